This design comes from an exercise in tuning for small area, a short achievable clock period and few clock cycles on the open sky130 flow, not from production work. Where RTL was checked, it was by simulation tests only, not by an equivalence proof against the original. Order is by start time. A run may have started before the one above it ended, and the first run may already hold edits. Not every run is shown, and edits may drop behaviour that the tests do not exercise. Only the layout flow was run in runs 1, 2, 5 to 8, 11 to 16, 23 to 28 and 37; the RTL was not checked for function there. No activity file was given, so power comes from the tool's default toggle rates.

## design/flow/design.v

```verilog
`timescale 1ns/100ps
`default_nettype none
module M1 (
   input  logic		Clock,
   input  logic		Resetn, 
   input  logic		start,
   output logic		done,
   input  logic   [15:0]   SRAM_read_data,
   output logic [17:0]	SRAM_address,
   output logic [15:0]	SRAM_write_data,
   output logic		SRAM_we_n
);
typedef enum logic [4:0] {
	S_IDLE,
	S_LEAD_IN0,
	S_LEAD_IN1,
	S_LEAD_IN2,
	S_LEAD_IN3,
	S_LEAD_IN4,
	S_LEAD_IN5,
	S_LEAD_IN6,
	S_LEAD_IN7,
	S_LEAD_IN8,
	S_COMMON_0,
	S_COMMON_1,
	S_COMMON_2,
	S_COMMON_3,
	S_COMMON_4,
	S_COMMON_5,
	S_COMMON_6,
	S_COMMON_7,
	S_LEAD_OUT0,
	S_LEAD_OUT1,
	S_LEAD_OUT2,
	S_LEAD_OUT3,
	S_LEAD_OUT4
} M1_state;
M1_state M1_S_state;
localparam [13:0] base_memory_Y = 14'd0;
localparam [15:0]base_memory_U = 16'd13824;
localparam [15:0]base_memory_V = 16'd20736;
localparam [17:0]base_memory_RGB = 18'd220672;
logic [13:0] memory_Y;
logic [15:0] memory_U;
logic [15:0] memory_V;
logic [17:0] memory_RGB;
logic [13:0] memory_offset_Y;
logic [15:0] memory_offset_UV;
logic [17:0] memory_offset_RGB;
logic [7:0] U9_m, U7_m, U5_m, U3_m, U1_m;
logic [7:0] U9_p, U7_p, U5_p, U3_p, U1_p;
logic [7:0] V9_m, V7_m, V5_m, V3_m, V1_m;
logic [7:0] V9_p, V7_p, V5_p, V3_p, V1_p;
logic [7:0] Uodd;
logic [7:0] Vodd;
logic [7:0] U_prime_even, V_prime_even;
logic [7:0] Ye, Yo;
logic [31:0] M0, M1, M2, M3;
logic [31:0] M0_buff, M1_buff, M2_buff, M3_buff;
logic [31:0] M0_op_1, M0_op_2, M1_op_1, M1_op_2, M2_op_1, M2_op_2, M3_op_1, M3_op_2;
logic [31:0] accU_prime, accV_prime;  
logic [7:0] U_prime_odd, V_prime_odd;
logic [31:0] Re, Ro;
logic [31:0] Ge, Go;
logic [31:0] Be, Bo;
logic [7:0] Re_write, Ro_write;
logic [7:0] Ge_write, Go_write;
logic [7:0] Be_write, Bo_write;
logic even_cycle, new_row;
logic [7:0] pixel_compute_counter;
logic [7:0] pixel_column_counter;
always_ff @ (posedge Clock or negedge Resetn) begin
	if (~Resetn) begin
		SRAM_we_n <= 1'b1;			
		done <= 1'd0;
		SRAM_write_data <= 16'd0;
		SRAM_address <= 18'd0;
		M1_S_state <= S_IDLE;
		U9_m <= 8'h0; U7_m <= 8'h0; U5_m <= 8'h0; U3_m <= 8'h0; U1_m <= 8'h0;
		U1_p <= 8'h0; U3_p <= 8'h0; U5_p <= 8'h0; U7_p <= 8'h0; U9_p <= 8'h0;
		V9_m <= 8'h0; V7_m <= 8'h0; V5_m <= 8'h0; V3_m <= 8'h0; V1_m <= 8'h0; 
		V1_p <= 8'h0; V3_p <= 8'h0; V5_p <= 8'h0; V7_p <= 8'h0; V9_p <= 8'h0;
		Ye <= 8'h0;
		Yo <= 8'h0;
		Uodd <= 8'h0;
		Vodd <= 8'h0;
		U_prime_even <= 8'h0;
		V_prime_even <= 8'h0;
		accU_prime <= 32'h0; 
		accV_prime <= 32'h0;
		new_row <= 1'b1;
		M0_op_1 <= 32'h0; M0_op_2 <= 32'h0; M1_op_1 <= 32'h0; M1_op_2 <= 32'h0; M2_op_1 <= 32'h0;
		M2_op_2 <= 32'h0; M3_op_1 <= 32'h0; M3_op_2<= 32'h0;
		Re <= 8'h0;
		Ro <= 8'h0;
		Ge <= 8'h0;
		Go <= 8'h0;
		Be <= 8'h0;	
		Bo <= 8'h0;
		M0_buff <= 32'h0;
		M1_buff <= 32'h0;
		M2_buff <= 32'h0;
		M3_buff <= 32'h0;
		memory_Y <= base_memory_Y;
		memory_U <= base_memory_U;
		memory_V <= base_memory_V;
		memory_RGB <= base_memory_RGB;
		memory_offset_Y <= 14'd0;
		memory_offset_UV <= 15'd0;
		memory_offset_RGB <= 17'd0;
		even_cycle <= 1'b1;
		pixel_compute_counter <= 8'h0;
		pixel_column_counter <= 8'h0;
	end else begin
			case (M1_S_state)
			S_IDLE: begin
					memory_Y <= base_memory_Y;
					memory_U <= base_memory_U;
					memory_V <= base_memory_V;
					memory_RGB <= base_memory_RGB;
					if (start == 1'b1) begin
						done <= 1'd0;
						memory_offset_Y <= 14'd0;
						memory_offset_RGB <= 18'd0;
						pixel_column_counter <= 8'h0;
						even_cycle <= 1'b1;
						memory_offset_UV <= 16'd0;
						M1_S_state <= S_LEAD_IN0;
						SRAM_address <= memory_U;  
					end 
			end
			S_LEAD_IN0: begin
					SRAM_address <= memory_V + memory_offset_UV;  
					memory_offset_UV <= memory_offset_UV + 1'b1;   
					SRAM_we_n <= 1'b1;
					M1_S_state <= S_LEAD_IN1;
					new_row <= 1'b1;
					pixel_compute_counter <= 7'b0;
			end
			S_LEAD_IN1: begin
					SRAM_address <= memory_U + memory_offset_UV;   
					M1_S_state <= S_LEAD_IN2;          					
			end
			S_LEAD_IN2: begin
					SRAM_address <= memory_V + memory_offset_UV;   
					U9_m <= SRAM_read_data[15:8]; 	
					U7_m <= SRAM_read_data[15:8]; 
					U5_m <= SRAM_read_data[15:8];  
					U3_m <= SRAM_read_data[15:8]; 
					U1_m <= SRAM_read_data[15:8];
					U1_p <= SRAM_read_data[7:0];
					memory_offset_UV <= memory_offset_UV + 1'b1;
					M1_S_state <= S_LEAD_IN3;			
			end
			S_LEAD_IN3: begin
					SRAM_address <= memory_U + memory_offset_UV;   
					V9_m <= SRAM_read_data[15:8]; 
					V7_m <= SRAM_read_data[15:8]; 
					V5_m <= SRAM_read_data[15:8];  
					V3_m <= SRAM_read_data[15:8]; 
					V1_m <= SRAM_read_data[15:8];
					V1_p <= SRAM_read_data[7:0];
					M1_S_state <= S_LEAD_IN4;				
			end
			S_LEAD_IN4: begin
					SRAM_address <= memory_V + memory_offset_UV;  
					memory_offset_UV <= memory_offset_UV + 1'b1;
					U3_p <= SRAM_read_data[15:8];
					U5_p <= SRAM_read_data[7:0];  
					M1_S_state <= S_LEAD_IN5;				
			end
			S_LEAD_IN5: begin
					SRAM_address <= memory_Y + memory_offset_Y;  
					V3_p <= SRAM_read_data[15:8];
					V5_p <= SRAM_read_data[7:0];  
					memory_offset_Y <= memory_offset_Y + 1'b1;
					M1_S_state <= S_LEAD_IN6;				
			end
			S_LEAD_IN6: begin 
					U7_p <= SRAM_read_data[15:8];
					U9_p <= SRAM_read_data[7:0];  
					M1_S_state <= S_LEAD_IN7;				
			end
			S_LEAD_IN7: begin
					V7_p <= SRAM_read_data[15:8];
					V9_p <= SRAM_read_data[7:0];  
					M1_S_state <= S_LEAD_IN8;				
			end
			S_LEAD_IN8: begin
					Ye <= SRAM_read_data[15:8];
					Yo <= SRAM_read_data[7:0];
					SRAM_address <= memory_RGB + memory_offset_RGB;
					U_prime_even <= U1_m;	
					V_prime_even <= V1_m;
					M0_op_1 <= 32'd36;   M0_op_2 <= {24'd0, U9_m};
					M1_op_1 <= 32'd98;   M1_op_2 <= {24'd0, U7_m};
					M2_op_1 <= 32'd233;  M2_op_2 <= {24'd0, U5_m};
					M3_op_1 <= 32'd528;  M3_op_2 <= {24'd0, U3_m};
					M1_S_state <= S_COMMON_0;				
			end
			S_COMMON_7: begin
					SRAM_address <= memory_RGB + memory_offset_RGB;
					Ye <= SRAM_read_data[15:8];
					Yo <= SRAM_read_data[7:0];
					Go <= (M1_buff - M3_buff - M0 + 32'd16384);
					Bo <= (M1_buff + M1 + 32'd16384);
					U_prime_even <= U1_m;	
					SRAM_write_data <= {Re_write, Ge_write};  
					V_prime_even <= V1_m;
					if(!new_row) begin 
					SRAM_we_n <= 1'b0;
					memory_offset_RGB <= memory_offset_RGB + 1'b1;
					end
					M0_op_1 <= 32'd36;   M0_op_2 <= {24'd0, U9_m};
					M1_op_1 <= 32'd98;   M1_op_2 <= {24'd0, U7_m};
					M2_op_1 <= 32'd233;  M2_op_2 <= {24'd0, U5_m};
					M3_op_1 <= 32'd528;  M3_op_2 <= {24'd0, U3_m};
					even_cycle <= !even_cycle;
					if(pixel_compute_counter < 190)
					M1_S_state <= S_COMMON_0;		
					else 
					M1_S_state <= S_LEAD_OUT0;
			end
			S_COMMON_0: begin
					SRAM_address <= memory_RGB + memory_offset_RGB;
					if(!new_row) begin 
					SRAM_we_n <= 1'b0;
					memory_offset_RGB <= memory_offset_RGB + 1'b1;
					end
					M0_op_1 <= 32'd1815; M0_op_2 <= {24'd0, U1_m};
					M1_op_1 <= 32'd1815; M1_op_2 <= {24'd0, U1_p};
					M2_op_1 <= 32'd528;  M2_op_2 <= {24'd0, U3_p};
					M3_op_1 <= 32'd233;  M3_op_2 <= {24'd0, U5_p};
					accU_prime <= M0 - M1 - M2 + M3;
					SRAM_write_data <= {Be_write, Ro_write};  
					M1_S_state <= S_COMMON_1; 
			end
			S_COMMON_1: begin
					SRAM_address <= memory_RGB + memory_offset_RGB;
					SRAM_write_data <= {Go_write, Bo_write};  
					if(!new_row) begin 
					SRAM_we_n <= 1'b0;
					memory_offset_RGB <= memory_offset_RGB + 1'b1;
					pixel_compute_counter <= pixel_compute_counter + 2'd2;
					end
					M0_op_1 <= 32'd98;   M0_op_2 <= {24'd0, U7_p};
					M1_op_1 <= 32'd36;   M1_op_2 <= {24'd0, U9_p};
					M2_op_1 <= 32'd36;   M2_op_2 <= {24'd0, V9_m};
					M3_op_1 <= 32'd98;   M3_op_2 <= {24'd0, V7_m};
				    accU_prime <= M0 + M1 + M2 - M3 + accU_prime;
					new_row <= 1'b0;
					M1_S_state <= S_COMMON_2;			
			end
			S_COMMON_2: begin
					if(even_cycle && pixel_compute_counter < 180) begin
						SRAM_address <= memory_U + memory_offset_UV;   
					end 
					M0_op_1 <= 32'd233;  M0_op_2 <= {24'd0, V5_m};
					M1_op_1 <= 32'd528;  M1_op_2 <= {24'd0, V3_m};
					M2_op_1 <= 32'd1815; M2_op_2 <= {24'd0, V1_m};
					M3_op_1 <= 32'd1815; M3_op_2 <= {24'd0, V1_p};
					SRAM_we_n <= 1'b1;
					accU_prime <= accU_prime - M0 + M1 + 32'd2048;  
					accV_prime <= M2 - M3;
					M1_S_state <= S_COMMON_3;				
			end
			S_COMMON_3: begin
					if(even_cycle && pixel_compute_counter < 180) begin  
					SRAM_address <= memory_V + memory_offset_UV;   
					memory_offset_UV <= memory_offset_UV + 1'b1;
					end 
					M0_op_1 <= 32'd528;  M0_op_2 <= {24'd0, V3_p};
					M1_op_1 <= 32'd233;  M1_op_2 <= {24'd0, V5_p};
					M2_op_1 <= 32'd98;   M2_op_2 <= {24'd0, V7_p};
					M3_op_1 <= 32'd36;   M3_op_2 <= {24'd0, V9_p};
					accV_prime <= -M0 + M1 + M2 + M3 + accV_prime;
					M1_S_state <= S_COMMON_4;				
			end
			S_COMMON_4: begin
				if(pixel_compute_counter < 190) begin  
					SRAM_address <= memory_Y + memory_offset_Y;   
					memory_offset_Y <= memory_offset_Y + 1'b1;	
				end 
					M0_op_1 <= 32'sd38142; M0_op_2 <= ({24'd0, Ye} - 32'sd16);             
					M1_op_1 <= 32'sd38142; M1_op_2 <= ({24'd0, Yo} - 32'sd16);             
					M2_op_1 <= 32'sd12845; M2_op_2 <= ({24'd0, U_prime_even} - 32'sd128); 
					M3_op_1 <= 32'sd12845; M3_op_2 <= ({24'd0, U_prime_odd}  - 32'sd128);
					accV_prime <= M0 - M1 - M2 + M3 + accV_prime + 32'd2048;   
					M1_S_state <= S_COMMON_5;				
			end
			S_COMMON_5: begin 
					U9_m <= U7_m;	
					U7_m <= U5_m;
					U5_m <= U3_m; 
					U3_m <= U1_m;
					U1_m <= U1_p;
					U1_p <= U3_p;
					U3_p <= U5_p;
					U5_p <= U7_p;  
					U7_p <= U9_p;  
					if(even_cycle && pixel_compute_counter < 180) begin
						U9_p <= SRAM_read_data[15:8];
						Uodd <= SRAM_read_data[7:0]; 
					end else if(!even_cycle && pixel_compute_counter < 180) begin
						U9_p <= Uodd;
					end
					M0_op_1 <= 32'sd66093; M0_op_2 <= ({24'd0, U_prime_even} - 32'sd128);
					M1_op_1 <= 32'sd52298; M1_op_2 <= ({24'd0, V_prime_even} - 32'sd128);  
					M2_op_1 <= 32'sd52298; M2_op_2 <= ({24'd0, V_prime_odd} - 32'sd128);  
					M3_op_1 <= 32'sd26640; M3_op_2 <= ({24'd0, V_prime_even} - 32'sd128);
					M0_buff <= M0;
					M1_buff <= M1;
					M2_buff <= M2;
					M3_buff <= M3;
					M1_S_state <= S_COMMON_6;				
			end   
			S_COMMON_6: begin
					V9_m <= V7_m;	
					V7_m <= V5_m;
					V5_m <= V3_m; 
					V3_m <= V1_m;
					V1_m <= V1_p;
					V1_p <= V3_p;
					V3_p <= V5_p;
					V5_p <= V7_p;  
					V7_p <= V9_p;  
					Re <= (M0_buff + M1 + 32'd16384);
					Ro <= (M1_buff + M2 + 32'd16384);
					Ge <= (M0_buff - M2_buff - M3 + 32'd16384);
					Be <= (M0_buff + M0 + 32'd16384);
					M0_op_1 <= 32'sd26640; M0_op_2 <= ({24'd0, V_prime_odd} - 32'sd128);
					M1_op_1 <= 32'sd66093; M1_op_2 <= ({24'd0, U_prime_odd} - 32'sd128);
					if(even_cycle && pixel_compute_counter < 180) begin
						V9_p <= SRAM_read_data[15:8];
						Vodd <= SRAM_read_data[7:0]; 
					end else if(!even_cycle && pixel_compute_counter < 180) begin
						V9_p <= Vodd;					
					end
					M1_S_state <= S_COMMON_7;
			end
			S_LEAD_OUT0: begin
					SRAM_address <= memory_RGB + memory_offset_RGB;
					SRAM_write_data <= {Be_write, Ro_write}; 
					memory_offset_RGB <= memory_offset_RGB + 1'b1;
					M1_S_state <= S_LEAD_OUT1;				
			end
			S_LEAD_OUT1: begin
				    SRAM_address <= memory_RGB + memory_offset_RGB;
					SRAM_write_data <= {Go_write, Bo_write}; 
					memory_offset_RGB <= memory_offset_RGB + 1'b1;
					M1_S_state <= S_LEAD_OUT2;
			end
			S_LEAD_OUT2: begin
			if(pixel_column_counter < 8'd143) begin
					M1_S_state <= S_LEAD_IN0;		
					new_row <= 1'b1;
					SRAM_address <= memory_U + memory_offset_UV;
					pixel_column_counter <= pixel_column_counter + 8'h1;	
					SRAM_we_n <= 1'b1;
			end else begin
					SRAM_we_n <= 1'b1;
					M1_S_state <= S_IDLE;
					done <= 1'b1;
					end
			end 
			default: M1_S_state <= S_IDLE;
			endcase
	end
	end
assign Re_write = Re[31] ? 8'h00 : |Re[30:23] ? 8'hFF : Re[22:15];  
assign Ro_write = Ro[31] ? 8'h00 : |Ro[30:23] ? 8'hFF : Ro[22:15];
assign Ge_write = Ge[31] ? 8'h00 : |Ge[30:23] ? 8'hFF : Ge[22:15];
assign Go_write = Go[31] ? 8'h00 : |Go[30:23] ? 8'hFF : Go[22:15];
assign Be_write = Be[31] ? 8'h00 : |Be[30:23] ? 8'hFF : Be[22:15];
assign Bo_write = Bo[31] ? 8'h00 : |Bo[30:23] ? 8'hFF : Bo[22:15];
assign U_prime_odd = accU_prime[31] ? 8'h00 : |accU_prime[30:20] ? 8'hFF : accU_prime[19:12];
assign V_prime_odd = accV_prime[31] ? 8'h00 : |accV_prime[30:20] ? 8'hFF : accV_prime[19:12];
logic [63:0] M0_result, M1_result, M2_result, M3_result;
assign M0 = M0_result[31:0];
assign M1 = M1_result[31:0];
assign M2 = M2_result[31:0];
assign M3 = M3_result[31:0];
assign M0_result = M0_op_1 * M0_op_2;
assign M1_result = M1_op_1 * M1_op_2;
assign M2_result = M2_op_1 * M2_op_2;
assign M3_result = M3_op_1 * M3_op_2;
endmodule
```

## design/flow/run.sh

```bash
#!/bin/bash
# synth_recipe.tcl (not shown) runs the flow's synth.tcl, then flattens the netlist and writes it again
# the make line also repeats each setting of config.mk as NAME=value (left out here)
make -C /OpenROAD-flow-scripts/flow DESIGN_CONFIG=/design/flow/config.mk WORK_HOME=/design/flow/orfs CLKGATE_MAP_FILE= SYNTH_SCRIPT=/design/flow/synth_recipe.tcl finish
```

## design/flow/config.mk

```make
export PLATFORM = sky130hd
export DESIGN_NAME = M1
export DESIGN_NICKNAME = M1
export VERILOG_FILES = /design/flow/design.v
export SDC_FILE = /design/flow/constraint.sdc
export NUM_CORES = 4
export LEC_CHECK = 0
export CAP_MARGIN = 20
export CORE_MARGIN = 2
export CORE_UTILIZATION = 40
export SLEW_MARGIN = 20
```

## design/flow/constraint.sdc

```tcl
create_clock -name core_clock -period 14.0 [get_ports {Clock}]
set_input_delay 2.8000 -clock core_clock [delete_from_list [all_inputs] [get_ports {Clock}]]
set_output_delay 2.8000 -clock core_clock [all_outputs]
set_load 0.01 [all_outputs]
```

==> impl_results.md, run 1 <==
* Status: complete, no violations
* DR iter-0 viols at 5,645
* Distinct cell type count after synthesis at 96
* Arrival @ worst endpoint at 13.50 ns
* Crit. End Element: register
* Setup TNS at 0 ns
* Worst Hold Class: reg2reg
* Worst slack at placement at 1.161 ns
* Critical Path Max Stage Delay at 0.83 ns
* CP most frequent cell: inv_1
* Final hold vios at 0
* Largest net degree at the start of global routing at around 190
* Final worst slack at approximately 1.1 ns
* Register-to-register setup slack at between 1 and 1.5 ns
* FP Rows at 176
* CP max-delay cell: dfrtp_1
* CTS Hold Buffers Added at 0
* CTS buffer count at 89
* Post-DR vias/cell at 5.454
* Top_reg_cell synth: dfrtp_1
* Ys Warns at 1
* CTS root buf: clkbuf_16
* #FFs+latches synth at 689
* Post-Syn Area per Cell at 9.289 sq um
* Die width at about 500 um
* Placed Area at 97,290 sq um
* Fillers at about 22,000
* Worst slew pin tran at 1.161 ns
* Post-synth top area cell: fa_1
* Reg-to-reg endpoint: accV_prime[31]
* RSZ-0062 raised after global routing: false
* WHS Endpoint: Ge[22]
* Multi-input gate area at 67,690 sq um
* Syn Inst Count at 9,992
* Sequential share of the synthesized area at 18.58%
* Final wirelength at about 300,000 um
* Slew headroom at 22.31%
* Worst r2r src: M1_op_2[30]
* Io pins at 55
* Initial antenna violation count at 12
* DIE AREA at roughly 240,000 sq um
* CTS tree: built
* Clock buffer depth at 3
* Post-synth EDFFs at 0
* Required time of the worst setup path at 14.58 ns
* DR pass1 iterations at 7
* R2R cell count at between 40 and 50
* HP Start: Ge[22]
* Register Area at roughly 17,000 sq um
* Port buffer count at 54
* Hold Path Depth at 2
* Number of clock sinks at 689
* Total number of vias at 71,240
* Postcts setup bufs at 0
* Vias in the first global route at 73,880
* Max-capacitance violation count at 0
* Netlist Area Pre-Place at 92,820 sq um
* DR WL/cell at 22.98 um
* Core area at 230,300 sq um
* First-pass GRT wire length at 459,300 um
* Residual DRC at 0
* Worst setup SP type: register
* Slew Viols, Final at 0
* Design area at around 100,000 sq um
* Skew-Pair Late Insertion Delay at between 0.7 and 0.8 ns
* Top cell type's share of synthesized area at 25.75%
* GRT overflow at 0
* Die height at 485.7 um
* Area grow syn2layout at 8.137%
* Post-synth top cells: inv_1, ha_1, fa_1, nand2_1, dfrtp_1
* Post-layout min period at 12.92 ns
* H-Tree Depth at 3
* HPWL after DPL at 248,600 um
* Post-CTS sizing at 0
* Fmax at slightly below 80 MHz
* Fraction of layout cells with a size suffix above 1 at 4.148%
* Nets@finish at 12,400
* Period utilization at 92.32%
* Synth async-reset ratio at 100.0%
* Count leader, synth: inv_1
* Routability congestion estimate at a little under 1
* Clock Skew at between 0.09 and 0.1 ns
* GRT Overall Usage at between 20% and 30%
* Worst-path clk slew at 0.06 ns
* Crit Path Max Fanout at 26
* Initial Util at 40.30%
* CP Class: reg2reg
* Top cells by area, synth: fa_1, dfrtp_1, ha_1
* Final setup vio count at 0
* Routed Antenna Nets at 0
==> logic make-up (layout without fill, tap and decap cells) <==
family	count (synthesis)	count (layout)	share of synthesized area (%)
adders and majority gates	2427	2427	42.36
buffers and inverters	2156	2193	8.746
and+or+nand+nor	2110	2110	10.53
AOI/OAI and AO/OA	1957	1957	13.41
DFF	689	689	18.58
xor gates and xnor gates	542	542	5.162
muxes	110	110	1.217
other	1	8	0.004040
==> flip-flops by register name, indices dropped and copies added, names as in the netlist, 11 cells and up <==
name               cells
Bo                    17
M3_op_1               13
M1_buff               32
Go                    17
accV_prime            32
memory_offset_RGB     18
M1_op_1               11
M0_buff               32
accU_prime            32
Ge                    17
Re                    17
M2_buff               32
SRAM_address          18
M0_op_1               13
M3_buff               32
Be                    17
memory_offset_Y       14
Ro                    17
SRAM_write_data       16
memory_offset_UV      16
==> metal layers <==
metal  routed length, um  GRT usage, %  vias to the layer above
met1              126300         33.94                    35790
met2              139100         41.29                     2323
met4               14500         11.03                        6
li1                    -             -                    32600
met5                  41             0                        -
met3               20210         4.192                      526
==> metrics by stage <==
stage | util [%] | hold WS (ns) | std cells
finish | 43.57 | 0.4649 | 13060
CTS | 43.54 | 0.4711 | 13050
detailed placement | 42.24 | 0.4591 | 12890
floorplan | - | 0.4334 | 9992
global route | 43.57 | 0.4998 | 13060
global placement | 42.22 | 0.4536 | 12890
==> worst max-delay path by stage <==
stage,from,endpoint,slack (ns),cells past startpoint
final,M1_op_2[30],accV_prime[31],1.08,48
after global routing,M1_op_2[30],accV_prime[31],0.32,44
after CTS,M1_op_2[30],accV_prime[31],1.12,47
after detailed placement,M1_op_2[30],accV_prime[31],1.16,47
after global placement,M1_op_2[30],accV_prime[31],1.16,47
after floorplan,M1_op_2[30],accV_prime[31],2.74,47
==> worst max-delay path: cells and delay by family (launching register included) <==
kind / cells / cell delay, ns
AO/OA/AOI/OAI: 13 / 3.23
XOR/XNOR: 4 / 0.62
adder cells (fa/ha/maj): 14 / 6.07
buffers and inverters: 12 / 1.05
flip-flops: 1 / 0.83
AND/OR/NAND/NOR: 5 / 0.93
==> cell usage in the layout, fill, tap and decap left out, types with 328 or more instances in the layout <==
cell / Yosys / layout
ha_1: 1226 / 1226
nor2_1: 352 / 335
o21ai_0: 651 / 651
fa_1: 1194 / 1194
and2_1: 340 / 340
a21oi_1: 440 / 439
nand2_1: 946 / 943
dfrtp_1: 686 / 684
inv_1: 1823 / 1823
xnor2_1: 333 / 328
==> final cells by class <==
cell class,count,share of cell area [%]
inverters,1827,6.833
multi-input cells,7147,67.44
clock buffers,129,2.568
clock inverters,32,0.4189
repair buffers,205,1.763
diodes,7,0.01745
well taps,3026,3.772
flip-flops and latches,689,17.18
Power of run 1 is left out: the tool's default activity adds up to more than one toggle a clock period on the data nets, which glitch-free logic cannot reach.
==> inputs of run 2 (changes only) <==
==> design/flow/design.v (replaced) <==
`timescale 1ns/100ps
`default_nettype none
module M1 (
   input  logic         Clock,
   input  logic         Resetn,
   input  logic         start,
   output logic         done,
   input  logic  [15:0] SRAM_read_data,
   output logic  [17:0] SRAM_address,
   output logic  [15:0] SRAM_write_data,
   output logic         SRAM_we_n
);
localparam [17:0] BASE_U   = 18'd13824;
localparam [17:0] BASE_V   = 18'd20736;
localparam [17:0] BASE_RGB = 18'd220672;
localparam [1:0] S_IDLE = 2'd0, S_FILL = 2'd1, S_RUN = 2'd2;
logic [1:0]  state;
logic [2:0]  ph;         
logic [6:0]  mc;         
logic [4:0]  fo;         
logic [13:0] YP;         
logic [12:0] CP;         
logic [17:0] WP;         
logic [7:0]  win [0:19];
logic [15:0] UB;
logic [7:0]  VB;
logic [15:0] Yr;
logic [7:0]  Up, Vp, B0h;
logic [8:0]  s0, s1, s2, s3, s4;
logic signed [22:0] F;
logic [7:0]  Fc;
assign s0 = {1'b0, win[0]} + {1'b0, win[18]};
assign s1 = {1'b0, win[2]} + {1'b0, win[16]};
assign s2 = {1'b0, win[4]} + {1'b0, win[14]};
assign s3 = {1'b0, win[6]} + {1'b0, win[12]};
assign s4 = {1'b0, win[8]} + {1'b0, win[10]};
assign F = 23'sd36 * $signed({14'd0, s0}) - 23'sd98 * $signed({14'd0, s1})
         - 23'sd233 * $signed({14'd0, s2}) + 23'sd528 * $signed({14'd0, s3})
         + 23'sd1815 * $signed({14'd0, s4}) + 23'sd2048;
assign Fc = F[22] ? 8'h00 : (|F[21:20]) ? 8'hFF : F[19:12];
logic        odd_sel;
logic [7:0]  Yi, Ui, Vi;
logic signed [26:0] R, G, B;
logic [7:0]  Rc, Gc, Bc;
assign Yi = odd_sel ? Yr[7:0] : Yr[15:8];
assign Ui = odd_sel ? Up : win[7];
assign Vi = odd_sel ? Vp : win[8];
assign R = 27'sd38142 * $signed({19'd0, Yi}) + 27'sd52298 * $signed({19'd0, Vi})
         + (27'sd16384 - 27'sd610272 - 27'sd6694144);
assign G = 27'sd38142 * $signed({19'd0, Yi}) - 27'sd12845 * $signed({19'd0, Ui})
         - 27'sd26640 * $signed({19'd0, Vi})
         + (27'sd16384 - 27'sd610272 + 27'sd1644160 + 27'sd3409920);
assign B = 27'sd38142 * $signed({19'd0, Yi}) + 27'sd66093 * $signed({19'd0, Ui})
         + (27'sd16384 - 27'sd610272 - 27'sd8459904);
assign Rc = R[26] ? 8'h00 : (|R[25:23]) ? 8'hFF : R[22:15];
assign Gc = G[26] ? 8'h00 : (|G[25:23]) ? 8'hFF : G[22:15];
assign Bc = B[26] ? 8'h00 : (|B[25:23]) ? 8'hFF : B[22:15];
logic run, fill;
logic m_neg;           
logic m_odd;           
logic [6:0] m;         
logic last_row;
assign run   = (state == S_RUN);
assign fill  = (state == S_FILL);
assign m_neg = (mc == 7'd0);
assign m     = mc - 7'd1;
assign m_odd = ~mc[0];
assign last_row = CP[12] & CP[11] & CP[9] & CP[8];    
localparam [2:0] SH_NONE = 3'd0, SH_BUS = 3'd1, SH_UBH = 3'd2, SH_UBL = 3'd3,
                 SH_VB = 3'd4, SH_CLAMP = 3'd5;
logic [2:0] sh;
logic ub_ld, vb_ld, y_ld, up_ld, vp_ld;
always_comb begin
   sh = SH_NONE;
   ub_ld = 1'b0; vb_ld = 1'b0; y_ld = 1'b0; up_ld = 1'b0; vp_ld = 1'b0;
   odd_sel = 1'b1;
   if (run) begin
      case (ph)
         3'd1: odd_sel = 1'b0;
         3'd2: begin
            if (mc == 7'd96) begin               
               sh = SH_BUS; ub_ld = 1'b1;
            end else if (!m_odd && m <= 7'd88 && !m_neg) begin
               sh = SH_BUS; vb_ld = 1'b1;
            end else if (m_odd && (m_neg || m <= 7'd89)) begin
               sh = SH_VB;
            end else
               sh = SH_CLAMP;
            if (m_odd && (m_neg || m <= 7'd87)) ub_ld = 1'b1;
         end
         3'd3: begin
            y_ld = 1'b1; up_ld = 1'b1;
            if (mc == 7'd96) begin               
               sh = SH_BUS; vb_ld = 1'b1;
            end else if (m_odd && (m_neg || m <= 7'd87))
               sh = SH_UBH;
            else if (!m_odd && m <= 7'd88)
               sh = SH_UBL;
            else
               sh = SH_CLAMP;
         end
         3'd4: begin
            vp_ld = 1'b1;
            if (mc == 7'd96) sh = SH_CLAMP;      
         end
         default: ;
      endcase
   end else if (fill) begin
      case (fo)
         5'd2:  begin sh = SH_BUS; ub_ld = 1'b1; end    
         5'd3:  begin sh = SH_BUS; vb_ld = 1'b1; end    
         5'd12: sh = SH_UBL;                            
         5'd13: sh = SH_VB;                             
         5'd14: begin sh = SH_BUS; ub_ld = 1'b1; end    
         5'd15: begin sh = SH_BUS; vb_ld = 1'b1; end    
         5'd16: sh = SH_UBL;                            
         5'd17: sh = SH_VB;                             
         5'd18: begin sh = SH_BUS; ub_ld = 1'b1; end    
         5'd19: begin sh = SH_BUS; vb_ld = 1'b1; end    
         5'd20: sh = SH_UBL;                            
         default: if (fo >= 5'd4) sh = SH_CLAMP;
      endcase
   end
end
logic [7:0] sh_in;
always_comb begin
   case (sh)
      SH_BUS:  sh_in = SRAM_read_data[15:8];
      SH_UBH:  sh_in = UB[15:8];
      SH_UBL:  sh_in = UB[7:0];
      SH_VB:   sh_in = VB;
      default: sh_in = win[18];
   endcase
end
always_ff @(posedge Clock) begin
   if (sh != SH_NONE) begin
      for (int i = 0; i < 19; i++) win[i] <= win[i+1];
      win[19] <= sh_in;
   end
   if (ub_ld) UB <= SRAM_read_data;
   if (vb_ld) VB <= SRAM_read_data[7:0];
   if (y_ld)  Yr <= SRAM_read_data;
   if (up_ld) Up <= Fc;
   if (vp_ld) Vp <= Fc;
   if (run && ph == 3'd1) B0h <= Bc;
   if (run) begin
      case (ph)
         3'd1: SRAM_write_data <= {Rc, Gc};
         3'd2: SRAM_write_data <= {B0h, Rc};
         3'd3: SRAM_write_data <= {Gc, Bc};
         default: ;
      endcase
   end
end
always_ff @(posedge Clock or negedge Resetn) begin
   if (~Resetn) begin
      state <= S_IDLE;
      done <= 1'b0;
      SRAM_we_n <= 1'b1;
      SRAM_address <= 18'd0;
      ph <= 3'd0;
      mc <= 7'd0;
      fo <= 5'd0;
      YP <= 14'd0;
      CP <= 13'd0;
      WP <= BASE_RGB;
   end else begin
      SRAM_we_n <= 1'b1;
      case (state)
         S_IDLE: begin
            if (start) begin
               done <= 1'b0;
               state <= S_FILL;
               fo <= 5'd0;
               YP <= 14'd0;
               CP <= 13'd0;
               WP <= BASE_RGB;
               SRAM_address <= BASE_U;               
            end
         end
         S_FILL: begin
            fo <= fo + 5'd1;
            case (fo)
               5'd0:  begin SRAM_address <= BASE_V + CP; CP <= CP + 13'd1; end
               5'd11: SRAM_address <= BASE_U + CP;
               5'd12: begin SRAM_address <= BASE_V + CP; CP <= CP + 13'd1; end
               5'd15: SRAM_address <= BASE_U + CP;
               5'd16: begin SRAM_address <= BASE_V + CP; CP <= CP + 13'd1; end
               5'd20: SRAM_address <= BASE_U + CP;   
               default: ;
            endcase
            if (fo == 5'd20) begin
               state <= S_RUN;
               ph <= 3'd0;
               mc <= 7'd0;
            end
         end
         default: begin  
            ph <= (ph == 3'd4) ? 3'd0 : ph + 3'd1;
            case (ph)
               3'd0: begin
                  if (mc != 7'd96) begin
                     SRAM_address <= {4'd0, YP};
                     YP <= YP + 14'd1;
                  end else if (!last_row) begin
                     SRAM_address <= BASE_V + CP;
                     CP <= CP + 13'd1;
                  end
               end
               3'd1, 3'd2, 3'd3: begin
                  if (!m_neg) begin
                     SRAM_address <= WP;
                     SRAM_we_n <= 1'b0;
                     WP <= WP + 18'd1;
                  end
               end
               default: begin  
                  if (mc == 7'd96) begin
                     if (last_row) begin
                        state <= S_IDLE;
                        done <= 1'b1;
                     end else begin
                        state <= S_FILL;
                        fo <= 5'd5;
                     end
                  end else begin
                     mc <= mc + 7'd1;
                     if (mc == 7'd95) begin
                        if (!last_row) SRAM_address <= BASE_U + CP;    
                     end else if (mc[0] && mc <= 7'd87) begin
                        SRAM_address <= BASE_U + CP;                   
                     end else if (!mc[0] && mc <= 7'd88) begin
                        SRAM_address <= BASE_V + CP;                   
                        CP <= CP + 13'd1;
                     end
                  end
               end
            endcase
         end
      endcase
   end
end
endmodule
==> impl_results.md, run 2 <==
* Status: complete, no violations (unchanged)
* Final hold vios at 0 (unchanged)
* Placed insts at 4,212 (was 12,890)
* Number of clock sinks at 322 (was 689)
* CTS Hold Buffers Added at 0 (unchanged)
* Die width at 288.4 um (was 485.7 um)
* Post-layout min period at 10.60 ns (was 12.92 ns)
* Critical Path Max Stage Delay at 0.63 ns (was 0.83 ns)
* Routed Antenna Nets at 0 (unchanged)
* Global route hottest layer: met2 (unchanged)
* Initial Util at 40.29% (was 40.30%)
* CTS tree: built (unchanged)
* Crit Path Max Fanout at 29 (was 26)
* Synth async-reset ratio at 25.47% (was 100.0%)
* Sequential share of the synthesized area at 28.65% (was 18.58%)
* Slew Viols, Final at 0 (unchanged)
* Arrival @ worst endpoint at 10.90 ns (was 13.50 ns)
* Worst r2r src: state[0] (was M1_op_2[30])
* Top_reg_cell synth: edfxtp_1 (was dfrtp_1)
* Io pins at 55 (unchanged)
* CP Class: reg2reg (unchanged)
* Register-to-register setup slack at 3.40 ns (was 1.08 ns)
* Top cell type's share of synthesized area at 24.06% (was 25.75%)
* Met2 Use GR at 29.27% (was 41.29%)
* RSZ-0062 raised after global routing: false (unchanged)
* Nets@finish at 4,019 (was 12,400)
* Post-synth EDFFs at 240 (was 0)
* Delay-heaviest family, CP: adder cells (unchanged)
* DIE AREA at 83,170 sq um (was 235,900 sq um)
* Clock buffer depth at 3 (unchanged)
* Syn Inst Count at 3,137 (was 9,992)
* Required time of the worst setup path at 14.30 ns (was 14.58 ns)
* Most flops, register: win
* Post-synth top area cell: ha_1 (was fa_1)
* Netlist Area Pre-Place at 32,350 sq um (was 92,820 sq um)
* Worst Hold Class: reg2reg (unchanged)
* Skew-Pair Late Insertion Delay at 0.55 ns (was 0.78 ns)
* Area grow syn2layout at 9.298% (was 8.137%)
* Reg-to-reg endpoint: SRAM_write_data[4] (was accV_prime[31])
* DR iter-0 viols at 1,356 (was 5,645)
* WHS Endpoint: win[2][0] (was Ge[22])
* Distinct cell type count after synthesis at 98 (was 96)
* Met3 usage at 1.438% (was 4.192%)
* CP max-delay cell: dfrtp_1 (unchanged)
* DR WL/cell at 16.82 um (was 22.98 um)
* Final setup vio count at 0 (unchanged)
* Count leader, synth: ha_1 (was inv_1)
* Worst setup SP type: register (unchanged)
* Worst slew pin tran at 1.001 ns (was 1.161 ns)
* Initial antenna violation count at 0 (was 12)
* Ant. Diodes at 0 (was 7)
* Top cells by area, synth: ha_1, edfxtp_1, fa_1 (was fa_1, dfrtp_1, ha_1)
* Final Non-Filler Cells at 4,277 (was 13,060)
* Slew headroom at 33.02% (was 22.31%)
* Post-synth top cells: ha_1, inv_1, edfxtp_1, fa_1, nor2_1 (was inv_1, ha_1, fa_1, nand2_1, dfrtp_1)
* CP most frequent cell: ha_1 (was inv_1)
* Postcts setup bufs at 0 (unchanged)
* GRT met1 Usage at 24.72% (was 33.94%)
* Worst path bufs/invs at 5 (was 12)
* Fillers at 7,568 (was 22,320)
* Max-capacitance violation count at 0 (unchanged)
* Worst-path clk slew at 0.06 ns (about the same)
* Top Registers: win: 160 flops, SRAM_address: 18 flops, WP: 18 flops
* Vias in the first global route at 21,730 (was 73,880)
* Most frequent cells in the layout: ha_1, inv_1, edfxtp_1, fa_1, nor2_1 (was inv_1, ha_1, fa_1, nand2_1, dfrtp_1)
* Die height at 288.4 um (was 485.7 um)
* GRT Overall Usage at 17.52% (was 25.59%)
* Final wirelength at 71,920 um (was 300,200 um)
* Fmax at 94.32 MHz (was 77.37 MHz)
* Routability congestion estimate at 0.9020 (was 0.9705)
* Post-Syn Area per Cell at 10.31 sq um (was 9.289 sq um)
* Core area at 80,290 sq um (was 230,300 sq um)
* Largest net degree at the start of global routing at 95 (was 188)
* #FFs+latches synth at 322 (was 689)
* CTS root buf: clkbuf_16 (unchanged)
* Port buffer count at 54 (unchanged)
* Total number of vias at 22,140 (was 71,240)
* Residual DRC at 0 (unchanged)
* First-pass GRT wire length at 116,500 um (was 459,300 um)
* Period utilization at 75.73% (was 92.32%)
* R2R cell count at 34 (was 48)
* Crit. End Element: register (unchanged)
* CTS buffer count at 35 (was 89)
* Post-CTS sizing at 0 (unchanged)
* Largest register FFs at 160
* Fraction of layout cells with a size suffix above 1 at 4.507% (was 4.148%)
* Ys Warns at 2 (was 1)
* GRT overflow at 0 (unchanged)
* Commonest non-fill, non-tap cell in the layout: ha_1 (was inv_1)
* Clock Skew at 0.02056 ns (was 0.09078 ns)
* FP Rows at 104 (was 176)
* DR pass1 iterations at 5 (was 7)
* H-Tree Depth at 2 (was 3)
* Hold Path Depth at 0 (was 2)
* Post-DR vias/cell at 5.177 (was 5.454)
* HPWL after DPL at 59,160 um (was 248,600 um)
* Setup TNS at 0 ns (unchanged)
* HP Start: win[3][0] (was Ge[22])
run 2: layer usage:
metal / wire length [um] / share of wire, % / up-vias
met4: 1477 / 2.1 / 0
met3: 2255 / 3.1 / 62
met2: 33800 / 47 / 341
met5: 0 / 0 / -
met1: 34390 / 48 / 10610
li1: - / - / 11130
run 2: worst max-delay path by stage:
| stage | startpoint | to | cells after the start |
|---|---|---|---|
| after floorplan | ph[1] | SRAM_write_data[4] | 38 |
| after global placement | state[0] | SRAM_write_data[7] | 34 |
| after detailed placement | state[0] | SRAM_write_data[4] | 34 |
| after CTS | state[0] | SRAM_write_data[4] | 34 |
| after global routing | state[0] | SRAM_write_data[4] | 37 |
| final | state[0] | SRAM_write_data[4] | 34 |
run 2: final cells by class:
| class | instances | area [sq um] | area share [%] |
|---|---|---|---|
| clock buffer | 39 | 890.9 | 2.519 |
| multi-input combinational | 2319 | 21200 | 59.95 |
| tap | 1060 | 1326 | 3.751 |
| sequential | 322 | 9269 | 26.21 |
| inverter | 443 | 1663 | 4.703 |
| clock inverter | 25 | 360.3 | 1.019 |
| timing repair buffer | 69 | 653.1 | 1.847 |
run 2: worst reg2reg max path, delay by kind of cell, from the launching register on:
kind | cells | cell delay, ns
AND/OR/NAND/NOR | 6 | 1.84
adder cells (fa/ha/maj) | 9 | 3.23
AO/OA/AOI/OAI | 9 | 1.96
XOR/XNOR | 3 | 1.08
flip-flops | 1 | 0.63
buffers and inverters | 5 | 0.70
multiplexers | 2 | 0.90
run 2: stage by stage:
stage	area, sq um	hold slack (ns)	utilization, %	worst slack [ns]
floorplan	32350	0.4003	-	4.429
global placement	34090	0.4007	42.46	3.641
detailed placement	34100	0.4045	42.47	3.402
CTS	35350	0.4140	44.03	3.350
global route	35360	0.4192	44.04	2.663
finish	35360	0.4144	44.04	3.398
run 2: cells by family (layout without fill, tap and decap cells):
kind of cell,after synthesis,count (layout),share of synthesized area (%)
flops,322,322,28.65
buf+inv,496,576,5.875
compound gates,635,635,13.19
xor+xnor,228,228,6.173
simple gates,603,603,9.035
fa+ha+maj,810,810,35.69
mux,43,43,1.388
Power of run 2 is not shown: the default activity estimate is doubtful for this run.
==> inputs of run 3 (changes only) <==
==> design/flow/design.v (replaced) <==
`timescale 1ns/100ps
`default_nettype none
module M1 (
   input  logic         Clock,
   input  logic         Resetn,
   input  logic         start,
   output logic         done,
   input  logic  [15:0] SRAM_read_data,
   output logic  [17:0] SRAM_address,
   output logic  [15:0] SRAM_write_data,
   output logic         SRAM_we_n
);
localparam [17:0] BASE_U   = 18'd13824;
localparam [17:0] BASE_V   = 18'd20736;
localparam [17:0] BASE_RGB = 18'd220672;
localparam [1:0] S_IDLE = 2'd0, S_FILL = 2'd1, S_RUN = 2'd2;
logic [1:0]  state;
logic [2:0]  ph;         
logic [6:0]  mc;         
logic [4:0]  fo;         
logic [13:0] YP;         
logic [12:0] CP;         
logic [17:0] WP;         
logic [7:0]  win [0:19];
logic [15:0] UB;
logic [7:0]  VB;
logic [15:0] Yr;
logic [7:0]  Up, Vp, B0h;
logic [8:0]  fs0, fs1, fs2, fs3, fs4;
logic [9:0]  fs24;
logic [21:0] Fs;
logic [7:0]  Fc;
assign fs0 = {1'b0, win[0]} + {1'b0, win[18]};
assign fs1 = {1'b0, win[2]} + {1'b0, win[16]};
assign fs2 = {1'b0, win[4]} + {1'b0, win[14]};
assign fs3 = {1'b0, win[6]} + {1'b0, win[12]};
assign fs4 = {1'b0, win[8]} + {1'b0, win[10]};
assign fs24 = {1'b0, fs2} + {1'b0, fs4};
logic [8:0]  nfs0, nfs1, nfs3, nfs4;
logic [9:0]  nfs24;
assign nfs0 = ~fs0;
assign nfs1 = ~fs1;
assign nfs3 = ~fs3;
assign nfs4 = ~fs4;
assign nfs24 = ~fs24;
logic fl1, fl2, fl3, fl4, fl5, fl6, fl7, fl8, fl9, fl10, fl11, fl12, fl13, fl14, fl15, fl16;
logic fl17, fl18, fl19, fl20, fl21, fl22, fl23, fl24, fl25, fl26, fl27, fl28, fl29, fl30, fl31, fl32;
logic fl33, fl34, fl35, fl36, fl37, fl38, fl39, fl40, fl41, fl42, fl43, fl44, fl45, fl46, fl47, fl48;
logic fl49, fl50, fl51, fl52, fl53, fl54, fl55, fl56, fl57, fl58, fl59, fl60, fl61, fl62, fl63, fl64;
logic fl65, fl66, fl67, fl68, fl69, fl70, fl71, fl72, fl73, fl74, fl75, fl76, fl77, fl78, fl79, fl80;
logic fl81, fl82, fl83, fl84, fl85, fl86, fl87, fl88, fl89, fl90, fl91, fl92, fl93, fl94, fl95, fl96;
logic fl97, fl98, fl99, fl100, fl101, fl102, fl103, fl104, fl105, fl106, fl107, fl108, fl109, fl110, fl111, fl112;
logic fl113, fl114, fl115, fl116, fl117, fl118, fl119, fl120, fl121, fl122, fl123, fl124, fl125, fl126, fl127, fl128;
logic fl129, fl130, fl131, fl132, fl133, fl134, fl135, fl136, fl137, fl138, fl139, fl140, fl141, fl142, fl143, fl144;
logic fl145, fl146, fl147, fl148, fl149, fl150, fl151, fl152, fl153, fl154, fl155, fl156, fl157, fl158, fl159, fl160;
logic fl161, fl162, fl163, fl164, fl165, fl166, fl167, fl168, fl169, fl170, fl171, fl172, fl173, fl174, fl175, fl176;
logic fl177, fl178, fl179, fl180, fl181, fl182, fl183, fl184, fl185, fl186, fl187, fl188, fl189, fl190;
assign fl1 = fs0[4] ^ fs0[1];
assign fl2 = fs0[4] & fs0[1];
assign fl3 = fs0[5] ^ fs0[2];
assign fl4 = fs0[5] & fs0[2];
assign fl5 = fs0[6] ^ fs0[3] ^ nfs1[7];
assign fl6 = (fs0[6] & fs0[3]) | (nfs1[7] & (fs0[6] ^ fs0[3]));
assign fl7 = nfs1[3] ^ nfs1[2];
assign fl8 = nfs1[3] & nfs1[2];
assign fl9 = fs0[7] ^ fs0[4] ^ nfs1[8];
assign fl10 = (fs0[7] & fs0[4]) | (nfs1[8] & (fs0[7] ^ fs0[4]));
assign fl11 = nfs1[4] ^ nfs1[3] ^ nfs24[9];
assign fl12 = (nfs1[4] & nfs1[3]) | (nfs24[9] & (nfs1[4] ^ nfs1[3]));
assign fl13 = fs0[8] ^ fs0[5] ^ nfs1[5];
assign fl14 = (fs0[8] & fs0[5]) | (nfs1[5] & (fs0[8] ^ fs0[5]));
assign fl15 = fs0[6] ^ nfs1[6];
assign fl16 = fs0[6] & nfs1[6];
assign fl17 = fs0[7] ^ nfs1[7];
assign fl18 = fs0[7] & nfs1[7];
assign fl19 = fs0[3] ^ fs0[0] ^ nfs1[4];
assign fl20 = (fs0[3] & fs0[0]) | (nfs1[4] & (fs0[3] ^ fs0[0]));
assign fl21 = nfs1[0] ^ nfs24[5];
assign fl22 = nfs1[0] & nfs24[5];
assign fl23 = fl1 ^ nfs1[5] ^ nfs1[1];
assign fl24 = (fl1 & nfs1[5]) | (nfs1[1] & (fl1 ^ nfs1[5]));
assign fl25 = nfs1[0] ^ nfs24[6] ^ nfs24[3];
assign fl26 = (nfs1[0] & nfs24[6]) | (nfs24[3] & (nfs1[0] ^ nfs24[6]));
assign fl27 = fs24[1] ^ fs3[2];
assign fl28 = fs24[1] & fs3[2];
assign fl29 = fl3 ^ nfs1[6] ^ nfs1[2];
assign fl30 = (fl3 & nfs1[6]) | (nfs1[2] & (fl3 ^ nfs1[6]));
assign fl31 = nfs1[1] ^ nfs24[7] ^ nfs24[4];
assign fl32 = (nfs1[1] & nfs24[7]) | (nfs24[4] & (nfs1[1] ^ nfs24[7]));
assign fl33 = fs24[2] ^ fs3[3] ^ fl2;
assign fl34 = (fs24[2] & fs3[3]) | (fl2 & (fs24[2] ^ fs3[3]));
assign fl35 = fl5 ^ fl7 ^ nfs24[8];
assign fl36 = (fl5 & fl7) | (nfs24[8] & (fl5 ^ fl7));
assign fl37 = nfs24[5] ^ fs24[3] ^ nfs24[0];
assign fl38 = (nfs24[5] & fs24[3]) | (nfs24[0] & (nfs24[5] ^ fs24[3]));
assign fl39 = fs3[4] ^ fl4 ^ fl30;
assign fl40 = (fs3[4] & fl4) | (fl30 & (fs3[4] ^ fl4));
assign fl41 = fl9 ^ fl11 ^ nfs24[6];
assign fl42 = (fl9 & fl11) | (nfs24[6] & (fl9 ^ fl11));
assign fl43 = fs24[4] ^ nfs24[1] ^ fs3[5];
assign fl44 = (fs24[4] & nfs24[1]) | (fs3[5] & (fs24[4] ^ nfs24[1]));
assign fl45 = fs3[0] ^ fl6 ^ fl8;
assign fl46 = (fs3[0] & fl6) | (fl8 & (fs3[0] ^ fl6));
assign fl47 = fl13 ^ nfs1[4] ^ nfs24[7];
assign fl48 = (fl13 & nfs1[4]) | (nfs24[7] & (fl13 ^ nfs1[4]));
assign fl49 = fs24[5] ^ nfs24[2] ^ fs3[6];
assign fl50 = (fs24[5] & nfs24[2]) | (fs3[6] & (fs24[5] ^ nfs24[2]));
assign fl51 = fs3[1] ^ fl10 ^ fl12;
assign fl52 = (fs3[1] & fl10) | (fl12 & (fs3[1] ^ fl10));
assign fl53 = fl15 ^ nfs1[5] ^ nfs24[8];
assign fl54 = (fl15 & nfs1[5]) | (nfs24[8] & (fl15 ^ nfs1[5]));
assign fl55 = fs24[6] ^ nfs24[3] ^ fs3[7];
assign fl56 = (fs24[6] & nfs24[3]) | (fs3[7] & (fs24[6] ^ nfs24[3]));
assign fl57 = fs3[2] ^ fs4[0] ^ fl14;
assign fl58 = (fs3[2] & fs4[0]) | (fl14 & (fs3[2] ^ fs4[0]));
assign fl59 = fl17 ^ nfs1[6] ^ nfs24[9];
assign fl60 = (fl17 & nfs1[6]) | (nfs24[9] & (fl17 ^ nfs1[6]));
assign fl61 = fs24[7] ^ nfs24[4] ^ fs3[8];
assign fl62 = (fs24[7] & nfs24[4]) | (fs3[8] & (fs24[7] ^ nfs24[4]));
assign fl63 = fs3[3] ^ fs4[1] ^ fl16;
assign fl64 = (fs3[3] & fs4[1]) | (fl16 & (fs3[3] ^ fs4[1]));
assign fl65 = fs0[8] ^ nfs1[8] ^ nfs1[7];
assign fl66 = (fs0[8] & nfs1[8]) | (nfs1[7] & (fs0[8] ^ nfs1[8]));
assign fl67 = fs24[8] ^ nfs24[5] ^ fs3[4];
assign fl68 = (fs24[8] & nfs24[5]) | (fs3[4] & (fs24[8] ^ nfs24[5]));
assign fl69 = fs4[2] ^ fl18 ^ fl60;
assign fl70 = (fs4[2] & fl18) | (fl60 & (fs4[2] ^ fl18));
assign fl71 = nfs1[8] ^ fs24[9] ^ nfs24[6];
assign fl72 = (nfs1[8] & fs24[9]) | (nfs24[6] & (nfs1[8] ^ fs24[9]));
assign fl73 = fs0[1] ^ nfs1[2];
assign fl74 = fs0[1] & nfs1[2];
assign fl75 = fs0[2] ^ nfs1[3] ^ nfs24[4];
assign fl76 = (fs0[2] & nfs1[3]) | (nfs24[4] & (fs0[2] ^ nfs1[3]));
assign fl77 = fl19 ^ fl21 ^ nfs24[2];
assign fl78 = (fl19 & fl21) | (nfs24[2] & (fl19 ^ fl21));
assign fl79 = fs24[0] ^ fs3[1];
assign fl80 = fs24[0] & fs3[1];
assign fl81 = fl23 ^ fl25 ^ fl27;
assign fl82 = (fl23 & fl25) | (fl27 & (fl23 ^ fl25));
assign fl83 = fl20 ^ fl22 ^ fl78;
assign fl84 = (fl20 & fl22) | (fl78 & (fl20 ^ fl22));
assign fl85 = fl29 ^ fl31 ^ fl33;
assign fl86 = (fl29 & fl31) | (fl33 & (fl29 ^ fl31));
assign fl87 = fl24 ^ fl26 ^ fl28;
assign fl88 = (fl24 & fl26) | (fl28 & (fl24 ^ fl26));
assign fl89 = fl35 ^ fl37 ^ fl39;
assign fl90 = (fl35 & fl37) | (fl39 & (fl35 ^ fl37));
assign fl91 = fl32 ^ fl34 ^ fl86;
assign fl92 = (fl32 & fl34) | (fl86 & (fl32 ^ fl34));
assign fl93 = fl41 ^ fl43 ^ fl45;
assign fl94 = (fl41 & fl43) | (fl45 & (fl41 ^ fl43));
assign fl95 = fl36 ^ fl38 ^ fl40;
assign fl96 = (fl36 & fl38) | (fl40 & (fl36 ^ fl38));
assign fl97 = fl47 ^ fl49 ^ fl51;
assign fl98 = (fl47 & fl49) | (fl51 & (fl47 ^ fl49));
assign fl99 = fl42 ^ fl44 ^ fl46;
assign fl100 = (fl42 & fl44) | (fl46 & (fl42 ^ fl44));
assign fl101 = fl53 ^ fl55 ^ fl57;
assign fl102 = (fl53 & fl55) | (fl57 & (fl53 ^ fl55));
assign fl103 = fl48 ^ fl50 ^ fl52;
assign fl104 = (fl48 & fl50) | (fl52 & (fl48 ^ fl50));
assign fl105 = fl59 ^ fl61 ^ fl63;
assign fl106 = (fl59 & fl61) | (fl63 & (fl59 ^ fl61));
assign fl107 = fl54 ^ fl56 ^ fl58;
assign fl108 = (fl54 & fl56) | (fl58 & (fl54 ^ fl56));
assign fl109 = fl65 ^ fl67 ^ fl69;
assign fl110 = (fl65 & fl67) | (fl69 & (fl65 ^ fl67));
assign fl111 = fl62 ^ fl64 ^ fl106;
assign fl112 = (fl62 & fl64) | (fl106 & (fl62 ^ fl64));
assign fl113 = fl71 ^ fs3[5] ^ fs4[3];
assign fl114 = (fl71 & fs3[5]) | (fs4[3] & (fl71 ^ fs3[5]));
assign fl115 = fl66 ^ fl68 ^ fl70;
assign fl116 = (fl66 & fl68) | (fl70 & (fl66 ^ fl68));
assign fl117 = nfs24[7] ^ fs3[6] ^ fs4[4];
assign fl118 = (nfs24[7] & fs3[6]) | (fs4[4] & (nfs24[7] ^ fs3[6]));
assign fl119 = nfs24[8] ^ fs3[7];
assign fl120 = nfs24[8] & fs3[7];
assign fl121 = nfs24[9] ^ fs3[8];
assign fl122 = nfs24[9] & fs3[8];
assign fl123 = fl73 ^ nfs24[3];
assign fl124 = fl73 & nfs24[3];
assign fl125 = fl75 ^ nfs24[1] ^ fs3[0];
assign fl126 = (fl75 & nfs24[1]) | (fs3[0] & (fl75 ^ nfs24[1]));
assign fl127 = fl77 ^ fl79 ^ fl76;
assign fl128 = (fl77 & fl79) | (fl76 & (fl77 ^ fl79));
assign fl129 = fl81 ^ fl83 ^ fl80;
assign fl130 = (fl81 & fl83) | (fl80 & (fl81 ^ fl83));
assign fl131 = fl85 ^ fl87 ^ fl82;
assign fl132 = (fl85 & fl87) | (fl82 & (fl85 ^ fl87));
assign fl133 = fl89 ^ fl91 ^ fl88;
assign fl134 = (fl89 & fl91) | (fl88 & (fl89 ^ fl91));
assign fl135 = fl93 ^ fl95 ^ fl90;
assign fl136 = (fl93 & fl95) | (fl90 & (fl93 ^ fl95));
assign fl137 = fl97 ^ fl99 ^ fl94;
assign fl138 = (fl97 & fl99) | (fl94 & (fl97 ^ fl99));
assign fl139 = fl101 ^ fl103 ^ fl98;
assign fl140 = (fl101 & fl103) | (fl98 & (fl101 ^ fl103));
assign fl141 = fl105 ^ fl107 ^ fl102;
assign fl142 = (fl105 & fl107) | (fl102 & (fl105 ^ fl107));
assign fl143 = fl109 ^ fl111 ^ fl108;
assign fl144 = (fl109 & fl111) | (fl108 & (fl109 ^ fl111));
assign fl145 = fl113 ^ fl115 ^ fl110;
assign fl146 = (fl113 & fl115) | (fl110 & (fl113 ^ fl115));
assign fl147 = fl117 ^ fl72 ^ fl114;
assign fl148 = (fl117 & fl72) | (fl114 & (fl117 ^ fl72));
assign fl149 = fl119 ^ fs4[5] ^ fl118;
assign fl150 = (fl119 & fs4[5]) | (fl118 & (fl119 ^ fs4[5]));
assign fl151 = fl121 ^ fs4[6] ^ fl120;
assign fl152 = (fl121 & fs4[6]) | (fl120 & (fl121 ^ fs4[6]));
assign fl153 = nfs1[0] ^ nfs24[1];
assign fl154 = nfs1[0] & nfs24[1];
assign fl155 = fs0[0] ^ nfs1[1] ^ nfs24[2];
assign fl156 = (fs0[0] & nfs1[1]) | (nfs24[2] & (fs0[0] ^ nfs1[1]));
assign fl157 = fl123 ^ nfs24[0] ^ fl156;
assign fl158 = (fl123 & nfs24[0]) | (fl156 & (fl123 ^ nfs24[0]));
assign fl159 = fl125 ^ fl74 ^ fl124;
assign fl160 = (fl125 & fl74) | (fl124 & (fl125 ^ fl74));
assign fl161 = fl127 ^ fl126 ^ fl160;
assign fl162 = (fl127 & fl126) | (fl160 & (fl127 ^ fl126));
assign fl163 = fl129 ^ fl128 ^ fl162;
assign fl164 = (fl129 & fl128) | (fl162 & (fl129 ^ fl128));
assign fl165 = fl131 ^ fl84 ^ fl130;
assign fl166 = (fl131 & fl84) | (fl130 & (fl131 ^ fl84));
assign fl167 = fl133 ^ fl132 ^ fl166;
assign fl168 = (fl133 & fl132) | (fl166 & (fl133 ^ fl132));
assign fl169 = fl135 ^ fl92 ^ fl134;
assign fl170 = (fl135 & fl92) | (fl134 & (fl135 ^ fl92));
assign fl171 = fl137 ^ fl96 ^ fl136;
assign fl172 = (fl137 & fl96) | (fl136 & (fl137 ^ fl96));
assign fl173 = fl139 ^ fl100 ^ fl138;
assign fl174 = (fl139 & fl100) | (fl138 & (fl139 ^ fl100));
assign fl175 = fl141 ^ fl104 ^ fl140;
assign fl176 = (fl141 & fl104) | (fl140 & (fl141 ^ fl104));
assign fl177 = fl143 ^ fl142 ^ fl176;
assign fl178 = (fl143 & fl142) | (fl176 & (fl143 ^ fl142));
assign fl179 = fl145 ^ fl112 ^ fl144;
assign fl180 = (fl145 & fl112) | (fl144 & (fl145 ^ fl112));
assign fl181 = fl147 ^ fl116 ^ fl146;
assign fl182 = (fl147 & fl116) | (fl146 & (fl147 ^ fl116));
assign fl183 = fl149 ^ fl148 ^ fl182;
assign fl184 = (fl149 & fl148) | (fl182 & (fl149 ^ fl148));
assign fl185 = fl151 ^ fl150 ^ fl184;
assign fl186 = (fl151 & fl150) | (fl184 & (fl151 ^ fl150));
assign fl187 = fs4[7] ^ fl122 ^ fl152;
assign fl188 = (fs4[7] & fl122) | (fl152 & (fs4[7] ^ fl122));
assign fl189 = fs4[8] ^ fl188;
assign fl190 = fs4[8] & fl188;
assign Fs = {1'b1, fl190, fl189, fl187, fl185, fl183, fl181, fl179, fl177, fl175, fl173, fl171, fl169, fl167, fl165, fl163, fl161, fl159, fl157, fl155, fl153, nfs24[0]} + {1'b0, 1'b1, 1'b1, fl186, 1'b1, 1'b1, fl180, fl178, 1'b1, fl174, fl172, fl170, fl168, 1'b1, fl164, 1'b1, 1'b1, fl158, 1'b1, fl154, 1'b1, 1'b1};
assign Fc = Fs[21] ? 8'h00 : Fs[20] ? 8'hFF : Fs[19:12];
logic        odd_sel;
logic [7:0]  Yi, Ui, Vi;
logic [24:0] Rs, Gs;
logic [25:0] Bs;
logic [7:0]  Rc, Gc, Bc;
assign Yi = odd_sel ? Yr[7:0] : Yr[15:8];
assign Ui = odd_sel ? Up : win[7];
assign Vi = odd_sel ? Vp : win[8];
logic [7:0]  nYi, nUi, nVi;
assign nYi = ~Yi;
assign nUi = ~Ui;
assign nVi = ~Vi;
logic px1, px2, px3, px4, px5, px6, px7, px8, px9, px10, px11, px12, px13, px14, px15, px16;
logic px17, px18, px19, px20, px21, px22, px23, px24, px25, px26, px27, px28, px29, px30, px31, px32;
logic px33, px34, px35, px36, px37, px38, px39, px40, px41, px42, px43, px44, px45, px46, px47, px48;
logic px49, px50, px51, px52, px53, px54, px55, px56, px57, px58, px59, px60, px61, px62, px63, px64;
logic px65, px66, px67, px68, px69, px70, px71, px72, px73, px74, px75, px76, px77, px78, px79, px80;
logic px81, px82, px83, px84, px85, px86, px87, px88, px89, px90, px91, px92, px93, px94, px95, px96;
logic px97, px98, px99, px100, px101, px102, px103, px104, px105, px106, px107, px108, px109, px110, px111, px112;
logic px113, px114, px115, px116, px117, px118, px119, px120, px121, px122, px123, px124, px125, px126, px127, px128;
logic px129, px130, px131, px132, px133, px134, px135, px136, px137, px138, px139, px140, px141, px142, px143, px144;
logic px145, px146, px147, px148, px149, px150, px151, px152, px153, px154, px155, px156, px157, px158, px159, px160;
logic px161, px162, px163, px164, px165, px166, px167, px168, px169, px170, px171, px172, px173, px174, px175, px176;
logic px177, px178, px179, px180, px181, px182, px183, px184, px185, px186, px187, px188, px189, px190, px191, px192;
logic px193, px194, px195, px196, px197, px198, px199, px200, px201, px202, px203, px204, px205, px206, px207, px208;
logic px209, px210, px211, px212, px213, px214, px215, px216, px217, px218, px219, px220, px221, px222, px223, px224;
logic px225, px226, px227, px228, px229, px230, px231, px232, px233, px234, px235, px236, px237, px238, px239, px240;
logic px241, px242, px243, px244, px245, px246, px247, px248, px249, px250, px251, px252, px253, px254, px255, px256;
logic px257, px258, px259, px260, px261, px262, px263, px264, px265, px266, px267, px268, px269, px270, px271, px272;
logic px273, px274, px275, px276, px277, px278, px279, px280, px281, px282, px283, px284, px285, px286, px287, px288;
logic px289, px290, px291, px292, px293, px294, px295, px296, px297, px298, px299, px300, px301, px302, px303, px304;
logic px305, px306, px307, px308, px309, px310, px311, px312, px313, px314, px315, px316, px317, px318, px319, px320;
logic px321, px322, px323, px324, px325, px326, px327, px328, px329, px330, px331, px332, px333, px334, px335, px336;
logic px337, px338, px339, px340, px341, px342, px343, px344, px345, px346, px347, px348, px349, px350, px351, px352;
logic px353, px354, px355, px356, px357, px358, px359, px360, px361, px362, px363, px364, px365, px366, px367, px368;
logic px369, px370, px371, px372, px373, px374, px375, px376, px377, px378, px379, px380, px381, px382, px383, px384;
logic px385, px386, px387, px388, px389, px390, px391, px392, px393, px394, px395, px396, px397, px398, px399, px400;
logic px401, px402, px403, px404, px405, px406, px407, px408, px409, px410, px411, px412, px413, px414, px415, px416;
logic px417, px418, px419, px420, px421, px422, px423, px424, px425, px426, px427, px428, px429, px430, px431, px432;
logic px433, px434, px435, px436, px437, px438;
assign px1 = Yi[7] ^ Yi[5];
assign px2 = Yi[7] & Yi[5];
assign px3 = Yi[6] ^ Yi[4];
assign px4 = Yi[6] & Yi[4];
assign px5 = Yi[7] ^ Yi[5];
assign px6 = Yi[7] & Yi[5];
assign px7 = Yi[4] ^ Yi[2];
assign px8 = Yi[4] & Yi[2];
assign px9 = Yi[5] ^ Yi[3] ^ Yi[1];
assign px10 = (Yi[5] & Yi[3]) | (Yi[1] & (Yi[5] ^ Yi[3]));
assign px11 = Yi[6] ^ Yi[4] ^ Yi[2];
assign px12 = (Yi[6] & Yi[4]) | (Yi[2] & (Yi[6] ^ Yi[4]));
assign px13 = px1 ^ Yi[3] ^ Yi[0];
assign px14 = (px1 & Yi[3]) | (Yi[0] & (px1 ^ Yi[3]));
assign px15 = px3 ^ Yi[1] ^ px2;
assign px16 = (px3 & Yi[1]) | (px2 & (px3 ^ Yi[1]));
assign px17 = px5 ^ Yi[2] ^ px4;
assign px18 = (px5 & Yi[2]) | (px4 & (px5 ^ Yi[2]));
assign px19 = Yi[6] ^ Yi[3] ^ px6;
assign px20 = (Yi[6] & Yi[3]) | (px6 & (Yi[6] ^ Yi[3]));
assign px21 = Yi[7] ^ Yi[4];
assign px22 = Yi[7] & Yi[4];
assign px23 = Yi[2] ^ Yi[0];
assign px24 = Yi[2] & Yi[0];
assign px25 = Yi[3] ^ Yi[1] ^ px24;
assign px26 = (Yi[3] & Yi[1]) | (px24 & (Yi[3] ^ Yi[1]));
assign px27 = px7 ^ Yi[0] ^ px26;
assign px28 = (px7 & Yi[0]) | (px26 & (px7 ^ Yi[0]));
assign px29 = px9 ^ px8 ^ px28;
assign px30 = (px9 & px8) | (px28 & (px9 ^ px8));
assign px31 = px11 ^ px10 ^ px30;
assign px32 = (px11 & px10) | (px30 & (px11 ^ px10));
assign px33 = px13 ^ px12 ^ px32;
assign px34 = (px13 & px12) | (px32 & (px13 ^ px12));
assign px35 = px15 ^ px14 ^ px34;
assign px36 = (px15 & px14) | (px34 & (px15 ^ px14));
assign px37 = px17 ^ px16 ^ px36;
assign px38 = (px17 & px16) | (px36 & (px17 ^ px16));
assign px39 = px19 ^ px18 ^ px38;
assign px40 = (px19 & px18) | (px38 & (px19 ^ px18));
assign px41 = px21 ^ px20 ^ px40;
assign px42 = (px21 & px20) | (px40 & (px21 ^ px20));
assign px43 = Yi[5] ^ px22 ^ px42;
assign px44 = (Yi[5] & px22) | (px42 & (Yi[5] ^ px22));
assign px45 = Yi[6] ^ px44;
assign px46 = Yi[6] & px44;
assign px47 = Yi[7] ^ px46;
assign px48 = Yi[7] & px46;
assign px49 = nYi[7] ^ Yi[0] ^ Vi[7];
assign px50 = (nYi[7] & Yi[0]) | (Vi[7] & (nYi[7] ^ Yi[0]));
assign px51 = px25 ^ Vi[5];
assign px52 = px25 & Vi[5];
assign px53 = px27 ^ Vi[6];
assign px54 = px27 & Vi[6];
assign px55 = px29 ^ Vi[7];
assign px56 = px29 & Vi[7];
assign px57 = px31 ^ Vi[4] ^ Vi[3];
assign px58 = (px31 & Vi[4]) | (Vi[3] & (px31 ^ Vi[4]));
assign px59 = px33 ^ Vi[5] ^ Vi[4];
assign px60 = (px33 & Vi[5]) | (Vi[4] & (px33 ^ Vi[5]));
assign px61 = Vi[1] ^ Vi[0];
assign px62 = Vi[1] & Vi[0];
assign px63 = px35 ^ Vi[6] ^ Vi[5];
assign px64 = (px35 & Vi[6]) | (Vi[5] & (px35 ^ Vi[6]));
assign px65 = Vi[2] ^ Vi[1];
assign px66 = Vi[2] & Vi[1];
assign px67 = px37 ^ Vi[7] ^ Vi[6];
assign px68 = (px37 & Vi[7]) | (Vi[6] & (px37 ^ Vi[7]));
assign px69 = Vi[3] ^ Vi[2];
assign px70 = Vi[3] & Vi[2];
assign px71 = px39 ^ Vi[7] ^ Vi[4];
assign px72 = (px39 & Vi[7]) | (Vi[4] & (px39 ^ Vi[7]));
assign px73 = nYi[4] ^ Vi[4];
assign px74 = nYi[4] & Vi[4];
assign px75 = nYi[5] ^ Vi[5] ^ Vi[3];
assign px76 = (nYi[5] & Vi[5]) | (Vi[3] & (nYi[5] ^ Vi[5]));
assign px77 = nYi[6] ^ Vi[6] ^ Vi[4];
assign px78 = (nYi[6] & Vi[6]) | (Vi[4] & (nYi[6] ^ Vi[6]));
assign px79 = px49 ^ Vi[5] ^ Vi[2];
assign px80 = (px49 & Vi[5]) | (Vi[2] & (px49 ^ Vi[5]));
assign px81 = Yi[1] ^ Vi[6] ^ Vi[3];
assign px82 = (Yi[1] & Vi[6]) | (Vi[3] & (Yi[1] ^ Vi[6]));
assign px83 = px23 ^ Vi[7] ^ Vi[4];
assign px84 = (px23 & Vi[7]) | (Vi[4] & (px23 ^ Vi[7]));
assign px85 = px51 ^ Vi[1] ^ Vi[0];
assign px86 = (px51 & Vi[1]) | (Vi[0] & (px51 ^ Vi[1]));
assign px87 = px53 ^ Vi[2] ^ Vi[1];
assign px88 = (px53 & Vi[2]) | (Vi[1] & (px53 ^ Vi[2]));
assign px89 = px55 ^ Vi[3] ^ Vi[2];
assign px90 = (px55 & Vi[3]) | (Vi[2] & (px55 ^ Vi[3]));
assign px91 = px57 ^ Vi[0] ^ px56;
assign px92 = (px57 & Vi[0]) | (px56 & (px57 ^ Vi[0]));
assign px93 = px59 ^ px61 ^ px58;
assign px94 = (px59 & px61) | (px58 & (px59 ^ px61));
assign px95 = px63 ^ px65 ^ px60;
assign px96 = (px63 & px65) | (px60 & (px63 ^ px65));
assign px97 = px67 ^ px69 ^ px64;
assign px98 = (px67 & px69) | (px64 & (px67 ^ px69));
assign px99 = px71 ^ Vi[3] ^ px68;
assign px100 = (px71 & Vi[3]) | (px68 & (px71 ^ Vi[3]));
assign px101 = px41 ^ Vi[5] ^ Vi[4];
assign px102 = (px41 & Vi[5]) | (Vi[4] & (px41 ^ Vi[5]));
assign px103 = px43 ^ Vi[6] ^ Vi[5];
assign px104 = (px43 & Vi[6]) | (Vi[5] & (px43 ^ Vi[6]));
assign px105 = px45 ^ Vi[7];
assign px106 = px45 & Vi[7];
assign px107 = nYi[0] ^ Vi[0];
assign px108 = nYi[0] & Vi[0];
assign px109 = nYi[1] ^ Vi[1];
assign px110 = nYi[1] & Vi[1];
assign px111 = nYi[2] ^ Vi[2] ^ Vi[0];
assign px112 = (nYi[2] & Vi[2]) | (Vi[0] & (nYi[2] ^ Vi[2]));
assign px113 = nYi[3] ^ Vi[3] ^ Vi[1];
assign px114 = (nYi[3] & Vi[3]) | (Vi[1] & (nYi[3] ^ Vi[3]));
assign px115 = px73 ^ Vi[2] ^ px114;
assign px116 = (px73 & Vi[2]) | (px114 & (px73 ^ Vi[2]));
assign px117 = px75 ^ Vi[0] ^ px74;
assign px118 = (px75 & Vi[0]) | (px74 & (px75 ^ Vi[0]));
assign px119 = px77 ^ Vi[1] ^ px76;
assign px120 = (px77 & Vi[1]) | (px76 & (px77 ^ Vi[1]));
assign px121 = px79 ^ px78 ^ px120;
assign px122 = (px79 & px78) | (px120 & (px79 ^ px78));
assign px123 = px81 ^ px50 ^ px80;
assign px124 = (px81 & px50) | (px80 & (px81 ^ px50));
assign px125 = px83 ^ Vi[0] ^ px82;
assign px126 = (px83 & Vi[0]) | (px82 & (px83 ^ Vi[0]));
assign px127 = px85 ^ px84 ^ px126;
assign px128 = (px85 & px84) | (px126 & (px85 ^ px84));
assign px129 = px87 ^ px52 ^ px86;
assign px130 = (px87 & px52) | (px86 & (px87 ^ px52));
assign px131 = px89 ^ px54 ^ px88;
assign px132 = (px89 & px54) | (px88 & (px89 ^ px54));
assign px133 = px91 ^ px90 ^ px132;
assign px134 = (px91 & px90) | (px132 & (px91 ^ px90));
assign px135 = px93 ^ px92 ^ px134;
assign px136 = (px93 & px92) | (px134 & (px93 ^ px92));
assign px137 = px95 ^ px62 ^ px94;
assign px138 = (px95 & px62) | (px94 & (px95 ^ px62));
assign px139 = px97 ^ px66 ^ px96;
assign px140 = (px97 & px66) | (px96 & (px97 ^ px66));
assign px141 = px99 ^ px70 ^ px98;
assign px142 = (px99 & px70) | (px98 & (px99 ^ px70));
assign px143 = px101 ^ px72 ^ px100;
assign px144 = (px101 & px72) | (px100 & (px101 ^ px72));
assign px145 = px103 ^ px102 ^ px144;
assign px146 = (px103 & px102) | (px144 & (px103 ^ px102));
assign px147 = px105 ^ Vi[6] ^ px104;
assign px148 = (px105 & Vi[6]) | (px104 & (px105 ^ Vi[6]));
assign px149 = px47 ^ Vi[7] ^ px106;
assign px150 = (px47 & Vi[7]) | (px106 & (px47 ^ Vi[7]));
assign px151 = px48 ^ px150;
assign px152 = px48 & px150;
assign px153 = nYi[5] ^ nUi[6];
assign px154 = nYi[5] & nUi[6];
assign px155 = nYi[6] ^ nUi[7] ^ nUi[5];
assign px156 = (nYi[6] & nUi[7]) | (nUi[5] & (nYi[6] ^ nUi[7]));
assign px157 = nYi[7] ^ Yi[0] ^ nUi[6];
assign px158 = (nYi[7] & Yi[0]) | (nUi[6] & (nYi[7] ^ Yi[0]));
assign px159 = Yi[1] ^ nUi[7];
assign px160 = Yi[1] & nUi[7];
assign px161 = px29 ^ nUi[4];
assign px162 = px29 & nUi[4];
assign px163 = px31 ^ nUi[5] ^ nUi[2];
assign px164 = (px31 & nUi[5]) | (nUi[2] & (px31 ^ nUi[5]));
assign px165 = nUi[1] ^ nVi[3];
assign px166 = nUi[1] & nVi[3];
assign px167 = px33 ^ nUi[6] ^ nUi[3];
assign px168 = (px33 & nUi[6]) | (nUi[3] & (px33 ^ nUi[6]));
assign px169 = nUi[2] ^ nVi[4];
assign px170 = nUi[2] & nVi[4];
assign px171 = px35 ^ nUi[7] ^ nUi[4];
assign px172 = (px35 & nUi[7]) | (nUi[4] & (px35 ^ nUi[7]));
assign px173 = nUi[3] ^ nVi[5];
assign px174 = nUi[3] & nVi[5];
assign px175 = px37 ^ nUi[5] ^ nUi[4];
assign px176 = (px37 & nUi[5]) | (nUi[4] & (px37 ^ nUi[5]));
assign px177 = nVi[6] ^ nVi[4];
assign px178 = nVi[6] & nVi[4];
assign px179 = px39 ^ nUi[6] ^ nUi[5];
assign px180 = (px39 & nUi[6]) | (nUi[5] & (px39 ^ nUi[6]));
assign px181 = px41 ^ nUi[7];
assign px182 = px41 & nUi[7];
assign px183 = nYi[2] ^ nUi[3];
assign px184 = nYi[2] & nUi[3];
assign px185 = nYi[3] ^ nUi[4] ^ nUi[2];
assign px186 = (nYi[3] & nUi[4]) | (nUi[2] & (nYi[3] ^ nUi[4]));
assign px187 = nUi[1] ^ nVi[0];
assign px188 = nUi[1] & nVi[0];
assign px189 = nYi[4] ^ nUi[5] ^ nUi[3];
assign px190 = (nYi[4] & nUi[5]) | (nUi[3] & (nYi[4] ^ nUi[5]));
assign px191 = nUi[2] ^ nUi[0] ^ nVi[1];
assign px192 = (nUi[2] & nUi[0]) | (nVi[1] & (nUi[2] ^ nUi[0]));
assign px193 = px153 ^ nUi[4] ^ nUi[3];
assign px194 = (px153 & nUi[4]) | (nUi[3] & (px153 ^ nUi[4]));
assign px195 = nUi[1] ^ nVi[2] ^ px190;
assign px196 = (nUi[1] & nVi[2]) | (px190 & (nUi[1] ^ nVi[2]));
assign px197 = px155 ^ nUi[4] ^ nUi[2];
assign px198 = (px155 & nUi[4]) | (nUi[2] & (px155 ^ nUi[4]));
assign px199 = nVi[3] ^ px154 ^ px194;
assign px200 = (nVi[3] & px154) | (px194 & (nVi[3] ^ px154));
assign px201 = px157 ^ nUi[5] ^ nUi[3];
assign px202 = (px157 & nUi[5]) | (nUi[3] & (px157 ^ nUi[5]));
assign px203 = nVi[4] ^ px156 ^ px198;
assign px204 = (nVi[4] & px156) | (px198 & (nVi[4] ^ px156));
assign px205 = px159 ^ nUi[6] ^ nUi[4];
assign px206 = (px159 & nUi[6]) | (nUi[4] & (px159 ^ nUi[6]));
assign px207 = nUi[0] ^ nVi[5] ^ px158;
assign px208 = (nUi[0] & nVi[5]) | (px158 & (nUi[0] ^ nVi[5]));
assign px209 = px23 ^ nUi[7] ^ nUi[5];
assign px210 = (px23 & nUi[7]) | (nUi[5] & (px23 ^ nUi[7]));
assign px211 = nUi[1] ^ nVi[6] ^ px160;
assign px212 = (nUi[1] & nVi[6]) | (px160 & (nUi[1] ^ nVi[6]));
assign px213 = px25 ^ nUi[6] ^ nUi[2];
assign px214 = (px25 & nUi[6]) | (nUi[2] & (px25 ^ nUi[6]));
assign px215 = nVi[7] ^ nVi[0] ^ px210;
assign px216 = (nVi[7] & nVi[0]) | (px210 & (nVi[7] ^ nVi[0]));
assign px217 = px27 ^ nUi[7] ^ nUi[3];
assign px218 = (px27 & nUi[7]) | (nUi[3] & (px27 ^ nUi[7]));
assign px219 = nUi[0] ^ nVi[1];
assign px220 = nUi[0] & nVi[1];
assign px221 = px161 ^ nUi[1] ^ nUi[0];
assign px222 = (px161 & nUi[1]) | (nUi[0] & (px161 ^ nUi[1]));
assign px223 = nVi[2] ^ nVi[0] ^ px218;
assign px224 = (nVi[2] & nVi[0]) | (px218 & (nVi[2] ^ nVi[0]));
assign px225 = px163 ^ px165 ^ nVi[1];
assign px226 = (px163 & px165) | (nVi[1] & (px163 ^ px165));
assign px227 = nVi[0] ^ px162 ^ px222;
assign px228 = (nVi[0] & px162) | (px222 & (nVi[0] ^ px162));
assign px229 = px167 ^ px169 ^ nVi[2];
assign px230 = (px167 & px169) | (nVi[2] & (px167 ^ px169));
assign px231 = nVi[1] ^ px164 ^ px166;
assign px232 = (nVi[1] & px164) | (px166 & (nVi[1] ^ px164));
assign px233 = px171 ^ px173 ^ nVi[3];
assign px234 = (px171 & px173) | (nVi[3] & (px171 ^ px173));
assign px235 = nVi[2] ^ px168 ^ px170;
assign px236 = (nVi[2] & px168) | (px170 & (nVi[2] ^ px168));
assign px237 = px175 ^ px177 ^ nVi[3];
assign px238 = (px175 & px177) | (nVi[3] & (px175 ^ px177));
assign px239 = px172 ^ px174 ^ px234;
assign px240 = (px172 & px174) | (px234 & (px172 ^ px174));
assign px241 = px179 ^ nVi[7] ^ nVi[5];
assign px242 = (px179 & nVi[7]) | (nVi[5] & (px179 ^ nVi[7]));
assign px243 = nVi[4] ^ px176 ^ px178;
assign px244 = (nVi[4] & px176) | (px178 & (nVi[4] ^ px176));
assign px245 = px181 ^ nUi[6] ^ nVi[6];
assign px246 = (px181 & nUi[6]) | (nVi[6] & (px181 ^ nUi[6]));
assign px247 = nVi[5] ^ px180 ^ px242;
assign px248 = (nVi[5] & px180) | (px242 & (nVi[5] ^ px180));
assign px249 = px43 ^ nUi[7] ^ nVi[7];
assign px250 = (px43 & nUi[7]) | (nVi[7] & (px43 ^ nUi[7]));
assign px251 = nVi[6] ^ px182;
assign px252 = nVi[6] & px182;
assign px253 = px45 ^ nVi[7];
assign px254 = px45 & nVi[7];
assign px255 = nYi[1] ^ nUi[2];
assign px256 = nYi[1] & nUi[2];
assign px257 = px183 ^ nUi[1] ^ nUi[0];
assign px258 = (px183 & nUi[1]) | (nUi[0] & (px183 ^ nUi[1]));
assign px259 = px185 ^ px187 ^ px184;
assign px260 = (px185 & px187) | (px184 & (px185 ^ px187));
assign px261 = px189 ^ px191 ^ px186;
assign px262 = (px189 & px191) | (px186 & (px189 ^ px191));
assign px263 = px193 ^ px195 ^ px192;
assign px264 = (px193 & px195) | (px192 & (px193 ^ px195));
assign px265 = px197 ^ px199 ^ px196;
assign px266 = (px197 & px199) | (px196 & (px197 ^ px199));
assign px267 = px201 ^ px203 ^ px200;
assign px268 = (px201 & px203) | (px200 & (px201 ^ px203));
assign px269 = px205 ^ px207 ^ px202;
assign px270 = (px205 & px207) | (px202 & (px205 ^ px207));
assign px271 = px209 ^ px211 ^ px206;
assign px272 = (px209 & px211) | (px206 & (px209 ^ px211));
assign px273 = px213 ^ px215 ^ px212;
assign px274 = (px213 & px215) | (px212 & (px213 ^ px215));
assign px275 = px217 ^ px219 ^ px214;
assign px276 = (px217 & px219) | (px214 & (px217 ^ px219));
assign px277 = px221 ^ px223 ^ px220;
assign px278 = (px221 & px223) | (px220 & (px221 ^ px223));
assign px279 = px225 ^ px227 ^ px224;
assign px280 = (px225 & px227) | (px224 & (px225 ^ px227));
assign px281 = px229 ^ px231 ^ px226;
assign px282 = (px229 & px231) | (px226 & (px229 ^ px231));
assign px283 = px233 ^ px235 ^ px230;
assign px284 = (px233 & px235) | (px230 & (px233 ^ px235));
assign px285 = px237 ^ px239 ^ px236;
assign px286 = (px237 & px239) | (px236 & (px237 ^ px239));
assign px287 = px241 ^ px243 ^ px238;
assign px288 = (px241 & px243) | (px238 & (px241 ^ px243));
assign px289 = px245 ^ px247 ^ px244;
assign px290 = (px245 & px247) | (px244 & (px245 ^ px247));
assign px291 = px249 ^ px251 ^ px246;
assign px292 = (px249 & px251) | (px246 & (px249 ^ px251));
assign px293 = px253 ^ px250 ^ px252;
assign px294 = (px253 & px250) | (px252 & (px253 ^ px250));
assign px295 = nYi[0] ^ nUi[1];
assign px296 = nYi[0] & nUi[1];
assign px297 = px255 ^ nUi[0] ^ px296;
assign px298 = (px255 & nUi[0]) | (px296 & (px255 ^ nUi[0]));
assign px299 = px257 ^ px256 ^ px298;
assign px300 = (px257 & px256) | (px298 & (px257 ^ px256));
assign px301 = px259 ^ px258 ^ px300;
assign px302 = (px259 & px258) | (px300 & (px259 ^ px258));
assign px303 = px261 ^ px188 ^ px260;
assign px304 = (px261 & px188) | (px260 & (px261 ^ px188));
assign px305 = px263 ^ px262 ^ px304;
assign px306 = (px263 & px262) | (px304 & (px263 ^ px262));
assign px307 = px265 ^ px264 ^ px306;
assign px308 = (px265 & px264) | (px306 & (px265 ^ px264));
assign px309 = px267 ^ px266 ^ px308;
assign px310 = (px267 & px266) | (px308 & (px267 ^ px266));
assign px311 = px269 ^ px204 ^ px268;
assign px312 = (px269 & px204) | (px268 & (px269 ^ px204));
assign px313 = px271 ^ px208 ^ px270;
assign px314 = (px271 & px208) | (px270 & (px271 ^ px208));
assign px315 = px273 ^ px272 ^ px314;
assign px316 = (px273 & px272) | (px314 & (px273 ^ px272));
assign px317 = px275 ^ px216 ^ px274;
assign px318 = (px275 & px216) | (px274 & (px275 ^ px216));
assign px319 = px277 ^ px276 ^ px318;
assign px320 = (px277 & px276) | (px318 & (px277 ^ px276));
assign px321 = px279 ^ px278 ^ px320;
assign px322 = (px279 & px278) | (px320 & (px279 ^ px278));
assign px323 = px281 ^ px228 ^ px280;
assign px324 = (px281 & px228) | (px280 & (px281 ^ px228));
assign px325 = px283 ^ px232 ^ px282;
assign px326 = (px283 & px232) | (px282 & (px283 ^ px232));
assign px327 = px285 ^ px284 ^ px326;
assign px328 = (px285 & px284) | (px326 & (px285 ^ px284));
assign px329 = px287 ^ px240 ^ px286;
assign px330 = (px287 & px240) | (px286 & (px287 ^ px240));
assign px331 = px289 ^ px288 ^ px330;
assign px332 = (px289 & px288) | (px330 & (px289 ^ px288));
assign px333 = px291 ^ px248 ^ px290;
assign px334 = (px291 & px248) | (px290 & (px291 ^ px248));
assign px335 = px293 ^ px292 ^ px334;
assign px336 = (px293 & px292) | (px334 & (px293 ^ px292));
assign px337 = px47 ^ px254 ^ px294;
assign px338 = (px47 & px254) | (px294 & (px47 ^ px254));
assign px339 = px48 ^ px338;
assign px340 = px48 & px338;
assign px341 = nYi[4] ^ Ui[5] ^ Ui[3];
assign px342 = (nYi[4] & Ui[5]) | (Ui[3] & (nYi[4] ^ Ui[5]));
assign px343 = nYi[5] ^ Ui[6] ^ Ui[4];
assign px344 = (nYi[5] & Ui[6]) | (Ui[4] & (nYi[5] ^ Ui[6]));
assign px345 = nYi[6] ^ Ui[7] ^ Ui[5];
assign px346 = (nYi[6] & Ui[7]) | (Ui[5] & (nYi[6] ^ Ui[7]));
assign px347 = Ui[4] ^ Ui[2];
assign px348 = Ui[4] & Ui[2];
assign px349 = nYi[7] ^ Yi[0] ^ Ui[6];
assign px350 = (nYi[7] & Yi[0]) | (Ui[6] & (nYi[7] ^ Yi[0]));
assign px351 = Ui[5] ^ Ui[3] ^ px346;
assign px352 = (Ui[5] & Ui[3]) | (px346 & (Ui[5] ^ Ui[3]));
assign px353 = Yi[1] ^ Ui[7] ^ Ui[6];
assign px354 = (Yi[1] & Ui[7]) | (Ui[6] & (Yi[1] ^ Ui[7]));
assign px355 = Ui[4] ^ Ui[0] ^ px350;
assign px356 = (Ui[4] & Ui[0]) | (px350 & (Ui[4] ^ Ui[0]));
assign px357 = px23 ^ Ui[7] ^ Ui[5];
assign px358 = (px23 & Ui[7]) | (Ui[5] & (px23 ^ Ui[7]));
assign px359 = Ui[1] ^ px354;
assign px360 = Ui[1] & px354;
assign px361 = px25 ^ Ui[6];
assign px362 = px25 & Ui[6];
assign px363 = px27 ^ Ui[7];
assign px364 = px27 & Ui[7];
assign px365 = nYi[2] ^ Ui[3];
assign px366 = nYi[2] & Ui[3];
assign px367 = nYi[3] ^ Ui[4] ^ Ui[2];
assign px368 = (nYi[3] & Ui[4]) | (Ui[2] & (nYi[3] ^ Ui[4]));
assign px369 = px341 ^ Ui[2] ^ Ui[0];
assign px370 = (px341 & Ui[2]) | (Ui[0] & (px341 ^ Ui[2]));
assign px371 = px343 ^ Ui[3] ^ Ui[1];
assign px372 = (px343 & Ui[3]) | (Ui[1] & (px343 ^ Ui[3]));
assign px373 = px345 ^ px347 ^ px344;
assign px374 = (px345 & px347) | (px344 & (px345 ^ px347));
assign px375 = px349 ^ px351 ^ px348;
assign px376 = (px349 & px351) | (px348 & (px349 ^ px351));
assign px377 = px353 ^ px355 ^ px352;
assign px378 = (px353 & px355) | (px352 & (px353 ^ px355));
assign px379 = px357 ^ px359 ^ px356;
assign px380 = (px357 & px359) | (px356 & (px357 ^ px359));
assign px381 = px361 ^ Ui[2] ^ px358;
assign px382 = (px361 & Ui[2]) | (px358 & (px361 ^ Ui[2]));
assign px383 = px363 ^ Ui[3] ^ px362;
assign px384 = (px363 & Ui[3]) | (px362 & (px363 ^ Ui[3]));
assign px385 = px29 ^ Ui[4];
assign px386 = px29 & Ui[4];
assign px387 = px31 ^ Ui[5];
assign px388 = px31 & Ui[5];
assign px389 = px33 ^ Ui[6];
assign px390 = px33 & Ui[6];
assign px391 = px35 ^ Ui[7] ^ Ui[0];
assign px392 = (px35 & Ui[7]) | (Ui[0] & (px35 ^ Ui[7]));
assign px393 = nYi[0] ^ Ui[1];
assign px394 = nYi[0] & Ui[1];
assign px395 = nYi[1] ^ Ui[2] ^ Ui[0];
assign px396 = (nYi[1] & Ui[2]) | (Ui[0] & (nYi[1] ^ Ui[2]));
assign px397 = px365 ^ Ui[1] ^ Ui[0];
assign px398 = (px365 & Ui[1]) | (Ui[0] & (px365 ^ Ui[1]));
assign px399 = px367 ^ Ui[1] ^ px366;
assign px400 = (px367 & Ui[1]) | (px366 & (px367 ^ Ui[1]));
assign px401 = px369 ^ px368 ^ px400;
assign px402 = (px369 & px368) | (px400 & (px369 ^ px368));
assign px403 = px371 ^ px342 ^ px370;
assign px404 = (px371 & px342) | (px370 & (px371 ^ px342));
assign px405 = px373 ^ px372 ^ px404;
assign px406 = (px373 & px372) | (px404 & (px373 ^ px372));
assign px407 = px375 ^ px374 ^ px406;
assign px408 = (px375 & px374) | (px406 & (px375 ^ px374));
assign px409 = px377 ^ px376 ^ px408;
assign px410 = (px377 & px376) | (px408 & (px377 ^ px376));
assign px411 = px379 ^ px378 ^ px410;
assign px412 = (px379 & px378) | (px410 & (px379 ^ px378));
assign px413 = px381 ^ px360 ^ px380;
assign px414 = (px381 & px360) | (px380 & (px381 ^ px360));
assign px415 = px383 ^ px382 ^ px414;
assign px416 = (px383 & px382) | (px414 & (px383 ^ px382));
assign px417 = px385 ^ px364 ^ px384;
assign px418 = (px385 & px364) | (px384 & (px385 ^ px364));
assign px419 = px387 ^ px386 ^ px418;
assign px420 = (px387 & px386) | (px418 & (px387 ^ px386));
assign px421 = px389 ^ px388 ^ px420;
assign px422 = (px389 & px388) | (px420 & (px389 ^ px388));
assign px423 = px391 ^ px390 ^ px422;
assign px424 = (px391 & px390) | (px422 & (px391 ^ px390));
assign px425 = px37 ^ Ui[1] ^ px392;
assign px426 = (px37 & Ui[1]) | (px392 & (px37 ^ Ui[1]));
assign px427 = px39 ^ Ui[2] ^ px426;
assign px428 = (px39 & Ui[2]) | (px426 & (px39 ^ Ui[2]));
assign px429 = px41 ^ Ui[3];
assign px430 = px41 & Ui[3];
assign px431 = px43 ^ Ui[4] ^ px430;
assign px432 = (px43 & Ui[4]) | (px430 & (px43 ^ Ui[4]));
assign px433 = px45 ^ Ui[5] ^ px432;
assign px434 = (px45 & Ui[5]) | (px432 & (px45 ^ Ui[5]));
assign px435 = px47 ^ Ui[6] ^ px434;
assign px436 = (px47 & Ui[6]) | (px434 & (px47 ^ Ui[6]));
assign px437 = px48 ^ Ui[7];
assign px438 = px48 & Ui[7];
assign Rs = {px152, px151, px149, px147, px145, px143, px141, px139, px137, px135, px133, px131, px129, px127, px125, px123, px121, px119, px117, px115, px113, px111, px109, px107, 1'b0} + {1'b1, 1'b1, px148, px146, 1'b1, px142, px140, px138, px136, 1'b1, 1'b1, px130, px128, 1'b1, px124, px122, 1'b1, px118, px116, 1'b1, px112, px110, px108, 1'b1, 1'b0};
assign Gs = {px340, px339, px337, px335, px333, px331, px329, px327, px325, px323, px321, px319, px317, px315, px313, px311, px309, px307, px305, px303, px301, px299, px297, px295, nUi[0]} + {1'b1, 1'b1, px336, 1'b1, px332, 1'b1, px328, 1'b1, px324, px322, 1'b1, 1'b1, px316, 1'b1, px312, px310, 1'b1, 1'b1, 1'b1, px302, 1'b1, 1'b1, 1'b1, 1'b1, 1'b1};
assign Bs = {1'b1, px438, px437, px435, px433, px431, px429, px427, px425, px423, px421, px419, px417, px415, px413, px411, px409, px407, px405, px403, px401, px399, px397, px395, px393, Ui[0]} + {1'b0, 1'b1, px436, 1'b1, 1'b1, 1'b1, px428, 1'b1, px424, 1'b1, 1'b1, 1'b1, px416, 1'b1, px412, 1'b1, 1'b1, 1'b1, 1'b1, px402, 1'b1, px398, px396, px394, 1'b1, 1'b0};
assign Rc = Rs[24] ? 8'h00 : Rs[23] ? 8'hFF : Rs[22:15];
assign Gc = Gs[24] ? 8'h00 : Gs[23] ? 8'hFF : Gs[22:15];
assign Bc = Bs[25] ? 8'h00 : (Bs[24] | Bs[23]) ? 8'hFF : Bs[22:15];
logic run, fill;
logic m_neg;           
logic m_odd;           
logic [6:0] m;         
logic last_row;
assign run   = (state == S_RUN);
assign fill  = (state == S_FILL);
assign m_neg = (mc == 7'd0);
assign m     = mc - 7'd1;
assign m_odd = ~mc[0];
assign last_row = CP[12] & CP[11] & CP[9] & CP[8];    
localparam [2:0] SH_NONE = 3'd0, SH_BUS = 3'd1, SH_UBH = 3'd2, SH_UBL = 3'd3,
                 SH_VB = 3'd4, SH_CLAMP = 3'd5;
logic [2:0] sh;
logic ub_ld, vb_ld, y_ld, up_ld, vp_ld;
always_comb begin
   sh = SH_NONE;
   ub_ld = 1'b0; vb_ld = 1'b0; y_ld = 1'b0; up_ld = 1'b0; vp_ld = 1'b0;
   odd_sel = 1'b1;
   if (run) begin
      case (ph)
         3'd1: odd_sel = 1'b0;
         3'd2: begin
            if (mc == 7'd96) begin               
               sh = SH_BUS; ub_ld = 1'b1;
            end else if (!m_odd && m <= 7'd88 && !m_neg) begin
               sh = SH_BUS; vb_ld = 1'b1;
            end else if (m_odd && (m_neg || m <= 7'd89)) begin
               sh = SH_VB;
            end else
               sh = SH_CLAMP;
            if (m_odd && (m_neg || m <= 7'd87)) ub_ld = 1'b1;
         end
         3'd3: begin
            y_ld = 1'b1; up_ld = 1'b1;
            if (mc == 7'd96) begin               
               sh = SH_BUS; vb_ld = 1'b1;
            end else if (m_odd && (m_neg || m <= 7'd87))
               sh = SH_UBH;
            else if (!m_odd && m <= 7'd88)
               sh = SH_UBL;
            else
               sh = SH_CLAMP;
         end
         3'd4: begin
            vp_ld = 1'b1;
            if (mc == 7'd96) sh = SH_CLAMP;      
         end
         default: ;
      endcase
   end else if (fill) begin
      case (fo)
         5'd2:  begin sh = SH_BUS; ub_ld = 1'b1; end    
         5'd3:  begin sh = SH_BUS; vb_ld = 1'b1; end    
         5'd12: sh = SH_UBL;                            
         5'd13: sh = SH_VB;                             
         5'd14: begin sh = SH_BUS; ub_ld = 1'b1; end    
         5'd15: begin sh = SH_BUS; vb_ld = 1'b1; end    
         5'd16: sh = SH_UBL;                            
         5'd17: sh = SH_VB;                             
         5'd18: begin sh = SH_BUS; ub_ld = 1'b1; end    
         5'd19: begin sh = SH_BUS; vb_ld = 1'b1; end    
         5'd20: sh = SH_UBL;                            
         default: if (fo >= 5'd4) sh = SH_CLAMP;
      endcase
   end
end
logic [7:0] sh_in;
always_comb begin
   case (sh)
      SH_BUS:  sh_in = SRAM_read_data[15:8];
      SH_UBH:  sh_in = UB[15:8];
      SH_UBL:  sh_in = UB[7:0];
      SH_VB:   sh_in = VB;
      default: sh_in = win[18];
   endcase
end
always_ff @(posedge Clock) begin
   if (sh != SH_NONE) begin
      for (int i = 0; i < 19; i++) win[i] <= win[i+1];
      win[19] <= sh_in;
   end
   if (ub_ld) UB <= SRAM_read_data;
   if (vb_ld) VB <= SRAM_read_data[7:0];
   if (y_ld)  Yr <= SRAM_read_data;
   if (up_ld) Up <= Fc;
   if (vp_ld) Vp <= Fc;
   B0h <= Bc;
   case (ph)
      3'd1:    SRAM_write_data <= {Rc, Gc};
      3'd2:    SRAM_write_data <= {B0h, Rc};
      default: SRAM_write_data <= {Gc, Bc};
   endcase
end
always_ff @(posedge Clock or negedge Resetn) begin
   if (~Resetn) begin
      state <= S_IDLE;
      done <= 1'b0;
      SRAM_we_n <= 1'b1;
   end else begin
      SRAM_we_n <= 1'b1;
      case (state)
         S_IDLE: if (start) begin
            done <= 1'b0;
            state <= S_FILL;
         end
         S_FILL: if (fo == 5'd20) state <= S_RUN;
         default: begin  
            if ((ph == 3'd1 || ph == 3'd2 || ph == 3'd3) && !m_neg) SRAM_we_n <= 1'b0;
            if (ph == 3'd4 && mc == 7'd96) begin
               if (last_row) begin
                  state <= S_IDLE;
                  done <= 1'b1;
               end else
                  state <= S_FILL;
            end
         end
      endcase
   end
end
always_ff @(posedge Clock) begin
   case (state)
      S_IDLE: begin
         if (start) begin
            fo <= 5'd0;
            YP <= 14'd0;
            CP <= 13'd0;
            WP <= BASE_RGB;
            SRAM_address <= BASE_U;               
         end
      end
      S_FILL: begin
         fo <= fo + 5'd1;
         case (fo)
            5'd0:  begin SRAM_address <= BASE_V + CP; CP <= CP + 13'd1; end
            5'd11: SRAM_address <= BASE_U + CP;
            5'd12: begin SRAM_address <= BASE_V + CP; CP <= CP + 13'd1; end
            5'd15: SRAM_address <= BASE_U + CP;
            5'd16: begin SRAM_address <= BASE_V + CP; CP <= CP + 13'd1; end
            5'd20: SRAM_address <= BASE_U + CP;   
            default: ;
         endcase
         ph <= 3'd0;
         mc <= 7'd0;
      end
      default: begin  
         ph <= (ph == 3'd4) ? 3'd0 : ph + 3'd1;
         case (ph)
            3'd0: begin
               if (mc != 7'd96) begin
                  SRAM_address <= {4'd0, YP};
                  YP <= YP + 14'd1;
               end else if (!last_row) begin
                  SRAM_address <= BASE_V + CP;
                  CP <= CP + 13'd1;
               end
            end
            3'd1, 3'd2, 3'd3: begin
               if (!m_neg) begin
                  SRAM_address <= WP;
                  WP <= WP + 18'd1;
               end
            end
            default: begin  
               if (mc == 7'd96) begin
                  fo <= 5'd5;
               end else begin
                  mc <= mc + 7'd1;
                  if (mc == 7'd95) begin
                     if (!last_row) SRAM_address <= BASE_U + CP;    
                  end else if (mc[0] && mc <= 7'd87) begin
                     SRAM_address <= BASE_U + CP;                   
                  end else if (!mc[0] && mc <= 7'd88) begin
                     SRAM_address <= BASE_V + CP;                   
                     CP <= CP + 13'd1;
                  end
               end
            end
         endcase
      end
   endcase
end
endmodule
==> impl_results.md, run 3 <==
* Most flops, register: win (unchanged)
* Post-synth top cells: inv_1, edfxtp_1, fa_1, ha_1, nor2_1 (was ha_1, inv_1, edfxtp_1, fa_1, nor2_1)
* Number of clock sinks at 322 (unchanged)
* Top_reg_cell synth: edfxtp_1 (unchanged)
* Post-synth top area cell: edfxtp_1 (was ha_1)
* Worst Hold Class: reg2reg (unchanged)
* Top cells by area, synth: edfxtp_1, fa_1, ha_1 (was ha_1, edfxtp_1, fa_1)
* Most frequent cells in the layout: inv_1, edfxtp_1, fa_1, ha_1, nor2_1 (was ha_1, inv_1, edfxtp_1, fa_1, nor2_1)
* Largest register FFs at 160 (unchanged)
* Critical Path Max Stage Delay at 0.82 ns (was 0.63 ns)
* Post-layout min period at 10.52 ns (was 10.60 ns)
* Commonest non-fill, non-tap cell in the layout: inv_1 (was ha_1)
* Setup TNS at 0 ns (unchanged)
* DIE AREA at 62,620 sq um (was 83,170 sq um)
* Crit path capture: SRAM_write_data[13] (was SRAM_write_data[4])
* Netlist Area Pre-Place at 24,250 sq um (was 32,350 sq um)
* Die width at 250.2 um (was 288.4 um)
* Fmax at 95.09 MHz (was 94.32 MHz)
* Worst r2r src: state[1] (was state[0])
* Arrival @ worst endpoint at 10.97 ns (was 10.90 ns)
* Initial antenna violation count at 0 (unchanged)
* Post-synth EDFFs at 294 (was 240)
* Core area at 60,130 sq um (was 80,290 sq um)
* Ys Warns at 2 (unchanged)
* Count leader, synth: inv_1 (was ha_1)
* Ant. Diodes at 0 (unchanged)
* DR iter-0 viols at 942 (was 1,356)
* Io pins at 55 (unchanged)
* Post-Syn Area per Cell at 11.60 sq um (was 10.31 sq um)
* Synth async-reset ratio at 1.242% (was 25.47%)
* CTS buffer count at 36 (was 35)
* Worst hold margin at 0.4164 ns (was 0.4144 ns)
* Slew Viols, Final at 0 (unchanged)
* CTS root buf: clkbuf_16 (unchanged)
* Port buffer count at 54 (unchanged)
* Delay-heaviest family, CP: adder cells (unchanged)
* Clock buffer depth at 3 (unchanged)
* RSZ-0062 raised after global routing: false (unchanged)
* Sequential share of the synthesized area at 38.80% (was 28.65%)
* Slew headroom at 27.08% (was 33.02%)
* Distinct cell type count after synthesis at 83 (was 98)
* Crit. End Element: register (unchanged)
* GRT overflow at 0 (unchanged)
* Period utilization at 75.12% (was 75.73%)
* First-pass GRT wire length at 92,850 um (was 116,500 um)
* Reg-to-reg endpoint: SRAM_write_data[13] (was SRAM_write_data[4])
* Vias in the first global route at 16,660 (was 21,730)
* Worst Setup SP: state[1] (was state[0])
* Top cell type's share of synthesized area at 36.40% (was 24.06%)
* #FFs+latches synth at 322 (unchanged)
* Crit Path Max Fanout at 25 (was 29)
* CP Class: reg2reg (unchanged)
* Total number of vias at 15,590 (was 22,140)
* DR pass1 iterations at 6 (was 5)
* Worst path bufs/invs at 6 (was 5)
* Final hold vios at 0 (unchanged)
* Post-CTS sizing at 0 (unchanged)
* H-Tree Depth at 2 (unchanged)
* CTS tree: built (unchanged)
* Nets@finish at 2,617 (was 4,019)
* HPWL after DPL at 45,340 um (was 59,160 um)
* Area grow syn2layout at 11.18% (was 9.298%)
* DR WL/cell at 19.48 um (was 16.82 um)
* Die height at 250.2 um (was 288.4 um)
* Register-to-register setup slack at 3.48 ns (was 3.40 ns)
* Fraction of layout cells with a size suffix above 1 at 5.032% (was 4.507%)
* Residual DRC at 0 (unchanged)
* Syn Inst Count at 2,091 (was 3,137)
* Largest net degree at the start of global routing at 84 (was 95)
* R2R cell count at 29 (was 34)
* Final wirelength at 57,830 um (was 71,920 um)
* Initial Util at 40.33% (was 40.29%)
* CTS Hold Buffers Added at 0 (unchanged)
* CP max-delay cell: dfrtp_1 (unchanged)
* Final setup vio count at 0 (unchanged)
* Top Registers: win: 160 flops, SRAM_address: 18 flops, WP: 18 flops (unchanged)
* Required time of the worst setup path at 14.46 ns (was 14.30 ns)
* Routability congestion estimate at 0.8844 (was 0.9020)
* GRT Overall Usage at 18.93% (was 17.52%)
* CP most frequent cell: fa_1 (was ha_1)
* FP Rows at 90 (was 104)
* Postcts setup bufs at 0 (unchanged)
* Worst slew pin tran at 1.090 ns (was 1.001 ns)
* Post-DR vias/cell at 5.253 (was 5.177)
* Skew-Pair Late Insertion Delay at 0.55 ns (about the same)
* Max-capacitance violation count at 0 (unchanged)
* Status: complete, no violations (unchanged)
* Clock Skew at 0.01842 ns (was 0.02056 ns)
* Worst-path clk slew at 0.06 ns (about the same)
* Routed Antenna Nets at 0 (unchanged)
* Worst setup SP type: register (unchanged)
* WP depth at 29 (was 34)
## run 3: cell count changes in the layout (fill, tap and decap cells not counted), moves of 54 or more
cell / delta
ha_1: -452
xnor2_1: -78
fa_1: +80
dfrtp_1: -71
nand2_1: -67
a21oi_1: -80
edfxtp_1: +54
o21ai_0: -64
## run 3: worst min path at each step
stage / cells past startpoint / from / slack (ns) / to
final: 0 / win[3][4] / 0.42 / win[2][4]
after global routing: 0 / win[17][4] / 0.42 / win[16][4]
after CTS: 0 / win[3][4] / 0.42 / win[2][4]
after detailed placement: 0 / win[3][7] / 0.40 / win[2][7]
after global placement: 0 / win[15][2] / 0.40 / win[14][2]
after floorplan: 0 / win[1][0] / 0.40 / win[0][0]
## run 3: area by class of cell
| type | instances | area [sq um] |
|---|---|---|
| Clock buffer | 52 | 1012 |
| Inverter | 395 | 1483 |
| Tap cell | 782 | 978.4 |
| Clock inverter | 12 | 145.1 |
| Fill cell | 5600 | 33170 |
| Multi-Input combinational cell | 1325 | 13200 |
| Timing Repair Buffer | 80 | 735.7 |
| Sequential cell | 322 | 9410 |
## run 3: cell families after synthesis
group | after synthesis | synth area share (%)
flops | 322 | 38.80
fa+ha+maj | 438 | 30.89
buf+inv | 444 | 7.073
mux | 40 | 1.775
simple gates | 395 | 8.027
compound gates | 353 | 9.859
xor+xnor | 99 | 3.575
## run 3: routing by layer
metal	global-route usage [%]	vias to the layer above	wire length, um
met5	0	-	0
met4	5.680	0	1543
met3	2.432	82	2171
met2	32.27	353	28500
met1	25.26	7887	25610
li1	-	7268	-
## run 3: worst register-to-register path: cells and delay by family (launching register included)
family / cells / cell delay, ns
AOI/OAI and AO/OA: 3 / 0.96
xor gates and xnor gates: 1 / 0.57
adders and majority gates: 14 / 5.83
buffers and inverters: 6 / 0.98
DFF: 1 / 0.82
muxes: 1 / 0.49
and+or+nand+nor: 4 / 0.81
## run 3: through the flow
| step | util (%) | instance area (sq um) | setup WS, ns | std cells |
|---|---|---|---|---|
| final | 44.84 | 26960 | 3.484 | 2968 |
| after global routing | 44.84 | 26960 | 2.864 | 2968 |
| after CTS | 44.80 | 26940 | 3.600 | 2968 |
| after detailed placement | 42.88 | 25780 | 3.566 | 2904 |
| after global placement | 42.88 | 25780 | 3.915 | 2904 |
| after floorplan | - | 24250 | 4.292 | 2091 |
Testbench counts for the RTL of run 3, summed over its fixed seeds: cycles 432,900.
Power of run 3 is not shown: the default activity estimate is doubtful for this run.
==> inputs of run 4 (changes only) <==
--- a/design/flow/config.mk
+++ b/design/flow/config.mk
@@ -6,6 +6,8 @@
 export NUM_CORES = 4
 export LEC_CHECK = 0
+export ABC_CLOCK_PERIOD_IN_PS = 4000
 export CAP_MARGIN = 20
 export CORE_MARGIN = 2
-export CORE_UTILIZATION = 40
+export CORE_UTILIZATION = 55
+export SETUP_SLACK_MARGIN = 5
 export SLEW_MARGIN = 20
==> impl_results.md, run 4 <==
* Clock Skew at 0.01482 ns (was 0.01842 ns)
* Largest net degree at the start of global routing at 88 (was 84)
* CP max-delay cell: fa_2 (was dfrtp_1)
* HP Start: win[19][7] (was win[3][4])
* Number of clock sinks at 322 (unchanged)
* Top cell type's share of synthesized area at 36.40% (unchanged)
* Commonest non-fill, non-tap cell in the layout: inv_1 (unchanged)
* CTS root buf: clkbuf_16 (unchanged)
* Reg-to-reg endpoint: SRAM_write_data[6] (was SRAM_write_data[13])
* Setup TNS at 0 ns (unchanged)
* Fraction of layout cells with a size suffix above 1 at 9.222% (was 5.032%)
* Most frequent cells in the layout: inv_1, edfxtp_1, fa_1, ha_1, nor2_1 (unchanged)
* Post-Syn Area per Cell at 11.60 sq um (unchanged)
* CP Class: reg2reg (unchanged)
* Distinct cell type count after synthesis at 83 (unchanged)
* Area grow syn2layout at 12.98% (was 11.18%)
* #FFs+latches synth at 322 (unchanged)
* R2R cell count at 30 (was 29)
* Initial antenna violation count at 0 (unchanged)
* Vias in the first global route at 16,510 (was 16,660)
* Worst-path clk slew at 0.06 ns (about the same)
* GRT Overall Usage at 26.80% (was 18.93%)
* Multi-input gate area at 13,480 sq um (was 13,200 sq um)
* DR iter-0 viols at 1,206 (was 942)
* Most flops, register: win (unchanged)
* Die height at 214.0 um (was 250.2 um)
* CP most frequent cell: fa_2 (was fa_1)
* Port buffer count at 54 (unchanged)
* Top_reg_cell synth: edfxtp_1 (unchanged)
* Final wirelength at 59,980 um (was 57,830 um)
* H-Tree Depth at 2 (unchanged)
* FP Rows at 76 (was 90)
* Clock buffer depth at 3 (unchanged)
* Count leader, synth: inv_1 (unchanged)
* Largest register FFs at 160 (unchanged)
* Post-DR vias/cell at 5.642 (was 5.253)
* Post-synth top area cell: edfxtp_1 (unchanged)
* Post-synth top cells: inv_1, edfxtp_1, fa_1, ha_1, nor2_1 (unchanged)
* Worst r2r src: ph[0] (was state[1])
* Initial Util at 56.06% (was 40.33%)
* Worst hold margin at 0.4135 ns (was 0.4164 ns)
* Routability congestion estimate at 0.9422 (was 0.8844)
* DR pass1 iterations at 5 (was 6)
* GRT overflow at 0 (unchanged)
* Final worst slack at 5.255 ns (was 3.484 ns)
* Residual DRC at 0 (unchanged)
* DR WL/cell at 21.36 um (was 19.48 um)
* Required time of the worst setup path at 14.42 ns (was 14.46 ns)
* Register Area at 9415 sq um (was 9410 sq um)
* Slew headroom at 28.97% (was 27.08%)
* Final hold vios at 0 (unchanged)
* Crit Path Max Fanout at 8 (was 25)
* Core area at 43,270 sq um (was 60,130 sq um)
* Worst setup SP type: register (unchanged)
* Top cells by area, synth: edfxtp_1, fa_1, ha_1 (unchanged)
* Max-capacitance violation count at 0 (unchanged)
* Hold Path Depth at 0 (unchanged)
* Sequential share of the synthesized area at 38.80% (unchanged)
* Syn Inst Count at 2,091 (unchanged)
* WHS Endpoint: win[18][7] (was win[2][4])
* First-pass GRT wire length at 94,250 um (was 92,850 um)
* Worst slew pin tran at 1.061 ns (was 1.090 ns)
* Ys Warns at 2 (unchanged)
* Total number of vias at 15,840 (was 15,590)
* CTS buffer count at 38 (was 36)
* Io pins at 55 (unchanged)
* Arrival @ worst endpoint at 9.17 ns (was 10.97 ns)
* CTS tree: built (unchanged)
* Fillers at 3,460 (was 5,600)
* Critical Path Max Stage Delay at 0.57 ns (was 0.82 ns)
* Status: complete, no violations (unchanged)
* Worst Setup SP: ph[0] (was state[1])
* RSZ-0062 raised after global routing: false (unchanged)
* Synth async-reset ratio at 1.242% (unchanged)
* Skew-Pair Late Insertion Delay at 0.54 ns (was 0.55 ns)
* Fmax at 114.4 MHz (was 95.09 MHz)
* Die width at 214.0 um (was 250.2 um)
* Routed Antenna Nets at 0 (unchanged)
* Worst slack at placement at 3.906 ns (was 3.566 ns)
* Top Registers: win: 160 flops, SRAM_address: 18 flops, WP: 18 flops (unchanged)
* Nets@finish at 2,654 (was 2,617)
* Crit. End Element: register (unchanged)
* Slew Viols, Final at 0 (unchanged)
* Ant. Diodes at 0 (unchanged)
* Post-layout min period at 8.745 ns (was 10.52 ns)
* Post-synth EDFFs at 294 (unchanged)
* Worst Hold Class: reg2reg (unchanged)
* HPWL after DPL at 46,180 um (was 45,340 um)
* Final setup vio count at 0 (unchanged)
* Period utilization at 62.46% (was 75.12%)
* Register-to-register setup slack at 5.25 ns (was 3.48 ns)
* Netlist Area Pre-Place at 24,250 sq um (unchanged)
* DIE AREA at 45,790 sq um (was 62,620 sq um)
[run 4: cell counts after synthesis]
Identical to the previous run, type by type.
[run 4: worst max-delay path: cells and delay by family (launching register included)]
| kind | cells | cell delay (ns) |
|---|---|---|
| multiplexers | 1 | 0.34 |
| buffers and inverters | 5 | 0.43 |
| AO/OA/AOI/OAI | 6 | 1.32 |
| adder cells (fa/ha/maj) | 16 | 5.63 |
| flip-flops | 1 | 0.46 |
| AND/OR/NAND/NOR | 2 | 0.45 |
[run 4: logic make-up after synthesis]
| kind of cell | synth area share, % |
|---|---|
| adder cells (fa/ha/maj) | 30.89 |
| buffers and inverters | 7.073 |
| multiplexers | 1.775 |
| AND/OR/NAND/NOR | 8.027 |
| XOR/XNOR | 3.575 |
| flip-flops | 38.80 |
| AO/OA/AOI/OAI | 9.859 |
[run 4: layout make-up]
class / count / area share [%]
timing repair buffer: 114 / 3.781
tap: 585 / 2.671
clock buffer: 52 / 3.927
inverter: 395 / 5.420
multi-input combinational: 1326 / 49.20
sequential: 322 / 34.36
clock inverter: 14 / 0.6393
[run 4: worst max-delay path by stage]
stage	slack, ns	to
2_1_floorplan	5.02	SRAM_write_data[13]
3_3_place_gp	4.07	SRAM_write_data[13]
3_5_place_dp	3.91	SRAM_write_data[13]
4_1_cts	5.03	Up[1]
5_1_grt	4.95	SRAM_write_data[5]
6_report	5.25	SRAM_write_data[6]
[run 4: routing by layer]
layer  track usage (%)  wire [um]  up-vias
met5                 0          0        -
met4             8.415       1851        0
met3             4.360       2837       92
met2             45.12      29430      376
met1             35.80      25860     8032
li1                  -          -     7342
[run 4: metrics by stage]
stage	instances	area (sq um)	util, %
after floorplan	2091	24310	-
after global placement	2707	25580	59.13
after detailed placement	2708	25590	59.14
after CTS	2788	27080	62.59
after global routing	2808	27400	63.33
final	2808	27400	63.33
[run 4: timing repair]
item	4_1_cts	5_1_grt
gates resized for setup	28	35
pin swaps	3	17
setup buffers	12	20
hold buffers	0	0
cloned	2	0
endpoints found under the setup margin	32	32
Power of run 4 is not shown: the default activity estimate is doubtful for this run.
## Run 5: large edit since run 4, in outline
design/flow/design.v: 916 -> 992 lines; modules unchanged: 0
  M1: edited, 914 -> 990 lines, shown in part
==> module M1, changes in run 5, first 40 of 1063 lines <==
@@ -92,6 +92,6 @@
 assign fl37 = nfs24[5] ^ fs24[3] ^ nfs24[0];
 assign fl38 = (nfs24[5] & fs24[3]) | (nfs24[0] & (nfs24[5] ^ fs24[3]));
-assign fl39 = fs3[4] ^ fl4 ^ fl30;
-assign fl40 = (fs3[4] & fl4) | (fl30 & (fs3[4] ^ fl4));
+assign fl39 = fs3[4] ^ fl4 ^ 1'b1;
+assign fl40 = (fs3[4] & fl4) | (1'b1 & (fs3[4] ^ fl4));
 assign fl41 = fl9 ^ fl11 ^ nfs24[6];
 assign fl42 = (fl9 & fl11) | (nfs24[6] & (fl9 ^ fl11));
@@ -122,6 +122,6 @@
 assign fl67 = fs24[8] ^ nfs24[5] ^ fs3[4];
 assign fl68 = (fs24[8] & nfs24[5]) | (fs3[4] & (fs24[8] ^ nfs24[5]));
-assign fl69 = fs4[2] ^ fl18 ^ fl60;
-assign fl70 = (fs4[2] & fl18) | (fl60 & (fs4[2] ^ fl18));
+assign fl69 = fs4[2] ^ fl18 ^ 1'b1;
+assign fl70 = (fs4[2] & fl18) | (1'b1 & (fs4[2] ^ fl18));
 assign fl71 = nfs1[8] ^ fs24[9] ^ nfs24[6];
 assign fl72 = (nfs1[8] & fs24[9]) | (nfs24[6] & (nfs1[8] ^ fs24[9]));
@@ -136,6 +136,6 @@
 assign fl81 = fl23 ^ fl25 ^ fl27;
 assign fl82 = (fl23 & fl25) | (fl27 & (fl23 ^ fl25));
-assign fl83 = fl20 ^ fl22 ^ fl78;
-assign fl84 = (fl20 & fl22) | (fl78 & (fl20 ^ fl22));
+assign fl83 = fl20 ^ fl22 ^ 1'b1;
+assign fl84 = (fl20 & fl22) | (1'b1 & (fl20 ^ fl22));
 assign fl85 = fl29 ^ fl31 ^ fl33;
 assign fl86 = (fl29 & fl31) | (fl33 & (fl29 ^ fl31));
@@ -144,6 +144,6 @@
 assign fl89 = fl35 ^ fl37 ^ fl39;
 assign fl90 = (fl35 & fl37) | (fl39 & (fl35 ^ fl37));
-assign fl91 = fl32 ^ fl34 ^ fl86;
-assign fl92 = (fl32 & fl34) | (fl86 & (fl32 ^ fl34));
+assign fl91 = fl30 ^ fl32 ^ fl34;
+assign fl92 = (fl30 & fl32) | (fl34 & (fl30 ^ fl32));
 assign fl93 = fl41 ^ fl43 ^ fl45;
 assign fl94 = (fl41 & fl43) | (fl45 & (fl41 ^ fl43));
@@ -164,6 +164,6 @@
 assign fl109 = fl65 ^ fl67 ^ fl69;
 assign fl110 = (fl65 & fl67) | (fl69 & (fl65 ^ fl67));
-assign fl111 = fl62 ^ fl64 ^ fl106;
==> impl_results.md, run 5 <==
* Critical Path Max Stage Delay at 0.55 ns (was 0.57 ns)
* Worst Hold Class: reg2reg (unchanged)
* Synth async-reset ratio at 1.156% (was 1.242%)
* Top cells by area, synth: edfxtp_1, fa_1, ha_1 (unchanged)
* Die width at 221.1 um (was 214.0 um)
* DR iter-0 viols at 1,090 (was 1,206)
* Area grow syn2layout at 9.670% (was 12.98%)
* Io pins at 55 (unchanged)
* Ys Warns at 2 (unchanged)
* CTS Hold Buffers Added at 0 (unchanged)
* Slew Viols, Final at 0 (unchanged)
* Period utilization at 60.56% (was 62.46%)
* First-pass GRT wire length at 96,010 um (was 94,250 um)
* Most frequent cells in the layout: inv_1, edfxtp_1, fa_1, ha_1, nor2_1 (unchanged)
* GRT overflow at 0 (unchanged)
* Crit Path Max Fanout at 7 (was 8)
* Post-Synth XOR/XNOR Area at 3.378% (was 3.575%)
* DIE AREA at 48,900 sq um (was 45,790 sq um)
* Number of clock sinks at 346 (was 322)
* Largest register FFs at 160 (unchanged)
* Worst slew pin tran at 1.037 ns (was 1.061 ns)
* Most flops, register: win (unchanged)
* Syn Inst Count at 2,304 (was 2,091)
* H-Tree Depth at 2 (unchanged)
* #FFs+latches synth at 346 (was 322)
* Largest family of logic cells by synthesized area: adder cells (unchanged)
* Post-synth top area cell: edfxtp_1 (unchanged)
* CTS root buf: clkbuf_16 (unchanged)
* Status: complete, no violations (unchanged)
* Post-DR vias/cell at 5.535 (was 5.642)
* Port buffer count at 54 (unchanged)
* Post-Syn Area per Cell at 11.25 sq um (was 11.60 sq um)
* Skew-Pair Late Insertion Delay at 0.56 ns (was 0.54 ns)
* Top Registers: win: 160 flops, SRAM_address: 18 flops, WP: 18 flops (unchanged)
* Top cell type's share of synthesized area at 34.05% (was 36.40%)
* DR pass1 iterations at 7 (was 5)
* Residual DRC at 0 (unchanged)
* Post-Synth Adder-Cell Area at 31.47% (was 30.89%)
* Compound-cell area share of the yosys netlist at 9.391% (was 9.859%)
* Max-capacitance violation count at 0 (unchanged)
* Count leader, synth: inv_1 (unchanged)
* DR WL/cell at 20.07 um (was 21.36 um)
* RSZ-0062 raised after global routing: false (unchanged)
* CTS tree: built (unchanged)
* Slew headroom at 30.90% (was 28.97%)
* CP max-delay cell: fa_1 (was fa_2)
* Required time of the worst setup path at 14.30 ns (was 14.42 ns)
* Final core utilization at 61.08% (was 63.33%)
* Post-layout min period at 8.479 ns (was 8.745 ns)
* Netlist Area Pre-Place at 25,930 sq um (was 24,250 sq um)
* Ant. Diodes at 0 (unchanged)
* Post-synth top cells: inv_1, edfxtp_1, fa_1, ha_1, nor2_1 (unchanged)
* HPWL after DPL at 47,380 um (was 46,180 um)
* CP most frequent cell: fa_1 (was fa_2)
* Commonest non-fill, non-tap cell in the layout: inv_1 (unchanged)
* Largest net degree at the start of global routing at 85 (was 88)
* Total number of vias at 16,630 (was 15,840)
* Die height at 221.1 um (was 214.0 um)
* Final setup vio count at 0 (unchanged)
* Initial antenna violation count at 0 (unchanged)
* Sequential share of the synthesized area at 38.15% (was 38.80%)
* Delay-heaviest family, CP: adder cells (unchanged)
* Post-synth EDFFs at 294 (unchanged)
* Setup TNS at 0 ns (unchanged)
* Final wirelength at 60,290 um (was 59,980 um)
* Distinct cell type count after synthesis at 87 (was 83)
* Routability congestion estimate at 0.9091 (was 0.9422)
* Arrival @ worst endpoint at 8.78 ns (was 9.17 ns)
* Worst path bufs/invs at 5 (unchanged)
* Routed Antenna Nets at 0 (unchanged)
* Final Non-Filler Cells at 3,004 (was 2,808)
* Core area at 46,560 sq um (was 43,270 sq um)
* Placed insts at 2,934 (was 2,708)
* GRT Overall Usage at 25.38% (was 26.80%)
* Fmax at 117.9 MHz (was 114.4 MHz)
* CP Class: reg2reg (unchanged)
* Top_reg_cell synth: edfxtp_1 (unchanged)
* Crit. End Element: register (unchanged)
* Fraction of layout cells with a size suffix above 1 at 5.590% (was 9.222%)
* Clock Skew at 0.01158 ns (was 0.01482 ns)
* Vias in the first global route at 17,360 (was 16,510)
* Post-synthesis mux area share at 2.061% (was 1.775%)
* Worst-path clk slew at 0.07 ns (was 0.06 ns)
* Simple-gate share of the synthesized area at 7.407% (was 8.027%)
* Clock buffer depth at 3 (unchanged)
* CTS buffer count at 39 (was 38)
* Final hold vios at 0 (unchanged)
* Worst setup SP type: register (unchanged)
* FP Rows at 79 (was 76)
* Nets@finish at 2,885 (was 2,654)
* Initial Util at 55.69% (was 56.06%)
-- run 5: cell types whose count changed after synthesis, sizes merged, moves of 12 or more --
| cell | delta |
|---|---|
| nand3 | +13 |
| a2111oi | -16 |
| mux2 | +19 |
| ha | +71 |
| a21oi | +16 |
| nor4 | -12 |
| dfxtp | +24 |
| nor2 | +18 |
| inv | +113 |
-- run 5: per-layer routing --
| layer | wire (um) | GRT usage, % | part of all wire [%] | vias to the layer above |
|---|---|---|---|---|
| met5 | 0 | 0 | 0 | - |
| met4 | 1481 | 7.318 | 2.5 | 0 |
| met3 | 2600 | 3.227 | 4.3 | 79 |
| met2 | 28710 | 41.62 | 48 | 374 |
| met1 | 27510 | 35.73 | 46 | 8354 |
| li1 | - | - | - | 7821 |
-- run 5: stage by stage --
| step | hold slack (ns) | worst slack, ns | cell area, sq um |
|---|---|---|---|
| after floorplan | 0.4003 | 6.009 | 25930 |
| after global placement | 0.4006 | 5.341 | 27130 |
| after detailed placement | 0.4045 | 5.149 | 27130 |
| after CTS | 0.4143 | 5.151 | 28390 |
| after global routing | 0.4184 | 4.978 | 28440 |
| final | 0.4124 | 5.521 | 28440 |
-- run 5: timing repair --
item                                    4_1_cts  5_1_grt
endpoints found under the hold margin         0        0
endpoints found under the setup margin        0       16
setup buffers                                 0        0
resized for setup                             0        8
-- run 5: final cells by class --
cell class | count | area [sq um]
Sequential cell | 346 | 9891
Clock inverter | 23 | 196.4
Fill cell | 3842 | 18120
Multi-Input combinational cell | 1407 | 13990
Inverter | 507 | 1903
Clock buffer | 47 | 1059
Timing Repair Buffer | 67 | 635.6
Tap cell | 607 | 759.5
-- run 5: worst paths after layout --
check                      startpoint   endpoint  slack [ns]  depth (start not counted)
max                         win[8][0]      Vp[6]        5.52                         32
min                         win[9][1]  win[8][1]        0.41                          0
max reg2reg                 win[8][0]      Vp[6]        5.52                         32
min reg2reg                 win[9][1]  win[8][1]        0.41                          0
max in group asynchronous      Resetn  SRAM_we_n       11.28                          1
min in group asynchronous      Resetn       done        2.46                          1
-- run 5: kinds of logic after synthesis --
kind of cell    count (synthesis)
simple gates                  402
compound gates                357
xor+xnor                      100
fa+ha+maj                     498
buf+inv                       551
flops                         346
mux                            50
Power of run 5 is not shown: the default activity estimate is doubtful for this run.
==> inputs of run 6 (changes only) <==
--- a/design/flow/design.v
+++ b/design/flow/design.v
@@ -29,5 +29,5 @@
 logic [8:0]  fs0, fs1, fs2, fs3, fs4;
 logic [9:0]  fs24;
-logic [21:0] Fs;
+logic [21:0] Fs, FrowA, FrowB, FrA, FrB;
 logic [7:0]  Fc;
 assign fs0 = {1'b0, win[0]} + {1'b0, win[18]};
@@ -246,5 +246,11 @@
 assign fl189 = fs4[8] ^ 1'b1;
 assign fl190 = fs4[8] & 1'b1;
-assign Fs = {1'b1, 1'b1, fl189, fl187, fl185, fl183, fl181, fl179, fl177, fl175, fl173, fl171, fl169, fl167, fl165, fl163, fl161, fl159, fl157, fl155, fl153, nfs24[0]} + {1'b0, fl190, fl188, fl186, fl184, fl182, fl180, fl178, fl176, fl174, fl172, fl170, fl168, fl166, fl164, fl162, fl160, fl158, fl156, fl154, 1'b1, 1'b1};
+assign FrowA = {1'b1, 1'b1, fl189, fl187, fl185, fl183, fl181, fl179, fl177, fl175, fl173, fl171, fl169, fl167, fl165, fl163, fl161, fl159, fl157, fl155, fl153, nfs24[0]};
+assign FrowB = {1'b0, fl190, fl188, fl186, fl184, fl182, fl180, fl178, fl176, fl174, fl172, fl170, fl168, fl166, fl164, fl162, fl160, fl158, fl156, fl154, 1'b1, 1'b1};
+always_ff @(posedge Clock) begin
+   FrA <= FrowA;
+   FrB <= FrowB;
+end
+assign Fs = FrA + FrB;
 assign Fc = Fs[21] ? 8'h00 : Fs[20] ? 8'hFF : Fs[19:12];
 logic        odd_sel;
@@ -829,5 +835,5 @@
    if (run) begin
       case (ph)
-         3'd0: odd_sel = 1'b0;
+         3'd0: begin odd_sel = 1'b0; vp_ld = 1'b1; end
          3'd2: begin
             if (mc == 7'd96) begin               
@@ -842,5 +848,5 @@
          end
          3'd3: begin
-            y_ld = 1'b1; up_ld = 1'b1;
+            y_ld = 1'b1;
             if (mc == 7'd96) begin               
                sh = SH_BUS; vb_ld = 1'b1;
@@ -853,5 +859,5 @@
          end
          3'd4: begin
-            vp_ld = 1'b1;
+            up_ld = 1'b1;
             if (mc == 7'd96) sh = SH_CLAMP;      
          end
==> impl_results.md, run 6 <==
* Fraction of layout cells with a size suffix above 1 at 5.403% (was 5.590%)
* DR WL/cell at 19.62 um (was 20.07 um)
* Placed insts at 3,016 (was 2,934)
* Final Non-Filler Cells at 3,096 (was 3,004)
* First-pass GRT wire length at 97,390 um (was 96,010 um)
* CP max-delay cell: a2111oi_0 (was fa_1)
* Fmax at 145.7 MHz (was 117.9 MHz)
* Worst path bufs/invs at 4 (was 5)
* Top Registers: win: 160 flops, FrA: 20 flops, FrB: 19 flops (was win: 160 flops, SRAM_address: 18 flops, WP: 18 flops)
* Top_reg_cell synth: edfxtp_1 (unchanged)
* Status: complete, no violations (unchanged)
* RSZ-0062 raised after global routing: false (unchanged)
* DR iter-0 viols at 1,172 (was 1,090)
* Residual DRC at 0 (unchanged)
* Final worst slack at 7.136 ns (was 5.521 ns)
* Count leader, synth: inv_1 (unchanged)
* CTS Hold Buffers Added at 0 (unchanged)
* GRT Overall Usage at 25.16% (was 25.38%)
* Post-CTS sizing at 0 (unchanged)
* Total number of vias at 16,990 (was 16,630)
* Commonest non-fill, non-tap cell in the layout: inv_1 (unchanged)
* Critical Path Max Stage Delay at 0.82 ns (was 0.55 ns)
* H-Tree Depth at 2 (unchanged)
* Worst slew pin tran at 1.107 ns (was 1.037 ns)
* Routability congestion estimate at 0.9206 (was 0.9091)
* Crit. End Element: register (unchanged)
* Reg-to-reg endpoint: SRAM_write_data[13] (was Vp[6])
* Routed Antenna Nets at 0 (unchanged)
* Largest net degree at the start of global routing at 58 (was 85)
* Worst slack at placement at 7.195 ns (was 5.149 ns)
* DR pass1 iterations at 8 (was 7)
* HP Start: win[9][3] (was win[9][1])
* Die height at 224.4 um (was 221.1 um)
* Post-synth top area cell: edfxtp_1 (unchanged)
* Nets@finish at 2,961 (was 2,885)
* Area grow syn2layout at 10.08% (was 9.670%)
* Initial Util at 55.86% (was 55.69%)
* Sequential share of the synthesized area at 39.93% (was 38.15%)
* CTS buffer count at 43 (was 39)
* Distinct cell type count after synthesis at 83 (was 87)
* Synth async-reset ratio at 1.039% (was 1.156%)
* Ys Warns at 2 (unchanged)
* Worst r2r src: Yi[1] (was win[8][0])
* CP Class: reg2reg (unchanged)
* Io pins at 55 (unchanged)
* Required time of the worst setup path at 14.50 ns (was 14.30 ns)
* R2R cell count at 19 (was 32)
* CTS root buf: clkbuf_16 (unchanged)
* WHS Endpoint: win[8][3] (was win[8][1])
* Crit Path Max Fanout at 6 (was 7)
* Top cells by area, synth: edfxtp_1, fa_1, ha_1 (unchanged)
* Most frequent cells in the layout: inv_1, edfxtp_1, fa_1, ha_1, nand2_1 (was inv_1, edfxtp_1, fa_1, ha_1, nor2_1)
* Post-synth top cells: inv_1, edfxtp_1, fa_1, ha_1, nor2_1 (unchanged)
* CTS tree: built (unchanged)
* Final hold vios at 0 (unchanged)
* Top cell type's share of synthesized area at 33.03% (was 34.05%)
* Core area at 47,850 sq um (was 46,560 sq um)
* Initial antenna violation count at 2 (was 0)
* Postcts setup bufs at 0 (unchanged)
* Clock buffer depth at 3 (unchanged)
* Delay-heaviest family, CP: adder cells (unchanged)
* Fillers at 3,940 (was 3,842)
* Arrival @ worst endpoint at 7.36 ns (was 8.78 ns)
* CP cell instances: inv_1, fa_1, ha_1, fa_1, inv_1, fa_1, inv_1, fa_1, fa_1, inv_1, ha_1, o21ai_0, a21oi_1, a2111oi_0, a21oi_1, o41ai_1, xnor2_1, nand2_1, o211ai_1
* Number of clock sinks at 385 (was 346)
* Post-layout min period at 6.864 ns (was 8.479 ns)
* Worst Hold Class: reg2reg (unchanged)
* Final wirelength at 60,750 um (was 60,290 um)
* Port buffer count at 54 (unchanged)
* Post-synth EDFFs at 294 (unchanged)
* Post-DR vias/cell at 5.487 (was 5.535)
* Netlist Area Pre-Place at 26,730 sq um (was 25,930 sq um)
* HPWL after DPL at 47,870 um (was 47,380 um)
* GRT overflow at 0 (unchanged)
* Hold Path Depth at 0 (unchanged)
* Largest register FFs at 160 (unchanged)
* Worst-path clk slew at 0.06 ns (was 0.07 ns)
* CP most frequent cell: fa_1 (unchanged)
* DIE AREA at 50,370 sq um (was 48,900 sq um)
* Period utilization at 49.03% (was 60.56%)
* Register-to-register setup slack at 7.14 ns (was 5.52 ns)
* Skew-Pair Late Insertion Delay at 0.58 ns (was 0.56 ns)
* Slew headroom at 25.91% (was 30.90%)
* Setup TNS at 0 ns (unchanged)
* Most flops, register: win (unchanged)
* Worst setup SP type: register (unchanged)
* Post-Syn Area per Cell at 11.26 sq um (was 11.25 sq um)
* Final setup vio count at 0 (unchanged)
* Vias in the first global route at 17,510 (was 17,360)
* Syn Inst Count at 2,373 (was 2,304)
* Max-capacitance violation count at 0 (unchanged)
* Slew Viols, Final at 0 (unchanged)
* Die width at 224.4 um (was 221.1 um)
* Clock Skew at 0.03462 ns (was 0.01158 ns)
* FP Rows at 80 (was 79)
* #FFs+latches synth at 385 (was 346)
## run 6: stage by stage
stage               hold slack [ns]  utilization, %  instance area (sq um)
finish                       0.4059           61.49                  29420
detailed placement           0.4045           58.53                  28000
global placement             0.4009           58.53                  28000
CTS                          0.4058           61.45                  29400
floorplan                    0.4003               -                  26730
global route                 0.4220           61.49                  29420
## run 6: area by class of cell
| class | count | area, sq um | area share (%) |
|---|---|---|---|
| Sequential cell | 385 | 10670 | 36.27 |
| Multi-Input combinational cell | 1413 | 13930 | 47.34 |
| Antenna cell | 1 | 2.502 | 0.008505 |
| Clock buffer | 55 | 1182 | 4.019 |
| Inverter | 536 | 2012 | 6.838 |
| Clock inverter | 24 | 219.0 | 0.7442 |
| Timing Repair Buffer | 67 | 638.1 | 2.169 |
| Tap cell | 615 | 769.5 | 2.615 |
## run 6: cells by family (layout without fill, tap and decap cells)
family	Yosys count	in the layout	share of synthesized area [%]
adder cells (fa/ha/maj)	502	502	30.66
buffers and inverters	575	682	8.127
other	0	1	0
AND/OR/NAND/NOR	404	404	7.064
XOR/XNOR	98	98	3.240
AO/OA/AOI/OAI	371	371	9.428
multiplexers	38	38	1.550
flip-flops	385	385	39.93
## run 6: worst register-to-register path, delay by kind of cell, from the launching register on
family,cells,cell delay (ns)
XOR/XNOR,1,0.32
buffers and inverters,4,0.40
flip-flops,1,0.64
adder cells (fa/ha/maj),7,3.25
AND/OR/NAND/NOR,1,0.29
AO/OA/AOI/OAI,6,1.88
## run 6: metal layers
layer	up-vias	wire, um	part of all wire, %	GRT usage (%)
li1	8078	-	-	-
met1	8492	28760	47	37.22
met2	342	28000	46	39.70
met3	73	2832	4.7	3.658
met4	2	1139	1.9	5.576
met5	-	13	0.021	0
## run 6: worst max path at each step
stage	depth (start not counted)	startpoint	slack (ns)	endpoint
6_report	19	Yi[1]	7.14	SRAM_write_data[13]
5_1_grt	19	Yi[1]	6.65	SRAM_write_data[3]
4_1_cts	19	Yi[1]	7.17	SRAM_write_data[12]
3_5_place_dp	19	Yi[1]	7.19	SRAM_write_data[13]
3_3_place_gp	19	Yi[1]	7.38	SRAM_write_data[4]
2_1_floorplan	11	mc[0]	6.00	win[0][0]
Power of run 6 is not shown: the default activity estimate is doubtful for this run.
==> inputs of run 7 (changes only) <==
==> design/flow/flow/run.sh (new file) <==
#!/bin/bash
set -euo pipefail
bash standard.sh SETUP_SLACK_MARGIN=9 finish > standard_make.log 2>&1
==> design/flow/standard.sh (new file) <==
#!/bin/bash
# synth_recipe.tcl (not shown) runs the flow's synth.tcl, then flattens the netlist and writes it again
# the make line also repeats each setting of config.mk as NAME=value (left out here)
make -C /OpenROAD-flow-scripts/flow DESIGN_CONFIG=/design/flow/config.mk WORK_HOME=/design/flow/orfs CLKGATE_MAP_FILE= SYNTH_SCRIPT=/design/flow/synth_recipe.tcl "${@:-finish}"
removed: design/flow/run.sh
==> impl_results.md, run 7 <==
* Worst-path clk slew at 0.06 ns (about the same)
* Die width at 224.4 um (unchanged)
* Final worst slack at 8.075 ns (was 7.136 ns)
* Met2 Use GR at 42.36% (was 39.70%)
* Nets@finish at 3,052 (was 2,961)
* Slew headroom at 16.47% (was 25.91%)
* FP Rows at 80 (unchanged)
* Post-DR vias/cell at 5.541 (was 5.487)
* Crit Path Max Fanout at 3 (was 6)
* Delay-heaviest family, CP: adder cells (unchanged)
* Max-capacitance violation count at 0 (unchanged)
* Largest register FFs at 160 (unchanged)
* Skew-Pair Late Insertion Delay at 0.58 ns (about the same)
* Slew Viols, Final at 0 (unchanged)
* Top cell type's share of synthesized area at 33.03% (unchanged)
* HPWL after DPL at 48,550 um (was 47,870 um)
* Die height at 224.4 um (unchanged)
* Required time of the worst setup path at 14.44 ns (was 14.50 ns)
* Worst Hold Class: reg2reg (unchanged)
* Clock buffer depth at 3 (unchanged)
* Distinct cell type count after synthesis at 83 (unchanged)
* Post-Syn Area per Cell at 11.26 sq um (unchanged)
* Global route hottest layer: met2 (unchanged)
* Post-synth top cells: inv_1, edfxtp_1, fa_1, ha_1, nor2_1 (unchanged)
* Top cells by area, synth: edfxtp_1, fa_1, ha_1 (unchanged)
* Core area at 47,850 sq um (unchanged)
* Commonest non-fill, non-tap cell in the layout: inv_1 (unchanged)
* Worst setup SP type: register (unchanged)
* Io pins at 55 (unchanged)
* Synth async-reset ratio at 1.039% (unchanged)
* Post-layout min period at 5.925 ns (was 6.864 ns)
* H-Tree Depth at 2 (unchanged)
* Top Registers: win: 160 flops, FrA: 20 flops, FrB: 19 flops (unchanged)
* Total number of vias at 17,640 (was 16,990)
* Worst hold margin at 0.4131 ns (was 0.4059 ns)
* Routability congestion estimate at 0.9111 (was 0.9206)
* Fraction of layout cells with a size suffix above 1 at 17.17% (was 5.403%)
* GRT Overall Usage at 25.99% (was 25.16%)
* CTS buffer count at 42 (was 43)
* Status: complete, no violations (unchanged)
* Initial Util at 55.86% (unchanged)
* Ys Warns at 2 (unchanged)
* Top_reg_cell synth: edfxtp_1 (unchanged)
* GRT overflow at 0 (unchanged)
* Worst slew pin tran at 1.250 ns (was 1.107 ns)
* Area grow syn2layout at 18.02% (was 10.08%)
* CP cell instances: buf_4, fa_2, inv_2, fa_1, inv_1, ha_2, fa_2, a21oi_2, nor2_2, nor2_1, o21bai_1, a21oi_2, o21bai_1, a21o_1, inv_2, fa_1, fa_1, inv_2, fa_1, inv_2, fa_2, fa_2 (was inv_1, fa_1, ha_1, fa_1, inv_1, fa_1, inv_1, fa_1, fa_1, inv_1, ha_1, o21ai_0, a21oi_1, a2111oi_0, a21oi_1, o41ai_1, xnor2_1, nand2_1, o211ai_1)
* RSZ-0062 raised after global routing: true (was false)
* CTS root buf: clkbuf_16 (unchanged)
* Final wirelength at 64,120 um (was 60,750 um)
* Setup TNS at 0 ns (unchanged)
* Netlist Area Pre-Place at 26,730 sq um (unchanged)
* #FFs+latches synth at 385 (unchanged)
* Worst path bufs/invs at 6 (was 4)
* Clock Skew at 0.02892 ns (was 0.03462 ns)
* Met3 usage at 3.475% (was 3.658%)
* Crit. End Element: register (unchanged)
* First-pass GRT wire length at 100,400 um (was 97,390 um)
* Post-synth top area cell: edfxtp_1 (unchanged)
* Count leader, synth: inv_1 (unchanged)
* CTS Hold Buffers Added at 0 (unchanged)
* Critical Path Max Stage Delay at 0.58 ns (was 0.82 ns)
* DIE AREA at 50,370 sq um (unchanged)
* Most frequent cells in the layout: inv_1, edfxtp_1, fa_1, ha_1, nand2_1 (unchanged)
* CP Class: reg2reg (unchanged)
* Final setup vio count at 0 (unchanged)
* DR iter-0 viols at 1,226 (was 1,172)
* Arrival @ worst endpoint at 6.36 ns (was 7.36 ns)
* Routed Antenna Nets at 0 (unchanged)
* Period utilization at 42.32% (was 49.03%)
* Fillers at 3,677 (was 3,940)
* DR pass1 iterations at 5 (was 8)
* Vias in the first global route at 18,350 (was 17,510)
* Most flops, register: win (unchanged)
* Initial antenna violation count at 1 (was 2)
* DR WL/cell at 20.14 um (was 19.62 um)
* Worst slack at placement at 7.955 ns (was 7.195 ns)
* CP max-delay cell: fa_2 (was a2111oi_0)
* Sequential share of the synthesized area at 39.93% (unchanged)
* Number of clock sinks at 385 (unchanged)
* Largest net degree at the start of global routing at 82 (was 58)
* Residual DRC at 0 (unchanged)
* Fmax at 168.8 MHz (was 145.7 MHz)
* GRT met1 Usage at 36.74% (was 37.22%)
* Syn Inst Count at 2,373 (unchanged)
* Port buffer count at 54 (unchanged)
* CTS tree: built (unchanged)
* Final hold vios at 0 (unchanged)
* Post-synth EDFFs at 294 (unchanged)
## run 7: cell counts after synthesis
No cell type changed its count.
## run 7: repair_timing
| item | 4_1_cts | 5_1_grt |
|---|---|---|
| pin swaps | 75 | 93 |
| resized for setup | 127 | 113 |
| setup buffers | 52 | 40 |
| setup endpoints to repair | 183 | 103 |
| endpoints found under the hold margin | 0 | 0 |
## run 7: path summary, 6_finish.rpt
check	to	from	cells after the start	slack [ns]
worst max-delay path	FrA[9]	win[8][1]	22	8.07
worst min-delay path	win[8][7]	win[9][7]	0	0.41
worst max register to register	FrA[9]	win[8][1]	22	8.07
worst min register to register	win[8][7]	win[9][7]	0	0.41
max in group asynchronous	SRAM_we_n	Resetn	1	11.33
min in group asynchronous	state[1]	Resetn	1	2.43
## run 7: area by class of cell
| type | instances | area (sq um) | area share (%) |
|---|---|---|---|
| multi-input combinational | 1413 | 15170 | 48.09 |
| sequential | 385 | 10700 | 33.93 |
| inverter | 536 | 2046 | 6.485 |
| timing repair buffer | 159 | 1441 | 4.569 |
| clock buffer | 58 | 1172 | 3.717 |
| tap | 615 | 769.5 | 2.439 |
| clock inverter | 17 | 240.2 | 0.7616 |
| antenna | 1 | 2.502 | 0.007933 |
## run 7: logic make-up after synthesis
group                      count (synthesis)  synth area share (%)
xor gates and xnor gates                  98                 3.240
AOI/OAI and AO/OA                        371                 9.428
buffers and inverters                    575                 8.127
muxes                                     38                 1.550
and+or+nand+nor                          404                 7.064
adders and majority gates                502                 30.66
DFF                                      385                 39.93
## run 7: worst reg2reg max path: cells and delay by family, from the launching register on
kind,cells,cell delay (ns)
flip-flops,1,0.44
adder cells (fa/ha/maj),9,4.01
AO/OA/AOI/OAI,5,0.74
buffers and inverters,6,0.42
AND/OR/NAND/NOR,2,0.20
## run 7: per-stage QoR
step / std cells / instance area, sq um / utilization (%)
global route: 3183 / 31540 / 65.92
finish: 3184 / 31540 / 65.93
global placement: 3015 / 28370 / 59.29
detailed placement: 3015 / 28370 / 59.30
floorplan: 2373 / 27110 / -
CTS: 3142 / 30720 / 64.21
## run 7: per-layer routing
metal,wire (um),part of all wire (%),vias to the layer above
li1,-,-,8282
met2,30270,47,418
met4,1770,2.8,0
met5,0,0,-
met1,29150,45,8836
met3,2932,4.6,105
Power of run 7 is not shown: the default activity estimate is doubtful for this run.
==> inputs of run 8 (changes only) <==
==> design/flow/flow/run.sh (replaced) <==
#!/bin/bash
set -euo pipefail
bash standard.sh SETUP_SLACK_MARGIN=7 finish > standard_make.log 2>&1
==> impl_results.md, run 8 <==
* Clock buffer depth at 3 (unchanged)
* Top cells by area, synth: edfxtp_1, fa_1, ha_1 (unchanged)
* Fillers at 3,942 (was 3,677)
* Clock Skew at 0.02519 ns (was 0.02892 ns)
* Initial Util at 55.86% (unchanged)
* Initial antenna violation count at 2 (was 1)
* Nets@finish at 2,962 (was 3,052)
* Routability congestion estimate at 0.9088 (was 0.9111)
* Fraction of layout cells with a size suffix above 1 at 5.482% (was 17.17%)
* CTS root buf: clkbuf_16 (unchanged)
* Top_reg_cell synth: edfxtp_1 (unchanged)
* Vias in the first global route at 17,610 (was 18,350)
* Max-capacitance violation count at 0 (unchanged)
* Final setup vio count at 0 (unchanged)
* #FFs+latches synth at 385 (unchanged)
* H-Tree Depth at 2 (unchanged)
* Final hold vios at 0 (unchanged)
* Most frequent cells in the layout: inv_1, edfxtp_1, fa_1, ha_1, nand2_1 (unchanged)
* Crit. End Element: register (unchanged)
* Most flops, register: win (unchanged)
* Routed Antenna Nets at 0 (unchanged)
* First-pass GRT wire length at 97,370 um (was 100,400 um)
* GRT overflow at 0 (unchanged)
* Setup TNS at 0 ns (unchanged)
* Slew headroom at 23.13% (was 16.47%)
* Worst setup SP type: register (unchanged)
* DR iter-0 viols at 1,291 (was 1,226)
* Die height at 224.4 um (unchanged)
* Status: complete, no violations (unchanged)
* HPWL after DPL at 47,880 um (was 48,550 um)
* CTS tree: built (unchanged)
* CTS buffer count at 43 (was 42)
* Top Registers: win: 160 flops, FrA: 20 flops, FrB: 19 flops (unchanged)
* Residual DRC at 0 (unchanged)
* Fmax at 152.7 MHz (was 168.8 MHz)
* Count leader, synth: inv_1 (unchanged)
* Multi-input gate area at 13,930 sq um (was 15,170 sq um)
* Synth async-reset ratio at 1.039% (unchanged)
* Worst Hold Class: reg2reg (unchanged)
* Number of clock sinks at 385 (unchanged)
* Post-DR vias/cell at 5.513 (was 5.541)
* Syn Inst Count at 2,373 (unchanged)
* DR pass1 iterations at 7 (was 5)
* Post-synth top cells: inv_1, edfxtp_1, fa_1, ha_1, nor2_1 (unchanged)
* Arrival @ worst endpoint at 7.03 ns (was 6.36 ns)
* Core area at 47,850 sq um (unchanged)
* Required time of the worst setup path at 14.48 ns (was 14.44 ns)
* Skew-Pair Late Insertion Delay at 0.57 ns (was 0.58 ns)
* Area grow syn2layout at 10.25% (was 18.02%)
* Period utilization at 46.77% (was 42.32%)
* Distinct cell type count after synthesis at 83 (unchanged)
* Slew Viols, Final at 0 (unchanged)
* Ys Warns at 2 (unchanged)
* Netlist Area Pre-Place at 26,730 sq um (unchanged)
* Worst slew pin tran at 1.149 ns (was 1.250 ns)
* Port buffer count at 54 (unchanged)
* Post-Syn Area per Cell at 11.26 sq um (unchanged)
* Final wirelength at 61,050 um (was 64,120 um)
* FP Rows at 80 (unchanged)
* Hold Path Depth at 0 (unchanged)
* Worst-path clk slew at 0.06 ns (about the same)
* Worst Setup SP: Yi[7] (was win[8][1])
* Die width at 224.4 um (unchanged)
* Crit Path Max Fanout at 10 (was 3)
* CP Class: reg2reg (unchanged)
* Commonest non-fill, non-tap cell in the layout: inv_1 (unchanged)
* Post-layout min period at 6.548 ns (was 5.925 ns)
* HP Start: win[11][4] (was win[9][7])
* CTS Hold Buffers Added at 0 (unchanged)
* Postcts setup bufs at 0 (was 52)
* DR WL/cell at 19.71 um (was 20.14 um)
* Worst r2r src: Yi[7] (was win[8][1])
* Largest register FFs at 160 (unchanged)
* Io pins at 55 (unchanged)
* Post-synth top area cell: edfxtp_1 (unchanged)
* Total number of vias at 17,080 (was 17,640)
* DIE AREA at 50,370 sq um (unchanged)
* R2R cell count at 20 (was 22)
* Post-synth EDFFs at 294 (unchanged)
* Sequential share of the synthesized area at 39.93% (unchanged)
* Top cell type's share of synthesized area at 33.03% (unchanged)
* RSZ-0062 raised after global routing: false (was true)
* Register Area at 10,670 sq um (was 10,700 sq um)
* Largest net degree at the start of global routing at 93 (was 82)
* Post-CTS sizing at 0 (was 127)
* GRT Overall Usage at 25.32% (was 25.99%)
==> run 8: cell counts after synthesis <==
Identical to the previous run, type by type.
==> run 8: through the flow <==
stage                     util (%)  hold WS (ns)  std cells  instance area (sq um)  worst slack [ns]
after CTS                    61.53        0.4034       3096                  29440             7.228
after detailed placement     58.55        0.4045       3017                  28010             7.252
after global placement       58.54        0.4005       3017                  28010             7.361
final                        61.58        0.4090       3098                  29470             7.452
after global routing         61.57        0.4223       3096                  29460             7.119
after floorplan                  -        0.4003       2373                  26730             8.054
==> run 8: area by class of cell <==
class | instances | area share (%)
antenna | 2 | 0.01699
clock buffer | 52 | 3.919
clock inverter | 27 | 0.9172
inverter | 536 | 6.828
multi-input combinational | 1413 | 47.29
sequential | 385 | 36.22
tap | 615 | 2.611
timing repair buffer | 68 | 2.204
==> run 8: routing by layer <==
| metal | track usage (%) | up-vias | wire [um] |
|---|---|---|---|
| li1 | - | 8072 | - |
| met1 | 36.23 | 8462 | 28040 |
| met2 | 39.51 | 450 | 27480 |
| met3 | 4.768 | 96 | 3823 |
| met4 | 7.691 | 0 | 1707 |
| met5 | 0 | - | 0 |
==> run 8: path summary, 6_finish.rpt <==
check	end	slack [ns]
worst min-delay path	win[10][4]	0.41
worst max register to register	SRAM_write_data[4]	7.45
min in group asynchronous	done	2.45
worst min register to register	win[10][4]	0.41
worst max-delay path	SRAM_write_data[4]	7.45
max in group asynchronous	SRAM_we_n	11.31
==> run 8: kinds of logic after synthesis <==
| family | synth area share, % |
|---|---|
| AND/OR/NAND/NOR | 7.064 |
| multiplexers | 1.550 |
| XOR/XNOR | 3.240 |
| adder cells (fa/ha/maj) | 30.66 |
| flip-flops | 39.93 |
| AO/OA/AOI/OAI | 9.428 |
| buffers and inverters | 8.127 |
==> run 8: critical path: stages (launching register included) <==
cell and delay (ns):
dfxtp_1 0.64, ha_1 0.38, fa_1 0.53, inv_1 0.05
ha_1 0.32, inv_1 0.11, fa_1 0.47, fa_1 0.52
inv_1 0.06, fa_1 0.52, inv_1 0.05, fa_1 0.47
ha_1 0.37, a21oi_1 0.25, nor2b_1 0.07, o21ai_0 0.18
a21oi_1 0.13, a221oi_1 0.39, xnor2_1 0.41, o21ai_0 0.30
o221ai_1 0.24
Power of run 8 is not shown: the default activity estimate is doubtful for this run.
==> inputs of run 9 (changes only) <==
--- a/design/flow/design.v
+++ b/design/flow/design.v
@@ -23,18 +23,27 @@
 logic [17:0] WP;         
 logic [7:0]  win [0:19];
-logic [15:0] UB;
-logic [7:0]  VB;
+logic [7:0]  UB;
+logic [15:0] VB;
 logic [15:0] Yr;
 logic [7:0]  Up, Vp, B0h;
-logic [8:0]  fs0, fs1, fs2, fs3, fs4;
+logic [8:0]  ps0, ps1, ps2, ps3, ps4;
+logic [9:0]  ps24;
+logic [8:0]  fs0, fs1, fs3, fs4;
 logic [9:0]  fs24;
 logic [21:0] Fs, FrowA, FrowB, FrA, FrB;
 logic [7:0]  Fc;
-assign fs0 = {1'b0, win[0]} + {1'b0, win[18]};
-assign fs1 = {1'b0, win[2]} + {1'b0, win[16]};
-assign fs2 = {1'b0, win[4]} + {1'b0, win[14]};
-assign fs3 = {1'b0, win[6]} + {1'b0, win[12]};
-assign fs4 = {1'b0, win[8]} + {1'b0, win[10]};
-assign fs24 = {1'b0, fs2} + {1'b0, fs4};
+assign ps0 = {1'b0, win[1]} + {1'b0, win[19]};
+assign ps1 = {1'b0, win[3]} + {1'b0, win[17]};
+assign ps2 = {1'b0, win[5]} + {1'b0, win[15]};
+assign ps3 = {1'b0, win[7]} + {1'b0, win[13]};
+assign ps4 = {1'b0, win[9]} + {1'b0, win[11]};
+assign ps24 = {1'b0, ps2} + {1'b0, ps4};
+always_ff @(posedge Clock) begin
+   fs0 <= ps0;
+   fs1 <= ps1;
+   fs3 <= ps3;
+   fs4 <= ps4;
+   fs24 <= ps24;
+end
 logic [8:0]  nfs0, nfs1, nfs3, nfs4;
 logic [9:0]  nfs24;
@@ -258,9 +267,11 @@
 logic [24:0] Rs, Gs;
 logic [25:0] Bs;
+logic [9:0]  Rr, Gr;
+logic [10:0] Br;
 logic [7:0]  Rc, Gc, Bc;
 always_ff @(posedge Clock) begin
    Yi <= odd_sel ? Yr[7:0] : Yr[15:8];
-   Ui <= odd_sel ? Up : win[7];
-   Vi <= odd_sel ? Vp : win[8];
+   Ui <= odd_sel ? Up : win[8];
+   Vi <= odd_sel ? Vp : win[7];
 end
 logic [7:0]  nYi, nUi, nVi;
@@ -811,7 +822,12 @@
 assign Gs = {1'b1, px383, px381, px379, px377, px375, px373, px371, px369, px367, px365, px363, px361, px359, px357, px355, px353, px351, px349, px347, px345, px343, px341, px339, nUi[0]} + {px384, px382, px380, px378, px376, px374, px372, px370, px368, px366, px364, px362, px360, px358, px356, px354, px352, px350, px348, px346, px344, px342, px340, 1'b1, 1'b1};
 assign Bs = {1'b1, px462, px507, px505, px503, px501, px499, px497, px495, px493, px491, px489, px487, px485, px483, px481, px479, px477, px475, px473, px471, px469, px467, px465, px463, Ui[0]} + {1'b0, px508, px506, px504, px502, px500, px498, px496, px494, px492, px490, px488, px486, px484, px482, px480, px478, px476, px474, px472, px470, px468, px466, px464, 1'b1, 1'b0};
-assign Rc = Rs[24] ? 8'h00 : Rs[23] ? 8'hFF : Rs[22:15];
-assign Gc = Gs[24] ? 8'h00 : Gs[23] ? 8'hFF : Gs[22:15];
-assign Bc = Bs[25] ? 8'h00 : (Bs[24] | Bs[23]) ? 8'hFF : Bs[22:15];
+always_ff @(posedge Clock) begin
+   Rr <= Rs[24:15];
+   Gr <= Gs[24:15];
+   Br <= Bs[25:15];
+end
+assign Rc = Rr[9] ? 8'h00 : Rr[8] ? 8'hFF : Rr[7:0];
+assign Gc = Gr[9] ? 8'h00 : Gr[8] ? 8'hFF : Gr[7:0];
+assign Bc = Br[10] ? 8'h00 : (Br[9] | Br[8]) ? 8'hFF : Br[7:0];
 logic run, fill;
 logic m_neg;           
@@ -825,6 +841,6 @@
 assign m_odd = ~mc[0];
 assign last_row = CP[12] & CP[11] & CP[9] & CP[8];    
-localparam [2:0] SH_NONE = 3'd0, SH_BUS = 3'd1, SH_UBH = 3'd2, SH_UBL = 3'd3,
-                 SH_VB = 3'd4, SH_CLAMP = 3'd5;
+localparam [2:0] SH_NONE = 3'd0, SH_BUS = 3'd1, SH_VBH = 3'd2, SH_VBL = 3'd3,
+                 SH_UB = 3'd4, SH_CLAMP = 3'd5;
 logic [2:0] sh;
 logic ub_ld, vb_ld, y_ld, up_ld, vp_ld;
@@ -835,46 +851,47 @@
    if (run) begin
       case (ph)
-         3'd0: begin odd_sel = 1'b0; vp_ld = 1'b1; end
+         3'd0: up_ld = 1'b1;
+         3'd1: ;
          3'd2: begin
             if (mc == 7'd96) begin               
-               sh = SH_BUS; ub_ld = 1'b1;
-            end else if (!m_odd && m <= 7'd88 && !m_neg) begin
                sh = SH_BUS; vb_ld = 1'b1;
+            end else if (!m_odd && m <= 7'd88 && !m_neg) begin
+               sh = SH_BUS; ub_ld = 1'b1;
             end else if (m_odd && (m_neg || m <= 7'd89)) begin
-               sh = SH_VB;
+               sh = SH_UB;
             end else
                sh = SH_CLAMP;
-            if (m_odd && (m_neg || m <= 7'd87)) ub_ld = 1'b1;
+            if (m_odd && (m_neg || m <= 7'd87)) vb_ld = 1'b1;
          end
          3'd3: begin
             y_ld = 1'b1;
             if (mc == 7'd96) begin               
-               sh = SH_BUS; vb_ld = 1'b1;
+               sh = SH_BUS; ub_ld = 1'b1;
             end else if (m_odd && (m_neg || m <= 7'd87))
-               sh = SH_UBH;
+               sh = SH_VBH;
             else if (!m_odd && m <= 7'd88)
-               sh = SH_UBL;
+               sh = SH_VBL;
             else
                sh = SH_CLAMP;
          end
-         3'd4: begin
-            up_ld = 1'b1;
+         default: begin  
+            vp_ld = 1'b1;
+            odd_sel = 1'b0;
             if (mc == 7'd96) sh = SH_CLAMP;      
          end
-         default: ;
       endcase
    end else if (fill) begin
       case (fo)
-         5'd2:  begin sh = SH_BUS; ub_ld = 1'b1; end    
-         5'd3:  begin sh = SH_BUS; vb_ld = 1'b1; end    
-         5'd12: sh = SH_UBL;                            
-         5'd13: sh = SH_VB;                             
-         5'd14: begin sh = SH_BUS; ub_ld = 1'b1; end    
-         5'd15: begin sh = SH_BUS; vb_ld = 1'b1; end    
-         5'd16: sh = SH_UBL;                            
-         5'd17: sh = SH_VB;                             
-         5'd18: begin sh = SH_BUS; ub_ld = 1'b1; end    
-         5'd19: begin sh = SH_BUS; vb_ld = 1'b1; end    
-         5'd20: sh = SH_UBL;                            
+         5'd2:  begin sh = SH_BUS; vb_ld = 1'b1; end    
+         5'd3:  begin sh = SH_BUS; ub_ld = 1'b1; end    
+         5'd12: sh = SH_VBL;                            
+         5'd13: sh = SH_UB;                             
+         5'd14: begin sh = SH_BUS; vb_ld = 1'b1; end    
+         5'd15: begin sh = SH_BUS; ub_ld = 1'b1; end    
+         5'd16: sh = SH_VBL;                            
+         5'd17: sh = SH_UB;                             
+         5'd18: begin sh = SH_BUS; vb_ld = 1'b1; end    
+         5'd19: begin sh = SH_BUS; ub_ld = 1'b1; end    
+         5'd20: sh = SH_VBL;                            
          default: if (fo >= 5'd4) sh = SH_CLAMP;
       endcase
@@ -885,7 +902,7 @@
    case (sh)
       SH_BUS:  sh_in = SRAM_read_data[15:8];
-      SH_UBH:  sh_in = UB[15:8];
-      SH_UBL:  sh_in = UB[7:0];
-      SH_VB:   sh_in = VB;
+      SH_VBH:  sh_in = VB[15:8];
+      SH_VBL:  sh_in = VB[7:0];
+      SH_UB:   sh_in = UB;
       default: sh_in = win[18];
    endcase
@@ -896,6 +913,6 @@
       win[19] <= sh_in;
    end
-   if (ub_ld) UB <= SRAM_read_data;
-   if (vb_ld) VB <= SRAM_read_data[7:0];
+   if (ub_ld) UB <= SRAM_read_data[7:0];
+   if (vb_ld) VB <= SRAM_read_data;
    if (y_ld)  Yr <= SRAM_read_data;
    if (up_ld) Up <= Fc;
@@ -942,5 +959,5 @@
             CP <= 13'd0;
             WP <= BASE_RGB;
-            SRAM_address <= BASE_U;               
+            SRAM_address <= BASE_V;               
          end
       end
@@ -948,10 +965,10 @@
          fo <= fo + 5'd1;
          case (fo)
-            5'd0:  begin SRAM_address <= BASE_V + CP; CP <= CP + 13'd1; end
-            5'd11: SRAM_address <= BASE_U + CP;
-            5'd12: begin SRAM_address <= BASE_V + CP; CP <= CP + 13'd1; end
-            5'd15: SRAM_address <= BASE_U + CP;
-            5'd16: begin SRAM_address <= BASE_V + CP; CP <= CP + 13'd1; end
-            5'd20: SRAM_address <= BASE_U + CP;   
+            5'd0:  begin SRAM_address <= BASE_U + CP; CP <= CP + 13'd1; end
+            5'd11: SRAM_address <= BASE_V + CP;
+            5'd12: begin SRAM_address <= BASE_U + CP; CP <= CP + 13'd1; end
+            5'd15: SRAM_address <= BASE_V + CP;
+            5'd16: begin SRAM_address <= BASE_U + CP; CP <= CP + 13'd1; end
+            5'd20: SRAM_address <= BASE_V + CP;   
             default: ;
          endcase
@@ -967,5 +984,5 @@
                   YP <= YP + 14'd1;
                end else if (!last_row) begin
-                  SRAM_address <= BASE_V + CP;
+                  SRAM_address <= BASE_U + CP;
                   CP <= CP + 13'd1;
                end
@@ -983,9 +1000,9 @@
                   mc <= mc + 7'd1;
                   if (mc == 7'd95) begin
-                     if (!last_row) SRAM_address <= BASE_U + CP;    
+                     if (!last_row) SRAM_address <= BASE_V + CP;    
                   end else if (mc[0] && mc <= 7'd87) begin
-                     SRAM_address <= BASE_U + CP;                   
-                  end else if (!mc[0] && mc <= 7'd88) begin
                      SRAM_address <= BASE_V + CP;                   
+                  end else if (!mc[0] && mc <= 7'd88) begin
+                     SRAM_address <= BASE_U + CP;                   
                      CP <= CP + 13'd1;
                   end
==> design/flow/run.sh (new file) <==
#!/bin/bash
# synth_recipe.tcl (not shown) runs the flow's synth.tcl, then flattens the netlist and writes it again
# the make line also repeats each setting of config.mk as NAME=value (left out here)
make -C /OpenROAD-flow-scripts/flow DESIGN_CONFIG=/design/flow/config.mk WORK_HOME=/design/flow/orfs CLKGATE_MAP_FILE= SYNTH_SCRIPT=/design/flow/synth_recipe.tcl finish
removed: design/flow/flow/run.sh
removed: design/flow/standard.sh
==> impl_results.md, run 9 <==
* Period utilization at 44.81% (was 46.77%)
* Delay-heaviest family, CP: adder cells (unchanged)
* RSZ-0062 raised after global routing: false (unchanged)
* Postcts setup bufs at 0 (unchanged)
* Top cells by area, synth: edfxtp_1, fa_1, dfxtp_1 (was edfxtp_1, fa_1, ha_1)
* CTS root buf: clkbuf_16 (unchanged)
* Critical Path Max Stage Delay at 0.55 ns (was 0.64 ns)
* Vias in the first global route at 17,740 (was 17,610)
* Fillers at 4,107 (was 3,942)
* HPWL after DPL at 47,630 um (was 47,880 um)
* CTS tree: built (unchanged)
* Max-capacitance violation count at 0 (unchanged)
* Fmax at 159.4 MHz (was 152.7 MHz)
* Design area at 30,550 sq um (was 29,470 sq um)
* Worst Hold Class: reg2reg (unchanged)
* Post-layout min period at 6.273 ns (was 6.548 ns)
* Fraction of layout cells with a size suffix above 1 at 4.224% (was 5.482%)
* DR pass1 iterations at 5 (was 7)
* Post-synth top cells: inv_1, edfxtp_1, fa_1, ha_1, dfxtp_1 (was inv_1, edfxtp_1, fa_1, ha_1, nor2_1)
* Most flops, register: win (unchanged)
* Final wirelength at 61,140 um (was 61,050 um)
* Final hold vios at 0 (unchanged)
* CP cell instances: inv_1, fa_1, ha_1, inv_1, fa_1, fa_1, inv_1, fa_1, fa_1, inv_1, ha_1, o211ai_1, nor2_1, o211ai_1, o31ai_1, a221o_1, a41oi_1, a21oi_1, a21oi_1, xor2_1 (was ha_1, fa_1, inv_1, ha_1, inv_1, fa_1, fa_1, inv_1, fa_1, inv_1, fa_1, ha_1, a21oi_1, nor2b_1, o21ai_0, a21oi_1, a221oi_1, xnor2_1, o21ai_0, o221ai_1)
* Ant. Diodes at 0 (was 2)
* CP max-delay cell: fa_1 (was dfxtp_1)
* Setup TNS at 0 ns (unchanged)
* Final core utilization at 61.26% (was 61.58%)
* Clock Skew at 0.02334 ns (was 0.02519 ns)
* Status: complete, no violations (unchanged)
* Post-DR vias/cell at 5.264 (was 5.513)
* Worst path bufs/invs at 4 (unchanged)
* Ys Warns at 2 (unchanged)
* Worst-path clk slew at 0.06 ns (about the same)
* Nets@finish at 3,006 (was 2,962)
* Top_reg_cell synth: edfxtp_1 (unchanged)
* Multi-input gate area at 13,480 sq um (was 13,930 sq um)
* Post-CTS sizing at 0 (unchanged)
* Placed Area at 28,940 sq um (was 28,010 sq um)
* Post-synth top area cell: edfxtp_1 (unchanged)
* Register Area at 11,970 sq um (was 10,670 sq um)
* Routability congestion estimate at 0.9480 (was 0.9088)
* CTS Hold Buffers Added at 0 (unchanged)
* Clock buffer depth at 3 (unchanged)
* Worst setup SP type: register (unchanged)
* CP Class: reg2reg (unchanged)
* Io pins at 55 (unchanged)
* DR iter-0 viols at 1,224 (was 1,291)
* Post-synth EDFFs at 286 (was 294)
* Residual DRC at 0 (unchanged)
* Syn Inst Count at 2,426 (was 2,373)
* GRT Overall Usage at 24.50% (was 25.32%)
* Slew headroom at 32.90% (was 23.13%)
* Required time of the worst setup path at 14.47 ns (was 14.48 ns)
* Area grow syn2layout at 10.46% (was 10.25%)
* GRT overflow at 0 (unchanged)
* Commonest non-fill, non-tap cell in the layout: inv_1 (unchanged)
* Distinct cell type count after synthesis at 73 (was 83)
* First-pass GRT wire length at 98,340 um (was 97,370 um)
* Top Registers: win: 152 flops, FrA: 20 flops, FrB: 19 flops (was win: 160 flops, FrA: 20 flops, FrB: 19 flops)
* Port buffer count at 54 (unchanged)
* Slew Viols, Final at 0 (unchanged)
* Die height at 228.2 um (was 224.4 um)
* DR WL/cell at 19.08 um (was 19.71 um)
* Largest net degree at the start of global routing at 55 (was 93)
* Crit. End Element: register (unchanged)
* Total number of vias at 16,870 (was 17,080)
* Post-Syn Area per Cell at 11.40 sq um (was 11.26 sq um)
* Initial antenna violation count at 1 (was 2)
* Netlist Area Pre-Place at 27,650 sq um (was 26,730 sq um)
* Sequential share of the synthesized area at 43.29% (was 39.93%)
* CP most frequent cell: fa_1 (unchanged)
* Crit Path Max Fanout at 8 (was 10)
* Synth async-reset ratio at 0.8811% (was 1.039%)
* Arrival @ worst endpoint at 6.74 ns (was 7.03 ns)
* Most frequent cells in the layout: inv_1, edfxtp_1, fa_1, ha_1, dfxtp_1 (was inv_1, edfxtp_1, fa_1, ha_1, nand2_1)
* H-Tree Depth at 2 (unchanged)
* Die width at 228.2 um (was 224.4 um)
* Number of clock sinks at 454 (was 385)
* Initial Util at 55.46% (was 55.86%)
* Routed Antenna Nets at 0 (unchanged)
* CTS buffer count at 50 (was 43)
* Final setup vio count at 0 (unchanged)
* Largest register FFs at 152 (was 160)
* DIE AREA at 52,090 sq um (was 50,370 sq um)
* FP Rows at 82 (was 80)
* Top cell type's share of synthesized area at 31.06% (was 33.03%)
* Count leader, synth: inv_1 (unchanged)
* #FFs+latches synth at 454 (was 385)
* Skew-Pair Late Insertion Delay at 0.60 ns (was 0.57 ns)
* Core area at 49,860 sq um (was 47,850 sq um)
* Worst slew pin tran at 1.003 ns (was 1.149 ns)
[run 9: cell types whose count changed in the layout (fill, tap and decap cells not counted), moves of 11 or more]
cell	change
a211oi_1	-11
a22oi_1	+14
dfxtp_1	+77
mux2_2	-25
nand2_1	+17
nor2_1	+30
o21bai_1	-13
o32ai_1	+14
xor2_1	+16
[run 9: layout make-up]
class | instances | area share [%]
multi-input combinational | 1380 | 44.12
sequential | 454 | 39.20
clock buffer | 70 | 4.678
clock inverter | 24 | 0.5776
inverter | 542 | 6.660
tap | 672 | 2.753
timing repair buffer | 63 | 2.015
[run 9: worst paths after layout]
check | cells after the start | start | to | slack [ns]
setup / recovery | 20 | Yi[6] | Gr[9] | 7.73
hold / removal | 0 | fs4[8] | FrB[20] | 0.36
setup reg to reg | 20 | Yi[6] | Gr[9] | 7.73
hold reg to reg | 0 | fs4[8] | FrB[20] | 0.36
max in group asynchronous | 1 | Resetn | SRAM_we_n | 11.30
min in group asynchronous | 1 | Resetn | done | 2.44
[run 9: logic make-up (layout without fill, tap and decap cells)]
kind of cell               after synthesis  in the layout  synth area share (%)
DFF                                    454            454                 43.29
buffers and inverters                  592            699                 8.094
AOI/OAI and AO/OA                      326            326                 7.954
and+or+nand+nor                        426            426                 6.932
adders and majority gates              502            502                 29.64
xor gates and xnor gates               112            112                 3.574
muxes                                   14             14                0.5158
[run 9: through the flow]
step	setup slack, ns	hold slack (ns)	std cells
floorplan	7.615	0.3308	2426
global placement	7.915	0.3369	3110
detailed placement	7.777	0.3510	3111
CTS	7.755	0.3529	3205
global route	7.332	0.3644	3205
finish	7.727	0.3569	3205
[run 9: per-layer routing]
layer,GRT usage (%),wire length [um]
met1,35.22,28900
met2,38.58,27670
met3,4.275,2946
met4,6.883,1615
met5,0,7
Testbench counts for the RTL of run 9, summed over its fixed seeds: cycles 432,900.
Power of run 9 is left out: the tool's default activity adds up to more than one toggle a clock period on the data nets, which glitch-free logic cannot reach.
==> inputs of run 10 (changes only) <==
==> design/flow/flow/run.sh (new file) <==
#!/bin/bash
set -euo pipefail
bash standard.sh SETUP_SLACK_MARGIN=9 finish > standard_make.log 2>&1
==> design/flow/standard.sh (new file) <==
#!/bin/bash
# synth_recipe.tcl (not shown) runs the flow's synth.tcl, then flattens the netlist and writes it again
# the make line also repeats each setting of config.mk as NAME=value (left out here)
make -C /OpenROAD-flow-scripts/flow DESIGN_CONFIG=/design/flow/config.mk WORK_HOME=/design/flow/orfs CLKGATE_MAP_FILE= SYNTH_SCRIPT=/design/flow/synth_recipe.tcl "${@:-finish}"
removed: design/flow/run.sh
==> impl_results.md, run 10 <==
* Worst slew pin tran at 0.9856 ns (was 1.003 ns)
* Worst-path clk slew at 0.06 ns (about the same)
* Register-to-register setup slack at 8.50 ns (was 7.73 ns)
* Final wirelength at 62,700 um (was 61,140 um)
* Number of clock sinks at 454 (unchanged)
* Crit path capture: Gr[9] (unchanged)
* Sequential share of the synthesized area at 43.29% (unchanged)
* Distinct cell type count after synthesis at 73 (unchanged)
* Initial Util at 55.46% (unchanged)
* Worst slack at placement at 8.336 ns (was 7.777 ns)
* FP Rows at 82 (unchanged)
* Final setup vio count at 0 (unchanged)
* Post-DR vias/cell at 5.295 (was 5.264)
* Clock buffer depth at 3 (unchanged)
* Fillers at 4,049 (was 4,107)
* Top cell type's share of synthesized area at 31.06% (unchanged)
* Fraction of layout cells with a size suffix above 1 at 8.932% (was 4.224%)
* Worst r2r src: Yi[6] (unchanged)
* Worst hold margin at 0.3578 ns (was 0.3569 ns)
* Final worst slack at 8.503 ns (was 7.727 ns)
* Top Registers: win: 152 flops, FrA: 20 flops, FrB: 19 flops (unchanged)
* Max-capacitance violation count at 0 (unchanged)
* Initial antenna violation count at 2 (was 1)
* Skew-Pair Late Insertion Delay at 0.62 ns (was 0.60 ns)
* Worst setup SP type: register (unchanged)
* Post-synth top cells: inv_1, edfxtp_1, fa_1, ha_1, dfxtp_1 (unchanged)
* HPWL after DPL at 48,050 um (was 47,630 um)
* Ys Warns at 2 (unchanged)
* DR iter-0 viols at 1,188 (was 1,224)
* DR pass1 iterations at 5 (unchanged)
* CTS buffer count at 49 (was 50)
* Residual DRC at 0 (unchanged)
* DIE AREA at 52,090 sq um (unchanged)
* Routed Antenna Nets at 0 (unchanged)
* #FFs+latches synth at 454 (unchanged)
* Top_reg_cell synth: edfxtp_1 (unchanged)
* Routability congestion estimate at 0.9064 (was 0.9480)
* Status: complete, no violations (unchanged)
* Netlist Area Pre-Place at 27,650 sq um (unchanged)
* Die width at 228.2 um (unchanged)
* Reg-to-reg endpoint: Gr[9] (unchanged)
* Count leader, synth: inv_1 (unchanged)
* Post-Syn Area per Cell at 11.40 sq um (unchanged)
* Largest register FFs at 152 (unchanged)
* Port buffer count at 54 (unchanged)
* CTS Hold Buffers Added at 0 (unchanged)
* Syn Inst Count at 2,426 (unchanged)
* Slew headroom at 34.29% (was 32.90%)
* CP Class: reg2reg (unchanged)
* Io pins at 55 (unchanged)
* DR WL/cell at 19.31 um (was 19.08 um)
* Area grow syn2layout at 13.54% (was 10.46%)
* Nets@finish at 3,049 (was 3,006)
* Final core utilization at 62.97% (was 61.26%)
* Multi-input gate area at 13,800 sq um (was 13,480 sq um)
* CTS root buf: clkbuf_16 (unchanged)
* Required time of the worst setup path at 14.48 ns (was 14.47 ns)
* Die height at 228.2 um (unchanged)
* Setup TNS at 0 ns (unchanged)
* Arrival @ worst endpoint at 5.97 ns (was 6.74 ns)
* Period utilization at 39.26% (was 44.81%)
* Clock Skew at 0.03409 ns (was 0.02334 ns)
* Final hold vios at 0 (unchanged)
* Synth async-reset ratio at 0.8811% (unchanged)
* Register Area at 12,000 sq um (was 11,970 sq um)
* Hold Path Depth at 0 (unchanged)
* Worst Hold Class: reg2reg (unchanged)
* Worst Setup SP: Yi[6] (unchanged)
* Post-synth EDFFs at 286 (unchanged)
* Top cells by area, synth: edfxtp_1, fa_1, dfxtp_1 (unchanged)
* Post-synth top area cell: edfxtp_1 (unchanged)
* GRT Overall Usage at 24.72% (was 24.50%)
* CTS tree: built (unchanged)
* First-pass GRT wire length at 99,100 um (was 98,340 um)
* RSZ-0062 raised after global routing: true (was false)
* R2R cell count at 20 (unchanged)
* Crit Path Max Fanout at 8 (unchanged)
* Most flops, register: win (unchanged)
* Core area at 49,860 sq um (unchanged)
* Largest net degree at the start of global routing at 95 (was 55)
* Ant. Diodes at 0 (unchanged)
* Fmax at 181.9 MHz (was 159.4 MHz)
* GRT overflow at 0 (unchanged)
* Vias in the first global route at 17,810 (was 17,740)
* Crit. End Element: register (unchanged)
* Most frequent cells in the layout: inv_1, edfxtp_1, fa_1, ha_1, dfxtp_1 (unchanged)
* Commonest non-fill, non-tap cell in the layout: inv_1 (unchanged)
* Slew Viols, Final at 0 (unchanged)
* H-Tree Depth at 2 (unchanged)
* Post-layout min period at 5.497 ns (was 6.273 ns)
* Total number of vias at 17,190 (was 16,870)
[run 10: cell count changes in the layout (fill, tap and decap cells not counted), moves of 7 or more]
cell,change
clkbuf_1,-7
inv_2,+15
a21oi_1,-9
ha_1,-11
ha_4,+11
dfxtp_4,+7
buf_4,+35
inv_1,-23
a21oi_2,+9
buf_6,+7
dfxtp_1,-10
clkinvlp_4,+7
[run 10: cells by family after synthesis]
| logic type | Yosys count | share of synthesized area (%) |
|---|---|---|
| buf+inv | 592 | 8.094 |
| simple gates | 426 | 6.932 |
| flops | 454 | 43.29 |
| mux | 14 | 0.5158 |
| xor+xnor | 112 | 3.574 |
| fa+ha+maj | 502 | 29.64 |
| compound gates | 326 | 7.954 |
[run 10: how the worst min path moves through the flow]
| stage | start | endpoint |
|---|---|---|
| 3_3_place_gp | fs4[8] | FrB[20] |
| 2_1_floorplan | fs4[8] | FrB[20] |
| 5_1_grt | fs4[8] | FrB[20] |
| 6_report | fs4[8] | FrB[20] |
| 4_1_cts | fs4[8] | FrB[20] |
| 3_5_place_dp | fs4[8] | FrB[20] |
[run 10: metrics by stage]
stage	instances	instance area, sq um
2_1_floorplan	2426	27790
3_3_place_gp	3111	29060
3_5_place_dp	3111	29060
4_1_cts	3232	31140
5_1_grt	3247	31400
6_report	3247	31400
[run 10: area by class of cell]
cell class | instances | area share, %
Multi-Input combinational cell | 1381 | 43.96
Sequential cell | 454 | 38.23
Inverter | 542 | 6.575
Clock buffer | 59 | 4.184
Timing Repair Buffer | 106 | 3.112
Tap cell | 672 | 2.678
Clock inverter | 33 | 1.267
[run 10: timing repair]
action	CTS	global route
gates cloned	0	1
setup endpoints to repair	77	82
setup buffers	29	14
pin swaps	26	28
gates resized for setup	29	35
[run 10: worst max-delay path, cell delays in order (launching register included)]
cell,delay [ns]
dfxtp_4,0.37
inv_8,0.10
fa_1,0.41
ha_1,0.29
inv_2,0.09
fa_1,0.44
fa_1,0.54
inv_2,0.04
fa_1,0.46
fa_1,0.52
inv_2,0.05
ha_4,0.26
o211ai_1,0.09
nor2_2,0.18
o211ai_1,0.18
o31ai_4,0.39
a221o_1,0.32
a41oi_2,0.18
a21oi_2,0.23
a21oi_2,0.08
xor2_1,0.16
[run 10: layer usage]
| metal | track usage, % | vias to the layer above | wire length, um |
|---|---|---|---|
| li1 | - | 8166 | - |
| met1 | 36.35 | 8533 | 29720 |
| met2 | 38.28 | 392 | 28010 |
| met3 | 3.900 | 102 | 3262 |
| met4 | 7.087 | 0 | 1714 |
| met5 | 0 | - | 0 |
Power of run 10 is left out for the same reason.
==> run 11: too many edits to list; what changed since run 10 <==
design/flow/design.v: 1015 -> 726 lines; modules unchanged: 0
  M1: edited, 1013 -> 716 lines, shown in part
  m1_fa: new, 4 lines
  m1_ha: new, 4 lines
==> module M1 as of run 11, first 54 of 716 lines <==
module M1 (
   input  logic         Clock,
   input  logic         Resetn,
   input  logic         start,
   output logic         done,
   input  logic  [15:0] SRAM_read_data,
   output logic  [17:0] SRAM_address,
   output logic  [15:0] SRAM_write_data,
   output logic         SRAM_we_n
);
localparam [17:0] BASE_U   = 18'd13824;
localparam [17:0] BASE_V   = 18'd20736;
localparam [17:0] BASE_RGB = 18'd220672;
localparam [1:0] S_IDLE = 2'd0, S_FILL = 2'd1, S_RUN = 2'd2;
logic [1:0]  state;
logic [2:0]  ph;         
logic [6:0]  mc;         
logic [13:0] YP;         
logic [12:0] CP;         
logic [15:0] WP;         
logic [7:0]  win [0:19];
logic [7:0]  UB;
logic [15:0] VB;
logic [15:0] Yr;
logic [7:0]  Up, Vp, B0h;
logic [8:0]  ps0, ps1, ps2, ps3, ps4;
logic [9:0]  ps24;
logic [8:0]  fs0, fs1, fs3, fs4;
logic [9:0]  fs24;
logic [21:0] Fs, FrowA, FrowB, FrA, FrB;
logic [7:0]  Fc;
assign ps0 = {1'b0, win[1]} + {1'b0, win[19]};
assign ps1 = {1'b0, win[3]} + {1'b0, win[17]};
assign ps2 = {1'b0, win[5]} + {1'b0, win[15]};
assign ps3 = {1'b0, win[7]} + {1'b0, win[13]};
assign ps4 = {1'b0, win[9]} + {1'b0, win[11]};
assign ps24 = {1'b0, ps2} + {1'b0, ps4};
always_ff @(posedge Clock) begin
   fs0 <= ps0;
   fs1 <= ps1;
   fs3 <= ps3;
   fs4 <= ps4;
   fs24 <= ps24;
end
logic [8:0]  nfs0, nfs1, nfs3, nfs4;
logic [9:0]  nfs24;
assign nfs0 = ~fs0;
assign nfs1 = ~fs1;
assign nfs3 = ~fs3;
assign nfs4 = ~fs4;
assign nfs24 = ~fs24;
logic fl1, fl2, fl3, fl4, fl5, fl6, fl7, fl8, fl9, fl10, fl11, fl12, fl13, fl14, fl15, fl16;
logic fl17, fl18, fl19, fl20, fl21, fl22, fl23, fl24, fl25, fl26, fl27, fl28, fl29, fl30, fl31, fl32;
logic fl33, fl34, fl35, fl36, fl37, fl38, fl39, fl40, fl41, fl42, fl43, fl44, fl45, fl46, fl47, fl48;
==> module m1_fa as of run 11 <==
module m1_fa (input logic a, input logic b, input logic c, output logic s, output logic co);
assign s = a ^ b ^ c;
assign co = (a & b) | (c & (a ^ b));
endmodule
==> module m1_ha as of run 11 <==
module m1_ha (input logic a, input logic b, output logic s, output logic co);
assign s = a ^ b;
assign co = a & b;
endmodule
--- a/design/flow/config.mk
+++ b/design/flow/config.mk
@@ -12,2 +12,3 @@
 export SETUP_SLACK_MARGIN = 5
 export SLEW_MARGIN = 20
+export SYNTH_HIERARCHICAL = 1
==> impl_results.md, run 11 <==
* First-pass GRT wire length at 100,200 um (was 99,100 um)
* Initial antenna violation count at 0 (was 2)
* CTS buffer count at 48 (was 49)
* Residual DRC at 0 (unchanged)
* Worst Hold Class: reg2reg (unchanged)
* Skew-Pair Late Insertion Delay at 0.59 ns (was 0.62 ns)
* Worst slew pin tran at 1.056 ns (was 0.9856 ns)
* Routed Antenna Nets at 0 (unchanged)
* Top cells by area, synth: edfxtp_1, fa_1, dfxtp_1 (unchanged)
* Syn Inst Count at 2,310 (was 2,426)
* Crit. End Element: register (unchanged)
* Most frequent cells in the layout: inv_1, edfxtp_1, fa_1, ha_1, dfxtp_1 (unchanged)
* Worst-path clk slew at 0.06 ns (about the same)
* CTS tree: built (unchanged)
* Max-capacitance violation count at 0 (unchanged)
* #FFs+latches synth at 446 (was 454)
* Slew Viols, Final at 0 (unchanged)
* CP cell instances: ha_4, fa_1, inv_1, ha_1, inv_2, fa_1, fa_1, fa_1, fa_1, ha_4, and4_1, and4_1, a32o_2, a211oi_4, buf_6, o31ai_4, o41ai_2, o21ai_0, xor2_1 (was inv_8, fa_1, ha_1, inv_2, fa_1, fa_1, inv_2, fa_1, fa_1, inv_2, ha_4, o211ai_1, nor2_2, o211ai_1, o31ai_4, a221o_1, a41oi_2, a21oi_2, a21oi_2, xor2_1)
* H-Tree Depth at 2 (unchanged)
* DIE AREA at 51,470 sq um (was 52,090 sq um)
* Post-DR vias/cell at 5.611 (was 5.295)
* CTS root buf: clkbuf_16 (unchanged)
* DR pass1 iterations at 6 (was 5)
* Count leader, synth: inv_1 (unchanged)
* Setup TNS at 0 ns (unchanged)
* Core area at 48,950 sq um (was 49,860 sq um)
* Netlist Area Pre-Place at 27,320 sq um (was 27,650 sq um)
* CP Class: reg2reg (unchanged)
* RSZ-0062 raised after global routing: true (unchanged)
* Slew headroom at 29.37% (was 34.29%)
* GRT Overall Usage at 25.45% (was 24.72%)
* Total number of vias at 17,360 (was 17,190)
* Post-synth EDFFs at 261 (was 286)
* GRT overflow at 0 (unchanged)
* Top cell type's share of synthesized area at 28.69% (was 31.06%)
* Final hold vios at 0 (unchanged)
* Initial Util at 55.81% (was 55.46%)
* Arrival @ worst endpoint at 5.95 ns (was 5.97 ns)
* Multi-input gate area at 14,610 sq um (was 13,800 sq um)
* DR WL/cell at 20.42 um (was 19.31 um)
* Status: complete, no violations (unchanged)
* Top_reg_cell synth: edfxtp_1 (unchanged)
* Die width at 226.9 um (was 228.2 um)
* Largest net degree at the start of global routing at 59 (was 95)
* CP most frequent cell: fa_1 (unchanged)
* Period utilization at 39.21% (was 39.26%)
* FP Rows at 81 (was 82)
* Critical Path Max Stage Delay at 0.52 ns (was 0.54 ns)
* Clock buffer depth at 3 (unchanged)
* Vias in the first global route at 18,110 (was 17,810)
* Fmax at 182.2 MHz (was 181.9 MHz)
* Routability congestion estimate at 0.8896 (was 0.9064)
* Crit Path Max Fanout at 4 (was 8)
* Final setup vio count at 0 (unchanged)
* Final wirelength at 63,170 um (was 62,700 um)
* Final core utilization at 62.64% (was 62.97%)
* CP max-delay cell: fa_1 (unchanged)
* Synth async-reset ratio at 0.8969% (was 0.8811%)
* Post-synth top cells: inv_1, edfxtp_1, fa_1, ha_1, dfxtp_1 (unchanged)
* Commonest non-fill, non-tap cell in the layout: inv_1 (unchanged)
* Post-Syn Area per Cell at 11.83 sq um (was 11.40 sq um)
* Largest register FFs at 152 (unchanged)
* HPWL after DPL at 47,480 um (was 48,050 um)
* Top Registers: win: 152 flops, FrA: 20 flops, FrB: 19 flops (unchanged)
* Post-layout min period at 5.489 ns (was 5.497 ns)
* Fraction of layout cells with a size suffix above 1 at 9.259% (was 8.932%)
* DR iter-0 viols at 1,194 (was 1,188)
* Io pins at 55 (unchanged)
* Number of clock sinks at 446 (was 454)
* Die height at 226.9 um (was 228.2 um)
* Nets@finish at 2,907 (was 3,049)
* Clock Skew at 0.03341 ns (was 0.03409 ns)
* Worst setup SP type: register (unchanged)
* Required time of the worst setup path at 14.46 ns (was 14.48 ns)
* Sequential share of the synthesized area at 42.32% (was 43.29%)
* Register Area at 11,580 sq um (was 12,000 sq um)
* Ant. Diodes at 0 (unchanged)
* Port buffer count at 54 (unchanged)
* Post-synth top area cell: edfxtp_1 (unchanged)
* Area grow syn2layout at 12.23% (was 13.54%)
* Distinct cell type count after synthesis at 78 (was 73)
* Most flops, register: win (unchanged)
* Fillers at 3,872 (was 4,049)
* Ys Warns at 8 (was 2)
-- run 11: changes by cell type in the layout (fill, tap and decap cells not counted), sizes merged, moves of 21 or more --
cell / before / now
a21oi: 84 / 105
edfxtp: 286 / 261
inv: 541 / 313
mux2: 2 / 23
nand2: 136 / 98
nor2: 148 / 118
o21ai: 61 / 90
o21bai: 14 / 39
-- run 11: cells by family after synthesis --
logic type | count (synthesis) | synth area share [%]
AOI/OAI and AO/OA | 447 | 10.90
xor gates and xnor gates | 100 | 3.206
adders and majority gates | 495 | 29.73
buffers and inverters | 380 | 5.280
DFF | 446 | 42.32
muxes | 26 | 1.058
and+or+nand+nor | 416 | 7.506
-- run 11: layout make-up --
type	count	share of cell area (%)
Clock buffer	57	4.195
Clock inverter	30	0.8733
Inverter	313	3.844
Multi-Input combinational cell	1484	47.66
Sequential cell	446	37.77
Tap cell	664	2.710
Timing Repair Buffer	98	2.914
Timing Repair inverter	2	0.04081
-- run 11: modules after synthesis (local to each module, per instance) --
module | cell area (sq um) | flip-flops and latches | copies in the design | cells
M1 | 21780 | 446 | 1 | 2014
m1_ha | 12.51 | 0 | 52 | 1
m1_fa | 20.02 | 0 | 244 | 1
-- run 11: path summary, 6_finish.rpt --
path	depth (start not counted)	from	end	slack (ns)
worst max-delay path	19	Yi[5]	Gr[8]	8.51
worst min-delay path	0	fs4[8]	FrB[20]	0.37
worst max register to register	19	Yi[5]	Gr[8]	8.51
worst min register to register	0	fs4[8]	FrB[20]	0.37
max in group asynchronous	1	Resetn	SRAM_we_n	11.29
min in group asynchronous	1	Resetn	done	2.45
-- run 11: per-stage QoR --
step / std cells / area (sq um) / setup WS, ns / hold WS, ns
global route: 3094 / 30660 / 8.337 / 0.3913
global placement: 2979 / 28660 / 8.400 / 0.3562
finish: 3094 / 30660 / 8.511 / 0.3749
CTS: 3084 / 30490 / 8.542 / 0.3740
floorplan: 2310 / 27440 / 8.607 / 0.3308
detailed placement: 2979 / 28660 / 8.298 / 0.3604
-- run 11: timing repair --
action / 4_1_cts / 5_1_grt
cloned: 1 / 1
pin swaps: 31 / 18
gates resized for setup: 33 / 24
buffers inserted: 17 / 9
hold buffers: 0 / 0
endpoints found under the setup margin: 131 / 156
-- run 11: critical path: cells and delay by family, from the launching register on --
family / cells / cell delay [ns]
DFF: 1 / 0.37
adders and majority gates: 8 / 3.21
xor gates and xnor gates: 1 / 0.17
buffers and inverters: 3 / 0.25
and+or+nand+nor: 2 / 0.32
AOI/OAI and AO/OA: 5 / 1.07
-- run 11: per-layer routing --
layer / share of wire [%] / global-route usage (%) / vias to the layer above
li1: - / - / 8197
met3: 4.5 / 3.797 / 108
met1: 47 / 36.59 / 8620
met5: 0 / 0 / -
met2: 47 / 40.44 / 434
met4: 2.3 / 6.982 / 0
Power of run 11 is not shown: the default activity estimate is doubtful for this run.
--- run 12: outline of the changes from run 11 ---
design/flow/design.v: 726 -> 735 lines; modules unchanged: 2
  M1: edited, 716 -> 725 lines, shown in part
==> module M1 as of run 12, first 54 of 725 lines <==
module M1 (
   input  logic         Clock,
   input  logic         Resetn,
   input  logic         start,
   output logic         done,
   input  logic  [15:0] SRAM_read_data,
   output logic  [17:0] SRAM_address,
   output logic  [15:0] SRAM_write_data,
   output logic         SRAM_we_n
);
localparam [17:0] BASE_U   = 18'd13824;
localparam [17:0] BASE_V   = 18'd20736;
localparam [17:0] BASE_RGB = 18'd220672;
localparam [1:0] S_IDLE = 2'd0, S_FILL = 2'd1, S_RUN = 2'd2;
logic [1:0]  state;
logic [2:0]  ph;         
logic [6:0]  mc;         
logic [13:0] YP;         
logic [12:0] CP;         
logic [15:0] WP;         
logic [7:0]  win [0:19];
logic [7:0]  UB;
logic [15:0] VB;
logic [15:0] Yr;
logic [7:0]  Up, Vp, B0h;
logic [8:0]  ps0, ps1, ps2, ps3, ps4;
logic [9:0]  ps24;
logic [8:0]  fs0, fs1, fs3, fs4;
logic [9:0]  fs24;
logic [21:0] Fs, FrowA, FrowB, FrA, FrB;
logic [7:0]  Fc;
assign ps0 = {1'b0, win[1]} + {1'b0, win[19]};
assign ps1 = {1'b0, win[3]} + {1'b0, win[17]};
assign ps2 = {1'b0, win[5]} + {1'b0, win[15]};
assign ps3 = {1'b0, win[7]} + {1'b0, win[13]};
assign ps4 = {1'b0, win[9]} + {1'b0, win[11]};
assign ps24 = {1'b0, ps2} + {1'b0, ps4};
always_ff @(posedge Clock) begin
   fs0 <= ps0;
   fs1 <= ps1;
   fs3 <= ps3;
   fs4 <= ps4;
   fs24 <= ps24;
end
logic [8:0]  nfs0, nfs1, nfs3, nfs4;
logic [9:0]  nfs24;
assign nfs0 = ~fs0;
assign nfs1 = ~fs1;
assign nfs3 = ~fs3;
assign nfs4 = ~fs4;
assign nfs24 = ~fs24;
logic fl1, fl2, fl3, fl4, fl5, fl6, fl7, fl8, fl9, fl10, fl11, fl12, fl13, fl14, fl15, fl16;
logic fl17, fl18, fl19, fl20, fl21, fl22, fl23, fl24, fl25, fl26, fl27, fl28, fl29, fl30, fl31, fl32;
logic fl33, fl34, fl35, fl36, fl37, fl38, fl39, fl40, fl41, fl42, fl43, fl44, fl45, fl46, fl47, fl48;
==> impl_results.md, run 12 <==
* First-pass GRT wire length at 95,960 um (was 100,200 um)
* Slew Viols, Final at 0 (unchanged)
* Core area at 48,750 sq um (was 48,950 sq um)
* Largest register FFs at 152 (unchanged)
* Worst Setup SP: Yi[2] (was Yi[5])
* Fraction of layout cells with a size suffix above 1 at 7.644% (was 9.259%)
* Initial antenna violation count at 1 (was 0)
* Total number of vias at 17,230 (was 17,360)
* Area grow syn2layout at 11.78% (was 12.23%)
* Post-DR vias/cell at 5.656 (was 5.611)
* CP Class: reg2reg (unchanged)
* CTS tree: built (unchanged)
* Most flops, register: win (unchanged)
* Largest family of logic cells by synthesized area: adder cells (unchanged)
* CTS buffer count at 48 (unchanged)
* Vias in the first global route at 17,310 (was 18,110)
* Final core utilization at 62.05% (was 62.64%)
* Compound-cell area share of the yosys netlist at 11.11% (was 10.90%)
* Initial Util at 55.51% (was 55.81%)
* Required time of the worst setup path at 14.48 ns (was 14.46 ns)
* Post-synthesis mux area share at 1.077% (was 1.058%)
* RSZ-0062 raised after global routing: true (unchanged)
* WP depth at 11 (was 19)
* Period utilization at 34.23% (was 39.21%)
* Syn Inst Count at 2,262 (was 2,310)
* Post-layout min period at 4.792 ns (was 5.489 ns)
* Fmax at 208.7 MHz (was 182.2 MHz)
* Final wirelength at 61,070 um (was 63,170 um)
* GRT overflow at 0 (unchanged)
* HPWL after DPL at 46,010 um (was 47,480 um)
* Clock Skew at 0.01885 ns (was 0.03341 ns)
* Largest net degree at the start of global routing at 77 (was 59)
* Final setup vio count at 0 (unchanged)
* Status: complete, no violations (unchanged)
* Post-Syn Area per Cell at 11.96 sq um (was 11.83 sq um)
* Post-synth EDFFs at 261 (unchanged)
* Netlist Area Pre-Place at 27,060 sq um (was 27,320 sq um)
* DR pass1 iterations at 5 (was 6)
* Sequential share of the synthesized area at 42.73% (was 42.32%)
* Distinct cell type count after synthesis at 80 (was 78)
* DR WL/cell at 20.05 um (was 20.42 um)
* Routed Antenna Nets at 0 (unchanged)
* Commonest non-fill, non-tap cell in the layout: inv_1 (unchanged)
* Arrival @ worst endpoint at 5.27 ns (was 5.95 ns)
* Worst r2r src: Yi[2] (was Yi[5])
* Worst setup SP type: register (unchanged)
* #FFs+latches synth at 446 (unchanged)
* Crit Path Max Fanout at 13 (was 4)
* Worst path bufs/invs at 1 (was 3)
* Most frequent cells in the layout: inv_1, fa_1, edfxtp_1, ha_1, dfxtp_1 (was inv_1, edfxtp_1, fa_1, ha_1, dfxtp_1)
* Final hold vios at 0 (unchanged)
* Top cell type's share of synthesized area at 28.96% (was 28.69%)
* Post-Synth XOR/XNOR Area at 3.070% (was 3.206%)
* Ys Warns at 8 (unchanged)
* Worst slew pin tran at 1.030 ns (was 1.056 ns)
* Top Registers: win: 152 flops, FrA: 20 flops, FrB: 19 flops (unchanged)
* R2R cell count at 11 (was 19)
* GRT Overall Usage at 24.53% (was 25.45%)
* Fillers at 3,909 (was 3,872)
* Delay-heaviest family, CP: adder cells (unchanged)
* Clock buffer depth at 3 (unchanged)
* Worst-path clk slew at 0.06 ns (about the same)
* Worst hold margin at 0.3636 ns (was 0.3749 ns)
* Die width at 225.8 um (was 226.9 um)
* Post-Synth Adder-Cell Area at 29.72% (was 29.73%)
* DIE AREA at 50,990 sq um (was 51,470 sq um)
* Nets@finish at 2,845 (was 2,907)
* Synth async-reset ratio at 0.8969% (unchanged)
* CTS root buf: clkbuf_16 (unchanged)
* Port buffer count at 54 (unchanged)
* Design area at 30,250 sq um (was 30,660 sq um)
* Die height at 225.8 um (was 226.9 um)
* Reg-to-reg endpoint: Rr[8] (was Gr[8])
* Routability congestion estimate at 0.8998 (was 0.8896)
* Setup TNS at 0 ns (unchanged)
* Crit. End Element: register (unchanged)
* Residual DRC at 0 (unchanged)
* Skew-Pair Late Insertion Delay at 0.59 ns (about the same)
* CP cell instances: buf_4, fa_1, fa_1, fa_1, fa_1, ha_1, and4_1, a31oi_2, a311oi_1, or4b_2, and3_1 (was ha_4, fa_1, inv_1, ha_1, inv_2, fa_1, fa_1, fa_1, fa_1, ha_4, and4_1, and4_1, a32o_2, a211oi_4, buf_6, o31ai_4, o41ai_2, o21ai_0, xor2_1)
* Crit path capture: Rr[8] (was Gr[8])
* Register-to-register setup slack at 9.21 ns (was 8.51 ns)
* Count leader, synth: inv_1 (unchanged)
* Top cells by area, synth: edfxtp_1, fa_1, dfxtp_1 (unchanged)
* CP most frequent cell: fa_1 (unchanged)
* FP Rows at 81 (unchanged)
* Number of clock sinks at 446 (unchanged)
* Placed Area at 28,360 sq um (was 28,660 sq um)
* Slew headroom at 30.69% (was 29.37%)
* Post-synth top area cell: edfxtp_1 (unchanged)
* Max-capacitance violation count at 0 (unchanged)
* Post-synth top cells: inv_1, fa_1, edfxtp_1, ha_1, dfxtp_1 (was inv_1, edfxtp_1, fa_1, ha_1, dfxtp_1)
* CTS Hold Buffers Added at 0 (unchanged)
* DR iter-0 viols at 1,167 (was 1,194)
* CP max-delay cell: or4b_2 (was fa_1)
* Top_reg_cell synth: edfxtp_1 (unchanged)
* Io pins at 55 (unchanged)
* Critical Path Max Stage Delay at 0.65 ns (was 0.52 ns)
* H-Tree Depth at 2 (unchanged)
* Simple-gate share of the synthesized area at 7.342% (was 7.506%)
* Worst Hold Class: reg2reg (unchanged)
-- run 12: changes by cell type after synthesis, sizes merged, moves of 8 or more --
cell / delta
a2111oi: +11
a211oi: +16
a21boi: +10
and2: +8
ha: -16
inv: -27
nand2b: -13
nor2: +11
nor3: -12
o211ai: -8
o21bai: -9
o221a: -9
o22ai: -13
-- run 12: routing by layer --
layer	vias up	share of wire, %	GRT usage, %
li1	8052	-	-
met4	0	1.7	5.618
met3	83	4.6	3.123
met1	8645	48	36.08
met5	-	0	0
met2	448	46	39.07
-- run 12: final cells by class --
type | count | area (sq um) | area share (%)
inverters | 286 | 1092 | 3.611
well taps | 664 | 830.8 | 2.746
diodes | 1 | 2.502 | 0.008272
clock inverters | 28 | 332.8 | 1.100
flip-flops and latches | 446 | 11580 | 38.28
clock buffers | 62 | 1324 | 4.376
multi-input cells | 1465 | 14240 | 47.08
repair buffers | 94 | 848.3 | 2.804
-- run 12: Yosys stat by module (local to each module, per instance) --
module	copies in the design	area (sq um)	flip-flops and latches
M1	1	21480	446
m1_ha	46	12.51	0
m1_fa	250	20.02	0
-- run 12: stage by stage --
stage	std cells	setup slack, ns
2_1_floorplan	2262	9.231
3_3_place_gp	2935	8.898
3_5_place_dp	2935	8.755
4_1_cts	3027	9.030
5_1_grt	3045	8.943
6_report	3046	9.208
-- run 12: kinds of logic (layout without fill, tap and decap cells) --
kind of cell               after synthesis  in the layout
adders and majority gates              485            485
AOI/OAI and AO/OA                      449            449
DFF                                    446            446
and+or+nand+nor                        410            411
buffers and inverters                  352            470
xor gates and xnor gates                94             94
muxes                                   26             26
other                                    0              1
-- run 12: worst reg2reg max path: cells and delay by family, from the launching register on --
| family | cells | cell delay, ns |
|---|---|---|
| adder cells (fa/ha/maj) | 5 | 2.39 |
| flip-flops | 1 | 0.38 |
| AO/OA/AOI/OAI | 2 | 0.50 |
| AND/OR/NAND/NOR | 3 | 1.08 |
| buffers and inverters | 1 | 0.35 |
-- run 12: worst min path at each step --
stage | to | slack [ns] | depth (start not counted) | start
4_1_cts | FrB[20] | 0.36 | 0 | fs4[8]
6_report | FrB[20] | 0.36 | 0 | fs4[8]
3_5_place_dp | FrB[20] | 0.35 | 0 | fs4[8]
5_1_grt | FrB[20] | 0.38 | 0 | fs4[8]
3_3_place_gp | FrB[20] | 0.35 | 0 | fs4[8]
2_1_floorplan | FrB[20] | 0.33 | 0 | fs4[8]
-- run 12: what timing repair did --
action / CTS / global route
buffers inserted: 1 / 18
endpoints found under the setup margin: 156 / 159
gates resized for setup: 6 / 21
cloned: 1 / 0
pin swaps: 1 / 4
Power of run 12 is not shown: the default activity estimate is doubtful for this run.
==> inputs of run 13 (changes only) <==
--- a/design/flow/design.v
+++ b/design/flow/design.v
@@ -175,5 +175,4 @@
 assign Fs = FrA + FrB;
 assign Fc = Fs[21] ? 8'h00 : Fs[20] ? 8'hFF : Fs[19:12];
-logic        odd_sel;
 logic [7:0]  Yi, Ui, Vi;
 logic [24:0] Rs, Gs;
@@ -183,7 +182,7 @@
 logic [7:0]  Rc, Gc, Bc;
 always_ff @(posedge Clock) begin
-   Yi <= odd_sel ? Yr[7:0] : Yr[15:8];
-   Ui <= odd_sel ? Up : win[8];
-   Vi <= odd_sel ? Vp : win[7];
+   Yi <= odd_sel_q ? Yr[7:0] : Yr[15:8];
+   Ui <= odd_sel_q ? Up : win[8];
+   Vi <= odd_sel_q ? Vp : win[7];
 end
 logic [7:0]  nYi, nUi, nVi;
@@ -553,34 +552,70 @@
 assign m_odd = ~mc[0];
 assign last_row = CP[12] & CP[11] & CP[9] & CP[8];    
+logic [1:0] state_n;
+logic [2:0] ph_n;
+logic [6:0] mc_n;
+always_comb begin
+   state_n = state; ph_n = ph; mc_n = mc;
+   case (state)
+      S_IDLE: if (start) begin
+         state_n = S_FILL; mc_n = 7'd0;
+      end
+      S_FILL: begin
+         ph_n = 3'd0;
+         if (mc == 7'd20) begin
+            state_n = S_RUN; mc_n = 7'd0;
+         end else
+            mc_n = mc + 7'd1;
+      end
+      default: begin  
+         ph_n = (ph == 3'd4) ? 3'd0 : ph + 3'd1;
+         if (ph == 3'd4) begin
+            if (mc == 7'd96) begin
+               state_n = last_row ? S_IDLE : S_FILL;
+               mc_n = 7'd5;
+            end else
+               mc_n = mc + 7'd1;
+         end
+      end
+   endcase
+end
 localparam [2:0] SH_NONE = 3'd0, SH_BUS = 3'd1, SH_VBH = 3'd2, SH_VBL = 3'd3,
                  SH_UB = 3'd4, SH_CLAMP = 3'd5;
-logic [2:0] sh;
-logic ub_ld, vb_ld, y_ld, up_ld, vp_ld;
+logic [2:0] sh, sh_q;
+logic ub_ld, vb_ld, y_ld, up_ld, vp_ld, odd_sel;
+logic ub_ld_q, vb_ld_q, y_ld_q, up_ld_q, vp_ld_q, odd_sel_q, shift_q;
+logic n_run, n_fill, n_neg, n_odd;
+logic [6:0] n_m;
+assign n_run = (state_n == S_RUN);
+assign n_fill = (state_n == S_FILL);
+assign n_neg = (mc_n == 7'd0);
+assign n_m   = mc_n - 7'd1;
+assign n_odd = ~mc_n[0];
 always_comb begin
    sh = SH_NONE;
    ub_ld = 1'b0; vb_ld = 1'b0; y_ld = 1'b0; up_ld = 1'b0; vp_ld = 1'b0;
    odd_sel = 1'b1;
-   if (run) begin
-      case (ph)
+   if (n_run) begin
+      case (ph_n)
          3'd0: up_ld = 1'b1;
          3'd1: ;
          3'd2: begin
-            if (mc == 7'd96) begin               
+            if (mc_n == 7'd96) begin               
                sh = SH_BUS; vb_ld = 1'b1;
-            end else if (!m_odd && m <= 7'd88 && !m_neg) begin
+            end else if (!n_odd && n_m <= 7'd88 && !n_neg) begin
                sh = SH_BUS; ub_ld = 1'b1;
-            end else if (m_odd && (m_neg || m <= 7'd89)) begin
+            end else if (n_odd && (n_neg || n_m <= 7'd89)) begin
                sh = SH_UB;
             end else
                sh = SH_CLAMP;
-            if (m_odd && (m_neg || m <= 7'd87)) vb_ld = 1'b1;
+            if (n_odd && (n_neg || n_m <= 7'd87)) vb_ld = 1'b1;
          end
          3'd3: begin
             y_ld = 1'b1;
-            if (mc == 7'd96) begin               
+            if (mc_n == 7'd96) begin               
                sh = SH_BUS; ub_ld = 1'b1;
-            end else if (m_odd && (m_neg || m <= 7'd87))
+            end else if (n_odd && (n_neg || n_m <= 7'd87))
                sh = SH_VBH;
-            else if (!m_odd && m <= 7'd88)
+            else if (!n_odd && n_m <= 7'd88)
                sh = SH_VBL;
             else
@@ -590,9 +625,9 @@
             vp_ld = 1'b1;
             odd_sel = 1'b0;
-            if (mc == 7'd96) sh = SH_CLAMP;      
+            if (mc_n == 7'd96) sh = SH_CLAMP;      
          end
       endcase
-   end else if (fill) begin
-      case (mc[4:0])
+   end else if (n_fill) begin
+      case (mc_n[4:0])
          5'd2:  begin sh = SH_BUS; vb_ld = 1'b1; end    
          5'd3:  begin sh = SH_BUS; ub_ld = 1'b1; end    
@@ -606,11 +641,17 @@
          5'd19: begin sh = SH_BUS; ub_ld = 1'b1; end    
          5'd20: sh = SH_VBL;                            
-         default: if (mc >= 7'd4) sh = SH_CLAMP;
+         default: if (mc_n >= 7'd4) sh = SH_CLAMP;
       endcase
    end
 end
+always_ff @(posedge Clock) begin
+   sh_q <= sh;
+   shift_q <= (sh != SH_NONE);
+   ub_ld_q <= ub_ld; vb_ld_q <= vb_ld; y_ld_q <= y_ld;
+   up_ld_q <= up_ld; vp_ld_q <= vp_ld; odd_sel_q <= odd_sel;
+end
 logic [7:0] sh_in;
 always_comb begin
-   case (sh)
+   case (sh_q)
       SH_BUS:  sh_in = SRAM_read_data[15:8];
       SH_VBH:  sh_in = VB[15:8];
@@ -621,13 +662,13 @@
 end
 always_ff @(posedge Clock) begin
-   if (sh != SH_NONE) begin
+   if (shift_q) begin
       for (int i = 0; i < 19; i++) win[i] <= win[i+1];
       win[19] <= sh_in;
    end
-   if (ub_ld) UB <= SRAM_read_data[7:0];
-   if (vb_ld) VB <= SRAM_read_data;
-   if (y_ld)  Yr <= SRAM_read_data;
-   if (up_ld) Up <= Fc;
-   if (vp_ld) Vp <= Fc;
+   if (ub_ld_q) UB <= SRAM_read_data[7:0];
+   if (vb_ld_q) VB <= SRAM_read_data;
+   if (y_ld_q)  Yr <= SRAM_read_data;
+   if (up_ld_q) Up <= Fc;
+   if (vp_ld_q) Vp <= Fc;
    B0h <= Bc;
    case (ph)
@@ -645,28 +686,21 @@
       SRAM_we_n <= 1'b1;
       case (state)
-         S_IDLE: if (start) begin
-            done <= 1'b0;
-            state <= S_FILL;
-         end
-         S_FILL: if (mc == 7'd20) state <= S_RUN;
+         S_IDLE: if (start) done <= 1'b0;
+         S_FILL: ;
          default: begin  
             if ((ph == 3'd1 || ph == 3'd2 || ph == 3'd3) && !m_neg) SRAM_we_n <= 1'b0;
-            if (ph == 3'd4 && mc == 7'd96) begin
-               if (last_row) begin
-                  state <= S_IDLE;
-                  done <= 1'b1;
-               end else
-                  state <= S_FILL;
-            end
+            if (ph == 3'd4 && mc == 7'd96 && last_row) done <= 1'b1;
          end
       endcase
+      state <= state_n;
    end
 end
 always_ff @(posedge Clock) begin
    SRAM_address <= {2'b11, WP};        
+   ph <= ph_n;
+   mc <= mc_n;
    case (state)
       S_IDLE: begin
          if (start) begin
-            mc <= 7'd0;
             YP <= 14'd0;
             CP <= 13'd0;
@@ -676,5 +710,4 @@
       end
       S_FILL: begin
-         mc <= (mc == 7'd20) ? 7'd0 : mc + 7'd1;
          case (mc[4:0])
             5'd0:  begin SRAM_address <= BASE_U + CP; CP <= CP + 13'd1; end
@@ -686,8 +719,6 @@
             default: ;
          endcase
-         ph <= 3'd0;
       end
       default: begin  
-         ph <= (ph == 3'd4) ? 3'd0 : ph + 3'd1;
          case (ph)
             3'd0: begin
@@ -707,8 +738,5 @@
             end
             default: begin  
-               if (mc == 7'd96) begin
-                  mc <= 7'd5;
-               end else begin
-                  mc <= mc + 7'd1;
+               if (mc != 7'd96) begin
                   if (mc == 7'd95) begin
                      if (!last_row) SRAM_address <= BASE_V + CP;    
==> impl_results.md, run 13 <==
* Status: complete, no violations (unchanged)
* Worst slew pin tran at 1.014 ns (was 1.030 ns)
* Die height at 226.6 um (was 225.8 um)
* Placed Area at 28,520 sq um (was 28,360 sq um)
* GRT overflow at 0 (unchanged)
* Worst setup SP type: input port (was register)
* Skew-Pair Late Insertion Delay at 0.60 ns (was 0.59 ns)
* HPWL after DPL at 45,630 um (was 46,010 um)
* Final setup vio count at 0 (unchanged)
* Post-synth top cells: inv_1, fa_1, edfxtp_1, ha_1, dfxtp_1 (unchanged)
* Fillers at 3,935 (was 3,909)
* Fraction of layout cells with a size suffix above 1 at 9.526% (was 7.644%)
* Final wirelength at 60,570 um (was 61,070 um)
* Top cell type's share of synthesized area at 27.66% (was 28.96%)
* RSZ-0062 raised after global routing: true (unchanged)
* Most frequent cells in the layout: fa_1, inv_1, edfxtp_1, ha_1, dfxtp_1 (was inv_1, fa_1, edfxtp_1, ha_1, dfxtp_1)
* Commonest non-fill, non-tap cell in the layout: fa_1 (was inv_1)
* DR iter-0 viols at 1,107 (was 1,167)
* Crit Path Max Fanout at 4 (was 13)
* Fmax at 195.5 MHz (was 208.7 MHz)
* Io pins at 55 (unchanged)
* Period utilization at 36.54% (was 34.23%)
* Final core utilization at 62.50% (was 62.05%)
* GRT Overall Usage at 24.91% (was 24.53%)
* Post-synth top area cell: edfxtp_1 (unchanged)
* Top_reg_cell synth: edfxtp_1 (unchanged)
* Multi-input gate area at 14,480 sq um (was 14,240 sq um)
* Top Registers: win: 152 flops, FrA: 20 flops, FrB: 19 flops (unchanged)
* Syn Inst Count at 2,277 (was 2,262)
* Area grow syn2layout at 12.28% (was 11.78%)
* Slew headroom at 32.40% (was 30.69%)
* Residual DRC at 0 (unchanged)
* CTS tree: built (unchanged)
* Routability congestion estimate at 0.8901 (was 0.8998)
* Distinct cell type count after synthesis at 86 (was 80)
* Post-Syn Area per Cell at 11.97 sq um (was 11.96 sq um)
* CTS root buf: clkbuf_16 (unchanged)
* Largest net degree at the start of global routing at 83 (was 77)
* Top cells by area, synth: edfxtp_1, fa_1, dfxtp_1 (unchanged)
* Initial antenna violation count at 0 (was 1)
* Arrival @ worst endpoint at 5.58 ns (was 5.27 ns)
* Post-DR vias/cell at 5.528 (was 5.656)
* Crit. End Element: register (unchanged)
* Ys Warns at 8 (unchanged)
* Design area at 30,590 sq um (was 30,250 sq um)
* Nets@finish at 2,869 (was 2,845)
* Total number of vias at 16,960 (was 17,230)
* Worst Hold Class: reg2reg (unchanged)
* Sequential share of the synthesized area at 42.80% (was 42.73%)
* #FFs+latches synth at 456 (was 446)
* Clock buffer depth at 3 (unchanged)
* Routed Antenna Nets at 0 (unchanged)
* Netlist Area Pre-Place at 27,250 sq um (was 27,060 sq um)
* Setup TNS at 0 ns (unchanged)
* Die width at 226.6 um (was 225.8 um)
* H-Tree Depth at 2 (unchanged)
* FP Rows at 81 (unchanged)
* Post-layout min period at 5.115 ns (was 4.792 ns)
* Core area at 48,950 sq um (was 48,750 sq um)
* DR WL/cell at 19.74 um (was 20.05 um)
* Vias in the first global route at 17,970 (was 17,310)
* Required time of the worst setup path at 14.47 ns (was 14.48 ns)
* Clock Skew at 0.02439 ns (was 0.01885 ns)
* First-pass GRT wire length at 97,940 um (was 95,960 um)
* Initial Util at 55.66% (was 55.51%)
* CP Class: in2reg (was reg2reg)
* Register Area at 11,690 sq um (was 11,580 sq um)
* Slew Viols, Final at 0 (unchanged)
* Count leader, synth: inv_1 (unchanged)
* Worst-path clk slew at 0.06 ns (about the same)
* Port buffer count at 54 (unchanged)
* CTS buffer count at 49 (was 48)
* Post-synth EDFFs at 251 (was 261)
* DR pass1 iterations at 5 (unchanged)
* DIE AREA at 51,340 sq um (was 50,990 sq um)
* Most flops, register: win (unchanged)
* Number of clock sinks at 456 (was 446)
* Max-capacitance violation count at 0 (unchanged)
* Final hold vios at 0 (unchanged)
* Largest register FFs at 152 (unchanged)
* Ant. Diodes at 0 (was 1)
* Synth async-reset ratio at 0.8772% (was 0.8969%)
-- run 13: cell type report --
| cell class | count | area share, % |
|---|---|---|
| clock buffers | 73 | 4.601 |
| flip-flops and latches | 456 | 38.20 |
| repair buffers | 101 | 3.124 |
| multi-input cells | 1486 | 47.34 |
| clock inverters | 19 | 0.6175 |
| inverters | 269 | 3.399 |
| well taps | 664 | 2.716 |
-- run 13: critical path: stages --
cell and delay (ns):
buf_8 0.10, or3_4 0.33, and3_4 0.18, a32o_2 0.24
buf_6 0.14, ha_4 0.17, buf_4 0.14, buf_4 0.14
xnor2_4 0.20, and3_1 0.22, nand4_1 0.15, a311oi_2 0.30
o21ai_2 0.10, a2111o_1 0.37
-- run 13: metrics by stage --
stage          cells  setup WS [ns]  hold slack [ns]
6_report        3068          8.885           0.3558
5_1_grt         3068          8.782           0.3679
4_1_cts         3061          8.833           0.3618
3_5_place_dp    2947          7.246           0.3521
3_3_place_gp    2947          7.263           0.3395
2_1_floorplan   2277          8.550           0.3308
-- run 13: final timing paths --
| kind | start | end | slack (ns) | depth (start not counted) |
|---|---|---|---|---|
| hold / removal | fs4[8] | FrB[20] | 0.36 | 0 |
| setup / recovery | start | shift_q | 8.89 | 14 |
| max in group asynchronous | Resetn | SRAM_we_n | 11.36 | 1 |
| setup reg to reg | Yi[5] | Gr[8] | 9.22 | 14 |
| min in group asynchronous | Resetn | state[0] | 2.40 | 1 |
| hold reg to reg | fs4[8] | FrB[20] | 0.36 | 0 |
-- run 13: per-layer routing --
metal | wire, um | track usage, % | vias to the layer above
met2 | 29540 | 42.08 | 351
met4 | 1356 | 6.473 | 0
li1 | - | - | 8082
met3 | 2526 | 3.939 | 93
met1 | 27140 | 33.70 | 8435
met5 | 0 | 0 | -
-- run 13: cells by family after synthesis --
kind of cell    Yosys count  synth area share (%)
fa+ha+maj               487                 29.61
xor+xnor                 91                 2.925
simple gates            446                 7.976
flops                   456                 42.80
mux                      35                 1.442
compound gates          427                 10.52
buf+inv                 335                 4.725
-- run 13: what timing repair did --
item	CTS	global route
setup endpoints to repair	14	14
setup buffers	22	7
hold buffers	0	0
resized for setup	37	34
pin swaps	6	6
gates cloned	0	0
-- run 13: per-module statistics from Yosys, one instance, submodules excluded --
module  cells  flops+latches  times used
m1_fa       1              0         250
M1       1981            456           1
m1_ha       1              0          46
Power of run 13 is not shown: the default activity estimate is doubtful for this run.
==> inputs of run 14 (changes only) <==
==> design/flow/flow/run.sh (replaced) <==
#!/bin/bash
set -euo pipefail
bash standard.sh SETUP_SLACK_MARGIN=10 finish > standard_make.log 2>&1
==> impl_results.md, run 14 <==
* Status: complete, no violations (unchanged)
* GRT Overall Usage at 25.67% (was 24.91%)
* Required time of the worst setup path at 14.48 ns (was 14.47 ns)
* DR pass1 iterations at 5 (unchanged)
* Commonest non-fill, non-tap cell in the layout: fa_1 (unchanged)
* Most frequent cells in the layout: fa_1, edfxtp_1, inv_1, ha_1, dfxtp_1 (was fa_1, inv_1, edfxtp_1, ha_1, dfxtp_1)
* Initial Util at 55.66% (unchanged)
* Top_reg_cell synth: edfxtp_1 (unchanged)
* DIE AREA at 51,340 sq um (unchanged)
* R2R cell count at 15 (was 14)
* Worst-path clk slew at 0.06 ns (about the same)
* Crit Path Max Fanout at 6 (was 4)
* Slew headroom at 29.76% (was 32.40%)
* Worst Setup SP: start (unchanged)
* Final hold vios at 0 (unchanged)
* Io pins at 55 (unchanged)
* Ys Warns at 8 (unchanged)
* Clock Skew at 0.01271 ns (was 0.02439 ns)
* Port buffer count at 54 (unchanged)
* HPWL after DPL at 45,730 um (was 45,630 um)
* Skew-Pair Late Insertion Delay at 0.61 ns (was 0.60 ns)
* Worst Hold Class: reg2reg (unchanged)
* DR iter-0 viols at 1,319 (was 1,107)
* Clock buffer depth at 3 (unchanged)
* Top cells by area, synth: edfxtp_1, fa_1, dfxtp_1 (unchanged)
* Initial antenna violation count at 3 (was 0)
* Fraction of layout cells with a size suffix above 1 at 16.26% (was 9.526%)
* Hold Path Depth at 0 (unchanged)
* RSZ-0062 raised after global routing: true (unchanged)
* Worst setup SP type: input port (unchanged)
* Top Registers: win: 152 flops, FrA: 20 flops, FrB: 19 flops (unchanged)
* Die height at 226.6 um (unchanged)
* Period utilization at 37.10% (was 36.54%)
* Synth async-reset ratio at 0.8772% (unchanged)
* Setup TNS at 0 ns (unchanged)
* DR WL/cell at 20.29 um (was 19.74 um)
* Crit. End Element: register (unchanged)
* Post-layout min period at 5.194 ns (was 5.115 ns)
* CP Class: in2reg (unchanged)
* #FFs+latches synth at 456 (unchanged)
* Most flops, register: win (unchanged)
* Largest register FFs at 152 (unchanged)
* Syn Inst Count at 2,277 (unchanged)
* Post-synth EDFFs at 251 (unchanged)
* Register-to-register setup slack at 9.45 ns (was 9.22 ns)
* Slew Viols, Final at 0 (unchanged)
* GRT overflow at 0 (unchanged)
* Largest net degree at the start of global routing at 78 (was 83)
* First-pass GRT wire length at 100,400 um (was 97,940 um)
* Routability congestion estimate at 0.8780 (was 0.8901)
* Max-capacitance violation count at 0 (unchanged)
* Post-Syn Area per Cell at 11.97 sq um (unchanged)
* Total number of vias at 17,550 (was 16,960)
* Residual DRC at 0 (unchanged)
* Area grow syn2layout at 16.61% (was 12.28%)
* Fillers at 3,734 (was 3,935)
* Post-DR vias/cell at 5.594 (was 5.528)
* Fmax at 192.5 MHz (was 195.5 MHz)
* H-Tree Depth at 2 (unchanged)
* Post-synth top area cell: edfxtp_1 (unchanged)
* CTS buffer count at 50 (was 49)
* Die width at 226.6 um (unchanged)
* Worst slew pin tran at 1.052 ns (was 1.014 ns)
* Routed Antenna Nets at 0 (unchanged)
* Final core utilization at 64.91% (was 62.50%)
* Distinct cell type count after synthesis at 86 (unchanged)
* Top cell type's share of synthesized area at 27.66% (unchanged)
* Core area at 48,950 sq um (unchanged)
* Multi-input gate area at 14,840 sq um (was 14,480 sq um)
* Final wirelength at 63,640 um (was 60,570 um)
* Worst r2r src: Yi[5] (unchanged)
* FP Rows at 81 (unchanged)
* CTS tree: built (unchanged)
* HP Start: fs4[8] (unchanged)
* Number of clock sinks at 456 (unchanged)
* Post-synth top cells: inv_1, fa_1, edfxtp_1, ha_1, dfxtp_1 (unchanged)
* Nets@finish at 2,936 (was 2,869)
* Vias in the first global route at 18,060 (was 17,970)
* Sequential share of the synthesized area at 42.80% (unchanged)
* Arrival @ worst endpoint at 5.68 ns (was 5.58 ns)
* Netlist Area Pre-Place at 27,250 sq um (unchanged)
* Count leader, synth: inv_1 (unchanged)
* Final setup vio count at 0 (unchanged)
* CTS root buf: clkbuf_16 (unchanged)
* Register Area at 11,750 sq um (was 11,690 sq um)
## run 14: per-layer routing
layer  part of all wire, %  vias up  track usage, %
met5                     0        -               0
met4                   3.1        0           8.659
met3                   5.5      134           4.898
met2                    46      458           40.07
met1                    46     8727           36.26
li1                      -     8228               -
## run 14: worst paths after layout
check / to
hold / removal: FrB[20]
setup reg to reg: Gr[7]
setup / recovery: shift_q
hold reg to reg: FrB[20]
min in group asynchronous: done
max in group asynchronous: SRAM_we_n
## run 14: what timing repair did
item	in CTS	in global routing
buffers inserted	77	28
pin swaps	71	60
hold buffers	0	0
endpoints found under the setup margin	121	45
gates resized for setup	188	58
## run 14: cells by family after synthesis
kind of cell    count (synthesis)  synth area share [%]
buf+inv                       335                 4.725
compound gates                427                 10.52
fa+ha+maj                     487                 29.61
xor+xnor                       91                 2.925
simple gates                  446                 7.976
flops                         456                 42.80
mux                            35                 1.442
## run 14: metrics by stage
| step | hold WS, ns | area, sq um | instances | worst slack [ns] |
|---|---|---|---|---|
| after floorplan | 0.3308 | 27400 | 2277 | 8.550 |
| after global routing | 0.3521 | 31770 | 3136 | 8.731 |
| after CTS | 0.3502 | 31360 | 3108 | 8.790 |
| after global placement | 0.3355 | 28560 | 2937 | 7.134 |
| after detailed placement | 0.3364 | 28560 | 2937 | 7.141 |
| final | 0.3494 | 31770 | 3137 | 8.806 |
## run 14: area by class of cell
type	count	share of cell area [%]
Antenna cell	1	0.007876
Tap cell	664	2.615
Sequential cell	456	36.99
Clock buffer	70	4.737
Inverter	269	3.284
Timing Repair Buffer	167	4.556
Multi-Input combinational cell	1486	46.72
Clock inverter	24	1.095
## run 14: Yosys stat by module (local to each module, per instance)
module	cells	area, sq um
M1	1981	21670
m1_ha	1	12.51
m1_fa	1	20.02
## run 14: critical path, stage by stage
cell,delay [ns]
buf_12,0.10
or3_4,0.38
and3_4,0.18
a32o_2,0.23
buf_6,0.13
nand4_4,0.13
nand4_1,0.11
or4_4,0.45
a2111oi_4,0.39
a211oi_2,0.11
a221o_1,0.36
a2111o_1,0.29
Power of run 14 is not shown: the default activity estimate is doubtful for this run.
==> inputs of run 15 (changes only) <==
--- a/design/flow/design.v
+++ b/design/flow/design.v
@@ -175,4 +175,5 @@
 assign Fs = FrA + FrB;
 assign Fc = Fs[21] ? 8'h00 : Fs[20] ? 8'hFF : Fs[19:12];
+logic        odd_sel;
 logic [7:0]  Yi, Ui, Vi;
 logic [24:0] Rs, Gs;
@@ -182,7 +183,7 @@
 logic [7:0]  Rc, Gc, Bc;
 always_ff @(posedge Clock) begin
-   Yi <= odd_sel_q ? Yr[7:0] : Yr[15:8];
-   Ui <= odd_sel_q ? Up : win[8];
-   Vi <= odd_sel_q ? Vp : win[7];
+   Yi <= odd_sel ? Yr[7:0] : Yr[15:8];
+   Ui <= odd_sel ? Up : win[8];
+   Vi <= odd_sel ? Vp : win[7];
 end
 logic [7:0]  nYi, nUi, nVi;
@@ -542,80 +543,55 @@
 assign Bc = Br[10] ? 8'h00 : (Br[9] | Br[8]) ? 8'hFF : Br[7:0];
 logic run, fill;
-logic m_neg;           
-logic m_odd;           
-logic [6:0] m;         
 logic last_row;
 assign run   = (state == S_RUN);
 assign fill  = (state == S_FILL);
-assign m_neg = (mc == 7'd0);
-assign m     = mc - 7'd1;
-assign m_odd = ~mc[0];
 assign last_row = CP[12] & CP[11] & CP[9] & CP[8];    
-logic [1:0] state_n;
-logic [2:0] ph_n;
-logic [6:0] mc_n;
-always_comb begin
-   state_n = state; ph_n = ph; mc_n = mc;
-   case (state)
-      S_IDLE: if (start) begin
-         state_n = S_FILL; mc_n = 7'd0;
-      end
-      S_FILL: begin
-         ph_n = 3'd0;
-         if (mc == 7'd20) begin
-            state_n = S_RUN; mc_n = 7'd0;
-         end else
-            mc_n = mc + 7'd1;
-      end
-      default: begin  
-         ph_n = (ph == 3'd4) ? 3'd0 : ph + 3'd1;
-         if (ph == 3'd4) begin
-            if (mc == 7'd96) begin
-               state_n = last_row ? S_IDLE : S_FILL;
-               mc_n = 7'd5;
-            end else
-               mc_n = mc + 7'd1;
-         end
-      end
-   endcase
+logic f_last, f_neg, f_odd, f_ubus, f_uub, f_vbh, f_vbl;
+logic [6:0] mc_new, m_new;
+logic upd_flags;
+assign mc_new = (state == S_FILL) ? 7'd0 : mc + 7'd1;
+assign m_new  = mc_new - 7'd1;
+assign upd_flags = (state == S_FILL) || (state == S_RUN && ph == 3'd4);
+always_ff @(posedge Clock) begin
+   if (upd_flags) begin
+      f_last <= (mc_new == 7'd96);
+      f_neg  <= (mc_new == 7'd0);
+      f_odd  <= ~mc_new[0];
+      f_ubus <= mc_new[0] && mc_new != 7'd0 && m_new <= 7'd88;
+      f_uub  <= ~mc_new[0] && (mc_new == 7'd0 || m_new <= 7'd89);
+      f_vbh  <= ~mc_new[0] && (mc_new == 7'd0 || m_new <= 7'd87);
+      f_vbl  <= mc_new[0] && mc_new != 7'd0 && m_new <= 7'd88;
+   end
 end
 localparam [2:0] SH_NONE = 3'd0, SH_BUS = 3'd1, SH_VBH = 3'd2, SH_VBL = 3'd3,
                  SH_UB = 3'd4, SH_CLAMP = 3'd5;
-logic [2:0] sh, sh_q;
-logic ub_ld, vb_ld, y_ld, up_ld, vp_ld, odd_sel;
-logic ub_ld_q, vb_ld_q, y_ld_q, up_ld_q, vp_ld_q, odd_sel_q, shift_q;
-logic n_run, n_fill, n_neg, n_odd;
-logic [6:0] n_m;
-assign n_run = (state_n == S_RUN);
-assign n_fill = (state_n == S_FILL);
-assign n_neg = (mc_n == 7'd0);
-assign n_m   = mc_n - 7'd1;
-assign n_odd = ~mc_n[0];
+logic [2:0] sh;
+logic ub_ld, vb_ld, y_ld, up_ld, vp_ld;
 always_comb begin
    sh = SH_NONE;
    ub_ld = 1'b0; vb_ld = 1'b0; y_ld = 1'b0; up_ld = 1'b0; vp_ld = 1'b0;
    odd_sel = 1'b1;
-   if (n_run) begin
-      case (ph_n)
+   if (run) begin
+      case (ph)
          3'd0: up_ld = 1'b1;
          3'd1: ;
          3'd2: begin
-            if (mc_n == 7'd96) begin               
+            if (f_last) begin                    
                sh = SH_BUS; vb_ld = 1'b1;
-            end else if (!n_odd && n_m <= 7'd88 && !n_neg) begin
+            end else if (f_ubus) begin
                sh = SH_BUS; ub_ld = 1'b1;
-            end else if (n_odd && (n_neg || n_m <= 7'd89)) begin
+            end else if (f_uub) begin
                sh = SH_UB;
             end else
                sh = SH_CLAMP;
-            if (n_odd && (n_neg || n_m <= 7'd87)) vb_ld = 1'b1;
+            if (f_vbh) vb_ld = 1'b1;
          end
          3'd3: begin
             y_ld = 1'b1;
-            if (mc_n == 7'd96) begin               
+            if (f_last) begin                    
                sh = SH_BUS; ub_ld = 1'b1;
-            end else if (n_odd && (n_neg || n_m <= 7'd87))
+            end else if (f_vbh)
                sh = SH_VBH;
-            else if (!n_odd && n_m <= 7'd88)
+            else if (f_vbl)
                sh = SH_VBL;
             else
@@ -625,9 +601,9 @@
             vp_ld = 1'b1;
             odd_sel = 1'b0;
-            if (mc_n == 7'd96) sh = SH_CLAMP;      
+            if (f_last) sh = SH_CLAMP;           
          end
       endcase
-   end else if (n_fill) begin
-      case (mc_n[4:0])
+   end else if (fill) begin
+      case (mc[4:0])
          5'd2:  begin sh = SH_BUS; vb_ld = 1'b1; end    
          5'd3:  begin sh = SH_BUS; ub_ld = 1'b1; end    
@@ -641,17 +617,11 @@
          5'd19: begin sh = SH_BUS; ub_ld = 1'b1; end    
          5'd20: sh = SH_VBL;                            
-         default: if (mc_n >= 7'd4) sh = SH_CLAMP;
+         default: if (mc >= 7'd4) sh = SH_CLAMP;
       endcase
    end
 end
-always_ff @(posedge Clock) begin
-   sh_q <= sh;
-   shift_q <= (sh != SH_NONE);
-   ub_ld_q <= ub_ld; vb_ld_q <= vb_ld; y_ld_q <= y_ld;
-   up_ld_q <= up_ld; vp_ld_q <= vp_ld; odd_sel_q <= odd_sel;
-end
 logic [7:0] sh_in;
 always_comb begin
-   case (sh_q)
+   case (sh)
       SH_BUS:  sh_in = SRAM_read_data[15:8];
       SH_VBH:  sh_in = VB[15:8];
@@ -662,13 +632,13 @@
 end
 always_ff @(posedge Clock) begin
-   if (shift_q) begin
+   if (sh != SH_NONE) begin
       for (int i = 0; i < 19; i++) win[i] <= win[i+1];
       win[19] <= sh_in;
    end
-   if (ub_ld_q) UB <= SRAM_read_data[7:0];
-   if (vb_ld_q) VB <= SRAM_read_data;
-   if (y_ld_q)  Yr <= SRAM_read_data;
-   if (up_ld_q) Up <= Fc;
-   if (vp_ld_q) Vp <= Fc;
+   if (ub_ld) UB <= SRAM_read_data[7:0];
+   if (vb_ld) VB <= SRAM_read_data;
+   if (y_ld)  Yr <= SRAM_read_data;
+   if (up_ld) Up <= Fc;
+   if (vp_ld) Vp <= Fc;
    B0h <= Bc;
    case (ph)
@@ -686,21 +656,28 @@
       SRAM_we_n <= 1'b1;
       case (state)
-         S_IDLE: if (start) done <= 1'b0;
-         S_FILL: ;
+         S_IDLE: if (start) begin
+            done <= 1'b0;
+            state <= S_FILL;
+         end
+         S_FILL: if (mc == 7'd20) state <= S_RUN;
          default: begin  
-            if ((ph == 3'd1 || ph == 3'd2 || ph == 3'd3) && !m_neg) SRAM_we_n <= 1'b0;
-            if (ph == 3'd4 && mc == 7'd96 && last_row) done <= 1'b1;
+            if ((ph == 3'd1 || ph == 3'd2 || ph == 3'd3) && !f_neg) SRAM_we_n <= 1'b0;
+            if (ph == 3'd4 && f_last) begin
+               if (last_row) begin
+                  state <= S_IDLE;
+                  done <= 1'b1;
+               end else
+                  state <= S_FILL;
+            end
          end
       endcase
-      state <= state_n;
    end
 end
 always_ff @(posedge Clock) begin
    SRAM_address <= {2'b11, WP};        
-   ph <= ph_n;
-   mc <= mc_n;
    case (state)
       S_IDLE: begin
          if (start) begin
+            mc <= 7'd0;
             YP <= 14'd0;
             CP <= 13'd0;
@@ -710,4 +687,5 @@
       end
       S_FILL: begin
+         mc <= (mc == 7'd20) ? 7'd0 : mc + 7'd1;
          case (mc[4:0])
             5'd0:  begin SRAM_address <= BASE_U + CP; CP <= CP + 13'd1; end
@@ -719,9 +697,11 @@
             default: ;
          endcase
+         ph <= 3'd0;
       end
       default: begin  
+         ph <= (ph == 3'd4) ? 3'd0 : ph + 3'd1;
          case (ph)
             3'd0: begin
-               if (mc != 7'd96) begin
+               if (!f_last) begin
                   SRAM_address <= {4'd0, YP};
                   YP <= YP + 14'd1;
@@ -732,5 +712,5 @@
             end
             3'd1, 3'd2, 3'd3: begin
-               if (!m_neg) begin
+               if (!f_neg) begin
                   SRAM_address <= {2'b11, WP};
                   WP <= WP + 16'd1;
@@ -738,5 +718,8 @@
             end
             default: begin  
-               if (mc != 7'd96) begin
+               if (f_last) begin
+                  mc <= 7'd5;
+               end else begin
+                  mc <= mc + 7'd1;
                   if (mc == 7'd95) begin
                      if (!last_row) SRAM_address <= BASE_V + CP;    
==> design/flow/flow/run.sh (replaced) <==
#!/bin/bash
set -euo pipefail
bash standard.sh SETUP_SLACK_MARGIN=9 finish > standard_make.log 2>&1
==> impl_results.md, run 15 <==
* Largest register FFs at 152 (unchanged)
* Ys Warns at 8 (unchanged)
* Number of clock sinks at 451 (was 456)
* Met3 wire length at 2927 um (was 3509 um)
* #FFs+latches synth at 451 (was 456)
* Vias in the first global route at 18,250 (was 18,060)
* Fmax at 206.9 MHz (was 192.5 MHz)
* Commonest non-fill, non-tap cell in the layout: inv_1 (was fa_1)
* H-Tree Depth at 2 (unchanged)
* Slew Viols, Final at 0 (unchanged)
* Fraction of layout cells with a size suffix above 1 at 6.561% (was 16.26%)
* DR iter-0 viols at 1,461 (was 1,319)
* Clock buffer depth at 3 (unchanged)
* Routed Antenna Nets at 0 (unchanged)
* DR WL/cell at 20.14 um (was 20.29 um)
* Critical Path Max Stage Delay at 0.64 ns (was 0.45 ns)
* GRT Overall Usage at 24.68% (was 25.67%)
* Most frequent cells in the layout: inv_1, edfxtp_1, fa_1, ha_1, nand2_1 (was fa_1, edfxtp_1, inv_1, ha_1, dfxtp_1)
* CTS Hold Buffers Added at 0 (unchanged)
* Max-capacitance violation count at 0 (unchanged)
* Routability congestion estimate at 0.8668 (was 0.8780)
* Worst Hold Class: reg2reg (unchanged)
* Post-DR vias/cell at 5.687 (was 5.594)
* Arrival @ worst endpoint at 5.36 ns (was 5.68 ns)
* DR WL met2 at 28,650 um (was 29,080 um)
* CP cell instances: clkinvlp_4, buf_4, fa_1, fa_1, fa_1, fa_1, ha_1, a21oi_1, o22ai_1, o21a_1, a41oi_1, o211ai_1, a31oi_1, nor2b_1 (was buf_12, or3_4, and3_4, a32o_2, buf_6, nand4_4, nand4_1, or4_4, a2111oi_4, a211oi_2, a221o_1, a2111o_1)
* Worst setup SP type: register (was input port)
* GRT overflow at 0 (unchanged)
* Crit Path Max Fanout at 7 (was 6)
* Worst-path clk slew at 0.06 ns (about the same)
* Residual DRC at 0 (unchanged)
* Total number of vias at 17,860 (was 17,550)
* Skew-Pair Late Insertion Delay at 0.60 ns (was 0.61 ns)
* Setup TNS at 0 ns (unchanged)
* WL met1 at 30,210 um (was 29,080 um)
* Top cells by area, synth: edfxtp_1, fa_1, dfxtp_1 (unchanged)
* DR pass1 iterations at 7 (was 5)
* Distinct cell type count after synthesis at 90 (was 86)
* Fillers at 4,110 (was 3,734)
* Nets@finish at 2,937 (was 2,936)
* CP max-delay cell: dfxtp_1 (was or4_4)
* Final hold vios at 0 (unchanged)
* Post-synth EDFFs at 266 (was 251)
* DIE AREA at 52,080 sq um (was 51,340 sq um)
* HPWL after DPL at 48,030 um (was 45,730 um)
* Synth async-reset ratio at 0.8869% (was 0.8772%)
* Top_reg_cell synth: edfxtp_1 (unchanged)
* Port buffer count at 54 (unchanged)
* Most flops, register: win (unchanged)
* Register Area at 11,740 sq um (was 11,750 sq um)
* Post-layout min period at 4.833 ns (was 5.194 ns)
* Count leader, synth: inv_1 (unchanged)
* Die width at 228.2 um (was 226.6 um)
* CTS tree: built (unchanged)
* Post-Syn Area per Cell at 11.70 sq um (was 11.97 sq um)
* First-pass GRT wire length at 101,000 um (was 100,400 um)
* Netlist Area Pre-Place at 27,650 sq um (was 27,250 sq um)
* FP Rows at 82 (was 81)
* Top Registers: win: 152 flops, FrA: 20 flops, FrB: 19 flops (unchanged)
* Final setup vio count at 0 (unchanged)
* Worst slew pin tran at 1.090 ns (was 1.052 ns)
* Core area at 49,860 sq um (was 48,950 sq um)
* Post-synth top cells: inv_1, edfxtp_1, fa_1, ha_1, dfxtp_1 (was inv_1, fa_1, edfxtp_1, ha_1, dfxtp_1)
* Initial Util at 55.45% (was 55.66%)
* Required time of the worst setup path at 14.53 ns (was 14.48 ns)
* Initial antenna violation count at 1 (was 3)
* RSZ-0062 raised after global routing: true (unchanged)
* Io pins at 55 (unchanged)
* Slew headroom at 27.16% (was 29.76%)
* Syn Inst Count at 2,363 (was 2,277)
* Post-synth top area cell: edfxtp_1 (unchanged)
* Period utilization at 34.52% (was 37.10%)
* Die height at 228.2 um (was 226.6 um)
* Area grow syn2layout at 11.12% (was 16.61%)
* Largest net degree at the start of global routing at 153 (was 78)
* Status: complete, no violations (unchanged)
* CP most frequent cell: fa_1
* CTS root buf: clkbuf_16 (unchanged)
* Top cell type's share of synthesized area at 28.89% (was 27.66%)
* CTS buffer count at 48 (was 50)
* Sequential share of the synthesized area at 42.36% (was 42.80%)
* Clock Skew at 0.01785 ns (was 0.01271 ns)
* Crit. End Element: register (unchanged)
* Ant. Diodes at 0 (was 1)
* Final wirelength at 63,250 um (was 63,640 um)
* CP Class: reg2reg (was in2reg)
* Max Used Layer: met4 (unchanged)
* Multi-input gate area at 14,680 sq um (was 14,840 sq um)
run 15: cell types whose count changed after synthesis, sizes merged, moves of 13 or more:
| cell | before | now |
|---|---|---|
| o21ai | 83 | 114 |
| nand2 | 127 | 179 |
| mux2 | 34 | 1 |
| dfxtp | 201 | 181 |
| edfxtp | 251 | 266 |
| nor2 | 121 | 134 |
run 15: path summary, 6_finish.rpt:
kind                         from         to  slack [ns]  cells past startpoint
hold / removal             fs4[8]    FrB[20]        0.35                      0
hold reg to reg            fs4[8]    FrB[20]        0.35                      0
setup reg to reg            Ui[5]      Gr[9]        9.17                     14
max in group asynchronous  Resetn  SRAM_we_n       11.35                      1
min in group asynchronous  Resetn       done        2.41                      1
setup / recovery            Ui[5]      Gr[9]        9.17                     14
run 15: area by class of cell:
cell class	count	area share, %
Clock buffer	58	4.443
Clock inverter	31	0.8959
Inverter	272	3.360
Multi-Input combinational cell	1573	47.77
Sequential cell	451	38.21
Tap cell	672	2.736
Timing Repair Buffer	84	2.594
run 15: critical path, delay by kind of cell, from the launching register on:
kind / cells / cell delay (ns)
fa+ha+maj: 5 / 2.37
compound gates: 6 / 1.11
flops: 1 / 0.64
buf+inv: 2 / 0.48
simple gates: 1 / 0.16
run 15: layer usage:
metal	vias up	GRT usage, %
met5	-	0
met4	0	6.087
met3	86	3.138
met2	457	38.19
met1	8939	37.21
li1	8381	-
run 15: per-stage QoR:
step	hold WS [ns]	cells	cell area [sq um]	setup slack, ns	utilization, %
detailed placement	0.3376	3037	28870	8.383	57.91
global route	0.3632	3141	30730	8.938	61.62
global placement	0.3365	3037	28870	8.541	57.91
finish	0.3496	3141	30730	9.167	61.62
floorplan	0.3308	2363	27650	9.218	-
CTS	0.3512	3126	30550	9.068	61.26
run 15: cell families after synthesis:
group,share of synthesized area [%]
AO/OA/AOI/OAI,11.27
buffers and inverters,4.738
AND/OR/NAND/NOR,8.819
multiplexers,0.3665
flip-flops,42.36
adder cells (fa/ha/maj),29.44
XOR/XNOR,3.009
run 15: Yosys stat by module, one instance, submodules excluded:
| module | copies in the design | flip-flops and latches |
|---|---|---|
| M1 | 1 | 451 |
| m1_fa | 250 | 0 |
| m1_ha | 46 | 0 |
run 15: repair_timing:
item	4_1_cts	5_1_grt
setup endpoints to repair	19	14
buffers inserted	0	13
pin swaps	0	1
gates resized for setup	11	16
Power of run 15 is not shown: default switching activity piles up to over one toggle a cycle in this logic, so the estimate is an artifact.
==> inputs of run 16 (changes only) <==
==> design/flow/flow/run.sh (replaced) <==
#!/bin/bash
set -euo pipefail
bash standard.sh SETUP_SLACK_MARGIN=10 finish > standard_make.log 2>&1
==> impl_results.md, run 16 <==
* Status: complete, no violations (unchanged)
* Top_reg_cell synth: edfxtp_1 (unchanged)
* Vias in the first global route at 18,380 (was 18,250)
* Post-Syn Area per Cell at 11.70 sq um (unchanged)
* CP most frequent cell: fa_1 (unchanged)
* Final wirelength at 66,340 um (was 63,250 um)
* Distinct cell type count after synthesis at 90 (unchanged)
* Multi-input gate area at 15,120 sq um (was 14,680 sq um)
* GRT overflow at 0 (unchanged)
* Most flops, register: win (unchanged)
* Slew Viols, Final at 0 (unchanged)
* Required time of the worst setup path at 14.54 ns (was 14.53 ns)
* Post-synth top area cell: edfxtp_1 (unchanged)
* Count leader, synth: inv_1 (unchanged)
* Sequential share of the synthesized area at 42.36% (unchanged)
* Top Registers: win: 152 flops, FrA: 20 flops, FrB: 19 flops (unchanged)
* Critical Path Max Stage Delay at 0.56 ns (was 0.64 ns)
* HPWL after DPL at 49,050 um (was 48,030 um)
* DR WL/cell at 20.72 um (was 20.14 um)
* Delay-heaviest family, CP: adder cells (unchanged)
* Worst r2r src: Yi[7] (was Ui[5])
* Io pins at 55 (unchanged)
* Initial antenna violation count at 7 (was 1)
* Synth async-reset ratio at 0.8869% (unchanged)
* Max-capacitance violation count at 0 (unchanged)
* Residual DRC at 0 (unchanged)
* #FFs+latches synth at 451 (unchanged)
* Period utilization at 31.59% (was 34.52%)
* Largest register FFs at 152 (unchanged)
* Clock buffer depth at 3 (unchanged)
* Post-synth top cells: inv_1, edfxtp_1, fa_1, ha_1, dfxtp_1 (unchanged)
* Top cells by area, synth: edfxtp_1, fa_1, dfxtp_1 (unchanged)
* Netlist Area Pre-Place at 27,650 sq um (unchanged)
* Die width at 228.2 um (unchanged)
* Worst Setup SP: Yi[7] (was Ui[5])
* Initial Util at 55.45% (unchanged)
* Top cell type's share of synthesized area at 28.89% (unchanged)
* Worst Hold Class: reg2reg (unchanged)
* Port buffer count at 54 (unchanged)
* Routability congestion estimate at 0.8945 (was 0.8668)
* Crit Path Max Fanout at 7 (unchanged)
* CP max-delay cell: fa_1 (was dfxtp_1)
* Area grow syn2layout at 14.76% (was 11.12%)
* Arrival @ worst endpoint at 4.96 ns (was 5.36 ns)
* CP Class: reg2reg (unchanged)
* HP Start: fs4[8] (unchanged)
* GRT Overall Usage at 25.75% (was 24.68%)
* Worst hold margin at 0.3501 ns (was 0.3496 ns)
* Total number of vias at 18,280 (was 17,860)
* FP Rows at 82 (unchanged)
* DR pass1 iterations at 5 (was 7)
* Final worst slack at 9.577 ns (was 9.167 ns)
* Fmax at 226.1 MHz (was 206.9 MHz)
* Skew-Pair Late Insertion Delay at 0.61 ns (was 0.60 ns)
* Setup TNS at 0 ns (unchanged)
* Final hold vios at 0 (unchanged)
* Most frequent cells in the layout: edfxtp_1, inv_1, fa_1, ha_1, nand2_1 (was inv_1, edfxtp_1, fa_1, ha_1, nand2_1)
* Die height at 228.2 um (unchanged)
* DR iter-0 viols at 1,462 (was 1,461)
* Register Area at 11,790 sq um (was 11,740 sq um)
* Largest net degree at the start of global routing at 153 (unchanged)
* Post-synth EDFFs at 266 (unchanged)
* CTS tree: built (unchanged)
* Post-DR vias/cell at 5.711 (was 5.687)
* RSZ-0062 raised after global routing: true (unchanged)
* Clock Skew at 0.02521 ns (was 0.01785 ns)
* Post-layout min period at 4.423 ns (was 4.833 ns)
* Final setup vio count at 0 (unchanged)
* Routed Antenna Nets at 0 (unchanged)
* Worst-path clk slew at 0.06 ns (about the same)
* DIE AREA at 52,080 sq um (unchanged)
* CTS root buf: clkbuf_16 (unchanged)
* CTS buffer count at 48 (unchanged)
* Worst path bufs/invs at 1 (was 2)
* First-pass GRT wire length at 103,900 um (was 101,000 um)
* Fraction of layout cells with a size suffix above 1 at 12.66% (was 6.561%)
* CP cell instances: buf_4, ha_4, fa_1, fa_1, fa_1, fa_1, ha_2, a21oi_1, o22ai_1, o21a_1, a41oi_2, o211ai_1, a31oi_1, nor2b_2 (was clkinvlp_4, buf_4, fa_1, fa_1, fa_1, fa_1, ha_1, a21oi_1, o22ai_1, o21a_1, a41oi_1, o211ai_1, a31oi_1, nor2b_1)
* Crit. End Element: register (unchanged)
* Slew headroom at 25.56% (was 27.16%)
* CTS Hold Buffers Added at 0 (unchanged)
* Commonest non-fill, non-tap cell in the layout: edfxtp_1 (was inv_1)
* Ys Warns at 8 (unchanged)
* H-Tree Depth at 2 (unchanged)
* Worst slew pin tran at 1.114 ns (was 1.090 ns)
* Core area at 49,860 sq um (unchanged)
* Nets@finish at 2,995 (was 2,937)
* Worst setup SP type: register (unchanged)
* Worst slack at placement at 9.239 ns (was 8.383 ns)
* Syn Inst Count at 2,363 (unchanged)
* Number of clock sinks at 451 (unchanged)
* Fillers at 3,996 (was 4,110)
-- run 16: cell counts after synthesis --
No cell type changed its count.
-- run 16: layer usage --
layer  wire (um)  part of all wire [%]  GRT usage (%)
met1       30860                    47          38.46
met2       29250                    44          38.36
met3        4198                   6.3          4.725
met4        1981                   3.0          8.007
met5          41                 0.062              0
-- run 16: cells by family (layout without fill, tap and decap cells) --
group,after synthesis,count (layout),share of synthesized area (%)
simple gates,510,510,8.819
fa+ha+maj,494,494,29.44
compound gates,464,464,11.27
flops,451,451,42.36
buf+inv,339,504,4.738
xor+xnor,95,95,3.009
mux,10,10,0.3665
other cells,0,1,0
-- run 16: what timing repair did --
item,4_1_cts,5_1_grt
pin swaps,55,44
buffers inserted,65,11
gates resized for setup,145,47
endpoints found under the setup margin,80,118
-- run 16: path summary, 6_finish.rpt --
check                      depth (start not counted)  slack [ns]   endpoint
min in group asynchronous                          1        2.41   state[1]
setup reg to reg                                  14        9.58      Gr[9]
hold reg to reg                                    0        0.35    FrB[20]
setup / recovery                                  14        9.58      Gr[9]
max in group asynchronous                          1       11.36  SRAM_we_n
hold / removal                                     0        0.35    FrB[20]
-- run 16: worst reg2reg max path: stages, from the launching register on --
cell      delay, ns
dfxtp_4        0.38
buf_4          0.15
ha_4           0.23
fa_1           0.56
fa_1           0.44
fa_1           0.47
fa_1           0.55
ha_2           0.32
a21oi_1        0.21
o22ai_1        0.14
o21a_1         0.19
a41oi_2        0.16
o211ai_1       0.15
a31oi_1        0.21
nor2b_2        0.18
-- run 16: metrics by stage --
stage / instances / cell area (sq um) / utilization (%)
final: 3201 / 31730 / 63.64
after global routing: 3200 / 31730 / 63.63
after CTS: 3188 / 31470 / 63.11
after detailed placement: 3033 / 29000 / 58.16
after global placement: 3033 / 29000 / 58.15
after floorplan: 2363 / 27810 / -
-- run 16: layout make-up --
cell class | count | share of cell area (%)
antenna | 1 | 0.007886
clock buffer | 61 | 4.195
clock inverter | 29 | 1.163
inverter | 272 | 3.328
multi-input combinational | 1573 | 47.65
sequential | 451 | 37.15
tap | 672 | 2.650
timing repair buffer | 142 | 3.856
-- run 16: Yosys stat by module (local to each module, per instance) --
module / copies in the design / cells inside
m1_fa: 250 / 1
m1_ha: 46 / 1
M1: 1 / 2067
Power of run 16 is left out for the same reason.
==> inputs of run 17 (changes only) <==
--- a/design/flow/design.v
+++ b/design/flow/design.v
@@ -177,6 +177,8 @@
 logic        odd_sel;
 logic [7:0]  Yi, Ui, Vi;
-logic [24:0] Rs, Gs;
-logic [25:0] Bs;
+logic [15:0] Rlo, Glo, Blo;
+logic [9:0]  RhA, RhB, GhA, GhB, RqA, RqB, GqA, GqB;
+logic [10:0] BhA, BhB, BqA, BqB;
+logic        Rq15, Gq15, Bq15;
 logic [9:0]  Rr, Gr;
 logic [10:0] Br;
@@ -531,12 +533,21 @@
 assign px526 = px481 | px480;
 m1_ha u_px527 (.a(Ui[7]), .b(px482), .s(px527), .co(px528));
-assign Rs = {1'b1, 1'b1, px183, px181, px179, px177, px175, px173, px171, px169, px167, px165, px163, px161, px159, px157, px155, px153, px151, px149, px147, px145, px143, px141, 1'b0} + {1'b0, px184, px182, px180, px178, px176, px174, px172, px170, px168, px166, px164, px162, px160, px158, px156, px154, px152, px150, px148, px146, px144, px142, 1'b1, 1'b0};
-assign Gs = {1'b1, 1'b1, px399, px397, px395, px393, px391, px389, px387, px385, px383, px381, px379, px377, px375, px373, px371, px369, px367, px365, px363, px361, px359, px357, nUi[0]} + {1'b0, px400, px398, px396, px394, px392, px390, px388, px386, px384, px382, px380, px378, px376, px374, px372, px370, px368, px366, px364, px362, px360, px358, 1'b1, 1'b1};
-assign Bs = {1'b1, 1'b1, px527, px525, px523, px521, px519, px517, px515, px513, px511, px509, px507, px505, px503, px501, px499, px497, px495, px493, px491, px489, px487, px485, px483, Ui[0]} + {1'b0, px528, px526, px524, px522, px520, px518, px516, px514, px512, px510, px508, px506, px504, px502, px500, px498, px496, px494, px492, px490, px488, px486, px484, 1'b1, 1'b0};
+assign Rlo = {1'b0, {px167, px165, px163, px161, px159, px157, px155, px153, px151, px149, px147, px145, px143, px141, 1'b0}} + {1'b0, {px166, px164, px162, px160, px158, px156, px154, px152, px150, px148, px146, px144, px142, 1'b1, 1'b0}};
+assign RhA = {1'b1, 1'b1, px183, px181, px179, px177, px175, px173, px171, px169};
+assign RhB = {1'b0, px184, px182, px180, px178, px176, px174, px172, px170, px168};
+assign Glo = {1'b0, {px383, px381, px379, px377, px375, px373, px371, px369, px367, px365, px363, px361, px359, px357, nUi[0]}} + {1'b0, {px382, px380, px378, px376, px374, px372, px370, px368, px366, px364, px362, px360, px358, 1'b1, 1'b1}};
+assign GhA = {1'b1, 1'b1, px399, px397, px395, px393, px391, px389, px387, px385};
+assign GhB = {1'b0, px400, px398, px396, px394, px392, px390, px388, px386, px384};
+assign Blo = {1'b0, {px509, px507, px505, px503, px501, px499, px497, px495, px493, px491, px489, px487, px485, px483, Ui[0]}} + {1'b0, {px508, px506, px504, px502, px500, px498, px496, px494, px492, px490, px488, px486, px484, 1'b1, 1'b0}};
+assign BhA = {1'b1, 1'b1, px527, px525, px523, px521, px519, px517, px515, px513, px511};
+assign BhB = {1'b0, px528, px526, px524, px522, px520, px518, px516, px514, px512, px510};
 always_ff @(posedge Clock) begin
-   Rr <= Rs[24:15];
-   Gr <= Gs[24:15];
-   Br <= Bs[25:15];
+   RqA <= RhA; RqB <= RhB; Rq15 <= Rlo[15];
+   GqA <= GhA; GqB <= GhB; Gq15 <= Glo[15];
+   BqA <= BhA; BqB <= BhB; Bq15 <= Blo[15];
 end
+assign Rr = RqA + RqB + {9'd0, Rq15};
+assign Gr = GqA + GqB + {9'd0, Gq15};
+assign Br = BqA + BqB + {10'd0, Bq15};
 assign Rc = Rr[9] ? 8'h00 : Rr[8] ? 8'hFF : Rr[7:0];
 assign Gc = Gr[9] ? 8'h00 : Gr[8] ? 8'hFF : Gr[7:0];
==> design/flow/flow/run.sh (replaced) <==
#!/bin/bash
set -euo pipefail
bash standard.sh SETUP_SLACK_MARGIN=9 finish > standard_make.log 2>&1
==> impl_results.md, run 17 <==
* Clock buffer depth at 3 (unchanged)
* CP Class: reg2out (was reg2reg)
* Final worst slack at 9.551 ns (was 9.577 ns)
* Final Non-Filler Cells at 3,147 (was 3,201)
* Initial Util at 55.65% (was 55.45%)
* CTS buffer count at 51 (was 48)
* Fillers at 4,108 (was 3,996)
* Core area at 50,070 sq um (was 49,860 sq um)
* Post-synth top cells: inv_1, fa_1, edfxtp_1, ha_1, dfxtp_1 (was inv_1, edfxtp_1, fa_1, ha_1, dfxtp_1)
* Worst Hold Class: reg2reg (unchanged)
* Worst setup SP type: register (unchanged)
* Initial antenna violation count at 0 (was 7)
* Worst-path clk slew at 0.06 ns (about the same)
* Post-synth top area cell: edfxtp_1 (unchanged)
* Critical Path Max Stage Delay at 0.53 ns (was 0.56 ns)
* GRT overflow at 0 (unchanged)
* RSZ-0062 raised after global routing: false (was true)
* Top_reg_cell synth: edfxtp_1 (unchanged)
* CTS Hold Buffers Added at 0 (unchanged)
* Io pins at 55 (unchanged)
* Post-synth EDFFs at 266 (unchanged)
* Delay-heaviest family, CP: flip-flops (was adder cells)
* Most flops, register: win (unchanged)
* Count leader, synth: inv_1 (unchanged)
* Nets@finish at 2,943 (was 2,995)
* Ys Warns at 8 (unchanged)
* Max-capacitance violation count at 0 (unchanged)
* Distinct cell type count after synthesis at 90 (unchanged)
* Worst path bufs/invs at 1 (unchanged)
* Post-DR vias/cell at 5.554 (was 5.711)
* DR iter-0 viols at 1,382 (was 1,462)
* Design area at 30,940 sq um (was 31,730 sq um)
* Fraction of layout cells with a size suffix above 1 at 5.899% (was 12.66%)
* Vias in the first global route at 18,490 (was 18,380)
* Slew Viols, Final at 0 (unchanged)
* #FFs+latches synth at 476 (was 451)
* Worst slew pin tran at 1.059 ns (was 1.114 ns)
* Largest register FFs at 152 (unchanged)
* Crit Path Max Fanout at 1 (was 7)
* Multi-input gate area at 14,360 sq um (was 15,120 sq um)
* Placed insts at 3,050 (was 3,033)
* Fmax at 224.8 MHz (was 226.1 MHz)
* Top cell type's share of synthesized area at 28.67% (was 28.89%)
* Skew-Pair Late Insertion Delay at 0.61 ns (about the same)
* Largest net degree at the start of global routing at 153 (unchanged)
* HPWL after DPL at 47,660 um (was 49,050 um)
* Slew headroom at 29.11% (was 25.56%)
* Arrival @ worst endpoint at 1.65 ns (was 4.96 ns)
* Clock Skew at 0.01879 ns (was 0.02521 ns)
* GRT Overall Usage at 24.74% (was 25.75%)
* Port buffer count at 54 (unchanged)
* DIE AREA at 52,480 sq um (was 52,080 sq um)
* Residual DRC at 0 (unchanged)
* Post-layout min period at 4.449 ns (was 4.423 ns)
* Postcts setup bufs at 0 (was 65)
* Ant. Diodes at 0 (was 1)
* R2R cell count at 9 (was 14)
* Post-Syn Area per Cell at 11.83 sq um (was 11.70 sq um)
* Sequential share of the synthesized area at 43.83% (was 42.36%)
* DR WL/cell at 19.97 um (was 20.72 um)
* Die height at 229.1 um (was 228.2 um)
* H-Tree Depth at 2 (unchanged)
* Area grow syn2layout at 11.02% (was 14.76%)
* CTS tree: built (unchanged)
* First-pass GRT wire length at 101,200 um (was 103,900 um)
* Die width at 229.1 um (was 228.2 um)
* Status: complete, no violations (unchanged)
* Worst slack at placement at 9.047 ns (was 9.239 ns)
* Most frequent cells in the layout: inv_1, fa_1, edfxtp_1, ha_1, dfxtp_1 (was edfxtp_1, inv_1, fa_1, ha_1, nand2_1)
* Hold Path Depth at 0 (unchanged)
* Synth async-reset ratio at 0.8403% (was 0.8869%)
* Top cells by area, synth: edfxtp_1, fa_1, dfxtp_1 (unchanged)
* Top Registers: win: 152 flops, FrA: 20 flops, FrB: 19 flops (unchanged)
* Syn Inst Count at 2,356 (was 2,363)
* Routability congestion estimate at 0.8954 (was 0.8945)
* FP Rows at 82 (unchanged)
* Final setup vio count at 0 (unchanged)
* WP depth at 1 (was 14)
* Number of clock sinks at 476 (was 451)
* CTS root buf: clkbuf_16 (unchanged)
* Placed Area at 29,180 sq um (was 29,000 sq um)
* Post-CTS sizing at 0 (was 145)
* Crit. End Element: primary output (was register)
* Register Area at 12,210 sq um (was 11,790 sq um)
* CP cell instances: clkdlybuf4s50_1 (was buf_4, ha_4, fa_1, fa_1, fa_1, fa_1, ha_2, a21oi_1, o22ai_1, o21a_1, a41oi_2, o211ai_1, a31oi_1, nor2b_2)
* Commonest non-fill, non-tap cell in the layout: inv_1 (was edfxtp_1)
* Total number of vias at 17,480 (was 18,280)
* Period utilization at 31.78% (was 31.59%)
* Required time of the worst setup path at 11.20 ns (was 14.54 ns)
* DR pass1 iterations at 6 (was 5)
* Setup TNS at 0 ns (unchanged)
* Routed Antenna Nets at 0 (unchanged)
* Final hold vios at 0 (unchanged)
* Netlist Area Pre-Place at 27,860 sq um (was 27,650 sq um)
* CP max-delay cell: dfstp_2 (was fa_1)
* Final wirelength at 62,830 um (was 66,340 um)
==> run 17: changes by cell type after synthesis, sizes merged, moves of 10 or more <==
| cell | previous run | this run |
|---|---|---|
| dfxtp | 181 | 206 |
| a21oi | 98 | 122 |
| a211oi | 31 | 15 |
| nand3 | 50 | 34 |
| o21bai | 22 | 6 |
| nor2 | 134 | 146 |
| inv | 270 | 281 |
| nand2 | 179 | 190 |
| a221oi | 22 | 12 |
| clkbuf | 46 | 36 |
==> run 17: kinds of logic (layout without fill, tap and decap cells) <==
kind of cell               after synthesis  after routing  synth area share, %
DFF                                    476            476                43.83
muxes                                   21             21               0.8172
xor gates and xnor gates                96             96                3.044
adders and majority gates              493            493                29.38
and+or+nand+nor                        500            500                8.105
buffers and inverters                  337            456                4.706
AOI/OAI and AO/OA                      433            433                10.12
==> run 17: through the flow <==
stage / util, % / hold WS, ns
after global routing: 61.79 / 0.3733
after detailed placement: 58.29 / 0.3456
final: 61.79 / 0.3650
after global placement: 58.29 / 0.3378
after CTS: 61.73 / 0.3650
after floorplan: - / 0.3308
==> run 17: Yosys stat by module, one instance, submodules excluded <==
module | cells | area (sq um)
M1 | 2060 | 22280
m1_fa | 1 | 20.02
m1_ha | 1 | 12.51
==> run 17: final timing paths <==
check                          start        end  slack (ns)
min reg2reg                   fs4[8]    FrB[20]        0.37
max in group asynchronous     Resetn  SRAM_we_n       11.36
min                           fs4[8]    FrB[20]        0.37
max                        SRAM_we_n  SRAM_we_n        9.55
max reg2reg                    Ui[2]       Gq15        9.80
min in group asynchronous     Resetn       done        2.40
==> run 17: metal layers <==
layer	GRT usage (%)	routed length [um]	up-vias
li1	-	-	8223
met1	35.15	29100	8757
met2	39.51	28980	391
met3	3.698	3072	106
met4	7.752	1683	0
met5	0	0	-
==> run 17: cell type report <==
type,instances,area share (%)
clock inverter,16,0.7240
timing repair buffer,78,2.394
multi-input combinational,1543,46.43
inverter,282,3.422
tap,672,2.718
clock buffer,80,4.837
sequential,476,39.48
Testbench counts for the RTL of run 17, summed over its fixed seeds: cycles 432,900.
Power of run 17 is not shown: the default activity estimate is doubtful for this run.
==> inputs of run 18 (changes only) <==
==> design/flow/flow/run.sh (replaced) <==
#!/bin/bash
set -euo pipefail
bash standard.sh SETUP_SLACK_MARGIN=10 finish > standard_make.log 2>&1
==> impl_results.md, run 18 <==
* Status: complete, no violations (unchanged)
* Synth async-reset ratio at 0.8403% (unchanged)
* WHS Endpoint: FrB[20] (unchanged)
* Skew-Pair Late Insertion Delay at 0.62 ns (was 0.61 ns)
* Initial antenna violation count at 0 (unchanged)
* DIE AREA at 52,480 sq um (unchanged)
* DR iter-0 viols at 1,450 (was 1,382)
* Worst setup SP type: register (unchanged)
* Count leader, synth: inv_1 (unchanged)
* Worst slack at placement at 9.017 ns (was 9.047 ns)
* Distinct cell type count after synthesis at 90 (unchanged)
* CP Class: reg2out (unchanged)
* Vias in the first global route at 18,270 (was 18,490)
* Top cells by area, synth: edfxtp_1, fa_1, dfxtp_1 (unchanged)
* CP cell instances: buf_6 (was clkdlybuf4s50_1)
* Max-capacitance violation count at 0 (unchanged)
* Post-synth EDFFs at 266 (unchanged)
* #FFs+latches synth at 476 (unchanged)
* Setup TNS at 0 ns (unchanged)
* Final hold vios at 0 (unchanged)
* Fraction of layout cells with a size suffix above 1 at 9.193% (was 5.899%)
* Final wirelength at 63,320 um (was 62,830 um)
* H-Tree Depth at 2 (unchanged)
* FP Rows at 82 (unchanged)
* Number of clock sinks at 476 (unchanged)
* Post-layout min period at 4.034 ns (was 4.449 ns)
* Final Non-Filler Cells at 3,174 (was 3,147)
* Core area at 50,070 sq um (unchanged)
* Syn Inst Count at 2,356 (unchanged)
* Clock buffer depth at 3 (unchanged)
* CTS tree: built (unchanged)
* Most flops, register: win (unchanged)
* Largest register FFs at 152 (unchanged)
* Clock Skew at 0.02590 ns (was 0.01879 ns)
* Final core utilization at 62.47% (was 61.79%)
* Hold Path Depth at 0 (unchanged)
* Area grow syn2layout at 12.25% (was 11.02%)
* Die width at 229.1 um (unchanged)
* DR pass1 iterations at 7 (was 6)
* Crit. End Element: primary output (unchanged)
* Commonest non-fill, non-tap cell in the layout: inv_1 (unchanged)
* Register-to-register setup slack at 10.15 ns (was 9.80 ns)
* Final worst slack at 9.966 ns (was 9.551 ns)
* CP max-delay cell: dfstp_2 (unchanged)
* Top_reg_cell synth: edfxtp_1 (unchanged)
* R2R cell count at 9 (unchanged)
* CTS buffer count at 51 (unchanged)
* Top Registers: win: 152 flops, FrA: 20 flops, FrB: 19 flops (unchanged)
* Required time of the worst setup path at 11.20 ns (about the same)
* Netlist Area Pre-Place at 27,860 sq um (unchanged)
* Post-Syn Area per Cell at 11.83 sq um (unchanged)
* Slew headroom at 31.97% (was 29.11%)
* Worst slew pin tran at 1.005 ns (was 1.059 ns)
* Worst r2r src: Ui[6] (was Ui[2])
* Ant. Diodes at 0 (unchanged)
* Post-DR vias/cell at 5.559 (was 5.554)
* Io pins at 55 (unchanged)
* HP Start: fs4[8] (unchanged)
* CTS root buf: clkbuf_16 (unchanged)
* HPWL after DPL at 47,280 um (was 47,660 um)
* Reg-to-reg endpoint: Gq15 (unchanged)
* Delay-heaviest family, CP: flip-flops (unchanged)
* Sequential share of the synthesized area at 43.83% (unchanged)
* Fmax at 247.9 MHz (was 224.8 MHz)
* Port buffer count at 54 (unchanged)
* Arrival @ worst endpoint at 1.23 ns (was 1.65 ns)
* Worst-path clk slew at 0.06 ns (about the same)
* Slew Viols, Final at 0 (unchanged)
* Most frequent cells in the layout: inv_1, fa_1, edfxtp_1, ha_1, dfxtp_1 (unchanged)
* Residual DRC at 0 (unchanged)
* Nets@finish at 2,970 (was 2,943)
* Critical Path Max Stage Delay at 0.53 ns (about the same)
* DR WL/cell at 19.95 um (was 19.97 um)
* Top cell type's share of synthesized area at 28.67% (unchanged)
* Post-synth top cells: inv_1, fa_1, edfxtp_1, ha_1, dfxtp_1 (unchanged)
* Routability congestion estimate at 0.8841 (was 0.8954)
* RSZ-0062 raised after global routing: true (was false)
* Initial Util at 55.65% (unchanged)
* First-pass GRT wire length at 100,100 um (was 101,200 um)
* Post-synth top area cell: edfxtp_1 (unchanged)
* Worst Hold Class: reg2reg (unchanged)
* Period utilization at 28.81% (was 31.78%)
* Largest net degree at the start of global routing at 153 (unchanged)
* Die height at 229.1 um (unchanged)
* GRT Overall Usage at 24.56% (was 24.74%)
* GRT overflow at 0 (unchanged)
* Ys Warns at 8 (unchanged)
* Placed insts at 3,048 (was 3,050)
* Total number of vias at 17,640 (was 17,480)
* Worst path bufs/invs at 1 (unchanged)
* Final setup vio count at 0 (unchanged)
* Routed Antenna Nets at 0 (unchanged)
* Crit Path Max Fanout at 1 (unchanged)
-- run 18: cell counts after synthesis --
No cell type changed its count.
-- run 18: layout make-up --
| cell class | instances | area (sq um) |
|---|---|---|
| clock inverter | 32 | 344.1 |
| timing repair buffer | 105 | 890.9 |
| tap | 672 | 840.8 |
| clock buffer | 64 | 1469 |
| multi-input combinational | 1543 | 14410 |
| fill | 4124 | 18790 |
| inverter | 282 | 1085 |
| sequential | 476 | 12240 |
-- run 18: worst max-delay path by stage --
stage          startpoint         to  slack [ns]  cells after the start
6_report        SRAM_we_n  SRAM_we_n        9.97                      1
5_1_grt         SRAM_we_n  SRAM_we_n        9.92                      1
4_1_cts         SRAM_we_n  SRAM_we_n        9.77                      1
3_5_place_dp        start      CP[4]        9.02                      3
3_3_place_gp        start      CP[0]        9.08                      3
2_1_floorplan       Yi[6]       Gq15       10.04                      9
-- run 18: through the flow --
| stage | cell area [sq um] | hold slack (ns) |
|---|---|---|
| after floorplan | 27880 | 0.3308 |
| after global placement | 29170 | 0.3396 |
| after detailed placement | 29170 | 0.3393 |
| after CTS | 31050 | 0.3689 |
| after global routing | 31280 | 0.3789 |
| final | 31280 | 0.3685 |
-- run 18: per-module statistics from Yosys (local to each module, per instance) --
module / times used / cells inside / flip-flops and latches
M1: 1 / 2060 / 476
m1_ha: 46 / 1 / 0
m1_fa: 250 / 1 / 0
-- run 18: what timing repair did --
item | 4_1_cts | 5_1_grt
pin swaps | 1 | 2
setup endpoints to repair | 91 | 155
hold buffers | 0 | 0
gates resized for setup | 93 | 41
buffers inserted | 7 | 22
-- run 18: routing by layer --
metal	track usage (%)	vias to the layer above	routed length, um	part of all wire (%)
li1	-	8283	-	-
met1	35.13	8813	29540	47
met2	38.92	444	28820	46
met3	4.196	103	3393	5.4
met4	6.920	0	1570	2.5
met5	0	-	0	0
-- run 18: cell families after synthesis --
group           after synthesis  synth area share [%]
buf+inv                     337                 4.706
mux                          21                0.8172
xor+xnor                     96                 3.044
simple gates                500                 8.105
compound gates              433                 10.12
flops                       476                 43.83
fa+ha+maj                   493                 29.38
Power of run 18 is not shown: the default activity estimate is doubtful for this run.
==> inputs of run 19 (changes only) <==
==> design/flow/flow/run.sh (replaced) <==
#!/bin/bash
set -euo pipefail
bash standard.sh SETUP_SLACK_MARGIN=11 finish > standard_make.log 2>&1
==> impl_results.md, run 19 <==
* Delay-heaviest family, CP: flip-flops (unchanged)
* FP Rows at 82 (unchanged)
* Clock Skew at 0.02270 ns (was 0.02590 ns)
* Ant. Diodes at 0 (unchanged)
* Ys Warns at 8 (unchanged)
* Io pins at 55 (unchanged)
* Slew Viols, Final at 0 (unchanged)
* Worst slew pin tran at 1.006 ns (was 1.005 ns)
* Routed Antenna Nets at 0 (unchanged)
* Slew headroom at 32.23% (was 31.97%)
* Required time of the worst setup path at 11.20 ns (about the same)
* Port buffer count at 54 (unchanged)
* Final Non-Filler Cells at 3,250 (was 3,174)
* Post-synth top cells: inv_1, fa_1, edfxtp_1, ha_1, dfxtp_1 (unchanged)
* Residual DRC at 0 (unchanged)
* Clock buffer depth at 3 (unchanged)
* Status: complete, no violations (unchanged)
* Fmax at 248.1 MHz (was 247.9 MHz)
* H-Tree Depth at 2 (unchanged)
* Final wirelength at 67,340 um (was 63,320 um)
* Placed insts at 3,039 (was 3,048)
* Final worst slack at 9.970 ns (was 9.966 ns)
* CTS tree: built (unchanged)
* DR iter-0 viols at 1,495 (was 1,450)
* Worst hold margin at 0.3822 ns (was 0.3685 ns)
* Period utilization at 28.79% (was 28.81%)
* Top cells by area, synth: edfxtp_1, fa_1, dfxtp_1 (unchanged)
* Number of clock sinks at 476 (unchanged)
* Post-synth top area cell: edfxtp_1 (unchanged)
* Synth async-reset ratio at 0.8403% (unchanged)
* CTS root buf: clkbuf_16 (unchanged)
* Sequential share of the synthesized area at 43.83% (unchanged)
* Worst path bufs/invs at 1 (unchanged)
* Critical Path Max Stage Delay at 0.53 ns (about the same)
* Worst Hold Class: reg2reg (unchanged)
* Post-DR vias/cell at 5.596 (was 5.559)
* Skew-Pair Late Insertion Delay at 0.60 ns (was 0.62 ns)
* Distinct cell type count after synthesis at 90 (unchanged)
* Arrival @ worst endpoint at 1.23 ns (about the same)
* Initial antenna violation count at 0 (unchanged)
* GRT overflow at 0 (unchanged)
* Commonest non-fill, non-tap cell in the layout: edfxtp_1 (was inv_1)
* Post-layout min period at 4.030 ns (was 4.034 ns)
* Final setup vio count at 0 (unchanged)
* CP cell instances: buf_6 (unchanged)
* Worst-path clk slew at 0.06 ns (about the same)
* DIE AREA at 52,480 sq um (unchanged)
* Worst slack at placement at 9.080 ns (was 9.017 ns)
* #FFs+latches synth at 476 (unchanged)
* Fraction of layout cells with a size suffix above 1 at 18.93% (was 9.193%)
* CP max-delay cell: dfstp_2 (unchanged)
* Initial Util at 55.65% (unchanged)
* Most frequent cells in the layout: edfxtp_1, inv_1, fa_1, ha_1, nand2_1 (was inv_1, fa_1, edfxtp_1, ha_1, dfxtp_1)
* DR pass1 iterations at 6 (was 7)
* CTS buffer count at 50 (was 51)
* CP Class: reg2out (unchanged)
* Syn Inst Count at 2,356 (unchanged)
* Core area at 50,070 sq um (unchanged)
* Total number of vias at 18,190 (was 17,640)
* DR WL/cell at 20.72 um (was 19.95 um)
* First-pass GRT wire length at 104,800 um (was 100,100 um)
* Nets@finish at 3,047 (was 2,970)
* Final hold vios at 0 (unchanged)
* RSZ-0062 raised after global routing: true (unchanged)
* Max-capacitance violation count at 0 (unchanged)
* Die width at 229.1 um (unchanged)
* Setup TNS at 0 ns (unchanged)
* Netlist Area Pre-Place at 27,860 sq um (unchanged)
* Largest net degree at the start of global routing at 54 (was 153)
* Vias in the first global route at 18,500 (was 18,270)
* Top cell type's share of synthesized area at 28.67% (unchanged)
* Post-Syn Area per Cell at 11.83 sq um (unchanged)
* Area grow syn2layout at 18.27% (was 12.25%)
* GRT Overall Usage at 25.99% (was 24.56%)
* Routability congestion estimate at 0.8817 (was 0.8841)
* Top_reg_cell synth: edfxtp_1 (unchanged)
* Crit Path Max Fanout at 1 (unchanged)
* Top Registers: win: 152 flops, FrA: 20 flops, FrB: 19 flops (unchanged)
* Crit. End Element: primary output (unchanged)
* Count leader, synth: inv_1 (unchanged)
* Post-synth EDFFs at 266 (unchanged)
* Die height at 229.1 um (unchanged)
* Most flops, register: win (unchanged)
* Worst setup SP type: register (unchanged)
* Largest register FFs at 152 (unchanged)
* HPWL after DPL at 47,950 um (was 47,280 um)
-- run 19: worst register-to-register path: stages, from the launching register on --
cell,delay [ns]
dfxtp_4,0.42
ha_4,0.22
fa_1,0.52
fa_1,0.42
fa_1,0.53
fa_1,0.47
ha_4,0.29
and3_4,0.18
nand3_2,0.06
a21oi_2,0.13
nand2_1,0.06
o211ai_1,0.16
-- run 19: final cells by class --
type,count,area (sq um)
well taps,672,840.8
repair buffers,178,1785
fillers,3927,17110
flip-flops and latches,476,12370
inverters,282,1110
clock buffers,76,1463
multi-input cells,1548,15150
clock inverters,18,240.2
-- run 19: path summary, 6_finish.rpt --
check,cells past startpoint,to,slack (ns),start
hold / removal,0,FrB[20],0.38,fs4[8]
setup / recovery,1,SRAM_we_n,9.97,SRAM_we_n
setup reg to reg,11,Gq15,10.45,Yi[6]
hold reg to reg,0,FrB[20],0.38,fs4[8]
min in group asynchronous,1,done,2.40,Resetn
max in group asynchronous,1,SRAM_we_n,11.36,Resetn
-- run 19: per-layer routing --
metal	routed length [um]	share of wire, %	vias to the layer above	GRT usage (%)
li1	-	-	8464	-
met5	0	0	-	0
met1	31330	47	9085	38.46
met4	1382	2.1	0	6.169
met3	3886	5.8	89	3.548
met2	30750	46	549	40.95
-- run 19: per-module statistics from Yosys (local to each module, per instance) --
module	area (sq um)	cells	flip-flops and latches
M1	22280	2060	476
m1_fa	20.02	1	0
m1_ha	12.51	1	0
-- run 19: logic make-up (layout without fill, tap and decap cells) --
group           count (synthesis)  count (layout)  synth area share, %
compound gates                433             433                10.12
buf+inv                       337             554                4.706
mux                            21              21               0.8172
flops                         476             476                43.83
simple gates                  500             505                8.105
fa+ha+maj                     493             493                29.38
xor+xnor                       96              96                3.044
-- run 19: metrics by stage --
step           area [sq um]  utilization, %
2_1_floorplan         28240               -
3_3_place_gp          29450           58.83
3_5_place_dp          29450           58.83
4_1_cts               32420           64.75
5_1_grt               32950           65.82
6_report              32950           65.82
-- run 19: timing repair --
item | 4_1_cts | 5_1_grt
hold buffers | 0 | 0
setup endpoints to repair | 321 | 245
pin swaps | 81 | 47
buffers inserted | 76 | 33
resized for setup | 353 | 66
cloned | 6 | 2
Power of run 19 is not shown: the default activity estimate is doubtful for this run.
==> inputs of run 20 (changes only) <==
--- a/design/flow/design.v
+++ b/design/flow/design.v
@@ -25,10 +25,12 @@
 logic [15:0] VB;
 logic [15:0] Yr;
-logic [7:0]  Up, Vp, B0h;
+logic [7:0]  Vp, B0h;
 logic [8:0]  ps0, ps1, ps2, ps3, ps4;
 logic [9:0]  ps24;
 logic [8:0]  fs0, fs1, fs3, fs4;
 logic [9:0]  fs24;
-logic [21:0] Fs, FrowA, FrowB, FrA, FrB;
+logic [12:0] Flo;
+logic [9:0]  FhA, FhB, FqA, FqB, Fs;
+logic        Fq12;
 logic [7:0]  Fc;
 assign ps0 = {1'b0, win[1]} + {1'b0, win[19]};
@@ -167,12 +169,14 @@
 assign fl189 = ~fs4[8];
 assign fl190 = fs4[8];
-assign FrowA = {1'b1, 1'b1, fl189, fl187, fl185, fl183, fl181, fl179, fl177, fl175, fl173, fl171, fl169, fl167, fl165, fl163, fl161, fl159, fl157, fl155, fl153, nfs24[0]};
-assign FrowB = {1'b0, fl190, fl188, fl186, fl184, fl182, fl180, fl178, fl176, fl174, fl172, fl170, fl168, fl166, fl164, fl162, fl160, fl158, fl156, fl154, 1'b1, 1'b1};
+assign Flo = {1'b0, {fl173, fl171, fl169, fl167, fl165, fl163, fl161, fl159, fl157, fl155, fl153, nfs24[0]}} + {1'b0, {fl172, fl170, fl168, fl166, fl164, fl162, fl160, fl158, fl156, fl154, 1'b1, 1'b1}};
+assign FhA = {1'b1, 1'b1, fl189, fl187, fl185, fl183, fl181, fl179, fl177, fl175};
+assign FhB = {1'b0, fl190, fl188, fl186, fl184, fl182, fl180, fl178, fl176, fl174};
 always_ff @(posedge Clock) begin
-   FrA <= FrowA;
-   FrB <= FrowB;
+   FqA <= FhA;
+   FqB <= FhB;
+   Fq12 <= Flo[12];
 end
-assign Fs = FrA + FrB;
-assign Fc = Fs[21] ? 8'h00 : Fs[20] ? 8'hFF : Fs[19:12];
+assign Fs = FqA + FqB + {9'd0, Fq12};
+assign Fc = Fs[9] ? 8'h00 : Fs[8] ? 8'hFF : Fs[7:0];
 logic        odd_sel;
 logic [7:0]  Yi, Ui, Vi;
@@ -186,5 +190,6 @@
 always_ff @(posedge Clock) begin
    Yi <= odd_sel ? Yr[7:0] : Yr[15:8];
-   Ui <= odd_sel ? Up : win[8];
+   if (!odd_sel) Ui <= win[8];
+   else if (up_ld) Ui <= Fc;        
    Vi <= odd_sel ? Vp : win[7];
 end
@@ -650,5 +655,4 @@
    if (vb_ld) VB <= SRAM_read_data;
    if (y_ld)  Yr <= SRAM_read_data;
-   if (up_ld) Up <= Fc;
    if (vp_ld) Vp <= Fc;
    B0h <= Bc;
==> design/flow/flow/run.sh (replaced) <==
#!/bin/bash
set -euo pipefail
bash standard.sh SETUP_SLACK_MARGIN=10 finish > standard_make.log 2>&1
--- a/design/flow/config.mk
+++ b/design/flow/config.mk
@@ -10,4 +10,6 @@
 export CORE_MARGIN = 2
 export CORE_UTILIZATION = 55
+export CTS_BUF_LIST = sky130_fd_sc_hd__clkbuf_8 sky130_fd_sc_hd__clkbuf_16
+export CTS_CLUSTER_SIZE = 20
 export SETUP_SLACK_MARGIN = 5
 export SLEW_MARGIN = 20
==> impl_results.md, run 20 <==
* Nets@finish at 2,899 (was 3,047)
* Total number of vias at 17,410 (was 18,190)
* Worst path bufs/invs at 1 (unchanged)
* Slew Viols, Final at 0 (unchanged)
* CP Class: reg2out (unchanged)
* Post-synth top area cell: edfxtp_1 (unchanged)
* Routability congestion estimate at 0.9076 (was 0.8817)
* Slew headroom at 35.92% (was 32.23%)
* Number of clock sinks at 447 (was 476)
* Top Registers: win: 152 flops, SRAM_address: 17 flops (was win: 152 flops, FrA: 20 flops, FrB: 19 flops)
* DR iter-0 viols at 1,419 (was 1,495)
* Largest register FFs at 152 (unchanged)
* Most flops, register: win (unchanged)
* CTS root buf: clkbuf_16 (unchanged)
* Delay-heaviest family, CP: flip-flops (unchanged)
* Max-capacitance violation count at 0 (unchanged)
* Required time of the worst setup path at 11.20 ns (about the same)
* Final hold vios at 0 (unchanged)
* #FFs+latches synth at 447 (was 476)
* Setup TNS at 0 ns (unchanged)
* Final wirelength at 62,070 um (was 67,340 um)
* Syn Inst Count at 2,292 (was 2,356)
* Post-DR vias/cell at 5.638 (was 5.596)
* Commonest non-fill, non-tap cell in the layout: inv_1 (was edfxtp_1)
* H-Tree Depth at 2 (unchanged)
* Initial Util at 55.87% (was 55.65%)
* Routed Antenna Nets at 0 (unchanged)
* Post-layout min period at 4.019 ns (was 4.030 ns)
* HPWL after DPL at 46,610 um (was 47,950 um)
* Crit. End Element: primary output (unchanged)
* Critical Path Max Stage Delay at 0.53 ns (about the same)
* Sequential share of the synthesized area at 42.45% (was 43.83%)
* Worst slew pin tran at 0.9612 ns (was 1.006 ns)
* CP max-delay cell: dfstp_2 (unchanged)
* Fraction of layout cells with a size suffix above 1 at 9.657% (was 18.93%)
* Count leader, synth: inv_1 (unchanged)
* CTS tree: built (unchanged)
* Post-synth EDFFs at 266 (unchanged)
* Final core utilization at 62.53% (was 65.82%)
* CP cell instances: buf_6 (unchanged)
* Met3 wire length at 3173 um (was 3886 um)
* Skew-Pair Late Insertion Delay at 0.61 ns (was 0.60 ns)
* Vias in the first global route at 17,730 (was 18,500)
* Status: complete, no violations (unchanged)
* Io pins at 55 (unchanged)
* Die height at 227.2 um (was 229.1 um)
* Max Used Layer: met4 (unchanged)
* Port buffer count at 54 (unchanged)
* Worst setup SP type: register (unchanged)
* Ys Warns at 8 (unchanged)
* FP Rows at 81 (was 82)
* Post-synth top cells: inv_1, fa_1, edfxtp_1, ha_1, dfxtp_1 (unchanged)
* Crit Path Max Fanout at 1 (unchanged)
* Top_reg_cell synth: edfxtp_1 (unchanged)
* DIE AREA at 51,630 sq um (was 52,480 sq um)
* Residual DRC at 0 (unchanged)
* Largest net degree at the start of global routing at 87 (was 54)
* DR WL met2 at 27,980 um (was 30,750 um)
* Clock Skew at 0.03276 ns (was 0.02270 ns)
* Netlist Area Pre-Place at 27,400 sq um (was 27,860 sq um)
* Clock buffer depth at 3 (unchanged)
* Most frequent cells in the layout: inv_1, fa_1, edfxtp_1, ha_1, dfxtp_1 (was edfxtp_1, inv_1, fa_1, ha_1, nand2_1)
* RSZ-0062 raised after global routing: true (unchanged)
* Arrival @ worst endpoint at 1.22 ns (was 1.23 ns)
* GRT overflow at 0 (unchanged)
* Area grow syn2layout at 11.92% (was 18.27%)
* GRT Overall Usage at 24.98% (was 25.99%)
* Initial antenna violation count at 0 (unchanged)
* Period utilization at 28.71% (was 28.79%)
* Top cell type's share of synthesized area at 29.15% (was 28.67%)
* Post-Syn Area per Cell at 11.96 sq um (was 11.83 sq um)
* Worst-path clk slew at 0.06 ns (about the same)
* WL met1 at 29,640 um (was 31,330 um)
* Worst Hold Class: reg2reg (unchanged)
* DR pass1 iterations at 8 (was 6)
* DR WL/cell at 20.10 um (was 20.72 um)
* CTS buffer count at 49 (was 50)
* Fmax at 248.8 MHz (was 248.1 MHz)
* Synth async-reset ratio at 0.8949% (was 0.8403%)
* Distinct cell type count after synthesis at 85 (was 90)
* Final setup vio count at 0 (unchanged)
* CTS Hold Buffers Added at 0 (unchanged)
* Core area at 49,050 sq um (was 50,070 sq um)
* First-pass GRT wire length at 98,210 um (was 104,800 um)
* Die width at 227.2 um (was 229.1 um)
* Top cells by area, synth: edfxtp_1, fa_1, dfxtp_1 (unchanged)
## run 20: area by class of cell
cell class	instances	area (sq um)
antenna	1	2.502
clock buffer	55	1320
clock inverter	32	376.6
fill	3937	18380
inverter	297	1141
multi-input combinational	1490	14480
sequential	447	11650
tap	664	830.8
timing repair buffer	102	874.6
## run 20: path summary, 6_finish.rpt
kind                            from         to  slack [ns]  cells past startpoint
max                        SRAM_we_n  SRAM_we_n        9.98                      1
min                           fs4[8]     FqB[8]        0.37                      0
max reg2reg                   fs1[7]       Fq12       10.02                     10
min reg2reg                   fs4[8]     FqB[8]        0.37                      0
max in group asynchronous     Resetn  SRAM_we_n       11.38                      1
min in group asynchronous     Resetn   state[1]        2.39                      1
## run 20: what timing repair did
| action | CTS | global route |
|---|---|---|
| setup buffers | 12 | 13 |
| pin swaps | 4 | 3 |
| gates resized for setup | 108 | 26 |
| cloned | 1 | 0 |
| endpoints found under the hold margin | 0 | 0 |
| setup endpoints to repair | 154 | 43 |
## run 20: cell families after synthesis
| family | share of synthesized area [%] |
|---|---|
| flops | 42.45 |
| simple gates | 7.397 |
| compound gates | 10.58 |
| xor+xnor | 2.991 |
| fa+ha+maj | 30.04 |
| mux | 1.484 |
| buf+inv | 5.054 |
## run 20: per-module statistics from Yosys (local to each module, per instance)
module	cell area, sq um	times used	flops+latches	cells inside
m1_fa	20.02	250	0	1
M1	21820	1	447	1996
m1_ha	12.51	46	0	1
## run 20: metal layers
layer  vias to the layer above  track usage (%)
met1                      8743            37.50
met2                       456            38.54
met5                         -                0
met4                         0            5.735
met3                        74            3.820
li1                       8136                -
## run 20: per-stage QoR
stage               instances  cell area [sq um]  hold WS, ns  setup slack, ns
finish                   3088              30670       0.3664            9.981
global route             3087              30670       0.3740            9.918
CTS                      3073              30530       0.3694            9.938
detailed placement       2973              28700       0.3608            9.229
global placement         2973              28700       0.3416            9.283
floorplan                2292              27420       0.3308            9.975
Testbench counts for the RTL of run 20, summed over its fixed seeds: cycles 432,900.
Power of run 20 is not shown: default switching activity piles up to over one toggle a cycle in this logic, so the estimate is an artifact.
==> inputs of run 21 (changes only) <==
--- a/design/flow/config.mk
+++ b/design/flow/config.mk
@@ -10,6 +10,5 @@
 export CORE_MARGIN = 2
 export CORE_UTILIZATION = 55
-export CTS_BUF_LIST = sky130_fd_sc_hd__clkbuf_8 sky130_fd_sc_hd__clkbuf_16
-export CTS_CLUSTER_SIZE = 20
+export CTS_BUF_LIST = sky130_fd_sc_hd__clkbuf_4 sky130_fd_sc_hd__clkbuf_8
 export SETUP_SLACK_MARGIN = 5
 export SLEW_MARGIN = 20
==> impl_results.md, run 21 <==
* Worst setup SP type: register (unchanged)
* DIE AREA at 51,630 sq um (unchanged)
* Worst r2r src: Yi[6] (was fs1[7])
* Worst Hold Class: reg2reg (unchanged)
* Distinct cell type count after synthesis at 85 (unchanged)
* Slew Viols, Final at 0 (unchanged)
* Commonest non-fill, non-tap cell in the layout: inv_1 (unchanged)
* Ys Warns at 8 (unchanged)
* CP max-delay cell: dfstp_2 (unchanged)
* DR pass1 iterations at 6 (was 8)
* Sequential share of the synthesized area at 42.45% (unchanged)
* Residual DRC at 0 (unchanged)
* Synth async-reset ratio at 0.8949% (unchanged)
* Clock buffer depth at 3 (unchanged)
* FP Rows at 81 (unchanged)
* HPWL after DPL at 46,610 um (unchanged)
* Register-to-register setup slack at 10.04 ns (was 10.02 ns)
* Fmax at 246.7 MHz (was 248.8 MHz)
* Core area at 49,050 sq um (unchanged)
* Largest register FFs at 152 (unchanged)
* Die height at 227.2 um (unchanged)
* Hold Path Depth at 0 (unchanged)
* Critical Path Max Stage Delay at 0.52 ns (was 0.53 ns)
* Top cell type's share of synthesized area at 29.15% (unchanged)
* Worst-path clk slew at 0.07 ns (was 0.06 ns)
* Nets@finish at 2,916 (was 2,899)
* Post-layout min period at 4.054 ns (was 4.019 ns)
* Post-synth top cells: inv_1, fa_1, edfxtp_1, ha_1, dfxtp_1 (unchanged)
* Slew headroom at 38.56% (was 35.92%)
* Post-synth top area cell: edfxtp_1 (unchanged)
* Reg-to-reg endpoint: Gq15 (was Fq12)
* Final hold vios at 0 (unchanged)
* Initial Util at 55.87% (unchanged)
* Delay-heaviest family, CP: flip-flops (unchanged)
* Crit Path Max Fanout at 1 (unchanged)
* Crit. End Element: primary output (unchanged)
* Global route hottest layer: met2 (unchanged)
* GRT met1 Usage at 37.55% (was 37.50%)
* Required time of the worst setup path at 11.20 ns (about the same)
* Worst path bufs/invs at 1 (unchanged)
* Port buffer count at 54 (unchanged)
* Met3 usage at 4.040% (was 3.820%)
* Vias in the first global route at 18,120 (was 17,730)
* Initial antenna violation count at 1 (was 0)
* Fillers at 4,008 (was 3,937)
* Period utilization at 28.96% (was 28.71%)
* Setup TNS at 0 ns (unchanged)
* Top Registers: win: 152 flops, SRAM_address: 17 flops (unchanged)
* Post-synth EDFFs at 266 (unchanged)
* Max-capacitance violation count at 0 (unchanged)
* RSZ-0062 raised after global routing: true (unchanged)
* Top cells by area, synth: edfxtp_1, fa_1, dfxtp_1 (unchanged)
* Area grow syn2layout at 11.10% (was 11.92%)
* DR iter-0 viols at 1,402 (was 1,419)
* HP Start: fs4[8] (unchanged)
* Count leader, synth: inv_1 (unchanged)
* Die width at 227.2 um (unchanged)
* R2R cell count at 12 (was 10)
* Skew-Pair Late Insertion Delay at 0.65 ns (was 0.61 ns)
* Most flops, register: win (unchanged)
* Post-Syn Area per Cell at 11.96 sq um (unchanged)
* Status: complete, no violations (unchanged)
* Arrival @ worst endpoint at 1.25 ns (was 1.22 ns)
* Io pins at 55 (unchanged)
* CTS tree: built (unchanged)
* Netlist Area Pre-Place at 27,400 sq um (unchanged)
* Final wirelength at 62,780 um (was 62,070 um)
* CTS root buf: clkbuf_8 (was clkbuf_16)
* Met2 Use GR at 39.05% (was 38.54%)
* Final setup vio count at 0 (unchanged)
* #FFs+latches synth at 447 (unchanged)
* Top_reg_cell synth: edfxtp_1 (unchanged)
* Total number of vias at 17,530 (was 17,410)
* Routed Antenna Nets at 0 (unchanged)
* Routability congestion estimate at 0.9076 (unchanged)
* WHS Endpoint: FqB[8] (unchanged)
* GRT Overall Usage at 25.32% (was 24.98%)
* Largest net degree at the start of global routing at 87 (unchanged)
* CP cell instances: buf_6 (unchanged)
* CTS buffer count at 78 (was 49)
* Post-DR vias/cell at 5.593 (was 5.638)
* GRT overflow at 0 (unchanged)
* Clock Skew at 0.02461 ns (was 0.03276 ns)
* Number of clock sinks at 447 (unchanged)
* CP Class: reg2out (unchanged)
* Most frequent cells in the layout: inv_1, fa_1, edfxtp_1, ha_1, dfxtp_1 (unchanged)
* Fraction of layout cells with a size suffix above 1 at 12.20% (was 9.657%)
* First-pass GRT wire length at 99,330 um (was 98,210 um)
* H-Tree Depth at 3 (was 2)
* Syn Inst Count at 2,292 (unchanged)
* Worst slew pin tran at 0.9119 ns (was 0.9612 ns)
* DR WL/cell at 20.03 um (was 20.10 um)
## run 21: modules after synthesis (local to each module, per instance)
module,cell area [sq um],flip-flops and latches,cells inside,copies in the design
M1,21820,447,1996,1
m1_fa,20.02,0,1,250
m1_ha,12.51,0,1,46
## run 21: per-layer routing
metal	vias to the layer above	part of all wire, %
met3	113	5.0
met1	8764	48
met4	2	2.3
met5	-	0.019
li1	8173	-
met2	475	45
## run 21: how the worst max path moves through the flow
stage                          from        end  slack [ns]  cells after the start
after detailed placement      start      CP[7]        9.23                      5
after global routing      SRAM_we_n  SRAM_we_n        9.88                      1
after floorplan               start      WP[0]        9.98                      2
after global placement        start      CP[0]        9.28                      5
after CTS                 SRAM_we_n  SRAM_we_n        9.89                      1
final                     SRAM_we_n  SRAM_we_n        9.95                      1
## run 21: timing repair
action | CTS | global route
pin swaps | 3 | 5
cloned | 1 | 0
endpoints found under the setup margin | 139 | 101
setup buffers | 11 | 2
resized for setup | 169 | 9
hold buffers | 0 | 0
## run 21: logic make-up (layout without fill, tap and decap cells)
logic type	count (synthesis)	count (layout)	synth area share, %
AO/OA/AOI/OAI	441	441	10.58
XOR/XNOR	91	91	2.991
adder cells (fa/ha/maj)	496	496	30.04
buffers and inverters	356	531	5.054
flip-flops	447	447	42.45
multiplexers	37	37	1.484
other	0	2	0
AND/OR/NAND/NOR	424	425	7.397
## run 21: area by class of cell
cell class | count | area (sq um) | share of cell area, %
multi-input cells | 1490 | 14460 | 47.49
flip-flops and latches | 447 | 11640 | 38.25
clock buffers | 119 | 1438 | 4.722
inverters | 297 | 1134 | 3.723
well taps | 664 | 830.8 | 2.729
repair buffers | 90 | 669.4 | 2.199
clock inverters | 25 | 265.3 | 0.8712
diodes | 2 | 5.005 | 0.01644
## run 21: stage by stage
step	instances	area (sq um)	hold slack, ns	util, %	setup WS (ns)
after detailed placement	2973	28700	0.3608	58.50	9.229
after CTS	3129	30380	0.3624	61.94	9.891
final	3134	30450	0.3616	62.07	9.946
after global routing	3132	30440	0.3730	62.06	9.883
after global placement	2973	28700	0.3416	58.50	9.283
after floorplan	2292	27420	0.3308	-	9.975
Power of run 21 is left out for the same reason.
==> inputs of run 22 (changes only) <==
--- a/design/flow/config.mk
+++ b/design/flow/config.mk
@@ -10,5 +10,4 @@
 export CORE_MARGIN = 2
 export CORE_UTILIZATION = 55
-export CTS_BUF_LIST = sky130_fd_sc_hd__clkbuf_4 sky130_fd_sc_hd__clkbuf_8
 export SETUP_SLACK_MARGIN = 5
 export SLEW_MARGIN = 20
==> impl_results.md, run 22 <==
* DR iter-0 viols at 1,419 (was 1,402)
* Final setup vio count at 0 (unchanged)
* Worst Hold Class: reg2reg (unchanged)
* Post-DR vias/cell at 5.620 (was 5.593)
* Total number of vias at 17,350 (was 17,530)
* DIE AREA at 51,630 sq um (unchanged)
* Top cell type's share of synthesized area at 29.15% (unchanged)
* Synth async-reset ratio at 0.8949% (unchanged)
* CTS root buf: clkbuf_16 (was clkbuf_8)
* Arrival @ worst endpoint at 1.22 ns (was 1.25 ns)
* Post-synth EDFFs at 266 (unchanged)
* Commonest non-fill, non-tap cell in the layout: inv_1 (unchanged)
* Final worst slack at 9.981 ns (was 9.946 ns)
* Fraction of layout cells with a size suffix above 1 at 9.657% (was 12.20%)
* Io pins at 55 (unchanged)
* Status: complete, no violations (unchanged)
* Most flops, register: win (unchanged)
* Required time of the worst setup path at 11.20 ns (about the same)
* Largest net degree at the start of global routing at 87 (unchanged)
* Setup TNS at 0 ns (unchanged)
* Core area at 49,050 sq um (unchanged)
* Slew Viols, Final at 0 (unchanged)
* #FFs+latches synth at 447 (unchanged)
* Most frequent cells in the layout: inv_1, fa_1, edfxtp_1, ha_1, dfxtp_1 (unchanged)
* Residual DRC at 0 (unchanged)
* FP Rows at 81 (unchanged)
* Worst slew pin tran at 0.9587 ns (was 0.9119 ns)
* Period utilization at 28.71% (was 28.96%)
* Nets@finish at 2,899 (was 2,916)
* Netlist Area Pre-Place at 27,400 sq um (unchanged)
* CTS tree: built (unchanged)
* Max-capacitance violation count at 0 (unchanged)
* Placed Area at 28,700 sq um (unchanged)
* Post-synth top area cell: edfxtp_1 (unchanged)
* Vias in the first global route at 17,730 (was 18,120)
* First-pass GRT wire length at 98,210 um (was 99,330 um)
* Critical Path Max Stage Delay at 0.53 ns (was 0.52 ns)
* Initial Util at 55.87% (unchanged)
* Distinct cell type count after synthesis at 85 (unchanged)
* Worst slack at placement at 9.229 ns (unchanged)
* Multi-input gate area at 14,480 sq um (was 14,460 sq um)
* Post-layout min period at 4.019 ns (was 4.054 ns)
* Area grow syn2layout at 11.92% (was 11.10%)
* DR WL/cell at 20.11 um (was 20.03 um)
* Post-synth top cells: inv_1, fa_1, edfxtp_1, ha_1, dfxtp_1 (unchanged)
* Worst setup SP type: register (unchanged)
* Post-Syn Area per Cell at 11.96 sq um (unchanged)
* Clock Skew at 0.03126 ns (was 0.02461 ns)
* CP Class: reg2out (unchanged)
* Worst-path clk slew at 0.06 ns (was 0.07 ns)
* Top Registers: win: 152 flops, SRAM_address: 17 flops (unchanged)
* Largest register FFs at 152 (unchanged)
* Slew headroom at 36.08% (was 38.56%)
* Ys Warns at 8 (unchanged)
* Sequential share of the synthesized area at 42.45% (unchanged)
* Number of clock sinks at 447 (unchanged)
* Crit. End Element: primary output (unchanged)
* Port buffer count at 54 (unchanged)
* Final wirelength at 62,110 um (was 62,780 um)
* Top_reg_cell synth: edfxtp_1 (unchanged)
* GRT Overall Usage at 24.98% (was 25.32%)
* Skew-Pair Late Insertion Delay at 0.61 ns (was 0.65 ns)
* GRT overflow at 0 (unchanged)
* Routability congestion estimate at 0.9076 (unchanged)
* Crit Path Max Fanout at 1 (unchanged)
* Initial antenna violation count at 0 (was 1)
* Clock buffer depth at 3 (unchanged)
* H-Tree Depth at 2 (was 3)
* Routed Antenna Nets at 0 (unchanged)
* Fmax at 248.8 MHz (was 246.7 MHz)
* Delay-heaviest family, CP: flip-flops (unchanged)
* Final hold vios at 0 (unchanged)
* CP max-delay cell: dfstp_2 (unchanged)
* Worst path bufs/invs at 1 (unchanged)
* CP cell instances: buf_6 (unchanged)
* Register Area at 11,650 sq um (was 11,640 sq um)
* RSZ-0062 raised after global routing: true (unchanged)
* Top cells by area, synth: edfxtp_1, fa_1, dfxtp_1 (unchanged)
* Design area at 30,670 sq um (was 30,450 sq um)
* DR pass1 iterations at 6 (unchanged)
* HPWL after DPL at 46,610 um (unchanged)
* Count leader, synth: inv_1 (unchanged)
* Fillers at 3,937 (was 4,008)
* CTS buffer count at 49 (was 78)
* Syn Inst Count at 2,292 (unchanged)
* Die width at 227.2 um (unchanged)
* Die height at 227.2 um (unchanged)
## run 22: layer usage
layer	global-route usage (%)	vias up	wire length [um]
li1	-	8131	-
met1	37.50	8676	29600
met2	38.54	465	28000
met3	3.820	82	3238
met4	5.735	0	1265
met5	0	-	0
## run 22: path summary, 6_finish.rpt
| check | startpoint | endpoint | depth (start not counted) | slack (ns) |
|---|---|---|---|---|
| max in group asynchronous | Resetn | SRAM_we_n | 1 | 11.38 |
| min | fs4[8] | FqB[8] | 0 | 0.37 |
| max | SRAM_we_n | SRAM_we_n | 1 | 9.98 |
| max reg2reg | fs1[7] | Fq12 | 10 | 10.02 |
| min in group asynchronous | Resetn | state[1] | 1 | 2.39 |
| min reg2reg | fs4[8] | FqB[8] | 0 | 0.37 |
## run 22: through the flow
step	std cells	hold WS (ns)	utilization, %
6_report	3088	0.3664	62.53
5_1_grt	3087	0.3740	62.52
4_1_cts	3073	0.3694	62.25
2_1_floorplan	2292	0.3308	-
3_5_place_dp	2973	0.3608	58.50
3_3_place_gp	2973	0.3416	58.50
## run 22: cell type report
type	count	share of cell area, %
multi-input cells	1490	47.20
clock inverters	23	1.118
well taps	664	2.709
inverters	297	3.720
clock buffers	64	4.414
flip-flops and latches	447	37.98
repair buffers	102	2.852
diodes	1	0.008159
## run 22: kinds of logic after synthesis
kind of cell	synth area share [%]
AOI/OAI and AO/OA	10.58
xor gates and xnor gates	2.991
adders and majority gates	30.04
buffers and inverters	5.054
DFF	42.45
muxes	1.484
and+or+nand+nor	7.397
## run 22: what timing repair did
item                                   CTS  global route
hold buffers                             0             0
resized for setup                      108            26
setup buffers                           12            13
pin swaps                                4             3
cloned                                   1             0
setup endpoints to repair              154            43
endpoints found under the hold margin    0             0
## run 22: Yosys stat by module, one instance, submodules excluded
module / flip-flops and latches / cells inside / area [sq um]
M1: 447 / 1996 / 21820
m1_fa: 0 / 1 / 20.02
m1_ha: 0 / 1 / 12.51
Power of run 22 is left out for the same reason.
==> inputs of run 23 (changes only) <==
--- a/design/flow/design.v
+++ b/design/flow/design.v
@@ -663,11 +663,13 @@
    endcase
 end
+logic we_q;
+assign SRAM_we_n = ~we_q;
 always_ff @(posedge Clock or negedge Resetn) begin
    if (~Resetn) begin
       state <= S_IDLE;
       done <= 1'b0;
-      SRAM_we_n <= 1'b1;
+      we_q <= 1'b0;
    end else begin
-      SRAM_we_n <= 1'b1;
+      we_q <= 1'b0;
       case (state)
          S_IDLE: if (start) begin
@@ -677,5 +679,5 @@
          S_FILL: if (mc == 7'd20) state <= S_RUN;
          default: begin  
-            if ((ph == 3'd1 || ph == 3'd2 || ph == 3'd3) && !f_neg) SRAM_we_n <= 1'b0;
+            if ((ph == 3'd1 || ph == 3'd2 || ph == 3'd3) && !f_neg) we_q <= 1'b1;
             if (ph == 3'd4 && f_last) begin
                if (last_row) begin
--- a/design/flow/config.mk
+++ b/design/flow/config.mk
@@ -10,4 +10,5 @@
 export CORE_MARGIN = 2
 export CORE_UTILIZATION = 55
+export CTS_BUF_LIST = sky130_fd_sc_hd__clkbuf_4 sky130_fd_sc_hd__clkbuf_8
 export SETUP_SLACK_MARGIN = 5
 export SLEW_MARGIN = 20
==> impl_results.md, run 23 <==
* Design area at 30,460 sq um (was 30,670 sq um)
* Crit Path Max Fanout at 2 (was 1)
* HPWL after DPL at 47,810 um (was 46,610 um)
* Max-capacitance violation count at 0 (unchanged)
* Worst-path clk slew at 0.06 ns (about the same)
* Top cell type's share of synthesized area at 29.10% (was 29.15%)
* HP Start: fs4[8] (unchanged)
* Distinct cell type count after synthesis at 97 (was 85)
* Fmax at 246.1 MHz (was 248.8 MHz)
* Ys Warns at 8 (unchanged)
* Required time of the worst setup path at 11.20 ns (about the same)
* Final Non-Filler Cells at 3,139 (was 3,088)
* Routability congestion estimate at 0.9029 (was 0.9076)
* Post-DR vias/cell at 5.574 (was 5.620)
* Worst path bufs/invs at 1 (unchanged)
* Skew-Pair Late Insertion Delay at 0.68 ns (was 0.61 ns)
* Top Registers: win: 152 flops, SRAM_address: 17 flops (unchanged)
* Area grow syn2layout at 10.97% (was 11.92%)
* DR WL/cell at 20.29 um (was 20.11 um)
* Initial antenna violation count at 2 (was 0)
* First-pass GRT wire length at 100,100 um (was 98,210 um)
* Worst setup SP type: register (unchanged)
* Post-synth top cells: inv_1, fa_1, edfxtp_1, ha_1, dfxtp_1 (unchanged)
* Netlist Area Pre-Place at 27,450 sq um (was 27,400 sq um)
* CTS buffer count at 77 (was 49)
* Arrival @ worst endpoint at 1.26 ns (was 1.22 ns)
* Vias in the first global route at 18,010 (was 17,730)
* Worst slew pin tran at 1.117 ns (was 0.9587 ns)
* Most frequent cells in the layout: inv_1, fa_1, edfxtp_1, ha_1, dfxtp_1 (unchanged)
* Nets@finish at 2,925 (was 2,899)
* CP Class: reg2out (unchanged)
* Post-layout min period at 4.064 ns (was 4.019 ns)
* Setup TNS at 0 ns (unchanged)
* DR iter-0 viols at 1,414 (was 1,419)
* Fillers at 4,010 (was 3,937)
* Post-Syn Area per Cell at 11.95 sq um (was 11.96 sq um)
* Status: complete, no violations (unchanged)
* DR pass1 iterations at 5 (was 6)
* Register-to-register setup slack at 10.13 ns (was 10.02 ns)
* Top cells by area, synth: edfxtp_1, fa_1, dfxtp_1 (unchanged)
* Multi-input gate area at 14,550 sq um (was 14,480 sq um)
* Die height at 227.4 um (was 227.2 um)
* Slew headroom at 25.50% (was 36.08%)
* CTS Hold Buffers Added at 0 (unchanged)
* Worst Setup SP: done (was SRAM_we_n)
* Clock buffer depth at 3 (unchanged)
* Worst r2r src: fs24[9] (was fs1[7])
* Io pins at 55 (unchanged)
* H-Tree Depth at 3 (was 2)
* DIE AREA at 51,700 sq um (was 51,630 sq um)
* Final worst slack at 9.936 ns (was 9.981 ns)
* Placed Area at 28,690 sq um (was 28,700 sq um)
* Slew Viols, Final at 0 (unchanged)
* WHS Endpoint: FqB[8] (unchanged)
* CP cell instances: buf_2 (was buf_6)
* CTS root buf: clkbuf_8 (was clkbuf_16)
* Crit. End Element: primary output (unchanged)
* Period utilization at 29.03% (was 28.71%)
* Largest register FFs at 152 (unchanged)
* Routed Antenna Nets at 0 (unchanged)
* Register Area at 11,650 sq um (about the same)
* Placed insts at 2,969 (was 2,973)
* GRT Overall Usage at 25.68% (was 24.98%)
* Total number of vias at 17,500 (was 17,350)
* RSZ-0062 raised after global routing: true (unchanged)
* Core area at 49,050 sq um (unchanged)
* Fraction of layout cells with a size suffix above 1 at 11.36% (was 9.657%)
* Number of clock sinks at 447 (unchanged)
* Critical Path Max Stage Delay at 0.43 ns (was 0.53 ns)
* Final setup vio count at 0 (unchanged)
* Hold Path Depth at 0 (unchanged)
* Final hold vios at 0 (unchanged)
* Die width at 227.4 um (was 227.2 um)
* Final wirelength at 63,680 um (was 62,110 um)
* Worst slack at placement at 9.289 ns (was 9.229 ns)
* Reg-to-reg endpoint: Fq12 (unchanged)
* Post-synth EDFFs at 266 (unchanged)
* Post-synth top area cell: edfxtp_1 (unchanged)
* CP max-delay cell: dfrtp_1 (was dfstp_2)
* Clock Skew at 0.04954 ns (was 0.03126 ns)
* Worst Hold Class: reg2reg (unchanged)
* Commonest non-fill, non-tap cell in the layout: inv_1 (unchanged)
* GRT overflow at 0 (unchanged)
* Count leader, synth: inv_1 (unchanged)
* Synth async-reset ratio at 0.8949% (unchanged)
* R2R cell count at 10 (unchanged)
* Port buffer count at 54 (unchanged)
* Top_reg_cell synth: edfxtp_1 (unchanged)
* Delay-heaviest family, CP: flip-flops (unchanged)
* Syn Inst Count at 2,296 (was 2,292)
* Most flops, register: win (unchanged)
* Residual DRC at 0 (unchanged)
* Sequential share of the synthesized area at 42.38% (was 42.45%)
* FP Rows at 81 (unchanged)
* #FFs+latches synth at 447 (unchanged)
* CTS tree: built (unchanged)
* Largest net degree at the start of global routing at 85 (was 87)
* Initial Util at 55.95% (was 55.87%)
-- run 23: cell count changes in the layout (fill, tap and decap cells not counted), moves of 10 or more --
cell,before,now
clkbuf_16,50,0
clkdlybuf4s15_1,13,0
nand2_1,110,139
mux2_2,29,10
clkbuf_8,5,88
buf_2,5,33
mux2i_1,8,18
a221oi_1,21,9
clkbuf_4,1,33
-- run 23: final cells by class --
| cell class | instances | share of cell area [%] |
|---|---|---|
| multi-input cells | 1507 | 47.78 |
| flip-flops and latches | 447 | 38.24 |
| clock buffers | 121 | 4.790 |
| inverters | 283 | 3.549 |
| well taps | 664 | 2.728 |
| repair buffers | 97 | 2.383 |
| clock inverters | 19 | 0.5258 |
| diodes | 1 | 0.008216 |
-- run 23: per-layer routing --
| metal | track usage (%) | wire length, um |
|---|---|---|
| met5 | 0 | 0 |
| met4 | 8.033 | 1686 |
| met3 | 5.098 | 3832 |
| met2 | 38.88 | 28200 |
| met1 | 37.46 | 29960 |
-- run 23: what timing repair did --
item / in CTS / in global routing
gates resized for setup: 160 / 15
setup buffers: 6 / 23
endpoints found under the setup margin: 121 / 107
pin swaps: 0 / 2
endpoints found under the hold margin: 0 / 0
-- run 23: cell families after synthesis --
group	share of synthesized area [%]
buffers and inverters	4.837
muxes	1.067
adders and majority gates	29.96
and+or+nand+nor	7.923
DFF	42.38
xor gates and xnor gates	2.900
AOI/OAI and AO/OA	10.93
-- run 23: worst max path at each step --
stage	endpoint	depth (start not counted)
6_report	done	1
5_1_grt	done	1
4_1_cts	done	1
3_5_place_dp	YP[3]	3
3_3_place_gp	YP[0]	3
2_1_floorplan	win[10][0]	10
-- run 23: per-module statistics from Yosys (local to each module, per instance) --
module  flip-flops and latches  times used  cells inside
M1                         447           1          2000
m1_fa                        0         250             1
m1_ha                        0          46             1
-- run 23: stage by stage --
step | hold slack [ns] | util, %
final | 0.3712 | 62.09
after global routing | 0.3803 | 62.09
after CTS | 0.3692 | 61.62
after detailed placement | 0.3546 | 58.49
after global placement | 0.3358 | 58.49
after floorplan | 0.3308 | -
Power of run 23 is left out for the same reason.
==> inputs of run 24 (changes only) <==
--- a/design/flow/config.mk
+++ b/design/flow/config.mk
@@ -9,5 +9,5 @@
 export CAP_MARGIN = 20
 export CORE_MARGIN = 2
-export CORE_UTILIZATION = 55
+export CORE_UTILIZATION = 65
 export CTS_BUF_LIST = sky130_fd_sc_hd__clkbuf_4 sky130_fd_sc_hd__clkbuf_8
 export SETUP_SLACK_MARGIN = 5
==> impl_results.md, run 24 <==
* Status: complete, no violations (unchanged)
* Largest register FFs at 152 (unchanged)
* Register-to-register setup slack at 10.05 ns (was 10.13 ns)
* Area grow syn2layout at 10.08% (was 10.97%)
* Ys Warns at 8 (unchanged)
* Io pins at 55 (unchanged)
* Slew Viols, Final at 0 (unchanged)
* Residual DRC at 0 (unchanged)
* Routed Antenna Nets at 0 (unchanged)
* CTS buffer count at 75 (was 77)
* Fmax at 250.8 MHz (was 246.1 MHz)
* Slew headroom at 36.28% (was 25.50%)
* Port buffer count at 54 (unchanged)
* Post-DR vias/cell at 5.873 (was 5.574)
* Top cell type's share of synthesized area at 29.10% (unchanged)
* Final core utilization at 72.19% (was 62.09%)
* Most frequent cells in the layout: inv_1, fa_1, edfxtp_1, ha_1, dfxtp_1 (unchanged)
* Fraction of layout cells with a size suffix above 1 at 10.50% (was 11.36%)
* Reg-to-reg endpoint: Gq15 (was Fq12)
* Crit Path Max Fanout at 1 (was 2)
* Core area at 41,850 sq um (was 49,050 sq um)
* Die height at 209.5 um (was 227.4 um)
* Post-Syn Area per Cell at 11.95 sq um (unchanged)
* Largest net degree at the start of global routing at 91 (was 85)
* HP Start: fs4[8] (unchanged)
* Most flops, register: win (unchanged)
* DIE AREA at 43,880 sq um (was 51,700 sq um)
* Netlist Area Pre-Place at 27,450 sq um (unchanged)
* Max-capacitance violation count at 0 (unchanged)
* #FFs+latches synth at 447 (unchanged)
* First-pass GRT wire length at 99,190 um (was 100,100 um)
* Worst Hold Class: reg2reg (unchanged)
* Period utilization at 28.48% (was 29.03%)
* Worst slack at placement at 9.350 ns (was 9.289 ns)
* Top_reg_cell synth: edfxtp_1 (unchanged)
* Critical Path Max Stage Delay at 0.37 ns (was 0.43 ns)
* Initial antenna violation count at 1 (was 2)
* Top Registers: win: 152 flops, SRAM_address: 17 flops (unchanged)
* Worst r2r src: Yi[4] (was fs24[9])
* Top cells by area, synth: edfxtp_1, fa_1, dfxtp_1 (unchanged)
* Crit. End Element: primary output (unchanged)
* Number of clock sinks at 447 (unchanged)
* Die width at 209.5 um (was 227.4 um)
* Final setup vio count at 0 (unchanged)
* Worst setup SP type: register (unchanged)
* CP cell instances: inv_1, buf_2 (was buf_2)
* GRT Overall Usage at 29.49% (was 25.68%)
* Count leader, synth: inv_1 (unchanged)
* Synth async-reset ratio at 0.8949% (unchanged)
* Post-synth EDFFs at 266 (unchanged)
* Worst-path clk slew at 0.07 ns (was 0.06 ns)
* Design area at 30,210 sq um (was 30,460 sq um)
* Final worst slack at 10.01 ns (was 9.936 ns)
* Total number of vias at 17,600 (was 17,500)
* Clock buffer depth at 3 (unchanged)
* FP Rows at 75 (was 81)
* CP max-delay cell: dfrtp_1 (unchanged)
* Required time of the worst setup path at 11.20 ns (about the same)
* Syn Inst Count at 2,296 (unchanged)
* Vias in the first global route at 18,400 (was 18,010)
* Hold Path Depth at 0 (unchanged)
* Placed Area at 28,540 sq um (was 28,690 sq um)
* CTS Hold Buffers Added at 0 (unchanged)
* Clock Skew at 0.02925 ns (was 0.04954 ns)
* HPWL after DPL at 45,960 um (was 47,810 um)
* Arrival @ worst endpoint at 1.19 ns (was 1.26 ns)
* CP Class: reg2out (unchanged)
* DR pass1 iterations at 6 (was 5)
* Nets@finish at 2,906 (was 2,925)
* Setup TNS at 0 ns (unchanged)
* H-Tree Depth at 3 (unchanged)
* Routability congestion estimate at 0.9287 (was 0.9029)
* Distinct cell type count after synthesis at 97 (unchanged)
* GRT overflow at 0 (unchanged)
* Final hold vios at 0 (unchanged)
* DR iter-0 viols at 1,446 (was 1,414)
* Skew-Pair Late Insertion Delay at 0.67 ns (was 0.68 ns)
* CTS root buf: clkbuf_8 (unchanged)
* Initial Util at 65.58% (was 55.95%)
* Post-synth top cells: inv_1, fa_1, edfxtp_1, ha_1, dfxtp_1 (unchanged)
* Worst slew pin tran at 0.9538 ns (was 1.117 ns)
* Post-layout min period at 3.988 ns (was 4.064 ns)
* R2R cell count at 9 (was 10)
* RSZ-0062 raised after global routing: true (unchanged)
* Commonest non-fill, non-tap cell in the layout: inv_1 (unchanged)
* DR WL/cell at 20.64 um (was 20.29 um)
* Worst Setup SP: we_q (was done)
* WHS Endpoint: FqB[8] (unchanged)
* Sequential share of the synthesized area at 42.38% (unchanged)
* CTS tree: built (unchanged)
* Final wirelength at 61,840 um (was 63,680 um)
* Post-synth top area cell: edfxtp_1 (unchanged)
[run 24: cell counts after synthesis]
No cell type changed its count.
[run 24: stage by stage]
stage	hold slack, ns	cells
after floorplan	0.3308	2296
after global placement	0.3377	2845
after detailed placement	0.3537	2845
after CTS	0.3576	2989
after global routing	0.3861	2996
final	0.3600	2996
[run 24: area by class of cell]
type	instances	area, sq um
timing repair buffer	80	571.8
fill	2936	11640
inverter	283	1077
multi-input combinational	1507	14550
tap	539	674.4
clock buffer	113	1361
clock inverter	26	329.1
sequential	447	11650
antenna	1	2.502
[run 24: modules after synthesis (local to each module, per instance)]
| module | cells | copies in the design | flops+latches |
|---|---|---|---|
| m1_fa | 1 | 250 | 0 |
| M1 | 2000 | 1 | 447 |
| m1_ha | 1 | 46 | 0 |
[run 24: kinds of logic after synthesis]
group	share of synthesized area [%]
AO/OA/AOI/OAI	10.93
XOR/XNOR	2.900
adder cells (fa/ha/maj)	29.96
buffers and inverters	4.837
flip-flops	42.38
multiplexers	1.067
AND/OR/NAND/NOR	7.923
[run 24: how the worst max path moves through the flow]
| stage | cells after the start | endpoint | slack, ns |
|---|---|---|---|
| after global routing | 11 | Gq15 | 9.88 |
| final | 2 | SRAM_we_n | 10.01 |
| after detailed placement | 3 | YP[0] | 9.35 |
| after CTS | 2 | SRAM_we_n | 9.95 |
| after floorplan | 10 | win[10][0] | 10.03 |
| after global placement | 3 | YP[0] | 9.38 |
[run 24: worst max-delay path, delay by kind of cell (launching register included)]
| kind | cells | cell delay (ns) |
|---|---|---|
| buffers and inverters | 2 | 0.16 |
| DFF | 1 | 0.37 |
[run 24: timing repair]
action	CTS	global route
resized for setup	158	8
setup endpoints to repair	37	102
buffers inserted	5	6
[run 24: metal layers]
| metal | up-vias | part of all wire, % | track usage (%) |
|---|---|---|---|
| met2 | 542 | 45 | 45.70 |
| met1 | 8797 | 46 | 42.82 |
| met5 | - | 0 | 0 |
| met3 | 92 | 6.7 | 5.581 |
| li1 | 8164 | - | - |
| met4 | 0 | 2.1 | 9.122 |
Power of run 24 is left out for the same reason.
==> inputs of run 25 (changes only) <==
--- a/design/flow/config.mk
+++ b/design/flow/config.mk
@@ -6,5 +6,5 @@
 export NUM_CORES = 4
 export LEC_CHECK = 0
-export ABC_CLOCK_PERIOD_IN_PS = 4000
+export ABC_CLOCK_PERIOD_IN_PS = 7000
 export CAP_MARGIN = 20
 export CORE_MARGIN = 2
==> impl_results.md, run 25 <==
* Sequential share of the synthesized area at 42.38% (unchanged)
* HP Start: fs4[8] (unchanged)
* Slew headroom at 36.28% (unchanged)
* Hold Path Depth at 0 (unchanged)
* Most frequent cells in the layout: inv_1, fa_1, edfxtp_1, ha_1, dfxtp_1 (unchanged)
* CP max-delay cell: dfrtp_1 (unchanged)
* Area grow syn2layout at 10.08% (unchanged)
* Die height at 209.5 um (unchanged)
* Fmax at 250.8 MHz (unchanged)
* Number of clock sinks at 447 (unchanged)
* Nets@finish at 2,906 (unchanged)
* Ys Warns at 8 (unchanged)
* Post-synth top cells: inv_1, fa_1, edfxtp_1, ha_1, dfxtp_1 (unchanged)
* Post-synth top area cell: edfxtp_1 (unchanged)
* Largest net degree at the start of global routing at 91 (unchanged)
* Vias in the first global route at 18,400 (unchanged)
* Die width at 209.5 um (unchanged)
* Register-to-register setup slack at 10.05 ns (about the same)
* Initial Util at 65.58% (unchanged)
* Critical Path Max Stage Delay at 0.37 ns (about the same)
* DR WL/cell at 20.64 um (unchanged)
* Required time of the worst setup path at 11.20 ns (about the same)
* Crit Path Max Fanout at 1 (unchanged)
* Setup TNS at 0 ns (unchanged)
* Post-DR vias/cell at 5.873 (unchanged)
* Skew-Pair Late Insertion Delay at 0.67 ns (about the same)
* Core area at 41,850 sq um (unchanged)
* Initial antenna violation count at 1 (unchanged)
* GRT overflow at 0 (unchanged)
* Worst path bufs/invs at 2 (unchanged)
* Status: complete, no violations (unchanged)
* FP Rows at 75 (unchanged)
* DIE AREA at 43,880 sq um (unchanged)
* GRT Overall Usage at 29.49% (unchanged)
* Max-capacitance violation count at 0 (unchanged)
* Io pins at 55 (unchanged)
* Worst slew pin tran at 0.9538 ns (unchanged)
* HPWL after DPL at 45,960 um (unchanged)
* Crit. End Element: primary output (unchanged)
* RSZ-0062 raised after global routing: true (unchanged)
* Arrival @ worst endpoint at 1.19 ns (about the same)
* Worst r2r src: Yi[4] (unchanged)
* Clock buffer depth at 3 (unchanged)
* CTS buffer count at 75 (unchanged)
* Syn Inst Count at 2,296 (unchanged)
* Period utilization at 28.48% (unchanged)
* Total number of vias at 17,600 (unchanged)
* Clock Skew at 0.02925 ns (unchanged)
* DR pass1 iterations at 6 (unchanged)
* Largest register FFs at 152 (unchanged)
* CTS tree: built (unchanged)
* Routed Antenna Nets at 0 (unchanged)
* Top_reg_cell synth: edfxtp_1 (unchanged)
* Commonest non-fill, non-tap cell in the layout: inv_1 (unchanged)
* Routability congestion estimate at 0.9287 (unchanged)
* First-pass GRT wire length at 99,190 um (unchanged)
* Most flops, register: win (unchanged)
* Post-Syn Area per Cell at 11.95 sq um (unchanged)
* #FFs+latches synth at 447 (unchanged)
* CTS root buf: clkbuf_8 (unchanged)
* Final setup vio count at 0 (unchanged)
* Worst setup SP type: register (unchanged)
* Reg-to-reg endpoint: Gq15 (unchanged)
* H-Tree Depth at 3 (unchanged)
* Port buffer count at 54 (unchanged)
* Count leader, synth: inv_1 (unchanged)
* Synth async-reset ratio at 0.8949% (unchanged)
* Distinct cell type count after synthesis at 97 (unchanged)
* Fraction of layout cells with a size suffix above 1 at 10.50% (unchanged)
* DR iter-0 viols at 1,446 (unchanged)
* Slew Viols, Final at 0 (unchanged)
* Worst-path clk slew at 0.07 ns (about the same)
* Post-synth EDFFs at 266 (unchanged)
* Top cells by area, synth: edfxtp_1, fa_1, dfxtp_1 (unchanged)
* Final wirelength at 61,840 um (unchanged)
* WHS Endpoint: FqB[8] (unchanged)
* Residual DRC at 0 (unchanged)
* Netlist Area Pre-Place at 27,450 sq um (unchanged)
* Post-layout min period at 3.988 ns (unchanged)
* Top cell type's share of synthesized area at 29.10% (unchanged)
* Worst Hold Class: reg2reg (unchanged)
* CTS Hold Buffers Added at 0 (unchanged)
* Delay-heaviest family, CP: flip-flops (unchanged)
* Top Registers: win: 152 flops, SRAM_address: 17 flops (unchanged)
* R2R cell count at 9 (unchanged)
* Final hold vios at 0 (unchanged)
* CP cell instances: inv_1, buf_2 (unchanged)
* CP Class: reg2out (unchanged)
## run 25: per-layer routing
layer / vias to the layer above / share of wire (%) / global-route usage [%]
li1: 8164 / - / -
met1: 8797 / 46 / 42.82
met2: 542 / 45 / 45.70
met3: 92 / 6.7 / 5.581
met4: 0 / 2.1 / 9.122
met5: - / 0 / 0
## run 25: how the worst max path moves through the flow
stage | from | end | slack (ns) | cells after the start
final | we_q | SRAM_we_n | 10.01 | 2
after global routing | Vi[0] | Gq15 | 9.88 | 11
after CTS | we_q | SRAM_we_n | 9.95 | 2
after detailed placement | start | YP[0] | 9.35 | 3
after global placement | start | YP[0] | 9.38 | 3
after floorplan | ph[2] | win[10][0] | 10.03 | 10
## run 25: area by class of cell
class,count,area [sq um]
multi-input cells,1507,14550
flip-flops and latches,447,11650
fillers,2936,11640
clock buffers,113,1361
inverters,283,1077
well taps,539,674.4
repair buffers,80,571.8
clock inverters,26,329.1
diodes,1,2.502
## run 25: cell families (layout without fill, tap and decap cells)
family / after synthesis / after routing / synth area share, %
muxes: 28 / 28 / 1.067
xor gates and xnor gates: 90 / 90 / 2.900
buffers and inverters: 342 / 502 / 4.837
and+or+nand+nor: 452 / 452 / 7.923
DFF: 447 / 447 / 42.38
other: 0 / 1 / 0
AOI/OAI and AO/OA: 442 / 442 / 10.93
adders and majority gates: 495 / 495 / 29.96
## run 25: modules after synthesis (local to each module, per instance)
module | copies in the design | flops+latches
m1_ha | 46 | 0
m1_fa | 250 | 0
M1 | 1 | 447
## run 25: stage by stage
| stage | instances | instance area [sq um] | utilization (%) | setup WS [ns] | hold slack (ns) |
|---|---|---|---|---|---|
| 4_1_cts | 2989 | 30120 | 71.96 | 9.949 | 0.3576 |
| 5_1_grt | 2996 | 30210 | 72.19 | 9.878 | 0.3861 |
| 2_1_floorplan | 2296 | 27460 | - | 10.03 | 0.3308 |
| 3_3_place_gp | 2845 | 28540 | 68.19 | 9.378 | 0.3377 |
| 3_5_place_dp | 2845 | 28540 | 68.19 | 9.350 | 0.3537 |
| 6_report | 2996 | 30210 | 72.19 | 10.01 | 0.3600 |
## run 25: repair_timing
item	in CTS	in global routing
setup buffers	5	6
gates resized for setup	158	8
setup endpoints to repair	37	102
Power of run 25 is left out for the same reason.
==> inputs of run 26 (changes only) <==
--- a/design/flow/config.mk
+++ b/design/flow/config.mk
@@ -6,5 +6,6 @@
 export NUM_CORES = 4
 export LEC_CHECK = 0
-export ABC_CLOCK_PERIOD_IN_PS = 7000
+export ABC_AREA = 1
+export ABC_CLOCK_PERIOD_IN_PS = 4000
 export CAP_MARGIN = 20
 export CORE_MARGIN = 2
==> impl_results.md, run 26 <==
* Clock Skew at 0.03304 ns (was 0.02925 ns)
* Register-to-register setup slack at 10.13 ns (was 10.05 ns)
* Post-Synth XOR/XNOR Area at 2.047% (was 2.899%)
* Post-synthesis mux area share at 0% (was 1.067%)
* Crit Path Max Fanout at 11 (was 1)
* Die width at 209.2 um (was 209.5 um)
* Synth async-reset ratio at 0.8949% (unchanged)
* Count leader, synth: inv_1 (unchanged)
* Sequential share of the synthesized area at 42.48% (was 42.38%)
* Io pins at 55 (unchanged)
* Commonest non-fill, non-tap cell in the layout: inv_1 (unchanged)
* Die height at 209.2 um (was 209.5 um)
* DR iter-0 viols at 1,431 (was 1,446)
* Worst Setup SP: start (was we_q)
* Ys Warns at 8 (unchanged)
* Top_reg_cell synth: edfxtp_1 (unchanged)
* Clock buffer depth at 3 (unchanged)
* Distinct cell type count after synthesis at 55 (was 97)
* Required time of the worst setup path at 14.60 ns (was 11.20 ns)
* Hold Path Depth at 0 (unchanged)
* Arrival @ worst endpoint at 4.58 ns (was 1.19 ns)
* Final wirelength at 63,360 um (was 61,840 um)
* Vias in the first global route at 18,700 (was 18,400)
* Final setup vio count at 0 (unchanged)
* Worst-path clk slew at 0.06 ns (was 0.07 ns)
* DR pass1 iterations at 6 (unchanged)
* CTS tree: built (unchanged)
* GRT Overall Usage at 29.71% (was 29.49%)
* FP Rows at 75 (unchanged)
* Status: complete, no violations (unchanged)
* Syn Inst Count at 2,551 (was 2,296)
* Top Registers: win: 152 flops, SRAM_address: 17 flops (unchanged)
* Slew headroom at 29.54% (was 36.28%)
* CTS buffer count at 74 (was 75)
* Crit path capture: SRAM_address[11] (was SRAM_we_n)
* Largest family of logic cells by synthesized area: adder cells (unchanged)
* Top cell type's share of synthesized area at 29.18% (was 29.10%)
* Fmax at 251.4 MHz (was 250.8 MHz)
* Post-synth top area cell: edfxtp_1 (unchanged)
* Reg-to-reg endpoint: Gq15 (unchanged)
* Max-capacitance violation count at 0 (unchanged)
* Fraction of layout cells with a size suffix above 1 at 10.25% (was 10.50%)
* Post-Synth Adder-Cell Area at 29.96% (about the same)
* Simple-gate share of the synthesized area at 11.55% (was 7.923%)
* First-pass GRT wire length at 99,560 um (was 99,190 um)
* Area grow syn2layout at 10.39% (was 10.08%)
* GRT overflow at 0 (unchanged)
* Register Area at 11,640 sq um (was 11,650 sq um)
* Fillers at 3,017 (was 2,936)
* Worst hold margin at 0.3676 ns (was 0.3600 ns)
* CTS Hold Buffers Added at 0 (unchanged)
* #FFs+latches synth at 447 (unchanged)
* Period utilization at 28.41% (was 28.48%)
* Most frequent cells in the layout: inv_1, nand2_1, edfxtp_1, fa_1, ha_1 (was inv_1, fa_1, edfxtp_1, ha_1, dfxtp_1)
* Skew-Pair Late Insertion Delay at 0.68 ns (was 0.67 ns)
* Crit. End Element: register (was primary output)
* CP Class: in2reg (was reg2out)
* R2R cell count at 9 (unchanged)
* Total number of vias at 18,640 (was 17,600)
* Final hold vios at 0 (unchanged)
* Largest net degree at the start of global routing at 77 (was 91)
* DIE AREA at 43,780 sq um (was 43,880 sq um)
* Most flops, register: win (unchanged)
* Initial antenna violation count at 3 (was 1)
* Worst slew pin tran at 1.056 ns (was 0.9538 ns)
* Number of clock sinks at 447 (unchanged)
* Core area at 41,760 sq um (was 41,850 sq um)
* Multi-input gate area at 14,000 sq um (was 14,550 sq um)
* Compound-cell area share of the yosys netlist at 7.235% (was 10.93%)
* Worst r2r src: Ui[1] (was Yi[4])
* Initial Util at 65.56% (was 65.58%)
* CTS root buf: clkbuf_8 (unchanged)
* Post-synth EDFFs at 266 (unchanged)
* Slew Viols, Final at 0 (unchanged)
* Port buffer count at 54 (unchanged)
* Worst Hold Class: reg2reg (unchanged)
* Setup TNS at 0 ns (unchanged)
* Top cells by area, synth: edfxtp_1, fa_1, dfxtp_1 (unchanged)
* Post-Syn Area per Cell at 10.73 sq um (was 11.95 sq um)
* RSZ-0062 raised after global routing: true (unchanged)
* Post-DR vias/cell at 5.679 (was 5.873)
* H-Tree Depth at 3 (unchanged)
* HPWL after DPL at 48,190 um (was 45,960 um)
* Worst setup SP type: input port (was register)
* Routed Antenna Nets at 0 (unchanged)
* Nets@finish at 3,192 (was 2,906)
* Netlist Area Pre-Place at 27,380 sq um (was 27,450 sq um)
* DR WL/cell at 19.31 um (was 20.64 um)
* Routability congestion estimate at 0.9360 (was 0.9287)
* Largest register FFs at 152 (unchanged)
* Residual DRC at 0 (unchanged)
* Post-layout min period at 3.977 ns (was 3.988 ns)
* Post-synth top cells: inv_1, nand2_1, fa_1, edfxtp_1, ha_1 (was inv_1, fa_1, edfxtp_1, ha_1, dfxtp_1)
## run 26: layout make-up
class | count | area share, %
Multi-Input combinational cell | 1628 | 46.31
Sequential cell | 447 | 38.52
Inverter | 435 | 5.453
Clock buffer | 121 | 4.786
Timing Repair Buffer | 94 | 2.252
Tap cell | 539 | 2.232
Clock inverter | 16 | 0.4264
Antenna cell | 2 | 0.01656
## run 26: worst min path at each step
stage | slack, ns | to | startpoint
after floorplan | 0.33 | FqB[8] | fs4[8]
after global placement | 0.36 | FqB[8] | fs4[8]
after detailed placement | 0.37 | FqB[8] | fs4[8]
after CTS | 0.38 | FqB[8] | fs4[8]
after global routing | 0.38 | FqB[8] | fs4[8]
final | 0.37 | FqB[8] | fs4[8]
## run 26: worst max-delay path, stage by stage
cell and delay (ns):
clkdlybuf4s50_1 0.45, nor2_2 0.22, inv_1 0.07, o21ai_1 0.20, o21ai_2 0.28, inv_1 0.21, nand2_1 0.06, and3_1 0.18
a21oi_1 0.11
## run 26: cell families after synthesis
kind of cell,after synthesis
compound gates,348
fa+ha+maj,493
xor+xnor,64
flops,447
buf+inv,477
simple gates,722
## run 26: per-layer routing
layer	up-vias	GRT usage, %	wire length [um]
met4	0	8.892	1370
met1	9114	43.64	28180
li1	8719	-	-
met3	105	5.185	4828
met5	-	0	0
met2	702	45.83	28980
## run 26: Yosys stat by module, one instance, submodules excluded
| module | cell area, sq um | flip-flops and latches | copies in the design |
|---|---|---|---|
| M1 | 21800 | 447 | 1 |
| m1_fa | 20.02 | 0 | 250 |
| m1_ha | 12.51 | 0 | 46 |
## run 26: what timing repair did
item | CTS | global route
gates cloned | 1 | 0
endpoints found under the setup margin | 193 | 189
pin swaps | 1 | 12
setup buffers | 5 | 20
gates resized for setup | 151 | 23
## run 26: metrics by stage
step	utilization (%)	cell area [sq um]	setup slack (ns)	instances
floorplan	-	27400	10.04	2551
global placement	68.33	28530	9.198	3117
detailed placement	68.34	28540	9.146	3117
CTS	71.87	30010	9.856	3260
global route	72.37	30220	9.880	3282
finish	72.37	30220	10.02	3282
Power of run 26 is left out for the same reason.
==> inputs of run 27 (changes only) <==
--- a/design/flow/design.v
+++ b/design/flow/design.v
@@ -34,9 +34,9 @@
 logic        Fq12;
 logic [7:0]  Fc;
-assign ps0 = {1'b0, win[1]} + {1'b0, win[19]};
-assign ps1 = {1'b0, win[3]} + {1'b0, win[17]};
+m1_rca #(8) u_ps0 (.a(win[1]), .b(win[19]), .ci(1'b0), .s(ps0[7:0]), .co(ps0[8]));
+m1_rca #(8) u_ps1 (.a(win[3]), .b(win[17]), .ci(1'b0), .s(ps1[7:0]), .co(ps1[8]));
 assign ps2 = {1'b0, win[5]} + {1'b0, win[15]};
-assign ps3 = {1'b0, win[7]} + {1'b0, win[13]};
-assign ps4 = {1'b0, win[9]} + {1'b0, win[11]};
+m1_rca #(8) u_ps3 (.a(win[7]), .b(win[13]), .ci(1'b0), .s(ps3[7:0]), .co(ps3[8]));
+m1_rca #(8) u_ps4 (.a(win[9]), .b(win[11]), .ci(1'b0), .s(ps4[7:0]), .co(ps4[8]));
 assign ps24 = {1'b0, ps2} + {1'b0, ps4};
 always_ff @(posedge Clock) begin
@@ -177,5 +177,6 @@
    Fq12 <= Flo[12];
 end
-assign Fs = FqA + FqB + {9'd0, Fq12};
+logic Fs_co;
+m1_rca #(10) u_fs (.a(FqA), .b(FqB), .ci(Fq12), .s(Fs), .co(Fs_co));
 assign Fc = Fs[9] ? 8'h00 : Fs[8] ? 8'hFF : Fs[7:0];
 logic        odd_sel;
@@ -552,7 +553,8 @@
    BqA <= BhA; BqB <= BhB; Bq15 <= Blo[15];
 end
-assign Rr = RqA + RqB + {9'd0, Rq15};
-assign Gr = GqA + GqB + {9'd0, Gq15};
-assign Br = BqA + BqB + {10'd0, Bq15};
+logic Rr_co, Gr_co, Br_co;
+m1_rca #(10) u_rr (.a(RqA), .b(RqB), .ci(Rq15), .s(Rr), .co(Rr_co));
+m1_rca #(10) u_gr (.a(GqA), .b(GqB), .ci(Gq15), .s(Gr), .co(Gr_co));
+m1_rca #(11) u_br (.a(BqA), .b(BqB), .ci(Bq15), .s(Br), .co(Br_co));
 assign Rc = Rr[9] ? 8'h00 : Rr[8] ? 8'hFF : Rr[7:0];
 assign Gc = Gr[9] ? 8'h00 : Gr[8] ? 8'hFF : Gr[7:0];
@@ -754,4 +756,18 @@
 end
 endmodule
+module m1_rca #(parameter int N = 8) (
+   input  logic [N-1:0] a,
+   input  logic [N-1:0] b,
+   input  logic         ci,
+   output logic [N-1:0] s,
+   output logic         co
+);
+logic [N:0] c;
+assign c[0] = ci;
+for (genvar i = 0; i < N; i++) begin : g_bit
+   m1_fa u_fa (.a(a[i]), .b(b[i]), .c(c[i]), .s(s[i]), .co(c[i+1]));
+end
+assign co = c[N];
+endmodule
 module m1_fa (input logic a, input logic b, input logic c, output logic s, output logic co);
 assign s = a ^ b ^ c;
--- a/design/flow/config.mk
+++ b/design/flow/config.mk
@@ -6,5 +6,4 @@
 export NUM_CORES = 4
 export LEC_CHECK = 0
-export ABC_AREA = 1
 export ABC_CLOCK_PERIOD_IN_PS = 4000
 export CAP_MARGIN = 20
==> impl_results.md, run 27 <==
* Slew Viols, Final at 0 (unchanged)
* Period utilization at 34.76% (was 28.41%)
* Worst slack at placement at 8.704 ns (was 9.146 ns)
* Top Registers: win: 152 flops, SRAM_address: 17 flops (unchanged)
* Routability congestion estimate at 0.8949 (was 0.9360)
* Io pins at 55 (unchanged)
* Count leader, synth: fa_1 (was inv_1)
* Most frequent cells in the layout: fa_1, edfxtp_1, inv_1, dfxtp_1, ha_1 (was inv_1, nand2_1, edfxtp_1, fa_1, ha_1)
* Top cells by area, synth: edfxtp_1, fa_1, dfxtp_1 (unchanged)
* Area grow syn2layout at 14.31% (was 10.39%)
* Top_reg_cell synth: edfxtp_1 (unchanged)
* CTS tree: built (unchanged)
* Nets@finish at 2,625 (was 3,192)
* Post-Syn Area per Cell at 13.30 sq um (was 10.73 sq um)
* Post-synthesis mux area share at 1.782% (was 0%)
* Ys Warns at 9 (was 8)
* Ant. Diodes at 0 (was 2)
* Worst setup SP type: register (was input port)
* Commonest non-fill, non-tap cell in the layout: fa_1 (was inv_1)
* Post-synth EDFFs at 266 (unchanged)
* CTS root buf: clkbuf_8 (unchanged)
* Crit Path Max Fanout at 8 (was 11)
* CP Class: reg2reg (was in2reg)
* Top cell type's share of synthesized area at 30.75% (was 29.18%)
* Placed Area at 27,300 sq um (was 28,540 sq um)
* Largest family of logic cells by synthesized area: adder cells (unchanged)
* Vias in the first global route at 16,630 (was 18,700)
* CTS Hold Buffers Added at 0 (unchanged)
* Residual DRC at 0 (unchanged)
* Post-synth top cells: fa_1, edfxtp_1, inv_1, dfxtp_1, ha_1 (was inv_1, nand2_1, fa_1, edfxtp_1, ha_1)
* Post-DR vias/cell at 5.848 (was 5.679)
* Multi-input gate area at 13,890 sq um (was 14,000 sq um)
* Total number of vias at 15,770 (was 18,640)
* Syn Inst Count at 1,953 (was 2,551)
* RSZ-0062 raised after global routing: true (unchanged)
* Worst slew pin tran at 1.134 ns (was 1.056 ns)
* Final Non-Filler Cells at 2,697 (was 3,282)
* Register Area at 11,650 sq um (was 11,640 sq um)
* Post-Synth Adder-Cell Area at 33.34% (was 29.96%)
* Clock buffer depth at 3 (unchanged)
* Slew headroom at 24.13% (was 29.54%)
* Placed insts at 2,505 (was 3,117)
* DR pass1 iterations at 6 (unchanged)
* Simple-gate share of the synthesized area at 6.295% (was 11.55%)
* Fillers at 2,560 (was 3,017)
* Post-Synth XOR/XNOR Area at 1.845% (was 2.047%)
* Synth async-reset ratio at 0.8949% (unchanged)
* Design area at 29,700 sq um (was 30,220 sq um)
* Initial Util at 65.69% (was 65.56%)
* Die height at 203.9 um (was 209.2 um)
* Status: complete, no violations (unchanged)
* CTS buffer count at 76 (was 74)
* Fraction of layout cells with a size suffix above 1 at 19.43% (was 10.25%)
* HPWL after DPL at 42,320 um (was 48,190 um)
* Routed Antenna Nets at 0 (unchanged)
* Core area at 39,550 sq um (was 41,760 sq um)
* Required time of the worst setup path at 14.49 ns (was 14.60 ns)
* Clock Skew at 0.04585 ns (was 0.03304 ns)
* Setup TNS at 0 ns (unchanged)
* Most flops, register: win (unchanged)
* Post-synth top area cell: edfxtp_1 (unchanged)
* Number of clock sinks at 447 (unchanged)
* Distinct cell type count after synthesis at 76 (was 55)
* GRT overflow at 0 (unchanged)
* Compound-cell area share of the yosys netlist at 7.956% (was 7.235%)
* Crit. End Element: register (unchanged)
* Final hold vios at 0 (unchanged)
* Worst-path clk slew at 0.06 ns (about the same)
* Sequential share of the synthesized area at 44.77% (was 42.48%)
* Post-layout min period at 4.866 ns (was 3.977 ns)
* #FFs+latches synth at 447 (unchanged)
* Worst Hold Class: reg2reg (unchanged)
* Final worst slack at 9.134 ns (was 10.02 ns)
* DR WL/cell at 21.79 um (was 19.31 um)
* Die width at 203.9 um (was 209.2 um)
* Max-capacitance violation count at 0 (unchanged)
* Skew-Pair Late Insertion Delay at 0.66 ns (was 0.68 ns)
* Largest net degree at the start of global routing at 73 (was 77)
* Final wirelength at 58,780 um (was 63,360 um)
* Arrival @ worst endpoint at 5.36 ns (was 4.58 ns)
* Netlist Area Pre-Place at 25,980 sq um (was 27,380 sq um)
* DR iter-0 viols at 1,119 (was 1,431)
* Port buffer count at 54 (unchanged)
* First-pass GRT wire length at 91,880 um (was 99,560 um)
* GRT Overall Usage at 29.57% (was 29.71%)
* H-Tree Depth at 3 (unchanged)
* Final setup vio count at 0 (unchanged)
* Largest register FFs at 152 (unchanged)
* DIE AREA at 41,580 sq um (was 43,780 sq um)
* Initial antenna violation count at 1 (was 3)
* Fmax at 205.5 MHz (was 251.4 MHz)
* FP Rows at 73 (was 75)
==> run 27: per-module statistics from Yosys, one instance, submodules excluded, excerpt <==
module / times used / cells inside
M1: 1 / 1584
m1_fa: 323 / 1
m1_ha: 46 / 1
==> run 27: cells by family after synthesis <==
group | after synthesis
buf+inv | 268
flops | 447
other cells | 2
simple gates | 343
fa+ha+maj | 493
mux | 42
xor+xnor | 53
compound gates | 305
==> run 27: layer usage <==
metal	global-route usage [%]	wire, um
met1	41.15	24570
met2	47.41	28360
met3	5.756	4221
met4	9.750	1630
met5	0	7
==> run 27: final timing paths <==
path                            startpoint                 end  slack [ns]  cells past startpoint
worst max register to register      BqA[0]  SRAM_write_data[0]        9.13                     15
min in group asynchronous           Resetn                done        2.34                      1
worst max-delay path                BqA[0]  SRAM_write_data[0]        9.13                     15
max in group asynchronous           Resetn            state[1]       11.47                      1
worst min register to register      fs4[8]              FqB[8]        0.36                      0
worst min-delay path                fs4[8]              FqB[8]        0.36                      0
==> run 27: area by class of cell <==
cell class	instances	area share [%]
inverters	208	2.743
clock buffers	115	4.719
clock inverters	22	0.9732
flip-flops and latches	447	39.23
multi-input cells	1253	46.78
repair buffers	127	3.345
well taps	525	2.212
==> run 27: repair_timing <==
action / in CTS / in global routing
pin swaps: 55 / 14
setup endpoints to repair: 223 / 137
gates cloned: 1 / 0
gates resized for setup: 232 / 32
endpoints found under the hold margin: 0 / 0
buffers inserted: 28 / 25
==> run 27: critical path, stage by stage (launching register included) <==
cell      delay (ns)
dfxtp_2         0.32
fa_2            0.38
fa_2            0.34
fa_2            0.35
fa_2            0.35
fa_2            0.34
fa_2            0.34
fa_2            0.35
fa_2            0.34
fa_2            0.35
fa_2            0.35
fa_2            0.55
buf_12          0.13
nor2_2          0.05
nand2_2         0.07
o221ai_2        0.09
==> run 27: stage by stage <==
step	utilization, %	hold WS, ns
after floorplan	-	0.3308
after global placement	69.01	0.3438
after detailed placement	69.02	0.3568
after CTS	74.30	0.3650
after global routing	75.09	0.3688
final	75.09	0.3642
Power of run 27 is left out for the same reason.
==> inputs of run 28 (changes only) <==
--- a/design/flow/design.v
+++ b/design/flow/design.v
@@ -177,6 +177,5 @@
    Fq12 <= Flo[12];
 end
-logic Fs_co;
-m1_rca #(10) u_fs (.a(FqA), .b(FqB), .ci(Fq12), .s(Fs), .co(Fs_co));
+assign Fs = FqA + FqB + {9'd0, Fq12};
 assign Fc = Fs[9] ? 8'h00 : Fs[8] ? 8'hFF : Fs[7:0];
 logic        odd_sel;
@@ -553,8 +552,7 @@
    BqA <= BhA; BqB <= BhB; Bq15 <= Blo[15];
 end
-logic Rr_co, Gr_co, Br_co;
-m1_rca #(10) u_rr (.a(RqA), .b(RqB), .ci(Rq15), .s(Rr), .co(Rr_co));
-m1_rca #(10) u_gr (.a(GqA), .b(GqB), .ci(Gq15), .s(Gr), .co(Gr_co));
-m1_rca #(11) u_br (.a(BqA), .b(BqB), .ci(Bq15), .s(Br), .co(Br_co));
+assign Rr = RqA + RqB + {9'd0, Rq15};
+assign Gr = GqA + GqB + {9'd0, Gq15};
+assign Br = BqA + BqB + {10'd0, Bq15};
 assign Rc = Rr[9] ? 8'h00 : Rr[8] ? 8'hFF : Rr[7:0];
 assign Gc = Gr[9] ? 8'h00 : Gr[8] ? 8'hFF : Gr[7:0];
==> impl_results.md, run 28 <==
* Routability congestion estimate at 0.9412 (was 0.8949)
* Routed Antenna Nets at 0 (unchanged)
* Count leader, synth: fa_1 (unchanged)
* Slew Viols, Final at 0 (unchanged)
* CTS Hold Buffers Added at 0 (unchanged)
* Post-DR vias/cell at 5.956 (was 5.848)
* Total number of vias at 17,010 (was 15,770)
* Max-capacitance violation count at 0 (unchanged)
* Fillers at 2,762 (was 2,560)
* CTS tree: built (unchanged)
* Top_reg_cell synth: edfxtp_1 (unchanged)
* Core area at 40,740 sq um (was 39,550 sq um)
* Setup TNS at 0 ns (unchanged)
* #FFs+latches synth at 447 (unchanged)
* Largest net degree at the start of global routing at 153 (was 73)
* RSZ-0062 raised after global routing: true (unchanged)
* Top cell type's share of synthesized area at 29.85% (was 30.75%)
* DR iter-0 viols at 1,401 (was 1,119)
* Post-synth EDFFs at 266 (unchanged)
* Crit Path Max Fanout at 4 (was 8)
* Final hold vios at 0 (unchanged)
* CP Class: reg2reg (unchanged)
* FP Rows at 74 (was 73)
* Post-Syn Area per Cell at 12.56 sq um (was 13.30 sq um)
* Number of clock sinks at 447 (unchanged)
* Period utilization at 33.50% (was 34.76%)
* Most flops, register: win (unchanged)
* Post-layout min period at 4.690 ns (was 4.866 ns)
* HPWL after DPL at 45,580 um (was 42,320 um)
* Sequential share of the synthesized area at 43.47% (was 44.77%)
* Top Registers: win: 152 flops, SRAM_address: 17 flops (unchanged)
* Synth async-reset ratio at 0.8949% (unchanged)
* Fmax at 213.2 MHz (was 205.5 MHz)
* Nets@finish at 2,773 (was 2,625)
* Worst Hold Class: reg2reg (unchanged)
* DR pass1 iterations at 5 (was 6)
* Status: complete, no violations (unchanged)
* Top cells by area, synth: edfxtp_1, fa_1, dfxtp_1 (unchanged)
* Worst slack at placement at 9.003 ns (was 8.704 ns)
* Largest register FFs at 152 (unchanged)
* Port buffer count at 54 (unchanged)
* Clock Skew at 0.06372 ns (was 0.04585 ns)
* Residual DRC at 0 (unchanged)
* GRT overflow at 0 (unchanged)
* Crit. End Element: register (unchanged)
* Final wirelength at 60,870 um (was 58,780 um)
* Worst slew pin tran at 1.108 ns (was 1.134 ns)
* Placed Area at 27,930 sq um (was 27,300 sq um)
* Netlist Area Pre-Place at 26,760 sq um (was 25,980 sq um)
* First-pass GRT wire length at 95,050 um (was 91,880 um)
* Register Area at 11,650 sq um (about the same)
* Design area at 29,900 sq um (was 29,700 sq um)
* Arrival @ worst endpoint at 5.25 ns (was 5.36 ns)
* Clock buffer depth at 3 (unchanged)
* Die width at 206.9 um (was 203.9 um)
* Required time of the worst setup path at 14.56 ns (was 14.49 ns)
* Final setup vio count at 0 (unchanged)
* Vias in the first global route at 17,400 (was 16,630)
* Final worst slack at 9.310 ns (was 9.134 ns)
* Most frequent cells in the layout: fa_1, edfxtp_1, inv_1, ha_1, dfxtp_1 (was fa_1, edfxtp_1, inv_1, dfxtp_1, ha_1)
* Syn Inst Count at 2,130 (was 1,953)
* Multi-input gate area at 14,140 sq um (was 13,890 sq um)
* Io pins at 55 (unchanged)
* Slew headroom at 26.11% (was 24.13%)
* Ant. Diodes at 0 (unchanged)
* Die height at 206.9 um (was 203.9 um)
* Post-synth top area cell: edfxtp_1 (unchanged)
* Worst hold margin at 0.4045 ns (was 0.3642 ns)
* CTS buffer count at 74 (was 76)
* Ys Warns at 9 (unchanged)
* Worst-path clk slew at 0.06 ns (about the same)
* CTS root buf: clkbuf_8 (unchanged)
* Post-synth top cells: fa_1, edfxtp_1, inv_1, ha_1, dfxtp_1 (was fa_1, edfxtp_1, inv_1, dfxtp_1, ha_1)
* Initial antenna violation count at 0 (was 1)
* Fraction of layout cells with a size suffix above 1 at 13.94% (was 19.43%)
* DR WL/cell at 21.31 um (was 21.79 um)
* Distinct cell type count after synthesis at 83 (was 76)
* Worst setup SP type: register (unchanged)
* Commonest non-fill, non-tap cell in the layout: fa_1 (unchanged)
* H-Tree Depth at 3 (unchanged)
* DIE AREA at 42,810 sq um (was 41,580 sq um)
* Initial Util at 65.68% (was 65.69%)
* GRT Overall Usage at 29.76% (was 29.57%)
* Skew-Pair Late Insertion Delay at 0.69 ns (was 0.66 ns)
* Area grow syn2layout at 11.75% (was 14.31%)
==> run 28: per-module statistics from Yosys (local to each module, per instance), excerpt <==
module	times used	flops+latches	cells
M1	1	447	1802
m1_fa	282	0	1
m1_ha	46	0	1
==> run 28: stage by stage <==
step | cells | utilization, %
global placement | 2680 | 68.53
CTS | 2823 | 72.57
global route | 2856 | 73.41
finish | 2856 | 73.41
detailed placement | 2680 | 68.55
floorplan | 2133 | -
==> run 28: what timing repair did <==
action                                  CTS  global route
buffers inserted                          8            32
endpoints found under the hold margin     0             0
endpoints found under the setup margin   73            89
resized for setup                       170            23
pin swaps                                 3             5
==> run 28: final cells by class <==
class	count	area share, %
well taps	532	2.226
clock inverters	24	0.9916
multi-input cells	1399	47.30
flip-flops and latches	447	38.97
inverters	226	2.899
clock buffers	111	4.648
repair buffers	117	2.966
==> run 28: logic make-up (layout without fill, tap and decap cells) <==
| group | count (synthesis) | after routing | share of synthesized area, % |
|---|---|---|---|
| flops | 447 | 447 | 43.47 |
| compound gates | 395 | 395 | 9.988 |
| simple gates | 399 | 399 | 6.981 |
| xor+xnor | 67 | 67 | 2.244 |
| mux | 45 | 45 | 1.828 |
| buf+inv | 287 | 478 | 4.227 |
| other cells | 1 | 4 | 0.01401 |
| fa+ha+maj | 489 | 489 | 31.25 |
==> run 28: critical path, cell delays in order, from the launching register on <==
cell and delay (ns):
edfxtp_1 0.43, fa_2 0.38, fa_2 0.36, fa_2 0.35
fa_2 0.35, fa_2 0.35, fa_2 0.36, fa_2 0.34
fa_1 0.47, fa_1 0.55, ha_4 0.22, a21oi_1 0.16
o21ai_1 0.10, xor2_1 0.15
==> run 28: path summary, 6_finish.rpt <==
check,endpoint,slack [ns],startpoint,depth (start not counted)
worst max-delay path,fs24[8],9.31,win[11][0],13
worst min-delay path,win[3][1],0.40,win[4][1],0
worst max register to register,fs24[8],9.31,win[11][0],13
worst min register to register,win[3][1],0.40,win[4][1],0
max in group asynchronous,we_q,11.40,Resetn,1
min in group asynchronous,state[1],2.37,Resetn,1
==> run 28: per-layer routing <==
metal | up-vias | wire length (um) | global-route usage, %
met5 | - | 0 | 0
met4 | 0 | 1351 | 8.561
met3 | 94 | 4401 | 7.551
met2 | 564 | 28130 | 45.75
met1 | 8644 | 26990 | 42.49
li1 | 7709 | - | -
Power of run 28 is not shown: the default activity estimate is doubtful for this run.
==> inputs of run 29 (changes only) <==
--- a/design/flow/design.v
+++ b/design/flow/design.v
@@ -23,6 +23,6 @@
 logic [7:0]  win [0:19];
 logic [7:0]  UB;
-logic [15:0] VB;
-logic [15:0] Yr;
+logic [7:0]  VBh, VBl;    
+logic [7:0]  Yrh, Yrl;    
 logic [7:0]  Vp, B0h;
 logic [8:0]  ps0, ps1, ps2, ps3, ps4;
@@ -38,5 +38,5 @@
 assign ps2 = {1'b0, win[5]} + {1'b0, win[15]};
 m1_rca #(8) u_ps3 (.a(win[7]), .b(win[13]), .ci(1'b0), .s(ps3[7:0]), .co(ps3[8]));
-m1_rca #(8) u_ps4 (.a(win[9]), .b(win[11]), .ci(1'b0), .s(ps4[7:0]), .co(ps4[8]));
+assign ps4 = {1'b0, win[9]} + {1'b0, win[11]};
 assign ps24 = {1'b0, ps2} + {1'b0, ps4};
 always_ff @(posedge Clock) begin
@@ -189,5 +189,5 @@
 logic [7:0]  Rc, Gc, Bc;
 always_ff @(posedge Clock) begin
-   Yi <= odd_sel ? Yr[7:0] : Yr[15:8];
+   Yi <= odd_sel ? Yrl : Yrh;
    if (!odd_sel) Ui <= win[8];
    else if (up_ld) Ui <= Fc;        
@@ -641,6 +641,6 @@
    case (sh)
       SH_BUS:  sh_in = SRAM_read_data[15:8];
-      SH_VBH:  sh_in = VB[15:8];
-      SH_VBL:  sh_in = VB[7:0];
+      SH_VBH:  sh_in = VBh;
+      SH_VBL:  sh_in = VBl;
       SH_UB:   sh_in = UB;
       default: sh_in = win[18];
@@ -653,6 +653,8 @@
    end
    if (ub_ld) UB <= SRAM_read_data[7:0];
-   if (vb_ld) VB <= SRAM_read_data;
-   if (y_ld)  Yr <= SRAM_read_data;
+   VBh <= SRAM_read_data[15:8];
+   Yrh <= SRAM_read_data[15:8];
+   if (vb_ld) VBl <= SRAM_read_data[7:0];
+   if (y_ld)  Yrl <= SRAM_read_data[7:0];
    if (vp_ld) Vp <= Fc;
    B0h <= Bc;
--- a/design/flow/config.mk
+++ b/design/flow/config.mk
@@ -9,5 +9,5 @@
 export CAP_MARGIN = 20
 export CORE_MARGIN = 2
-export CORE_UTILIZATION = 65
+export CORE_UTILIZATION = 75
 export CTS_BUF_LIST = sky130_fd_sc_hd__clkbuf_4 sky130_fd_sc_hd__clkbuf_8
 export SETUP_SLACK_MARGIN = 5
==> impl_results.md, run 29 <==
* Post-Syn Area per Cell at 12.28 sq um (was 12.56 sq um)
* Reg-to-reg endpoint: Gq15 (was fs24[8])
* Routed Antenna Nets at 0 (unchanged)
* Most frequent cells in the layout: fa_1, edfxtp_1, inv_1, ha_1, dfxtp_1 (unchanged)
* Io pins at 55 (unchanged)
* Post-synth top cells: fa_1, inv_1, edfxtp_1, ha_1, dfxtp_1 (was fa_1, edfxtp_1, inv_1, ha_1, dfxtp_1)
* HP Start: fs4[8] (was win[4][1])
* WP depth at 9 (was 13)
* Required time of the worst setup path at 14.51 ns (was 14.56 ns)
* Worst Hold Class: reg2reg (unchanged)
* Netlist Area Pre-Place at 26,420 sq um (was 26,760 sq um)
* Slew headroom at 32.62% (was 26.11%)
* Crit. End Element: register (unchanged)
* HPWL after DPL at 47,280 um (was 45,580 um)
* Worst-path clk slew at 0.08 ns (was 0.06 ns)
* CTS Hold Buffers Added at 0 (unchanged)
* Synth async-reset ratio at 0.9112% (was 0.8949%)
* CP Class: reg2reg (unchanged)
* Top Registers: win: 152 flops, SRAM_address: 17 flops (unchanged)
* Clock Skew at 0.03486 ns (was 0.06372 ns)
* GRT Overall Usage at 38.37% (was 29.76%)
* Most flops, register: win (unchanged)
* CP cell instances: clkinvlp_4, fa_1, fa_1, fa_1, fa_1, ha_1, a21o_1, a221oi_1, o211ai_1 (was fa_2, fa_2, fa_2, fa_2, fa_2, fa_2, fa_2, fa_1, fa_1, ha_4, a21oi_1, o21ai_1, xor2_1)
* Crit Path Max Fanout at 7 (was 4)
* Commonest non-fill, non-tap cell in the layout: fa_1 (unchanged)
* Initial Util at 76.29% (was 65.68%)
* DR WL/cell at 24.50 um (was 21.31 um)
* Top cell type's share of synthesized area at 28.42% (was 29.85%)
* Critical Path Max Stage Delay at 0.56 ns (was 0.55 ns)
* Final worst slack at 9.978 ns (was 9.310 ns)
* Status: complete, no violations (unchanged)
* Register-to-register setup slack at 9.98 ns (was 9.31 ns)
* CTS root buf: clkbuf_8 (unchanged)
* Placed Area at 27,440 sq um (was 27,930 sq um)
* Post-synth top area cell: edfxtp_1 (unchanged)
* First-pass GRT wire length at 104,800 um (was 95,050 um)
* Routability congestion estimate at 1.023 (was 0.9412)
* FP Rows at 68 (was 74)
* H-Tree Depth at 3 (unchanged)
* Number of clock sinks at 439 (was 447)
* Ys Warns at 9 (unchanged)
* Core area at 34,630 sq um (was 40,740 sq um)
* Worst setup SP type: register (unchanged)
* Worst slack at placement at 9.001 ns (was 9.003 ns)
* Period utilization at 28.73% (was 33.50%)
* CP most frequent cell: fa_1 (was fa_2)
* Post-layout min period at 4.022 ns (was 4.690 ns)
* Post-DR vias/cell at 6.466 (was 5.956)
* DR iter-0 viols at 1,846 (was 1,401)
* CTS tree: built (unchanged)
* Worst hold margin at 0.3649 ns (was 0.4045 ns)
* Distinct cell type count after synthesis at 85 (was 83)
* Nets@finish at 2,783 (was 2,773)
* #FFs+latches synth at 439 (was 447)
* Post-synth EDFFs at 250 (was 266)
* Top_reg_cell synth: edfxtp_1 (unchanged)
* Total number of vias at 18,040 (was 17,010)
* Max-capacitance violation count at 0 (unchanged)
* WHS Endpoint: FqB[8] (was win[3][1])
* Fillers at 1,699 (was 2,762)
* GRT overflow at 0 (unchanged)
* Arrival @ worst endpoint at 4.53 ns (was 5.25 ns)
* Initial antenna violation count at 2 (was 0)
* Worst path bufs/invs at 1 (was 0)
* Slew Viols, Final at 0 (unchanged)
* Setup TNS at 0 ns (unchanged)
* Largest register FFs at 152 (unchanged)
* WL met1 at 25,130 um (was 26,990 um)
* Clock buffer depth at 3 (unchanged)
* Vias in the first global route at 18,800 (was 17,400)
* Die width at 191.7 um (was 206.9 um)
* Met3 wire length at 6131 um (was 4401 um)
* Final hold vios at 0 (unchanged)
* Count leader, synth: fa_1 (unchanged)
* Max Used Layer: met4 (unchanged)
* Die height at 191.7 um (was 206.9 um)
* Area grow syn2layout at 10.97% (was 11.75%)
* Sequential share of the synthesized area at 42.81% (was 43.47%)
* Port buffer count at 54 (unchanged)
* R2R cell count at 9 (was 13)
* Residual DRC at 0 (unchanged)
* Hold Path Depth at 0 (unchanged)
* DIE AREA at 36,740 sq um (was 42,810 sq um)
* DR WL met2 at 32,620 um (was 28,130 um)
* Final setup vio count at 0 (unchanged)
* DR pass1 iterations at 6 (was 5)
* Syn Inst Count at 2,151 (was 2,130)
* Worst slew pin tran at 1.011 ns (was 1.108 ns)
* CTS buffer count at 71 (was 74)
* Final wirelength at 68,330 um (was 60,870 um)
* Fraction of layout cells with a size suffix above 1 at 12.05% (was 13.94%)
* RSZ-0062 raised after global routing: true (unchanged)
* CP max-delay cell: edfxtp_1 (was fa_1)
* Delay-heaviest family, CP: adder cells (unchanged)
* Design area at 29,320 sq um (was 29,900 sq um)
* Top cells by area, synth: edfxtp_1, fa_1, dfxtp_1 (unchanged)
* Largest net degree at the start of global routing at 64 (was 153)
* Skew-Pair Late Insertion Delay at 0.65 ns (was 0.69 ns)
* Worst r2r src: Ui[6] (was win[11][0])
* Fmax at 248.6 MHz (was 213.2 MHz)
## run 29: changes by cell type after synthesis, sizes merged, moves of 6 or more
| cell | delta |
|---|---|
| nand2 | +35 |
| inv | +30 |
| nor2 | -29 |
| mux2 | -22 |
| edfxtp | -16 |
| a21oi | -9 |
| dfxtp | +8 |
| xnor2 | +8 |
| fa | -7 |
| ha | +7 |
| o21ai | +7 |
| a2bb2oi | +6 |
## run 29: layout make-up
type / count / area [sq um] / share of cell area (%)
Antenna cell: 2 / 5.005 / 0.01707
Clock buffer: 102 / 1272 / 4.340
Clock inverter: 28 / 335.3 / 1.144
Inverter: 259 / 994.7 / 3.393
Multi-Input combinational cell: 1405 / 14030 / 47.84
Sequential cell: 439 / 11340 / 38.68
Tap cell: 455 / 569.3 / 1.942
Timing Repair Buffer: 99 / 774.5 / 2.642
## run 29: logic make-up (layout without fill, tap and decap cells)
group / Yosys count / count (layout) / share of synthesized area (%)
other cells: 1 / 5 / 0.01419
mux: 20 / 20 / 0.8004
buf+inv: 311 / 488 / 4.589
flops: 439 / 439 / 42.81
fa+ha+maj: 490 / 490 / 31.49
xor+xnor: 79 / 79 / 2.647
compound gates: 396 / 396 / 10.11
simple gates: 415 / 417 / 7.535
## run 29: metrics by stage
stage / cells / utilization, %
5_1_grt: 2789 / 84.67
3_5_place_dp: 2627 / 79.24
4_1_cts: 2768 / 84.12
6_report: 2789 / 84.67
3_3_place_gp: 2627 / 79.24
2_1_floorplan: 2153 / -
## run 29: how the worst max path moves through the flow
stage / from / end / slack [ns]
6_report: Ui[6] / Gq15 / 9.98
5_1_grt: Ui[6] / Gq15 / 9.82
4_1_cts: we_q / SRAM_we_n / 9.99
3_5_place_dp: start / SRAM_address[7] / 9.00
3_3_place_gp: start / SRAM_address[1] / 9.05
2_1_floorplan: start / YP[0] / 10.04
## run 29: what timing repair did
| action | CTS | global route |
|---|---|---|
| pin swaps | 5 | 5 |
| gates resized for setup | 149 | 25 |
| endpoints found under the hold margin | 0 | 0 |
| setup endpoints to repair | 224 | 107 |
| setup buffers | 9 | 19 |
| cloned | 2 | 0 |
## run 29: Yosys stat by module (local to each module, per instance), excerpt
module,cells,times used,cell area (sq um)
m1_ha,1,46,12.51
M1,1831,1,20360
m1_fa,1,274,20.02
## run 29: worst register-to-register path: stages (launching register included)
cell,delay (ns)
edfxtp_1,0.56
clkinvlp_4,0.35
fa_1,0.55
fa_1,0.54
fa_1,0.52
fa_1,0.49
ha_1,0.30
a21o_1,0.18
a221oi_1,0.30
o211ai_1,0.12
## run 29: layer usage
| metal | GRT usage [%] | vias up |
|---|---|---|
| li1 | - | 7703 |
| met3 | 9.191 | 306 |
| met1 | 48.14 | 8996 |
| met5 | 0 | - |
| met4 | 21.54 | 0 |
| met2 | 61.82 | 1030 |
Testbench counts for the RTL of run 29, summed over its fixed seeds: cycles 432,900.
Power of run 29 is not shown: default switching activity piles up to over one toggle a cycle in this logic, so the estimate is an artifact.
==> inputs of run 30 (changes only) <==
--- a/design/flow/config.mk
+++ b/design/flow/config.mk
@@ -9,5 +9,5 @@
 export CAP_MARGIN = 20
 export CORE_MARGIN = 2
-export CORE_UTILIZATION = 75
+export CORE_UTILIZATION = 65
 export CTS_BUF_LIST = sky130_fd_sc_hd__clkbuf_4 sky130_fd_sc_hd__clkbuf_8
 export SETUP_SLACK_MARGIN = 5
==> impl_results.md, run 30 <==
* Global route hottest layer: met2 (unchanged)
* Largest register FFs at 152 (unchanged)
* DR WL/cell at 21.81 um (was 24.50 um)
* DIE AREA at 42,270 sq um (was 36,740 sq um)
* Most frequent cells in the layout: fa_1, edfxtp_1, inv_1, ha_1, dfxtp_1 (unchanged)
* Worst Hold Class: reg2reg (unchanged)
* First-pass GRT wire length at 97,650 um (was 104,800 um)
* Die width at 205.6 um (was 191.7 um)
* Worst-path clk slew at 0.06 ns (was 0.08 ns)
* CP Class: reg2out (was reg2reg)
* Sequential share of the synthesized area at 42.81% (unchanged)
* Skew-Pair Late Insertion Delay at 0.65 ns (about the same)
* Final wirelength at 62,340 um (was 68,330 um)
* Post-synth top cells: fa_1, inv_1, edfxtp_1, ha_1, dfxtp_1 (unchanged)
* Core area at 39,910 sq um (was 34,630 sq um)
* Total number of vias at 17,000 (was 18,040)
* DR pass1 iterations at 6 (unchanged)
* Setup TNS at 0 ns (unchanged)
* Final setup vio count at 0 (unchanged)
* Port buffer count at 54 (unchanged)
* Ys Warns at 9 (unchanged)
* DR iter-0 viols at 1,311 (was 1,846)
* Distinct cell type count after synthesis at 85 (unchanged)
* Initial Util at 66.19% (was 76.29%)
* Period utilization at 28.27% (was 28.73%)
* Slew Viols, Final at 0 (unchanged)
* Post-synth top area cell: edfxtp_1 (unchanged)
* RSZ-0062 raised after global routing: true (unchanged)
* Most flops, register: win (unchanged)
* Count leader, synth: fa_1 (unchanged)
* Worst path bufs/invs at 2 (was 1)
* Met3 usage at 6.272% (was 9.191%)
* CTS buffer count at 73 (was 71)
* Largest net degree at the start of global routing at 83 (was 64)
* Clock buffer depth at 3 (unchanged)
* Vias in the first global route at 17,560 (was 18,800)
* Required time of the worst setup path at 11.20 ns (was 14.51 ns)
* Delay-heaviest family, CP: flip-flops (was adder cells)
* HPWL after DPL at 46,720 um (was 47,280 um)
* Netlist Area Pre-Place at 26,420 sq um (unchanged)
* CP cell instances: inv_1, buf_2 (was clkinvlp_4, fa_1, fa_1, fa_1, fa_1, ha_1, a21o_1, a221oi_1, o211ai_1)
* Ant. Diodes at 0 (was 2)
* Critical Path Max Stage Delay at 0.37 ns (was 0.56 ns)
* Final hold vios at 0 (unchanged)
* Fillers at 2,682 (was 1,699)
* Area grow syn2layout at 11.04% (was 10.97%)
* Crit Path Max Fanout at 1 (was 7)
* Top Registers: win: 152 flops, SRAM_address: 17 flops (unchanged)
* CTS root buf: clkbuf_8 (unchanged)
* Status: complete, no violations (unchanged)
* Post-DR vias/cell at 5.946 (was 6.466)
* Synth async-reset ratio at 0.9112% (unchanged)
* GRT overflow at 0 (unchanged)
* Max-capacitance violation count at 0 (unchanged)
* Slew headroom at 28.34% (was 32.62%)
* Post-Syn Area per Cell at 12.28 sq um (unchanged)
* H-Tree Depth at 3 (unchanged)
* Arrival @ worst endpoint at 1.16 ns (was 4.53 ns)
* FP Rows at 73 (was 68)
* Top cell type's share of synthesized area at 28.42% (unchanged)
* Routability congestion estimate at 0.9070 (was 1.023)
* Post-layout min period at 3.958 ns (was 4.022 ns)
* Fraction of layout cells with a size suffix above 1 at 12.43% (was 12.05%)
* Top cells by area, synth: edfxtp_1, fa_1, dfxtp_1 (unchanged)
* Syn Inst Count at 2,151 (unchanged)
* Post-synth EDFFs at 250 (unchanged)
* Clock Skew at 0.04047 ns (was 0.03486 ns)
* #FFs+latches synth at 439 (unchanged)
* Fmax at 252.6 MHz (was 248.6 MHz)
* Met2 Use GR at 51.56% (was 61.82%)
* CTS tree: built (unchanged)
* CP max-delay cell: dfrtp_1 (was edfxtp_1)
* Die height at 205.6 um (was 191.7 um)
* Routed Antenna Nets at 0 (unchanged)
* Commonest non-fill, non-tap cell in the layout: fa_1 (unchanged)
* Nets@finish at 2,785 (was 2,783)
* Top_reg_cell synth: edfxtp_1 (unchanged)
* Residual DRC at 0 (unchanged)
* GRT met1 Usage at 41.11% (was 48.14%)
* Worst slew pin tran at 1.075 ns (was 1.011 ns)
* Io pins at 55 (unchanged)
* Worst setup SP type: register (unchanged)
* GRT Overall Usage at 31.01% (was 38.37%)
* Number of clock sinks at 439 (unchanged)
* Initial antenna violation count at 2 (unchanged)
* Crit. End Element: primary output (was register)
[run 30: worst paths after layout]
path                           start        end  slack [ns]  cells past startpoint
max in group asynchronous     Resetn       we_q       11.46                      1
setup reg to reg           win[7][0]     fs3[7]       10.05                      8
min in group asynchronous     Resetn   state[1]        2.37                      1
hold reg to reg               fs4[8]     FqB[8]        0.35                      0
hold / removal                fs4[8]     FqB[8]        0.35                      0
setup / recovery                we_q  SRAM_we_n       10.04                      2
[run 30: layout make-up]
cell class / instances / area (sq um) / area share (%)
Timing Repair Buffer: 99 / 729.5 / 2.486
Sequential cell: 439 / 11330 / 38.63
Tap cell: 525 / 656.9 / 2.239
Multi-Input combinational cell: 1405 / 14000 / 47.74
Clock buffer: 107 / 1348 / 4.593
Inverter: 259 / 998.5 / 3.403
Clock inverter: 25 / 266.5 / 0.9084
[run 30: repair_timing]
item                       CTS  global route
gates cloned                 1             1
gates resized for setup    163            24
setup endpoints to repair  141           110
hold buffers                 0             0
buffers inserted             9            23
pin swaps                    0             5
[run 30: per-module statistics from Yosys (local to each module, per instance), a selection]
| module | flip-flops and latches | cell area, sq um |
|---|---|---|
| m1_fa | 0 | 20.02 |
| m1_ha | 0 | 12.51 |
| M1 | 439 | 20360 |
[run 30: logic make-up after synthesis]
kind of cell	after synthesis	share of synthesized area, %
other cells	1	0.01419
flops	439	42.81
mux	20	0.8004
xor+xnor	79	2.647
simple gates	415	7.535
fa+ha+maj	490	31.49
compound gates	396	10.11
buf+inv	311	4.589
[run 30: routing by layer]
metal	wire, um	part of all wire [%]	vias up
met1	25590	41	8519
met5	0	0	-
met2	30490	49	645
li1	-	-	7714
met4	1871	3.0	0
met3	4388	7.0	121
[run 30: through the flow]
step	setup WS [ns]	hold WS (ns)	area, sq um	util [%]	instances
2_1_floorplan	10.04	0.3308	26440	-	2153
3_3_place_gp	8.943	0.3326	27500	68.89	2693
3_5_place_dp	9.187	0.3356	27500	68.90	2693
4_1_cts	9.982	0.3491	29140	73.00	2835
5_1_grt	9.971	0.3516	29340	73.50	2859
6_report	10.04	0.3494	29340	73.50	2859
Power of run 30 is left out for the same reason.
==> inputs of run 31 (changes only) <==
--- a/design/flow/design.v
+++ b/design/flow/design.v
@@ -590,6 +590,9 @@
    if (run) begin
       case (ph)
-         3'd0: up_ld = 1'b1;
-         3'd1: ;
+         3'd0: begin
+            up_ld = 1'b1;
+            if (f_neg) begin sh = SH_BUS; ub_ld = 1'b1; end    
+         end
+         3'd1: if (f_neg) sh = SH_VBL;                       
          3'd2: begin
             if (f_last) begin                    
@@ -631,6 +634,4 @@
          5'd17: sh = SH_UB;                             
          5'd18: begin sh = SH_BUS; vb_ld = 1'b1; end    
-         5'd19: begin sh = SH_BUS; ub_ld = 1'b1; end    
-         5'd20: sh = SH_VBL;                            
          default: if (mc >= 7'd4) sh = SH_CLAMP;
       endcase
@@ -679,5 +680,5 @@
             state <= S_FILL;
          end
-         S_FILL: if (mc == 7'd20) state <= S_RUN;
+         S_FILL: if (mc == 7'd18) state <= S_RUN;
          default: begin  
             if ((ph == 3'd1 || ph == 3'd2 || ph == 3'd3) && !f_neg) we_q <= 1'b1;
@@ -706,5 +707,5 @@
       end
       S_FILL: begin
-         mc <= (mc == 7'd20) ? 7'd0 : mc + 7'd1;
+         mc <= (mc == 7'd18) ? 7'd0 : mc + 7'd1;
          case (mc[4:0])
             5'd0:  begin SRAM_address <= BASE_U + CP; CP <= CP + 13'd1; end
@@ -713,5 +714,5 @@
             5'd15: SRAM_address <= BASE_V + CP;
             5'd16: begin SRAM_address <= BASE_U + CP; CP <= CP + 13'd1; end
-            5'd20: SRAM_address <= BASE_V + CP;   
+            5'd18: SRAM_address <= BASE_V + CP;   
             default: ;
          endcase
==> impl_results.md, run 31 <==
* CTS Hold Buffers Added at 0 (unchanged)
* Critical Path Max Stage Delay at 0.36 ns (was 0.37 ns)
* DR iter-0 viols at 1,514 (was 1,311)
* #FFs+latches synth at 439 (unchanged)
* Period utilization at 28.41% (was 28.27%)
* Post-Synth Adder-Cell Area at 31.57% (was 31.49%)
* Top cells by area, synth: edfxtp_1, fa_1, dfxtp_1 (unchanged)
* Synth async-reset ratio at 0.9112% (unchanged)
* Final setup vio count at 0 (unchanged)
* Clock buffer depth at 3 (unchanged)
* Worst-path clk slew at 0.06 ns (about the same)
* Worst Hold Class: reg2reg (unchanged)
* Vias in the first global route at 17,550 (was 17,560)
* Worst Setup SP: we_q (unchanged)
* H-Tree Depth at 3 (unchanged)
* Fmax at 251.4 MHz (was 252.6 MHz)
* Distinct cell type count after synthesis at 85 (unchanged)
* Crit Path Max Fanout at 1 (unchanged)
* Initial antenna violation count at 4 (was 2)
* Worst slew pin tran at 1.054 ns (was 1.075 ns)
* Post-DR vias/cell at 5.922 (was 5.946)
* Setup TNS at 0 ns (unchanged)
* RSZ-0062 raised after global routing: true (unchanged)
* Clock Skew at 0.03743 ns (was 0.04047 ns)
* Residual DRC at 0 (unchanged)
* Nets@finish at 2,785 (unchanged)
* DR pass1 iterations at 5 (was 6)
* CTS root buf: clkbuf_8 (unchanged)
* Area grow syn2layout at 11.14% (was 11.04%)
* Count leader, synth: fa_1 (unchanged)
* CP max-delay cell: dfrtp_1 (unchanged)
* Routability congestion estimate at 0.9465 (was 0.9070)
* Hold Path Depth at 0 (unchanged)
* Post-synthesis mux area share at 0.9918% (was 0.8004%)
* FP Rows at 73 (unchanged)
* Post-synth top cells: fa_1, inv_1, edfxtp_1, ha_1, dfxtp_1 (unchanged)
* First-pass GRT wire length at 96,120 um (was 97,650 um)
* Sequential share of the synthesized area at 42.90% (was 42.81%)
* CP cell instances: inv_1, buf_2 (unchanged)
* Crit. End Element: primary output (unchanged)
* Worst r2r src: win[1][0] (was win[7][0])
* Routed Antenna Nets at 0 (unchanged)
* Post-synth EDFFs at 250 (unchanged)
* Post-Syn Area per Cell at 12.29 sq um (was 12.28 sq um)
* Number of clock sinks at 439 (unchanged)
* Io pins at 55 (unchanged)
* Syn Inst Count at 2,146 (was 2,151)
* Largest family of logic cells by synthesized area: adder cells (unchanged)
* Simple-gate share of the synthesized area at 7.075% (was 7.535%)
* DR WL/cell at 21.45 um (was 21.81 um)
* Required time of the worst setup path at 11.20 ns (about the same)
* Initial Util at 66.06% (was 66.19%)
* Post-layout min period at 3.977 ns (was 3.958 ns)
* Top Registers: win: 152 flops, SRAM_address: 17 flops (unchanged)
* Design area at 29,300 sq um (was 29,340 sq um)
* CTS buffer count at 72 (was 73)
* R2R cell count at 8 (unchanged)
* Compound-cell area share of the yosys netlist at 9.932% (was 10.11%)
* Register Area at 11,340 sq um (was 11,330 sq um)
* Worst setup SP type: register (unchanged)
* Fraction of layout cells with a size suffix above 1 at 12.63% (was 12.43%)
* Final core utilization at 73.41% (was 73.50%)
* Die width at 205.4 um (was 205.6 um)
* Fillers at 2,779 (was 2,682)
* Largest net degree at the start of global routing at 77 (was 83)
* Port buffer count at 54 (unchanged)
* GRT overflow at 0 (unchanged)
* Placed Area at 27,470 sq um (was 27,500 sq um)
* Post-Synth XOR/XNOR Area at 2.748% (was 2.647%)
* Die height at 205.4 um (was 205.6 um)
* Multi-input gate area at 13,940 sq um (was 14,000 sq um)
* Arrival @ worst endpoint at 1.18 ns (was 1.16 ns)
* HP Start: fs4[8] (unchanged)
* DIE AREA at 42,190 sq um (was 42,270 sq um)
* Netlist Area Pre-Place at 26,370 sq um (was 26,420 sq um)
* Slew Viols, Final at 0 (unchanged)
* Register-to-register setup slack at 10.08 ns (was 10.05 ns)
* CTS tree: built (unchanged)
* Commonest non-fill, non-tap cell in the layout: fa_1 (unchanged)
* Status: complete, no violations (unchanged)
* Largest register FFs at 152 (unchanged)
* Reg-to-reg endpoint: fs0[7] (was fs3[7])
* Skew-Pair Late Insertion Delay at 0.66 ns (was 0.65 ns)
* WHS Endpoint: FqB[8] (unchanged)
* CP Class: reg2out (unchanged)
* Most flops, register: win (unchanged)
* Max-capacitance violation count at 0 (unchanged)
* Final wirelength at 61,380 um (was 62,340 um)
* Core area at 39,910 sq um (unchanged)
* Most frequent cells in the layout: fa_1, inv_1, edfxtp_1, ha_1, dfxtp_1 (was fa_1, edfxtp_1, inv_1, ha_1, dfxtp_1)
* Final hold vios at 0 (unchanged)
* Slew headroom at 29.49% (was 28.34%)
* Top_reg_cell synth: edfxtp_1 (unchanged)
* Worst hold margin at 0.3620 ns (was 0.3494 ns)
* GRT Overall Usage at 30.52% (was 31.01%)
* Total number of vias at 16,950 (was 17,000)
* HPWL after DPL at 46,110 um (was 46,720 um)
* Top cell type's share of synthesized area at 28.47% (was 28.42%)
* Ys Warns at 9 (unchanged)
* Post-synth top area cell: edfxtp_1 (unchanged)
-- run 31: changes by cell type in the layout (fill, tap and decap cells not counted), sizes merged, moves of 9 or more --
cell    change
a21o       -11
a21oi      +15
a221oi     +11
buf         -9
clkbuf      +9
inv        +20
nand2       -9
o221a       -9
-- run 31: worst max path at each step --
stage | end | slack [ns] | cells after the start
after floorplan | win[10][0] | 10.01 | 10
after global placement | YP[3] | 9.17 | 3
after detailed placement | win[6][6] | 8.95 | 10
after CTS | f_ubus | 9.98 | 12
after global routing | SRAM_we_n | 9.98 | 2
final | SRAM_we_n | 10.02 | 2
-- run 31: final cells by class --
type	instances	area share, %
Clock buffer	108	4.475
Timing Repair Buffer	99	2.553
Tap cell	525	2.242
Antenna cell	1	0.008540
Multi-Input combinational cell	1389	47.58
Inverter	275	3.604
Clock inverter	26	0.8497
Sequential cell	439	38.68
-- run 31: logic make-up (layout without fill, tap and decap cells) --
kind of cell	Yosys count	in the layout
mux	24	24
xor+xnor	81	81
buf+inv	323	508
simple gates	394	396
flops	439	439
fa+ha+maj	490	490
other cells	1	4
compound gates	394	395
-- run 31: metal layers --
layer / vias up / GRT usage [%] / share of wire, %
met5: - / 0 / 0.011
met4: 2 / 7.965 / 2.1
met1: 8507 / 42.90 / 43
met2: 664 / 47.15 / 45
li1: 7666 / - / -
met3: 111 / 8.758 / 9.2
-- run 31: worst max-delay path: cells and delay by family, from the launching register on --
family,cells,cell delay (ns)
buffers and inverters,2,0.17
flip-flops,1,0.36
-- run 31: per-stage QoR --
| step | setup slack [ns] | cells |
|---|---|---|
| CTS | 9.983 | 2838 |
| global route | 9.982 | 2861 |
| global placement | 9.173 | 2692 |
| floorplan | 10.01 | 2148 |
| detailed placement | 8.948 | 2692 |
| finish | 10.02 | 2862 |
-- run 31: timing repair --
item,CTS,global route
cloned,3,0
resized for setup,147,36
setup endpoints to repair,206,126
hold endpoints to repair,0,0
setup buffers,9,23
pin swaps,3,6
-- run 31: Yosys stat by module (local to each module, per instance), a selection --
module | area [sq um] | flip-flops and latches | copies in the design
m1_ha | 12.51 | 0 | 46
M1 | 20310 | 439 | 1
m1_fa | 20.02 | 0 | 274
Testbench counts for the RTL of run 31, summed over its fixed seeds: cycles 431,172.
Power of run 31 is left out for the same reason.
==> inputs of run 32 (changes only) <==
--- a/design/flow/config.mk
+++ b/design/flow/config.mk
@@ -10,5 +10,6 @@
 export CORE_MARGIN = 2
 export CORE_UTILIZATION = 65
-export CTS_BUF_LIST = sky130_fd_sc_hd__clkbuf_4 sky130_fd_sc_hd__clkbuf_8
+export CTS_CLUSTER_DIAMETER = 60
+export CTS_CLUSTER_SIZE = 25
 export SETUP_SLACK_MARGIN = 5
 export SLEW_MARGIN = 20
==> impl_results.md, run 32 <==
* Most frequent cells in the layout: fa_1, inv_1, edfxtp_1, ha_1, dfxtp_1 (unchanged)
* Required time of the worst setup path at 11.20 ns (about the same)
* Routability congestion estimate at 0.9465 (unchanged)
* Distinct cell type count after synthesis at 85 (unchanged)
* Skew-Pair Late Insertion Delay at 0.58 ns (was 0.66 ns)
* GRT overflow at 0 (unchanged)
* Fraction of layout cells with a size suffix above 1 at 8.746% (was 12.63%)
* Final setup vio count at 0 (unchanged)
* CTS buffer count at 35 (was 72)
* Post-synth top cells: fa_1, inv_1, edfxtp_1, ha_1, dfxtp_1 (unchanged)
* Post-Synth Adder-Cell Area at 31.57% (unchanged)
* DR WL/cell at 21.89 um (was 21.45 um)
* Period utilization at 28.33% (was 28.41%)
* RSZ-0062 raised after global routing: false (was true)
* Residual DRC at 0 (unchanged)
* Slew headroom at 27.89% (was 29.49%)
* Ys Warns at 9 (unchanged)
* Post-synth top area cell: edfxtp_1 (unchanged)
* Synth async-reset ratio at 0.9112% (unchanged)
* CP max-delay cell: dfxtp_1 (was dfrtp_1)
* Crit Path Max Fanout at 1 (unchanged)
* DR iter-0 viols at 1,481 (was 1,514)
* First-pass GRT wire length at 95,600 um (was 96,120 um)
* Most flops, register: win (unchanged)
* Total number of vias at 16,730 (was 16,950)
* Post-synthesis mux area share at 0.9918% (unchanged)
* Worst slew pin tran at 1.078 ns (was 1.054 ns)
* CTS tree: built (unchanged)
* Commonest non-fill, non-tap cell in the layout: fa_1 (unchanged)
* Count leader, synth: fa_1 (unchanged)
* Final wirelength at 61,060 um (was 61,380 um)
* Port buffer count at 54 (unchanged)
* Largest register FFs at 152 (unchanged)
* Vias in the first global route at 17,230 (was 17,550)
* Largest net degree at the start of global routing at 77 (unchanged)
* Post-layout min period at 3.966 ns (was 3.977 ns)
* Setup TNS at 0 ns (unchanged)
* CP cell instances: dlygate4sd2_1 (was inv_1, buf_2)
* Top_reg_cell synth: edfxtp_1 (unchanged)
* Die width at 205.4 um (unchanged)
* Die height at 205.4 um (unchanged)
* Number of clock sinks at 439 (unchanged)
* Final hold vios at 0 (unchanged)
* Netlist Area Pre-Place at 26,370 sq um (unchanged)
* Simple-gate share of the synthesized area at 7.075% (unchanged)
* Arrival @ worst endpoint at 1.17 ns (was 1.18 ns)
* Multi-input gate area at 13,950 sq um (was 13,940 sq um)
* GRT Overall Usage at 30.24% (was 30.52%)
* Post-Syn Area per Cell at 12.29 sq um (unchanged)
* DR pass1 iterations at 6 (was 5)
* Nets@finish at 2,746 (was 2,785)
* #FFs+latches synth at 439 (unchanged)
* Max-capacitance violation count at 0 (unchanged)
* Slew Viols, Final at 0 (unchanged)
* Area grow syn2layout at 10.22% (was 11.14%)
* Io pins at 55 (unchanged)
* DIE AREA at 42,190 sq um (unchanged)
* CP Class: reg2out (unchanged)
* Worst-path clk slew at 0.08 ns (was 0.06 ns)
* Final core utilization at 72.81% (was 73.41%)
* Post-synth EDFFs at 250 (unchanged)
* Initial Util at 66.06% (unchanged)
* Initial antenna violation count at 4 (unchanged)
* Top cells by area, synth: edfxtp_1, fa_1, dfxtp_1 (unchanged)
* Critical Path Max Stage Delay at 0.33 ns (was 0.36 ns)
* Clock buffer depth at 3 (unchanged)
* CTS root buf: clkbuf_16 (was clkbuf_8)
* Syn Inst Count at 2,146 (unchanged)
* Clock Skew at 0.04562 ns (was 0.03743 ns)
* Compound-cell area share of the yosys netlist at 9.932% (unchanged)
* Delay-heaviest family, CP: flip-flops (unchanged)
* CTS Hold Buffers Added at 0 (unchanged)
* Top Registers: win: 152 flops, SRAM_address: 17 flops (unchanged)
* Crit. End Element: primary output (unchanged)
* H-Tree Depth at 2 (was 3)
* Post-Synth XOR/XNOR Area at 2.748% (unchanged)
* Routed Antenna Nets at 0 (unchanged)
* Register Area at 11,340 sq um (unchanged)
* Worst setup SP type: register (unchanged)
* Worst path bufs/invs at 1 (was 2)
* Status: complete, no violations (unchanged)
* Worst Hold Class: reg2reg (unchanged)
* HPWL after DPL at 46,110 um (unchanged)
* Core area at 39,910 sq um (unchanged)
* Fmax at 252.1 MHz (was 251.4 MHz)
* Largest family of logic cells by synthesized area: adder cells (unchanged)
* Sequential share of the synthesized area at 42.90% (unchanged)
* Fillers at 2,779 (unchanged)
* FP Rows at 73 (unchanged)
* Top cell type's share of synthesized area at 28.47% (unchanged)
* Post-DR vias/cell at 5.996 (was 5.922)
## run 32: per-layer routing
layer | GRT usage [%] | routed length [um]
met5 | 0 | 7
met4 | 7.374 | 1233
met3 | 7.238 | 5657
met2 | 47.44 | 27820
met1 | 43.05 | 26350
## run 32: cell type report
cell class              count  share of cell area, %
inverters                 275                  3.634
well taps                 525                  2.260
multi-input cells        1389                  48.01
repair buffers             97                  2.945
clock inverters            26                  1.012
flip-flops and latches    439                  39.01
clock buffers              38                  3.126
diodes                      1               0.008611
## run 32: final timing paths
kind,start,to,slack (ns),depth (start not counted)
max in group asynchronous,Resetn,state[0],11.31,1
min in group asynchronous,Resetn,state[1],2.45,1
min,fs4[8],FqB[8],0.38,0
min reg2reg,fs4[8],FqB[8],0.38,0
max reg2reg,win[3][0],fs1[7],10.06,8
max,SRAM_address[8],SRAM_address[8],10.03,1
## run 32: through the flow
stage / cells / instance area (sq um) / worst slack, ns / hold slack (ns)
final: 2790 / 29060 / 10.03 / 0.3825
after global routing: 2789 / 29060 / 9.971 / 0.3982
after CTS: 2768 / 28830 / 9.963 / 0.3811
after detailed placement: 2692 / 27470 / 8.948 / 0.3533
after global placement: 2692 / 27470 / 9.173 / 0.3416
after floorplan: 2148 / 26410 / 10.01 / 0.3308
## run 32: repair_timing
action	4_1_cts	5_1_grt
cloned	3	0
gates resized for setup	75	31
pin swaps	4	5
setup endpoints to repair	236	116
setup buffers	9	21
## run 32: logic make-up (layout without fill, tap and decap cells)
kind of cell    count (synthesis)  count (layout)
buf+inv                       323             436
flops                         439             439
other cells                     1               4
mux                            24              24
simple gates                  394             396
fa+ha+maj                     490             490
compound gates                394             395
xor+xnor                       81              81
## run 32: per-module statistics from Yosys (local to each module, per instance), excerpt
| module | area [sq um] | flops+latches |
|---|---|---|
| m1_ha | 12.51 | 0 |
| M1 | 20310 | 439 |
| m1_fa | 20.02 | 0 |
## run 32: worst register-to-register path: cells and delay by family (launching register included)
family,cells,cell delay (ns)
flip-flops,1,0.42
adder cells (fa/ha/maj),8,3.42
Power of run 32 is left out for the same reason.
==> inputs of run 33 (changes only) <==
--- a/design/flow/config.mk
+++ b/design/flow/config.mk
@@ -10,6 +10,6 @@
 export CORE_MARGIN = 2
 export CORE_UTILIZATION = 65
-export CTS_CLUSTER_DIAMETER = 60
-export CTS_CLUSTER_SIZE = 25
+export CTS_CLUSTER_DIAMETER = 45
+export CTS_CLUSTER_SIZE = 18
 export SETUP_SLACK_MARGIN = 5
 export SLEW_MARGIN = 20
==> impl_results.md, run 33 <==
* Status: complete, no violations (unchanged)
* Routability congestion estimate at 0.9465 (unchanged)
* Fraction of layout cells with a size suffix above 1 at 10.10% (was 8.746%)
* Period utilization at 28.33% (about the same)
* Worst slew pin tran at 1.086 ns (was 1.078 ns)
* Post-DR vias/cell at 6.021 (was 5.996)
* Core area at 39,910 sq um (unchanged)
* Syn Inst Count at 2,146 (unchanged)
* Fillers at 2,723 (was 2,779)
* Count leader, synth: fa_1 (unchanged)
* Synth async-reset ratio at 0.9112% (unchanged)
* Crit Path Max Fanout at 1 (unchanged)
* Nets@finish at 2,765 (was 2,746)
* DR WL met2 at 28,200 um (was 27,820 um)
* Top cells by area, synth: edfxtp_1, fa_1, dfxtp_1 (unchanged)
* CP Class: reg2out (unchanged)
* Initial Util at 66.06% (unchanged)
* CTS Hold Buffers Added at 0 (unchanged)
* Sequential share of the synthesized area at 42.90% (unchanged)
* Die height at 205.4 um (unchanged)
* Ys Warns at 9 (unchanged)
* CTS tree: built (unchanged)
* Final wirelength at 61,660 um (was 61,060 um)
* Final Non-Filler Cells at 2,822 (was 2,790)
* Final hold vios at 0 (unchanged)
* Skew-Pair Late Insertion Delay at 0.59 ns (was 0.58 ns)
* Most frequent cells in the layout: fa_1, inv_1, edfxtp_1, ha_1, dfxtp_1 (unchanged)
* Final core utilization at 74.00% (was 72.81%)
* WL met1 at 27,200 um (was 26,350 um)
* Most flops, register: win (unchanged)
* Post-Syn Area per Cell at 12.29 sq um (unchanged)
* Final setup vio count at 0 (unchanged)
* Die width at 205.4 um (unchanged)
* Residual DRC at 0 (unchanged)
* HP Start: fs4[8] (unchanged)
* Top Registers: win: 152 flops, SRAM_address: 17 flops (unchanged)
* GRT overflow at 0 (unchanged)
* Reg-to-reg endpoint: fs1[7] (unchanged)
* CTS buffer count at 48 (was 35)
* Slew headroom at 27.33% (was 27.89%)
* Clock Skew at 0.02551 ns (was 0.04562 ns)
* First-pass GRT wire length at 97,230 um (was 95,600 um)
* CP cell instances: clkdlybuf4s15_2 (was dlygate4sd2_1)
* #FFs+latches synth at 439 (unchanged)
* CTS root buf: clkbuf_16 (unchanged)
* R2R cell count at 8 (unchanged)
* CP max-delay cell: dfxtp_2 (was dfxtp_1)
* Vias in the first global route at 17,460 (was 17,230)
* GRT Overall Usage at 30.67% (was 30.24%)
* Hold Path Depth at 0 (unchanged)
* H-Tree Depth at 2 (unchanged)
* Netlist Area Pre-Place at 26,370 sq um (unchanged)
* Required time of the worst setup path at 11.20 ns (about the same)
* Fmax at 252.2 MHz (was 252.1 MHz)
* Post-synth EDFFs at 250 (unchanged)
* Worst Hold Class: reg2reg (unchanged)
* Io pins at 55 (unchanged)
* Register Area at 11,330 sq um (was 11,340 sq um)
* Critical Path Max Stage Delay at 0.35 ns (was 0.33 ns)
* Area grow syn2layout at 12.03% (was 10.22%)
* DR pass1 iterations at 5 (was 6)
* Worst r2r src: win[3][0] (unchanged)
* DR WL/cell at 21.85 um (was 21.89 um)
* Worst-path clk slew at 0.07 ns (was 0.08 ns)
* Post-synth top cells: fa_1, inv_1, edfxtp_1, ha_1, dfxtp_1 (unchanged)
* Placed insts at 2,692 (unchanged)
* Largest net degree at the start of global routing at 77 (unchanged)
* Multi-input gate area at 13,950 sq um (about the same)
* Setup TNS at 0 ns (unchanged)
* Delay-heaviest family, CP: flip-flops (unchanged)
* Top_reg_cell synth: edfxtp_1 (unchanged)
* Max-capacitance violation count at 0 (unchanged)
* Clock buffer depth at 3 (unchanged)
* Register-to-register setup slack at 10.06 ns (about the same)
* Worst setup SP type: register (unchanged)
* FP Rows at 73 (unchanged)
* Routed Antenna Nets at 0 (unchanged)
* Total number of vias at 16,990 (was 16,730)
* Post-synth top area cell: edfxtp_1 (unchanged)
* Max Used Layer: met4 (was met5)
* Crit. End Element: primary output (unchanged)
* Port buffer count at 54 (unchanged)
* HPWL after DPL at 46,110 um (unchanged)
* RSZ-0062 raised after global routing: false (unchanged)
* DR iter-0 viols at 1,463 (was 1,481)
* Top cell type's share of synthesized area at 28.47% (unchanged)
* Arrival @ worst endpoint at 1.17 ns (about the same)
* Initial antenna violation count at 3 (was 4)
* Commonest non-fill, non-tap cell in the layout: fa_1 (unchanged)
* Slew Viols, Final at 0 (unchanged)
* Post-layout min period at 3.966 ns (about the same)
* Largest register FFs at 152 (unchanged)
* Number of clock sinks at 439 (unchanged)
* WHS Endpoint: FqB[8] (unchanged)
* Met3 wire length at 5015 um (was 5657 um)
* Worst path bufs/invs at 1 (unchanged)
* DIE AREA at 42,190 sq um (unchanged)
* Distinct cell type count after synthesis at 85 (unchanged)
==> run 33: changes by cell type in the layout (fill, tap and decap cells not counted), sizes merged, moves of 2 or more <==
cell         delta
dlygate4sd2    -10
clkbuf         +26
buf            +10
clkinv          -2
bufinv          +2
inv             +5
==> run 33: timing repair <==
item                                   CTS  global route
resized for setup                       84            39
setup buffers                           11            25
gates cloned                             3             0
endpoints found under the hold margin    0             0
pin swaps                                4             7
setup endpoints to repair              236           127
==> run 33: area by class of cell <==
| cell class | instances | area share (%) |
|---|---|---|
| repair buffers | 103 | 2.923 |
| diodes | 1 | 0.008472 |
| inverters | 275 | 3.575 |
| well taps | 525 | 2.224 |
| multi-input cells | 1389 | 47.23 |
| flip-flops and latches | 439 | 38.37 |
| clock inverters | 31 | 1.224 |
| clock buffers | 59 | 4.452 |
==> run 33: layer usage <==
layer  vias to the layer above  global-route usage, %
met5                         -                      0
met2                       652                  48.06
li1                       7623                      -
met4                         0                  7.605
met1                      8624                  44.57
met3                        92                  6.066
==> run 33: Yosys stat by module (local to each module, per instance), excerpt <==
module / flops+latches / area, sq um / copies in the design
m1_ha: 0 / 12.51 / 46
M1: 439 / 20310 / 1
m1_fa: 0 / 20.02 / 274
==> run 33: logic make-up after synthesis <==
logic type	Yosys count	synth area share, %
other cells	1	0.01422
simple gates	394	7.075
xor+xnor	81	2.748
compound gates	394	9.932
buf+inv	323	4.774
mux	24	0.9918
flops	439	42.90
fa+ha+maj	490	31.57
==> run 33: worst max path at each step <==
stage                                 end  depth (start not counted)  slack (ns)             from
after floorplan                win[10][0]                         10       10.01            mc[0]
after global placement              YP[3]                          3        9.17            start
after detailed placement        win[6][6]                         10        8.95            ph[0]
after CTS                 SRAM_address[7]                          1       10.00  SRAM_address[7]
after global routing                 Gq15                         12        9.99            Yi[6]
final                     SRAM_address[9]                          1       10.03  SRAM_address[9]
==> run 33: through the flow <==
stage,instance area [sq um],hold slack (ns),setup slack (ns)
after detailed placement,27470,0.3533,8.948
after global routing,29540,0.3776,9.991
final,29540,0.3753,10.03
after global placement,27470,0.3416,9.173
after CTS,29310,0.3710,10.00
after floorplan,26410,0.3308,10.01
Power of run 33 is left out for the same reason.
==> inputs of run 34 (changes only) <==
--- a/design/flow/config.mk
+++ b/design/flow/config.mk
@@ -10,6 +10,6 @@
 export CORE_MARGIN = 2
 export CORE_UTILIZATION = 65
-export CTS_CLUSTER_DIAMETER = 45
-export CTS_CLUSTER_SIZE = 18
+export CTS_CLUSTER_DIAMETER = 70
+export CTS_CLUSTER_SIZE = 32
 export SETUP_SLACK_MARGIN = 5
 export SLEW_MARGIN = 20
==> impl_results.md, run 34 <==
* Fmax at 251.6 MHz (was 252.2 MHz)
* Ys Warns at 9 (unchanged)
* First-pass GRT wire length at 94,760 um (was 97,230 um)
* Core area at 39,910 sq um (unchanged)
* Post-synth EDFFs at 250 (unchanged)
* Synth async-reset ratio at 0.9112% (unchanged)
* HP Start: fs4[8] (unchanged)
* Io pins at 55 (unchanged)
* GRT overflow at 0 (unchanged)
* Top cells by area, synth: edfxtp_1, fa_1, dfxtp_1 (unchanged)
* Syn Inst Count at 2,146 (unchanged)
* CTS tree: built (unchanged)
* Commonest non-fill, non-tap cell in the layout: fa_1 (unchanged)
* Setup TNS at 0 ns (unchanged)
* Hold Path Depth at 0 (unchanged)
* Port buffer count at 54 (unchanged)
* Worst Setup SP: SRAM_address[2] (was SRAM_address[9])
* Final setup vio count at 0 (unchanged)
* Largest net degree at the start of global routing at 77 (unchanged)
* Post-synth top cells: fa_1, inv_1, edfxtp_1, ha_1, dfxtp_1 (unchanged)
* Design area at 28,790 sq um (was 29,540 sq um)
* Initial antenna violation count at 3 (unchanged)
* Worst r2r src: win[19][0] (was win[3][0])
* DIE AREA at 42,190 sq um (unchanged)
* CTS root buf: clkbuf_16 (unchanged)
* Skew-Pair Late Insertion Delay at 0.59 ns (about the same)
* Required time of the worst setup path at 11.20 ns (about the same)
* Routability congestion estimate at 0.9465 (unchanged)
* Vias in the first global route at 17,090 (was 17,460)
* Largest register FFs at 152 (unchanged)
* #FFs+latches synth at 439 (unchanged)
* Worst path bufs/invs at 1 (unchanged)
* Arrival @ worst endpoint at 1.17 ns (about the same)
* Die height at 205.4 um (unchanged)
* Status: complete, no violations (unchanged)
* Crit Path Max Fanout at 1 (unchanged)
* Fraction of layout cells with a size suffix above 1 at 8.148% (was 10.10%)
* H-Tree Depth at 1 (was 2)
* Clock Skew at 0.03386 ns (was 0.02551 ns)
* DR WL/cell at 21.79 um (was 21.85 um)
* Die width at 205.4 um (unchanged)
* Post-DR vias/cell at 6.017 (was 6.021)
* Final hold vios at 0 (unchanged)
* Slew Viols, Final at 0 (unchanged)
* Post-Syn Area per Cell at 12.29 sq um (unchanged)
* Final wirelength at 60,390 um (was 61,660 um)
* Critical Path Max Stage Delay at 0.31 ns (was 0.35 ns)
* DR iter-0 viols at 1,513 (was 1,463)
* Top_reg_cell synth: edfxtp_1 (unchanged)
* Nets@finish at 2,737 (was 2,765)
* WP depth at 1 (unchanged)
* Post-layout min period at 3.974 ns (was 3.966 ns)
* Post-synth top area cell: edfxtp_1 (unchanged)
* Routed Antenna Nets at 0 (unchanged)
* Worst slew pin tran at 1.065 ns (was 1.086 ns)
* HPWL after DPL at 46,110 um (unchanged)
* Worst Hold Class: reg2reg (unchanged)
* DR pass1 iterations at 7 (was 5)
* Delay-heaviest family, CP: flip-flops (unchanged)
* R2R cell count at 8 (unchanged)
* FP Rows at 73 (unchanged)
* CP max-delay cell: dfxtp_1 (was dfxtp_2)
* Top Registers: win: 152 flops, SRAM_address: 17 flops (unchanged)
* Clock buffer depth at 3 (unchanged)
* Crit. End Element: primary output (unchanged)
* Most frequent cells in the layout: fa_1, inv_1, edfxtp_1, ha_1, dfxtp_1 (unchanged)
* Count leader, synth: fa_1 (unchanged)
* GRT Overall Usage at 29.82% (was 30.67%)
* Worst-path clk slew at 0.11 ns (was 0.07 ns)
* Netlist Area Pre-Place at 26,370 sq um (unchanged)
* Worst setup SP type: register (unchanged)
* Initial Util at 66.06% (unchanged)
* Slew headroom at 28.79% (was 27.33%)
* Number of clock sinks at 439 (unchanged)
* RSZ-0062 raised after global routing: false (unchanged)
* Ant. Diodes at 0 (was 1)
* Top cell type's share of synthesized area at 28.47% (unchanged)
* Max-capacitance violation count at 0 (unchanged)
* Total number of vias at 16,670 (was 16,990)
* CTS buffer count at 25 (was 48)
* Period utilization at 28.39% (was 28.33%)
* Placed Area at 27,470 sq um (unchanged)
* Most flops, register: win (unchanged)
* Area grow syn2layout at 9.192% (was 12.03%)
* CTS Hold Buffers Added at 0 (unchanged)
* Distinct cell type count after synthesis at 85 (unchanged)
* Residual DRC at 0 (unchanged)
* Sequential share of the synthesized area at 42.90% (unchanged)
* CP cell instances: dlygate4sd2_1 (was clkdlybuf4s15_2)
* CP Class: reg2out (unchanged)
## run 34: cell counts after synthesis
Identical to the previous run, type by type.
## run 34: final cells by class
cell class	count	area (sq um)
Sequential cell	439	11330
Timing Repair Buffer	98	853.3
Clock buffer	25	625.6
Clock inverter	20	316.6
Multi-Input combinational cell	1389	13950
Fill cell	2812	11120
Tap cell	525	656.9
Inverter	275	1056
## run 34: routing by layer
layer	track usage, %	share of wire (%)	vias to the layer above
li1	-	-	7545
met1	42.45	43	8429
met2	47.27	46	622
met3	7.159	8.8	76
met4	6.244	2.0	2
met5	0	0.012	-
## run 34: worst paths after layout
kind	endpoint	slack, ns
setup / recovery	SRAM_address[2]	10.03
hold / removal	FqB[8]	0.38
setup reg to reg	fs0[7]	10.11
hold reg to reg	FqB[8]	0.38
max in group asynchronous	state[0]	11.32
min in group asynchronous	state[1]	2.44
## run 34: Yosys stat by module (local to each module, per instance), excerpt
| module | cell area [sq um] | times used | flip-flops and latches | cells |
|---|---|---|---|---|
| M1 | 20310 | 1 | 439 | 1826 |
| m1_ha | 12.51 | 46 | 0 | 1 |
| m1_fa | 20.02 | 274 | 0 | 1 |
## run 34: repair_timing
action | CTS | global route
endpoints found under the hold margin | 0 | 0
gates resized for setup | 85 | 39
cloned | 3 | 0
buffers inserted | 11 | 20
pin swaps | 3 | 7
setup endpoints to repair | 234 | 128
## run 34: logic make-up after synthesis
kind of cell | Yosys count | share of synthesized area [%]
mux | 24 | 0.9918
buf+inv | 323 | 4.774
other cells | 1 | 0.01422
flops | 439 | 42.90
xor+xnor | 81 | 2.748
fa+ha+maj | 490 | 31.57
compound gates | 394 | 9.932
simple gates | 394 | 7.075
## run 34: through the flow
stage / std cells / setup WS (ns) / util, % / hold slack [ns]
after global placement: 2692 / 9.173 / 68.83 / 0.3416
after global routing: 2771 / 9.988 / 72.13 / 0.3920
after CTS: 2751 / 10.00 / 71.58 / 0.3846
after floorplan: 2148 / 10.01 / - / 0.3308
final: 2771 / 10.03 / 72.13 / 0.3808
after detailed placement: 2692 / 8.948 / 68.83 / 0.3533
Power of run 34 is left out for the same reason.
==> run 35: too many edits to list; what changed since run 34 <==
design/flow/design.v: 780 -> 718 lines; modules unchanged: 3
  M1: edited, 756 -> 694 lines, shown in part
==> module M1, changes in run 35, first 64 of 688 lines <==
@@ -177,23 +177,48 @@
 assign Fs = FqA + FqB + {9'd0, Fq12};
 assign Fc = Fs[9] ? 8'h00 : Fs[8] ? 8'hFF : Fs[7:0];
-logic        odd_sel;
-logic [7:0]  Yi, Ui, Vi;
-logic [15:0] Rlo, Glo, Blo;
-logic [9:0]  RhA, RhB, GhA, GhB, RqA, RqB, GqA, GqB;
-logic [10:0] BhA, BhB, BqA, BqB;
-logic        Rq15, Gq15, Bq15;
-logic [9:0]  Rr, Gr;
-logic [10:0] Br;
-logic [7:0]  Rc, Gc, Bc;
+logic [7:0]  Yi, Ci, GU, GV;
+logic        selB, selR;
+logic [15:0] RBlo, Glo;
+logic [10:0] RBhA, RBhB, RBqA, RBqB, RBr;
+logic [9:0]  GhA, GhB, GqA, GqB, Gr;
+logic        RBq15, Gq15;
+logic [7:0]  RBc, Gc;
 always_ff @(posedge Clock) begin
-   Yi <= odd_sel ? Yrl : Yrh;
-   if (!odd_sel) Ui <= win[8];
-   else if (up_ld) Ui <= Fc;        
-   Vi <= odd_sel ? Vp : win[7];
+   case (ph)
+      3'd3: begin                       
+         Yi <= SRAM_read_data[15:8];
+         Ci <= win[9];
+         selB <= 1'b1;
+      end
+      3'd4: begin                       
+         Yi <= Yrh;
+         Ci <= win[7];
+         selB <= 1'b0;
+         GU <= win[8];
+         GV <= win[7];
+      end
+      3'd0: begin                       
+         Yi <= Yrl;
+         Ci <= Vp;
+         selB <= 1'b0;
+         GU <= Fc;
+      end
+      default: begin                    
+         Yi <= Yrl;
+         Ci <= GU;
+         selB <= 1'b1;
+         GV <= Vp;
+      end
+   endcase
 end
-logic [7:0]  nYi, nUi, nVi;
+assign selR = ~selB;
+logic [7:0]  nYi, CR, nCR, CB, nCB, nGU, nGV;
 assign nYi = ~Yi;
-assign nUi = ~Ui;
-assign nVi = ~Vi;
+assign CR  = Ci & {8{selR}};
+assign nCR = ~Ci & {8{selR}};
+assign CB  = Ci & {8{selB}};
+assign nCB = ~Ci & {8{selB}};
+assign nGU = ~GU;
+assign nGV = ~GV;
 logic px1, px2, px3, px4, px5, px6, px7, px8, px9, px10, px11, px12, px13, px14, px15, px16;
--- a/design/flow/config.mk
+++ b/design/flow/config.mk
@@ -10,6 +10,6 @@
 export CORE_MARGIN = 2
 export CORE_UTILIZATION = 65
-export CTS_CLUSTER_DIAMETER = 70
-export CTS_CLUSTER_SIZE = 32
+export CTS_CLUSTER_DIAMETER = 60
+export CTS_CLUSTER_SIZE = 25
 export SETUP_SLACK_MARGIN = 5
 export SLEW_MARGIN = 20
==> impl_results.md, run 35 <==
* Largest register FFs at 152 (unchanged)
* H-Tree Depth at 1 (unchanged)
* Die width at 202.9 um (was 205.4 um)
* Initial antenna violation count at 1 (was 3)
* DR iter-0 viols at 1,450 (was 1,513)
* CTS Hold Buffers Added at 0 (unchanged)
* Vias in the first global route at 16,670 (was 17,090)
* Top cells by area, synth: edfxtp_1, fa_1, dfxtp_1 (unchanged)
* Worst path bufs/invs at 1 (unchanged)
* First-pass GRT wire length at 91,270 um (was 94,760 um)
* Ys Warns at 9 (unchanged)
* Skew-Pair Late Insertion Delay at 0.62 ns (was 0.59 ns)
* Period utilization at 28.35% (was 28.39%)
* DR WL/cell at 21.80 um (was 21.79 um)
* Most flops, register: win (unchanged)
* CP cell instances: clkdlybuf4s15_2 (was dlygate4sd2_1)
* Final hold vios at 0 (unchanged)
* Slew headroom at 33.06% (was 28.79%)
* DR pass1 iterations at 6 (was 7)
* Number of clock sinks at 430 (was 439)
* Post-synth top area cell: edfxtp_1 (unchanged)
* Status: complete, no violations (unchanged)
* Post-Syn Area per Cell at 12.40 sq um (was 12.29 sq um)
* Fillers at 2,604 (was 2,812)
* Post-synth EDFFs at 266 (was 250)
* Max-capacitance violation count at 0 (unchanged)
* DIE AREA at 41,190 sq um (was 42,190 sq um)
* Largest net degree at the start of global routing at 77 (unchanged)
* Io pins at 55 (unchanged)
* Sequential share of the synthesized area at 43.89% (was 42.90%)
* Nets@finish at 2,626 (was 2,737)
* CTS buffer count at 31 (was 25)
* Post-DR vias/cell at 6.017 (about the same)
* Residual DRC at 0 (unchanged)
* Arrival @ worst endpoint at 1.17 ns (about the same)
* Most frequent cells in the layout: fa_1, edfxtp_1, inv_1, ha_1, nor2_1 (was fa_1, inv_1, edfxtp_1, ha_1, dfxtp_1)
* Worst slew pin tran at 1.004 ns (was 1.065 ns)
* Synth async-reset ratio at 0.9302% (was 0.9112%)
* Crit Path Max Fanout at 1 (unchanged)
* Slew Viols, Final at 0 (unchanged)
* Final core utilization at 72.96% (was 72.13%)
* Worst-path clk slew at 0.09 ns (was 0.11 ns)
* Initial Util at 66.26% (was 66.06%)
* Count leader, synth: fa_1 (unchanged)
* Final wirelength at 58,930 um (was 60,390 um)
* Worst setup SP type: register (unchanged)
* Setup TNS at 0 ns (unchanged)
* Worst Hold Class: reg2reg (unchanged)
* Required time of the worst setup path at 11.20 ns (about the same)
* CP max-delay cell: dfxtp_1 (unchanged)
* CTS root buf: clkbuf_16 (unchanged)
* Total number of vias at 16,260 (was 16,670)
* Die height at 202.9 um (was 205.4 um)
* GRT overflow at 0 (unchanged)
* Top_reg_cell synth: edfxtp_1 (unchanged)
* CP Class: reg2out (unchanged)
* Clock Skew at 0.01729 ns (was 0.03386 ns)
* Final setup vio count at 0 (unchanged)
* Crit. End Element: primary output (unchanged)
* Final worst slack at 10.03 ns (about the same)
* Critical Path Max Stage Delay at 0.33 ns (was 0.31 ns)
* Netlist Area Pre-Place at 25,730 sq um (was 26,370 sq um)
* Top Registers: win: 152 flops, SRAM_address: 17 flops (unchanged)
* Core area at 38,830 sq um (was 39,910 sq um)
* Multi-input gate area at 13,440 sq um (was 13,950 sq um)
* Delay-heaviest family, CP: flip-flops (unchanged)
* Port buffer count at 54 (unchanged)
* RSZ-0062 raised after global routing: true (was false)
* #FFs+latches synth at 430 (was 439)
* Worst slack at placement at 8.953 ns (was 8.948 ns)
* Syn Inst Count at 2,075 (was 2,146)
* FP Rows at 72 (was 73)
* Top cell type's share of synthesized area at 31.05% (was 28.47%)
* Ant. Diodes at 0 (unchanged)
* CTS tree: built (unchanged)
* Post-synth top cells: fa_1, edfxtp_1, inv_1, dfxtp_1, ha_1 (was fa_1, inv_1, edfxtp_1, ha_1, dfxtp_1)
* GRT Overall Usage at 29.04% (was 29.82%)
* Area grow syn2layout at 10.12% (was 9.192%)
* Post-layout min period at 3.969 ns (was 3.974 ns)
* Commonest non-fill, non-tap cell in the layout: fa_1 (unchanged)
* Register Area at 11,340 sq um (was 11,330 sq um)
* Fmax at 252.0 MHz (was 251.6 MHz)
* Routed Antenna Nets at 0 (unchanged)
* Clock buffer depth at 3 (unchanged)
* HPWL after DPL at 44,490 um (was 46,110 um)
* Routability congestion estimate at 0.9303 (was 0.9465)
* Distinct cell type count after synthesis at 84 (was 85)
* Fraction of layout cells with a size suffix above 1 at 10.16% (was 8.148%)
[run 35: path summary, 6_finish.rpt]
path	slack, ns	start	endpoint	cells after the start
max in group asynchronous	11.42	Resetn	state[0]	1
min	0.36	fs4[8]	FqB[8]	0
min in group asynchronous	2.40	Resetn	we_q	1
max	10.03	SRAM_address[4]	SRAM_address[4]	1
max reg2reg	10.04	selB	RBq15	11
min reg2reg	0.36	fs4[8]	FqB[8]	0
[run 35: logic make-up (layout without fill, tap and decap cells)]
kind of cell	after synthesis	count (layout)	synth area share, %
AOI/OAI and AO/OA	343	343	9.187
xor gates and xnor gates	70	70	2.412
adders and majority gates	447	447	30.17
buffers and inverters	281	388	4.319
DFF	430	430	43.89
muxes	26	26	1.050
other	1	3	0.01458
and+or+nand+nor	477	478	8.958
[run 35: what timing repair did]
item,in CTS,in global routing
cloned,1,0
gates resized for setup,141,33
setup endpoints to repair,214,189
pin swaps,1,5
setup buffers,2,43
[run 35: area by class of cell]
cell class	instances	area share [%]
Clock buffer	34	2.853
Clock inverter	24	1.188
Inverter	219	2.999
Multi-Input combinational cell	1367	47.43
Sequential cell	430	40.03
Tap cell	518	2.288
Timing Repair Buffer	111	3.220
[run 35: stage by stage]
| step | hold WS, ns | cell area [sq um] | cells |
|---|---|---|---|
| 2_1_floorplan | 0.3308 | 25740 | 2077 |
| 5_1_grt | 0.3700 | 28330 | 2703 |
| 3_5_place_dp | 0.3397 | 26750 | 2599 |
| 6_report | 0.3577 | 28330 | 2703 |
| 4_1_cts | 0.3571 | 27900 | 2660 |
| 3_3_place_gp | 0.3387 | 26750 | 2599 |
[run 35: layer usage]
| metal | wire [um] | GRT usage, % |
|---|---|---|
| met5 | 12 | 0 |
| met4 | 1912 | 8.785 |
| met3 | 4571 | 5.811 |
| met2 | 27430 | 46.32 |
| met1 | 25010 | 40.86 |
[run 35: per-module statistics from Yosys, one instance, submodules excluded, a selection]
| module | times used | cell area (sq um) | flip-flops and latches |
|---|---|---|---|
| M1 | 1 | 19760 | 430 |
| m1_ha | 40 | 12.51 | 0 |
| m1_fa | 273 | 20.02 | 0 |
Testbench counts for the RTL of run 35, summed over its fixed seeds: cycles 431,172.
Power of run 35 is left out for the same reason.
==> inputs of run 36 (changes only) <==
--- a/design/flow/config.mk
+++ b/design/flow/config.mk
@@ -10,6 +10,6 @@
 export CORE_MARGIN = 2
 export CORE_UTILIZATION = 65
-export CTS_CLUSTER_DIAMETER = 60
-export CTS_CLUSTER_SIZE = 25
+export CTS_CLUSTER_DIAMETER = 65
+export CTS_CLUSTER_SIZE = 30
 export SETUP_SLACK_MARGIN = 5
 export SLEW_MARGIN = 20
==> impl_results.md, run 36 <==
* Largest register FFs at 152 (unchanged)
* Initial Util at 66.26% (unchanged)
* Met2 Use GR at 46.53% (was 46.32%)
* Crit Path Max Fanout at 1 (unchanged)
* Register-to-register setup slack at 10.06 ns (was 10.04 ns)
* Final hold vios at 0 (unchanged)
* Critical Path Max Stage Delay at 0.34 ns (was 0.33 ns)
* Required time of the worst setup path at 11.20 ns (about the same)
* Worst-path clk slew at 0.11 ns (was 0.09 ns)
* Arrival @ worst endpoint at 1.17 ns (about the same)
* Top cell type's share of synthesized area at 31.05% (unchanged)
* Final setup vio count at 0 (unchanged)
* Syn Inst Count at 2,075 (unchanged)
* Nets@finish at 2,627 (was 2,626)
* Distinct cell type count after synthesis at 84 (unchanged)
* Worst slew pin tran at 1.018 ns (was 1.004 ns)
* Post-synth top cells: fa_1, edfxtp_1, inv_1, dfxtp_1, ha_1 (unchanged)
* Post-synth top area cell: edfxtp_1 (unchanged)
* GRT met1 Usage at 41.83% (was 40.86%)
* Design area at 28,350 sq um (was 28,330 sq um)
* CTS buffer count at 28 (was 31)
* DR WL/cell at 21.91 um (was 21.80 um)
* CP cell instances: clkdlybuf4s15_2 (unchanged)
* Max-capacitance violation count at 0 (unchanged)
* CTS Hold Buffers Added at 0 (unchanged)
* CP max-delay cell: dfxtp_2 (was dfxtp_1)
* Count leader, synth: fa_1 (unchanged)
* Status: complete, no violations (unchanged)
* DIE AREA at 41,190 sq um (unchanged)
* Area grow syn2layout at 10.19% (was 10.12%)
* Delay-heaviest family, CP: flip-flops (unchanged)
* Fillers at 2,581 (was 2,604)
* Skew-Pair Late Insertion Delay at 0.64 ns (was 0.62 ns)
* Largest net degree at the start of global routing at 77 (unchanged)
* Worst path bufs/invs at 1 (unchanged)
* Ant. Diodes at 0 (unchanged)
* Io pins at 55 (unchanged)
* Crit. End Element: primary output (unchanged)
* Top_reg_cell synth: edfxtp_1 (unchanged)
* First-pass GRT wire length at 91,620 um (was 91,270 um)
* Top cells by area, synth: edfxtp_1, fa_1, dfxtp_1 (unchanged)
* Clock Skew at 0.04369 ns (was 0.01729 ns)
* Post-DR vias/cell at 6.011 (was 6.017)
* FP Rows at 72 (unchanged)
* Worst Hold Class: reg2reg (unchanged)
* Most flops, register: win (unchanged)
* Vias in the first global route at 16,660 (was 16,670)
* GRT Overall Usage at 29.07% (was 29.04%)
* Slew Viols, Final at 0 (unchanged)
* Number of clock sinks at 430 (unchanged)
* CP Class: reg2out (unchanged)
* Synth async-reset ratio at 0.9302% (unchanged)
* Post-Syn Area per Cell at 12.40 sq um (unchanged)
* Slew headroom at 32.01% (was 33.06%)
* Residual DRC at 0 (unchanged)
* Post-layout min period at 3.974 ns (was 3.969 ns)
* DR iter-0 viols at 1,385 (was 1,450)
* Worst setup SP type: register (unchanged)
* Routability congestion estimate at 0.9303 (unchanged)
* HPWL after DPL at 44,490 um (unchanged)
* H-Tree Depth at 1 (unchanged)
* Register Area at 11,340 sq um (about the same)
* Multi-input gate area at 13,470 sq um (was 13,440 sq um)
* Port buffer count at 54 (unchanged)
* Commonest non-fill, non-tap cell in the layout: fa_1 (unchanged)
* Final core utilization at 73.02% (was 72.96%)
* Netlist Area Pre-Place at 25,730 sq um (unchanged)
* Clock buffer depth at 3 (unchanged)
* Routed Antenna Nets at 0 (unchanged)
* Top Registers: win: 152 flops, SRAM_address: 17 flops (unchanged)
* Total number of vias at 16,240 (was 16,260)
* Sequential share of the synthesized area at 43.89% (unchanged)
* Placed Area at 26,750 sq um (unchanged)
* Met3 usage at 4.944% (was 5.811%)
* Fmax at 251.6 MHz (was 252.0 MHz)
* #FFs+latches synth at 430 (unchanged)
* Post-synth EDFFs at 266 (unchanged)
* Ys Warns at 9 (unchanged)
* Core area at 38,830 sq um (unchanged)
* CTS root buf: clkbuf_16 (unchanged)
* Die width at 202.9 um (unchanged)
* CTS tree: built (unchanged)
* Final wirelength at 59,170 um (was 58,930 um)
* Fraction of layout cells with a size suffix above 1 at 10.22% (was 10.16%)
* GRT overflow at 0 (unchanged)
* Period utilization at 28.39% (was 28.35%)
* RSZ-0062 raised after global routing: true (unchanged)
* Most frequent cells in the layout: fa_1, edfxtp_1, inv_1, ha_1, nor2_1 (unchanged)
* Initial antenna violation count at 0 (was 1)
* Setup TNS at 0 ns (unchanged)
* Die height at 202.9 um (unchanged)
* Global route hottest layer: met2 (unchanged)
* DR pass1 iterations at 5 (was 6)
[run 36: worst paths after layout]
check | startpoint | to | depth (start not counted)
max | SRAM_address[1] | SRAM_address[1] | 1
min | fs4[8] | FqB[8] | 0
max in group asynchronous | Resetn | state[0] | 1
min in group asynchronous | Resetn | we_q | 1
max reg2reg | selB | RBq15 | 11
min reg2reg | fs4[8] | FqB[8] | 0
[run 36: layout make-up]
| type | count | share of cell area [%] |
|---|---|---|
| multi-input combinational | 1369 | 47.51 |
| sequential | 430 | 40.01 |
| timing repair buffer | 113 | 3.253 |
| inverter | 219 | 2.997 |
| clock buffer | 30 | 2.498 |
| tap | 518 | 2.286 |
| clock inverter | 22 | 1.452 |
[run 36: what timing repair did]
item                       in CTS  in global routing
setup endpoints to repair     215                189
gates cloned                    2                  1
pin swaps                       3                  4
gates resized for setup       135                 41
buffers inserted                3                 44
[run 36: logic make-up after synthesis]
logic type / after synthesis / synth area share, %
flops: 430 / 43.89
xor+xnor: 70 / 2.412
compound gates: 343 / 9.187
buf+inv: 281 / 4.319
simple gates: 477 / 8.958
fa+ha+maj: 447 / 30.17
other cells: 1 / 0.01458
mux: 26 / 1.050
[run 36: modules after synthesis (local to each module, per instance), a selection]
module / cells / times used / flip-flops and latches / cell area (sq um)
m1_ha: 1 / 40 / 0 / 12.51
M1: 1762 / 1 / 430 / 19760
m1_fa: 1 / 273 / 0 / 20.02
[run 36: per-layer routing]
metal	up-vias	share of wire, %
met2	583	47
li1	7356	-
met4	0	2.7
met3	99	6.8
met5	-	0
met1	8198	44
[run 36: through the flow]
stage,instances,hold WS [ns],setup WS (ns)
4_1_cts,2656,0.3731,9.848
2_1_floorplan,2077,0.3308,10.04
6_report,2701,0.3751,10.03
5_1_grt,2701,0.3876,9.930
3_3_place_gp,2599,0.3387,9.069
3_5_place_dp,2599,0.3397,8.953
Power of run 36 is left out for the same reason.
==> inputs of run 37 (changes only) <==
--- a/design/flow/design.v
+++ b/design/flow/design.v
@@ -177,5 +177,7 @@
    Fq12 <= Flo[12];
 end
-assign Fs = FqA + FqB + {9'd0, Fq12};
+logic Fc5;
+m1_rca #(5) u_fl (.a(FqA[4:0]), .b(FqB[4:0]), .ci(Fq12), .s(Fs[4:0]), .co(Fc5));
+assign Fs[9:5] = FqA[9:5] + FqB[9:5] + {4'd0, Fc5};
 assign Fc = Fs[9] ? 8'h00 : Fs[8] ? 8'hFF : Fs[7:0];
 logic [7:0]  Yi, Ci, GU, GV;
@@ -497,6 +499,9 @@
    GqA <= GhA; GqB <= GhB; Gq15 <= Glo[15];
 end
-assign RBr = RBqA + RBqB + {10'd0, RBq15};
-assign Gr = GqA + GqB + {9'd0, Gq15};
+logic RBc5, Gc5;
+m1_rca #(5) u_rbl (.a(RBqA[4:0]), .b(RBqB[4:0]), .ci(RBq15), .s(RBr[4:0]), .co(RBc5));
+assign RBr[10:5] = RBqA[10:5] + RBqB[10:5] + {5'd0, RBc5};
+m1_rca #(5) u_gl (.a(GqA[4:0]), .b(GqB[4:0]), .ci(Gq15), .s(Gr[4:0]), .co(Gc5));
+assign Gr[9:5] = GqA[9:5] + GqB[9:5] + {4'd0, Gc5};
 assign RBc = RBr[10] ? 8'h00 : (RBr[9] | RBr[8]) ? 8'hFF : RBr[7:0];
 assign Gc = Gr[9] ? 8'h00 : Gr[8] ? 8'hFF : Gr[7:0];
--- a/design/flow/config.mk
+++ b/design/flow/config.mk
@@ -10,6 +10,6 @@
 export CORE_MARGIN = 2
 export CORE_UTILIZATION = 65
-export CTS_CLUSTER_DIAMETER = 65
-export CTS_CLUSTER_SIZE = 30
+export CTS_CLUSTER_DIAMETER = 60
+export CTS_CLUSTER_SIZE = 25
 export SETUP_SLACK_MARGIN = 5
 export SLEW_MARGIN = 20
==> impl_results.md, run 37 <==
* Post-synth EDFFs at 266 (unchanged)
* Die width at 201.6 um (was 202.9 um)
* Final wirelength at 57,650 um (was 59,170 um)
* FP Rows at 72 (unchanged)
* Sequential share of the synthesized area at 44.48% (was 43.89%)
* Distinct cell type count after synthesis at 81 (was 84)
* Most flops, register: win (unchanged)
* Top cell type's share of synthesized area at 31.47% (was 31.05%)
* Port buffer count at 54 (unchanged)
* CTS root buf: clkbuf_16 (unchanged)
* Ys Warns at 9 (unchanged)
* Worst slew pin tran at 1.118 ns (was 1.018 ns)
* Most frequent cells in the layout: fa_1, edfxtp_1, inv_1, dfxtp_1, ha_1 (was fa_1, edfxtp_1, inv_1, ha_1, nor2_1)
* Placed Area at 26,430 sq um (was 26,750 sq um)
* Count leader, synth: fa_1 (unchanged)
* Syn Inst Count at 1,993 (was 2,075)
* Largest register FFs at 152 (unchanged)
* Clock Skew at 0.03579 ns (was 0.04369 ns)
* Setup TNS at 0 ns (unchanged)
* Reg-to-reg endpoint: SRAM_write_data[15] (was RBq15)
* GRT overflow at 0 (unchanged)
* Final hold vios at 0 (unchanged)
* Final setup vio count at 0 (unchanged)
* CTS tree: built (unchanged)
* Commonest non-fill, non-tap cell in the layout: fa_1 (unchanged)
* Top Registers: win: 152 flops, SRAM_address: 17 flops (unchanged)
* P per Cell Area at 157.7 nW/um^2
* GRT Overall Usage at 29.20% (was 29.07%)
* Crit path capture: SRAM_write_data[15] (was SRAM_address[1])
* Fillers at 2,635 (was 2,581)
* Routability congestion estimate at 0.9167 (was 0.9303)
* Crit. End Element: register (was primary output)
* DR iter-0 viols at 1,363 (was 1,385)
* Worst Hold Class: reg2reg (unchanged)
* CTS buffer count at 34 (was 28)
* Final core utilization at 73.32% (was 73.02%)
* Crit Path Max Fanout at 8 (was 1)
* Residual DRC at 0 (unchanged)
* Post-Syn Area per Cell at 12.74 sq um (was 12.40 sq um)
* Leakage at approximately 11 nW
* Routed Antenna Nets at 0 (unchanged)
* DR pass1 iterations at 7 (was 5)
* DR WL/cell at 22.01 um (was 21.91 um)
* Worst r2r src: RBqA[0] (was selB)
* DIE AREA at 40,650 sq um (was 41,190 sq um)
* Worst-path clk slew at 0.09 ns (was 0.11 ns)
* Number of clock sinks at 430 (unchanged)
* Fraction of layout cells with a size suffix above 1 at 10.76% (was 10.22%)
* Max-capacitance violation count at 0 (unchanged)
* Post-synth top cells: fa_1, edfxtp_1, inv_1, dfxtp_1, ha_1 (unchanged)
* Register-to-register setup slack at 9.97 ns (was 10.06 ns)
* Clock buffer depth at 3 (unchanged)
* Nets@finish at 2,541 (was 2,627)
* Slew Viols, Final at 0 (unchanged)
* CP Class: reg2reg (was reg2out)
* Period utilization at 28.76% (was 28.39%)
* Netlist Area Pre-Place at 25,380 sq um (was 25,730 sq um)
* Core area at 38,560 sq um (was 38,830 sq um)
* Post-DR vias/cell at 5.972 (was 6.011)
* Peak supply drop at 0.0001366 V
* Required time of the worst setup path at 14.41 ns (was 11.20 ns)
* Io pins at 55 (unchanged)
* Worst setup SP type: register (unchanged)
* Fmax at 248.4 MHz (was 251.6 MHz)
* Post-layout min period at 4.026 ns (was 3.974 ns)
* Final Non-Filler Cells at 2,619 (was 2,701)
* Top cells by area, synth: edfxtp_1, fa_1, dfxtp_1 (unchanged)
* Top_reg_cell synth: edfxtp_1 (unchanged)
* Largest net degree at the start of global routing at 153 (was 77)
* Initial Util at 65.84% (was 66.26%)
* First-pass GRT wire length at 90,750 um (was 91,620 um)
* Worst Setup SP: RBqA[0] (was SRAM_address[1])
* Skew-Pair Late Insertion Delay at 0.57 ns (was 0.64 ns)
* HPWL after DPL at 43,060 um (was 44,490 um)
* #FFs+latches synth at 430 (unchanged)
* Die height at 201.6 um (was 202.9 um)
* H-Tree Depth at 2 (was 1)
* Post-synth top area cell: edfxtp_1 (unchanged)
* Design area at 28,270 sq um (was 28,350 sq um)
* Placed insts at 2,515 (was 2,599)
* Vias in the first global route at 16,250 (was 16,660)
* Synth async-reset ratio at 0.9302% (unchanged)
* Arrival @ worst endpoint at 4.44 ns (was 1.17 ns)
* Area grow syn2layout at 11.37% (was 10.19%)
* Slew headroom at 25.45% (was 32.01%)
* R2R cell count at 16 (was 11)
* Status: complete, no violations (unchanged)
* Total number of vias at 15,640 (was 16,240)
* Initial antenna violation count at 2 (was 0)
* RSZ-0062 raised after global routing: true (unchanged)
-- run 37: worst min path at each step --
stage,startpoint,end,slack (ns),cells after the start
after floorplan,fs4[8],FqB[8],0.33,0
after global placement,fs4[8],FqB[8],0.34,0
after detailed placement,fs4[8],FqB[8],0.34,0
after CTS,fs4[8],FqB[8],0.36,0
after global routing,fs4[8],FqB[8],0.37,0
final,fs4[8],FqB[8],0.36,0
-- run 37: what timing repair did --
action / CTS / global route
buffers inserted: 10 / 31
resized for setup: 94 / 66
pin swaps: 22 / 18
endpoints found under the setup margin: 89 / 54
hold buffers: 0 / 0
-- run 37: metal layers --
metal	part of all wire (%)	global-route usage, %	vias up	wire, um
li1	-	-	7029	-
met1	43	42.45	7960	24570
met2	49	47.44	575	28060
met3	6.5	4.179	75	3751
met4	2.2	6.644	2	1261
met5	0.017	0	-	10
-- run 37: layout make-up --
class / instances / area [sq um] / share of cell area, %
clock inverters: 20 / 247.7 / 0.8763
repair buffers: 109 / 974.7 / 3.448
inverters: 242 / 928.4 / 3.284
diodes: 1 / 2.502 / 0.008852
multi-input cells: 1258 / 13220 / 46.76
well taps: 518 / 648.1 / 2.293
clock buffers: 41 / 928.4 / 3.284
flip-flops and latches: 430 / 11320 / 40.05
-- run 37: per-stage QoR --
stage          total power, mW  hold slack, ns  setup WS, ns
6_report                 4.457          0.3580         9.974
5_1_grt                  4.838          0.3676         9.814
4_1_cts                  4.352          0.3580         9.807
3_5_place_dp             3.289          0.3415         9.267
3_3_place_gp             3.219          0.3367         9.302
2_1_floorplan            2.838          0.3308         9.973
-- run 37: cell families (layout without fill, tap and decap cells) --
logic type / after synthesis / after routing / share of synthesized area (%)
other: 1 / 4 / 0.01477
muxes: 41 / 41 / 1.656
buffers and inverters: 307 / 412 / 4.683
AOI/OAI and AO/OA: 343 / 343 / 9.301
DFF: 430 / 430 / 44.48
xor gates and xnor gates: 58 / 58 / 2.055
adders and majority gates: 447 / 447 / 31.02
and+or+nand+nor: 366 / 366 / 6.787
-- run 37: critical path: stages, from the launching register on --
cell,delay (ns)
dfxtp_2,0.33
fa_2,0.38
fa_2,0.34
fa_2,0.35
fa_2,0.34
fa_2,0.34
inv_2,0.06
fa_2,0.21
inv_2,0.04
fa_2,0.34
a21o_1,0.18
nor2_1,0.10
mux2i_1,0.11
o32a_4,0.30
o21a_4,0.26
a22oi_2,0.12
o22ai_1,0.11
-- run 37: per-module statistics from Yosys (local to each module, per instance), excerpt --
module | cells inside | flops+latches | cell area, sq um | copies in the design
m1_fa | 1 | 0 | 20.02 | 288
m1_ha | 1 | 0 | 12.51 | 40
M1 | 1665 | 430 | 19120 | 1
-- run 37: power breakdown --
| part | internal [mW] | total [mW] | switching, mW |
|---|---|---|---|
| Sequential | 1.45 | 1.51 | 0.0568 |
| Clock | 0.508 | 1.02 | 0.515 |
| Combinational | 0.932 | 1.93 | 0.996 |
| Total | 2.89 | 4.46 | 1.57 |
==> inputs of run 38 (changes only) <==
--- a/design/flow/design.v
+++ b/design/flow/design.v
@@ -177,7 +177,5 @@
    Fq12 <= Flo[12];
 end
-logic Fc5;
-m1_rca #(5) u_fl (.a(FqA[4:0]), .b(FqB[4:0]), .ci(Fq12), .s(Fs[4:0]), .co(Fc5));
-assign Fs[9:5] = FqA[9:5] + FqB[9:5] + {4'd0, Fc5};
+assign Fs = FqA + FqB + {9'd0, Fq12};
 assign Fc = Fs[9] ? 8'h00 : Fs[8] ? 8'hFF : Fs[7:0];
 logic [7:0]  Yi, Ci, GU, GV;
@@ -499,9 +497,6 @@
    GqA <= GhA; GqB <= GhB; Gq15 <= Glo[15];
 end
-logic RBc5, Gc5;
-m1_rca #(5) u_rbl (.a(RBqA[4:0]), .b(RBqB[4:0]), .ci(RBq15), .s(RBr[4:0]), .co(RBc5));
-assign RBr[10:5] = RBqA[10:5] + RBqB[10:5] + {5'd0, RBc5};
-m1_rca #(5) u_gl (.a(GqA[4:0]), .b(GqB[4:0]), .ci(Gq15), .s(Gr[4:0]), .co(Gc5));
-assign Gr[9:5] = GqA[9:5] + GqB[9:5] + {4'd0, Gc5};
+assign RBr = RBqA + RBqB + {10'd0, RBq15};
+assign Gr = GqA + GqB + {9'd0, Gq15};
 assign RBc = RBr[10] ? 8'h00 : (RBr[9] | RBr[8]) ? 8'hFF : RBr[7:0];
 assign Gc = Gr[9] ? 8'h00 : Gr[8] ? 8'hFF : Gr[7:0];
==> design/flow/flow/run.sh (replaced) <==
#!/bin/bash
set -euo pipefail
bash standard.sh SETUP_SLACK_MARGIN=10.15 finish > standard_make.log 2>&1
==> impl_results.md, run 38 <==
* Syn Inst Count at 2,075 (was 1,993)
* Worst r2r src: selB (was RBqA[0])
* CTS root buf: clkbuf_16 (unchanged)
* Most frequent cells in the layout: fa_1, edfxtp_1, inv_1, ha_1, nor2_1 (was fa_1, edfxtp_1, inv_1, dfxtp_1, ha_1)
* Top cells by area, synth: edfxtp_1, fa_1, dfxtp_1 (unchanged)
* Reg-to-reg endpoint: RBq15 (was SRAM_write_data[15])
* CTS tree: built (unchanged)
* DR iter-0 viols at 1,458 (was 1,363)
* Die height at 202.9 um (was 201.6 um)
* DR WL/cell at 21.77 um (was 22.01 um)
* #FFs+latches synth at 430 (unchanged)
* Worst slew pin tran at 1.047 ns (was 1.118 ns)
* Arrival @ worst endpoint at 1.22 ns (was 4.44 ns)
* Max-capacitance violation count at 0 (unchanged)
* FP Rows at 72 (unchanged)
* Worst-path clk slew at 0.09 ns (about the same)
* Status: complete, no violations (unchanged)
* CP max-delay cell: dfrtp_1 (was fa_2)
* Final hold vios at 0 (unchanged)
* Largest register FFs at 152 (unchanged)
* Post-DR vias/cell at 5.995 (was 5.972)
* Post-synth EDFFs at 266 (unchanged)
* Post-synthesis mux area share at 1.050% (was 1.656%)
* Port buffer count at 54 (unchanged)
* Distinct cell type count after synthesis at 84 (was 81)
* Largest family of logic cells by synthesized area: adder cells (unchanged)
* CP Class: reg2out (was reg2reg)
* GRT overflow at 0 (unchanged)
* Count leader, synth: fa_1 (unchanged)
* Routability congestion estimate at 0.9350 (was 0.9167)
* Nets@finish at 2,614 (was 2,541)
* HPWL after DPL at 44,520 um (was 43,060 um)
* Register-to-register setup slack at 10.10 ns (was 9.97 ns)
* Simple-gate share of the synthesized area at 8.958% (was 6.787%)
* R2R cell count at 11 (was 16)
* Worst setup SP type: register (unchanged)
* Post-Synth Adder-Cell Area at 30.17% (was 31.02%)
* Fmax at 248.7 MHz (was 248.4 MHz)
* Initial Util at 66.26% (was 65.84%)
* CTS buffer count at 31 (was 34)
* Die width at 202.9 um (was 201.6 um)
* Top Registers: win: 152 flops, SRAM_address: 17 flops (unchanged)
* Worst path bufs/invs at 2 (unchanged)
* Period utilization at 28.72% (was 28.76%)
* Area grow syn2layout at 10.15% (was 11.37%)
* Post-synth top area cell: edfxtp_1 (unchanged)
* Skew-Pair Late Insertion Delay at 0.63 ns (was 0.57 ns)
* Largest net degree at the start of global routing at 77 (was 153)
* Io pins at 55 (unchanged)
* Residual DRC at 0 (unchanged)
* Top_reg_cell synth: edfxtp_1 (unchanged)
* Post-Syn Area per Cell at 12.40 sq um (was 12.74 sq um)
* Crit path capture: SRAM_we_n (was SRAM_write_data[15])
* Final setup vio count at 0 (unchanged)
* Clock Skew at 0.05279 ns (was 0.03579 ns)
* Post-Synth XOR/XNOR Area at 2.412% (was 2.055%)
* Worst Hold Class: reg2reg (unchanged)
* Worst Setup SP: we_q (was RBqA[0])
* Vias in the first global route at 16,390 (was 16,250)
* Top cell type's share of synthesized area at 31.05% (was 31.47%)
* Total number of vias at 16,150 (was 15,640)
* Ys Warns at 9 (unchanged)
* CP cell instances: inv_1, buf_2 (was fa_2, fa_2, fa_2, fa_2, fa_2, inv_2, fa_2, inv_2, fa_2, a21o_1, nor2_1, mux2i_1, o32a_4, o21a_4, a22oi_2, o22ai_1)
* Critical Path Max Stage Delay at 0.42 ns (was 0.38 ns)
* Initial antenna violation count at 3 (was 2)
* Setup TNS at 0 ns (unchanged)
* DR pass1 iterations at 5 (was 7)
* Final wirelength at 58,640 um (was 57,650 um)
* Slew headroom at 30.07% (was 25.45%)
* Crit Path Max Fanout at 1 (was 8)
* Worst hold margin at 0.3591 ns (was 0.3580 ns)
* Fillers at 2,632 (was 2,635)
* Slew Viols, Final at 0 (unchanged)
* Netlist Area Pre-Place at 25,730 sq um (was 25,380 sq um)
* Commonest non-fill, non-tap cell in the layout: fa_1 (unchanged)
* WP depth at 2 (was 16)
* Post-synth top cells: fa_1, edfxtp_1, inv_1, dfxtp_1, ha_1 (unchanged)
* Most flops, register: win (unchanged)
* Sequential share of the synthesized area at 43.89% (was 44.48%)
* First-pass GRT wire length at 90,750 um (unchanged)
* Routed Antenna Nets at 0 (unchanged)
* RSZ-0062 raised after global routing: true (unchanged)
* Core area at 38,830 sq um (was 38,560 sq um)
* CTS Hold Buffers Added at 0 (unchanged)
* H-Tree Depth at 1 (was 2)
* Fraction of layout cells with a size suffix above 1 at 11.73% (was 10.76%)
* Post-layout min period at 4.021 ns (was 4.026 ns)
* Delay-heaviest family, CP: flip-flops (was adder cells)
* Synth async-reset ratio at 0.9302% (unchanged)
* Clock buffer depth at 3 (unchanged)
* Required time of the worst setup path at 11.20 ns (was 14.41 ns)
* DIE AREA at 41,190 sq um (was 40,650 sq um)
* Number of clock sinks at 430 (unchanged)
* Compound-cell area share of the yosys netlist at 9.187% (was 9.301%)
* Crit. End Element: primary output (was register)
* GRT Overall Usage at 28.92% (was 29.20%)
==> run 38: cell types whose count changed after synthesis, sizes merged, moves of 9 or more <==
cell	before	now
xnor2	28	39
a22o	9	0
ha	143	158
nor3	14	28
nand3	30	45
fa	304	289
and2	16	32
a21o	19	28
a22oi	19	8
o22ai	25	14
mux2i	33	18
a221oi	28	5
inv	239	216
nor2	110	144
==> run 38: worst min-delay path by stage <==
stage                 from      to  cells past startpoint
finish              fs4[8]  FqB[8]                      0
floorplan           fs4[8]  FqB[8]                      0
global placement    fs4[8]  FqB[8]                      0
detailed placement  fs4[8]  FqB[8]                      0
CTS                 fs4[8]  FqB[8]                      0
global route        fs4[8]  FqB[8]                      0
==> run 38: cell type report <==
| class | instances | area [sq um] | area share [%] |
|---|---|---|---|
| clock buffers | 38 | 853.3 | 3.011 |
| flip-flops and latches | 430 | 11380 | 40.15 |
| multi-input cells | 1368 | 13510 | 47.69 |
| well taps | 518 | 648.1 | 2.287 |
| diodes | 3 | 7.507 | 0.02649 |
| repair buffers | 98 | 834.6 | 2.945 |
| clock inverters | 20 | 247.7 | 0.8743 |
| inverters | 219 | 853.3 | 3.011 |
==> run 38: kinds of logic (layout without fill, tap and decap cells) <==
group,count (synthesis),count (layout)
AOI/OAI and AO/OA,343,343
xor gates and xnor gates,70,70
adders and majority gates,447,447
buffers and inverters,281,375
DFF,430,430
muxes,26,26
other,1,6
and+or+nand+nor,477,479
==> run 38: worst reg2reg max path, cell delays in order, from the launching register on <==
cell      delay, ns
dfxtp_4        0.42
buf_4          0.18
nor2b_2        0.23
fa_1           0.48
fa_1           0.54
fa_1           0.52
fa_1           0.49
ha_1           0.31
a21o_1         0.18
a21oi_1        0.13
o21a_1         0.16
o211ai_1       0.10
==> run 38: timing repair <==
action	4_1_cts	5_1_grt
setup endpoints to repair	228	189
cloned	1	1
hold endpoints to repair	0	0
setup buffers	11	23
pin swaps	6	22
gates resized for setup	226	47
==> run 38: per-module statistics from Yosys, one instance, submodules excluded, excerpt <==
| module | cell area (sq um) | cells |
|---|---|---|
| m1_ha | 12.51 | 1 |
| M1 | 19760 | 1762 |
| m1_fa | 20.02 | 1 |
==> run 38: stage by stage <==
step | instance area [sq um] | utilization, % | std cells | setup slack [ns]
final | 28340 | 72.98 | 2694 | 9.979
after global routing | 28330 | 72.96 | 2691 | 9.972
after CTS | 28000 | 72.11 | 2667 | 9.936
after detailed placement | 26750 | 68.89 | 2597 | 9.302
after global placement | 26740 | 68.88 | 2597 | 9.371
after floorplan | 25760 | - | 2077 | 10.16
==> run 38: routing by layer <==
metal	GRT usage [%]	wire length (um)	vias up
li1	-	-	7346
met1	41.01	25350	8107
met2	46.04	27370	588
met3	5.072	4114	109
met4	9.333	1802	0
met5	0	0	-
Testbench counts for the RTL of run 38, summed over its fixed seeds: cycles 431,172.
Power of run 38 is left out: the tool's default activity adds up to more than one toggle a clock period on the data nets, which glitch-free logic cannot reach.
==> inputs of run 39 (changes only) <==
==> design/flow/flow/run.sh (replaced) <==
#!/bin/bash
set -euo pipefail
bash standard.sh SETUP_SLACK_MARGIN=10.3 finish > standard_make.log 2>&1
==> impl_results.md, run 39 <==
* DIE AREA at 41,190 sq um (unchanged)
* Top_reg_cell synth: edfxtp_1 (unchanged)
* FP Rows at 72 (unchanged)
* Final wirelength at 60,010 um (was 58,640 um)
* Worst-path clk slew at 0.09 ns (about the same)
* Post-DR vias/cell at 6.060 (was 5.995)
* Slew headroom at 31.37% (was 30.07%)
* Met3 usage at 3.596% (was 5.072%)
* Vias in the first global route at 16,790 (was 16,390)
* Routability congestion estimate at 0.9326 (was 0.9350)
* Sequential share of the synthesized area at 43.89% (unchanged)
* Top cells by area, synth: edfxtp_1, fa_1, dfxtp_1 (unchanged)
* Post-Syn Area per Cell at 12.40 sq um (unchanged)
* H-Tree Depth at 1 (unchanged)
* Netlist Area Pre-Place at 25,730 sq um (unchanged)
* Clock Skew at 0.02293 ns (was 0.05279 ns)
* DR WL/cell at 22.18 um (was 21.77 um)
* GRT Overall Usage at 29.97% (was 28.92%)
* Arrival @ worst endpoint at 1.18 ns (was 1.22 ns)
* Initial antenna violation count at 3 (unchanged)
* Crit Path Max Fanout at 2 (was 1)
* Max-capacitance violation count at 0 (unchanged)
* Residual DRC at 0 (unchanged)
* Required time of the worst setup path at 11.20 ns (about the same)
* HP Start: fs4[8] (unchanged)
* Final setup vio count at 0 (unchanged)
* Crit. End Element: primary output (unchanged)
* Fillers at 2,617 (was 2,632)
* Most frequent cells in the layout: fa_1, edfxtp_1, inv_1, ha_1, nor2_1 (unchanged)
* Total number of vias at 16,390 (was 16,150)
* Worst r2r src: fs1[7] (was selB)
* Most flops, register: win (unchanged)
* GRT met1 Usage at 45.12% (was 41.01%)
* Global route hottest layer: met2 (unchanged)
* Reg-to-reg endpoint: Fq12 (was RBq15)
* Fmax at 251.4 MHz (was 248.7 MHz)
* CP cell instances: buf_2 (was inv_1, buf_2)
* CTS root buf: clkbuf_16 (unchanged)
* Worst slack at placement at 9.385 ns (was 9.302 ns)
* Met2 Use GR at 47.35% (was 46.04%)
* Core area at 38,830 sq um (unchanged)
* Worst Hold Class: reg2reg (unchanged)
* Largest net degree at the start of global routing at 77 (unchanged)
* Post-synth EDFFs at 266 (unchanged)
* CP max-delay cell: dfrtp_1 (unchanged)
* R2R cell count at 10 (was 11)
* Count leader, synth: fa_1 (unchanged)
* HPWL after DPL at 44,700 um (was 44,520 um)
* Distinct cell type count after synthesis at 84 (unchanged)
* Status: complete, no violations (unchanged)
* Die width at 202.9 um (unchanged)
* Ys Warns at 9 (unchanged)
* Worst path bufs/invs at 1 (was 2)
* Worst setup SP type: register (unchanged)
* Syn Inst Count at 2,075 (unchanged)
* Setup TNS at 0 ns (unchanged)
* Placed Area at 26,800 sq um (was 26,750 sq um)
* WHS Endpoint: FqB[8] (unchanged)
* Post-layout min period at 3.977 ns (was 4.021 ns)
* Fraction of layout cells with a size suffix above 1 at 13.45% (was 11.73%)
* Post-synth top cells: fa_1, edfxtp_1, inv_1, dfxtp_1, ha_1 (unchanged)
* Final worst slack at 10.02 ns (was 9.979 ns)
* Clock buffer depth at 3 (unchanged)
* Critical Path Max Stage Delay at 0.42 ns (about the same)
* Routed Antenna Nets at 0 (unchanged)
* Delay-heaviest family, CP: flip-flops (unchanged)
* Largest register FFs at 152 (unchanged)
* GRT overflow at 0 (unchanged)
* DR pass1 iterations at 6 (was 5)
* CP Class: reg2out (unchanged)
* Final hold vios at 0 (unchanged)
* Hold Path Depth at 0 (unchanged)
* #FFs+latches synth at 430 (unchanged)
* Design area at 28,640 sq um (was 28,340 sq um)
* Commonest non-fill, non-tap cell in the layout: fa_1 (unchanged)
* Worst slew pin tran at 1.027 ns (was 1.047 ns)
* Register-to-register setup slack at 10.23 ns (was 10.10 ns)
* Synth async-reset ratio at 0.9302% (unchanged)
* Top Registers: win: 152 flops, SRAM_address: 17 flops (unchanged)
* Area grow syn2layout at 11.30% (was 10.15%)
* Top cell type's share of synthesized area at 31.05% (unchanged)
* First-pass GRT wire length at 94,300 um (was 90,750 um)
* Initial Util at 66.26% (unchanged)
* DR iter-0 viols at 1,264 (was 1,458)
* Post-synth top area cell: edfxtp_1 (unchanged)
* Skew-Pair Late Insertion Delay at 0.62 ns (was 0.63 ns)
* Slew Viols, Final at 0 (unchanged)
* Port buffer count at 54 (unchanged)
* Period utilization at 28.41% (was 28.72%)
* Number of clock sinks at 430 (unchanged)
* CTS tree: built (unchanged)
* Final core utilization at 73.75% (was 72.98%)
* CTS buffer count at 31 (unchanged)
* Io pins at 55 (unchanged)
* Nets@finish at 2,627 (was 2,614)
* RSZ-0062 raised after global routing: true (unchanged)
* Die height at 202.9 um (unchanged)
## run 39: layout make-up
cell class	count	area [sq um]	area share, %
repair buffers	111	964.7	3.369
clock buffers	34	787.0	2.748
well taps	518	648.1	2.263
diodes	1	2.502	0.008739
clock inverters	24	349.1	1.219
inverters	219	863.3	3.015
flip-flops and latches	430	11370	39.71
multi-input cells	1368	13650	47.67
## run 39: cells by family (layout without fill, tap and decap cells)
| family | Yosys count | count (layout) | share of synthesized area (%) |
|---|---|---|---|
| AO/OA/AOI/OAI | 343 | 343 | 9.187 |
| adder cells (fa/ha/maj) | 447 | 447 | 30.17 |
| buffers and inverters | 281 | 388 | 4.319 |
| AND/OR/NAND/NOR | 477 | 479 | 8.958 |
| other | 1 | 4 | 0.01458 |
| flip-flops | 430 | 430 | 43.89 |
| multiplexers | 26 | 26 | 1.050 |
| XOR/XNOR | 70 | 70 | 2.412 |
## run 39: stage by stage
| step | std cells | hold slack [ns] |
|---|---|---|
| after detailed placement | 2600 | 0.3541 |
| final | 2705 | 0.3786 |
| after floorplan | 2077 | 0.3308 |
| after global placement | 2600 | 0.3439 |
| after global routing | 2704 | 0.3789 |
| after CTS | 2693 | 0.3678 |
## run 39: how the worst max path moves through the flow
stage          depth (start not counted)  startpoint              end
3_5_place_dp                           6       start  SRAM_address[9]
3_3_place_gp                           3       start           CP[12]
2_1_floorplan                         12        selB            RBq15
6_report                               1        done             done
5_1_grt                                2        we_q        SRAM_we_n
4_1_cts                                1        done             done
## run 39: what timing repair did
action,in CTS,in global routing
pin swaps,19,36
hold buffers,0,0
resized for setup,249,55
hold endpoints to repair,0,0
setup buffers,33,11
endpoints found under the setup margin,265,175
gates cloned,2,0
## run 39: routing by layer
metal | routed length [um] | part of all wire (%)
met5 | 0 | 0
met4 | 1530 | 2.5
met3 | 4116 | 6.9
met2 | 27910 | 47
met1 | 26450 | 44
## run 39: per-module statistics from Yosys (local to each module, per instance), excerpt
module	times used	cells inside	flip-flops and latches	area, sq um
m1_ha	40	1	0	12.51
M1	1	1762	430	19760
m1_fa	273	1	0	20.02
Power of run 39 is left out for the same reason.
==> inputs of run 40 (changes only) <==
==> design/flow/flow/run.sh (replaced) <==
#!/bin/bash
set -euo pipefail
bash standard.sh SETUP_SLACK_MARGIN=10 finish > standard_make.log 2>&1
--- a/design/flow/config.mk
+++ b/design/flow/config.mk
@@ -15,2 +15,3 @@
 export SLEW_MARGIN = 20
 export SYNTH_HIERARCHICAL = 1
+export TNS_END_PERCENT = 20
==> impl_results.md, run 40 <==
* Status: complete, no violations (unchanged)
* Crit. End Element: primary output (unchanged)
* Final core utilization at 73.12% (was 73.75%)
* Residual DRC at 0 (unchanged)
* Fmax at 251.1 MHz (was 251.4 MHz)
* Register-to-register setup slack at 10.03 ns (was 10.23 ns)
* Worst slew pin tran at 0.9846 ns (was 1.027 ns)
* FP Rows at 72 (unchanged)
* DIE AREA at 41,190 sq um (unchanged)
* Placed insts at 2,601 (was 2,600)
* Nets@finish at 2,622 (was 2,627)
* Most frequent cells in the layout: fa_1, edfxtp_1, inv_1, ha_1, nor2_1 (unchanged)
* Final wirelength at 58,490 um (was 60,010 um)
* CTS root buf: clkbuf_16 (unchanged)
* GRT Overall Usage at 28.92% (was 29.97%)
* Slew headroom at 34.36% (was 31.37%)
* Most flops, register: win (unchanged)
* Core area at 38,830 sq um (unchanged)
* Syn Inst Count at 2,075 (unchanged)
* Total number of vias at 16,240 (was 16,390)
* Largest net degree at the start of global routing at 77 (unchanged)
* Port buffer count at 54 (unchanged)
* WP depth at 1 (unchanged)
* H-Tree Depth at 1 (unchanged)
* CP cell instances: clkdlybuf4s15_2 (was buf_2)
* Top_reg_cell synth: edfxtp_1 (unchanged)
* Multi-input gate area at 13,460 sq um (was 13,650 sq um)
* Post-synth top cells: fa_1, edfxtp_1, inv_1, dfxtp_1, ha_1 (unchanged)
* DR pass1 iterations at 6 (unchanged)
* Final Non-Filler Cells at 2,699 (was 2,705)
* Required time of the worst setup path at 11.20 ns (about the same)
* Slew Viols, Final at 0 (unchanged)
* Final setup vio count at 0 (unchanged)
* Crit Path Max Fanout at 1 (was 2)
* Die width at 202.9 um (unchanged)
* Hold Path Depth at 0 (unchanged)
* CTS tree: built (unchanged)
* Commonest non-fill, non-tap cell in the layout: fa_1 (unchanged)
* Worst-path clk slew at 0.09 ns (about the same)
* RSZ-0062 raised after global routing: true (unchanged)
* Io pins at 55 (unchanged)
* HP Start: fs4[8] (unchanged)
* CP max-delay cell: dfxtp_2 (was dfrtp_1)
* Setup TNS at 0 ns (unchanged)
* Worst path bufs/invs at 1 (unchanged)
* HPWL after DPL at 44,360 um (was 44,700 um)
* Skew-Pair Late Insertion Delay at 0.63 ns (was 0.62 ns)
* Clock buffer depth at 3 (unchanged)
* Sequential share of the synthesized area at 43.89% (unchanged)
* Fraction of layout cells with a size suffix above 1 at 9.995% (was 13.45%)
* Initial antenna violation count at 2 (was 3)
* Synth async-reset ratio at 0.9302% (unchanged)
* Number of clock sinks at 430 (unchanged)
* WHS Endpoint: FqB[8] (unchanged)
* Reg-to-reg endpoint: Fq12 (unchanged)
* Routed Antenna Nets at 0 (unchanged)
* CP Class: reg2out (unchanged)
* R2R cell count at 10 (unchanged)
* Top cells by area, synth: edfxtp_1, fa_1, dfxtp_1 (unchanged)
* DR WL/cell at 21.67 um (was 22.18 um)
* GRT overflow at 0 (unchanged)
* Ant. Diodes at 0 (was 1)
* Netlist Area Pre-Place at 25,730 sq um (unchanged)
* Delay-heaviest family, CP: flip-flops (unchanged)
* First-pass GRT wire length at 91,460 um (was 94,300 um)
* Register Area at 11,330 sq um (was 11,370 sq um)
* Top Registers: win: 152 flops, SRAM_address: 17 flops (unchanged)
* Count leader, synth: fa_1 (unchanged)
* CTS buffer count at 31 (unchanged)
* Vias in the first global route at 16,470 (was 16,790)
* Ys Warns at 9 (unchanged)
* Post-synth top area cell: edfxtp_1 (unchanged)
* Area grow syn2layout at 10.35% (was 11.30%)
* #FFs+latches synth at 430 (unchanged)
* Max-capacitance violation count at 0 (unchanged)
* Period utilization at 28.44% (was 28.41%)
* Die height at 202.9 um (unchanged)
* Worst Hold Class: reg2reg (unchanged)
* Routability congestion estimate at 0.9673 (was 0.9326)
* Clock Skew at 0.03973 ns (was 0.02293 ns)
* Critical Path Max Stage Delay at 0.34 ns (was 0.42 ns)
* Worst r2r src: fs1[7] (unchanged)
* Post-DR vias/cell at 6.018 (was 6.060)
* Distinct cell type count after synthesis at 84 (unchanged)
* Final hold vios at 0 (unchanged)
* DR iter-0 viols at 1,587 (was 1,264)
* Arrival @ worst endpoint at 1.18 ns (about the same)
* Largest register FFs at 152 (unchanged)
* Top cell type's share of synthesized area at 31.05% (unchanged)
* Fillers at 2,599 (was 2,617)
* Post-synth EDFFs at 266 (unchanged)
* Worst setup SP type: register (unchanged)
* Initial Util at 66.26% (unchanged)
* Post-Syn Area per Cell at 12.40 sq um (unchanged)
* Post-layout min period at 3.982 ns (was 3.977 ns)
==> run 40: modules after synthesis, one instance, submodules excluded, excerpt <==
module | cells inside | copies in the design | cell area (sq um) | flip-flops and latches
m1_fa | 1 | 273 | 20.02 | 0
M1 | 1762 | 1 | 19760 | 430
m1_ha | 1 | 40 | 12.51 | 0
==> run 40: worst max path at each step <==
stage / to / startpoint / slack (ns)
2_1_floorplan: RBq15 / selB / 9.92
3_3_place_gp: CP[0] / start / 9.04
3_5_place_dp: mc[1] / start / 9.18
4_1_cts: SRAM_we_n / we_q / 9.87
5_1_grt: Fq12 / fs1[7] / 9.86
6_report: SRAM_address[5] / SRAM_address[5] / 10.02
==> run 40: final cells by class <==
type,instances,area share (%)
multi-input cells,1367,47.40
flip-flops and latches,430,39.92
repair buffers,107,3.239
inverters,219,3.006
clock buffers,33,2.759
well taps,518,2.283
clock inverters,25,1.393
==> run 40: cell families (layout without fill, tap and decap cells) <==
logic type / Yosys count / after routing / synth area share, %
compound gates: 343 / 343 / 9.187
xor+xnor: 70 / 70 / 2.412
fa+ha+maj: 447 / 447 / 30.17
buf+inv: 281 / 384 / 4.319
flops: 430 / 430 / 43.89
mux: 26 / 26 / 1.050
other cells: 1 / 3 / 0.01458
simple gates: 477 / 478 / 8.958
==> run 40: through the flow <==
stage / setup slack, ns / area [sq um] / hold WS (ns)
after global placement: 9.037 / 26760 / 0.3393
after detailed placement: 9.178 / 26770 / 0.3489
after CTS: 9.866 / 27990 / 0.3803
after global routing: 9.861 / 28390 / 0.4005
after floorplan: 9.920 / 25740 / 0.3308
final: 10.02 / 28390 / 0.3839
==> run 40: per-layer routing <==
layer / share of wire (%) / up-vias / global-route usage [%]
met5: 0.022 / - / 0
met4: 2.8 / 2 / 7.039
met3: 6.6 / 102 / 3.965
met2: 47 / 658 / 46.28
met1: 44 / 8125 / 42.55
li1: - / 7356 / -
==> run 40: what timing repair did <==
action,4_1_cts,5_1_grt
hold buffers,0,0
setup buffers,2,36
endpoints found under the setup margin,201,159
resized for setup,143,37
gates cloned,1,1
pin swaps,1,2
endpoints found under the hold margin,0,0
Power of run 40 is left out for the same reason.
==> inputs of run 41 (changes only) <==
--- a/design/flow/config.mk
+++ b/design/flow/config.mk
@@ -15,3 +15,3 @@
 export SLEW_MARGIN = 20
 export SYNTH_HIERARCHICAL = 1
-export TNS_END_PERCENT = 20
+export TNS_END_PERCENT = 50
==> impl_results.md, run 41 <==
* Delay-heaviest family, CP: flip-flops (unchanged)
* Design area at 28,390 sq um (unchanged)
* Distinct cell type count after synthesis at 84 (unchanged)
* Nets@finish at 2,622 (unchanged)
* Ant. Diodes at 0 (unchanged)
* First-pass GRT wire length at 91,460 um (unchanged)
* Area grow syn2layout at 10.35% (unchanged)
* Commonest non-fill, non-tap cell in the layout: fa_1 (unchanged)
* Status: complete, no violations (unchanged)
* CTS root buf: clkbuf_16 (unchanged)
* Crit Path Max Fanout at 1 (unchanged)
* Post-layout min period at 3.982 ns (unchanged)
* Residual DRC at 0 (unchanged)
* Clock Skew at 0.03973 ns (unchanged)
* Post-synth top area cell: edfxtp_1 (unchanged)
* Initial Util at 66.26% (unchanged)
* Worst setup SP type: register (unchanged)
* Number of clock sinks at 430 (unchanged)
* Top Registers: win: 152 flops, SRAM_address: 17 flops (unchanged)
* GRT overflow at 0 (unchanged)
* Register-to-register setup slack at 10.03 ns (about the same)
* Final setup vio count at 0 (unchanged)
* Max-capacitance violation count at 0 (unchanged)
* Post-synth EDFFs at 266 (unchanged)
* Routed Antenna Nets at 0 (unchanged)
* #FFs+latches synth at 430 (unchanged)
* Top cell type's share of synthesized area at 31.05% (unchanged)
* Worst r2r src: fs1[7] (unchanged)
* Top cells by area, synth: edfxtp_1, fa_1, dfxtp_1 (unchanged)
* H-Tree Depth at 1 (unchanged)
* Most frequent cells in the layout: fa_1, edfxtp_1, inv_1, ha_1, nor2_1 (unchanged)
* Required time of the worst setup path at 11.20 ns (about the same)
* Total number of vias at 16,240 (unchanged)
* Routability congestion estimate at 0.9673 (unchanged)
* CP cell instances: clkdlybuf4s15_2 (unchanged)
* Port buffer count at 54 (unchanged)
* Worst slew pin tran at 0.9846 ns (unchanged)
* CTS Hold Buffers Added at 0 (unchanged)
* Critical Path Max Stage Delay at 0.34 ns (about the same)
* Top_reg_cell synth: edfxtp_1 (unchanged)
* R2R cell count at 10 (unchanged)
* HPWL after DPL at 44,360 um (unchanged)
* Final hold vios at 0 (unchanged)
* FP Rows at 72 (unchanged)
* Worst path bufs/invs at 1 (unchanged)
* Ys Warns at 9 (unchanged)
* Post-DR vias/cell at 6.018 (unchanged)
* DR pass1 iterations at 6 (unchanged)
* Initial antenna violation count at 2 (unchanged)
* Count leader, synth: fa_1 (unchanged)
* WP depth at 1 (unchanged)
* Vias in the first global route at 16,470 (unchanged)
* Reg-to-reg endpoint: Fq12 (unchanged)
* Synth async-reset ratio at 0.9302% (unchanged)
* Placed Area at 26,770 sq um (unchanged)
* Sequential share of the synthesized area at 43.89% (unchanged)
* Die height at 202.9 um (unchanged)
* Largest net degree at the start of global routing at 77 (unchanged)
* Arrival @ worst endpoint at 1.18 ns (about the same)
* Netlist Area Pre-Place at 25,730 sq um (unchanged)
* Most flops, register: win (unchanged)
* CP Class: reg2out (unchanged)
* GRT Overall Usage at 28.92% (unchanged)
* Io pins at 55 (unchanged)
* Skew-Pair Late Insertion Delay at 0.63 ns (about the same)
* Final wirelength at 58,490 um (unchanged)
* CTS tree: built (unchanged)
* DR WL/cell at 21.67 um (unchanged)
* Worst-path clk slew at 0.09 ns (about the same)
* CTS buffer count at 31 (unchanged)
* Clock buffer depth at 3 (unchanged)
* Slew headroom at 34.36% (unchanged)
* Worst Setup SP: SRAM_address[5] (unchanged)
* Fmax at 251.1 MHz (unchanged)
* Fraction of layout cells with a size suffix above 1 at 9.995% (unchanged)
* Post-synth top cells: fa_1, edfxtp_1, inv_1, dfxtp_1, ha_1 (unchanged)
* Post-Syn Area per Cell at 12.40 sq um (unchanged)
* CP max-delay cell: dfxtp_2 (unchanged)
* Core area at 38,830 sq um (unchanged)
* Slew Viols, Final at 0 (unchanged)
* Largest register FFs at 152 (unchanged)
* Worst Hold Class: reg2reg (unchanged)
* Setup TNS at 0 ns (unchanged)
* Die width at 202.9 um (unchanged)
* DR iter-0 viols at 1,587 (unchanged)
* Crit path capture: SRAM_address[5] (unchanged)
* Crit. End Element: primary output (unchanged)
* DIE AREA at 41,190 sq um (unchanged)
* Period utilization at 28.44% (unchanged)
* RSZ-0062 raised after global routing: true (unchanged)
* Syn Inst Count at 2,075 (unchanged)
-- run 41: cell counts in the layout (fill, tap and decap cells not counted) --
Identical to the previous run, type by type.
-- run 41: modules after synthesis, one instance, submodules excluded, excerpt --
module,flip-flops and latches,area [sq um]
M1,430,19760
m1_fa,0,20.02
m1_ha,0,12.51
-- run 41: final cells by class --
cell class,instances,area [sq um]
clock buffer,33,783.3
clock inverter,25,395.4
fill,2599,10440
inverter,219,853.3
multi-input combinational,1367,13460
sequential,430,11330
tap,518,648.1
timing repair buffer,107,919.6
-- run 41: kinds of logic (layout without fill, tap and decap cells) --
| kind of cell | after synthesis | count (layout) | synth area share [%] |
|---|---|---|---|
| other | 1 | 3 | 0.01458 |
| flip-flops | 430 | 430 | 43.89 |
| adder cells (fa/ha/maj) | 447 | 447 | 30.17 |
| multiplexers | 26 | 26 | 1.050 |
| XOR/XNOR | 70 | 70 | 2.412 |
| buffers and inverters | 281 | 384 | 4.319 |
| AO/OA/AOI/OAI | 343 | 343 | 9.187 |
| AND/OR/NAND/NOR | 477 | 478 | 8.958 |
-- run 41: how the worst min path moves through the flow --
| stage | from | to | slack (ns) | depth (start not counted) |
|---|---|---|---|---|
| after global placement | fs4[8] | FqB[8] | 0.34 | 0 |
| after detailed placement | fs4[8] | FqB[8] | 0.35 | 0 |
| after CTS | fs4[8] | FqB[8] | 0.38 | 0 |
| after floorplan | fs4[8] | FqB[8] | 0.33 | 0 |
| after global routing | fs4[8] | FqB[8] | 0.40 | 0 |
| final | fs4[8] | FqB[8] | 0.38 | 0 |
-- run 41: per-stage QoR --
step / util (%) / hold slack, ns / cells / setup slack, ns
global placement: 68.92 / 0.3393 / 2601 / 9.037
finish: 73.12 / 0.3839 / 2699 / 10.02
CTS: 72.09 / 0.3803 / 2662 / 9.866
floorplan: - / 0.3308 / 2077 / 9.920
detailed placement: 68.94 / 0.3489 / 2601 / 9.178
global route: 73.12 / 0.4005 / 2699 / 9.861
-- run 41: per-layer routing --
metal	GRT usage, %	wire length [um]	vias to the layer above
li1	-	-	7356
met1	42.55	25470	8125
met2	46.28	27500	658
met3	3.965	3878	102
met4	7.039	1640	2
met5	0	13	-
-- run 41: what timing repair did --
item / in CTS / in global routing
pin swaps: 1 / 2
buffers inserted: 2 / 36
setup endpoints to repair: 201 / 159
cloned: 1 / 1
resized for setup: 143 / 37
Power of run 41 is left out for the same reason.

==> separate check: timing with driven ports <==
No port has a modelled driver above. Below, the same layouts with a new extraction and two added sets of constraints. Step 1: set_driving_cell puts a clkbuf_16 on Clock and a buf_2 on each other input, an assumption about the parent block. Step 2 times the ports against the registers' clock, not the clock port: input delays grow and output delays shrink by t, the midpoint of the rising clock arrivals with the driver on. Three values: ideal, step 1, step 2; two values: the first two.
| run | shift t [ns] | setup slack, ns | hold slack, ns | worst setup path at the end | worst slew at a driven data input, ns |
|---|---|---|---|---|---|
| run 1 | 0.832 | 1.075 / 1.075 / 1.075 | 0.465 / 0.465 / 0.465 | register to register | 0.08 |
| run 2 | 0.603 | 3.398 / 3.398 / 3.398 | 0.414 / 0.414 / 0.414 | register to register | 0.04 |
| run 3 | 0.602 | 3.484 / 3.484 / 3.484 | 0.416 / 0.416 / 0.416 | register to register | 0.04 |
| run 4 | 0.591 | 5.255 / 5.255 / 5.255 | 0.414 / 0.414 / 0.414 | register to register | 0.03 |
| run 5 | 0.611 | 5.521 / 5.521 / 5.521 | 0.412 / 0.412 / 0.412 | register to register | 0.04 |
| run 6 | 0.623 | 7.136 / 7.136 / 7.136 | 0.406 / 0.406 / 0.406 | register to register | 0.03 |
| run 7 | 0.621 | 8.075 / 8.075 / 8.075 | 0.413 / 0.413 / 0.413 | register to register | 0.03 |
| run 8 | 0.621 | 7.452 / 7.452 / 7.452 | 0.409 / 0.409 / 0.409 | register to register | 0.03 |
| run 9 | 0.645 | 7.727 / 7.727 / 7.727 | 0.357 / 0.357 / 0.357 | register to register | 0.04 |
| run 10 | 0.657 | 8.503 / 8.503 / 8.503 | 0.358 / 0.358 / 0.358 | register to register | 0.04 |
| run 11 | 0.635 | 8.511 / 8.511 / 8.511 | 0.375 / 0.375 / 0.375 | register to register | 0.04 |
| run 12 | 0.646 | 9.208 / 9.208 / 9.208 | 0.364 / 0.364 / 0.364 | register to register | 0.03 |
| run 13 | 0.644 | 8.885 / 8.905 / 8.261 | 0.356 / 0.356 / 0.356 | input to register | 0.06 |
| run 14 | 0.662 | 8.806 / 8.819 / 8.157 | 0.349 / 0.349 / 0.349 | input to register | 0.06 |
| run 15 | 0.646 | 9.167 / 9.167 / 9.045 | 0.350 / 0.350 / 0.350 | input to register | 0.04 |
| run 16 | 0.651 | 9.577 / 9.577 / 9.500 | 0.350 / 0.350 / 0.350 | input to register | 0.04 |
| run 17 | 0.661 | 9.551 / 9.491 / 9.230 | 0.365 / 0.365 / 0.365 | input to register | 0.04 |
| run 18 | 0.667 | 9.966 / 9.905 / 9.719 | 0.368 / 0.368 / 0.368 | input to register | 0.05 |
| run 19 | 0.653 | 9.970 / 9.909 / 10.152 | 0.382 / 0.382 / 0.382 | input to register | 0.08 |
| run 20 | 0.650 | 9.981 / 9.922 / 9.544 | 0.366 / 0.366 / 0.366 | input to register | 0.03 |
| run 21 | 0.695 | 9.946 / 9.892 / 9.462 | 0.362 / 0.362 / 0.362 | input to register | 0.03 |
| run 22 | 0.651 | 9.981 / 9.922 / 9.541 | 0.366 / 0.366 / 0.366 | input to register | 0.03 |
| run 23 | 0.714 | 9.936 / 9.880 / 9.401 | 0.371 / 0.371 / 0.371 | input to register | 0.07 |
| run 24 | 0.706 | 10.012 / 9.958 / 9.448 | 0.360 / 0.360 / 0.360 | input to register | 0.04 |
| run 25 | 0.706 | 10.012 / 9.958 / 9.448 | 0.360 / 0.360 / 0.360 | input to register | 0.04 |
| run 26 | 0.712 | 10.023 / 9.977 / 9.342 | 0.368 / 0.368 / 0.368 | input to register | 0.12 |
| run 27 | 0.689 | 9.134 / 9.134 / 9.134 | 0.364 / 0.364 / 0.364 | register to register | 0.05 |
| run 28 | 0.714 | 9.310 / 9.310 / 9.310 | 0.405 / 0.405 / 0.405 | register to register | 0.06 |
| run 29 | 0.675 | 9.978 / 9.978 / 9.458 | 0.365 / 0.365 / 0.365 | input to register | 0.13 |
| run 30 | 0.678 | 10.042 / 9.989 / 9.395 | 0.349 / 0.349 / 0.349 | input to register | 0.12 |
| run 31 | 0.692 | 10.023 / 9.970 / 9.422 | 0.362 / 0.362 / 0.362 | input to register | 0.12 |
| run 32 | 0.616 | 10.034 / 9.974 / 9.489 | 0.382 / 0.382 / 0.382 | input to register | 0.12 |
| run 33 | 0.643 | 10.035 / 9.977 / 9.493 | 0.375 / 0.375 / 0.375 | input to register | 0.12 |
| run 34 | 0.629 | 10.026 / 9.970 / 9.506 | 0.381 / 0.381 / 0.381 | input to register | 0.11 |
| run 35 | 0.674 | 10.032 / 9.974 / 9.671 | 0.358 / 0.358 / 0.358 | input to register | 0.04 |
| run 36 | 0.667 | 10.026 / 9.971 / 9.696 | 0.375 / 0.375 / 0.375 | input to register | 0.04 |
| run 37 | 0.613 | 9.974 / 9.974 / 9.443 | 0.358 / 0.358 / 0.358 | input to register | 0.05 |
| run 38 | 0.654 | 9.979 / 9.925 / 9.653 | 0.359 / 0.359 / 0.359 | input to register | 0.04 |
| run 39 | 0.663 | 10.023 / 9.968 / 9.763 | 0.379 / 0.379 / 0.379 | input to register | 0.04 |
| run 40 | 0.666 | 10.018 / 9.964 / 9.675 | 0.384 / 0.384 / 0.384 | input to register | 0.04 |
| run 41 | 0.666 | 10.018 / 9.964 / 9.675 | 0.384 / 0.384 / 0.384 | input to register | 0.04 |
After both steps setup and hold are still met in every run listed. For run 26, which loses most, drivers alone change the setup slack by -0.046 ns; drivers and shift together by -0.681 ns.
